Source: an optimization exercise on an open RTL-to-GDS flow (aim: small area and a short achievable clock period). Production flows keep margins and buffers that such runs may drop.
At most, simulation tests tie the RTL to the original design; equivalence was not proved.
Order is by start time. A run may have started before the one above it ended, and the first run may already hold edits.
Some runs may be left out. An edit can pass the tests and still lose a function that they never use.
Function not checked in runs 2 to 16, 18, 22 and 29: the RTL went through the layout flow alone.
Power is estimated from default activity; no workload was simulated.

### run.sh
#!/bin/bash
# synth_recipe.tcl (not shown) runs the flow's synth.tcl, then flattens the netlist and writes it again
# the make line also repeats each setting of config.mk as NAME=value (left out here)
make -C /OpenROAD-flow-scripts/flow DESIGN_CONFIG=/design/flow/config.mk WORK_HOME=/design/flow/orfs CLKGATE_MAP_FILE= SYNTH_SCRIPT=/design/flow/synth_recipe.tcl finish
### config.mk
export PLATFORM = sky130hd
export DESIGN_NAME = chronos_ex
export DESIGN_NICKNAME = chronos_ex
export VERILOG_FILES = /design/flow/design.v
export SDC_FILE = /design/flow/constraint.sdc
export NUM_CORES = 4
export LEC_CHECK = 0
export CAP_MARGIN = 20
export CORE_MARGIN = 2
export CORE_UTILIZATION = 40
export SLEW_MARGIN = 20
### constraint.sdc
create_clock -name core_clock -period 5.5 [get_ports {clk}]
set_input_delay 1.1000 -clock core_clock [delete_from_list [all_inputs] [get_ports {clk}]]
set_output_delay 1.1000 -clock core_clock [all_outputs]
set_load 0.01 [all_outputs]
### design.v
module decode_alu(
    op1, op2, alu_sel,
    inst, rs1, rs2);
    output reg [31:0] op1, op2;
    output reg [3:0] alu_sel;
    input [31:0] inst, rs1, rs2;
    wire [6:0] opcode = inst[6:0];
    wire [2:0] funct3 = inst[14:12];
    wire [4:0] shamt = inst[24:20];
    wire [6:0] funct7 = inst[31:25];
    wire [11:0] imm12 = inst[31:20];
    wire [19:0] lui_imm = inst[31:12];
    wire [31:0] sign_ext_imm = imm12[11] ? {20'hFFFFF, imm12} : {20'b0, imm12};
    wire [6:0] imm12hi = inst[31:25];
    wire [4:0] imm12lo = inst[11:7];
    wire [11:0] split_imm12 = {imm12hi, imm12lo};
    always @(*) begin
        op1 = (opcode == 7'b0110111) ? {12'b0, lui_imm} : rs1;
        case (opcode)
            7'b0110011:
                op2 = (funct3 == 3'b000 && funct7[5]) ? -rs2 : rs2;
            7'b0010011:
                case (funct3)
                    3'b000, 3'b010, 3'b011, 3'b100, 3'b110, 3'b111:
                        op2 = sign_ext_imm;
                    3'b001, 3'b101:
                        op2 = shamt;
                    default:
                        op2 = 0;
                endcase
            7'b0100011:
                op2 = {{20{split_imm12[11]}}, split_imm12};
            7'b0000011:
                op2 = sign_ext_imm;
            default:
                op2 = rs2;
        endcase
        case (opcode)
            7'b0110011, 7'b0010011:
                case (funct3)
                    3'b000:  alu_sel = 4'd0;
                    3'b001:  alu_sel = 4'd1;
                    3'b010:  alu_sel = 4'd2;
                    3'b011: alu_sel = 4'd3;
                    3'b100:  alu_sel = 4'd4;
                    3'b101:   alu_sel = inst[30] ? 4'd6 : 4'd5;
                    3'b110:   alu_sel = 4'd7;
                    3'b111:  alu_sel = 4'd8;
                    default:  alu_sel = 4'd10;
                endcase
            7'b0000011, 7'b0100011:
                alu_sel = 4'd0;
            7'b0110111:
                alu_sel = 4'd9;
            7'b1100011:
                case (funct3)
                    3'b000, 3'b001:   alu_sel = 4'd4;
                    3'b100, 3'b101:   alu_sel = 4'd2;
                    3'b110, 3'b111: alu_sel = 4'd3;
                    default: alu_sel = 4'd10;
                endcase
            default:
                alu_sel = 4'd10;
        endcase
    end
endmodule
module alu (
	output reg [31:0] alu_out,
	input [31:0] op1,
	input [31:0] op2,
	input [3:0] alu_sel
);
	always @ (*) begin
		case (alu_sel)
			4'd0:  alu_out = op1 + op2;
			4'd1:  alu_out = op1 << op2[4:0];
			4'd2:  alu_out = $signed(op1) < $signed(op2) ? 1 : 0;
			4'd3: alu_out = op1 < op2 ? 1 : 0;
			4'd4:  alu_out = op1 ^ op2;
			4'd5:  alu_out = op1 >> op2[4:0];
			4'd6:  alu_out = $signed(op1) >>> op2[4:0];
			4'd7:   alu_out = op1 | op2;
			4'd8:  alu_out = op1 & op2;
			4'd9:  alu_out = op1 << 12;
			4'd10: alu_out = 0;
			default:   alu_out = 0;
		endcase
	end
endmodule
module branch_gen(
    branch_target, branch_taken,
    inst, pc, alu_out);
    output [31:0] branch_target;
    output reg branch_taken;
    input [31:0] inst, pc, alu_out;
    wire [6:0] opcode = inst[6:0];
    wire [2:0] funct3 = inst[14:12];
    wire [11:0] branch_split_imm = {inst[31], inst[7], inst[30:25], inst[11:8]};
    wire [31:0] branch_imm = { {20{branch_split_imm[11]}}, branch_split_imm };
    assign branch_target = pc + ($signed(branch_imm) << 1);
    always @(*) begin
        branch_taken = 0;
        if (opcode == 7'b1100011) begin
            case (funct3)
                3'b000:
                    branch_taken = (alu_out == 0);
                3'b001:
                    branch_taken = (alu_out != 0);
                3'b100:
                    branch_taken = (alu_out == 1);
                3'b101:
                    branch_taken = (alu_out != 1);
                3'b110:
                    branch_taken = (alu_out == 1);
                3'b111:
                    branch_taken = (alu_out != 1);
                default:
                    branch_taken = 0;
            endcase
        end
    end
endmodule
module store_format (
	input [31:0] instruction,
	input [31:0] data,	 
	input [31:0] addr,	 
	output reg [31:0] write_data,
	output reg [3:0] write_mask
);
	wire [6:0] opcode = instruction[6:0];
	wire [2:0] funct3 = instruction[14:12];
	reg [31:0] write_data_masked;
	always @ (*) begin
		case (funct3)
			3'b000  : write_data_masked = data & 32'hFF;
			3'b001  : write_data_masked = data & 32'hFFFF;
			3'b010  : write_data_masked = data & 32'hFFFFFFFF;
			default: write_data_masked = 32'h0;
		endcase
	end
	always @ (*) begin
		case (addr[1:0])
			2'b00: write_data = write_data_masked;
			2'b01: write_data = write_data_masked << 8;
			2'b10: write_data = write_data_masked << 16;
			2'b11: write_data = write_data_masked << 24;
			default: write_data = 32'b0;
		endcase
	end
	always @ (*) begin
		if (opcode != 7'b0100011)
			write_mask = 4'b0;
		else case (funct3)
			3'b000  : write_mask =    4'b1 << addr[1:0];
			3'b001  : write_mask =   4'b11 << addr[1:0];
			3'b010  : write_mask = 4'b1111;
			default: write_mask = 0;
		endcase
	end
endmodule
module chronos_ex (
	input clk,
	input rst,               
	input in_valid,
	input [31:0] inst,
	input [31:0] pc,
	input [31:0] rs1_data,
	input [31:0] rs2_data,
	output reg out_valid,
	output reg [31:0] result,
	output reg br_taken,
	output reg [31:0] br_target,
	output reg [31:0] mem_wdata,
	output reg [3:0] mem_wmask
);
	wire [31:0] op1_id, op2_id;
	wire [3:0] alu_sel_id;
	decode_alu alu_decoder(
		.op1(op1_id),
		.op2(op2_id),
		.alu_sel(alu_sel_id),
		.inst(inst),
		.rs1(rs1_data),
		.rs2(rs2_data));
	reg valid_ex;
	reg [31:0] inst_ex, pc_ex, op1_ex, op2_ex, rs2_ex;
	reg [3:0] alu_sel_ex;
	always @(posedge clk) begin
		if (rst == 0) begin
			valid_ex <= 0;
			inst_ex <= 0;
			pc_ex <= 0;
			op1_ex <= 0;
			op2_ex <= 0;
			rs2_ex <= 0;
			alu_sel_ex <= 0;
		end
		else begin
			valid_ex <= in_valid;
			inst_ex <= inst;
			pc_ex <= pc;
			op1_ex <= op1_id;
			op2_ex <= op2_id;
			rs2_ex <= rs2_data;
			alu_sel_ex <= alu_sel_id;
		end
	end
	wire [31:0] alu_out_ex;
	alu _alu(
		.alu_out(alu_out_ex),
		.op1(op1_ex),
		.op2(op2_ex),
		.alu_sel(alu_sel_ex));
	wire [31:0] branch_target_ex;
	wire branch_taken_ex;
	branch_gen _branch_gen(
		.branch_target(branch_target_ex),
		.branch_taken(branch_taken_ex),
		.inst(inst_ex),
		.pc(pc_ex),
		.alu_out(alu_out_ex));
	wire [31:0] write_data_ex;
	wire [3:0] write_mask_ex;
	store_format _store_format(
		.instruction(inst_ex),
		.data(rs2_ex),
		.addr(alu_out_ex),
		.write_data(write_data_ex),
		.write_mask(write_mask_ex));
	always @(posedge clk) begin
		if (rst == 0) begin
			out_valid <= 0;
			result <= 0;
			br_taken <= 0;
			br_target <= 0;
			mem_wdata <= 0;
			mem_wmask <= 0;
		end
		else begin
			out_valid <= valid_ex;
			result <= alu_out_ex;
			br_taken <= branch_taken_ex;
			br_target <= branch_target_ex;
			mem_wdata <= write_data_ex;
			mem_wmask <= write_mask_ex;
		end
	end
endmodule
==> notes.md, run 1 <==
* Finish-stage setup viols at 0
* Fin Setup TNS at 0 ps
* Clock transition at path regs at 60 ps
* Reg2reg end: br_taken
* Critical Path End: br_taken
* CTS tree: yes
* Post-Syn Nets at 2,589
* Fillcell total at 4,560
* Fin crit share at 91.5%
* FMAX at 199 MHz
* Max H-tree Level at 1
* Routability Congestion at 1.05
* Wire length per cell at 29.3 um
* Critical Path Start: op2_ex[1]
* Die W at 222 um
* Number of enable flip-flop cells after synthesis at 0
* Worst Path Arrival at 5500 ps
* # nets final at 2,784
* Vias in the first global route at 19.0k
* WS Path Type: reg -> reg
* Grt total ovfl at 0
* Cells after Synth at 2,327
* Vias/cell at 6.31
* VDD IR max at 267 uV
* Status: timing/DRC/antenna clean
* Clk_skew at 29.8 ps
* Static leakage at 9.43 nW
* Clock sinks at 257
* HP Class: reg -> reg
* CP required at 5970 ps
* Drt first pass iters at 6
* CORE AREA at 0.0468 mm2
* Synth top area share at 27.1%
* Area growth, synth to finish at 22.4%
* Multi-input logic area at 0.0127 mm2
* CP Capture Type: flip-flop
* Vias at 19.9k
* PostCTS Resize Cnt at 0
* Port bufs at 232
* Initial antenna violation count at 2
* Cell variety after synth at 91
* Synthesized flop and latch total at 257
* Count leader, synth: dfxtp_1
* Power density cells at 242 mW/mm2
* Synth top area cells: dfxtp_1 27%, ha_1 8.5%, mux4_2 6.5%, nor2_1 4.7%, mux2i_1 4.3%
* Worst path buffer plus inverter count at 1
* Drt initial violations at 2,680
* Worst r2r src: op2_ex[1]
* Global-route wire length before repair at 132,000 um
* Slew Limit Fails at 0
* Antenna Violating Nets Remaining at 0
* Layout cells sized above 1 at 10.9%
* CP Cell Sequence: buf_4, mux2i_1, a2bb2oi_1, o32a_1, mux4_2, o211ai_1, nor4_1, nand4_1, nor4b_2, nand4_1, or4b_1, mux2i_1
* Largest net degree at the start of global routing at 78
* Slew HR at 29.9%
* # DRC at 0
* Clock latency at the later pin of the worst-skew pair at 610 ps
* Post-Route WL at 92,400 um
* Synth Warn # at 5
* Stages on the worst setup path at 12
* Starting Density at 40.6%
* Ant. Diodes at 0
* Slowest Stage Delay on Critical Path at 630 ps
* Hold Vio Cnt, Final at 0
* Synthesized area per cell at 8.17 um2
* Clock root cell: clkbuf_16
* Reg2Reg Setup Slack at 470 ps
* Startpoint types: flip-flop
* Post-route minimum period at 5030 ps
* Family with the most delay on the worst path: simple AND/OR/NAND/NOR gates
* RSZ-0062 raised after global routing: no
* Share of synthesized registers carrying an async set or reset at 0%
* Die area at 0.0493 mm2
* R2R cell count at 12
* CP max stage cell: dfxtp_4
* Commonest cells post-synth: 257 x dfxtp_1, 240 x nor2_1, 172 x nand2_1, 161 x a21oi_1, 134 x clkbuf_1
* Slew @ Worst Pin at 1020 ps
* Synthesized area at 0.0190 mm2
* # rows at 79
* Fin util at 49.8%
* Dominant cell type by area after synthesis: dfxtp_1
* Synth Flop Type: dfxtp_1
* Setup Fix Bufs, Post-CTS at 0
* Post-DP HPWL at 72,400 um
* Cts hold-fix bufs at 0
* All-layer global routing usage at 36.2%
* Sequential element share of the synthesized area at 27.1%
* Num ports at 233
* Clk buf depth at 3
* Die Span Y at 222 um
* CP Max Fanout at 36
* Reg area at 0.00515 mm2
* Max-cap violations at 0
* CTS buffer count at 29
[cells in the final DEF (no fill, tap or decap), drive strengths merged, types with 25 or more instances in the layout]
master | netlist | layout
clkdlybuf4s50 | 0 | 231
o21ai | 114 | 114
dfxtp | 257 | 257
o211ai | 26 | 26
a21oi | 161 | 161
buf | 42 | 109
nor3 | 53 | 53
a22oi | 31 | 31
mux2i | 81 | 81
clkbuf | 134 | 37
o22ai | 31 | 31
a211oi | 32 | 32
nand2 | 172 | 172
a31oi | 35 | 35
ha | 129 | 129
xnor2 | 25 | 25
and2 | 114 | 114
nand3 | 28 | 28
inv | 115 | 117
a21o | 46 | 46
nor2 | 240 | 240
mux4 | 57 | 57
and3 | 30 | 30
[kinds of logic (layout without fill, tap and decap cells)]
| group | after synthesis | count (layout) | synth area share [%] |
|---|---|---|---|
| adder cells (fa/ha/maj) | 131 | 131 | 8.70 |
| AND/OR/NAND/NOR | 792 | 792 | 20.8 |
| multiplexers | 162 | 162 | 12.5 |
| XOR/XNOR | 43 | 43 | 1.98 |
| AO/OA/AOI/OAI | 648 | 648 | 22.7 |
| flip-flops | 257 | 257 | 27.1 |
| buffers and inverters | 294 | 512 | 6.29 |
[layer usage]
metal,vias up,wire length [um],track usage (%),part of all wire [%]
met1,9616,38100,48.2,41
met3,233,9630,8.42,10
li1,8828,-,-,-
met4,2,4690,16.6,5.1
met2,1224,39900,55.8,43
met5,-,16,0,0.017
[metrics by stage]
step	hold WS, ps	instance area, um2	instances	power, mW	worst slack, ps
after floorplan	412	19000	2327	2.90	1250
after global placement	414	22200	3098	3.55	701
after detailed placement	420	22200	3098	3.55	625
after CTS	434	23300	3152	5.62	591
after global routing	461	23300	3152	5.82	359
final	432	23300	3152	5.63	469
[power by group]
part	internal (mW)	total (mW)	switching (mW)	leakage, nW
Clock	1.22	2.07	0.845	0.496
Combinational	0.607	1.49	0.879	6.81
Sequential	1.97	2.08	0.112	2.13
[worst min-delay path by stage]
stage,from,end,slack [ps],cells after the start
after detailed placement,pc_ex[0],br_target[0],420,1
after CTS,pc_ex[0],br_target[0],430,1
after floorplan,pc_ex[0],br_target[0],410,1
final,pc_ex[0],br_target[0],430,1
after global placement,pc_ex[0],br_target[0],410,1
after global routing,pc_ex[0],br_target[0],460,1
[flip-flops by register name, indices dropped and copies added, names as in the netlist]
register and count:
alu_sel_ex 4, br_taken 1, br_target 32, inst_ex 22, mem_wdata 32, mem_wmask 4, op1_ex 32, op2_ex 32
out_valid 1, pc_ex 32, result 32, rs2_ex 32, valid_ex 1
[layout make-up]
cell class | instances | share of cell area (%)
Sequential cell | 257 | 22.1
Clock buffer | 37 | 3.42
Inverter | 118 | 1.91
Tap cell | 607 | 3.26
Multi-Input combinational cell | 1776 | 54.7
Timing Repair Buffer | 340 | 13.6
Clock inverter | 17 | 0.968
==> run 2, diff against run 1 <==
==> design.v (replaced) <==
module decode_alu (
	input [31:0] inst,
	input [31:0] rs1,
	output [31:0] a,
	output [11:0] imm,
	output [9:0] ctl
);
	wire [6:0] opc = inst[6:0];
	wire [2:0] f3 = inst[14:12];
	wire is_op    = opc == 7'b0110011;
	wire is_opimm = opc == 7'b0010011;
	wire is_lui   = opc == 7'b0110111;
	wire is_load  = opc == 7'b0000011;
	wire is_store = opc == 7'b0100011;
	wire is_br    = opc == 7'b1100011;
	assign a = is_lui ? {inst[31:12], 12'b0} : rs1;
	assign imm = is_store ? {inst[31:25], inst[11:7]} : is_lui ? 12'b0 : inst[31:20];
	wire [1:0] k = (is_op | is_opimm) ? 2'd1 :
	               (is_load | is_store | is_lui) ? 2'd2 :
	               is_br ? 2'd3 : 2'd0;
	wire use_imm = is_opimm | is_load | is_store | is_lui;
	wire sub = ((is_op | is_opimm) & (f3 == 3'd2 || f3 == 3'd3)) |
	           (is_op & f3 == 3'd0 & inst[30]) | is_br;
	wire uns = is_br ? f3[1] : f3[0];
	assign ctl = {is_store, k, f3, inst[30], uns, sub, use_imm};
endmodule
module alu (
	input [31:0] a,
	input [31:0] r2,
	input [11:0] imm,
	input [9:0] ctl,
	output [31:0] alu_out,
	output taken
);
	wire use_imm = ctl[0];
	wire sub = ctl[1];
	wire uns = ctl[2];
	wire i30 = ctl[3];
	wire [2:0] f3 = ctl[6:4];
	wire [1:0] k = ctl[8:7];
	wire [31:0] b = use_imm ? {{20{imm[11]}}, imm} : r2;
	wire [31:0] bx = b ^ {32{sub}};
	wire [32:0] s = {1'b0, a} + {1'b0, bx} + {32'b0, sub};
	wire ltu = ~s[32];
	wire lt = uns ? ltu : (ltu ^ a[31] ^ b[31]);
	wire eq = a == b;
	wire left = ~f3[2];
	wire [31:0] ar;
	genvar i;
	generate for (i = 0; i < 32; i = i + 1) begin : g_rev
		assign ar[i] = a[31 - i];
	end endgenerate
	wire [31:0] sx = left ? ar : a;
	wire fill = i30 & a[31] & ~left;
	wire [31:0] sr = $signed({fill, sx}) >>> b[4:0];
	wire [31:0] sl;
	generate for (i = 0; i < 32; i = i + 1) begin : g_rev2
		assign sl[i] = sr[31 - i];
	end endgenerate
	reg [31:0] r;
	always @(*) begin
		r = 32'b0;
		case (k)
			2'd1: case (f3)
				3'd0: r = s[31:0];
				3'd1: r = sl;
				3'd2, 3'd3: r = {31'b0, lt};
				3'd4: r = a ^ b;
				3'd5: r = sr;
				3'd6: r = a | b;
				3'd7: r = a & b;
			endcase
			2'd2: r = s[31:0];
			2'd3: case (f3)
				3'd0, 3'd1: r = a ^ b;
				3'd4, 3'd5, 3'd6, 3'd7: r = {31'b0, lt};
				default: r = 32'b0;
			endcase
			default: r = 32'b0;
		endcase
	end
	assign alu_out = r;
	assign taken = (k == 2'd3) & (f3[2] ? (lt ^ f3[0]) : (~f3[1] & (eq ^ f3[0])));
endmodule
module branch_gen (
	input [31:0] inst,
	input [31:0] pc,
	output [31:0] branch_target
);
	wire [12:0] bimm = {inst[31], inst[7], inst[30:25], inst[11:8], 1'b0};
	assign branch_target = pc + {{19{bimm[12]}}, bimm};
endmodule
module store_mask (
	input [2:0] f3,
	input is_store,
	input [31:0] data,
	output [31:0] d,
	output [1:0] kind       
);
	assign d = f3 == 3'd0 ? {24'b0, data[7:0]} :
	           f3 == 3'd1 ? {16'b0, data[15:0]} :
	           f3 == 3'd2 ? data : 32'b0;
	assign kind = (is_store & f3[2:1] == 2'b00) ? (f3[0] ? 2'd2 : 2'd1) :
	              (is_store & f3 == 3'd2) ? 2'd3 : 2'd0;
endmodule
module store_format (
	input [31:0] d,
	input [1:0] kind,
	input [1:0] lane,
	output [31:0] write_data,
	output [3:0] write_mask
);
	assign write_data = d << {lane, 3'b000};
	wire [3:0] m = kind == 2'd1 ? 4'b0001 : kind == 2'd2 ? 4'b0011 : kind == 2'd3 ? 4'b1111 : 4'b0000;
	assign write_mask = kind == 2'd3 ? 4'b1111 : m << lane;
endmodule
module chronos_ex (
	input clk,
	input rst,               
	input in_valid,
	input [31:0] inst,
	input [31:0] pc,
	input [31:0] rs1_data,
	input [31:0] rs2_data,
	output reg out_valid,
	output reg [31:0] result,
	output reg br_taken,
	output reg [31:0] br_target,
	output [31:0] mem_wdata,
	output [3:0] mem_wmask
);
	wire [31:0] a_id, b_id;
	wire [11:0] imm_id;
	wire [9:0] ctl_id;
	decode_alu dec (
		.inst(inst), .rs1(rs1_data), .a(a_id), .imm(imm_id), .ctl(ctl_id));
	wire [31:0] tgt_id;
	branch_gen bgen (.inst(inst), .pc(pc), .branch_target(tgt_id));
	reg v1;
	reg [31:0] a1, r2_1, tgt1;
	reg [11:0] imm1;
	reg [9:0] ctl1;
	always @(posedge clk) begin
		v1 <= rst & in_valid;
		a1 <= a_id;
		r2_1 <= rs2_data;
		imm1 <= imm_id;
		tgt1 <= tgt_id;
		ctl1 <= ctl_id;
	end
	wire [31:0] alu_out;
	wire taken;
	alu _alu (.a(a1), .r2(r2_1), .imm(imm1), .ctl(ctl1), .alu_out(alu_out), .taken(taken));
	wire [31:0] d2;
	wire [1:0] sk2;
	store_mask sm (.f3(ctl1[6:4]), .is_store(ctl1[9]), .data(r2_1), .d(d2), .kind(sk2));
	reg [31:0] d_q;
	reg [1:0] sk_q;
	always @(posedge clk) begin
		out_valid <= rst & v1;
		result <= alu_out;
		br_taken <= taken;
		br_target <= tgt1;
		d_q <= d2;
		sk_q <= sk2;
	end
	store_format sf (.d(d_q), .kind(sk_q), .lane(result[1:0]),
		.write_data(mem_wdata), .write_mask(mem_wmask));
endmodule
==> notes.md, run 2 <==
* Status: timing/DRC/antenna clean
* Clock sinks at 219
* Flop pwr share at 36.9%
* CP required at 5950 ps
* Synthesized flop and latch total at 219
* RSZ-0062 raised after global routing: no
* Max-cap violations at 0
* Synth Warn # at 2
* HP Class: reg -> reg
* # nets final at 2,141
* CP Cell Sequence: buf_4, mux2i_4, buf_4, nand2_1, o21ai_0, fa_1, a211oi_1, o211ai_1, a41oi_1, o31a_1, o2bb2ai_1, a41oi_1, mux2i_1, nor3_1, nor4_1
* Setup Fix Bufs, Post-CTS at 0
* Antenna Violating Nets Remaining at 0
* Pwr Total at 5.00 mW
* Post-Route WL at 56,500 um
* Synth top area share at 30.5%
* Stages on the worst setup path at 15
* Num ports at 233
* Power density cells at 276 mW/mm2
* Vias at 13.6k
* FMAX at 233 MHz
* Finish-stage setup viols at 0
* Clk buf depth at 3
* Post-DP HPWL at 45,000 um
* Drt initial violations at 1,346
* Slew HR at 25.7%
* WS Path Type: reg -> reg
* Die W at 194 um
* Largest net degree at the start of global routing at 46
* Fin Setup TNS at 0 ps
* Share of synthesized registers carrying an async set or reset at 0%
* Count leader, synth: dfxtp_1
* Initial antenna violation count at 2
* Cts hold-fix bufs at 0
* Static leakage at 7.58 nW
* Layout cells sized above 1 at 7.41%
* Clock transition at path regs at 60 ps
* # rows at 69
* Top layer in use: met4
* Clock latency at the later pin of the worst-skew pair at 570 ps
* Synthesized area at 0.0144 mm2
* Hold WS at 318 ps
* Port bufs at 232
* CTS buffer count at 27
* CP Capture Type: flip-flop
* Comb power frac at 27.5%
* R2R cell count at 15
* Global-route wire length before repair at 84,000 um
* Commonest cells post-synth: 219 x dfxtp_1, 183 x nand2_1, 125 x ha_1, 123 x a21oi_1, 109 x nor2_1
* CP max stage cell: o2bb2ai_1
* VDD IR max at 254 uV
* Area growth, synth to finish at 25.6%
* Cells after Synth at 1,682
* Vias/cell at 5.75
* Drt first pass iters at 5
* Synth top area cells: dfxtp_1 30%, ha_1 11%, mux2i_1 6.4%, mux4_2 5.0%, nand2_1 4.8%
* Synthesized area per cell at 8.56 um2
* Worst path buffer plus inverter count at 2
* Hold depth at 0
* Clock power share at 35.6%
* Fin crit share at 78.1%
* Grt total ovfl at 0
* Slowest Stage Delay on Critical Path at 490 ps
* Fin util at 51.0%
* CP Max Fanout at 23
* CORE AREA at 0.0355 mm2
* Synth Flop Type: dfxtp_1
* Sequential element share of the synthesized area at 30.5%
* Max H-tree Level at 1
* Number of enable flip-flop cells after synthesis at 0
* All-layer global routing usage at 29.4%
* Switching share of power at 31.9%
* Clock root cell: clkbuf_16
* M1 WL at 24,600 um
* Metal2 WL at 25,100 um
* Die Span Y at 194 um
* Hold Vio Cnt, Final at 0
* Vias in the first global route at 13.3k
* Clk_skew at 32.1 ps
* Die area at 0.0375 mm2
* Starting Density at 40.6%
* Highest-count cells in the layout ignoring fill and taps: 232 x clkdlybuf4s50_1, 215 x dfxtp_1, 183 x nand2_1
* Cell variety after synth at 72
* Post-Syn Nets at 1,940
* Slew Limit Fails at 0
* Wire length per cell at 23.9 um
* # DRC at 0
* Startpoint types: flip-flop
* Internal at 3.40 mW
* Metal3 WL at 4560 um
* Family with the most delay on the worst path: compound AO/OA/AOI/OAI gates
* Worst Path Arrival at 4750 ps
* Routability Congestion at 0.977
* PostCTS Resize Cnt at 0
* Slew @ Worst Pin at 1110 ps
* Commonest non-fill, non-tap cell in the layout: clkdlybuf4s50_1
* CTS tree: yes
* Post-route minimum period at 4300 ps
* Dominant cell type by area after synthesis: dfxtp_1
* Net Sw Power at 1.60 mW
[run 2: changes by cell type after synthesis, moves of 20 or more]
cell      delta
nor2_1     -131
clkbuf_1    -70
and2_1      -48
xnor2_1     +40
a21oi_1     -38
dfxtp_1     -38
nor3_1      -36
inv_1       -24
mux4_2      -23
a31oi_1     -22
a21o_1      -21
buf_2       -20
[run 2: cell families (layout without fill, tap and decap cells)]
family,after synthesis,count (layout),share of synthesized area (%)
xor+xnor,86,86,5.23
fa+ha+maj,128,128,11.2
flops,219,219,30.5
mux,132,132,12.1
buf+inv,183,403,5.05
other cells,0,2,0
compound gates,457,457,20.6
simple gates,477,477,15.4
[run 2: worst paths after layout]
| check | start | to | slack [ps] |
|---|---|---|---|
| worst max register to register | ctl1[0] | result[30] | 1200 |
| worst max-delay path | ctl1[0] | result[30] | 1200 |
| worst min-delay path | tgt1[12] | br_target[12] | 320 |
| worst min register to register | tgt1[12] | br_target[12] | 320 |
[run 2: area by class of cell]
cell class / instances / area (um2)
inverters: 94 / 353
diodes: 2 / 5.00
clock inverters: 14 / 154
multi-input cells: 1280 / 9330
repair buffers: 261 / 2540
well taps: 461 / 577
fillers: 3388 / 17400
clock buffers: 34 / 742
flip-flops and latches: 219 / 4390
[run 2: metal layers]
metal	vias to the layer above	global-route usage [%]
met2	631	45.9
met4	0	11.6
met1	6443	39.9
li1	6427	-
met5	-	0
met3	108	5.83
[run 2: worst reg2reg max path, stage by stage, from the launching register on]
cell       delay, ps
dfxtp_1          310
buf_4            260
mux2i_4          290
buf_4            370
nand2_1           90
o21ai_0          130
fa_1             280
a211oi_1         120
o211ai_1         250
a41oi_1          290
o31a_1           410
o2bb2ai_1        490
a41oi_1          260
mux2i_1          210
nor3_1            60
nor4_1           350
[run 2: stage by stage]
step / std cells / area (um2) / setup slack [ps]
after floorplan: 1682 / 14400 / 1410
after global placement: 2315 / 17200 / 1320
after detailed placement: 2315 / 17200 / 1220
after CTS: 2363 / 18100 / 1230
after global routing: 2364 / 18100 / 913
final: 2365 / 18100 / 1200
[run 2: power by group through the flow]
stage / Clock (mW) / Combinational, mW / Sequential (mW)
floorplan: 0 / 0.781 / 1.85
global placement: 0 / 1.36 / 1.88
detailed placement: 0 / 1.35 / 1.87
CTS: 1.82 / 1.36 / 1.84
global route: 1.88 / 1.48 / 1.86
finish: 1.78 / 1.38 / 1.85
==> run 3, diff against run 2 <==
==> design.v (replaced) <==
module decode_alu (
	input [31:0] inst,
	input [31:0] rs1,
	input [31:0] rs2,
	output [31:0] a,
	output [11:0] imm,
	output [11:0] ctl
);
	wire [6:0] opc = inst[6:0];
	wire [2:0] f3 = inst[14:12];
	wire is_op    = opc == 7'b0110011;
	wire is_opimm = opc == 7'b0010011;
	wire is_lui   = opc == 7'b0110111;
	wire is_load  = opc == 7'b0000011;
	wire is_store = opc == 7'b0100011;
	wire is_br    = opc == 7'b1100011;
	wire is_alu   = is_op | is_opimm;
	wire is_sh    = is_alu & (f3[1:0] == 2'b01);
	wire [4:0] shamt = inst[5] ? rs2[4:0] : inst[24:20];
	wire left = ~f3[2];
	wire [31:0] ar;
	genvar i;
	generate for (i = 0; i < 32; i = i + 1) begin : g_rev
		assign ar[i] = rs1[31 - i];
	end endgenerate
	wire [31:0] sx = left ? ar : rs1;
	wire fill = inst[30] & rs1[31] & ~left;
	wire [31:0] sr = $signed({fill, sx}) >>> shamt;
	wire [31:0] sl;
	generate for (i = 0; i < 32; i = i + 1) begin : g_rev2
		assign sl[i] = sr[31 - i];
	end endgenerate
	wire [31:0] a_ns = is_lui ? {inst[31:12], 12'b0} : rs1;
	assign a = is_sh ? (left ? sl : sr) : a_ns;
	assign imm = is_store ? {inst[31:25], inst[11:7]} : (is_lui | is_sh) ? 12'b0 : inst[31:20];
	wire is_slt = is_alu & (f3[2:1] == 2'b01);
	wire do_sub = is_op & (f3 == 3'd0) & inst[30];
	wire do_add = (is_alu & (f3 == 3'd0)) | is_load | is_store | is_lui;
	wire use_imm = is_opimm | is_load | is_store | is_lui | is_sh;
	wire sub = do_sub | is_slt | (is_br & f3[2]);
	wire is_xor = is_alu & (f3 == 3'd4);
	wire is_or  = is_alu & (f3 == 3'd6);
	wire is_and = is_alu & (f3 == 3'd7);
	wire br_x = is_br & (f3[2:1] == 2'b00);
	wire kp = do_add | is_sh | is_xor | is_or | br_x;
	wire kg = is_or | is_and;
	wire en_lt = is_slt | (is_br & f3[2]);
	wire uns = is_br ? f3[1] : f3[0];
	wire ten = is_br & (f3[2:1] != 2'b01);
	wire inv = f3[0];
	wire [1:0] dk = (f3 == 3'd0) ? 2'd1 : (f3 == 3'd1) ? 2'd2 : (f3 == 3'd2) ? 2'd3 : 2'd0;
	assign ctl = {is_store, dk, inv, ten, uns, en_lt, do_add, kg, kp, sub, use_imm};
endmodule
module alu (
	input [31:0] a,
	input [31:0] r2,
	input [11:0] imm,
	input [8:0] ctl,
	output [31:0] alu_out,
	output taken
);
	wire use_imm = ctl[0];
	wire sub = ctl[1];
	wire kp = ctl[2];
	wire kg = ctl[3];
	wire ce = ctl[4];
	wire en_lt = ctl[5];
	wire uns = ctl[6];
	wire ten = ctl[7];
	wire inv = ctl[8];
	wire [31:0] b = use_imm ? {{20{imm[11]}}, imm} : r2;
	wire [31:0] bx = b ^ {32{sub}};
	wire [31:0] p = a ^ bx;
	wire [31:0] g = a & bx;
	wire [32:0] c;
	prefix_carry #(.W(32)) pc0 (.p(p), .g(g), .ci(sub), .c(c));
	wire ltu = ~c[32];
	wire lt = uns ? ltu : (ltu ^ a[31] ^ b[31]);
	wire eq = ~|p;
	wire [31:0] l = (p & {32{kp}}) | (g & {32{kg}});
	wire [31:0] r = l ^ (c[31:0] & {32{ce}});
	assign alu_out = {r[31:1], r[0] | (lt & en_lt)};
	assign taken = ten & ((en_lt ? lt : eq) ^ inv);
endmodule
module prefix_carry #(parameter W = 32) (
	input [W-1:0] p,
	input [W-1:0] g,
	input ci,
	output [W:0] c
);
	localparam L = $clog2(W);
	wire [W-1:0] gg [0:L];
	wire [W-1:0] pp [0:L];
	assign gg[0] = {g[W-1:1], g[0] | (p[0] & ci)};
	assign pp[0] = {p[W-1:1], 1'b0};
	genvar l, i;
	generate for (l = 0; l < L; l = l + 1) begin : g_lev
		for (i = 0; i < W; i = i + 1) begin : g_bit
			if ((i >> l) & 1) begin : g_op
				localparam integer J = ((i >> l) << l) - 1;
				assign gg[l+1][i] = gg[l][i] | (pp[l][i] & gg[l][J]);
				assign pp[l+1][i] = pp[l][i] & pp[l][J];
			end else begin : g_pass
				assign gg[l+1][i] = gg[l][i];
				assign pp[l+1][i] = pp[l][i];
			end
		end
	end endgenerate
	assign c = {gg[L], ci};
endmodule
module branch_gen (
	input [31:0] inst,
	input [31:0] pc,
	output [31:0] branch_target
);
	wire [11:0] bimm = {inst[31], inst[7], inst[30:25], inst[11:8]};
	wire [12:0] lo = {1'b0, pc[12:1]} + {1'b0, bimm};
	wire cy = lo[12];
	wire sg = bimm[11];
	wire [18:0] hi = pc[31:13];
	wire [18:0] inc, dec;
	genvar i;
	generate for (i = 0; i < 19; i = i + 1) begin : g_id
		if (i == 0) begin : g0
			assign inc[i] = ~hi[i];
			assign dec[i] = ~hi[i];
		end else begin : gn
			assign inc[i] = hi[i] ^ (&hi[i-1:0]);
			assign dec[i] = hi[i] ^ ~(|hi[i-1:0]);
		end
	end endgenerate
	wire [18:0] hi_t = (cy == sg) ? hi : (cy ? inc : dec);
	assign branch_target = {hi_t, lo[11:0], pc[0]};
endmodule
module store_mask (
	input [1:0] dk,         
	input is_store,
	input [31:0] data,
	output [31:0] d,
	output [1:0] kind       
);
	assign d = {data[31:16] & {16{dk == 2'd3}}, data[15:8] & {8{dk[1]}}, data[7:0] & {8{dk != 2'd0}}};
	assign kind = is_store ? dk : 2'd0;
endmodule
module store_format (
	input [31:0] d,
	input [1:0] kind,
	input [1:0] lane,
	output [31:0] write_data,
	output [3:0] write_mask
);
	assign write_data = d << {lane, 3'b000};
	wire [3:0] m = kind == 2'd1 ? 4'b0001 : kind == 2'd2 ? 4'b0011 : kind == 2'd3 ? 4'b1111 : 4'b0000;
	assign write_mask = kind == 2'd3 ? 4'b1111 : m << lane;
endmodule
module chronos_ex (
	input clk,
	input rst,               
	input in_valid,
	input [31:0] inst,
	input [31:0] pc,
	input [31:0] rs1_data,
	input [31:0] rs2_data,
	output reg out_valid,
	output reg [31:0] result,
	output reg br_taken,
	output reg [31:0] br_target,
	output [31:0] mem_wdata,
	output [3:0] mem_wmask
);
	wire [31:0] a_id;
	wire [11:0] imm_id;
	wire [11:0] ctl_id;
	decode_alu dec (
		.inst(inst), .rs1(rs1_data), .rs2(rs2_data), .a(a_id), .imm(imm_id), .ctl(ctl_id));
	wire [31:0] tgt_id;
	branch_gen bgen (.inst(inst), .pc(pc), .branch_target(tgt_id));
	reg v1;
	reg [31:0] a1, r2_1, tgt1;
	reg [11:0] imm1;
	reg [11:0] ctl1;
	always @(posedge clk) begin
		v1 <= rst & in_valid;
		a1 <= a_id;
		r2_1 <= rs2_data;
		imm1 <= imm_id;
		tgt1 <= tgt_id;
		ctl1 <= ctl_id;
	end
	wire [31:0] alu_out;
	wire taken;
	alu _alu (.a(a1), .r2(r2_1), .imm(imm1), .ctl(ctl1[8:0]), .alu_out(alu_out), .taken(taken));
	wire [31:0] d2;
	wire [1:0] sk2;
	store_mask sm (.dk(ctl1[10:9]), .is_store(ctl1[11]), .data(r2_1), .d(d2), .kind(sk2));
	reg [31:0] d_q;
	reg [1:0] sk_q;
	always @(posedge clk) begin
		out_valid <= rst & v1;
		result <= alu_out;
		br_taken <= taken;
		br_target <= tgt1;
		d_q <= d2;
		sk_q <= sk2;
	end
	store_format sf (.d(d_q), .kind(sk_q), .lane(result[1:0]),
		.write_data(mem_wdata), .write_mask(mem_wmask));
endmodule
==> notes.md, run 3 <==
* CP Cell Sequence: and2_1, a21oi_1, xnor2_1, ha_1, o21ai_0, o21bai_1, a211oi_1, o21ai_4, a2111oi_4, o2111ai_1, nand3_1, mux2i_1
* Post-Route WL at 42,700 um
* Area growth, synth to finish at 29.2%
* Slew Limit Fails at 0
* Post-DP HPWL at 33,200 um
* Top layer in use: met4
* R2R cell count at 12
* Finish-stage setup viols at 0
* Starting Density at 40.4%
* Synth Warn # at 2
* Comb power frac at 22.4%
* Commonest cells post-synth: 221 x dfxtp_1, 119 x nand2_1, 83 x mux2i_1, 82 x nor2_1, 76 x a21oi_1
* # rows at 63
* Clk buf depth at 3
* Fin crit share at 77.1%
* Reg2reg end: br_taken
* Highest-count cells in the layout ignoring fill and taps: 231 x clkdlybuf4s50_1, 219 x dfxtp_1, 119 x nand2_1
* Slowest Stage Delay on Critical Path at 840 ps
* Antenna Violating Nets Remaining at 0
* Num ports at 233
* Net Sw Power at 1.25 mW
* Number of enable flip-flop cells after synthesis at 0
* Cell variety after synth at 79
* Clock latency at the later pin of the worst-skew pair at 540 ps
* Max H-tree Level at 1
* Dominant cell type by area after synthesis: dfxtp_1
* Share of synthesized registers carrying an async set or reset at 0%
* Die Span Y at 176 um
* CP Max Fanout at 21
* All-layer global routing usage at 27.3%
* Synthesized area per cell at 9.33 um2
* Routability Congestion at 0.965
* # nets final at 1,652
* CP required at 5970 ps
* Wire length per cell at 22.6 um
* Vias in the first global route at 10.6k
* Synth top area share at 37.3%
* Vias at 10.6k
* Clk_skew at 12.9 ps
* Drt first pass iters at 6
* Initial antenna violation count at 0
* M1 WL at 17,800 um
* Switching share of power at 28.8%
* Internal at 3.08 mW
* CP max stage cell: dfxtp_1
* Hold Vio Cnt, Final at 0
* Drt initial violations at 911
* Port bufs at 232
* WS Path Type: reg -> reg
* Worst r2r src: ctl1[0]
* Clock sinks at 221
* Count leader, synth: dfxtp_1
* Final worst slack at 1260 ps
* VDD IR max at 235 uV
* Grt total ovfl at 0
* Cell Count, Final, Fillers Out at 1,885
* Fin Setup TNS at 0 ps
* Reg2Reg Setup Slack at 1260 ps
* Setup Slack @ Placement at 993 ps
* # DRC at 0
* Clock power share at 36.7%
* Layout cells sized above 1 at 8.23%
* Worst Path Arrival at 4710 ps
* Die W at 176 um
* CORE AREA at 0.0294 mm2
* Die area at 0.0311 mm2
* Critical Path End: br_taken
* Clock transition at path regs at 60 ps
* Max-cap violations at 0
* Sequential element share of the synthesized area at 37.3%
* Commonest non-fill, non-tap cell in the layout: clkdlybuf4s50_1
* Startpoint types: flip-flop
* Synth top area cells: dfxtp_1 37%, mux2i_1 7.0%, mux4_2 5.9%, ha_1 4.6%, xnor2_1 4.2%
* Clock root cell: clkbuf_16
* Synthesized flop and latch total at 221
* Metal2 WL at 20,500 um
* Slew HR at 32.7%
* PostCTS Resize Cnt at 0
* Cells after Synth at 1,272
* CP Capture Type: flip-flop
* Metal3 WL at 2750 um
* Cts hold-fix bufs at 0
* Fillcell total at 2,719
* Setup Fix Bufs, Post-CTS at 0
* CTS tree: yes
* HP Class: reg -> reg
* Flop pwr share at 40.9%
* Global-route wire length before repair at 64,600 um
* Largest net degree at the start of global routing at 40
* Placed cells at 1,839
* Post-route minimum period at 4240 ps
* Post-Syn Nets at 1,448
* Synthesized area at 0.0119 mm2
* Critical Path Start: ctl1[0]
* Slew @ Worst Pin at 1010 ps
* Vias/cell at 5.62
* CTS buffer count at 25
* Static leakage at 5.90 nW
* Power density cells at 282 mW/mm2
* Synth Flop Type: dfxtp_1
* Status: timing/DRC/antenna clean
* RSZ-0062 raised after global routing: no
* FMAX at 236 MHz
[run 3: final cells by class]
class | count | area, um2 | share of cell area, %
flip-flops and latches | 221 | 4430 | 28.9
diodes | 1 | 2.50 | 0.0163
repair buffers | 254 | 2480 | 16.2
clock buffers | 39 | 738 | 4.81
well taps | 390 | 488 | 3.18
inverters | 16 | 60.1 | 0.391
multi-input cells | 958 | 7090 | 46.2
clock inverters | 6 | 55.1 | 0.359
[run 3: layer usage]
metal	up-vias	GRT usage, %
li1	5045	-
met1	5052	34.6
met2	420	46.7
met3	80	4.63
met4	0	9.88
met5	-	0
[run 3: power by group through the flow]
stage / Sequential [mW] / Combinational (mW) / Clock [mW]
finish: 1.77 / 0.971 / 1.59
detailed placement: 1.80 / 0.959 / 0
global placement: 1.80 / 0.966 / 0
CTS: 1.77 / 0.965 / 1.63
floorplan: 1.79 / 0.539 / 0
global route: 1.78 / 1.05 / 1.70
[run 3: worst min-delay path by stage]
stage | start | endpoint | slack [ps] | cells after the start
after floorplan | tgt1[0] | br_target[0] | 310 | 0
after global placement | tgt1[13] | br_target[13] | 310 | 0
after detailed placement | tgt1[30] | br_target[30] | 310 | 0
after CTS | tgt1[12] | br_target[12] | 330 | 0
after global routing | tgt1[1] | br_target[1] | 330 | 0
final | tgt1[12] | br_target[12] | 320 | 0
[run 3: worst max-delay path: cells and delay by family (launching register included)]
| kind | cells | cell delay [ps] |
|---|---|---|
| and+or+nand+nor | 2 | 850 |
| xor gates and xnor gates | 1 | 340 |
| muxes | 1 | 190 |
| AOI/OAI and AO/OA | 7 | 1600 |
| DFF | 1 | 840 |
| adders and majority gates | 1 | 360 |
[run 3: cell families after synthesis]
logic type      synth area share, %
fa+ha+maj                      4.89
mux                            14.1
flops                          37.3
simple gates                   16.1
compound gates                 17.4
buf+inv                        3.16
xor+xnor                       7.08
[run 3: through the flow]
| step | total power, mW | area, um2 | hold slack, ps | util, % |
|---|---|---|---|---|
| after global routing | 4.52 | 15300 | 328 | 52.2 |
| after detailed placement | 2.76 | 14500 | 312 | 49.5 |
| after floorplan | 2.33 | 11900 | 310 | - |
| after global placement | 2.77 | 14500 | 310 | 49.5 |
| after CTS | 4.37 | 15300 | 326 | 52.2 |
| final | 4.33 | 15300 | 319 | 52.2 |
==> run 4, diff against run 3 <==
--- a/design.v
+++ b/design.v
@@ -115,21 +115,18 @@
 );
 	wire [11:0] bimm = {inst[31], inst[7], inst[30:25], inst[11:8]};
-	wire [12:0] lo = {1'b0, pc[12:1]} + {1'b0, bimm};
-	wire cy = lo[12];
+	wire [11:0] pl = pc[12:1];
+	wire [11:0] lp = pl ^ bimm;
+	wire [12:0] lc;
+	prefix_carry #(.W(12)) lo_c (.p(lp), .g(pl & bimm), .ci(1'b0), .c(lc));
+	wire cy = lc[12];
 	wire sg = bimm[11];
 	wire [18:0] hi = pc[31:13];
-	wire [18:0] inc, dec;
-	genvar i;
-	generate for (i = 0; i < 19; i = i + 1) begin : g_id
-		if (i == 0) begin : g0
-			assign inc[i] = ~hi[i];
-			assign dec[i] = ~hi[i];
-		end else begin : gn
-			assign inc[i] = hi[i] ^ (&hi[i-1:0]);
-			assign dec[i] = hi[i] ^ ~(|hi[i-1:0]);
-		end
-	end endgenerate
-	wire [18:0] hi_t = (cy == sg) ? hi : (cy ? inc : dec);
-	assign branch_target = {hi_t, lo[11:0], pc[0]};
+	wire [19:0] ic, dc;    
+	prefix_carry #(.W(19)) inc_c (.p(hi), .g(19'b0), .ci(1'b1), .c(ic));
+	prefix_carry #(.W(19)) dec_c (.p(~hi), .g(19'b0), .ci(1'b1), .c(dc));
+	wire up = cy & ~sg;
+	wire dn = ~cy & sg;
+	wire [18:0] hi_t = hi ^ ((ic[18:0] & {19{up}}) | (dc[18:0] & {19{dn}}));
+	assign branch_target = {hi_t, lp ^ lc[11:0], pc[0]};
 endmodule
 module store_mask (
--- a/config.mk
+++ b/config.mk
@@ -9,3 +9,4 @@
 export CORE_MARGIN = 2
 export CORE_UTILIZATION = 40
+export SETUP_SLACK_MARGIN = 2.0
 export SLEW_MARGIN = 20
==> notes.md, run 4 <==
* Status: timing/DRC/antenna clean
* Ant. Diodes at 0
* Wire length per cell at 22.2 um
* CP Capture Type: flip-flop
* Post-route minimum period at 4360 ps
* Sequential element share of the synthesized area at 37.5%
* Grt total ovfl at 0
* CORE AREA at 0.0289 mm2
* Slew @ Worst Pin at 821 ps
* Slew HR at 45.1%
* # rows at 62
* Initial antenna violation count at 0
* Commonest cells post-synth: 221 x dfxtp_1, 97 x nand2_1, 83 x nor2_1, 82 x a21oi_1, 77 x mux2i_1
* FMAX at 229 MHz
* RSZ-0062 raised after global routing: yes
* Die area at 0.0309 mm2
* Cell Count, Final, Fillers Out at 1,921
* Starting Density at 40.9%
* Cts hold-fix bufs at 0
* Drt initial violations at 743
* # nets final at 1,702
* CTS buffer count at 24
* Critical Path Start: inst[8]
* Routability Congestion at 0.999
* Clock transition at path regs at 60 ps
* Switching share of power at 28.2%
* Port bufs at 232
* Max H-tree Level at 1
* Synth top area share at 37.5%
* Post-Syn Nets at 1,444
* All-layer global routing usage at 26.8%
* Reg area at 0.00443 mm2
* Vias/cell at 5.62
* Worst Path Arrival at 4800 ps
* Cell variety after synth at 74
* Internal at 3.18 mW
* VDD IR max at 206 uV
* Area growth, synth to finish at 37.1%
* Pwr Total at 4.44 mW
* # DRC at 0
* Net Sw Power at 1.25 mW
* Slew Limit Fails at 0
* Synth Flop Type: dfxtp_1
* HP Class: reg -> reg
* Synthesized area at 0.0118 mm2
* Count leader, synth: dfxtp_1
* Number of enable flip-flop cells after synthesis at 0
* Comb power frac at 23.1%
* Dominant cell type by area after synthesis: dfxtp_1
* Die W at 176 um
* Vias at 10.8k
* Clk buf depth at 3
* Placed cells at 1,833
* Synthesized flop and latch total at 221
* Static leakage at 6.30 nW
* Synth top area cells: dfxtp_1 37%, mux2i_1 6.5%, mux4_2 5.7%, ha_1 4.8%, xnor2_1 4.5%
* Fin crit share at 79.3%
* Worst r2r src: ctl1[0]
* Antenna Violating Nets Remaining at 0
* Num ports at 233
* Min-delay src: tgt1[21]
* Clk_skew at 9.50 ps
* Clock root cell: clkbuf_16
* Vias in the first global route at 10.7k
* Die Span Y at 176 um
* Clock sinks at 221
* CP required at 5940 ps
* WS Path Type: in -> reg
* Post-Route WL at 42,600 um
* Power density cells at 274 mW/mm2
* Max-cap violations at 0
* Synthesized area per cell at 9.34 um2
* Cells after Synth at 1,264
* Fillcell total at 2,595
* CP Max Fanout at 4
* Synth Warn # at 4
* Largest net degree at the start of global routing at 41
* Flop pwr share at 39.8%
* Startpoint types: input pin
* Clock power share at 37.1%
* Clock latency at the later pin of the worst-skew pair at 520 ps
* Hold Vio Cnt, Final at 0
* Finish-stage setup viols at 0
* CTS tree: yes
* Commonest non-fill, non-tap cell in the layout: clkdlybuf4s50_1
* Highest-count cells in the layout ignoring fill and taps: 219 x clkdlybuf4s50_1, 218 x dfxtp_1, 96 x nand2_1
* Layout cells sized above 1 at 16.5%
* Global-route wire length before repair at 63,700 um
* Share of synthesized registers carrying an async set or reset at 0%
* Post-DP HPWL at 32,100 um
* Multi-input logic area at 0.00733 mm2
* Drt first pass iters at 5
==> run 4: area by class of cell <==
cell class                      instances  share of cell area (%)
Timing Repair Buffer                  307                    18.5
Multi-Input combinational cell        936                    45.4
Inverter                               30                   0.743
Tap cell                              384                    2.97
Sequential cell                       221                    27.4
Clock inverter                         11                   0.874
Timing Repair inverter                  2                  0.0928
Clock buffer                           30                    4.11
==> run 4: logic make-up (layout without fill, tap and decap cells) <==
group,Yosys count,count (layout),synth area share (%)
buffers and inverters,109,380,3.90
AOI/OAI and AO/OA,312,312,17.4
and+or+nand+nor,366,367,15.8
DFF,221,221,37.5
muxes,116,117,13.2
xor gates and xnor gates,90,90,6.68
adders and majority gates,50,50,5.53
==> run 4: metal layers <==
metal / up-vias / share of wire, % / GRT usage (%)
met4: 0 / 4.7 / 11.3
met1: 5150 / 42 / 34.0
met5: - / 0 / 0
met2: 407 / 49 / 46.9
li1: 5138 / - / -
met3: 97 / 4.7 / 2.27
==> run 4: final timing paths <==
path / endpoint / slack (ps) / cells past startpoint
worst min-delay path: br_target[21] / 320 / 0
worst min register to register: br_target[21] / 320 / 0
worst max register to register: result[31] / 2060 / 13
worst max-delay path: tgt1[27] / 1140 / 21
==> run 4: power groups by stage <==
stage	Clock (mW)	Sequential (mW)	Combinational [mW]
finish	1.65	1.76	1.03
detailed placement	0	1.80	0.932
global placement	0	1.80	0.934
CTS	1.67	1.76	0.984
floorplan	0	1.79	0.503
global route	1.74	1.77	1.09
==> run 4: what timing repair did <==
| item | in CTS | in global routing |
|---|---|---|
| buffers inserted | 31 | 12 |
| setup endpoints to repair | 92 | 59 |
| pin swaps | 37 | 36 |
| cloned | 3 | 1 |
| gates resized for setup | 97 | 52 |
==> run 4: worst max-delay path: stages <==
cell       delay, ps
buf_8            100
ha_4             150
inv_2             40
fa_2             230
nor2b_4           50
o21ai_2          140
a21boi_1          90
o21ai_2          210
a21oi_2          110
o2111ai_2        230
a31oi_2          120
nor2_1           120
ha_2             200
or4b_4           490
nor4_4           190
nand4bb_1        190
or3_1            360
or2_4            280
buf_4            160
o21ai_2          110
xor2_1           140
==> run 4: stage by stage <==
step                      utilization (%)  TNS, ps  cell area (um2)  hold WS (ps)  worst slack (ps)
after floorplan                         -        0            11800           310               946
after global placement               50.3        0            14500           310              11.9
after detailed placement             50.3    -54.6            14500           312             -27.4
after CTS                            55.0        0            15900           323               990
after global routing                 56.0        0            16200           325               899
final                                56.0        0            16200           325              1140
==> run 5, diff against run 4 <==
--- a/config.mk
+++ b/config.mk
@@ -9,4 +9,4 @@
 export CORE_MARGIN = 2
 export CORE_UTILIZATION = 40
-export SETUP_SLACK_MARGIN = 2.0
+export SETUP_SLACK_MARGIN = 3.0
 export SLEW_MARGIN = 20
==> notes.md, run 5 <==
* Startpoint types: input pin
* Num ports at 233
* Vias at 12.3k
* Share of synthesized registers carrying an async set or reset at 0%
* Global-route wire length before repair at 70,000 um
* Post-DP HPWL at 32,100 um
* Layout cells sized above 1 at 43.1%
* Synth Area in Adders at 5.53%
* Slew HR at 47.1%
* CP Capture Type: flip-flop
* Drt first pass iters at 7
* All-layer global routing usage at 29.4%
* Clock latency at the later pin of the worst-skew pair at 520 ps
* Fillcell total at 2,127
* Status: timing/DRC/antenna clean
* Cells after Synth at 1,264
* Vias/cell at 5.74
* Commonest cells post-synth: 221 x dfxtp_1, 97 x nand2_1, 83 x nor2_1, 82 x a21oi_1, 77 x mux2i_1
* FMAX at 230 MHz
* Synth Warn # at 4
* Clk buf depth at 3
* Sequential element share of the synthesized area at 37.5%
* Cell Count, Final, Fillers Out at 2,140
* Initial antenna violation count at 1
* Fin crit share at 79.2%
* CP required at 5910 ps
* Die area at 0.0309 mm2
* Fin Setup TNS at 0 ps
* Clk_skew at 20.9 ps
* Finish-stage setup viols at 0
* Worst Path Arrival at 4770 ps
* Multiplexer area fraction after synthesis at 13.2%
* Slowest Stage Delay on Critical Path at 480 ps
* Die Span Y at 176 um
* Post-Synth Simple-Gate Area at 15.8%
* # nets final at 1,917
* Vias in the first global route at 11.9k
* Wire length per cell at 22.8 um
* Largest family of logic cells by synthesized area: compound AO/OA/AOI/OAI gates
* Cell variety after synth at 74
* Setup Slack @ Placement at 79.6 ps
* CP Max Fanout at 5
* Grt total ovfl at 0
* Synth Area in Compound Gates at 17.4%
* Hold Vio Cnt, Final at 0
* Power density cells at 248 mW/mm2
* Static leakage at 8.34 nW
* Cts hold-fix bufs at 0
* WS Path Type: in -> reg
* Clock sinks at 221
* Synth Flop Type: dfxtp_1
* CTS tree: yes
* Port bufs at 232
* HP Class: reg -> reg
* Area growth, synth to finish at 70.5%
* Commonest non-fill, non-tap cell in the layout: dfxtp_1
* Max H-tree Level at 1
* Reg area at 0.00444 mm2
* Synthesized area at 0.0118 mm2
* # rows at 62
* Highest-count cells in the layout ignoring fill and taps: 217 x dfxtp_1, 160 x buf_4, 104 x clkdlybuf4s50_1
* Antenna Violating Nets Remaining at 0
* Die W at 176 um
* Drt initial violations at 1,184
* Clock transition at path regs at 60 ps
* XOR/XNOR Fraction of Synth Area at 6.68%
* RSZ-0062 raised after global routing: yes
* Synth top area share at 37.5%
* # DRC at 0
* Max-cap violations at 0
* CTS buffer count at 25
* Synth top area cells: dfxtp_1 37%, mux2i_1 6.5%, mux4_2 5.7%, ha_1 4.8%, xnor2_1 4.5%
* VDD IR max at 275 uV
* Placed cells at 1,825
* Number of enable flip-flop cells after synthesis at 0
* Starting Density at 40.9%
* CORE AREA at 0.0289 mm2
* Final worst slack at 1140 ps
* Synthesized flop and latch total at 221
* Multi-input logic area at 0.00915 mm2
* Largest net degree at the start of global routing at 41
* CP max stage cell: or4b_4
* Clock root cell: clkbuf_16
* Post-route minimum period at 4360 ps
* Dominant cell type by area after synthesis: dfxtp_1
* Routability Congestion at 0.969
* Synthesized area per cell at 9.34 um2
* Post-Route WL at 48,700 um
* Post-Syn Nets at 1,444
* Count leader, synth: dfxtp_1
* Slew @ Worst Pin at 792 ps
* Slew Limit Fails at 0
* CP Cell Sequence: buf_6, ha_4, inv_2, fa_2, nor2b_4, o21ai_2, a21boi_2, o21ai_2, a21oi_2, o2111ai_2, a31oi_2, nor2_1, ha_2, or4b_4, nor4_4, nand4bb_1, or3_4, or2_4, nor4_4, a41oi_2, xnor2_1
==> run 5: cell count changes in the layout (fill, tap and decap cells not counted), moves of 18 or more <==
cell / before / now
a21oi_1: 68 / 42
a21oi_4: 0 / 18
buf_2: 2 / 32
buf_4: 53 / 160
buf_6: 19 / 100
clkdlybuf4s50_1: 219 / 104
dlygate4sd2_1: 6 / 56
dlymetal6s2s_1: 1 / 22
mux2i_1: 72 / 28
mux2i_4: 1 / 29
nor2_1: 79 / 55
o21ai_0: 60 / 14
o21ai_1: 2 / 24
o21ai_2: 6 / 25
==> run 5: cells by family after synthesis <==
family,Yosys count
AND/OR/NAND/NOR,366
AO/OA/AOI/OAI,312
flip-flops,221
multiplexers,116
buffers and inverters,109
XOR/XNOR,90
adder cells (fa/ha/maj),50
==> run 5: layout make-up <==
type	count	area share, %
antenna	1	0.0124
clock buffer	31	3.42
clock inverter	14	0.852
inverter	30	0.647
multi-input combinational	942	45.4
sequential	221	22.1
tap	384	2.39
timing repair buffer	515	25.1
timing repair inverter	2	0.0684
==> run 5: through the flow <==
stage / power (mW) / cell area (um2) / hold WS, ps / utilization (%)
final: 5.00 / 20100 / 324 / 69.7
after detailed placement: 2.76 / 14700 / 312 / 51.0
after global routing: 5.16 / 20100 / 327 / 69.7
after global placement: 2.76 / 14700 / 310 / 51.0
after CTS: 4.80 / 18500 / 324 / 64.3
after floorplan: 2.35 / 12300 / 310 / -
==> run 5: critical path: cells and delay by family <==
family	cells	cell delay, ps
adders and majority gates	3	540
AOI/OAI and AO/OA	7	990
and+or+nand+nor	8	1840
buffers and inverters	2	140
xor gates and xnor gates	1	150
==> run 5: final timing paths <==
check	startpoint	to	slack, ps	cells after the start
max	inst[8]	tgt1[29]	1140	21
min	tgt1[17]	br_target[17]	320	0
max reg2reg	ctl1[0]	result[31]	2140	14
min reg2reg	tgt1[17]	br_target[17]	320	0
==> run 5: power by group <==
part | internal (mW) | switching, mW | leakage (nW)
sequential | 1.71 | 0.0641 | 1.84
combinational | 0.759 | 0.754 | 6.08
clock | 1.03 | 0.678 | 0.414
==> run 5: repair_timing <==
item | 4_1_cts | 5_1_grt
buffers inserted | 171 | 80
gates resized for setup | 610 | 221
hold endpoints to repair | 0 | 0
pin swaps | 140 | 130
cloned | 17 | 1
endpoints found under the setup margin | 152 | 153
==> run 5: metal layers <==
layer	share of wire (%)	vias to the layer above	GRT usage [%]
met5	0	-	0
met4	5.2	0	13.1
met3	6.9	146	3.40
met2	49	637	50.9
met1	39	5915	36.8
li1	-	5596	-
==> run 6, diff against run 5 <==
==> design.v (replaced) <==
module decode_alu (
	input [31:0] inst,
	input [31:0] rs1,
	input [31:0] rs2,
	output [31:0] a,
	output [31:0] b,
	output [31:0] d,
	output [12:0] ctl
);
	wire [6:0] opc = inst[6:0];
	wire [2:0] f3 = inst[14:12];
	wire is_op    = opc == 7'b0110011;
	wire is_opimm = opc == 7'b0010011;
	wire is_lui   = opc == 7'b0110111;
	wire is_load  = opc == 7'b0000011;
	wire is_store = opc == 7'b0100011;
	wire is_br    = opc == 7'b1100011;
	wire is_alu   = is_op | is_opimm;
	wire is_sll   = is_alu & (f3 == 3'd1);
	wire is_sr    = is_alu & (f3 == 3'd5);
	wire is_slt   = is_alu & (f3[2:1] == 2'b01);
	wire do_sub   = is_op & (f3 == 3'd0) & inst[30];
	wire do_add   = (is_alu & (f3 == 3'd0)) | is_load | is_store | is_lui;
	wire sub = do_sub | is_slt | (is_br & f3[2]);
	wire [31:0] ar;
	genvar i;
	generate for (i = 0; i < 32; i = i + 1) begin : g_rev
		assign ar[i] = rs1[31 - i];
	end endgenerate
	assign a = is_sll ? ar : (rs1 & {32{~is_lui}});
	wire [31:0] iimm = {{20{inst[31]}}, inst[31:20]};
	wire [31:0] simm = {{20{inst[31]}}, inst[31:25], inst[11:7]};
	wire [31:0] bsel = is_lui ? {inst[31:12], 12'b0} :
	                   is_store ? simm :
	                   (is_opimm | is_load) ? iimm : rs2;
	assign b = bsel ^ {32{sub}};
	assign d = {rs2[31:16] & {16{f3 == 3'd2}}, rs2[15:8] & {8{f3 == 3'd1 || f3 == 3'd2}},
	            rs2[7:0] & {8{f3[2] == 1'b0 && f3[1:0] != 2'b11}}};
	wire is_xor = is_alu & (f3 == 3'd4);
	wire is_or  = is_alu & (f3 == 3'd6);
	wire is_and = is_alu & (f3 == 3'd7);
	wire br_x = is_br & (f3[2:1] == 2'b00);
	wire kp = do_add | is_xor | is_or | br_x;
	wire kg = is_or | is_and;
	wire en_lt = is_slt | (is_br & f3[2]);
	wire uns = is_br ? f3[1] : f3[0];
	wire ten = is_br & (f3[2:1] != 2'b01);
	wire inv = f3[0];
	wire arith = inst[30];
	wire [1:0] wk = ~is_store ? 2'd0 : (f3 == 3'd0) ? 2'd1 : (f3 == 3'd1) ? 2'd2 : (f3 == 3'd2) ? 2'd3 : 2'd0;
	assign ctl = {wk, arith, is_sr, is_sll, inv, ten, uns, en_lt, do_add, kg, kp, sub};
endmodule
module alu (
	input [31:0] a,
	input [31:0] b,
	input [10:0] ctl,
	output [31:0] alu_out,
	output taken
);
	wire sub = ctl[0];
	wire kp = ctl[1];
	wire kg = ctl[2];
	wire ce = ctl[3];
	wire en_lt = ctl[4];
	wire uns = ctl[5];
	wire ten = ctl[6];
	wire inv = ctl[7];
	wire kl = ctl[8];
	wire kr = ctl[9];
	wire arith = ctl[10];
	wire [31:0] p = a ^ b;
	wire [31:0] g = a & b;
	wire [32:0] c;
	prefix_carry #(.W(32)) pc0 (.p(p), .g(g), .ci(sub), .c(c));
	wire ltu = ~c[32];
	wire lt = uns ? ltu : (ltu ^ a[31] ^ ~b[31]);
	wire eq = ~|p;
	wire fill = arith & kr & a[31];
	wire [31:0] sr = $signed({fill, a}) >>> b[4:0];
	wire [31:0] sh;
	genvar i;
	generate for (i = 0; i < 32; i = i + 1) begin : g_sh
		assign sh[i] = (sr[i] & kr) | (sr[31 - i] & kl);
	end endgenerate
	wire [31:0] l = (p & {32{kp}}) | (g & {32{kg}});
	wire [31:0] r = (l ^ (c[31:0] & {32{ce}})) | sh;
	assign alu_out = {r[31:1], r[0] | (lt & en_lt)};
	assign taken = ten & ((en_lt ? lt : eq) ^ inv);
endmodule
module prefix_carry #(parameter W = 32) (
	input [W-1:0] p,
	input [W-1:0] g,
	input ci,
	output [W:0] c
);
	localparam L = $clog2(W);
	wire [W-1:0] gg [0:L];
	wire [W-1:0] pp [0:L];
	assign gg[0] = {g[W-1:1], g[0] | (p[0] & ci)};
	assign pp[0] = {p[W-1:1], 1'b0};
	genvar l, i;
	generate for (l = 0; l < L; l = l + 1) begin : g_lev
		for (i = 0; i < W; i = i + 1) begin : g_bit
			if ((i >> l) & 1) begin : g_op
				localparam integer J = ((i >> l) << l) - 1;
				assign gg[l+1][i] = gg[l][i] | (pp[l][i] & gg[l][J]);
				assign pp[l+1][i] = pp[l][i] & pp[l][J];
			end else begin : g_pass
				assign gg[l+1][i] = gg[l][i];
				assign pp[l+1][i] = pp[l][i];
			end
		end
	end endgenerate
	assign c = {gg[L], ci};
endmodule
module branch_gen (
	input [31:0] inst,
	input [31:0] pc,
	output [33:0] branch_lo      
);
	wire [11:0] bimm = {inst[31], inst[7], inst[30:25], inst[11:8]};
	wire [12:0] lo = {1'b0, pc[12:1]} + {1'b0, bimm};
	assign branch_lo = {bimm[11], lo[12], pc[31:13], lo[11:0], pc[0]};
endmodule
module branch_hi (
	input [33:0] branch_lo,
	output [31:0] branch_target
);
	wire sg = branch_lo[33];
	wire cy = branch_lo[32];
	wire [18:0] hi = branch_lo[31:13];
	wire [18:0] inc, dec;
	genvar i;
	generate for (i = 0; i < 19; i = i + 1) begin : g_id
		if (i == 0) begin : g0
			assign inc[i] = ~hi[i];
			assign dec[i] = ~hi[i];
		end else begin : gn
			assign inc[i] = hi[i] ^ (&hi[i-1:0]);
			assign dec[i] = hi[i] ^ ~(|hi[i-1:0]);
		end
	end endgenerate
	wire [18:0] hi_t = (cy == sg) ? hi : (cy ? inc : dec);
	assign branch_target = {hi_t, branch_lo[12:0]};
endmodule
module store_format (
	input [31:0] d,
	input [1:0] kind,       
	input [1:0] lane,
	output [31:0] write_data,
	output [3:0] write_mask
);
	assign write_data = d << {lane, 3'b000};
	wire [3:0] m = kind == 2'd1 ? 4'b0001 : kind == 2'd2 ? 4'b0011 : kind == 2'd3 ? 4'b1111 : 4'b0000;
	assign write_mask = kind == 2'd3 ? 4'b1111 : m << lane;
endmodule
module chronos_ex (
	input clk,
	input rst,               
	input in_valid,
	input [31:0] inst,
	input [31:0] pc,
	input [31:0] rs1_data,
	input [31:0] rs2_data,
	output reg out_valid,
	output reg [31:0] result,
	output reg br_taken,
	output reg [31:0] br_target,
	output [31:0] mem_wdata,
	output [3:0] mem_wmask
);
	wire [31:0] a_id, b_id, d_id;
	wire [12:0] ctl_id;
	decode_alu dec (
		.inst(inst), .rs1(rs1_data), .rs2(rs2_data),
		.a(a_id), .b(b_id), .d(d_id), .ctl(ctl_id));
	wire [33:0] tgt_id;
	branch_gen bgen (.inst(inst), .pc(pc), .branch_lo(tgt_id));
	reg v1;
	reg [31:0] a1, b1, d1;
	reg [33:0] tgt1;
	reg [12:0] ctl1;
	always @(posedge clk) begin
		v1 <= rst & in_valid;
		a1 <= a_id;
		b1 <= b_id;
		d1 <= d_id;
		tgt1 <= tgt_id;
		ctl1 <= ctl_id;
	end
	wire [31:0] alu_out;
	wire taken;
	alu _alu (.a(a1), .b(b1), .ctl(ctl1[10:0]), .alu_out(alu_out), .taken(taken));
	wire [31:0] tgt2;
	branch_hi bhi (.branch_lo(tgt1), .branch_target(tgt2));
	reg [31:0] d_q;
	reg [1:0] sk_q;
	always @(posedge clk) begin
		out_valid <= rst & v1;
		result <= alu_out;
		br_taken <= taken;
		br_target <= tgt2;
		d_q <= d1;
		sk_q <= ctl1[12:11];
	end
	store_format sf (.d(d_q), .kind(sk_q), .lane(result[1:0]),
		.write_data(mem_wdata), .write_mask(mem_wmask));
endmodule
--- a/config.mk
+++ b/config.mk
@@ -9,4 +9,4 @@
 export CORE_MARGIN = 2
 export CORE_UTILIZATION = 40
-export SETUP_SLACK_MARGIN = 3.0
+export SETUP_SLACK_MARGIN = 2.5
 export SLEW_MARGIN = 20
==> notes.md, run 6 <==
* Fin crit share at 54.7%
* Metal2 WL at 17,400 um
* Top layer in use: met4
* Finish-stage setup viols at 0
* Setup Slack @ Placement at 1700 ps
* Slew @ Worst Pin at 1120 ps
* Highest-count cells in the layout ignoring fill and taps: 240 x dfxtp_1, 202 x nand2_1, 197 x clkdlybuf4s50_1
* Metal3 WL at 2490 um
* Hold Vio Cnt, Final at 0
* Multi-input logic area at 0.00701 mm2
* Status: timing/DRC/antenna clean
* Synthesized flop and latch total at 244
* Clock power share at 39.7%
* Power density cells at 289 mW/mm2
* Post-Syn Nets at 1,552
* Die Span Y at 178 um
* Largest net degree at the start of global routing at 65
* Synth top area cells: dfxtp_1 40%, nand2_1 6.3%, ha_1 4.5%, xnor2_1 4.3%, a21oi_1 4.2%
* Synth Warn # at 2
* Static leakage at 6.56 nW
* CP required at 4400 ps
* Routability Congestion at 0.942
* Vias at 11.0k
* CTS tree: yes
* Cells after Synth at 1,376
* Post-Route WL at 39,200 um
* Starting Density at 40.8%
* Vias/cell at 5.48
* Pwr Total at 4.68 mW
* Clock root cell: clkbuf_16
* Largest register FFs at 34
* Fin util at 54.3%
* CP Max Fanout at 12
* Sequential element share of the synthesized area at 40.2%
* Max-cap violations at 0
* Synth top area share at 40.2%
* Synthesized area at 0.0121 mm2
* # rows at 63
* Final worst slack at 2490 ps
* Switching share of power at 26.8%
* Net Sw Power at 1.26 mW
* Initial antenna violation count at 0
* Die W at 178 um
* Comb power frac at 18.3%
* Post-DP HPWL at 29,800 um
* Clk_skew at 10.9 ps
* Clock sinks at 244
* Fin Setup TNS at 0 ps
* Vias in the first global route at 10.3k
* Finished Cell Area at 0.0162 mm2
* Synth Flop Type: dfxtp_1
* HP Class: reg -> reg
* Num ports at 233
* Synthesized area per cell at 8.83 um2
* VDD IR max at 207 uV
* Grt total ovfl at 0
* RSZ-0062 raised after global routing: yes
* Startpoint types: flip-flop
* CP Capture Type: output pin
* Die area at 0.0318 mm2
* Clock latency at the later pin of the worst-skew pair at 550 ps
* Flop pwr share at 41.9%
* Worst Path Arrival at 1910 ps
* Post-route minimum period at 3010 ps
* # nets final at 1,774
* Fillcell total at 2,767
* WS Path Type: reg -> out
* Max H-tree Level at 1
* Layout cells sized above 1 at 10.2%
* FMAX at 332 MHz
* Dominant cell type by area after synthesis: dfxtp_1
* Global-route wire length before repair at 59,100 um
* Commonest non-fill, non-tap cell in the layout: dfxtp_1
* Commonest cells post-synth: 244 x dfxtp_1, 203 x nand2_1, 103 x a21oi_1, 99 x o21ai_0, 59 x xnor2_1
* Area growth, synth to finish at 33.2%
* Number of enable flip-flop cells after synthesis at 0
* CORE AREA at 0.0298 mm2
* DP Area at 0.0148 mm2
* # DRC at 0
* Clk buf depth at 3
* Clock transition at path regs at 60 ps
* Cell variety after synth at 74
* Port bufs at 232
* CTS buffer count at 27
* Share of synthesized registers carrying an async set or reset at 0%
* Drt first pass iters at 5
* Count leader, synth: dfxtp_1
* M1 WL at 18,100 um
* Antenna Violating Nets Remaining at 0
* Reg area at 0.00489 mm2
* Wire length per cell at 19.5 um
* Drt initial violations at 1,070
* Internal at 3.43 mW
* Slew HR at 25.3%
* All-layer global routing usage at 24.2%
* Largest Register: tgt1
* Ant. Diodes at 0
* Slew Limit Fails at 0
run 6: logic make-up (layout without fill, tap and decap cells):
kind of cell | count (synthesis) | count (layout) | share of synthesized area [%]
compound gates | 383 | 384 | 19.9
xor+xnor | 90 | 90 | 6.49
fa+ha+maj | 46 | 46 | 4.78
buf+inv | 107 | 347 | 3.74
flops | 244 | 244 | 40.2
mux | 70 | 70 | 7.81
simple gates | 436 | 436 | 17.0
run 6: worst max-delay path, cell delays in order (launching register included):
cell and delay [ps]:
dfxtp_4 360, buf_4 150, bufbuf_16 280, a211oi_1 210
a21oi_1 70, dlygate4sd2_1 290
run 6: power groups by stage:
stage	logic, mW	clock network, mW	registers (mW)
global placement	0.825	0	2.00
global route	0.928	1.98	1.97
finish	0.857	1.86	1.96
floorplan	0.477	0	1.98
detailed placement	0.830	0	2.00
CTS	0.840	1.89	1.96
run 6: layer usage:
layer / global-route usage, % / up-vias
met4: 7.28 / 0
met3: 3.56 / 72
li1: - / 5352
met1: 34.2 / 5173
met2: 38.1 / 408
met5: 0 / -
run 6: path summary, 6_finish.rpt:
| kind | start | endpoint | slack, ps | cells after the start |
|---|---|---|---|---|
| max | result[0] | mem_wdata[29] | 2490 | 5 |
| min | d1[18] | d_q[18] | 320 | 0 |
| max reg2reg | b1[0] | result[19] | 2600 | 11 |
| min reg2reg | d1[18] | d_q[18] | 320 | 0 |
run 6: layout make-up:
class / instances / area share (%)
Clock buffer: 38 / 4.80
Inverter: 26 / 0.603
Multi-Input combinational cell: 1026 / 43.3
Timing Repair Buffer: 273 / 17.0
Sequential cell: 244 / 30.2
Clock inverter: 10 / 0.982
Tap cell: 390 / 3.02
run 6: what timing repair did:
action | CTS | global route
endpoints found under the setup margin | 68 | 84
gates resized for setup | 55 | 57
cloned | 4 | 0
hold buffers | 0 | 0
buffers inserted | 6 | 14
pin swaps | 3 | 3
run 6: metrics by stage:
stage                     instances  hold WS [ps]
after floorplan                1376           310
after global placement         1935           310
after detailed placement       1935           312
after CTS                      1993           322
after global routing           2007           325
final                          2007           321
==> run 7, diff against run 6 <==
--- a/config.mk
+++ b/config.mk
@@ -9,4 +9,4 @@
 export CORE_MARGIN = 2
 export CORE_UTILIZATION = 40
-export SETUP_SLACK_MARGIN = 2.5
+export SETUP_SLACK_MARGIN = 3.2
 export SLEW_MARGIN = 20
==> notes.md, run 7 <==
* Worst Path Arrival at 1700 ps
* Num ports at 233
* Vias at 12.0k
* VDD IR max at 203 uV
* Largest Register: tgt1
* Slowest Stage Delay on Critical Path at 440 ps
* Clock transition at path regs at 60 ps
* Post-Syn Nets at 1,552
* Dominant cell type by area after synthesis: dfxtp_1
* All-layer global routing usage at 26.8%
* Vias/cell at 5.69
* Count leader, synth: dfxtp_1
* Vias in the first global route at 11.2k
* Cts hold-fix bufs at 0
* Synthesized area at 0.0121 mm2
* Finished Cell Area at 0.0183 mm2
* Die Span Y at 178 um
* # DRC at 0
* Die W at 178 um
* Static leakage at 7.50 nW
* Port bufs at 232
* Clock root cell: clkbuf_16
* Hold Vio Cnt, Final at 0
* Starting Density at 40.8%
* Synth Flop Type: dfxtp_1
* Post-route minimum period at 2800 ps
* Commonest cells post-synth: 244 x dfxtp_1, 203 x nand2_1, 103 x a21oi_1, 99 x o21ai_0, 59 x xnor2_1
* Sequential element share of the synthesized area at 40.2%
* # nets final at 1,873
* Worst path buffer plus inverter count at 3
* WS Path Type: reg -> out
* CP Cell Sequence: buf_12, buf_12, mux2i_1, o21ai_1, buf_2
* Status: timing/DRC/antenna clean
* Family with the most delay on the worst path: flip-flops
* Slew @ Worst Pin at 1100 ps
* Fin Setup TNS at 0 ps
* Ant. Diodes at 0
* CP required at 4400 ps
* Wire length per cell at 21.2 um
* Slew Limit Fails at 0
* HP Class: reg -> reg
* Highest-count cells in the layout ignoring fill and taps: 217 x dfxtp_1, 186 x nand2_1, 108 x clkdlybuf4s50_1
* Routability Congestion at 0.944
* Worst path most repeated cell: buf_12
* Global-route wire length before repair at 65,300 um
* Die area at 0.0318 mm2
* DP Area at 0.0149 mm2
* R2R cell count at 11
* Clk buf depth at 3
* Power density cells at 263 mW/mm2
* CTS tree: yes
* CP max stage cell: dfxtp_4
* Stages on the worst setup path at 5
* Cell variety after synth at 74
* CP Max Fanout at 7
* Largest register FFs at 34
* Drt first pass iters at 6
* CP Capture Type: output pin
* Antenna Violating Nets Remaining at 0
* Hold depth at 0
* Multi-input logic area at 0.00816 mm2
* # rows at 63
* Share of synthesized registers carrying an async set or reset at 0%
* Finish-stage setup viols at 0
* Startpoint types: flip-flop
* Reg2Reg Setup Slack at 2960 ps
* Max-cap violations at 0
* Synth Warn # at 2
* CORE AREA at 0.0298 mm2
* Max H-tree Level at 1
* FMAX at 357 MHz
* Clk_skew at 16.9 ps
* Slew HR at 26.3%
* Layout cells sized above 1 at 28.9%
* Fin crit share at 51.0%
* Post-DP HPWL at 29,600 um
* Synth top area share at 40.2%
* Area growth, synth to finish at 50.5%
* Grt total ovfl at 0
* Clock sinks at 244
* Synthesized area per cell at 8.83 um2
* Synthesized flop and latch total at 244
* Cells after Synth at 1,376
* RSZ-0062 raised after global routing: yes
* CTS buffer count at 27
* Commonest non-fill, non-tap cell in the layout: dfxtp_1
* Reg area at 0.00496 mm2
* Post-Route WL at 44,500 um
* Drt initial violations at 1,118
* Number of enable flip-flop cells after synthesis at 0
* Clock latency at the later pin of the worst-skew pair at 560 ps
* Fillcell total at 2,534
* Initial antenna violation count at 0
* Synth top area cells: dfxtp_1 40%, nand2_1 6.3%, ha_1 4.5%, xnor2_1 4.3%, a21oi_1 4.2%
* Largest net degree at the start of global routing at 65
## run 7: power breakdown
group	total [mW]	internal, mW	switching [mW]
clock	1.72	0.989	0.733
sequential	1.98	1.88	0.0926
combinational	1.11	0.564	0.548
## run 7: path summary, 6_finish.rpt
kind             start       endpoint
max          result[0]  mem_wdata[19]
min           tgt1[10]  br_target[10]
max reg2reg      b1[2]     result[28]
min reg2reg   tgt1[10]  br_target[10]
## run 7: area by class of cell
| class | instances | area share (%) |
|---|---|---|
| Multi-Input combinational cell | 1028 | 44.7 |
| Sequential cell | 244 | 27.1 |
| Timing Repair Buffer | 369 | 20.2 |
| Clock buffer | 33 | 3.98 |
| Tap cell | 390 | 2.67 |
| Inverter | 26 | 0.664 |
| Clock inverter | 11 | 0.596 |
| Timing Repair inverter | 1 | 0.0479 |
## run 7: worst register-to-register path: stages, from the launching register on
cell and delay [ps]:
dfxtp_4 350, buf_12 120, ha_4 240, a21o_1 160, a21oi_2 170, a21o_1 220
a211o_1 180, nand2_2 90, o211a_1 250, o21a_1 210, xnor2_2 170, a221o_1 270
## run 7: cells by family (layout without fill, tap and decap cells)
family / Yosys count / after routing / share of synthesized area [%]
flip-flops: 244 / 244 / 40.2
AO/OA/AOI/OAI: 383 / 383 / 19.9
XOR/XNOR: 90 / 90 / 6.49
buffers and inverters: 107 / 440 / 3.74
AND/OR/NAND/NOR: 436 / 439 / 17.0
multiplexers: 70 / 70 / 7.81
adder cells (fa/ha/maj): 46 / 46 / 4.78
## run 7: layer usage
layer  vias to the layer above  track usage [%]  wire length, um
met4                         0             9.38             1670
met5                         -                0                0
met2                       576             43.1            20500
li1                       5583                -                -
met1                      5668             35.9            18800
met3                       123             5.05             3510
## run 7: timing repair
action | 4_1_cts | 5_1_grt
pin swaps | 76 | 68
gates resized for setup | 504 | 161
gates cloned | 14 | 5
buffers inserted | 78 | 29
endpoints found under the setup margin | 218 | 142
## run 7: metrics by stage
step           setup WS, ps  power [mW]  std cells  util, %  hold slack [ps]
3_3_place_gp           1640        2.84       1932     50.0              310
4_1_cts                2690        4.70       2068     58.2              322
2_1_floorplan          2810        2.47       1376        -              310
5_1_grt                2640        5.00       2102     61.3              327
3_5_place_dp           1580        2.84       1932     50.0              312
6_report               2700        4.81       2102     61.3              319
==> run 8, diff against run 7 <==
==> flow/run.sh (new file) <==
#!/bin/bash
# Own layout flow: the standard layout (standard.sh, standard synthesis
# unchanged), except that buffer_ports gives every port a buf_1 buffer.
# make's full output goes to standard.log; each ORFS step logs under orfs/logs/.
set -euo pipefail
export BUFFER_PORTS_ARGS="-buffer_cell sky130_fd_sc_hd__buf_1"
bash standard.sh > standard.log 2>&1
==> standard.sh (new file) <==
#!/bin/bash
# synth_recipe.tcl (not shown) runs the flow's synth.tcl, then flattens the netlist and writes it again
# the make line also repeats each setting of config.mk as NAME=value (left out here)
make -C /OpenROAD-flow-scripts/flow DESIGN_CONFIG=/design/flow/config.mk WORK_HOME=/design/flow/orfs CLKGATE_MAP_FILE= SYNTH_SCRIPT=/design/flow/synth_recipe.tcl "${@:-finish}"
--- a/config.mk
+++ b/config.mk
@@ -9,4 +9,4 @@
 export CORE_MARGIN = 2
 export CORE_UTILIZATION = 40
-export SETUP_SLACK_MARGIN = 3.2
+export SETUP_SLACK_MARGIN = 2.5
 export SLEW_MARGIN = 20
removed: run.sh
==> notes.md, run 8 <==
* Synthesized flop and latch total at 244
* Commonest non-fill, non-tap cell in the layout: dfxtp_1
* Cell variety after synth at 74
* Num ports at 233
* Fin Setup TNS at 0 ps
* Reg2reg end: result[27]
* R2R cell count at 11
* Synthesized area per cell at 8.83 um2
* Slew HR at 26.4%
* Drt first pass iters at 5
* HP Class: reg -> reg
* Initial antenna violation count at 0
* Antenna Violating Nets Remaining at 0
* Clock transition at path regs at 60 ps
* Routability Congestion at 0.955
* M1 WL at 16,700 um
* Layout cells sized above 1 at 7.21%
* CTS buffer count at 27
* FMAX at 343 MHz
* Slew @ Worst Pin at 1100 ps
* Final worst slack at 2590 ps
* Commonest cells post-synth: 244 x dfxtp_1, 203 x nand2_1, 103 x a21oi_1, 99 x o21ai_0, 59 x xnor2_1
* CP Max Fanout at 38
* Finished Cell Area at 0.0144 mm2
* Area growth, synth to finish at 18.3%
* Number of enable flip-flop cells after synthesis at 0
* Worst r2r src: b1[0]
* Drt initial violations at 1,189
* Post-route minimum period at 2910 ps
* Startpoint types: flip-flop
* Clk buf depth at 3
* Slew Limit Fails at 0
* WS Path Type: reg -> out
* # rows at 63
* Status: timing/DRC/antenna clean
* Max H-tree Level at 1
* Clock sinks at 244
* DP Area at 0.0133 mm2
* Synth Flop Type: dfxtp_1
* # nets final at 1,751
* Clock root cell: clkbuf_16
* CTS tree: yes
* Wire length per cell at 19.1 um
* Max-cap violations at 0
* CP Capture Type: output pin
* Metal2 WL at 16,700 um
* Synth top area share at 40.2%
* Clock latency at the later pin of the worst-skew pair at 550 ps
* Vias in the first global route at 9,927
* Die area at 0.0318 mm2
* Hold depth at 0
* Cts hold-fix bufs at 0
* Starting Density at 40.8%
* CP required at 4400 ps
* Post-Route WL at 37,900 um
* Die Span Y at 178 um
* Share of synthesized registers carrying an async set or reset at 0%
* RSZ-0062 raised after global routing: yes
* Worst Hold End: br_target[12]
* Die W at 178 um
* Hold Vio Cnt, Final at 0
* Highest-count cells in the layout ignoring fill and taps: 241 x dfxtp_1, 231 x buf_1, 202 x nand2_1
* Sequential element share of the synthesized area at 40.2%
* Static leakage at 5.55 nW
* Synthesized area at 0.0121 mm2
* Power density cells at 315 mW/mm2
* Metal3 WL at 3420 um
* Ant. Diodes at 0
* VDD IR max at 229 uV
* Fin crit share at 53.0%
* Finish-stage setup viols at 0
* Cells after Synth at 1,376
* CORE AREA at 0.0298 mm2
* Vias/cell at 5.51
* Reg2Reg Setup Slack at 2620 ps
* Synth top area cells: dfxtp_1 40%, nand2_1 6.3%, ha_1 4.5%, xnor2_1 4.3%, a21oi_1 4.2%
* Largest Register: tgt1
* Largest register FFs at 34
* Grt total ovfl at 0
* # DRC at 0
* Count leader, synth: dfxtp_1
* Vias at 10.9k
* Setup Slack @ Placement at 1450 ps
* Min-delay src: tgt1[12]
* Top layer in use: met4
* Worst Path Arrival at 1810 ps
* All-layer global routing usage at 23.0%
* Clk_skew at 12.5 ps
* Fin util at 48.2%
* Dominant cell type by area after synthesis: dfxtp_1
* Synth Warn # at 2
* Largest net degree at the start of global routing at 65
* Global-route wire length before repair at 56,200 um
* Port bufs at 232
* Post-DP HPWL at 28,700 um
* Post-Syn Nets at 1,552
[run 8: cell counts after synthesis]
Identical to the previous run, type by type.
[run 8: kinds of logic (layout without fill, tap and decap cells)]
group / Yosys count / count (layout) / share of synthesized area (%)
buffers and inverters: 107 / 324 / 3.74
and+or+nand+nor: 436 / 437 / 17.0
muxes: 70 / 70 / 7.81
AOI/OAI and AO/OA: 383 / 383 / 19.9
DFF: 244 / 244 / 40.2
adders and majority gates: 46 / 46 / 4.78
xor gates and xnor gates: 90 / 90 / 6.49
[run 8: critical path, cell delays in order, from the launching register on]
cell	delay, ps
dfxtp_1	330
buf_8	280
nor2_2	140
maj3_1	370
buf_1	130
[run 8: how the worst max path moves through the flow]
stage	from	endpoint	slack (ps)	cells past startpoint
finish	result[0]	mem_wmask[0]	2590	4
global route	result[1]	mem_wmask[2]	2500	6
global placement	inst[3]	b1[14]	1500	7
CTS	result[0]	mem_wmask[0]	2500	4
floorplan	inst[8]	tgt1[11]	2660	12
detailed placement	inst[3]	b1[14]	1450	7
[run 8: final cells by class]
class                      instances  area [um2]
fill                            2885       15400
multi-input combinational       1026        6890
sequential                       244        4890
timing repair buffer             250        1090
clock buffer                      34         732
tap                              390         488
clock inverter                    14         180
inverter                          26         101
[run 8: repair_timing]
item / 4_1_cts / 5_1_grt
pin swaps: 0 / 1
setup buffers: 0 / 1
cloned: 0 / 2
gates resized for setup: 8 / 18
setup endpoints to repair: 95 / 93
[run 8: layer usage]
layer / vias up / GRT usage [%]
met3: 74 / 5.18
met2: 501 / 35.4
met4: 0 / 7.08
li1: 5306 / -
met5: - / 0
met1: 5042 / 32.0
[run 8: report_power, final]
part / total, mW / internal, mW / switching (mW)
registers: 1.97 / 1.88 / 0.0845
logic: 0.728 / 0.290 / 0.438
clock network: 1.83 / 1.09 / 0.739
[run 8: metrics by stage]
stage | std cells | total power, mW | hold WS (ps)
floorplan | 1376 | 2.46 | 310
global placement | 1933 | 2.70 | 310
detailed placement | 1933 | 2.71 | 312
CTS | 1981 | 4.54 | 319
global route | 1984 | 4.71 | 326
finish | 1984 | 4.53 | 319
==> run 9, diff against run 8 <==
==> flow/run.sh (replaced) <==
#!/bin/bash
# Own layout flow: the standard layout (standard.sh, standard synthesis
# unchanged), except that buffer_ports gives every port a buf_2 buffer.
# make's full output goes to standard.log; each ORFS step logs under orfs/logs/.
set -euo pipefail
export BUFFER_PORTS_ARGS="-buffer_cell sky130_fd_sc_hd__buf_2"
bash standard.sh > standard.log 2>&1
==> notes.md, run 9 <==
* VDD IR max at 236 uV
* Routability Congestion at 0.949
* Setup Slack @ Placement at 1540 ps
* CP Cell Sequence: buf_2, nand3b_1, or3_1, nor2_1, nand2_1, mux2i_1, a41oi_4, buf_4, xnor2_1
* RSZ-0062 raised after global routing: yes
* CTS buffer count at 26
* Final worst slack at 2600 ps
* Vias in the first global route at 9,935
* Pwr Total at 4.53 mW
* Global-route wire length before repair at 57,100 um
* CORE AREA at 0.0298 mm2
* Drt first pass iters at 5
* All-layer global routing usage at 23.2%
* Die W at 178 um
* Largest Register: tgt1
* Post-Syn Nets at 1,552
* Drt initial violations at 928
* Synthesized area per cell at 8.83 um2
* Slowest Stage Delay on Critical Path at 470 ps
* Multi-input logic area at 0.00688 mm2
* Power density cells at 310 mW/mm2
* Fin Setup TNS at 0 ps
* Synth Flop Type: dfxtp_1
* Starting Density at 40.8%
* Clock sinks at 244
* Hold WS at 319 ps
* Initial antenna violation count at 1
* HP Class: reg -> reg
* Vias at 10.7k
* Clock root cell: clkbuf_16
* Max H-tree Level at 1
* Synth top area share at 40.2%
* FMAX at 344 MHz
* Share of synthesized registers carrying an async set or reset at 0%
* Layout cells sized above 1 at 21.3%
* CP required at 5950 ps
* Synth Warn # at 2
* Fin crit share at 52.8%
* Fillcell total at 2,831
* Worst Path Arrival at 3350 ps
* Slew @ Worst Pin at 827 ps
* Die area at 0.0318 mm2
* Cells after Synth at 1,376
* Port bufs at 232
* Placed cells at 1,932
* Clock transition at path regs at 60 ps
* Post-Route WL at 37,800 um
* CP Capture Type: flip-flop
* Static leakage at 6.25 nW
* # DRC at 0
* Vias/cell at 5.42
* Grt total ovfl at 0
* Antenna Violating Nets Remaining at 0
* Reg area at 0.00489 mm2
* Commonest non-fill, non-tap cell in the layout: dfxtp_1
* CTS tree: yes
* Wire length per cell at 19.1 um
* Status: timing/DRC/antenna clean
* Sequential element share of the synthesized area at 40.2%
* Die Span Y at 178 um
* Startpoint types: input pin
* Commonest cells post-synth: 244 x dfxtp_1, 203 x nand2_1, 103 x a21oi_1, 99 x o21ai_0, 59 x xnor2_1
* Synthesized area at 0.0121 mm2
* Count leader, synth: dfxtp_1
* Clock latency at the later pin of the worst-skew pair at 560 ps
* # rows at 63
* DP Area at 0.0136 mm2
* Cell Count, Final, Fillers Out at 1,980
* Num ports at 233
* Dominant cell type by area after synthesis: dfxtp_1
* CP max stage cell: or3_1
* Synthesized flop and latch total at 244
* Ant. Diodes at 0
* Largest register FFs at 34
* Cts hold-fix bufs at 0
* Clk buf depth at 3
* Cell variety after synth at 74
* Highest-count cells in the layout ignoring fill and taps: 242 x dfxtp_1, 232 x buf_2, 202 x nand2_1
* Area growth, synth to finish at 20.1%
* Max-cap violations at 0
* Slew Limit Fails at 0
* WS Path Type: in -> reg
* Post-DP HPWL at 29,000 um
* Clk_skew at 17.7 ps
* Fin util at 49.0%
* # nets final at 1,748
* CP Max Fanout at 33
* Largest net degree at the start of global routing at 65
* Slew HR at 44.8%
* Finish-stage setup viols at 0
* Hold Vio Cnt, Final at 0
* Synth top area cells: dfxtp_1 40%, nand2_1 6.3%, ha_1 4.5%, xnor2_1 4.3%, a21oi_1 4.2%
* Finished Cell Area at 0.0146 mm2
* Post-route minimum period at 2900 ps
* Number of enable flip-flop cells after synthesis at 0
==> run 9: cell counts after synthesis <==
No cell type changed its count.
==> run 9: routing by layer <==
| metal | share of wire (%) | global-route usage, % | wire [um] | vias to the layer above |
|---|---|---|---|---|
| met4 | 2.5 | 5.59 | 955 | 2 |
| li1 | - | - | - | 5295 |
| met3 | 6.6 | 3.58 | 2510 | 62 |
| met2 | 45 | 37.5 | 17000 | 429 |
| met5 | 0.034 | 0 | 13 | - |
| met1 | 46 | 32.6 | 17300 | 4953 |
==> run 9: area by class of cell <==
type                            instances  area share [%]
Clock buffer                           37            5.15
Clock inverter                          9            1.06
Inverter                               26           0.669
Multi-Input combinational cell       1026            47.1
Sequential cell                       244            33.5
Tap cell                              390            3.34
Timing Repair Buffer                  248            9.11
==> run 9: final timing paths <==
check / startpoint / to / slack (ps) / depth (start not counted)
min reg2reg: d1[16] / d_q[16] / 320 / 0
max reg2reg: b1[0] / result[27] / 2630 / 11
max: inst[3] / b1[3] / 2600 / 9
min: d1[16] / d_q[16] / 320 / 0
==> run 9: critical path: cells and delay by family <==
family | cells | cell delay [ps]
xor+xnor | 1 | 360
mux | 1 | 310
compound gates | 1 | 40
buf+inv | 2 | 400
simple gates | 4 | 1130
==> run 9: cell families (layout without fill, tap and decap cells) <==
kind of cell             after synthesis  in the layout  synth area share, %
adder cells (fa/ha/maj)               46             46                 4.78
AO/OA/AOI/OAI                        383            383                 19.9
AND/OR/NAND/NOR                      436            437                 17.0
buffers and inverters                107            320                 3.74
XOR/XNOR                              90             90                 6.49
multiplexers                          70             70                 7.81
flip-flops                           244            244                 40.2
==> run 9: power breakdown <==
part	switching, mW	total, mW	internal [mW]
combinational	0.438	0.750	0.311
clock	0.716	1.81	1.10
sequential	0.0801	1.96	1.88
total	1.23	4.53	3.29
==> run 9: repair_timing <==
action                                  4_1_cts  5_1_grt
pin swaps                                     0        1
gates cloned                                  0        1
endpoints found under the setup margin       77       69
buffers inserted                              0        1
resized for setup                            10       10
==> run 10, diff against run 9 <==
--- a/config.mk
+++ b/config.mk
@@ -9,4 +9,5 @@
 export CORE_MARGIN = 2
 export CORE_UTILIZATION = 40
+export CTS_BUF_LIST = sky130_fd_sc_hd__clkbuf_4 sky130_fd_sc_hd__clkbuf_8
 export SETUP_SLACK_MARGIN = 2.5
 export SLEW_MARGIN = 20
==> notes.md, run 10 <==
* Status: timing/DRC/antenna clean
* Initial antenna violation count at 1
* Synth top area share at 40.2%
* Setup Slack @ Placement at 1540 ps
* Pwr Total at 4.45 mW
* Synthesized flop and latch total at 244
* Slew @ Worst Pin at 821 ps
* Num ports at 233
* FMAX at 343 MHz
* Antenna Violating Nets Remaining at 0
* Die area at 0.0318 mm2
* Global-route wire length before repair at 57,600 um
* Post-DP HPWL at 29,000 um
* Fillcell total at 2,841
* Layout cells sized above 1 at 22.7%
* Starting Density at 40.8%
* # rows at 63
* Port bufs at 232
* Slew Limit Fails at 0
* Ant. Diodes at 0
* Synthesized area at 0.0121 mm2
* Multiplexer area fraction after synthesis at 7.81%
* Slew HR at 45.2%
* Cell Count, Final, Fillers Out at 2,004
* Synth Area in Adders at 4.78%
* Final worst slack at 2580 ps
* Synth top area cells: dfxtp_1 40%, nand2_1 6.3%, ha_1 4.5%, xnor2_1 4.3%, a21oi_1 4.2%
* Highest-count cells in the layout ignoring fill and taps: 242 x dfxtp_1, 232 x buf_2, 202 x nand2_1
* Cell variety after synth at 74
* Placed cells at 1,932
* VDD IR max at 165 uV
* Cells after Synth at 1,376
* Fin Setup TNS at 0 ps
* Count leader, synth: dfxtp_1
* WS Path Type: in -> reg
* Dominant cell type by area after synthesis: dfxtp_1
* CTS tree: yes
* Vias at 10.8k
* Max H-tree Level at 2
* Largest family of logic cells by synthesized area: compound AO/OA/AOI/OAI gates
* Hold WS at 320 ps
* Startpoint types: input pin
* Finish-stage setup viols at 0
* Clk buf depth at 3
* # nets final at 1,764
* Die Span Y at 178 um
* Number of enable flip-flop cells after synthesis at 0
* Share of synthesized registers carrying an async set or reset at 0%
* RSZ-0062 raised after global routing: yes
* Max-cap violations at 0
* CP Max Fanout at 33
* CP required at 5930 ps
* Area growth, synth to finish at 20.0%
* Power density cells at 305 mW/mm2
* Die W at 178 um
* Static leakage at 6.28 nW
* CORE AREA at 0.0298 mm2
* Largest register FFs at 34
* Fin crit share at 53.1%
* CTS buffer count at 42
* CP Capture Type: flip-flop
* Vias/cell at 5.40
* Grt total ovfl at 0
* Synth Warn # at 2
* Drt first pass iters at 6
* Wire length per cell at 18.9 um
* Synth Area in Compound Gates at 19.9%
* Clock sinks at 244
* Clock root cell: clkbuf_8
* Routability Congestion at 0.949
* Clock latency at the later pin of the worst-skew pair at 550 ps
* Post-route minimum period at 2920 ps
* Post-Synth Simple-Gate Area at 17.0%
* Largest Register: tgt1
* All-layer global routing usage at 23.5%
* Sequential element share of the synthesized area at 40.2%
* Synth Flop Type: dfxtp_1
* Hold Vio Cnt, Final at 0
* Vias in the first global route at 10.1k
* Worst Path Arrival at 3350 ps
* Clock transition at path regs at 60 ps
* Clk_skew at 16.4 ps
* Largest net degree at the start of global routing at 65
* Commonest non-fill, non-tap cell in the layout: dfxtp_1
* XOR/XNOR Fraction of Synth Area at 6.49%
* Drt initial violations at 895
* Synthesized area per cell at 8.83 um2
* Commonest cells post-synth: 244 x dfxtp_1, 203 x nand2_1, 103 x a21oi_1, 99 x o21ai_0, 59 x xnor2_1
* # DRC at 0
* Cts hold-fix bufs at 0
* Post-Route WL at 38,000 um
* HP Class: reg -> reg
* Post-Syn Nets at 1,552
[run 10: logic make-up after synthesis]
family                     count (synthesis)
buffers and inverters                    107
AOI/OAI and AO/OA                        383
and+or+nand+nor                          436
xor gates and xnor gates                  90
DFF                                      244
adders and majority gates                 46
muxes                                     70
[run 10: path summary, 6_finish.rpt]
kind                 start       endpoint  slack, ps  cells after the start
setup / recovery   inst[3]          b1[3]       2580                      9
hold / removal    tgt1[11]  br_target[11]        320                      0
setup reg to reg     b1[0]     result[27]       2640                     11
hold reg to reg   tgt1[11]  br_target[11]        320                      0
[run 10: what timing repair did]
action / in CTS / in global routing
endpoints found under the hold margin: 0 / 0
endpoints found under the setup margin: 78 / 69
buffers inserted: 0 / 1
cloned: 0 / 1
pin swaps: 0 / 1
resized for setup: 10 / 9
[run 10: cell type report]
class / instances / area (um2) / area share (%)
multi-input combinational: 1026 / 6880 / 47.2
inverter: 26 / 97.6 / 0.669
sequential: 244 / 4890 / 33.5
tap: 390 / 488 / 3.35
timing repair buffer: 248 / 1330 / 9.09
clock buffer: 64 / 806 / 5.53
clock inverter: 6 / 96.3 / 0.661
[run 10: routing by layer]
layer / wire, um / vias to the layer above / GRT usage [%] / part of all wire [%]
met5: 13 / - / 0 / 0.034
met2: 17200 / 426 / 37.5 / 45
met4: 809 / 2 / 7.11 / 2.1
met1: 17400 / 4999 / 32.6 / 46
met3: 2570 / 56 / 4.01 / 6.8
li1: - / 5333 / - / -
[run 10: report_power, final]
group / leakage, nW / switching, mW / internal, mW
combinational: 3.78 / 0.437 / 0.311
clock: 0.469 / 0.711 / 1.03
sequential: 2.03 / 0.0801 / 1.88
total: 6.28 / 1.23 / 3.22
[run 10: worst max-delay path, cell delays in order]
cell and delay [ps]:
buf_2 90, nand3b_1 310, or3_1 470, nor2_1 240, nand2_1 110, mux2i_1 320
a41oi_4 40, buf_4 310, xnor2_1 350
[run 10: per-stage QoR]
step                      instance area (um2)  utilization [%]
after global routing                    14600             48.9
after detailed placement                13600             45.6
after CTS                               14500             48.8
after floorplan                         12100                -
final                                   14600             48.9
after global placement                  13600             45.6
==> run 11, diff against run 10 <==
--- a/design.v
+++ b/design.v
@@ -3,6 +3,7 @@
 	input [31:0] rs1,
 	input [31:0] rs2,
-	output [31:0] a,
-	output [31:0] b,
+	output [31:0] p,
+	output [31:0] g,
+	output [4:0] sa,
 	output [31:0] d,
 	output [12:0] ctl
@@ -10,4 +11,26 @@
 	wire [6:0] opc = inst[6:0];
 	wire [2:0] f3 = inst[14:12];
+	wire i2 = inst[2], i4 = inst[4], i5 = inst[5], i6 = inst[6];
+	wire rev = i4 & (f3 == 3'b001);                    
+	wire shp = i4 & ~i2 & (f3[1:0] == 2'b01);          
+	wire sub_s = (i5 & i4 & ~i2 & (f3 == 3'd0) & inst[30]) |    
+	             (i4 & ~i2 & (f3[2:1] == 2'b01)) |              
+	             (i6 & f3[2]);                                  
+	wire [31:0] ar;
+	genvar i;
+	generate for (i = 0; i < 32; i = i + 1) begin : g_rev
+		assign ar[i] = rs1[31 - i];
+	end endgenerate
+	wire [31:0] a = (rev ? ar : rs1) & {32{~i2}};
+	wire [31:0] iimm = {{20{inst[31]}}, inst[31:20]};
+	wire [31:0] simm = {{20{inst[31]}}, inst[31:25], inst[11:7]};
+	wire [31:0] uimm = {inst[31:12], 12'b0};
+	wire [31:0] bsel = ~i5 ? iimm : i2 ? uimm : (i4 | i6) ? rs2 : simm;
+	wire [31:0] b = (bsel & {32{~shp}}) ^ {32{sub_s}};
+	assign p = a ^ b;
+	assign g = a & b;
+	assign sa = i5 ? rs2[4:0] : inst[24:20];
+	assign d = {rs2[31:16] & {16{f3 == 3'd2}}, rs2[15:8] & {8{f3 == 3'd1 || f3 == 3'd2}},
+	            rs2[7:0] & {8{f3[2] == 1'b0 && f3[1:0] != 2'b11}}};
 	wire is_op    = opc == 7'b0110011;
 	wire is_opimm = opc == 7'b0010011;
@@ -20,21 +43,5 @@
 	wire is_sr    = is_alu & (f3 == 3'd5);
 	wire is_slt   = is_alu & (f3[2:1] == 2'b01);
-	wire do_sub   = is_op & (f3 == 3'd0) & inst[30];
 	wire do_add   = (is_alu & (f3 == 3'd0)) | is_load | is_store | is_lui;
-	wire sub = do_sub | is_slt | (is_br & f3[2]);
-	wire [31:0] ar;
-	genvar i;
-	generate for (i = 0; i < 32; i = i + 1) begin : g_rev
-		assign ar[i] = rs1[31 - i];
-	end endgenerate
-	assign a = is_sll ? ar : (rs1 & {32{~is_lui}});
-	wire [31:0] iimm = {{20{inst[31]}}, inst[31:20]};
-	wire [31:0] simm = {{20{inst[31]}}, inst[31:25], inst[11:7]};
-	wire [31:0] bsel = is_lui ? {inst[31:12], 12'b0} :
-	                   is_store ? simm :
-	                   (is_opimm | is_load) ? iimm : rs2;
-	assign b = bsel ^ {32{sub}};
-	assign d = {rs2[31:16] & {16{f3 == 3'd2}}, rs2[15:8] & {8{f3 == 3'd1 || f3 == 3'd2}},
-	            rs2[7:0] & {8{f3[2] == 1'b0 && f3[1:0] != 2'b11}}};
 	wire is_xor = is_alu & (f3 == 3'd4);
 	wire is_or  = is_alu & (f3 == 3'd6);
@@ -49,11 +56,14 @@
 	wire arith = inst[30];
 	wire [1:0] wk = ~is_store ? 2'd0 : (f3 == 3'd0) ? 2'd1 : (f3 == 3'd1) ? 2'd2 : (f3 == 3'd2) ? 2'd3 : 2'd0;
-	assign ctl = {wk, arith, is_sr, is_sll, inv, ten, uns, en_lt, do_add, kg, kp, sub};
+	assign ctl = {wk, arith, is_sr, is_sll, inv, ten, uns, en_lt, do_add, kg, kp, sub_s};
 endmodule
 module alu (
-	input [31:0] a,
-	input [31:0] b,
+	input [31:0] p,
+	input [31:0] g,
+	input [4:0] sa,
 	input [10:0] ctl,
 	output [31:0] alu_out,
+	output [1:0] lane,
+	output lt_en,
 	output taken
 );
@@ -69,13 +79,12 @@
 	wire kr = ctl[9];
 	wire arith = ctl[10];
-	wire [31:0] p = a ^ b;
-	wire [31:0] g = a & b;
 	wire [32:0] c;
 	prefix_carry #(.W(32)) pc0 (.p(p), .g(g), .ci(sub), .c(c));
 	wire ltu = ~c[32];
-	wire lt = uns ? ltu : (ltu ^ a[31] ^ ~b[31]);
+	wire lt = uns ? ltu : (ltu ^ p[31] ^ sub);
 	wire eq = ~|p;
-	wire fill = arith & kr & a[31];
-	wire [31:0] sr = $signed({fill, a}) >>> b[4:0];
+	assign lt_en = lt & en_lt;
+	wire fill = arith & kr & p[31];
+	wire [31:0] sr = $signed({fill, p}) >>> sa;
 	wire [31:0] sh;
 	genvar i;
@@ -83,7 +92,10 @@
 		assign sh[i] = (sr[i] & kr) | (sr[31 - i] & kl);
 	end endgenerate
-	wire [31:0] l = (p & {32{kp}}) | (g & {32{kg}});
-	wire [31:0] r = (l ^ (c[31:0] & {32{ce}})) | sh;
-	assign alu_out = {r[31:1], r[0] | (lt & en_lt)};
+	wire [31:0] l = ((p & {32{kp}}) | (g & {32{kg}})) ^ (c[31:0] & {32{ce}});
+	wire [31:0] r = l | sh;
+	assign alu_out = {r[31:1], r[0] | lt_en};
+	wire sz = sa == 5'd0;
+	wire so = sa == 5'd1;
+	assign lane = l[1:0] | {kl & ((sz & p[30]) | (so & p[31])), kl & sz & p[31]};
 	assign taken = ten & ((en_lt ? lt : eq) ^ inv);
 endmodule
@@ -168,21 +180,24 @@
 	output reg [31:0] br_target,
 	output [31:0] mem_wdata,
-	output [3:0] mem_wmask
-);
-	wire [31:0] a_id, b_id, d_id;
+	output reg [3:0] mem_wmask
+);
+	wire [31:0] p_id, g_id, d_id;
+	wire [4:0] sa_id;
 	wire [12:0] ctl_id;
 	decode_alu dec (
 		.inst(inst), .rs1(rs1_data), .rs2(rs2_data),
-		.a(a_id), .b(b_id), .d(d_id), .ctl(ctl_id));
+		.p(p_id), .g(g_id), .sa(sa_id), .d(d_id), .ctl(ctl_id));
 	wire [33:0] tgt_id;
 	branch_gen bgen (.inst(inst), .pc(pc), .branch_lo(tgt_id));
 	reg v1;
-	reg [31:0] a1, b1, d1;
+	reg [31:0] p1, g1, d1;
+	reg [4:0] sa1;
 	reg [33:0] tgt1;
 	reg [12:0] ctl1;
 	always @(posedge clk) begin
 		v1 <= rst & in_valid;
-		a1 <= a_id;
-		b1 <= b_id;
+		p1 <= p_id;
+		g1 <= g_id;
+		sa1 <= sa_id;
 		d1 <= d_id;
 		tgt1 <= tgt_id;
@@ -190,10 +205,16 @@
 	end
 	wire [31:0] alu_out;
-	wire taken;
-	alu _alu (.a(a1), .b(b1), .ctl(ctl1[10:0]), .alu_out(alu_out), .taken(taken));
+	wire [1:0] lane;
+	wire taken, lt_en;
+	alu _alu (.p(p1), .g(g1), .sa(sa1), .ctl(ctl1[10:0]),
+		.alu_out(alu_out), .lane(lane), .lt_en(lt_en), .taken(taken));
 	wire [31:0] tgt2;
 	branch_hi bhi (.branch_lo(tgt1), .branch_target(tgt2));
-	reg [31:0] d_q;
-	reg [1:0] sk_q;
+	wire [31:0] w2;
+	wire [3:0] m2;
+	store_format sf (.d(d1), .kind(ctl1[12:11]), .lane(lane),
+		.write_data(w2), .write_mask(m2));
+	reg [31:0] w_q;
+	reg up_q;
 	always @(posedge clk) begin
 		out_valid <= rst & v1;
@@ -201,8 +222,8 @@
 		br_taken <= taken;
 		br_target <= tgt2;
-		d_q <= d1;
-		sk_q <= ctl1[12:11];
+		w_q <= w2;
+		up_q <= lt_en;
+		mem_wmask <= m2;
 	end
-	store_format sf (.d(d_q), .kind(sk_q), .lane(result[1:0]),
-		.write_data(mem_wdata), .write_mask(mem_wmask));
-endmodule
+	assign mem_wdata = up_q ? {w_q[23:0], 8'b0} : w_q;
+endmodule
==> flow/run.sh (replaced) <==
#!/bin/bash
# Own layout flow: the standard layout (standard.sh, standard synthesis
# unchanged), except that buffer_ports gives every port a buf_1 buffer.
# make's full output goes to standard.log; each ORFS step logs under orfs/logs/.
set -euo pipefail
export BUFFER_PORTS_ARGS="-buffer_cell sky130_fd_sc_hd__buf_1"
bash standard.sh > standard.log 2>&1
--- a/config.mk
+++ b/config.mk
@@ -9,5 +9,4 @@
 export CORE_MARGIN = 2
 export CORE_UTILIZATION = 40
-export CTS_BUF_LIST = sky130_fd_sc_hd__clkbuf_4 sky130_fd_sc_hd__clkbuf_8
 export SETUP_SLACK_MARGIN = 2.5
 export SLEW_MARGIN = 20
==> notes.md, run 11 <==
* CP Max Fanout at 5
* Fillcell total at 3,022
* # DRC at 0
* Fin crit share at 54.3%
* HP Class: reg -> reg
* Area growth, synth to finish at 17.5%
* Power density cells at 333 mW/mm2
* Synthesized flop and latch total at 252
* Cell variety after synth at 65
* Placed cells at 1,960
* CORE AREA at 0.0307 mm2
* Post-route minimum period at 2990 ps
* Final worst slack at 2510 ps
* Family with the most delay on the worst path: simple AND/OR/NAND/NOR gates
* Worst Path Arrival at 3470 ps
* Clock root cell: clkbuf_16
* Highest-count cells in the layout ignoring fill and taps: 248 x dfxtp_1, 230 x buf_1, 168 x nand2_1
* R2R cell count at 9
* Clock transition at path regs at 60 ps
* Post-DP HPWL at 30,800 um
* CP Cell Sequence: nor4_4, nand4bb_2, or3_4, or2_4, or4_4, or4_4, or3_1, a21oi_2, xor2_1
* Post-Syn Nets at 1,580
* Cell Count, Final, Fillers Out at 2,015
* # rows at 64
* Slowest Stage Delay on Critical Path at 440 ps
* Worst r2r src: tgt1[14]
* Wire length per cell at 19.8 um
* Sequential element share of the synthesized area at 40.2%
* Layout cells sized above 1 at 9.76%
* All-layer global routing usage at 23.6%
* Fin util at 47.9%
* Pwr Total at 4.90 mW
* Vias in the first global route at 10.7k
* Global-route wire length before repair at 61,000 um
* Startpoint types: flip-flop
* Cells after Synth at 1,404
* CP Capture Type: flip-flop
* Reg2Reg Setup Slack at 2510 ps
* Die W at 181 um
* Drt first pass iters at 5
* Num ports at 233
* Status: timing/DRC/antenna clean
* Antenna Violating Nets Remaining at 0
* Die area at 0.0328 mm2
* VDD IR max at 222 uV
* Largest net degree at the start of global routing at 50
* Cts hold-fix bufs at 0
* Static leakage at 5.86 nW
* Die Span Y at 181 um
* Hold depth at 0
* Synthesized area per cell at 8.93 um2
* RSZ-0062 raised after global routing: yes
* Multi-input logic area at 0.00710 mm2
* Commonest non-fill, non-tap cell in the layout: dfxtp_1
* WS Path Type: reg -> reg
* Initial antenna violation count at 2
* Slew HR at 45.5%
* Max H-tree Level at 1
* Share of synthesized registers carrying an async set or reset at 0%
* Hold WS at 327 ps
* Clk_skew at 14.2 ps
* Post-Route WL at 39,900 um
* Fin Setup TNS at 0 ps
* Worst path buffer plus inverter count at 0
* Vias/cell at 5.53
* Routability Congestion at 0.903
* Clock latency at the later pin of the worst-skew pair at 550 ps
* Reg2reg end: br_target[31]
* Hold Vio Cnt, Final at 0
* Finish-stage setup viols at 0
* CTS tree: yes
* Synth top area cells: dfxtp_1 40%, nand2_1 5.1%, mux2i_1 4.5%, ha_1 4.4%, a21oi_1 4.3%
* Starting Density at 40.8%
* Drt initial violations at 1,059
* CP required at 5990 ps
* Clock sinks at 252
* Clk buf depth at 3
* Worst path most repeated cell: or4_4
* Slew Limit Fails at 0
* Count leader, synth: dfxtp_1
* DP Area at 0.0137 mm2
* Vias at 11.2k
* Synth Flop Type: dfxtp_1
* Synthesized area at 0.0125 mm2
* Port bufs at 232
* Synth Warn # at 2
* FMAX at 335 MHz
* Finished Cell Area at 0.0147 mm2
* Largest register FFs at 34
* Worst Hold End: br_target[5]
* Commonest cells post-synth: 252 x dfxtp_1, 169 x nand2_1, 109 x nor2_1, 108 x a21oi_1, 76 x clkbuf_1
* Number of enable flip-flop cells after synthesis at 0
* Reg area at 0.00506 mm2
* CP max stage cell: or4_4
* Min-delay src: tgt1[5]
* Slew @ Worst Pin at 813 ps
* Grt total ovfl at 0
* Synth top area share at 40.2%
* Max-cap violations at 0
* # nets final at 1,775
* Largest Register: tgt1
* Dominant cell type by area after synthesis: dfxtp_1
* Setup Slack @ Placement at 1800 ps
* Ant. Diodes at 0
* CTS buffer count at 27
[run 11: cell types whose count changed in the layout (fill, tap and decap cells not counted), sizes merged, moves of 13 or more]
cell	before	now
nor2	58	109
o21ai	125	76
mux2	8	47
nand2	204	169
clkbuf	64	36
a221oi	1	19
nand3	21	6
mux2i	43	56
[run 11: worst register-to-register path, cell delays in order (launching register included)]
cell and delay, ps:
dfxtp_4 360, nor4_4 310, nand4bb_2 140, or3_4 360
or2_4 260, or4_4 440, or4_4 440, or3_1 330
a21oi_2 130, xor2_1 140
[run 11: layer usage]
layer	vias up	GRT usage, %	part of all wire [%]	routed length, um
met4	2	7.32	3.1	1260
met3	74	3.99	7.1	2820
met2	461	39.8	46	18300
li1	5375	-	-	-
met5	-	0	0.023	9
met1	5238	30.9	44	17500
[run 11: what timing repair did]
item | in CTS | in global routing
buffers inserted | 2 | 4
pin swaps | 2 | 1
gates resized for setup | 8 | 12
endpoints found under the setup margin | 25 | 62
[run 11: how the worst max path moves through the flow]
stage | start | to | slack, ps | cells after the start
finish | tgt1[14] | br_target[31] | 2510 | 9
global placement | inst[5] | p1[25] | 1890 | 7
global route | tgt1[14] | br_target[31] | 2370 | 9
detailed placement | inst[5] | p1[25] | 1800 | 7
floorplan | inst[12] | p1[21] | 2500 | 8
CTS | inst[2] | p1[25] | 2510 | 7
[run 11: layout make-up]
cell class | instances | share of cell area (%)
clock buffer | 35 | 4.93
clock inverter | 14 | 1.06
inverter | 30 | 0.790
multi-input combinational | 1032 | 48.2
sequential | 252 | 34.3
tap | 396 | 3.36
timing repair buffer | 256 | 7.35
[run 11: power breakdown]
part	internal, mW	leakage (nW)	switching (mW)
logic	0.376	3.35	0.544
clock network	1.03	0.421	0.758
registers	1.99	2.09	0.203
total	3.40	5.86	1.51
[run 11: kinds of logic after synthesis]
logic type | Yosys count | synth area share, %
DFF | 252 | 40.2
buffers and inverters | 120 | 3.65
AOI/OAI and AO/OA | 358 | 18.6
and+or+nand+nor | 426 | 15.9
xor gates and xnor gates | 87 | 6.08
adders and majority gates | 46 | 4.63
muxes | 115 | 10.8
==> run 12, diff against run 11 <==
--- a/config.mk
+++ b/config.mk
@@ -11,2 +11,4 @@
 export SETUP_SLACK_MARGIN = 2.5
 export SLEW_MARGIN = 20
+export SYNTH_HIERARCHICAL = 1
+export SYNTH_MINIMUM_KEEP_SIZE = 0
==> notes.md, run 12 <==
* Net Sw Power at 1.58 mW
* Fin crit share at 52.0%
* Multi-input logic area at 0.00820 mm2
* Vias/cell at 5.83
* Post-DP HPWL at 36,100 um
* Sequential element share of the synthesized area at 35.6%
* Finish-stage setup viols at 0
* CTS buffer count at 27
* Vias in the first global route at 11.8k
* Power density cells at 323 mW/mm2
* Internal at 3.57 mW
* Commonest non-fill, non-tap cell in the layout: dfxtp_1
* Post-Route WL at 47,500 um
* Starting Density at 40.8%
* Min-delay src: tgt1[7]
* All-layer global routing usage at 25.3%
* HP Class: reg -> reg
* Count leader, synth: dfxtp_1
* Synthesized area per cell at 9.27 um2
* Vias at 12.5k
* Fin Setup TNS at 0 ps
* Synth top area share at 35.6%
* Die area at 0.0369 mm2
* Synth Area in Compound Gates at 19.8%
* Clock transition at path regs at 60 ps
* Hold Vio Cnt, Final at 0
* Startpoint types: input pin
* Clk buf depth at 3
* Global-route wire length before repair at 70,900 um
* Multiplexer area fraction after synthesis at 12.1%
* Worst r2r src: p1[17]
* Slew @ Worst Pin at 959 ps
* Worst Path Arrival at 3290 ps
* Layout cells sized above 1 at 12.9%
* Die W at 192 um
* Slew Limit Fails at 0
* Comb power frac at 20.9%
* R2R cell count at 11
* Grt total ovfl at 0
* XOR/XNOR Fraction of Synth Area at 4.64%
* Post-Synth Simple-Gate Area at 16.8%
* WS Path Type: in -> reg
* Fillcell total at 3,434
* Num ports at 233
* Synth Flop Type: dfxtp_1
* CP Capture Type: flip-flop
* Post-Syn Nets at 1,704
* Area growth, synth to finish at 12.2%
* Port bufs at 232
* Critical Path Start: inst[2]
* Reg area at 0.00507 mm2
* FMAX at 350 MHz
* Hold depth at 0
* Share of synthesized registers carrying an async set or reset at 0%
* CTS tree: yes
* Switching share of power at 30.6%
* Max-cap violations at 0
* Static leakage at 6.06 nW
* Post-route minimum period at 2860 ps
* Commonest cells post-synth: 252 x dfxtp_1, 190 x nand2_1, 85 x a21oi_1, 59 x nor2_1, 55 x buf_4
* # nets final at 1,844
* VDD IR max at 246 uV
* CP Max Fanout at 41
* Max H-tree Level at 1
* Cells after Synth at 1,528
* # DRC at 0
* Largest Register: tgt1
* Wire length per cell at 22.2 um
* Synth top area cells: dfxtp_1 36%, mux4_2 5.1%, nand2_1 5.0%, ha_1 3.9%, mux2_2 3.4%
* Routability Congestion at 0.938
* CORE AREA at 0.0347 mm2
* Initial antenna violation count at 5
* RSZ-0062 raised after global routing: no
* Clock root cell: clkbuf_16
* Highest-count cells in the layout ignoring fill and taps: 239 x dfxtp_1, 228 x buf_1, 190 x nand2_1
* # rows at 68
* Drt initial violations at 1,233
* Largest register FFs at 34
* Synthesized flop and latch total at 252
* Clk_skew at 18.9 ps
* Status: timing/DRC/antenna clean
* Number of enable flip-flop cells after synthesis at 0
* Synthesized area at 0.0142 mm2
* Largest family of logic cells by synthesized area: compound AO/OA/AOI/OAI gates
* Fin util at 45.8%
* CP required at 5930 ps
* Clock latency at the later pin of the worst-skew pair at 550 ps
* Clock power share at 35.4%
* Antenna Violating Nets Remaining at 0
* Drt first pass iters at 6
* Largest net degree at the start of global routing at 48
* Clock sinks at 252
* Synth Area in Adders at 4.03%
* Synth Warn # at 8
* Dominant cell type by area after synthesis: dfxtp_1
* Flop pwr share at 43.7%
* Die Span Y at 192 um
* Cell variety after synth at 94
* Slew HR at 35.9%
## run 12: cell types whose count changed after synthesis, moves of 23 or more
cell      delta
a21oi_1     -23
buf_2       +26
buf_4       +55
clkbuf_1    -32
nor2_1      -50
o21ai_0     -43
## run 12: power groups by stage
| stage | Sequential [mW] | Clock, mW | Combinational [mW] |
|---|---|---|---|
| 2_1_floorplan | 2.16 | 0 | 0.781 |
| 3_3_place_gp | 2.26 | 0 | 1.03 |
| 3_5_place_dp | 2.27 | 0 | 1.04 |
| 4_1_cts | 2.23 | 1.86 | 1.05 |
| 5_1_grt | 2.26 | 1.93 | 1.16 |
| 6_report | 2.25 | 1.82 | 1.07 |
## run 12: repair_timing
action,in CTS,in global routing
gates resized for setup,4,22
hold buffers,0,0
buffers inserted,0,6
setup endpoints to repair,43,66
pin swaps,1,2
cloned,1,0
## run 12: kinds of logic (layout without fill, tap and decap cells)
family / count (synthesis) / in the layout
adders and majority gates: 45 / 45
and+or+nand+nor: 476 / 476
DFF: 252 / 252
AOI/OAI and AO/OA: 388 / 389
muxes: 122 / 122
buffers and inverters: 170 / 328
xor gates and xnor gates: 75 / 75
other: 0 / 2
## run 12: path summary, 6_finish.rpt
kind,slack (ps),endpoint
setup / recovery,2640,p1[6]
setup reg to reg,2670,br_taken
hold / removal,330,br_target[7]
hold reg to reg,330,br_target[7]
## run 12: final cells by class
cell class / count / share of cell area, %
multi-input cells: 1107 / 51.6
inverters: 25 / 0.621
repair buffers: 255 / 6.69
diodes: 2 / 0.0315
clock buffers: 40 / 4.93
well taps: 455 / 3.58
flip-flops and latches: 252 / 31.9
clock inverters: 8 / 0.739
## run 12: per-module statistics from Yosys (local to each module, per instance), excerpt
module        cell area (um2)  cells inside  flops+latches
alu                      3460           444              0
branch_gen                777           103              0
branch_hi                 712           107              0
chronos_ex               5410           289            252
decode_alu               2470           378              0
store_format              627            95              0
## run 12: through the flow
step           cell area [um2]  power (mW)  std cells  hold WS (ps)  setup WS, ps
2_1_floorplan            14200        2.94       1528           400          2880
3_3_place_gp             14900        3.30       2087           311          1770
3_5_place_dp             14900        3.31       2087           312          1750
4_1_cts                  15800        5.14       2136           327          2510
5_1_grt                  15900        5.35       2143           333          2500
6_report                 15900        5.14       2144           326          2640
## run 12: critical path, cell delays in order
cell      delay, ps
clkbuf_4        330
nor4bb_4        330
buf_4           380
or2_0           360
a21oi_1         110
xnor2_1         350
ha_1            300
## run 12: layer usage
metal  GRT usage, %  share of wire [%]  vias up
li1               -                  -     5831
met1           33.2                 42     5940
met2           40.3                 45      602
met3           5.17                8.4      114
met4           10.5                4.3        2
met5              0             0.0084        -
==> run 13, diff against run 12 <==
==> design.v: back to that of run 6 <==
--- a/config.mk
+++ b/config.mk
@@ -9,6 +9,4 @@
 export CORE_MARGIN = 2
 export CORE_UTILIZATION = 40
-export SETUP_SLACK_MARGIN = 2.5
+export SETUP_SLACK_MARGIN = 2.8
 export SLEW_MARGIN = 20
-export SYNTH_HIERARCHICAL = 1
-export SYNTH_MINIMUM_KEEP_SIZE = 0
==> notes.md, run 13 <==
* # nets final at 1,790
* Commonest cells post-synth: 244 x dfxtp_1, 203 x nand2_1, 103 x a21oi_1, 99 x o21ai_0, 59 x xnor2_1
* Fin crit share at 52.5%
* Fillcell total at 2,769
* Reg2Reg Setup Slack at 2880 ps
* # DRC at 0
* CP Max Fanout at 5
* Drt first pass iters at 5
* DP Area at 0.0134 mm2
* CTS buffer count at 27
* Clk buf depth at 3
* Clk_skew at 7.75 ps
* Finish-stage setup viols at 0
* Max-cap violations at 0
* Initial antenna violation count at 2
* Worst Path Arrival at 1790 ps
* Area growth, synth to finish at 27.5%
* FMAX at 346 MHz
* XOR/XNOR Fraction of Synth Area at 6.49%
* Synth Warn # at 2
* CTS tree: yes
* Cell variety after synth at 74
* Wire length per cell at 20.0 um
* Slew HR at 26.3%
* Synth Area in Adders at 4.78%
* Static leakage at 5.99 nW
* Post-Syn Nets at 1,552
* Hold depth at 0
* Die Span Y at 178 um
* Slew Limit Fails at 0
* Share of synthesized registers carrying an async set or reset at 0%
* # rows at 63
* Largest family of logic cells by synthesized area: compound AO/OA/AOI/OAI gates
* WS Path Type: reg -> out
* Finished Cell Area at 0.0155 mm2
* CP required at 4400 ps
* Synth Area in Compound Gates at 19.9%
* Slew @ Worst Pin at 1100 ps
* Drt initial violations at 1,066
* Reg2reg end: result[30]
* Synth top area share at 40.2%
* Worst r2r src: a1[22]
* Internal at 3.24 mW
* Synthesized area per cell at 8.83 um2
* Dominant cell type by area after synthesis: dfxtp_1
* Worst Hold End: br_target[10]
* Post-route minimum period at 2890 ps
* Routability Congestion at 0.964
* Hold Vio Cnt, Final at 0
* Clock sinks at 244
* Largest net degree at the start of global routing at 65
* Largest register FFs at 34
* Net Sw Power at 1.30 mW
* Clock transition at path regs at 60 ps
* Num ports at 233
* Min-delay src: tgt1[10]
* Die area at 0.0318 mm2
* Clock power share at 38.0%
* Max H-tree Level at 1
* Commonest non-fill, non-tap cell in the layout: dfxtp_1
* Count leader, synth: dfxtp_1
* All-layer global routing usage at 24.5%
* Antenna Violating Nets Remaining at 0
* Clock latency at the later pin of the worst-skew pair at 550 ps
* Sequential element share of the synthesized area at 40.2%
* Port bufs at 232
* Vias at 11.2k
* Power density cells at 293 mW/mm2
* Post-Synth Simple-Gate Area at 17.0%
* RSZ-0062 raised after global routing: yes
* Global-route wire length before repair at 59,600 um
* Largest Register: tgt1
* Synthesized area at 0.0121 mm2
* Startpoint types: flip-flop
* Post-DP HPWL at 29,200 um
* Grt total ovfl at 0
* Highest-count cells in the layout ignoring fill and taps: 226 x dfxtp_1, 201 x nand2_1, 196 x buf_1
* Post-Route WL at 40,500 um
* CP Capture Type: output pin
* CORE AREA at 0.0298 mm2
* Status: timing/DRC/antenna clean
* Comb power frac at 18.4%
* Die W at 178 um
* Number of enable flip-flop cells after synthesis at 0
* Clock root cell: clkbuf_16
* VDD IR max at 231 uV
* Layout cells sized above 1 at 17.0%
* Synthesized flop and latch total at 244
* Synth Flop Type: dfxtp_1
* HP Class: reg -> reg
* Switching share of power at 28.7%
* Cells after Synth at 1,376
* Synth top area cells: dfxtp_1 40%, nand2_1 6.3%, ha_1 4.5%, xnor2_1 4.3%, a21oi_1 4.2%
* Multiplexer area fraction after synthesis at 7.81%
* Vias in the first global route at 10.4k
* Cell Count, Final, Fillers Out at 2,024
* Vias/cell at 5.56
* Flop pwr share at 43.6%
* Starting Density at 40.8%
* Placed cells at 1,935
* R2R cell count at 8
* Fin Setup TNS at 0 ps
==> run 13: cell count changes after synthesis, moves of 14 or more <==
cell     previous run  this run
o21ai_0            31        99
buf_4              55         4
mux2_2             43         5
o22ai_1            28         1
a21oi_1            85       103
a32oi_1            18         0
buf_2              26        11
xnor2_1            45        59
==> run 13: critical path, cell delays in order (launching register included) <==
cell and delay [ps]:
dfxtp_4 360, buf_12 110, clkinvlp_4 140, buf_12 160, nor2_4 130, nand2_1 80, o21ai_1 90, buf_2 160
==> run 13: metrics by stage <==
| step | util (%) | hold slack, ps | setup slack, ps | power (mW) |
|---|---|---|---|---|
| final | 52.0 | 324 | 2610 | 4.54 |
| after global routing | 52.0 | 326 | 2570 | 4.73 |
| after CTS | 50.0 | 325 | 2660 | 4.50 |
| after detailed placement | 44.8 | 312 | 1490 | 2.71 |
| after global placement | 44.8 | 310 | 1550 | 2.71 |
| after floorplan | - | 310 | 2750 | 2.46 |
==> run 13: cells by family after synthesis <==
logic type,count (synthesis)
flip-flops,244
AND/OR/NAND/NOR,436
multiplexers,70
adder cells (fa/ha/maj),46
XOR/XNOR,90
AO/OA/AOI/OAI,383
buffers and inverters,107
==> run 13: timing repair <==
| action | 4_1_cts | 5_1_grt |
|---|---|---|
| buffers inserted | 12 | 16 |
| gates resized for setup | 105 | 105 |
| cloned | 8 | 4 |
| pin swaps | 18 | 29 |
| setup endpoints to repair | 128 | 116 |
| hold buffers | 0 | 0 |
==> run 13: cell type report <==
cell class / instances / area (um2) / share of cell area, %
Sequential cell: 244 / 4920 / 31.8
Tap cell: 390 / 488 / 3.15
Antenna cell: 1 / 2.50 / 0.0162
Timing Repair Buffer: 288 / 1720 / 11.1
Clock buffer: 32 / 714 / 4.61
Clock inverter: 16 / 145 / 0.937
Multi-Input combinational cell: 1027 / 7400 / 47.8
Inverter: 26 / 101 / 0.654
==> run 13: metal layers <==
metal / routed length [um] / track usage (%) / up-vias
met2: 18300 / 39.1 / 492
met1: 17700 / 34.0 / 5264
met5: 0 / 0 / -
li1: - / - / 5413
met4: 1450 / 7.38 / 0
met3: 3070 / 3.94 / 78
==> run 13: power groups by stage <==
stage	combinational, mW	clock, mW	sequential [mW]
4_1_cts	0.765	1.76	1.97
3_3_place_gp	0.709	0	2.00
5_1_grt	0.909	1.83	1.99
3_5_place_dp	0.713	0	2.00
2_1_floorplan	0.480	0	1.98
6_report	0.837	1.72	1.98
==> run 13: worst max path at each step <==
| stage | slack, ps | depth (start not counted) | startpoint | to |
|---|---|---|---|---|
| final | 2610 | 7 | result[1] | mem_wdata[20] |
| after detailed placement | 1490 | 7 | inst[3] | b1[14] |
| after floorplan | 2750 | 12 | inst[8] | tgt1[11] |
| after global routing | 2570 | 7 | result[1] | mem_wdata[20] |
| after CTS | 2660 | 6 | result[1] | mem_wmask[2] |
| after global placement | 1550 | 7 | inst[3] | b1[14] |
==> run 14, diff against run 13 <==
--- a/config.mk
+++ b/config.mk
@@ -9,4 +9,4 @@
 export CORE_MARGIN = 2
 export CORE_UTILIZATION = 40
-export SETUP_SLACK_MARGIN = 2.8
+export SETUP_SLACK_MARGIN = 2.0
 export SLEW_MARGIN = 20
==> notes.md, run 14 <==
* Synth top area cells: dfxtp_1 40%, nand2_1 6.3%, ha_1 4.5%, xnor2_1 4.3%, a21oi_1 4.2%
* CTS tree: yes
* Num ports at 233
* # DRC at 0
* Drt initial violations at 1,110
* Largest Register: tgt1
* CP required at 5920 ps
* Area growth, synth to finish at 17.1%
* Net Sw Power at 1.25 mW
* Status: timing/DRC/antenna clean
* Flop pwr share at 43.7%
* Global-route wire length before repair at 56,200 um
* Clock latency at the later pin of the worst-skew pair at 550 ps
* Dominant cell type by area after synthesis: dfxtp_1
* Initial antenna violation count at 0
* CTS buffer count at 27
* Drt first pass iters at 6
* Clock root cell: clkbuf_16
* # rows at 63
* VDD IR max at 229 uV
* Commonest non-fill, non-tap cell in the layout: dfxtp_1
* Min-delay src: tgt1[12]
* Starting Density at 40.8%
* Die W at 178 um
* Fin Setup TNS at 0 ps
* Max-cap violations at 0
* Layout cells sized above 1 at 6.60%
* Max H-tree Level at 1
* HP Class: reg -> reg
* Die area at 0.0318 mm2
* Vias in the first global route at 9,928
* CP Max Fanout at 38
* Internal at 3.26 mW
* Critical Path Start: b1[1]
* Wire length per cell at 18.9 um
* Static leakage at 5.49 nW
* Slew HR at 25.6%
* Routability Congestion at 0.955
* Grt total ovfl at 0
* Switching share of power at 27.8%
* Count leader, synth: dfxtp_1
* Worst r2r src: b1[1]
* Finish-stage setup viols at 0
* WS Path Type: reg -> reg
* Setup Fix Bufs, Post-CTS at 0
* Finished Cell Area at 0.0142 mm2
* Cells after Synth at 1,376
* Synthesized area per cell at 8.83 um2
* CP Capture Type: flip-flop
* Clock transition at path regs at 60 ps
* DP Area at 0.0133 mm2
* Worst Path Arrival at 3640 ps
* FMAX at 311 MHz
* Vias at 10.8k
* Hold depth at 0
* Synthesized flop and latch total at 244
* Synthesized area at 0.0121 mm2
* Clock sinks at 244
* Number of enable flip-flop cells after synthesis at 0
* RSZ-0062 raised after global routing: no
* Clk buf depth at 3
* Startpoint types: flip-flop
* Cell variety after synth at 74
* Commonest cells post-synth: 244 x dfxtp_1, 203 x nand2_1, 103 x a21oi_1, 99 x o21ai_0, 59 x xnor2_1
* CORE AREA at 0.0298 mm2
* Post-DP HPWL at 28,700 um
* Clk_skew at 11.9 ps
* Largest register FFs at 34
* Sequential element share of the synthesized area at 40.2%
* # nets final at 1,748
* Share of synthesized registers carrying an async set or reset at 0%
* Die Span Y at 178 um
* Synth Flop Type: dfxtp_1
* Slew Limit Fails at 0
* Ant. Diodes at 0
* Antenna Violating Nets Remaining at 0
* Post-Syn Nets at 1,552
* Highest-count cells in the layout ignoring fill and taps: 242 x dfxtp_1, 232 x buf_1, 203 x nand2_1
* Post-Route WL at 37,500 um
* Clock power share at 40.5%
* R2R cell count at 9
* Hold Vio Cnt, Final at 0
* Comb power frac at 15.8%
* Slew @ Worst Pin at 1110 ps
* Port bufs at 232
* Post-route minimum period at 3210 ps
* Fin crit share at 58.5%
* Largest net degree at the start of global routing at 65
* Synth Warn # at 2
* Vias/cell at 5.48
* All-layer global routing usage at 23.0%
* Power density cells at 317 mW/mm2
* Synth top area share at 40.2%
## run 14: cell counts after synthesis
No cell type changed its count.
## run 14: worst max-delay path, cell delays in order (launching register included)
cell and delay, ps:
dfxtp_2 970, buf_4 380, mux4_2 540, nand2_1 80, o21ai_1 90, o21ai_0 260
mux2i_1 200, a22o_1 260, nor3_1 170, a211oi_1 100
## run 14: cell families after synthesis
family / share of synthesized area, %
AO/OA/AOI/OAI: 19.9
multiplexers: 7.81
flip-flops: 40.2
buffers and inverters: 3.74
AND/OR/NAND/NOR: 17.0
adder cells (fa/ha/maj): 4.78
XOR/XNOR: 6.49
## run 14: worst paths after layout
check | to | slack, ps
max | result[31] | 2290
min | br_target[12] | 320
max reg2reg | result[31] | 2290
min reg2reg | br_target[12] | 320
## run 14: per-stage QoR
stage               power, mW  setup WS (ps)  util [%]  hold slack, ps  std cells
finish                   4.51           2290      47.8             320       1981
global route             4.70           2100      47.8             326       1981
CTS                      4.54           2000      47.7             319       1981
detailed placement       2.71           1450      44.7             312       1933
global placement         2.70           1500      44.7             310       1933
floorplan                2.46           2660         -             310       1376
## run 14: final cells by class
type	count	area [um2]
timing repair buffer	248	991
clock inverter	14	180
inverter	26	97.6
fill	2903	15600
clock buffer	34	732
sequential	244	4890
multi-input combinational	1025	6850
tap	390	488
## run 14: per-layer routing
layer	global-route usage, %	wire (um)
met5	0	0
met1	32.0	16500
met4	7.08	1080
met2	35.4	16500
met3	5.18	3430
## run 14: what timing repair did
action / CTS / global route
hold buffers: 0 / 0
resized for setup: 0 / 1
setup endpoints to repair: 0 / 2
## run 14: power by group through the flow
stage / Sequential (mW) / Combinational [mW] / Clock (mW)
4_1_cts: 1.97 / 0.702 / 1.87
3_3_place_gp: 2.01 / 0.693 / 0
3_5_place_dp: 2.01 / 0.698 / 0
6_report: 1.97 / 0.712 / 1.83
5_1_grt: 1.98 / 0.782 / 1.93
2_1_floorplan: 1.98 / 0.477 / 0
==> run 15, diff against run 14 <==
--- a/design.v
+++ b/design.v
@@ -22,5 +22,9 @@
 	wire do_sub   = is_op & (f3 == 3'd0) & inst[30];
 	wire do_add   = (is_alu & (f3 == 3'd0)) | is_load | is_store | is_lui;
-	wire sub = do_sub | is_slt | (is_br & f3[2]);
+	wire i2 = inst[2], i4 = inst[4], i5 = inst[5], i6 = inst[6];
+	wire rev = i4 & (f3 == 3'b001);                    
+	wire sub_s = (i5 & i4 & ~i2 & (f3 == 3'd0) & inst[30]) |    
+	             (i4 & ~i2 & (f3[2:1] == 2'b01)) |              
+	             (i6 & f3[2]);                                  
 	wire [31:0] ar;
 	genvar i;
@@ -28,11 +32,10 @@
 		assign ar[i] = rs1[31 - i];
 	end endgenerate
-	assign a = is_sll ? ar : (rs1 & {32{~is_lui}});
+	assign a = (rev ? ar : rs1) & {32{~i2}};
 	wire [31:0] iimm = {{20{inst[31]}}, inst[31:20]};
 	wire [31:0] simm = {{20{inst[31]}}, inst[31:25], inst[11:7]};
-	wire [31:0] bsel = is_lui ? {inst[31:12], 12'b0} :
-	                   is_store ? simm :
-	                   (is_opimm | is_load) ? iimm : rs2;
-	assign b = bsel ^ {32{sub}};
+	wire [31:0] uimm = {inst[31:12], 12'b0};
+	wire [31:0] bsel = ~i5 ? iimm : i2 ? uimm : (i4 | i6) ? rs2 : simm;
+	assign b = bsel ^ {32{sub_s}};
 	assign d = {rs2[31:16] & {16{f3 == 3'd2}}, rs2[15:8] & {8{f3 == 3'd1 || f3 == 3'd2}},
 	            rs2[7:0] & {8{f3[2] == 1'b0 && f3[1:0] != 2'b11}}};
@@ -49,5 +52,5 @@
 	wire arith = inst[30];
 	wire [1:0] wk = ~is_store ? 2'd0 : (f3 == 3'd0) ? 2'd1 : (f3 == 3'd1) ? 2'd2 : (f3 == 3'd2) ? 2'd3 : 2'd0;
-	assign ctl = {wk, arith, is_sr, is_sll, inv, ten, uns, en_lt, do_add, kg, kp, sub};
+	assign ctl = {wk, arith, is_sr, is_sll, inv, ten, uns, en_lt, do_add, kg, kp, sub_s};
 endmodule
 module alu (
--- a/config.mk
+++ b/config.mk
@@ -9,4 +9,4 @@
 export CORE_MARGIN = 2
 export CORE_UTILIZATION = 40
-export SETUP_SLACK_MARGIN = 2.0
+export SETUP_SLACK_MARGIN = 2.5
 export SLEW_MARGIN = 20
==> notes.md, run 15 <==
* Status: timing/DRC/antenna clean
* # rows at 63
* CP required at 5990 ps
* Clock root cell: clkbuf_16
* Cts hold-fix bufs at 0
* Multi-input logic area at 0.00687 mm2
* Power density cells at 328 mW/mm2
* Routability Congestion at 0.940
* Port bufs at 232
* Slew @ Worst Pin at 929 ps
* Cells after Synth at 1,358
* Post-Route WL at 37,900 um
* CP Max Fanout at 3
* Startpoint types: flip-flop
* Commonest non-fill, non-tap cell in the layout: dfxtp_1
* Slew HR at 37.8%
* CP Cell Sequence: or3_4, or4b_4, nor4_4, nand2b_2, or4_4, or3_4, or3_4, o22ai_2, xor2_1
* Max H-tree Level at 1
* Static leakage at 5.59 nW
* # nets final at 1,734
* Placed cells at 1,911
* Dominant cell type by area after synthesis: dfxtp_1
* Post-DP HPWL at 29,200 um
* Wire length per cell at 19.3 um
* Slowest Stage Delay on Critical Path at 510 ps
* Drt first pass iters at 5
* Highest-count cells in the layout ignoring fill and taps: 237 x dfxtp_1, 232 x buf_1, 152 x nand2_1
* WS Path Type: reg -> reg
* # DRC at 0
* Clk buf depth at 3
* Finish-stage setup viols at 0
* Hold Vio Cnt, Final at 0
* Largest net degree at the start of global routing at 48
* Starting Density at 40.6%
* Cell Count, Final, Fillers Out at 1,966
* Largest register FFs at 34
* Max-cap violations at 0
* RSZ-0062 raised after global routing: yes
* Commonest cells post-synth: 244 x dfxtp_1, 152 x nand2_1, 109 x a21oi_1, 89 x nor2_1, 79 x o21ai_0
* HP Class: reg -> reg
* Global-route wire length before repair at 56,400 um
* Num ports at 233
* Worst Path Arrival at 3500 ps
* Layout cells sized above 1 at 8.38%
* Vias at 10.7k
* Post-Syn Nets at 1,534
* Synth top area cells: dfxtp_1 40%, mux2i_1 6.3%, nand2_1 4.7%, ha_1 4.6%, a21oi_1 4.5%
* Slew Limit Fails at 0
* FMAX at 332 MHz
* Vias/cell at 5.45
* Count leader, synth: dfxtp_1
* Family with the most delay on the worst path: simple AND/OR/NAND/NOR gates
* Die W at 178 um
* Fin Setup TNS at 0 ps
* Clock transition at path regs at 60 ps
* Fin crit share at 54.8%
* Synthesized flop and latch total at 244
* Drt initial violations at 992
* Ant. Diodes at 0
* Worst path most repeated cell: or3_4
* Pwr Total at 4.72 mW
* Largest Register: tgt1
* CP Capture Type: flip-flop
* CTS buffer count at 26
* Synth top area share at 40.4%
* Grt total ovfl at 0
* Post-route minimum period at 3010 ps
* Cell variety after synth at 64
* Initial antenna violation count at 1
* Clk_skew at 27.5 ps
* VDD IR max at 202 uV
* Vias in the first global route at 9,753
* Synthesized area at 0.0121 mm2
* Clock sinks at 244
* Reg area at 0.00490 mm2
* Die area at 0.0316 mm2
* Die Span Y at 178 um
* Synthesized area per cell at 8.89 um2
* Area growth, synth to finish at 18.9%
* CORE AREA at 0.0297 mm2
* All-layer global routing usage at 23.3%
* Sequential element share of the synthesized area at 40.4%
* Share of synthesized registers carrying an async set or reset at 0%
* CTS tree: yes
* Synth Flop Type: dfxtp_1
* Number of enable flip-flop cells after synthesis at 0
* Antenna Violating Nets Remaining at 0
* Worst path buffer plus inverter count at 0
* Clock latency at the later pin of the worst-skew pair at 560 ps
* CP max stage cell: or4b_4
* Synth Warn # at 2
* Fillcell total at 2,891
run 15: cells by family after synthesis:
logic type / after synthesis / share of synthesized area (%)
adders and majority gates: 46 / 4.81
and+or+nand+nor: 408 / 16.2
buffers and inverters: 119 / 3.78
xor gates and xnor gates: 89 / 6.45
DFF: 244 / 40.4
AOI/OAI and AO/OA: 349 / 18.6
muxes: 103 / 9.66
run 15: metrics by stage:
step	hold slack (ps)	utilization [%]	setup WS [ps]	cell area, um2
6_report	318	48.3	2490	14400
5_1_grt	327	48.3	2400	14400
4_1_cts	320	47.8	2380	14200
3_5_place_dp	312	44.6	2120	13300
3_3_place_gp	310	44.6	2200	13300
2_1_floorplan	310	-	2470	12100
run 15: cell type report:
| class | instances | share of cell area, % |
|---|---|---|
| tap | 390 | 3.40 |
| clock buffer | 36 | 4.93 |
| clock inverter | 10 | 0.827 |
| multi-input combinational | 996 | 47.8 |
| timing repair buffer | 259 | 8.04 |
| sequential | 244 | 34.1 |
| inverter | 31 | 0.836 |
run 15: per-layer routing:
metal  wire length [um]  GRT usage (%)  up-vias  part of all wire [%]
met1              17200           33.4     5002                    45
li1                   -              -     5238                     -
met2              17100           37.1      424                    45
met4                960           5.74        0                   2.5
met3               2600           2.89       55                   6.9
met5                  0              0        -                     0
run 15: path summary, 6_finish.rpt:
kind,from,depth (start not counted),slack (ps),end
setup reg to reg,tgt1[13],9,2490,br_target[31]
hold reg to reg,d1[9],0,320,d_q[9]
setup / recovery,tgt1[13],9,2490,br_target[31]
hold / removal,d1[9],0,320,d_q[9]
run 15: timing repair:
item / in CTS / in global routing
setup endpoints to repair: 31 / 32
buffers inserted: 6 / 1
endpoints found under the hold margin: 0 / 0
gates resized for setup: 25 / 30
gates cloned: 0 / 2
pin swaps: 10 / 8
run 15: power by group:
group          internal (mW)  switching [mW]  leakage (nW)
clock                  0.954           0.719         0.379
combinational          0.402           0.631          3.19
sequential              1.91           0.100          2.03
==> run 16, diff against run 15 <==
--- a/design.v
+++ b/design.v
@@ -22,9 +22,5 @@
 	wire do_sub   = is_op & (f3 == 3'd0) & inst[30];
 	wire do_add   = (is_alu & (f3 == 3'd0)) | is_load | is_store | is_lui;
-	wire i2 = inst[2], i4 = inst[4], i5 = inst[5], i6 = inst[6];
-	wire rev = i4 & (f3 == 3'b001);                    
-	wire sub_s = (i5 & i4 & ~i2 & (f3 == 3'd0) & inst[30]) |    
-	             (i4 & ~i2 & (f3[2:1] == 2'b01)) |              
-	             (i6 & f3[2]);                                  
+	wire sub = do_sub | is_slt | (is_br & f3[2]);
 	wire [31:0] ar;
 	genvar i;
@@ -32,10 +28,11 @@
 		assign ar[i] = rs1[31 - i];
 	end endgenerate
-	assign a = (rev ? ar : rs1) & {32{~i2}};
+	assign a = is_sll ? ar : (rs1 & {32{~is_lui}});
 	wire [31:0] iimm = {{20{inst[31]}}, inst[31:20]};
 	wire [31:0] simm = {{20{inst[31]}}, inst[31:25], inst[11:7]};
-	wire [31:0] uimm = {inst[31:12], 12'b0};
-	wire [31:0] bsel = ~i5 ? iimm : i2 ? uimm : (i4 | i6) ? rs2 : simm;
-	assign b = bsel ^ {32{sub_s}};
+	wire [31:0] bsel = is_lui ? {inst[31:12], 12'b0} :
+	                   is_store ? simm :
+	                   (is_opimm | is_load) ? iimm : rs2;
+	assign b = bsel ^ {32{sub}};
 	assign d = {rs2[31:16] & {16{f3 == 3'd2}}, rs2[15:8] & {8{f3 == 3'd1 || f3 == 3'd2}},
 	            rs2[7:0] & {8{f3[2] == 1'b0 && f3[1:0] != 2'b11}}};
@@ -52,5 +49,5 @@
 	wire arith = inst[30];
 	wire [1:0] wk = ~is_store ? 2'd0 : (f3 == 3'd0) ? 2'd1 : (f3 == 3'd1) ? 2'd2 : (f3 == 3'd2) ? 2'd3 : 2'd0;
-	assign ctl = {wk, arith, is_sr, is_sll, inv, ten, uns, en_lt, do_add, kg, kp, sub_s};
+	assign ctl = {wk, arith, is_sr, is_sll, inv, ten, uns, en_lt, do_add, kg, kp, sub};
 endmodule
 module alu (
--- a/config.mk
+++ b/config.mk
@@ -8,5 +8,7 @@
 export CAP_MARGIN = 20
 export CORE_MARGIN = 2
-export CORE_UTILIZATION = 40
+export CORE_UTILIZATION = 55
+export CTS_CLUSTER_DIAMETER = 80
+export CTS_CLUSTER_SIZE = 30
 export SETUP_SLACK_MARGIN = 2.5
 export SLEW_MARGIN = 20
==> notes.md, run 16 <==
* VDD IR max at 239 uV
* Cell Count, Final, Fillers Out at 1,844
* Reg2reg end: result[31]
* FMAX at 344 MHz
* Post-route minimum period at 2910 ps
* Hold WS at 334 ps
* Area growth, synth to finish at 12.7%
* Commonest non-fill, non-tap cell in the layout: dfxtp_1
* # nets final at 1,736
* Power density cells at 273 mW/mm2
* Synth top area cells: dfxtp_1 40%, nand2_1 6.3%, ha_1 4.5%, xnor2_1 4.3%, a21oi_1 4.2%
* Count leader, synth: dfxtp_1
* Port bufs at 232
* R2R cell count at 9
* Layout cells sized above 1 at 5.56%
* Clk buf depth at 3
* Metal3 WL at 3280 um
* Worst path buffer plus inverter count at 2
* Dominant cell type by area after synthesis: dfxtp_1
* Post-Route WL at 35,900 um
* Synth Flop Type: dfxtp_1
* Post-Syn Nets at 1,552
* Cts hold-fix bufs at 0
* Commonest cells post-synth: 244 x dfxtp_1, 203 x nand2_1, 103 x a21oi_1, 99 x o21ai_0, 59 x xnor2_1
* Global-route wire length before repair at 55,200 um
* Slew @ Worst Pin at 820 ps
* HP Class: reg -> reg
* Fin crit share at 52.9%
* Status: timing/DRC/antenna clean
* Slowest Stage Delay on Critical Path at 370 ps
* Num ports at 233
* Placed cells at 1,821
* Ant. Diodes at 0
* Routability Congestion at 0.943
* Fin Setup TNS at 0 ps
* WS Path Type: reg -> out
* Fin util at 62.9%
* Min-delay src: tgt1[1]
* CP Max Fanout at 37
* M1 WL at 15,800 um
* # rows at 54
* CP Cell Sequence: buf_6, nor2_2, maj3_1, buf_1
* Synthesized area at 0.0121 mm2
* Drt first pass iters at 6
* Die area at 0.0233 mm2
* Worst Path Arrival at 1810 ps
* CP max stage cell: maj3_1
* Number of enable flip-flop cells after synthesis at 0
* Top layer in use: met4
* Share of synthesized registers carrying an async set or reset at 0%
* Grt total ovfl at 0
* Reg area at 0.00489 mm2
* Cells after Synth at 1,376
* Drt initial violations at 1,040
* Clock root cell: clkbuf_16
* Highest-count cells in the layout ignoring fill and taps: 241 x dfxtp_1, 232 x buf_1, 202 x nand2_1
* Synthesized area per cell at 8.83 um2
* CP Capture Type: output pin
* Hold depth at 0
* Hold Vio Cnt, Final at 0
* All-layer global routing usage at 29.7%
* CTS tree: yes
* Multi-input logic area at 0.00688 mm2
* Vias/cell at 5.86
* Synthesized flop and latch total at 244
* Starting Density at 55.8%
* CORE AREA at 0.0218 mm2
* Vias in the first global route at 9,906
* Clock transition at path regs at 110 ps
* Vias at 10.8k
* Static leakage at 5.28 nW
* Worst Hold End: br_target[1]
* Critical Path Start: result[0]
* CTS buffer count at 13
* Max H-tree Level at 1
* Die W at 153 um
* Clock latency at the later pin of the worst-skew pair at 490 ps
* Wire length per cell at 19.5 um
* Synth top area share at 40.2%
* Largest register FFs at 34
* Synth Warn # at 2
* CP required at 4400 ps
* Finish-stage setup viols at 0
* Max-cap violations at 0
* Family with the most delay on the worst path: buffers and inverters
* Worst r2r src: b1[1]
* Slew HR at 45.4%
* Die Span Y at 153 um
* # DRC at 0
* Cell variety after synth at 74
* Initial antenna violation count at 0
* Metal2 WL at 15,600 um
* Post-DP HPWL at 27,300 um
* Startpoint types: flip-flop
* Clock sinks at 244
* Sequential element share of the synthesized area at 40.2%
* Largest net degree at the start of global routing at 65
* Fillcell total at 1,962
* Reg2Reg Setup Slack at 2660 ps
* Largest Register: tgt1
* Antenna Violating Nets Remaining at 0
* RSZ-0062 raised after global routing: no
* Slew Limit Fails at 0
* Clk_skew at 32.4 ps
## run 16: power breakdown
part / switching [mW] / leakage [nW] / internal, mW / total [mW]
registers: 0.0811 / 2.03 / 1.88 / 1.96
clock network: 0.585 / 0.198 / 0.470 / 1.05
logic: 0.438 / 3.05 / 0.289 / 0.727
total: 1.10 / 5.28 / 2.64 / 3.74
## run 16: repair_timing
action                                  4_1_cts  5_1_grt
buffers inserted                              1        3
endpoints found under the setup margin       87       81
pin swaps                                     0        1
resized for setup                             7       13
## run 16: logic make-up (layout without fill, tap and decap cells)
| logic type | count (synthesis) | count (layout) | share of synthesized area [%] |
|---|---|---|---|
| buffers and inverters | 107 | 295 | 3.74 |
| and+or+nand+nor | 436 | 436 | 17.0 |
| adders and majority gates | 46 | 46 | 4.78 |
| xor gates and xnor gates | 90 | 90 | 6.49 |
| AOI/OAI and AO/OA | 383 | 383 | 19.9 |
| muxes | 70 | 70 | 7.81 |
| DFF | 244 | 244 | 40.2 |
## run 16: worst register-to-register path: stages (launching register included)
cell	delay (ps)
dfxtp_4	510
buf_4	300
mux2_1	370
o21ai_0	250
o21ai_0	240
a21oi_1	320
mux2i_1	200
a22o_1	270
nor3_1	180
a211oi_1	90
## run 16: stage by stage
stage               total power [mW]  cell area, um2  worst slack, ps
finish                          3.74           13700             2590
floorplan                       2.46           12100             2660
CTS                             3.74           13600             2500
global route                    3.91           13700             2490
global placement                2.69           13200             1560
detailed placement              2.70           13200             1530
## run 16: routing by layer
layer  GRT usage, %  vias up
met4           9.70        0
li1               -     5251
met3           5.80       66
met5              0        -
met2           45.0      501
met1           42.8     4986
## run 16: how the worst max path moves through the flow
stage                   end  cells after the start  slack, ps
2_1_floorplan      tgt1[11]                     12       2660
3_3_place_gp         b1[14]                      7       1560
3_5_place_dp         b1[14]                      7       1530
4_1_cts        mem_wmask[0]                      4       2500
5_1_grt        mem_wmask[0]                      4       2490
6_report       mem_wmask[0]                      4       2590
## run 16: final cells by class
cell class	instances	area share, %
Clock buffer	14	2.48
Clock inverter	5	0.493
Inverter	26	0.713
Multi-Input combinational cell	1025	50.2
Sequential cell	244	35.7
Tap cell	280	2.56
Timing Repair Buffer	250	7.80
==> run 17, diff against run 16 <==
--- a/design.v
+++ b/design.v
@@ -94,5 +94,5 @@
 	output [W:0] c
 );
-	localparam L = $clog2(W);
+	localparam L = (W > 16) ? 5 : (W > 8) ? 4 : (W > 4) ? 3 : (W > 2) ? 2 : 1;
 	wire [W-1:0] gg [0:L];
 	wire [W-1:0] pp [0:L];
==> notes.md, run 17 <==
* VDD IR max at 239 uV
* RSZ-0062 raised after global routing: no
* Grt total ovfl at 0
* Synth Flop Type: dfxtp_1
* Fin Setup TNS at 0 ps
* Met1 Use GR at 42.8%
* Fin crit share at 52.9%
* Max H-tree Level at 1
* Largest register FFs at 34
* All-layer global routing usage at 29.7%
* Starting Density at 55.8%
* Synthesized flop and latch total at 244
* Static leakage at 5.28 nW
* Routability Congestion at 0.943
* Sequential element share of the synthesized area at 40.2%
* Slew Limit Fails at 0
* Vias/cell at 5.86
* Clk buf depth at 3
* Num ports at 233
* WS Path Type: reg -> out
* Vias at 10.8k
* Post-DP HPWL at 27,300 um
* CP Capture Type: output pin
* Dominant cell type by area after synthesis: dfxtp_1
* Clk_skew at 32.4 ps
* Cell variety after synth at 74
* Commonest cells post-synth: 244 x dfxtp_1, 203 x nand2_1, 103 x a21oi_1, 99 x o21ai_0, 59 x xnor2_1
* Final worst slack at 2590 ps
* Synthesized area at 0.0121 mm2
* Placed cells at 1,821
* Wire length per cell at 19.5 um
* Share of synthesized registers carrying an async set or reset at 0%
* Hold Vio Cnt, Final at 0
* Drt first pass iters at 6
* FMAX at 344 MHz
* Post-route minimum period at 2910 ps
* Highest-count cells in the layout ignoring fill and taps: 241 x dfxtp_1, 232 x buf_1, 202 x nand2_1
* Reg2Reg Setup Slack at 2660 ps
* Clock latency at the later pin of the worst-skew pair at 490 ps
* Port bufs at 232
* Initial antenna violation count at 0
* Most crowded layer after global routing: met2
* Worst Path Arrival at 1810 ps
* Vias in the first global route at 9,906
* HP Class: reg -> reg
* Clock sinks at 244
* Slew @ Worst Pin at 820 ps
* Die Span Y at 153 um
* Ant. Diodes at 0
* Antenna Violating Nets Remaining at 0
* Global-route wire length before repair at 55,200 um
* Largest Register: tgt1
* Count leader, synth: dfxtp_1
* Power density cells at 273 mW/mm2
* Post-Route WL at 35,900 um
* CP Max Fanout at 37
* Synth Warn # at 2
* Synth top area share at 40.2%
* Setup Slack @ Placement at 1530 ps
* CP required at 4400 ps
* Synth top area cells: dfxtp_1 40%, nand2_1 6.3%, ha_1 4.5%, xnor2_1 4.3%, a21oi_1 4.2%
* # nets final at 1,736
* Slowest Stage Delay on Critical Path at 370 ps
* Met2 Use GR at 45.0%
* Slew HR at 45.4%
* Layout cells sized above 1 at 5.56%
* Cell Count, Final, Fillers Out at 1,844
* Cells after Synth at 1,376
* Commonest non-fill, non-tap cell in the layout: dfxtp_1
* Pwr Total at 3.74 mW
* Synthesized area per cell at 8.83 um2
* # DRC at 0
* Status: timing/DRC/antenna clean
* Clock transition at path regs at 110 ps
* Startpoint types: flip-flop
* # rows at 54
* Area growth, synth to finish at 12.7%
* CORE AREA at 0.0218 mm2
* Die area at 0.0233 mm2
* CP max stage cell: maj3_1
* Die W at 153 um
* CTS tree: yes
* Cts hold-fix bufs at 0
* Drt initial violations at 1,040
* Finish-stage setup viols at 0
* Number of enable flip-flop cells after synthesis at 0
* CP Cell Sequence: buf_6, nor2_2, maj3_1, buf_1
* CTS buffer count at 13
* Largest net degree at the start of global routing at 65
* Max-cap violations at 0
* Post-Syn Nets at 1,552
* Clock root cell: clkbuf_16
* Met3 usage at 5.80%
[run 17: cell counts after synthesis]
Identical to the previous run, type by type.
[run 17: path summary, 6_finish.rpt]
kind,end,startpoint,cells past startpoint
setup / recovery,mem_wmask[0],result[0],4
hold reg to reg,br_target[1],tgt1[1],0
setup reg to reg,result[31],b1[1],9
hold / removal,br_target[1],tgt1[1],0
[run 17: kinds of logic (layout without fill, tap and decap cells)]
group,Yosys count,after routing,share of synthesized area (%)
DFF,244,244,40.2
buffers and inverters,107,295,3.74
adders and majority gates,46,46,4.78
xor gates and xnor gates,90,90,6.49
and+or+nand+nor,436,436,17.0
AOI/OAI and AO/OA,383,383,19.9
muxes,70,70,7.81
[run 17: worst max-delay path: cells and delay by family (launching register included)]
family / cells / cell delay (ps)
adder cells (fa/ha/maj): 1 / 370
flip-flops: 1 / 340
buffers and inverters: 2 / 450
AND/OR/NAND/NOR: 1 / 150
[run 17: layout make-up]
| cell class | instances | area (um2) |
|---|---|---|
| clock inverters | 5 | 67.6 |
| fillers | 1962 | 8060 |
| well taps | 280 | 350 |
| inverters | 26 | 97.6 |
| flip-flops and latches | 244 | 4890 |
| clock buffers | 14 | 339 |
| repair buffers | 250 | 1070 |
| multi-input cells | 1025 | 6880 |
[run 17: power by group]
part	switching, mW	internal, mW	total [mW]	leakage, nW
Combinational	0.438	0.289	0.727	3.05
Sequential	0.0811	1.88	1.96	2.03
Clock	0.585	0.470	1.05	0.198
Total	1.10	2.64	3.74	5.28
[run 17: routing by layer]
layer  vias up  share of wire, %
met2       501                43
met4         0               3.4
li1       5251                 -
met5         -                 0
met3        66               9.1
met1      4986                44
[run 17: what timing repair did]
| item | in CTS | in global routing |
|---|---|---|
| endpoints found under the hold margin | 0 | 0 |
| pin swaps | 0 | 1 |
| endpoints found under the setup margin | 87 | 81 |
| gates resized for setup | 7 | 13 |
| setup buffers | 1 | 3 |
[run 17: per-stage QoR]
stage / cell area (um2) / hold WS, ps / utilization (%)
finish: 13700 / 334 / 62.9
global route: 13700 / 341 / 62.9
CTS: 13600 / 337 / 62.5
detailed placement: 13200 / 312 / 60.5
global placement: 13200 / 310 / 60.5
floorplan: 12100 / 310 / -
==> run 18, diff against run 17 <==
--- a/design.v
+++ b/design.v
@@ -22,5 +22,9 @@
 	wire do_sub   = is_op & (f3 == 3'd0) & inst[30];
 	wire do_add   = (is_alu & (f3 == 3'd0)) | is_load | is_store | is_lui;
-	wire sub = do_sub | is_slt | (is_br & f3[2]);
+	wire i2 = inst[2], i4 = inst[4], i5 = inst[5], i6 = inst[6];
+	wire rev = i4 & (f3 == 3'b001);                    
+	wire sub_s = (i5 & i4 & ~i2 & (f3 == 3'd0) & inst[30]) |    
+	             (i4 & ~i2 & (f3[2:1] == 2'b01)) |              
+	             (i6 & f3[2]);                                  
 	wire [31:0] ar;
 	genvar i;
@@ -28,11 +32,10 @@
 		assign ar[i] = rs1[31 - i];
 	end endgenerate
-	assign a = is_sll ? ar : (rs1 & {32{~is_lui}});
+	assign a = (rev ? ar : rs1) & {32{~i2}};
 	wire [31:0] iimm = {{20{inst[31]}}, inst[31:20]};
 	wire [31:0] simm = {{20{inst[31]}}, inst[31:25], inst[11:7]};
-	wire [31:0] bsel = is_lui ? {inst[31:12], 12'b0} :
-	                   is_store ? simm :
-	                   (is_opimm | is_load) ? iimm : rs2;
-	assign b = bsel ^ {32{sub}};
+	wire [31:0] uimm = {inst[31:12], 12'b0};
+	wire [31:0] bsel = ~i5 ? iimm : i2 ? uimm : (i4 | i6) ? rs2 : simm;
+	assign b = bsel ^ {32{sub_s}};
 	assign d = {rs2[31:16] & {16{f3 == 3'd2}}, rs2[15:8] & {8{f3 == 3'd1 || f3 == 3'd2}},
 	            rs2[7:0] & {8{f3[2] == 1'b0 && f3[1:0] != 2'b11}}};
@@ -49,5 +52,5 @@
 	wire arith = inst[30];
 	wire [1:0] wk = ~is_store ? 2'd0 : (f3 == 3'd0) ? 2'd1 : (f3 == 3'd1) ? 2'd2 : (f3 == 3'd2) ? 2'd3 : 2'd0;
-	assign ctl = {wk, arith, is_sr, is_sll, inv, ten, uns, en_lt, do_add, kg, kp, sub};
+	assign ctl = {wk, arith, is_sr, is_sll, inv, ten, uns, en_lt, do_add, kg, kp, sub_s};
 endmodule
 module alu (
@@ -56,4 +59,6 @@
 	input [10:0] ctl,
 	output [31:0] alu_out,
+	output [1:0] lane,
+	output lt_en,
 	output taken
 );
@@ -83,7 +88,11 @@
 		assign sh[i] = (sr[i] & kr) | (sr[31 - i] & kl);
 	end endgenerate
-	wire [31:0] l = (p & {32{kp}}) | (g & {32{kg}});
-	wire [31:0] r = (l ^ (c[31:0] & {32{ce}})) | sh;
-	assign alu_out = {r[31:1], r[0] | (lt & en_lt)};
+	wire [31:0] l = ((p & {32{kp}}) | (g & {32{kg}})) ^ (c[31:0] & {32{ce}});
+	wire [31:0] r = l | sh;
+	assign lt_en = lt & en_lt;
+	assign alu_out = {r[31:1], r[0] | lt_en};
+	wire sz = b[4:0] == 5'd0;
+	wire so = b[4:0] == 5'd1;
+	assign lane = l[1:0] | {kl & ((sz & a[30]) | (so & a[31])), kl & sz & a[31]};
 	assign taken = ten & ((en_lt ? lt : eq) ^ inv);
 endmodule
@@ -168,5 +177,5 @@
 	output reg [31:0] br_target,
 	output [31:0] mem_wdata,
-	output [3:0] mem_wmask
+	output reg [3:0] mem_wmask
 );
 	wire [31:0] a_id, b_id, d_id;
@@ -190,10 +199,16 @@
 	end
 	wire [31:0] alu_out;
-	wire taken;
-	alu _alu (.a(a1), .b(b1), .ctl(ctl1[10:0]), .alu_out(alu_out), .taken(taken));
+	wire [1:0] lane;
+	wire taken, lt_en;
+	alu _alu (.a(a1), .b(b1), .ctl(ctl1[10:0]), .alu_out(alu_out), .lane(lane),
+		.lt_en(lt_en), .taken(taken));
 	wire [31:0] tgt2;
 	branch_hi bhi (.branch_lo(tgt1), .branch_target(tgt2));
-	reg [31:0] d_q;
-	reg [1:0] sk_q;
+	wire [31:0] w2;
+	wire [3:0] m2;
+	store_format sf (.d(d1), .kind(ctl1[12:11]), .lane(lane),
+		.write_data(w2), .write_mask(m2));
+	reg [31:0] w_q;
+	reg up_q;
 	always @(posedge clk) begin
 		out_valid <= rst & v1;
@@ -201,8 +216,8 @@
 		br_taken <= taken;
 		br_target <= tgt2;
-		d_q <= d1;
-		sk_q <= ctl1[12:11];
+		w_q <= w2;
+		up_q <= lt_en;
+		mem_wmask <= m2;
 	end
-	store_format sf (.d(d_q), .kind(sk_q), .lane(result[1:0]),
-		.write_data(mem_wdata), .write_mask(mem_wmask));
-endmodule
+	assign mem_wdata = up_q ? {w_q[23:0], 8'b0} : w_q;
+endmodule
==> notes.md, run 18 <==
* Reg2Reg Setup Slack at 2530 ps
* HP Class: reg -> reg
* CP Max Fanout at 8
* Antenna Violating Nets Remaining at 0
* Cts hold-fix bufs at 0
* CTS buffer count at 14
* Commonest cells post-synth: 247 x dfxtp_1, 179 x nand2_1, 116 x a21oi_1, 87 x nor2_1, 73 x o21ai_0
* FMAX at 336 MHz
* Wire length per cell at 20.5 um
* Clock root cell: clkbuf_16
* CP required at 5890 ps
* Max-cap violations at 0
* Die W at 158 um
* Number of enable flip-flop cells after synthesis at 0
* CP max stage cell: or4_4
* Worst path buffer plus inverter count at 0
* Stages on the worst setup path at 9
* # rows at 56
* Static leakage at 5.67 nW
* Slew @ Worst Pin at 1040 ps
* Share of synthesized registers carrying an async set or reset at 0%
* Highest-count cells in the layout ignoring fill and taps: 240 x dfxtp_1, 232 x buf_1, 179 x nand2_1
* Clk_skew at 21.4 ps
* Dominant cell type by area after synthesis: dfxtp_1
* Synthesized area per cell at 9.16 um2
* Clk buf depth at 3
* Synth top area share at 37.8%
* Synth Warn # at 2
* Clock transition at path regs at 100 ps
* Grt total ovfl at 0
* Finish-stage setup viols at 0
* Vias at 11.5k
* Post-Route WL at 39,400 um
* Starting Density at 55.9%
* Post-DP HPWL at 30,100 um
* Initial antenna violation count at 0
* Metal2 WL at 16,700 um
* Status: timing/DRC/antenna clean
* Clock sinks at 247
* Hold depth at 0
* Placed cells at 1,902
* Routability Congestion at 0.970
* VDD IR max at 352 uV
* Synthesized flop and latch total at 247
* CP Capture Type: flip-flop
* Cells after Synth at 1,428
* Ant. Diodes at 0
* Layout cells sized above 1 at 8.53%
* Post-Syn Nets at 1,604
* Worst Path Arrival at 3370 ps
* Family with the most delay on the worst path: simple AND/OR/NAND/NOR gates
* CP Cell Sequence: ha_2, nand4_1, or2_4, or4_4, a21oi_2, o31ai_1, and4bb_2, mux2_1, o311ai_1
* Die Span Y at 158 um
* Drt first pass iters at 5
* Synth Flop Type: dfxtp_1
* DP Area at 0.0140 mm2
* Power density cells at 296 mW/mm2
* Vias in the first global route at 10.4k
* Cell Count, Final, Fillers Out at 1,926
* Post-route minimum period at 2970 ps
* Slew Limit Fails at 0
* CORE AREA at 0.0234 mm2
* Commonest non-fill, non-tap cell in the layout: dfxtp_1
* # DRC at 0
* # nets final at 1,777
* R2R cell count at 9
* CTS tree: yes
* Synthesized area at 0.0131 mm2
* Hold Vio Cnt, Final at 0
* Cell variety after synth at 79
* Drt initial violations at 1,033
* Max H-tree Level at 1
* Num ports at 233
* Area growth, synth to finish at 11.7%
* Largest net degree at the start of global routing at 52
* Largest Register: tgt1
* Vias/cell at 5.95
* Synth top area cells: dfxtp_1 38%, nand2_1 5.1%, a21oi_1 4.4%, mux4_2 4.3%, ha_1 4.2%
* Fin util at 62.4%
* RSZ-0062 raised after global routing: yes
* M1 WL at 17,500 um
* Metal3 WL at 3620 um
* Top layer in use: met4
* Slew HR at 30.4%
* Fin crit share at 54.1%
* Sequential element share of the synthesized area at 37.8%
* Global-route wire length before repair at 59,900 um
* WS Path Type: reg -> reg
* Finished Cell Area at 0.0146 mm2
* Pwr Total at 4.33 mW
* Startpoint types: flip-flop
* Port bufs at 232
* Largest register FFs at 34
* All-layer global routing usage at 31.1%
* Fin Setup TNS at 0 ps
* Slowest Stage Delay on Critical Path at 520 ps
* Count leader, synth: dfxtp_1
* Clock latency at the later pin of the worst-skew pair at 500 ps
* Die area at 0.0250 mm2
run 18: kinds of logic after synthesis:
| group | count (synthesis) | share of synthesized area, % |
|---|---|---|
| simple gates | 443 | 16.0 |
| xor+xnor | 86 | 5.76 |
| flops | 247 | 37.8 |
| mux | 130 | 13.9 |
| compound gates | 354 | 17.4 |
| fa+ha+maj | 46 | 4.44 |
| buf+inv | 122 | 4.67 |
run 18: through the flow:
step,hold WS (ps),setup slack [ps]
2_1_floorplan,310,2720
3_3_place_gp,311,2130
3_5_place_dp,312,2080
4_1_cts,338,2500
5_1_grt,343,2380
6_report,336,2530
run 18: final cells by class:
class / count / area [um2]
inverters: 31 / 116
well taps: 319 / 399
clock buffers: 15 / 375
repair buffers: 248 / 1020
fillers: 2098 / 8790
clock inverters: 7 / 100
flip-flops and latches: 247 / 4960
multi-input cells: 1059 / 7640
run 18: layer usage:
layer | up-vias | track usage [%]
li1 | 5497 | -
met1 | 5291 | 44.8
met2 | 587 | 46.9
met3 | 88 | 5.78
met4 | 0 | 10.4
met5 | - | 0
run 18: timing repair:
| item | CTS | global route |
|---|---|---|
| resized for setup | 11 | 23 |
| pin swaps | 0 | 1 |
| setup buffers | 0 | 2 |
| setup endpoints to repair | 38 | 47 |
run 18: final timing paths:
path | start | end
setup / recovery | a1[16] | br_taken
hold / removal | tgt1[5] | br_target[5]
setup reg to reg | a1[16] | br_taken
hold reg to reg | tgt1[5] | br_target[5]
run 18: where the power goes:
part	switching, mW	total (mW)	internal (mW)	leakage [nW]
Clock	0.636	1.17	0.531	0.228
Combinational	0.659	1.11	0.449	3.39
Sequential	0.121	2.05	1.93	2.05
==> run 19, diff against run 18 <==
==> design.v: back to that of run 17 <==
--- a/config.mk
+++ b/config.mk
@@ -8,7 +8,8 @@
 export CAP_MARGIN = 20
 export CORE_MARGIN = 2
-export CORE_UTILIZATION = 55
+export CORE_UTILIZATION = 70
 export CTS_CLUSTER_DIAMETER = 80
 export CTS_CLUSTER_SIZE = 30
+export PLACE_DENSITY = 0.8
 export SETUP_SLACK_MARGIN = 2.5
 export SLEW_MARGIN = 20
==> notes.md, run 19 <==
* Status: timing/DRC/antenna clean
* Port bufs at 232
* Clk buf depth at 3
* Commonest cells post-synth: 244 x dfxtp_1, 203 x nand2_1, 103 x a21oi_1, 99 x o21ai_0, 59 x xnor2_1
* Largest net degree at the start of global routing at 65
* Post-DP HPWL at 26,200 um
* Synthesized area at 0.0121 mm2
* Largest Register: tgt1
* Cts hold-fix bufs at 0
* Pwr Total at 3.72 mW
* RSZ-0062 raised after global routing: no
* XOR/XNOR Fraction of Synth Area at 6.49%
* Synth top area cells: dfxtp_1 40%, nand2_1 6.3%, ha_1 4.5%, xnor2_1 4.3%, a21oi_1 4.2%
* All-layer global routing usage at 37.2%
* CORE AREA at 0.0171 mm2
* Slew HR at 47.2%
* Synth top area share at 40.2%
* VDD IR max at 358 uV
* Wire length per cell at 19.7 um
* Static leakage at 5.26 nW
* Fin Setup TNS at 0 ps
* Cell variety after synth at 74
* Post-Route WL at 35,200 um
* Slew @ Worst Pin at 792 ps
* Power density cells at 274 mW/mm2
* Cells after Synth at 1,376
* FMAX at 343 MHz
* Clock transition at path regs at 110 ps
* Largest register FFs at 34
* Hold Vio Cnt, Final at 0
* # rows at 48
* CP Cell Sequence: buf_6, nor2_2, maj3_1, buf_1
* Sequential element share of the synthesized area at 40.2%
* CTS tree: yes
* Multiplexer area fraction after synthesis at 7.81%
* Antenna Violating Nets Remaining at 0
* Highest-count cells in the layout ignoring fill and taps: 240 x dfxtp_1, 232 x buf_1, 202 x nand2_1
* Finished Cell Area at 0.0136 mm2
* Starting Density at 71.0%
* WS Path Type: reg -> out
* Clock root cell: clkbuf_16
* Die area at 0.0184 mm2
* Post-Syn Nets at 1,552
* Commonest non-fill, non-tap cell in the layout: dfxtp_1
* Max-cap violations at 0
* Dominant cell type by area after synthesis: dfxtp_1
* Vias at 11.3k
* Hold WS at 330 ps
* Worst Path Arrival at 1820 ps
* # nets final at 1,732
* HP Class: reg -> reg
* Count leader, synth: dfxtp_1
* Fin util at 79.3%
* Largest family of logic cells by synthesized area: compound AO/OA/AOI/OAI gates
* Fin crit share at 53.1%
* # DRC at 0
* Clock latency at the later pin of the worst-skew pair at 490 ps
* Die Span Y at 136 um
* DP Area at 0.0131 mm2
* Drt initial violations at 1,338
* Area growth, synth to finish at 11.8%
* Slowest Stage Delay on Critical Path at 370 ps
* Post-route minimum period at 2920 ps
* Synth Area in Adders at 4.78%
* Clock sinks at 244
* Worst r2r src: b1[1]
* CP Capture Type: output pin
* Vias in the first global route at 10.1k
* Synth Area in Compound Gates at 19.9%
* Vias/cell at 6.34
* Synthesized flop and latch total at 244
* Ant. Diodes at 0
* CP required at 4400 ps
* Num ports at 233
* Global-route wire length before repair at 53,500 um
* CP max stage cell: maj3_1
* Clk_skew at 17.2 ps
* Synth Flop Type: dfxtp_1
* Post-Synth Simple-Gate Area at 17.0%
* Synthesized area per cell at 8.83 um2
* Startpoint types: flip-flop
* Critical Path Start: result[0]
* Routability Congestion at 1.07
* Slew Limit Fails at 0
* Drt first pass iters at 6
* Share of synthesized registers carrying an async set or reset at 0%
* CTS buffer count at 12
* Die W at 136 um
* CP Max Fanout at 37
* Initial antenna violation count at 0
* Max H-tree Level at 1
* Synth Warn # at 2
* Finish-stage setup viols at 0
* Layout cells sized above 1 at 5.52%
* Number of enable flip-flop cells after synthesis at 0
* Min-delay src: tgt1[6]
* Grt total ovfl at 0
-- run 19: changes by cell type after synthesis, sizes merged, moves of 11 or more --
cell | previous run | this run
o21ai | 78 | 125
mux2 | 42 | 8
nor2 | 87 | 57
nand2 | 179 | 204
a221oi | 22 | 1
mux4 | 34 | 19
a21oi | 117 | 103
xnor2 | 46 | 59
mux2i | 54 | 43
-- run 19: worst paths after layout --
path / end / slack (ps) / depth (start not counted)
hold reg to reg: br_target[6] / 330 / 0
setup / recovery: mem_wmask[0] / 2580 / 4
setup reg to reg: result[29] / 2650 / 8
hold / removal: br_target[6] / 330 / 0
-- run 19: layer usage --
| metal | part of all wire, % | up-vias | global-route usage, % |
|---|---|---|---|
| met4 | 4.4 | 0 | 13.5 |
| met2 | 45 | 715 | 59.0 |
| met1 | 39 | 5219 | 50.5 |
| li1 | - | 5254 | - |
| met3 | 11 | 114 | 7.74 |
| met5 | 0 | - | 0 |
-- run 19: per-stage QoR --
step           std cells  setup slack [ps]
3_5_place_dp        1765              1550
3_3_place_gp        1765              1610
2_1_floorplan       1376              2660
6_report            1784              2580
5_1_grt             1784              2490
4_1_cts             1782              2510
-- run 19: what timing repair did --
| action | in CTS | in global routing |
|---|---|---|
| endpoints found under the hold margin | 0 | 0 |
| setup buffers | 0 | 2 |
| setup endpoints to repair | 101 | 84 |
| resized for setup | 9 | 15 |
-- run 19: logic make-up after synthesis --
logic type,after synthesis
flops,244
mux,70
fa+ha+maj,46
xor+xnor,90
buf+inv,107
compound gates,383
simple gates,436
-- run 19: where the power goes --
group | total [mW] | switching [mW] | internal, mW
combinational | 0.715 | 0.428 | 0.287
sequential | 1.97 | 0.0898 | 1.88
clock | 1.03 | 0.549 | 0.485
-- run 19: critical path: cells and delay by family, from the launching register on --
family        cells  cell delay [ps]
buf+inv           2              450
fa+ha+maj         1              370
simple gates      1              160
flops             1              350
-- run 19: layout make-up --
class	instances	area, um2
timing repair buffer	247	1030
tap	225	282
inverter	26	97.6
clock buffer	13	325
multi-input combinational	1025	6900
sequential	244	4900
fill	1219	3540
clock inverter	4	56.3
==> run 20, diff against run 19 <==
--- a/config.mk
+++ b/config.mk
@@ -6,10 +6,10 @@
 export NUM_CORES = 4
 export LEC_CHECK = 0
+export ABC_AREA = 1
 export CAP_MARGIN = 20
 export CORE_MARGIN = 2
-export CORE_UTILIZATION = 70
+export CORE_UTILIZATION = 55
 export CTS_CLUSTER_DIAMETER = 80
 export CTS_CLUSTER_SIZE = 30
-export PLACE_DENSITY = 0.8
 export SETUP_SLACK_MARGIN = 2.5
 export SLEW_MARGIN = 20
==> notes.md, run 20 <==
* Status: timing/DRC/antenna clean
* Drt initial violations at 1,198
* Grt total ovfl at 0
* Vias/cell at 5.52
* M1 WL at 17,300 um
* Drt first pass iters at 5
* Clk buf depth at 3
* Critical Path Start: result[1]
* Post-Syn Nets at 1,873
* Max-cap violations at 0
* Largest register FFs at 34
* Fin Setup TNS at 0 ps
* Clock transition at path regs at 100 ps
* All-layer global routing usage at 31.1%
* Slew HR at 27.7%
* Power density cells at 272 mW/mm2
* Share of synthesized registers carrying an async set or reset at 0%
* Synth Warn # at 2
* FMAX at 347 MHz
* Sequential element share of the synthesized area at 38.8%
* Dominant cell type by area after synthesis: dfxtp_1
* WS Path Type: reg -> out
* Metal3 WL at 3090 um
* Slew @ Worst Pin at 1080 ps
* Synthesized flop and latch total at 244
* Area growth, synth to finish at 11.3%
* Reg2Reg Setup Slack at 2700 ps
* Startpoint types: flip-flop
* Number of enable flip-flop cells after synthesis at 0
* R2R cell count at 16
* Cell variety after synth at 55
* Fin crit share at 52.4%
* Max H-tree Level at 1
* Routability Congestion at 0.965
* VDD IR max at 306 uV
* Starting Density at 55.7%
* Hold Vio Cnt, Final at 0
* Worst Path Arrival at 1780 ps
* Synth top area share at 38.8%
* CP required at 4400 ps
* CP Capture Type: output pin
* CTS tree: yes
* Post-DP HPWL at 29,800 um
* Die W at 155 um
* Largest Register: tgt1
* HP Class: reg -> reg
* CP Max Fanout at 14
* Layout cells sized above 1 at 5.05%
* Highest-count cells in the layout ignoring fill and taps: 346 x nand2_1, 243 x dfxtp_1, 232 x buf_1
* Worst r2r src: b1[0]
* Port bufs at 232
* Pwr Total at 3.81 mW
* Synthesized area at 0.0126 mm2
* Global-route wire length before repair at 58,500 um
* Commonest cells post-synth: 347 x nand2_1, 244 x dfxtp_1, 194 x inv_1, 133 x nand3_1, 119 x o21ai_0
* Ant. Diodes at 0
* Antenna Violating Nets Remaining at 0
* Clock root cell: clkbuf_16
* Static leakage at 6.20 nW
* Critical Path End: mem_wdata[29]
* Clk_skew at 25.3 ps
* # rows at 55
* # DRC at 0
* Wire length per cell at 17.6 um
* Slew Limit Fails at 0
* Post-route minimum period at 2880 ps
* Num ports at 233
* Cts hold-fix bufs at 0
* Clock latency at the later pin of the worst-skew pair at 480 ps
* CTS buffer count at 13
* Synthesized area per cell at 7.41 um2
* Reg2reg end: result[26]
* Finish-stage setup viols at 0
* Metal2 WL at 17,000 um
* Count leader, synth: nand2_1
* Vias at 12.0k
* Synth top area cells: dfxtp_1 39%, nand2_1 10%, inv_1 5.8%, nand3_1 5.3%, o21ai_0 4.7%
* Initial antenna violation count at 1
* Post-Route WL at 38,200 um
* Clock sinks at 244
* RSZ-0062 raised after global routing: yes
* Synth Flop Type: dfxtp_1
* Cells after Synth at 1,697
* CORE AREA at 0.0226 mm2
* Largest net degree at the start of global routing at 52
* Vias in the first global route at 10.8k
* Top layer in use: met5
* Die area at 0.0241 mm2
* # nets final at 2,054
* Die Span Y at 155 um
* Commonest non-fill, non-tap cell in the layout: nand2_1
run 20: cell count changes after synthesis, moves of 36 or more:
| cell | change |
|---|---|
| and2_1 | -47 |
| a21oi_1 | -42 |
| nand3_1 | +112 |
| nor2_1 | +48 |
| xor2_1 | +36 |
| nand2_1 | +144 |
| xnor2_1 | -52 |
| inv_1 | +170 |
run 20: routing by layer:
layer / global-route usage, % / up-vias
li1: - / 5987
met1: 44.2 / 5408
met2: 49.8 / 521
met3: 5.60 / 48
met4: 6.16 / 2
met5: 0 / -
run 20: logic make-up (layout without fill, tap and decap cells):
group	count (synthesis)	count (layout)	synth area share, %
buffers and inverters	292	478	9.56
flip-flops	244	244	38.8
AND/OR/NAND/NOR	669	669	23.3
AO/OA/AOI/OAI	362	362	17.7
adder cells (fa/ha/maj)	45	45	4.54
multiplexers	11	11	0.876
XOR/XNOR	74	74	5.15
run 20: worst max-delay path: stages, from the launching register on:
cell	delay (ps)
dfxtp_4	420
clkinvlp_4	80
buf_4	190
buf_4	150
o21ai_0	70
o22ai_1	210
buf_1	180
run 20: worst min-delay path by stage:
stage / from / endpoint / slack (ps) / depth (start not counted)
2_1_floorplan: tgt1[0] / br_target[0] / 310 / 0
3_3_place_gp: d1[0] / d_q[0] / 310 / 0
3_5_place_dp: tgt1[8] / br_target[8] / 310 / 0
4_1_cts: d1[9] / d_q[9] / 340 / 0
5_1_grt: d1[27] / d_q[27] / 340 / 0
6_report: d1[26] / d_q[26] / 330 / 0
run 20: stage by stage:
stage	hold slack [ps]	instance area [um2]	util, %	cells	setup WS (ps)
3_3_place_gp	310	13500	59.7	2143	1980
3_5_place_dp	312	13500	59.7	2143	1870
6_report	334	14000	62.0	2168	2620
5_1_grt	342	14000	62.0	2168	2470
4_1_cts	336	14000	61.9	2167	2560
2_1_floorplan	310	12600	-	1697	2950
run 20: power breakdown:
group	total [mW]	switching, mW	leakage, nW	internal, mW
clock	1.11	0.583	0.217	0.530
sequential	1.95	0.0678	2.03	1.89
combinational	0.739	0.494	3.95	0.245
total	3.81	1.14	6.20	2.66
run 20: final cells by class:
| class | count | area (um2) |
|---|---|---|
| well taps | 285 | 357 |
| repair buffers | 246 | 988 |
| flip-flops and latches | 244 | 4890 |
| clock buffers | 15 | 353 |
| multi-input cells | 1161 | 6490 |
| repair inverters | 2 | 15.0 |
| clock inverters | 5 | 92.6 |
| inverters | 210 | 808 |
| fillers | 2172 | 8580 |
run 20: what timing repair did:
action                                  4_1_cts  5_1_grt
resized for setup                             9        6
gates cloned                                  2        0
endpoints found under the setup margin       35       26
buffers inserted                              2        1
==> run 21, diff against run 20 <==
--- a/config.mk
+++ b/config.mk
@@ -6,5 +6,4 @@
 export NUM_CORES = 4
 export LEC_CHECK = 0
-export ABC_AREA = 1
 export CAP_MARGIN = 20
 export CORE_MARGIN = 2
@@ -12,4 +11,4 @@
 export CTS_CLUSTER_DIAMETER = 80
 export CTS_CLUSTER_SIZE = 30
-export SETUP_SLACK_MARGIN = 2.5
+export SETUP_SLACK_MARGIN = 2.7
 export SLEW_MARGIN = 20
==> notes.md, run 21 <==
* CTS buffer count at 13
* Cell variety after synth at 74
* Area growth, synth to finish at 16.5%
* Hold Vio Cnt, Final at 0
* Share of synthesized registers carrying an async set or reset at 0%
* Number of enable flip-flop cells after synthesis at 0
* DP Area at 0.0132 mm2
* Vias in the first global route at 9,875
* Cell Count, Final, Fillers Out at 1,868
* Num ports at 233
* Finish-stage setup viols at 0
* # nets final at 1,761
* Synthesized flop and latch total at 244
* Die W at 153 um
* Post-Route WL at 36,800 um
* Finished Cell Area at 0.0142 mm2
* Slew @ Worst Pin at 648 ps
* Synthesized area at 0.0121 mm2
* Largest net degree at the start of global routing at 65
* Dominant cell type by area after synthesis: dfxtp_1
* Vias at 11.0k
* Initial antenna violation count at 0
* Clock sinks at 244
* Clock transition at path regs at 100 ps
* Synth Flop Type: dfxtp_1
* Routability Congestion at 0.983
* Post-Syn Nets at 1,552
* Largest Register: tgt1
* VDD IR max at 341 uV
* CP Capture Type: output pin
* Cells after Synth at 1,376
* Post-route minimum period at 2770 ps
* CP Max Fanout at 9
* Global-route wire length before repair at 55,800 um
* Synth top area share at 40.2%
* Synth Warn # at 2
* Slew HR at 56.8%
* Max H-tree Level at 1
* CORE AREA at 0.0218 mm2
* Fin crit share at 50.4%
* Worst Path Arrival at 1670 ps
* Vias/cell at 5.88
* Highest-count cells in the layout ignoring fill and taps: 235 x dfxtp_1, 226 x buf_1, 202 x nand2_1
* Drt first pass iters at 5
* Sequential element share of the synthesized area at 40.2%
* Max-cap violations at 0
* Static leakage at 5.45 nW
* Wire length per cell at 19.7 um
* Antenna Violating Nets Remaining at 0
* Count leader, synth: dfxtp_1
* Startpoint types: flip-flop
* # DRC at 0
* Power density cells at 267 mW/mm2
* Post-DP HPWL at 27,200 um
* Setup Slack @ Placement at 1540 ps
* Synth top area cells: dfxtp_1 40%, nand2_1 6.3%, ha_1 4.5%, xnor2_1 4.3%, a21oi_1 4.2%
* Clock root cell: clkbuf_16
* Port bufs at 232
* Slew Limit Fails at 0
* FMAX at 361 MHz
* Largest register FFs at 34
* Placed cells at 1,826
* Commonest cells post-synth: 244 x dfxtp_1, 203 x nand2_1, 103 x a21oi_1, 99 x o21ai_0, 59 x xnor2_1
* WS Path Type: reg -> out
* Cts hold-fix bufs at 0
* Final worst slack at 2730 ps
* Grt total ovfl at 0
* Drt initial violations at 1,318
* Clk buf depth at 3
* # rows at 54
* Ant. Diodes at 0
* Synthesized area per cell at 8.83 um2
* CTS tree: yes
* All-layer global routing usage at 30.0%
* Starting Density at 55.8%
* Die Span Y at 153 um
* Status: timing/DRC/antenna clean
* Clk_skew at 20.8 ps
* CP required at 4400 ps
* HP Class: reg -> reg
* Layout cells sized above 1 at 9.13%
* Clock latency at the later pin of the worst-skew pair at 480 ps
* RSZ-0062 raised after global routing: yes
* Commonest non-fill, non-tap cell in the layout: dfxtp_1
* Fin Setup TNS at 0 ps
* Die area at 0.0233 mm2
## run 21: changes by cell type in the layout (fill, tap and decap cells not counted), sizes merged, moves of 28 or more
cell   delta
nor2     -56
nand2   -146
o21ai    -48
and2     +48
xnor2    +52
inv     -175
nand3   -112
xor2     -36
a21oi    +39
a22oi    +28
mux2i    +32
## run 21: report_power, final
group	internal [mW]	leakage [nW]	switching [mW]	total (mW)
registers	1.88	2.03	0.0878	1.97
logic	0.322	3.23	0.446	0.768
clock network	0.458	0.191	0.590	1.05
total	2.66	5.45	1.12	3.78
## run 21: logic make-up after synthesis
family / share of synthesized area, %
multiplexers: 7.81
AO/OA/AOI/OAI: 19.9
flip-flops: 40.2
AND/OR/NAND/NOR: 17.0
adder cells (fa/ha/maj): 4.78
buffers and inverters: 3.74
XOR/XNOR: 6.49
## run 21: final cells by class
| class | instances | area [um2] |
|---|---|---|
| clock inverter | 5 | 76.3 |
| clock buffer | 13 | 325 |
| inverter | 26 | 101 |
| fill | 1878 | 7600 |
| tap | 280 | 350 |
| sequential | 244 | 4910 |
| timing repair buffer | 274 | 1330 |
| multi-input combinational | 1026 | 7060 |
## run 21: repair_timing
action | 4_1_cts | 5_1_grt
setup buffers | 1 | 19
hold endpoints to repair | 0 | 0
endpoints found under the setup margin | 119 | 94
gates cloned | 3 | 1
resized for setup | 24 | 49
pin swaps | 1 | 9
## run 21: through the flow
stage                     utilization, %  power, mW  hold slack (ps)
after detailed placement            60.7       2.70              312
final                               65.1       3.78              335
after global placement              60.7       2.69              310
after floorplan                        -       2.46              310
after CTS                           63.3       3.74              333
after global routing                65.1       3.96              342
## run 21: final timing paths
check / startpoint / end / cells past startpoint / slack (ps)
worst max-delay path: result[1] / mem_wmask[0] / 5 / 2730
worst min-delay path: tgt1[1] / br_target[1] / 0 / 330
worst max register to register: a1[21] / result[28] / 10 / 2730
worst min register to register: tgt1[1] / br_target[1] / 0 / 330
## run 21: metal layers
| layer | track usage (%) | vias to the layer above | routed length, um |
|---|---|---|---|
| met5 | 0 | - | 0 |
| met4 | 8.86 | 0 | 1230 |
| met3 | 4.92 | 74 | 3800 |
| met2 | 46.1 | 578 | 16000 |
| met1 | 43.8 | 5027 | 15800 |
| li1 | - | 5309 | - |
## run 21: critical path, stage by stage, from the launching register on
cell	delay [ps]
dfxtp_4	360
buf_12	120
buf_4	160
nor2_4	210
maj3_1	200
buf_1	140
==> run 22, diff against run 21 <==
--- a/design.v
+++ b/design.v
@@ -23,4 +23,9 @@
 	wire do_add   = (is_alu & (f3 == 3'd0)) | is_load | is_store | is_lui;
 	wire sub = do_sub | is_slt | (is_br & f3[2]);
+	wire i2 = inst[2], i4 = inst[4];
+	wire rev = i4 & (f3 == 3'b001);                    
+	wire shp = i4 & ~i2 & (f3[1:0] == 2'b01);          
+	wire [4:0] shamt = inst[5] ? rs2[4:0] : inst[24:20];
+	wire fill = inst[30] & f3[2] & rs1[31];
 	wire [31:0] ar;
 	genvar i;
@@ -28,5 +33,8 @@
 		assign ar[i] = rs1[31 - i];
 	end endgenerate
-	assign a = is_sll ? ar : (rs1 & {32{~is_lui}});
+	wire [31:0] x0 = rev ? ar : rs1;
+	wire [31:0] x1 = (shp & shamt[4]) ? {{16{fill}}, x0[31:16]} : x0;
+	wire [31:0] x2 = (shp & shamt[3]) ? {{8{fill}}, x1[31:8]} : x1;
+	assign a = x2 & {32{~i2}};
 	wire [31:0] iimm = {{20{inst[31]}}, inst[31:20]};
 	wire [31:0] simm = {{20{inst[31]}}, inst[31:25], inst[11:7]};
@@ -77,5 +85,5 @@
 	wire eq = ~|p;
 	wire fill = arith & kr & a[31];
-	wire [31:0] sr = $signed({fill, a}) >>> b[4:0];
+	wire [31:0] sr = $signed({fill, a}) >>> b[2:0];
 	wire [31:0] sh;
 	genvar i;
@@ -130,16 +138,16 @@
 	wire cy = branch_lo[32];
 	wire [18:0] hi = branch_lo[31:13];
-	wire [18:0] inc, dec;
+	wire dn = sg & ~cy;
+	wire [18:0] x = hi ^ {19{dn}};
+	wire [18:0] t;
 	genvar i;
-	generate for (i = 0; i < 19; i = i + 1) begin : g_id
+	generate for (i = 0; i < 19; i = i + 1) begin : g_t
 		if (i == 0) begin : g0
-			assign inc[i] = ~hi[i];
-			assign dec[i] = ~hi[i];
+			assign t[i] = 1'b1;
 		end else begin : gn
-			assign inc[i] = hi[i] ^ (&hi[i-1:0]);
-			assign dec[i] = hi[i] ^ ~(|hi[i-1:0]);
+			assign t[i] = &x[i-1:0];
 		end
 	end endgenerate
-	wire [18:0] hi_t = (cy == sg) ? hi : (cy ? inc : dec);
+	wire [18:0] hi_t = hi ^ (t & {19{cy ^ sg}});
 	assign branch_target = {hi_t, branch_lo[12:0]};
 endmodule
--- a/config.mk
+++ b/config.mk
@@ -11,4 +11,4 @@
 export CTS_CLUSTER_DIAMETER = 80
 export CTS_CLUSTER_SIZE = 30
-export SETUP_SLACK_MARGIN = 2.7
+export SETUP_SLACK_MARGIN = 2.5
 export SLEW_MARGIN = 20
==> notes.md, run 22 <==
* Hold WS at 302 ps
* Starting Density at 55.5%
* # DRC at 0
* CP Max Fanout at 20
* Post-Route WL at 33,900 um
* Startpoint types: flip-flop
* # rows at 54
* Wire length per cell at 19.5 um
* Status: timing/DRC/antenna clean
* Reg2Reg Setup Slack at 2600 ps
* Finish-stage setup viols at 0
* Min-delay src: tgt1[4]
* Clock sinks at 244
* Fin Setup TNS at 0 ps
* Worst Hold End: br_target[4]
* Hold Vio Cnt, Final at 0
* Synth Warn # at 2
* Fin crit share at 52.9%
* Post-DP HPWL at 25,400 um
* Count leader, synth: dfxtp_1
* Reg2reg end: result[0]
* Commonest non-fill, non-tap cell in the layout: dfxtp_1
* Dominant cell type by area after synthesis: dfxtp_1
* Synthesized flop and latch total at 244
* Drt initial violations at 834
* Cells after Synth at 1,255
* R2R cell count at 10
* Drt first pass iters at 6
* Layout cells sized above 1 at 8.17%
* Largest Register: tgt1
* Ant. Diodes at 0
* CP required at 4400 ps
* CP Cell Sequence: buf_6, nor2_2, maj3_1, buf_1
* Share of synthesized registers carrying an async set or reset at 0%
* Clk buf depth at 3
* VDD IR max at 193 uV
* Initial antenna violation count at 0
* Family with the most delay on the worst path: flip-flops
* Clock root cell: clkbuf_16
* Commonest cells post-synth: 244 x dfxtp_1, 123 x nand2_1, 85 x a21oi_1, 73 x mux2i_1, 72 x o21ai_0
* # nets final at 1,627
* CTS tree: yes
* Power density cells at 279 mW/mm2
* Clock transition at path regs at 110 ps
* Vias in the first global route at 9,093
* Die area at 0.0230 mm2
* Post-route minimum period at 2910 ps
* Grt total ovfl at 0
* Synthesized area per cell at 9.55 um2
* Global-route wire length before repair at 50,100 um
* Worst path buffer plus inverter count at 2
* Slew @ Worst Pin at 1070 ps
* Hold depth at 0
* CORE AREA at 0.0216 mm2
* Cts hold-fix bufs at 0
* HP Class: reg -> reg
* Die Span Y at 152 um
* Vias/cell at 5.84
* Area growth, synth to finish at 14.4%
* Port bufs at 232
* Largest register FFs at 34
* Worst r2r src: a1[25]
* Max H-tree Level at 1
* FMAX at 344 MHz
* Routability Congestion at 0.943
* Synth top area cells: dfxtp_1 41%, mux2i_1 6.1%, xor2_1 5.0%, ha_1 4.7%, nand2_1 3.9%
* Number of enable flip-flop cells after synthesis at 0
* Cell variety after synth at 72
* RSZ-0062 raised after global routing: no
* Sequential element share of the synthesized area at 40.7%
* Max-cap violations at 0
* Worst Path Arrival at 1810 ps
* Num ports at 233
* Clk_skew at 29.6 ps
* Synthesized area at 0.0120 mm2
* Vias at 10.1k
* Synth Flop Type: dfxtp_1
* Highest-count cells in the layout ignoring fill and taps: 241 x dfxtp_1, 231 x buf_1, 121 x nand2_1
* Antenna Violating Nets Remaining at 0
* CP max stage cell: dfxtp_4
* WS Path Type: reg -> out
* CP Capture Type: output pin
* Static leakage at 5.39 nW
* Slowest Stage Delay on Critical Path at 490 ps
* Post-Syn Nets at 1,432
* Die W at 152 um
* Clock latency at the later pin of the worst-skew pair at 510 ps
* CTS buffer count at 14
* Largest net degree at the start of global routing at 47
* Synth top area share at 40.7%
* All-layer global routing usage at 28.4%
* Slew Limit Fails at 0
* Slew HR at 28.7%
run 22: how the worst max path moves through the flow:
stage | depth (start not counted) | end | from | slack, ps
finish | 4 | mem_wmask[0] | result[0] | 2590
global route | 4 | mem_wmask[0] | result[0] | 2500
global placement | 9 | a1[3] | inst[12] | 1790
CTS | 7 | a1[11] | inst[12] | 2480
floorplan | 12 | tgt1[32] | inst[8] | 2510
detailed placement | 9 | a1[3] | inst[12] | 1730
run 22: final cells by class:
class	instances	area, um2
Clock inverter	6	98.8
Fill cell	1899	7900
Clock buffer	16	379
Inverter	18	67.6
Sequential cell	244	4900
Timing Repair Buffer	253	1080
Tap cell	280	350
Multi-Input combinational cell	919	6850
run 22: timing repair:
item | 4_1_cts | 5_1_grt
setup endpoints to repair | 61 | 76
gates resized for setup | 13 | 24
endpoints found under the hold margin | 0 | 0
pin swaps | 1 | 4
buffers inserted | 0 | 5
cloned | 1 | 1
run 22: stage by stage:
step	instance area [um2]	util [%]	power [mW]	worst slack (ps)	instances
final	13700	63.5	3.82	2590	1736
after global routing	13700	63.5	3.98	2500	1736
after CTS	13600	62.7	3.83	2480	1730
after detailed placement	13000	60.3	2.65	1730	1707
after global placement	13000	60.3	2.64	1790	1707
after floorplan	12000	-	2.42	2510	1255
run 22: worst register-to-register path, cell delays in order (launching register included):
cell and delay, ps:
dfxtp_1 480, ha_1 360, a21o_1 210, a21o_1 180
a21o_1 170, a21o_1 180, a21o_1 200, or3_1 310
o21a_2 220, xnor2_1 130, a221o_1 340
run 22: report_power, final:
part / internal [mW] / switching (mW) / total (mW)
logic: 0.283 / 0.396 / 0.679
registers: 1.88 / 0.0800 / 1.96
clock network: 0.538 / 0.643 / 1.18
run 22: logic make-up after synthesis:
| group | after synthesis | synth area share (%) |
|---|---|---|
| DFF | 244 | 40.7 |
| and+or+nand+nor | 332 | 14.0 |
| AOI/OAI and AO/OA | 328 | 18.3 |
| muxes | 115 | 11.8 |
| buffers and inverters | 93 | 3.17 |
| xor gates and xnor gates | 96 | 7.01 |
| adders and majority gates | 47 | 4.95 |
run 22: metal layers:
layer | routed length (um) | global-route usage, %
met1 | 15200 | 41.2
met2 | 15100 | 43.8
met3 | 2850 | 4.97
met4 | 782 | 7.36
met5 | 0 | 0
==> run 23, diff against run 22 <==
--- a/design.v
+++ b/design.v
@@ -22,5 +22,4 @@
 	wire do_sub   = is_op & (f3 == 3'd0) & inst[30];
 	wire do_add   = (is_alu & (f3 == 3'd0)) | is_load | is_store | is_lui;
-	wire sub = do_sub | is_slt | (is_br & f3[2]);
 	wire i2 = inst[2], i4 = inst[4];
 	wire rev = i4 & (f3 == 3'b001);                    
@@ -37,10 +36,13 @@
 	wire [31:0] x2 = (shp & shamt[3]) ? {{8{fill}}, x1[31:8]} : x1;
 	assign a = x2 & {32{~i2}};
+	wire i5 = inst[5], i6 = inst[6];
+	wire sub_s = (i5 & i4 & ~i2 & (f3 == 3'd0) & inst[30]) |    
+	             (i4 & ~i2 & (f3[2:1] == 2'b01)) |              
+	             (i6 & f3[2]);                                  
 	wire [31:0] iimm = {{20{inst[31]}}, inst[31:20]};
 	wire [31:0] simm = {{20{inst[31]}}, inst[31:25], inst[11:7]};
-	wire [31:0] bsel = is_lui ? {inst[31:12], 12'b0} :
-	                   is_store ? simm :
-	                   (is_opimm | is_load) ? iimm : rs2;
-	assign b = bsel ^ {32{sub}};
+	wire [31:0] uimm = {inst[31:12], 12'b0};
+	wire [31:0] bsel = ~i5 ? iimm : i2 ? uimm : (i4 | i6) ? rs2 : simm;
+	assign b = bsel ^ {32{sub_s}};
 	assign d = {rs2[31:16] & {16{f3 == 3'd2}}, rs2[15:8] & {8{f3 == 3'd1 || f3 == 3'd2}},
 	            rs2[7:0] & {8{f3[2] == 1'b0 && f3[1:0] != 2'b11}}};
@@ -57,5 +59,5 @@
 	wire arith = inst[30];
 	wire [1:0] wk = ~is_store ? 2'd0 : (f3 == 3'd0) ? 2'd1 : (f3 == 3'd1) ? 2'd2 : (f3 == 3'd2) ? 2'd3 : 2'd0;
-	assign ctl = {wk, arith, is_sr, is_sll, inv, ten, uns, en_lt, do_add, kg, kp, sub};
+	assign ctl = {wk, arith, is_sr, is_sll, inv, ten, uns, en_lt, do_add, kg, kp, sub_s};
 endmodule
 module alu (
==> notes.md, run 23 <==
* Status: timing/DRC/antenna clean
* Fillcell total at 1,867
* Clk buf depth at 3
* Fin Setup TNS at 0 ps
* Sequential element share of the synthesized area at 41.1%
* Die W at 151 um
* Clock latency at the later pin of the worst-skew pair at 490 ps
* Wire length per cell at 19.3 um
* Cells after Synth at 1,269
* Clock root cell: clkbuf_16
* R2R cell count at 11
* Slew Limit Fails at 0
* Highest-count cells in the layout ignoring fill and taps: 241 x dfxtp_1, 231 x buf_1, 124 x nand2_1
* Routability Congestion at 0.976
* Largest net degree at the start of global routing at 50
* Synth top area share at 41.1%
* FMAX at 342 MHz
* Post-Syn Nets at 1,446
* Grt total ovfl at 0
* Fin util at 64.2%
* Static leakage at 5.33 nW
* Global-route wire length before repair at 50,100 um
* Max-cap violations at 0
* Drt initial violations at 748
* CP Cell Sequence: buf_12, ha_1, a21o_1, and4_2, o211ai_2, nand3_2, a31oi_4, nor4b_4, o21a_2, xnor2_1, a221o_1
* Vias in the first global route at 9,115
* Die area at 0.0228 mm2
* RSZ-0062 raised after global routing: no
* Port bufs at 232
* Largest Register: tgt1
* Hold WS at 333 ps
* Die Span Y at 151 um
* HP Class: reg -> reg
* Drt first pass iters at 5
* Family with the most delay on the worst path: compound AO/OA/AOI/OAI gates
* Starting Density at 56.3%
* Share of synthesized registers carrying an async set or reset at 0%
* Largest register FFs at 34
* Num ports at 233
* Synth Warn # at 2
* Initial antenna violation count at 0
* # rows at 53
* CP required at 5880 ps
* Hold depth at 0
* Hold Vio Cnt, Final at 0
* Antenna Violating Nets Remaining at 0
* Max H-tree Level at 1
* Stages on the worst setup path at 11
* Layout cells sized above 1 at 8.06%
* Finish-stage setup viols at 0
* Ant. Diodes at 0
* Count leader, synth: dfxtp_1
* Clock transition at path regs at 100 ps
* Slew HR at 39.9%
* Worst Path Arrival at 3310 ps
* Commonest cells post-synth: 244 x dfxtp_1, 125 x nand2_1, 81 x nor2_1, 71 x a21oi_1, 69 x mux2i_1
* Synth Flop Type: dfxtp_1
* Post-DP HPWL at 25,900 um
* Post-Route WL at 33,600 um
* CTS buffer count at 14
* Clock sinks at 244
* CP Capture Type: flip-flop
* Dominant cell type by area after synthesis: dfxtp_1
* Power density cells at 301 mW/mm2
* WS Path Type: reg -> reg
* CTS tree: yes
* Number of enable flip-flop cells after synthesis at 0
* Synth top area cells: dfxtp_1 41%, mux2i_1 5.8%, ha_1 4.7%, xor2_1 4.2%, nand2_1 3.9%
* Commonest non-fill, non-tap cell in the layout: dfxtp_1
* All-layer global routing usage at 28.5%
* VDD IR max at 240 uV
* # nets final at 1,635
* Slowest Stage Delay on Critical Path at 370 ps
* Vias at 10.2k
* Area growth, synth to finish at 13.9%
* # DRC at 0
* Synthesized area per cell at 9.36 um2
* Synthesized flop and latch total at 244
* Slew @ Worst Pin at 902 ps
* Clk_skew at 13.2 ps
* Startpoint types: flip-flop
* CP max stage cell: dfxtp_4
* Cell variety after synth at 62
* Worst path buffer plus inverter count at 1
* Fin crit share at 53.2%
* CP Max Fanout at 16
* CORE AREA at 0.0211 mm2
* Post-route minimum period at 2930 ps
* Vias/cell at 5.84
* Synthesized area at 0.0119 mm2
## run 23: where the power goes
group          switching [mW]  internal [mW]  total, mW
Sequential              0.101           1.91       2.01
Combinational           0.524          0.369      0.894
Clock                   0.631          0.538       1.17
Total                    1.26           2.82       4.07
## run 23: worst paths after layout
kind	slack [ps]	to	startpoint
worst min-delay path	330	d_q[28]	d1[28]
worst max-delay path	2570	result[0]	b1[0]
worst min register to register	330	d_q[28]	d1[28]
worst max register to register	2570	result[0]	b1[0]
## run 23: cell families (layout without fill, tap and decap cells)
| group | Yosys count | after routing | synth area share [%] |
|---|---|---|---|
| flip-flops | 244 | 244 | 41.1 |
| buffers and inverters | 100 | 294 | 3.25 |
| adder cells (fa/ha/maj) | 47 | 47 | 4.99 |
| multiplexers | 119 | 119 | 11.6 |
| AO/OA/AOI/OAI | 311 | 311 | 17.6 |
| XOR/XNOR | 95 | 95 | 7.00 |
| AND/OR/NAND/NOR | 353 | 354 | 14.5 |
## run 23: cell type report
class,instances,area [um2],area share [%]
Timing Repair Buffer,250,1050,7.77
Clock inverter,7,109,0.805
Clock buffer,15,375,2.77
Sequential cell,244,4890,36.2
Tap cell,275,344,2.54
Multi-Input combinational cell,926,6680,49.3
Inverter,22,82.6,0.610
## run 23: per-layer routing
metal | wire (um) | track usage [%]
met3 | 2760 | 4.82
met2 | 14800 | 44.4
met5 | 0 | 0
met1 | 15100 | 41.0
met4 | 903 | 7.66
## run 23: stage by stage
stage | total power [mW] | cell area (um2) | cells | setup WS (ps)
final | 4.07 | 13500 | 1739 | 2570
after global routing | 4.25 | 13500 | 1739 | 2520
after CTS | 4.07 | 13400 | 1734 | 2500
after detailed placement | 2.90 | 12900 | 1712 | 2040
after global placement | 2.89 | 12900 | 1712 | 2060
after floorplan | 2.62 | 11900 | 1269 | 2510
## run 23: worst reg2reg max path: stages, from the launching register on
cell,delay (ps)
dfxtp_4,370
buf_12,160
ha_1,340
a21o_1,220
and4_2,270
o211ai_2,180
nand3_2,130
a31oi_4,310
nor4b_4,100
o21a_2,250
xnor2_1,130
a221o_1,360
## run 23: timing repair
action                                  4_1_cts  5_1_grt
endpoints found under the setup margin       18       48
cloned                                        0        2
endpoints found under the hold margin         0        0
resized for setup                             7       17
buffers inserted                              0        3
pin swaps                                     0        2
hold buffers                                  0        0
==> run 24, diff against run 23 <==
==> config.mk (replaced) <==
export PLATFORM = sky130hd
export DESIGN_NAME = chronos_ex
export DESIGN_NICKNAME = chronos_ex
export VERILOG_FILES = /design/flow/design.v
export SDC_FILE = /design/flow/constraint.sdc
export NUM_CORES = 4
export LEC_CHECK = 0
export CAP_MARGIN = 0
export CORE_MARGIN = 2
export CORE_UTILIZATION = 60
export CTS_CLUSTER_DIAMETER = 60
export CTS_CLUSTER_SIZE = 30
export SETUP_SLACK_MARGIN = 2.6
export SLEW_MARGIN = 0
==> notes.md, run 24 <==
* VDD IR max at 247 uV
* All-layer global routing usage at 30.7%
* Placed cells at 1,702
* Clk buf depth at 3
* CP Max Fanout at 3
* Slowest Stage Delay on Critical Path at 370 ps
* Finish-stage setup viols at 0
* RSZ-0062 raised after global routing: no
* Cells after Synth at 1,269
* Largest net degree at the start of global routing at 41
* Hold Vio Cnt, Final at 0
* Flop pwr share at 45.9%
* Largest Register: tgt1
* # nets final at 1,639
* Grt total ovfl at 0
* CTS buffer count at 18
* Antenna Violating Nets Remaining at 0
* # DRC at 0
* Commonest cells post-synth: 244 x dfxtp_1, 125 x nand2_1, 81 x nor2_1, 71 x a21oi_1, 69 x mux2i_1
* Area growth, synth to finish at 15.8%
* Worst Path Arrival at 3270 ps
* Comb power frac at 20.5%
* Synth Flop Type: dfxtp_1
* CTS tree: yes
* Static leakage at 5.45 nW
* Vias in the first global route at 9,322
* Dominant cell type by area after synthesis: dfxtp_1
* Starting Density at 61.0%
* Ant. Diodes at 0
* Fin Setup TNS at 0 ps
* Sequential element share of the synthesized area at 41.1%
* Port bufs at 232
* Die W at 145 um
* Commonest non-fill, non-tap cell in the layout: dfxtp_1
* Max H-tree Level at 1
* Clock latency at the later pin of the worst-skew pair at 510 ps
* Synthesized area per cell at 9.36 um2
* Die Span Y at 145 um
* Post-DP HPWL at 24,800 um
* CP max stage cell: dfxtp_2
* Die area at 0.0209 mm2
* Synth top area share at 41.1%
* Cell Count, Final, Fillers Out at 1,739
* HP Class: reg -> reg
* Net Sw Power at 1.38 mW
* Share of synthesized registers carrying an async set or reset at 0%
* Post-Syn Nets at 1,446
* Drt initial violations at 803
* Fin crit share at 52.2%
* Slew HR at 13.8%
* Drt first pass iters at 5
* Clock transition at path regs at 100 ps
* Clock sinks at 244
* Synthesized area at 0.0119 mm2
* Global-route wire length before repair at 49,700 um
* CP Cell Sequence: buf_12, ha_1, a21o_1, and4_1, o211ai_2, nand3_2, a31oi_4, nor4b_4, o21a_2, xnor2_1, a221o_1
* FMAX at 348 MHz
* Routability Congestion at 0.985
* Max-cap violations at 0
* Synth Warn # at 2
* CP required at 5900 ps
* Vias at 10.2k
* Clock root cell: clkbuf_16
* Internal at 3.00 mW
* WS Path Type: reg -> reg
* Clk_skew at 24.5 ps
* Cell variety after synth at 62
* Hold WS at 319 ps
* CORE AREA at 0.0195 mm2
* Switching share of power at 31.5%
* Status: timing/DRC/antenna clean
* Layout cells sized above 1 at 8.75%
* Post-Route WL at 32,600 um
* CP Capture Type: flip-flop
* Slew Limit Fails at 0
* Startpoint types: flip-flop
* Initial antenna violation count at 0
* Num ports at 233
* Power density cells at 318 mW/mm2
* Clock power share at 33.5%
* # rows at 51
* Vias/cell at 5.89
* Synthesized flop and latch total at 244
* Count leader, synth: dfxtp_1
* Number of enable flip-flop cells after synthesis at 0
* Largest register FFs at 34
* Synth top area cells: dfxtp_1 41%, mux2i_1 5.8%, ha_1 4.7%, xor2_1 4.2%, nand2_1 3.9%
* Wire length per cell at 18.8 um
* Fillcell total at 1,551
* Slew @ Worst Pin at 1290 ps
* Post-route minimum period at 2870 ps
* Highest-count cells in the layout ignoring fill and taps: 241 x dfxtp_1, 231 x buf_1, 123 x nand2_1
run 24: path summary, 6_finish.rpt:
path         startpoint             to  slack, ps  cells past startpoint
min reg2reg    tgt1[11]  br_target[11]        320                      0
min            tgt1[11]  br_target[11]        320                      0
max               b1[0]      result[0]       2630                     11
max reg2reg       b1[0]      result[0]       2630                     11
run 24: stage by stage:
stage / cell area [um2] / worst slack, ps / util [%] / power, mW
after floorplan: 11900 / 2630 / - / 2.62
after global placement: 12900 / 2050 / 66.3 / 2.88
after detailed placement: 12900 / 1860 / 66.3 / 2.89
after CTS: 13700 / 2590 / 70.4 / 4.38
after global routing: 13800 / 2600 / 70.7 / 4.57
final: 13800 / 2630 / 70.7 / 4.37
run 24: routing by layer:
metal  track usage (%)  wire, um
met4              9.35       961
met3              7.50      3230
met1              42.4     14200
met5                 0         0
met2              47.5     14200
run 24: cell type report:
type	instances	area, um2	share of cell area [%]
well taps	265	332	2.41
multi-input cells	926	6680	48.6
clock inverters	13	209	1.52
inverters	22	82.6	0.600
clock buffers	19	475	3.46
flip-flops and latches	244	4890	35.6
repair buffers	250	1080	7.87
run 24: logic make-up after synthesis:
logic type | Yosys count | synth area share [%]
XOR/XNOR | 95 | 7.00
buffers and inverters | 100 | 3.25
adder cells (fa/ha/maj) | 47 | 4.99
AND/OR/NAND/NOR | 353 | 14.5
AO/OA/AOI/OAI | 311 | 17.6
flip-flops | 244 | 41.1
multiplexers | 119 | 11.6
run 24: worst max-delay path: cells and delay by family, from the launching register on:
family / cells / cell delay (ps)
AO/OA/AOI/OAI: 5 / 1300
AND/OR/NAND/NOR: 3 / 480
flip-flops: 1 / 370
adder cells (fa/ha/maj): 1 / 330
XOR/XNOR: 1 / 150
buffers and inverters: 1 / 130
run 24: what timing repair did:
action                     4_1_cts  5_1_grt
pin swaps                        3        3
setup endpoints to repair       39       42
setup buffers                    2        1
resized for setup               17       16
hold endpoints to repair         0        0
gates cloned                     1        1
hold buffers                     0        0
run 24: power groups by stage:
stage | Combinational (mW) | Sequential, mW | Clock [mW]
after global placement | 0.840 | 2.04 | 0
after CTS | 0.877 | 2.00 | 1.49
final | 0.898 | 2.01 | 1.47
after detailed placement | 0.849 | 2.04 | 0
after global routing | 0.979 | 2.02 | 1.57
after floorplan | 0.607 | 2.01 | 0
==> run 25, diff against run 24 <==
--- a/config.mk
+++ b/config.mk
@@ -8,7 +8,7 @@
 export CAP_MARGIN = 0
 export CORE_MARGIN = 2
-export CORE_UTILIZATION = 60
-export CTS_CLUSTER_DIAMETER = 60
+export CORE_UTILIZATION = 55
+export CTS_CLUSTER_DIAMETER = 80
 export CTS_CLUSTER_SIZE = 30
-export SETUP_SLACK_MARGIN = 2.6
+export SETUP_SLACK_MARGIN = 2.3
 export SLEW_MARGIN = 0
==> notes.md, run 25 <==
* Status: timing/DRC/antenna clean
* Finish-stage setup viols at 0
* Worst path buffer plus inverter count at 1
* Synth top area share at 41.1%
* HP Class: reg -> reg
* Number of enable flip-flop cells after synthesis at 0
* Cell variety after synth at 62
* RSZ-0062 raised after global routing: yes
* Hold depth at 0
* CORE AREA at 0.0211 mm2
* Synthesized area per cell at 9.36 um2
* CP Cell Sequence: buf_6, ha_1, a21o_1, and4_1, o211ai_2, nand3_2, a31oi_4, nor4b_4, o21a_2, xnor2_1, a221o_1
* Clk_skew at 22.4 ps
* Count leader, synth: dfxtp_1
* Wire length per cell at 19.2 um
* CP max stage cell: a221o_1
* Max H-tree Level at 1
* Cells after Synth at 1,269
* Post-DP HPWL at 25,900 um
* Area growth, synth to finish at 13.1%
* Port bufs at 232
* R2R cell count at 11
* All-layer global routing usage at 28.5%
* Vias at 10.1k
* Vias in the first global route at 9,060
* Highest-count cells in the layout ignoring fill and taps: 244 x dfxtp_1, 232 x buf_1, 124 x nand2_1
* Placed cells at 1,712
* CTS tree: yes
* Clock root cell: clkbuf_16
* Min-delay src: tgt1[4]
* Grt total ovfl at 0
* Slew HR at 12.5%
* Drt first pass iters at 5
* Vias/cell at 5.80
* Fin crit share at 55.9%
* Worst Path Arrival at 3450 ps
* Die Span Y at 151 um
* Hold WS at 317 ps
* Clock sinks at 244
* Critical Path Start: b1[0]
* CP required at 5880 ps
* Drt initial violations at 683
* Clk buf depth at 3
* VDD IR max at 256 uV
* Num ports at 233
* Cts hold-fix bufs at 0
* Post-Syn Nets at 1,446
* Sequential element share of the synthesized area at 41.1%
* DP Area at 0.0129 mm2
* # DRC at 0
* Post-route minimum period at 3070 ps
* Commonest non-fill, non-tap cell in the layout: dfxtp_1
* Synth top area cells: dfxtp_1 41%, mux2i_1 5.8%, ha_1 4.7%, xor2_1 4.2%, nand2_1 3.9%
* # nets final at 1,631
* Worst Hold End: br_target[4]
* Largest register FFs at 34
* Reg2Reg Setup Slack at 2430 ps
* Startpoint types: flip-flop
* Reg2reg end: result[0]
* CP Capture Type: flip-flop
* Die W at 151 um
* Antenna Violating Nets Remaining at 0
* Largest net degree at the start of global routing at 50
* Slew @ Worst Pin at 1310 ps
* Share of synthesized registers carrying an async set or reset at 0%
* Commonest cells post-synth: 244 x dfxtp_1, 125 x nand2_1, 81 x nor2_1, 71 x a21oi_1, 69 x mux2i_1
* Post-Route WL at 33,300 um
* Starting Density at 56.3%
* Power density cells at 305 mW/mm2
* Clock transition at path regs at 110 ps
* Global-route wire length before repair at 50,100 um
* Synthesized flop and latch total at 244
* Hold Vio Cnt, Final at 0
* Slowest Stage Delay on Critical Path at 360 ps
* Initial antenna violation count at 0
* Family with the most delay on the worst path: compound AO/OA/AOI/OAI gates
* Synthesized area at 0.0119 mm2
* CTS buffer count at 15
* CP Max Fanout at 31
* WS Path Type: reg -> reg
* Synth Flop Type: dfxtp_1
* # rows at 53
* Layout cells sized above 1 at 7.05%
* Routability Congestion at 0.976
* Static leakage at 5.30 nW
* Ant. Diodes at 0
* FMAX at 326 MHz
* Cell Count, Final, Fillers Out at 1,735
* Die area at 0.0228 mm2
* Slew Limit Fails at 0
* Max-cap violations at 0
* Worst r2r src: b1[0]
* Finished Cell Area at 0.0134 mm2
* Clock latency at the later pin of the worst-skew pair at 490 ps
* Largest Register: tgt1
* Synth Warn # at 2
* Dominant cell type by area after synthesis: dfxtp_1
* Fin Setup TNS at 0 ps
run 25: cell counts after synthesis:
Identical to the previous run, type by type.
run 25: final cells by class:
class / count / area (um2)
inverters: 22 / 82.6
well taps: 275 / 344
multi-input cells: 925 / 6640
flip-flops and latches: 244 / 4880
clock inverters: 8 / 134
fillers: 1889 / 7650
repair buffers: 246 / 980
clock buffers: 15 / 375
run 25: how the worst max path moves through the flow:
stage | cells after the start | end | slack [ps]
2_1_floorplan | 12 | tgt1[32] | 2510
3_3_place_gp | 5 | a1[29] | 2060
3_5_place_dp | 7 | a1[14] | 2060
4_1_cts | 11 | result[0] | 2360
5_1_grt | 11 | result[0] | 2290
6_report | 11 | result[0] | 2430
run 25: worst register-to-register path: stages (launching register included):
cell,delay [ps]
dfxtp_1,340
buf_6,290
ha_1,330
a21o_1,220
and4_1,250
o211ai_2,210
nand3_2,170
a31oi_4,310
nor4b_4,100
o21a_2,250
xnor2_1,130
a221o_1,360
run 25: per-stage QoR:
stage               total power [mW]  util (%)  setup WS, ps
floorplan                       2.62         -          2510
global placement                2.89      61.2          2060
detailed placement              2.90      61.2          2060
CTS                             4.10      63.7          2360
global route                    4.28      63.7          2290
finish                          4.10      63.7          2430
run 25: cells by family after synthesis:
| kind of cell | after synthesis | synth area share (%) |
|---|---|---|
| AOI/OAI and AO/OA | 311 | 17.6 |
| DFF | 244 | 41.1 |
| buffers and inverters | 100 | 3.25 |
| xor gates and xnor gates | 95 | 7.00 |
| adders and majority gates | 47 | 4.99 |
| and+or+nand+nor | 353 | 14.5 |
| muxes | 119 | 11.6 |
run 25: layer usage:
layer	track usage, %	part of all wire [%]
met5	0	0
met4	8.41	2.8
met3	4.82	8.8
met2	44.6	44
met1	40.6	45
run 25: power by group:
part           total, mW  internal, mW  switching (mW)
Combinational      0.873         0.355           0.518
Sequential          2.01          1.91          0.0995
Clock               1.22         0.551           0.668
run 25: timing repair:
item	4_1_cts	5_1_grt
resized for setup	1	4
endpoints found under the setup margin	8	9
buffers inserted	0	0
==> run 26, diff against run 25 <==
--- a/config.mk
+++ b/config.mk
@@ -11,4 +11,6 @@
 export CTS_CLUSTER_DIAMETER = 80
 export CTS_CLUSTER_SIZE = 30
-export SETUP_SLACK_MARGIN = 2.3
+export SETUP_SLACK_MARGIN = 2.5
 export SLEW_MARGIN = 0
+export SYNTH_HIERARCHICAL = 1
+export SYNTH_MINIMUM_KEEP_SIZE = 0
==> notes.md, run 26 <==
* Cells after Synth at 1,341
* Commonest non-fill, non-tap cell in the layout: dfxtp_1
* Wire length per cell at 19.9 um
* CORE AREA at 0.0234 mm2
* Vias at 10.4k
* FMAX at 349 MHz
* Synth top area share at 37.5%
* Synth Warn # at 8
* Multiplexer area fraction after synthesis at 14.0%
* Flop pwr share at 47.8%
* R2R cell count at 11
* Global-route wire length before repair at 53,700 um
* Post-route minimum period at 2870 ps
* Worst path buffer plus inverter count at 2
* Cts hold-fix bufs at 0
* Largest family of logic cells by synthesized area: compound AO/OA/AOI/OAI gates
* Hold WS at 332 ps
* Switching share of power at 31.0%
* Layout cells sized above 1 at 9.14%
* Clock power share at 29.3%
* Commonest cells post-synth: 244 x dfxtp_1, 90 x nand2_1, 89 x mux2i_1, 85 x a21oi_1, 62 x nor2_1
* HP Class: reg -> reg
* Largest net degree at the start of global routing at 40
* Slew @ Worst Pin at 1240 ps
* Post-Route WL at 36,000 um
* Largest register FFs at 34
* Post-Synth Simple-Gate Area at 12.0%
* Clock sinks at 244
* Share of synthesized registers carrying an async set or reset at 0%
* Critical Path Start: result[0]
* Synth Area in Compound Gates at 18.2%
* Worst r2r src: b1[0]
* Synth Area in Adders at 4.47%
* Placed cells at 1,781
* Die W at 158 um
* Slew HR at 16.8%
* Family with the most delay on the worst path: buffers and inverters
* Starting Density at 55.7%
* Worst Path Arrival at 1770 ps
* Die area at 0.0249 mm2
* CP Cell Sequence: buf_6, and2b_4, nand2_1, o21ai_1, buf_1
* Area growth, synth to finish at 8.79%
* VDD IR max at 267 uV
* WS Path Type: reg -> out
* Count leader, synth: dfxtp_1
* Post-DP HPWL at 27,600 um
* CTS buffer count at 14
* Status: timing/DRC/antenna clean
* RSZ-0062 raised after global routing: no
* Grt total ovfl at 0
* Cell variety after synth at 87
* Synth top area cells: dfxtp_1 37%, mux2i_1 6.8%, ha_1 4.3%, xor2_1 3.3%, a21oi_1 3.3%
* Clk buf depth at 3
* Drt first pass iters at 6
* Dominant cell type by area after synthesis: dfxtp_1
* Largest Register: tgt1
* Clk_skew at 20.3 ps
* DP Area at 0.0136 mm2
* Hold Vio Cnt, Final at 0
* XOR/XNOR Fraction of Synth Area at 6.52%
* Vias/cell at 5.73
* Clock transition at path regs at 100 ps
* Synthesized area at 0.0130 mm2
* Worst Hold End: br_target[6]
* Fin Setup TNS at 0 ps
* Min-delay src: tgt1[6]
* Clock latency at the later pin of the worst-skew pair at 500 ps
* Finished Cell Area at 0.0142 mm2
* Clock root cell: clkbuf_16
* CP Capture Type: output pin
* Highest-count cells in the layout ignoring fill and taps: 243 x dfxtp_1, 230 x buf_1, 90 x nand2_1
* Initial antenna violation count at 1
* Max-cap violations at 0
* Power density cells at 296 mW/mm2
* Synthesized area per cell at 9.72 um2
* CP Max Fanout at 37
* Startpoint types: flip-flop
* Reg2reg end: result[23]
* Antenna Violating Nets Remaining at 0
* CTS tree: yes
* # nets final at 1,657
* # DRC at 0
* Finish-stage setup viols at 0
* Slew Limit Fails at 0
* Post-Syn Nets at 1,518
* Slowest Stage Delay on Critical Path at 340 ps
* All-layer global routing usage at 28.0%
* Drt initial violations at 778
* Fin crit share at 52.1%
* CP required at 4400 ps
* Port bufs at 232
* Num ports at 233
* Synth Flop Type: dfxtp_1
* Die Span Y at 158 um
* Routability Congestion at 0.952
* Sequential element share of the synthesized area at 37.5%
* Cell Count, Final, Fillers Out at 1,808
* Net Sw Power at 1.30 mW
* Internal at 2.89 mW
* Vias in the first global route at 9,578
* CP max stage cell: dfxtp_1
* Static leakage at 5.61 nW
* Hold depth at 0
* # rows at 56
* Reg2Reg Setup Slack at 2680 ps
* Synthesized flop and latch total at 244
* Comb power frac at 23.0%
* Number of enable flip-flop cells after synthesis at 0
* Max H-tree Level at 1
==> run 26: cell count changes in the layout (fill, tap and decap cells not counted), moves of 9 or more <==
cell / delta
a221oi_1: -12
nand2_1: -34
a21oi_1: +15
o22ai_1: +16
inv_1: +9
mux2_1: +18
mux2_2: -15
a31oi_1: -10
mux2_4: +20
o21ai_0: -32
xnor2_1: +10
nor2_1: -19
o21ai_1: +30
mux2i_1: +20
==> run 26: how the worst max path moves through the flow <==
stage                                to  depth (start not counted)
after floorplan                tgt1[12]                          6
after global placement           a1[17]                          6
after detailed placement         a1[22]                          6
after CTS                    result[23]                         11
after global routing          result[0]                         11
final                     mem_wdata[20]                          5
==> run 26: cell type report <==
type | instances | area, um2
Sequential cell | 244 | 4890
Antenna cell | 1 | 2.50
Fill cell | 2150 | 9220
Clock inverter | 9 | 136
Timing Repair Buffer | 247 | 1020
Tap cell | 319 | 399
Multi-Input combinational cell | 940 | 7240
Inverter | 33 | 124
Clock buffer | 15 | 375
==> run 26: power groups by stage <==
stage | combinational, mW | sequential (mW) | clock [mW]
finish | 0.962 | 2.00 | 1.23
global route | 1.06 | 2.01 | 1.32
CTS | 0.946 | 2.00 | 1.26
detailed placement | 0.940 | 2.04 | 0
global placement | 0.932 | 2.04 | 0
floorplan | 0.736 | 2.01 | 0
==> run 26: cells by family after synthesis <==
logic type | count (synthesis)
AOI/OAI and AO/OA | 344
and+or+nand+nor | 295
DFF | 244
muxes | 158
buffers and inverters | 157
xor gates and xnor gates | 97
adders and majority gates | 46
==> run 26: timing repair <==
item	CTS	global route
buffers inserted	0	2
gates resized for setup	5	18
pin swaps	0	2
endpoints found under the setup margin	25	65
==> run 26: metal layers <==
layer	vias to the layer above	routed length, um	global-route usage, %
met1	4847	15600	37.9
met3	54	2810	4.95
met2	409	16600	45.3
li1	5057	-	-
met5	-	0	0
met4	0	1050	9.57
==> run 26: per-module statistics from Yosys (local to each module, per instance), a selection <==
module | flops+latches | times used
branch_gen | 0 | 1
store_format | 0 | 1
chronos_ex | 244 | 1
alu | 0 | 1
branch_hi | 0 | 1
decode_alu | 0 | 1
==> run 26: through the flow <==
stage,power [mW],utilization [%],setup slack [ps]
final,4.19,60.6,2630
after detailed placement,2.98,58.0,1910
after CTS,4.20,60.3,2490
after global placement,2.97,58.0,1980
after floorplan,2.75,-,2950
after global routing,4.39,60.6,2500
==> run 27, diff against run 26 <==
--- a/config.mk
+++ b/config.mk
@@ -13,4 +13,2 @@
 export SETUP_SLACK_MARGIN = 2.5
 export SLEW_MARGIN = 0
-export SYNTH_HIERARCHICAL = 1
-export SYNTH_MINIMUM_KEEP_SIZE = 0
==> notes.md, run 27 <==
* Wire length per cell at 19.3 um
* Fillcell total at 1,882
* Vias in the first global route at 9,073
* Slew Limit Fails at 0
* CP required at 4400 ps
* Finished Cell Area at 0.0135 mm2
* Met3 usage at 4.79%
* CTS buffer count at 15
* CORE AREA at 0.0211 mm2
* Met1 Use GR at 40.6%
* Startpoint types: flip-flop
* Worst Path Arrival at 1790 ps
* Clk_skew at 22.5 ps
* Static leakage at 5.34 nW
* Final worst slack at 2610 ps
* FMAX at 346 MHz
* Largest family of logic cells by synthesized area: compound AO/OA/AOI/OAI gates
* Number of enable flip-flop cells after synthesis at 0
* Largest register FFs at 34
* Multiplexer area fraction after synthesis at 11.6%
* Synth Area in Adders at 4.99%
* Setup Slack @ Placement at 2060 ps
* Power density cells at 305 mW/mm2
* All-layer global routing usage at 28.6%
* Drt initial violations at 784
* Cell Count, Final, Fillers Out at 1,738
* Post-route minimum period at 2890 ps
* Clock sinks at 244
* HP Class: reg -> reg
* Fin Setup TNS at 0 ps
* Synth Flop Type: dfxtp_1
* Grt total ovfl at 0
* # DRC at 0
* Vias/cell at 5.81
* Synthesized flop and latch total at 244
* Synth top area share at 41.1%
* Slew @ Worst Pin at 1310 ps
* Dominant cell type by area after synthesis: dfxtp_1
* Largest Register: tgt1
* Synth top area cells: dfxtp_1 41%, mux2i_1 5.8%, ha_1 4.7%, xor2_1 4.2%, nand2_1 3.9%
* Largest net degree at the start of global routing at 50
* XOR/XNOR Fraction of Synth Area at 7.00%
* Area growth, synth to finish at 13.9%
* CP Max Fanout at 37
* Clk buf depth at 3
* Status: timing/DRC/antenna clean
* Count leader, synth: dfxtp_1
* Post-Route WL at 33,600 um
* Cts hold-fix bufs at 0
* Most crowded layer after global routing: met2
* Fin crit share at 52.6%
* Starting Density at 56.3%
* Routability Congestion at 0.976
* # nets final at 1,634
* Synth Area in Compound Gates at 17.6%
* Pwr Total at 4.12 mW
* Clock root cell: clkbuf_16
* DP Area at 0.0129 mm2
* Clock transition at path regs at 120 ps
* Drt first pass iters at 6
* Highest-count cells in the layout ignoring fill and taps: 243 x dfxtp_1, 231 x buf_1, 124 x nand2_1
* Vias at 10.1k
* Sequential element share of the synthesized area at 41.1%
* Share of synthesized registers carrying an async set or reset at 0%
* Slew HR at 12.8%
* Post-DP HPWL at 25,900 um
* Met2 Use GR at 44.9%
* WS Path Type: reg -> out
* VDD IR max at 256 uV
* Max-cap violations at 0
* Max H-tree Level at 1
* Die Span Y at 151 um
* Num ports at 233
* Ant. Diodes at 0
* Layout cells sized above 1 at 7.72%
* Global-route wire length before repair at 50,200 um
* Hold Vio Cnt, Final at 0
* Antenna Violating Nets Remaining at 0
* Cells after Synth at 1,269
* Clock latency at the later pin of the worst-skew pair at 490 ps
* # rows at 53
* Cell variety after synth at 62
* Synthesized area at 0.0119 mm2
* Initial antenna violation count at 0
* Die W at 151 um
* Post-Synth Simple-Gate Area at 14.5%
* Die area at 0.0228 mm2
* Port bufs at 232
* CP Capture Type: output pin
* Placed cells at 1,712
* CTS tree: yes
* Post-Syn Nets at 1,446
* Commonest cells post-synth: 244 x dfxtp_1, 125 x nand2_1, 81 x nor2_1, 71 x a21oi_1, 69 x mux2i_1
* Finish-stage setup viols at 0
* Synth Warn # at 2
* Commonest non-fill, non-tap cell in the layout: dfxtp_1
* RSZ-0062 raised after global routing: no
* Synthesized area per cell at 9.36 um2
==> run 27: cell types whose count changed after synthesis, sizes merged, moves of 17 or more <==
cell / delta
a21oi: -17
buf: -72
clkbuf: +26
mux2: -23
mux2i: -20
nand2: +34
nor2: +18
==> run 27: routing by layer <==
layer	vias to the layer above	part of all wire (%)	wire length, um
met1	4684	44	14900
met5	-	0	0
met4	0	2.8	948
li1	4919	-	-
met3	53	9.0	3010
met2	434	44	14700
==> run 27: cell families (layout without fill, tap and decap cells) <==
| logic type | count (synthesis) | in the layout |
|---|---|---|
| buf+inv | 100 | 294 |
| flops | 244 | 244 |
| xor+xnor | 95 | 95 |
| mux | 119 | 119 |
| fa+ha+maj | 47 | 47 |
| simple gates | 353 | 353 |
| compound gates | 311 | 311 |
==> run 27: worst max-delay path, stage by stage (launching register included) <==
cell     delay [ps]
dfxtp_1         340
buf_6           270
nor2b_4         320
o21ai_0         110
o31ai_1          80
buf_1           180
==> run 27: timing repair <==
action	in CTS	in global routing
endpoints found under the setup margin	17	44
gates cloned	0	1
gates resized for setup	8	16
pin swaps	0	2
buffers inserted	0	2
==> run 27: through the flow <==
step	utilization [%]	hold slack [ps]
6_report	64.2	315
2_1_floorplan	-	310
3_5_place_dp	61.2	312
4_1_cts	63.8	322
3_3_place_gp	61.2	310
5_1_grt	64.2	319
==> run 27: worst paths after layout <==
path / from / end / slack [ps] / cells past startpoint
setup / recovery: result[0] / mem_wmask[2] / 2610 / 5
hold / removal: tgt1[4] / br_target[4] / 310 / 0
setup reg to reg: b1[0] / result[0] / 2610 / 11
hold reg to reg: tgt1[4] / br_target[4] / 310 / 0
==> run 27: cell type report <==
class                      count  area, um2  share of cell area (%)
sequential                   244       4890                    36.1
tap                          275        344                    2.54
inverter                      22       82.6                   0.610
timing repair buffer         249       1050                    7.74
clock buffer                  15        375                    2.77
clock inverter                 8        134                   0.989
multi-input combinational    925       6660                    49.2
==> run 27: power breakdown <==
| part | switching [mW] | internal, mW | leakage (nW) |
|---|---|---|---|
| clock | 0.669 | 0.551 | 0.244 |
| sequential | 0.102 | 1.91 | 2.02 |
| combinational | 0.521 | 0.369 | 3.07 |
==> run 28, diff against run 27 <==
--- a/config.mk
+++ b/config.mk
@@ -11,4 +11,4 @@
 export CTS_CLUSTER_DIAMETER = 80
 export CTS_CLUSTER_SIZE = 30
-export SETUP_SLACK_MARGIN = 2.5
+export SETUP_SLACK_MARGIN = 2.6
 export SLEW_MARGIN = 0
==> notes.md, run 28 <==
* Status: timing/DRC/antenna clean
* Antenna Violating Nets Remaining at 0
* WS Path Type: reg -> reg
* HP Class: reg -> reg
* # DRC at 0
* Clock latency at the later pin of the worst-skew pair at 500 ps
* Synthesized area per cell at 9.36 um2
* Fin Setup TNS at 0 ps
* RSZ-0062 raised after global routing: no
* CP Capture Type: flip-flop
* Highest-count cells in the layout ignoring fill and taps: 241 x dfxtp_1, 231 x buf_1, 124 x nand2_1
* Startpoint types: flip-flop
* Count leader, synth: dfxtp_1
* CP required at 5870 ps
* Fillcell total at 1,883
* Synth top area share at 41.1%
* Finish-stage setup viols at 0
* Die Span Y at 151 um
* # nets final at 1,637
* Initial antenna violation count at 1
* Power density cells at 300 mW/mm2
* Synth Flop Type: dfxtp_1
* Clock root cell: clkbuf_16
* Worst r2r src: a1[25]
* CTS buffer count at 14
* Worst Path Arrival at 3220 ps
* Slew HR at 18.0%
* Area growth, synth to finish at 14.4%
* Port bufs at 232
* Vias at 10.1k
* Die W at 151 um
* CP Max Fanout at 5
* Critical Path Start: a1[25]
* Clock transition at path regs at 110 ps
* Hold depth at 0
* Synthesized flop and latch total at 244
* Grt total ovfl at 0
* Slew @ Worst Pin at 1210 ps
* Largest Register: tgt1
* Vias/cell at 5.81
* Largest register FFs at 34
* Starting Density at 56.3%
* Num ports at 233
* VDD IR max at 201 uV
* Max-cap violations at 0
* Post-route minimum period at 2850 ps
* Slew Limit Fails at 0
* CORE AREA at 0.0211 mm2
* Worst Hold End: br_target[3]
* Global-route wire length before repair at 51,000 um
* Clk buf depth at 3
* R2R cell count at 10
* Commonest non-fill, non-tap cell in the layout: dfxtp_1
* Cell variety after synth at 62
* Synth Warn # at 2
* Synthesized area at 0.0119 mm2
* Clock sinks at 244
* Post-Route WL at 33,300 um
* # rows at 53
* Drt first pass iters at 5
* Fin crit share at 51.8%
* Routability Congestion at 0.932
* Setup Slack @ Placement at 2120 ps
* Static leakage at 5.34 nW
* Reg2Reg Setup Slack at 2650 ps
* FMAX at 351 MHz
* Die area at 0.0228 mm2
* Cell Count, Final, Fillers Out at 1,741
* Ant. Diodes at 0
* Commonest cells post-synth: 244 x dfxtp_1, 125 x nand2_1, 81 x nor2_1, 71 x a21oi_1, 69 x mux2i_1
* Cells after Synth at 1,269
* Layout cells sized above 1 at 8.39%
* Number of enable flip-flop cells after synthesis at 0
* CTS tree: yes
* Sequential element share of the synthesized area at 41.1%
* Vias in the first global route at 9,306
* Post-Syn Nets at 1,446
* All-layer global routing usage at 28.8%
* Fin util at 64.5%
* Share of synthesized registers carrying an async set or reset at 0%
* Max H-tree Level at 1
* Synth top area cells: dfxtp_1 41%, mux2i_1 5.8%, ha_1 4.7%, xor2_1 4.2%, nand2_1 3.9%
* Placed cells at 1,714
* Min-delay src: tgt1[3]
* Final worst slack at 2650 ps
* Hold Vio Cnt, Final at 0
* Reg2reg end: result[0]
* Dominant cell type by area after synthesis: dfxtp_1
* Drt initial violations at 688
* Clk_skew at 28.8 ps
* Wire length per cell at 19.1 um
* Post-DP HPWL at 25,700 um
* Largest net degree at the start of global routing at 50
-- run 28: logic make-up (layout without fill, tap and decap cells) --
logic type,count (synthesis),in the layout,share of synthesized area [%]
buffers and inverters,100,296,3.25
DFF,244,244,41.1
xor gates and xnor gates,95,95,7.00
and+or+nand+nor,353,354,14.5
adders and majority gates,47,47,4.99
muxes,119,119,11.6
AOI/OAI and AO/OA,311,311,17.6
-- run 28: worst max-delay path by stage --
stage	end	slack, ps	depth (start not counted)
global route	result[11]	2570	10
global placement	a1[28]	2110	5
finish	result[0]	2650	10
floorplan	tgt1[11]	2630	12
CTS	mem_wmask[2]	2600	5
detailed placement	a1[15]	2120	7
-- run 28: layer usage --
metal	global-route usage, %	part of all wire [%]	vias to the layer above
met5	0	0	-
met1	42.8	46	4649
met2	43.1	42	488
li1	-	-	4917
met3	4.79	8.6	60
met4	8.32	2.7	0
-- run 28: critical path: stages, from the launching register on --
cell     delay [ps]
dfxtp_2         420
ha_2            340
a21o_1          190
a21o_1          200
a21o_1          180
a21o_1          180
a21o_1          200
or3_1           310
o21a_2          220
xnor2_1         130
a221o_1         350
-- run 28: power breakdown --
part	internal (mW)	switching (mW)	total, mW
clock	0.536	0.631	1.17
sequential	1.91	0.0982	2.01
combinational	0.377	0.531	0.908
total	2.82	1.26	4.08
-- run 28: layout make-up --
cell class                      count  area, um2  area share (%)
Clock buffer                       15        375            2.76
Clock inverter                      7        105           0.773
Inverter                           22       82.6           0.607
Multi-Input combinational cell    926       6710            49.3
Sequential cell                   244       4890            36.0
Tap cell                          275        344            2.53
Timing Repair Buffer              252       1090            8.05
-- run 28: metrics by stage --
step / power (mW) / hold WS [ps] / cell area (um2)
5_1_grt: 4.26 / 321 / 13600
4_1_cts: 4.08 / 322 / 13500
3_3_place_gp: 2.89 / 310 / 12900
3_5_place_dp: 2.90 / 312 / 12900
2_1_floorplan: 2.62 / 310 / 11900
6_report: 4.08 / 318 / 13600
-- run 28: what timing repair did --
| item | CTS | global route |
|---|---|---|
| setup endpoints to repair | 36 | 61 |
| endpoints found under the hold margin | 0 | 0 |
| resized for setup | 14 | 19 |
| gates cloned | 1 | 1 |
| setup buffers | 2 | 1 |
| hold buffers | 0 | 0 |
| pin swaps | 2 | 7 |
==> run 29, diff against run 28 <==
--- a/design.v
+++ b/design.v
@@ -1,4 +1,5 @@
 module decode_alu (
 	input [31:0] inst,
+	input [31:0] pc,
 	input [31:0] rs1,
 	input [31:0] rs2,
@@ -6,6 +7,8 @@
 	output [31:0] b,
 	output [31:0] d,
-	output [12:0] ctl
-);
+	output [12:0] ctl,
+	output [33:0] tgt       
+);
+	branch_gen bgen (.inst(inst), .pc(pc), .branch_lo(tgt));
 	wire [6:0] opc = inst[6:0];
 	wire [2:0] f3 = inst[14:12];
@@ -61,41 +64,4 @@
 	assign ctl = {wk, arith, is_sr, is_sll, inv, ten, uns, en_lt, do_add, kg, kp, sub_s};
 endmodule
-module alu (
-	input [31:0] a,
-	input [31:0] b,
-	input [10:0] ctl,
-	output [31:0] alu_out,
-	output taken
-);
-	wire sub = ctl[0];
-	wire kp = ctl[1];
-	wire kg = ctl[2];
-	wire ce = ctl[3];
-	wire en_lt = ctl[4];
-	wire uns = ctl[5];
-	wire ten = ctl[6];
-	wire inv = ctl[7];
-	wire kl = ctl[8];
-	wire kr = ctl[9];
-	wire arith = ctl[10];
-	wire [31:0] p = a ^ b;
-	wire [31:0] g = a & b;
-	wire [32:0] c;
-	prefix_carry #(.W(32)) pc0 (.p(p), .g(g), .ci(sub), .c(c));
-	wire ltu = ~c[32];
-	wire lt = uns ? ltu : (ltu ^ a[31] ^ ~b[31]);
-	wire eq = ~|p;
-	wire fill = arith & kr & a[31];
-	wire [31:0] sr = $signed({fill, a}) >>> b[2:0];
-	wire [31:0] sh;
-	genvar i;
-	generate for (i = 0; i < 32; i = i + 1) begin : g_sh
-		assign sh[i] = (sr[i] & kr) | (sr[31 - i] & kl);
-	end endgenerate
-	wire [31:0] l = (p & {32{kp}}) | (g & {32{kg}});
-	wire [31:0] r = (l ^ (c[31:0] & {32{ce}})) | sh;
-	assign alu_out = {r[31:1], r[0] | (lt & en_lt)};
-	assign taken = ten & ((en_lt ? lt : eq) ^ inv);
-endmodule
 module prefix_carry #(parameter W = 32) (
 	input [W-1:0] p,
@@ -182,9 +148,8 @@
 	wire [31:0] a_id, b_id, d_id;
 	wire [12:0] ctl_id;
+	wire [33:0] tgt_id;
 	decode_alu dec (
-		.inst(inst), .rs1(rs1_data), .rs2(rs2_data),
-		.a(a_id), .b(b_id), .d(d_id), .ctl(ctl_id));
-	wire [33:0] tgt_id;
-	branch_gen bgen (.inst(inst), .pc(pc), .branch_lo(tgt_id));
+		.inst(inst), .pc(pc), .rs1(rs1_data), .rs2(rs2_data),
+		.a(a_id), .b(b_id), .d(d_id), .ctl(ctl_id), .tgt(tgt_id));
 	reg v1;
 	reg [31:0] a1, b1, d1;
@@ -199,7 +164,33 @@
 		ctl1 <= ctl_id;
 	end
-	wire [31:0] alu_out;
-	wire taken;
-	alu _alu (.a(a1), .b(b1), .ctl(ctl1[10:0]), .alu_out(alu_out), .taken(taken));
+	wire sub = ctl1[0];
+	wire kp = ctl1[1];
+	wire kg = ctl1[2];
+	wire ce = ctl1[3];
+	wire en_lt = ctl1[4];
+	wire uns = ctl1[5];
+	wire ten = ctl1[6];
+	wire inv = ctl1[7];
+	wire kl = ctl1[8];
+	wire kr = ctl1[9];
+	wire arith = ctl1[10];
+	wire [31:0] p = a1 ^ b1;
+	wire [31:0] g = a1 & b1;
+	wire [32:0] c;
+	prefix_carry #(.W(32)) pc0 (.p(p), .g(g), .ci(sub), .c(c));
+	wire ltu = ~c[32];
+	wire lt = uns ? ltu : (ltu ^ a1[31] ^ ~b1[31]);
+	wire eq = ~|p;
+	wire fill = arith & kr & a1[31];
+	wire [31:0] sr = $signed({fill, a1}) >>> b1[2:0];
+	wire [31:0] sh;
+	genvar i;
+	generate for (i = 0; i < 32; i = i + 1) begin : g_sh
+		assign sh[i] = (sr[i] & kr) | (sr[31 - i] & kl);
+	end endgenerate
+	wire [31:0] l = (p & {32{kp}}) | (g & {32{kg}});
+	wire [31:0] r = (l ^ (c[31:0] & {32{ce}})) | sh;
+	wire [31:0] alu_out = {r[31:1], r[0] | (lt & en_lt)};
+	wire taken = ten & ((en_lt ? lt : eq) ^ inv);
 	wire [31:0] tgt2;
 	branch_hi bhi (.branch_lo(tgt1), .branch_target(tgt2));
--- a/config.mk
+++ b/config.mk
@@ -13,2 +13,4 @@
 export SETUP_SLACK_MARGIN = 2.6
 export SLEW_MARGIN = 0
+export SYNTH_HIERARCHICAL = 1
+export SYNTH_MINIMUM_KEEP_SIZE = 300
==> notes.md, run 29 <==
* Initial antenna violation count at 2
* VDD IR max at 200 uV
* Startpoint types: flip-flop
* FMAX at 346 MHz
* Cells after Synth at 1,338
* Antenna Violating Nets Remaining at 0
* Min-delay src: d1[30]
* Vias at 10.5k
* Synthesized flop and latch total at 244
* CP Cell Sequence: ha_1, a21oi_1, o21ai_2, a211o_1, a221o_2, or4_1, nand4_1, o21ai_0, and3_1
* Worst Path Arrival at 3280 ps
* Clock power share at 29.2%
* Reg2reg end: br_taken
* Routability Congestion at 1.03
* Port bufs at 232
* Clk_skew at 41.2 ps
* DP Area at 0.0133 mm2
* Sequential element share of the synthesized area at 38.5%
* # DRC at 0
* Hold depth at 0
* Multi-input logic area at 0.00707 mm2
* Reg area at 0.00489 mm2
* Area growth, synth to finish at 10.3%
* Synth top area cells: dfxtp_1 39%, mux2i_1 6.1%, ha_1 4.4%, xor2_1 3.6%, a21oi_1 3.3%
* Die W at 156 um
* Reg2Reg Setup Slack at 2610 ps
* Static leakage at 5.38 nW
* Pwr Total at 4.19 mW
* R2R cell count at 9
* Clock latency at the later pin of the worst-skew pair at 510 ps
* Clock root cell: clkbuf_16
* Switching share of power at 31.2%
* Die Span Y at 156 um
* Post-Syn Nets at 1,515
* HP Class: reg -> reg
* CP Max Fanout at 5
* Grt total ovfl at 0
* Share of synthesized registers carrying an async set or reset at 0%
* Net Sw Power at 1.31 mW
* Power density cells at 300 mW/mm2
* Largest net degree at the start of global routing at 40
* Post-DP HPWL at 27,400 um
* Synth Warn # at 8
* Synth top area share at 38.5%
* Layout cells sized above 1 at 9.13%
* Largest Register: tgt1
* # nets final at 1,669
* Commonest cells post-synth: 244 x dfxtp_1, 106 x nand2_1, 84 x a21oi_1, 77 x mux2i_1, 74 x nor2_1
* Synthesized area at 0.0127 mm2
* Worst path buffer plus inverter count at 0
* All-layer global routing usage at 28.3%
* Clock transition at path regs at 120 ps
* Global-route wire length before repair at 53,800 um
* Largest register FFs at 34
* Max H-tree Level at 1
* Comb power frac at 22.6%
* CP Capture Type: flip-flop
* WS Path Type: reg -> reg
* Clock sinks at 244
* Slew Limit Fails at 0
* CTS tree: yes
* Vias in the first global route at 9,370
* Count leader, synth: dfxtp_1
* Wire length per cell at 20.1 um
* Family with the most delay on the worst path: compound AO/OA/AOI/OAI gates
* Post-Route WL at 35,900 um
* Commonest non-fill, non-tap cell in the layout: dfxtp_1
* Max-cap violations at 0
* Internal at 2.88 mW
* Slew @ Worst Pin at 1290 ps
* Status: timing/DRC/antenna clean
* Drt initial violations at 876
* Fin crit share at 52.6%
* Highest-count cells in the layout ignoring fill and taps: 239 x dfxtp_1, 230 x buf_1, 106 x nand2_1
* Finished Cell Area at 0.0140 mm2
* Fin Setup TNS at 0 ps
* Drt first pass iters at 5
* Fillcell total at 2,019
* CTS buffer count at 14
* Worst Hold End: d_q[30]
* Dominant cell type by area after synthesis: dfxtp_1
* Die area at 0.0243 mm2
* Hold Vio Cnt, Final at 0
* Flop pwr share at 48.1%
* Slew HR at 13.9%
* CP required at 5890 ps
* CP max stage cell: or4_1
* Worst r2r src: a1[11]
* Vias/cell at 5.91
* Finish-stage setup viols at 0
* Post-route minimum period at 2890 ps
* Clk buf depth at 3
* Starting Density at 56.0%
* # rows at 55
* Number of enable flip-flop cells after synthesis at 0
* CORE AREA at 0.0226 mm2
* Synth Flop Type: dfxtp_1
* RSZ-0062 raised after global routing: yes
* Slowest Stage Delay on Critical Path at 530 ps
* Synthesized area per cell at 9.47 um2
* Num ports at 233
* Cell variety after synth at 87
## run 29: metal layers
layer	global-route usage, %	vias to the layer above	part of all wire (%)
met5	0	-	0
met4	7.91	0	2.5
met3	4.58	50	8.5
met2	43.2	497	43
met1	41.4	4879	46
li1	-	5122	-
## run 29: modules after synthesis, one instance, submodules excluded
| module | cells inside | flip-flops and latches | copies in the design |
|---|---|---|---|
| store_format | 95 | 0 | 1 |
| chronos_ex | 780 | 244 | 1 |
| decode_alu | 463 | 0 | 1 |
## run 29: per-stage QoR
step	std cells	utilization [%]	setup WS [ps]	hold slack [ps]
6_report	1786	61.7	2610	330
4_1_cts	1783	61.3	2600	337
5_1_grt	1786	61.7	2520	341
3_5_place_dp	1759	58.9	2090	312
2_1_floorplan	1338	-	2790	310
3_3_place_gp	1759	58.9	2190	311
## run 29: worst max path at each step
| stage | startpoint | to | cells after the start |
|---|---|---|---|
| after detailed placement | inst[12] | a1[8] | 6 |
| after CTS | result[1] | mem_wdata[19] | 5 |
| final | a1[11] | br_taken | 9 |
| after global placement | inst[12] | a1[15] | 6 |
| after global routing | a1[13] | br_taken | 9 |
| after floorplan | inst[8] | tgt1[11] | 8 |
## run 29: timing repair
action | 4_1_cts | 5_1_grt
hold buffers | 0 | 0
gates resized for setup | 10 | 24
pin swaps | 1 | 3
gates cloned | 0 | 1
endpoints found under the setup margin | 23 | 54
buffers inserted | 0 | 1
## run 29: layout make-up
class	instances	area share, %
sequential	244	35.0
antenna	1	0.0179
clock buffer	17	2.81
timing repair buffer	247	7.31
inverter	30	0.806
tap	285	2.55
clock inverter	7	0.922
multi-input combinational	955	50.6
## run 29: logic make-up after synthesis
kind of cell,after synthesis,share of synthesized area [%]
and+or+nand+nor,353,14.2
AOI/OAI and AO/OA,352,20.1
DFF,244,38.5
buffers and inverters,140,6.35
muxes,111,9.87
xor gates and xnor gates,92,6.36
adders and majority gates,46,4.60
## run 29: power by group through the flow
stage          clock network, mW  logic [mW]  registers, mW
3_5_place_dp                   0       0.911           2.05
4_1_cts                     1.25       0.919           2.01
2_1_floorplan                  0       0.669           2.01
5_1_grt                     1.31        1.04           2.02
3_3_place_gp                   0       0.906           2.05
6_report                    1.22       0.948           2.01
==> run 30, diff against run 29 <==
==> design.v: back to that of run 23 <==
--- a/config.mk
+++ b/config.mk
@@ -9,8 +9,7 @@
 export CORE_MARGIN = 2
 export CORE_UTILIZATION = 55
-export CTS_CLUSTER_DIAMETER = 80
-export CTS_CLUSTER_SIZE = 30
+export CTS_BUF_LIST = sky130_fd_sc_hd__clkbuf_8 sky130_fd_sc_hd__clkbuf_16
+export CTS_CLUSTER_DIAMETER = 60
+export CTS_CLUSTER_SIZE = 24
 export SETUP_SLACK_MARGIN = 2.6
 export SLEW_MARGIN = 0
-export SYNTH_HIERARCHICAL = 1
-export SYNTH_MINIMUM_KEEP_SIZE = 300
==> notes.md, run 30 <==
* M1 WL at 15,000 um
* Top layer in use: met4
* Commonest cells post-synth: 244 x dfxtp_1, 125 x nand2_1, 81 x nor2_1, 71 x a21oi_1, 69 x mux2i_1
* Die W at 151 um
* Hold Vio Cnt, Final at 0
* R2R cell count at 10
* Cell variety after synth at 62
* Static leakage at 5.39 nW
* Synth Area in Compound Gates at 17.6%
* All-layer global routing usage at 28.8%
* Vias in the first global route at 9,313
* Post-DP HPWL at 25,700 um
* Worst r2r src: a1[25]
* Worst Path Arrival at 3200 ps
* Max-cap violations at 0
* Slowest Stage Delay on Critical Path at 400 ps
* Post-Route WL at 33,300 um
* Synth top area cells: dfxtp_1 41%, mux2i_1 5.8%, ha_1 4.7%, xor2_1 4.2%, nand2_1 3.9%
* # nets final at 1,640
* FMAX at 356 MHz
* Die area at 0.0228 mm2
* Largest family of logic cells by synthesized area: compound AO/OA/AOI/OAI gates
* Clock root cell: clkbuf_16
* Die Span Y at 151 um
* Startpoint types: flip-flop
* Cells after Synth at 1,269
* Post-Syn Nets at 1,446
* CP max stage cell: dfxtp_4
* Drt first pass iters at 5
* Cts hold-fix bufs at 0
* Min-delay src: d1[25]
* Clk buf depth at 3
* CP Max Fanout at 5
* Critical Path End: result[0]
* WS Path Type: reg -> reg
* Commonest non-fill, non-tap cell in the layout: dfxtp_1
* Clock sinks at 244
* Clock latency at the later pin of the worst-skew pair at 510 ps
* Worst path buffer plus inverter count at 0
* Fillcell total at 1,853
* Vias at 10.1k
* Starting Density at 56.3%
* Synthesized flop and latch total at 244
* Routability Congestion at 0.932
* Critical Path Start: a1[25]
* CP Cell Sequence: ha_2, a21o_1, a21o_1, a21o_1, a21o_1, a21o_1, or3_1, o21a_2, xnor2_1, a221o_1
* Synth top area share at 41.1%
* CTS tree: yes
* Largest Register: tgt1
* Layout cells sized above 1 at 8.70%
* Worst path most repeated cell: a21o_1
* Clk_skew at 14.1 ps
* Largest net degree at the start of global routing at 50
* Post-route minimum period at 2810 ps
* Pwr Total at 4.21 mW
* Reg2reg end: result[0]
* Max H-tree Level at 1
* Slew HR at 18.7%
* Num ports at 233
* Multi-input logic area at 0.00670 mm2
* Antenna Violating Nets Remaining at 0
* Synth Flop Type: dfxtp_1
* Post-Synth Simple-Gate Area at 14.5%
* VDD IR max at 308 uV
* CTS buffer count at 17
* Metal3 WL at 3300 um
* CORE AREA at 0.0211 mm2
* XOR/XNOR Fraction of Synth Area at 7.00%
* Synth Area in Adders at 4.99%
* Clock transition at path regs at 90 ps
* Vias/cell at 5.75
* Metal2 WL at 13,900 um
* Multiplexer area fraction after synthesis at 11.6%
* Ant. Diodes at 0
* Largest register FFs at 34
* Fin util at 64.9%
* Synth Warn # at 2
* Status: timing/DRC/antenna clean
* Finish-stage setup viols at 0
* Power density cells at 308 mW/mm2
* Family with the most delay on the worst path: compound AO/OA/AOI/OAI gates
* Share of synthesized registers carrying an async set or reset at 0%
* Synthesized area per cell at 9.36 um2
* Stages on the worst setup path at 10
* Sequential element share of the synthesized area at 41.1%
* CP required at 5890 ps
* Hold WS at 319 ps
* Fin crit share at 51.1%
* Fin Setup TNS at 0 ps
* RSZ-0062 raised after global routing: no
* Reg area at 0.00489 mm2
* Count leader, synth: dfxtp_1
* Highest-count cells in the layout ignoring fill and taps: 241 x dfxtp_1, 231 x buf_1, 124 x nand2_1
* Area growth, synth to finish at 15.2%
* # rows at 53
* Initial antenna violation count at 0
* CP Capture Type: flip-flop
* Global-route wire length before repair at 50,900 um
* Number of enable flip-flop cells after synthesis at 0
* Synthesized area at 0.0119 mm2
* Dominant cell type by area after synthesis: dfxtp_1
* Grt total ovfl at 0
* Port bufs at 232
* Slew Limit Fails at 0
* Drt initial violations at 611
* Wire length per cell at 19.0 um
* # DRC at 0
* Slew @ Worst Pin at 1200 ps
* HP Class: reg -> reg
* Reg2Reg Setup Slack at 2690 ps
==> run 30: changes by cell type after synthesis, sizes merged, moves of 7 or more <==
cell    before  now
a21oi       85   71
a221o       35   27
buf         73   19
clkbuf      37   59
inv         29   21
mux2        21   39
mux2i       84   69
nand2      106  125
nand3       26   13
nor2b       13   24
o211ai      18    7
o22ai       11    4
==> run 30: area by class of cell <==
type / instances / area share (%)
repair buffers: 252 / 8.00
clock buffers: 17 / 3.11
multi-input cells: 926 / 49.0
clock inverters: 11 / 1.07
flip-flops and latches: 244 / 35.7
inverters: 22 / 0.603
well taps: 275 / 2.51
==> run 30: how the worst min path moves through the flow <==
stage | end | slack, ps | depth (start not counted)
after floorplan | br_target[0] | 310 | 0
after global placement | d_q[10] | 310 | 0
after detailed placement | d_q[10] | 310 | 0
after CTS | d_q[25] | 320 | 0
after global routing | d_q[25] | 320 | 0
final | d_q[25] | 320 | 0
==> run 30: kinds of logic (layout without fill, tap and decap cells) <==
family          count (synthesis)  count (layout)
simple gates                  353             354
compound gates                311             311
flops                         244             244
mux                           119             119
buf+inv                       100             302
xor+xnor                       95              95
fa+ha+maj                      47              47
==> run 30: where the power goes <==
part	switching, mW	total [mW]	leakage [nW]	internal (mW)
Clock	0.652	1.30	0.279	0.650
Sequential	0.0985	2.01	2.02	1.91
Combinational	0.528	0.905	3.09	0.377
==> run 30: repair_timing <==
action	in CTS	in global routing
pin swaps	2	7
gates cloned	1	1
buffers inserted	2	1
setup endpoints to repair	36	59
gates resized for setup	14	20
==> run 30: through the flow <==
| stage | instances | cell area, um2 | setup slack (ps) |
|---|---|---|---|
| floorplan | 1269 | 11900 | 2630 |
| global placement | 1714 | 12900 | 2110 |
| detailed placement | 1714 | 12900 | 2120 |
| CTS | 1745 | 13600 | 2590 |
| global route | 1747 | 13700 | 2590 |
| finish | 1747 | 13700 | 2690 |
==> run 30: layer usage <==
layer / global-route usage, % / up-vias
met5: 0 / -
met4: 9.35 / 0
met3: 6.08 / 64
met2: 42.9 / 494
met1: 41.6 / 4564
li1: - / 4928
==> run 31, diff against run 30 <==
--- a/config.mk
+++ b/config.mk
@@ -12,4 +12,4 @@
 export CTS_CLUSTER_DIAMETER = 60
 export CTS_CLUSTER_SIZE = 24
-export SETUP_SLACK_MARGIN = 2.6
+export SETUP_SLACK_MARGIN = 2.85
 export SLEW_MARGIN = 0
==> notes.md, run 31 <==
* Clock transition at path regs at 90 ps
* # nets final at 1,667
* Internal at 3.01 mW
* CP Capture Type: output pin
* Die W at 151 um
* Met2 Use GR at 44.7%
* Fin crit share at 49.7%
* All-layer global routing usage at 29.2%
* Vias in the first global route at 9,283
* Clock root cell: clkbuf_16
* # DRC at 0
* Met1 Use GR at 41.2%
* Highest-count cells in the layout ignoring fill and taps: 233 x dfxtp_1, 208 x buf_1, 123 x nand2_1
* Critical Path Start: result[1]
* Synth top area share at 41.1%
* CORE AREA at 0.0211 mm2
* Synthesized flop and latch total at 244
* Ant. Diodes at 0
* Largest net degree at the start of global routing at 41
* Startpoint types: flip-flop
* Drt initial violations at 837
* Post-Route WL at 34,800 um
* Routability Congestion at 0.946
* Initial antenna violation count at 0
* Static leakage at 5.74 nW
* Layout cells sized above 1 at 15.6%
* CTS tree: yes
* Dominant cell type by area after synthesis: dfxtp_1
* Hold Vio Cnt, Final at 0
* Post-Syn Nets at 1,446
* Number of enable flip-flop cells after synthesis at 0
* Wire length per cell at 19.6 um
* RSZ-0062 raised after global routing: yes
* Finish-stage setup viols at 0
* Pwr Total at 4.35 mW
* Worst r2r src: b1[0]
* Post-DP HPWL at 25,800 um
* Worst path buffer plus inverter count at 2
* CP max stage cell: dfxtp_4
* Power density cells at 302 mW/mm2
* CP required at 4400 ps
* Cts hold-fix bufs at 0
* Sequential element share of the synthesized area at 41.1%
* Port bufs at 232
* Fin Setup TNS at 0 ps
* Synth top area cells: dfxtp_1 41%, mux2i_1 5.8%, ha_1 4.7%, xor2_1 4.2%, nand2_1 3.9%
* Largest Register: tgt1
* HP Class: reg -> reg
* Synth Flop Type: dfxtp_1
* CP Max Fanout at 11
* Placed cells at 1,713
* Synth Warn # at 2
* Clk_skew at 23.2 ps
* VDD IR max at 220 uV
* Clk buf depth at 3
* Slew Limit Fails at 0
* Num ports at 233
* FMAX at 366 MHz
* Status: timing/DRC/antenna clean
* Antenna Violating Nets Remaining at 0
* Min-delay src: d1[30]
* Switching share of power at 30.9%
* Slew @ Worst Pin at 1370 ps
* Die Span Y at 151 um
* Max-cap violations at 0
* Most crowded layer after global routing: met2
* Cell variety after synth at 62
* Flop pwr share at 46.3%
* Hold WS at 325 ps
* Slew HR at 8.82%
* Vias/cell at 5.81
* Slowest Stage Delay on Critical Path at 420 ps
* Met3 usage at 6.30%
* Net Sw Power at 1.35 mW
* Fillcell total at 1,746
* Clock power share at 31.3%
* Largest register FFs at 34
* Family with the most delay on the worst path: flip-flops
* Clock latency at the later pin of the worst-skew pair at 510 ps
* Cell Count, Final, Fillers Out at 1,774
* Count leader, synth: dfxtp_1
* Max H-tree Level at 1
* Die area at 0.0228 mm2
* Worst Path Arrival at 1630 ps
* Area growth, synth to finish at 21.5%
* Synthesized area at 0.0119 mm2
* Commonest cells post-synth: 244 x dfxtp_1, 125 x nand2_1, 81 x nor2_1, 71 x a21oi_1, 69 x mux2i_1
* Share of synthesized registers carrying an async set or reset at 0%
* Global-route wire length before repair at 51,100 um
* Starting Density at 56.3%
* Cells after Synth at 1,269
* Commonest non-fill, non-tap cell in the layout: dfxtp_1
* Clock sinks at 244
* WS Path Type: reg -> out
* Grt total ovfl at 0
* Vias at 10.3k
* # rows at 53
* CP Cell Sequence: buf_12, nor2b_1, a211oi_1, a21oi_1, buf_1
* Synthesized area per cell at 9.36 um2
* Drt first pass iters at 5
* CTS buffer count at 18
* Comb power frac at 22.4%
* Post-route minimum period at 2730 ps
## run 31: area by class of cell
type	count	area, um2	share of cell area, %
inverter	22	86.3	0.598
clock buffer	19	475	3.29
multi-input combinational	928	7020	48.6
clock inverter	10	128	0.884
timing repair buffer	276	1470	10.2
tap	275	344	2.38
sequential	244	4910	34.0
## run 31: per-layer routing
metal	wire length, um	up-vias
li1	-	4987
met1	15400	4760
met2	15000	500
met3	3290	62
met4	1000	2
met5	35	-
## run 31: repair_timing
| item | CTS | global route |
|---|---|---|
| endpoints found under the setup margin | 104 | 100 |
| pin swaps | 8 | 23 |
| setup buffers | 14 | 9 |
| resized for setup | 54 | 97 |
| gates cloned | 5 | 4 |
## run 31: final timing paths
check             slack (ps)  cells after the start       endpoint
setup / recovery        2770                      5  mem_wdata[26]
hold / removal           330                      0        d_q[30]
setup reg to reg        2860                     11      result[0]
hold reg to reg          330                      0        d_q[30]
## run 31: power by group through the flow
stage	sequential, mW	clock [mW]	combinational, mW
floorplan	2.01	0	0.612
global placement	2.04	0	0.848
detailed placement	2.04	0	0.858
CTS	2.01	1.39	0.912
global route	2.03	1.46	1.06
finish	2.01	1.36	0.977
## run 31: worst reg2reg max path, stage by stage, from the launching register on
cell and delay, ps:
dfxtp_4 360, buf_12 120, ha_4 240, a21o_1 180
and4_4 190, o211ai_2 200, nand3_2 160, a31oi_4 280
nor4b_4 90, o21a_2 220, xnor2_1 120, a221o_1 340
## run 31: metrics by stage
stage	worst slack (ps)	utilization, %	cell area (um2)
finish	2770	68.5	14400
global route	2710	68.5	14400
CTS	2780	66.3	14000
detailed placement	2080	61.5	13000
global placement	2130	61.5	13000
floorplan	2810	-	12000
## run 31: logic make-up after synthesis
logic type      after synthesis  share of synthesized area (%)
mux                         119                           11.6
xor+xnor                     95                           7.00
compound gates              311                           17.6
simple gates                353                           14.5
fa+ha+maj                    47                           4.99
buf+inv                     100                           3.25
flops                       244                           41.1
==> run 32, diff against run 31 <==
--- a/config.mk
+++ b/config.mk
@@ -12,4 +12,4 @@
 export CTS_CLUSTER_DIAMETER = 60
 export CTS_CLUSTER_SIZE = 24
-export SETUP_SLACK_MARGIN = 2.85
+export SETUP_SLACK_MARGIN = 2.7
 export SLEW_MARGIN = 0
==> notes.md, run 32 <==
* VDD IR max at 271 uV
* Synth top area share at 41.1%
* Synthesized flop and latch total at 244
* All-layer global routing usage at 28.6%
* Slew @ Worst Pin at 911 ps
* Startpoint types: flip-flop
* CP Capture Type: output pin
* # rows at 53
* Largest net degree at the start of global routing at 41
* Post-route minimum period at 2750 ps
* CTS tree: yes
* Post-DP HPWL at 25,700 um
* Hold Vio Cnt, Final at 0
* Share of synthesized registers carrying an async set or reset at 0%
* Clock root cell: clkbuf_16
* Static leakage at 5.49 nW
* WS Path Type: reg -> out
* Synth Warn # at 2
* Vias at 10.1k
* # DRC at 0
* Die area at 0.0228 mm2
* CORE AREA at 0.0211 mm2
* Vias/cell at 5.76
* Max H-tree Level at 1
* Max-cap violations at 0
* Num ports at 233
* Pwr Total at 4.20 mW
* Clock transition at path regs at 90 ps
* Grt total ovfl at 0
* Status: timing/DRC/antenna clean
* Cell variety after synth at 62
* Count leader, synth: dfxtp_1
* Antenna Violating Nets Remaining at 0
* Die Span Y at 151 um
* Slew HR at 39.0%
* Layout cells sized above 1 at 10.4%
* Die W at 151 um
* Port bufs at 232
* Commonest cells post-synth: 244 x dfxtp_1, 125 x nand2_1, 81 x nor2_1, 71 x a21oi_1, 69 x mux2i_1
* Dominant cell type by area after synthesis: dfxtp_1
* Fin Setup TNS at 0 ps
* Slowest Stage Delay on Critical Path at 390 ps
* Starting Density at 56.3%
* CP required at 4400 ps
* FMAX at 364 MHz
* Synthesized area per cell at 9.36 um2
* Fin crit share at 50.0%
* Wire length per cell at 19.2 um
* Slew Limit Fails at 0
* Drt first pass iters at 7
* Commonest non-fill, non-tap cell in the layout: dfxtp_1
* Initial antenna violation count at 1
* Post-Route WL at 33,800 um
* RSZ-0062 raised after global routing: yes
* Largest register FFs at 34
* Worst Path Arrival at 1650 ps
* Worst path buffer plus inverter count at 2
* Family with the most delay on the worst path: flip-flops
* Clk_skew at 20.9 ps
* Clk buf depth at 3
* CP Cell Sequence: buf_12, nor2b_2, nand2_1, o21ai_0, buf_1
* Cts hold-fix bufs at 0
* Synth Flop Type: dfxtp_1
* Largest Register: tgt1
* Reg2Reg Setup Slack at 2780 ps
* Area growth, synth to finish at 17.0%
* Number of enable flip-flop cells after synthesis at 0
* CP Max Fanout at 14
* DP Area at 0.0129 mm2
* Synth top area cells: dfxtp_1 41%, mux2i_1 5.8%, ha_1 4.7%, xor2_1 4.2%, nand2_1 3.9%
* Clock latency at the later pin of the worst-skew pair at 510 ps
* Highest-count cells in the layout ignoring fill and taps: 237 x dfxtp_1, 229 x buf_1, 123 x nand2_1
* Finish-stage setup viols at 0
* Vias in the first global route at 9,243
* Clock sinks at 244
* Power density cells at 302 mW/mm2
* Sequential element share of the synthesized area at 41.1%
* CTS buffer count at 17
* Routability Congestion at 0.952
* Drt initial violations at 613
* CP max stage cell: dfxtp_4
* Cells after Synth at 1,269
* HP Class: reg -> reg
* Synthesized area at 0.0119 mm2
* Global-route wire length before repair at 50,300 um
* Post-Syn Nets at 1,446
* Finished Cell Area at 0.0139 mm2
* # nets final at 1,650
run 32: cell count changes in the layout (fill, tap and decap cells not counted), sizes merged:
cell    change
clkbuf      -4
nor2        -1
buf        -11
clkinv      +2
diode       +1
a21oi       -1
run 32: kinds of logic (layout without fill, tap and decap cells):
logic type	count (synthesis)	after routing	share of synthesized area, %
fa+ha+maj	47	47	4.99
mux	119	119	11.6
other cells	0	1	0
simple gates	353	354	14.5
flops	244	244	41.1
compound gates	311	311	17.6
buf+inv	100	314	3.25
xor+xnor	95	95	7.00
run 32: layout make-up:
type	instances	area, um2
fillers	1822	7190
multi-input cells	926	6750
flip-flops and latches	244	4900
repair buffers	262	1260
clock buffers	18	439
well taps	275	344
clock inverters	12	111
inverters	22	82.6
diodes	1	2.50
run 32: repair_timing:
item / 4_1_cts / 5_1_grt
setup buffers: 3 / 6
pin swaps: 3 / 3
endpoints found under the setup margin: 67 / 76
cloned: 2 / 4
gates resized for setup: 27 / 34
run 32: final timing paths:
kind,startpoint,end,cells after the start
setup reg to reg,b1[25],result[0],10
hold reg to reg,d1[25],d_q[25],0
hold / removal,d1[25],d_q[25],0
setup / recovery,result[0],mem_wdata[20],5
run 32: worst reg2reg max path: stages (launching register included):
cell and delay [ps]:
dfxtp_2 400, ha_4 240, a21o_1 190, a21o_1 190, a21o_1 180, a21o_1 190
a21o_1 200, or3_1 300, o21a_2 220, xnor2_1 130, a221o_1 380
run 32: per-stage QoR:
stage               utilization (%)  cells  worst slack, ps  hold WS, ps
floorplan                         -   1269             2700          310
global placement               61.4   1714             2000          310
detailed placement             61.4   1714             1840          312
CTS                            64.8   1749             2700          329
global route                   65.9   1760             2660          335
finish                         65.9   1760             2750          328
run 32: report_power, final:
group	internal, mW	switching, mW
registers	1.91	0.104
clock network	0.613	0.650
logic	0.394	0.527
run 32: metal layers:
metal  part of all wire, %  GRT usage (%)
met1                    45           41.0
met2                    43           42.9
met3                   9.5           6.45
met4                   2.8           9.25
met5                     0              0
==> run 33, diff against run 32 <==
==> design.v: back to that of run 17 <==
==> notes.md, run 33 <==
* All-layer global routing usage at 30.5%
* Commonest cells post-synth: 244 x dfxtp_1, 203 x nand2_1, 103 x a21oi_1, 99 x o21ai_0, 59 x xnor2_1
* Flop pwr share at 46.3%
* Post-DP HPWL at 27,200 um
* Clock transition at path regs at 90 ps
* Hold WS at 320 ps
* Die Span Y at 153 um
* Starting Density at 55.8%
* CP Capture Type: flip-flop
* CTS tree: yes
* Startpoint types: flip-flop
* Comb power frac at 18.0%
* Clk buf depth at 3
* Routability Congestion at 0.983
* Post-Route WL at 37,100 um
* Wire length per cell at 19.7 um
* Clock root cell: clkbuf_16
* Static leakage at 5.60 nW
* Status: timing/DRC/antenna clean
* Fin util at 66.4%
* Cell variety after synth at 74
* Share of synthesized registers carrying an async set or reset at 0%
* WS Path Type: reg -> reg
* Switching share of power at 29.6%
* Max-cap violations at 0
* RSZ-0062 raised after global routing: yes
* Layout cells sized above 1 at 9.93%
* FMAX at 360 MHz
* Vias at 11.0k
* Clk_skew at 25.2 ps
* Min-delay src: d1[4]
* HP Class: reg -> reg
* R2R cell count at 10
* Vias in the first global route at 10.0k
* Antenna Violating Nets Remaining at 0
* Largest net degree at the start of global routing at 65
* Dominant cell type by area after synthesis: dfxtp_1
* Clock latency at the later pin of the worst-skew pair at 530 ps
* CORE AREA at 0.0218 mm2
* Count leader, synth: dfxtp_1
* CP Max Fanout at 6
* Slew @ Worst Pin at 1230 ps
* Cells after Synth at 1,376
* CTS buffer count at 19
* CP required at 5890 ps
* Post-Syn Nets at 1,552
* Cts hold-fix bufs at 0
* Largest register FFs at 34
* Commonest non-fill, non-tap cell in the layout: dfxtp_1
* Num ports at 233
* Net Sw Power at 1.26 mW
* Vias/cell at 5.85
* Synth top area share at 40.2%
* Grt total ovfl at 0
* Synthesized area per cell at 8.83 um2
* # DRC at 0
* Slew Limit Fails at 0
* Slew HR at 17.8%
* Finish-stage setup viols at 0
* Area growth, synth to finish at 18.8%
* Critical Path Start: a1[21]
* Worst Path Arrival at 3170 ps
* VDD IR max at 352 uV
* Sequential element share of the synthesized area at 40.2%
* Synthesized flop and latch total at 244
* Ant. Diodes at 0
* Hold Vio Cnt, Final at 0
* Highest-count cells in the layout ignoring fill and taps: 235 x dfxtp_1, 225 x buf_1, 202 x nand2_1
* Hold depth at 0
* Power density cells at 295 mW/mm2
* Number of enable flip-flop cells after synthesis at 0
* Clock power share at 35.7%
* Max H-tree Level at 1
* Clock sinks at 244
* Synth Warn # at 2
* Worst r2r src: a1[21]
* Initial antenna violation count at 0
* Global-route wire length before repair at 56,500 um
* Largest Register: tgt1
* Fin Setup TNS at 0 ps
* # rows at 54
* Post-route minimum period at 2780 ps
* # nets final at 1,765
* Die area at 0.0233 mm2
* Drt first pass iters at 5
* Synth Flop Type: dfxtp_1
* Internal at 2.99 mW
* Synth top area cells: dfxtp_1 40%, nand2_1 6.3%, ha_1 4.5%, xnor2_1 4.3%, a21oi_1 4.2%
* Fin crit share at 50.5%
* Port bufs at 232
* Die W at 153 um
* Synthesized area at 0.0121 mm2
* Drt initial violations at 1,244
==> run 33: changes by cell type in the layout (fill, tap and decap cells not counted), moves of 23 or more <==
cell,change
nand2_1,+79
mux2_2,-34
a21oi_1,+32
o21ai_1,+23
xor2_1,-26
o21ai_0,+31
mux2i_1,-26
==> run 33: area by class of cell <==
cell class                      count  area (um2)
Timing Repair Buffer              272        1310
Inverter                           26         101
Clock inverter                     13         213
Clock buffer                       20         489
Sequential cell                   244        4910
Multi-Input combinational cell   1026        7060
Tap cell                          280         350
Fill cell                        1860        7320
==> run 33: timing repair <==
action / 4_1_cts / 5_1_grt
setup endpoints to repair: 123 / 95
setup buffers: 4 / 14
pin swaps: 1 / 10
gates cloned: 3 / 1
resized for setup: 28 / 57
==> run 33: critical path: stages, from the launching register on <==
cell and delay [ps]:
dfxtp_2 430, ha_1 330, a21o_1 200, a21oi_1 230, nor2b_1 80, nor3_1 310
inv_1 160, o211a_1 260, o21a_1 180, xnor2_1 180, a221o_1 300
==> run 33: cells by family after synthesis <==
logic type	synth area share (%)
AOI/OAI and AO/OA	19.9
xor gates and xnor gates	6.49
and+or+nand+nor	17.0
muxes	7.81
DFF	40.2
buffers and inverters	3.74
adders and majority gates	4.78
==> run 33: final timing paths <==
path | to | slack, ps
worst min register to register | d_q[4] | 320
worst max-delay path | result[28] | 2720
worst min-delay path | d_q[4] | 320
worst max register to register | result[28] | 2720
==> run 33: metrics by stage <==
| stage | cell area [um2] | power (mW) | setup WS, ps | cells |
|---|---|---|---|---|
| floorplan | 12200 | 2.46 | 2680 | 1376 |
| global placement | 13200 | 2.69 | 1590 | 1826 |
| detailed placement | 13200 | 2.70 | 1540 | 1826 |
| CTS | 14100 | 4.22 | 2700 | 1866 |
| global route | 14400 | 4.42 | 2680 | 1881 |
| finish | 14400 | 4.25 | 2720 | 1881 |
==> run 33: power by group through the flow <==
stage	clock network [mW]	logic, mW	registers [mW]
2_1_floorplan	0	0.478	1.98
3_3_place_gp	0	0.687	2.01
3_5_place_dp	0	0.693	2.01
4_1_cts	1.54	0.712	1.96
5_1_grt	1.61	0.838	1.98
6_report	1.52	0.767	1.97
==> run 33: routing by layer <==
layer  global-route usage (%)  part of all wire (%)
met1                     43.9                    44
met2                     46.4                    43
met3                     5.29                   9.2
met4                     10.3                   3.6
met5                        0                     0
==> run 34, diff against run 33 <==
==> design.v: back to that of run 23 <==
--- a/config.mk
+++ b/config.mk
@@ -11,5 +11,5 @@
 export CTS_BUF_LIST = sky130_fd_sc_hd__clkbuf_8 sky130_fd_sc_hd__clkbuf_16
 export CTS_CLUSTER_DIAMETER = 60
-export CTS_CLUSTER_SIZE = 24
-export SETUP_SLACK_MARGIN = 2.7
+export CTS_CLUSTER_SIZE = 20
+export SETUP_SLACK_MARGIN = 2.75
 export SLEW_MARGIN = 0
==> notes.md, run 34 <==
* Die W at 151 um
* Synth top area share at 41.1%
* Area growth, synth to finish at 17.5%
* Worst Path Arrival at 1660 ps
* CP required at 4400 ps
* Synthesized flop and latch total at 244
* Max-cap violations at 0
* Num ports at 233
* Clock sinks at 244
* CTS buffer count at 19
* Startpoint types: flip-flop
* Vias/cell at 5.86
* Net Sw Power at 1.29 mW
* M1 WL at 15,100 um
* Clk_skew at 17.2 ps
* Vias in the first global route at 9,404
* # nets final at 1,654
* Fillcell total at 1,833
* Slew @ Worst Pin at 1240 ps
* CORE AREA at 0.0211 mm2
* Commonest cells post-synth: 244 x dfxtp_1, 125 x nand2_1, 81 x nor2_1, 71 x a21oi_1, 69 x mux2i_1
* Cell variety after synth at 62
* Reg2Reg Setup Slack at 2820 ps
* Global-route wire length before repair at 51,000 um
* Clock latency at the later pin of the worst-skew pair at 500 ps
* Count leader, synth: dfxtp_1
* CP Cell Sequence: buf_12, nor2b_1, a211oi_2, a21oi_1, clkbuf_2
* Hold Vio Cnt, Final at 0
* Antenna Violating Nets Remaining at 0
* CP Max Fanout at 10
* Clk buf depth at 3
* Min-delay src: tgt1[12]
* Hold WS at 319 ps
* Wire length per cell at 19.5 um
* Switching share of power at 30.3%
* Synthesized area at 0.0119 mm2
* Grt total ovfl at 0
* Max H-tree Level at 1
* FMAX at 362 MHz
* Worst path buffer plus inverter count at 2
* Fin Setup TNS at 0 ps
* Share of synthesized registers carrying an async set or reset at 0%
* Sequential element share of the synthesized area at 41.1%
* Clock root cell: clkbuf_16
* Worst r2r src: b1[25]
* Power density cells at 305 mW/mm2
* Top layer in use: met4
* Clock power share at 30.9%
* Flop pwr share at 47.4%
* Dominant cell type by area after synthesis: dfxtp_1
* Die Span Y at 151 um
* Synth Flop Type: dfxtp_1
* CP max stage cell: dfxtp_4
* Slew Limit Fails at 0
* Slew HR at 16.1%
* Layout cells sized above 1 at 11.1%
* Fin crit share at 50.2%
* All-layer global routing usage at 29.0%
* Reg2reg end: result[0]
* Finish-stage setup viols at 0
* Starting Density at 56.3%
* Number of enable flip-flop cells after synthesis at 0
* Largest register FFs at 34
* Post-route minimum period at 2760 ps
* Static leakage at 5.56 nW
* Hold depth at 0
* # rows at 53
* R2R cell count at 10
* Slowest Stage Delay on Critical Path at 390 ps
* Largest Register: tgt1
* Metal2 WL at 14,800 um
* Internal at 2.97 mW
* Synthesized area per cell at 9.36 um2
* CTS tree: yes
* Cts hold-fix bufs at 0
* Die area at 0.0228 mm2
* Worst Hold End: br_target[12]
* WS Path Type: reg -> out
* CP Capture Type: output pin
* Drt first pass iters at 5
* HP Class: reg -> reg
* Cells after Synth at 1,269
* Metal3 WL at 3200 um
* Port bufs at 232
* Post-Route WL at 34,200 um
* Synth Warn # at 2
* Initial antenna violation count at 2
* Ant. Diodes at 0
* # DRC at 0
* Family with the most delay on the worst path: flip-flops
* Comb power frac at 21.7%
* Clock transition at path regs at 80 ps
* Vias at 10.3k
* Highest-count cells in the layout ignoring fill and taps: 237 x dfxtp_1, 223 x buf_1, 123 x nand2_1
* Post-DP HPWL at 25,700 um
* Largest net degree at the start of global routing at 41
* Commonest non-fill, non-tap cell in the layout: dfxtp_1
* VDD IR max at 331 uV
* Post-Syn Nets at 1,446
* Synth top area cells: dfxtp_1 41%, mux2i_1 5.8%, ha_1 4.7%, xor2_1 4.2%, nand2_1 3.9%
* RSZ-0062 raised after global routing: yes
* Routability Congestion at 0.943
* Drt initial violations at 605
* Status: timing/DRC/antenna clean
run 34: worst register-to-register path, delay by kind of cell (launching register included):
| family | cells | cell delay [ps] |
|---|---|---|
| AOI/OAI and AO/OA | 7 | 1500 |
| adders and majority gates | 1 | 280 |
| DFF | 1 | 380 |
| xor gates and xnor gates | 1 | 120 |
| and+or+nand+nor | 1 | 300 |
run 34: worst max path at each step:
| stage | startpoint | depth (start not counted) | endpoint |
|---|---|---|---|
| 2_1_floorplan | inst[8] | 12 | tgt1[11] |
| 3_3_place_gp | inst[5] | 5 | a1[28] |
| 3_5_place_dp | inst[2] | 8 | a1[20] |
| 4_1_cts | result[1] | 5 | mem_wmask[2] |
| 5_1_grt | result[1] | 5 | mem_wdata[27] |
| 6_report | result[1] | 5 | mem_wdata[27] |
run 34: layer usage:
metal | up-vias | global-route usage, %
li1 | 4953 | -
met1 | 4831 | 40.0
met2 | 463 | 44.4
met3 | 68 | 7.02
met4 | 0 | 10.3
met5 | - | 0
run 34: kinds of logic (layout without fill, tap and decap cells):
logic type,Yosys count,after routing,share of synthesized area (%)
fa+ha+maj,47,47,4.99
compound gates,311,311,17.6
flops,244,244,41.1
mux,119,119,11.6
buf+inv,100,314,3.25
simple gates,353,354,14.5
xor+xnor,95,95,7.00
run 34: timing repair:
action	CTS	global route
resized for setup	30	45
pin swaps	2	3
endpoints found under the setup margin	66	69
hold endpoints to repair	0	0
buffers inserted	2	7
gates cloned	4	2
run 34: area by class of cell:
type	instances	area, um2	area share [%]
timing repair buffer	264	1290	9.27
clock buffer	19	475	3.41
sequential	244	4900	35.1
tap	275	344	2.46
inverter	22	82.6	0.591
clock inverter	9	91.3	0.654
multi-input combinational	926	6780	48.5
run 34: power groups by stage:
stage	combinational, mW	sequential (mW)	clock [mW]
final	0.925	2.02	1.31
after global routing	1.01	2.02	1.39
after CTS	0.886	2.01	1.33
after detailed placement	0.852	2.05	0
after global placement	0.845	2.04	0
after floorplan	0.609	2.01	0
run 34: per-stage QoR:
stage | cell area (um2) | setup WS, ps | util [%] | std cells | power (mW)
2_1_floorplan | 11900 | 2750 | - | 1269 | 2.62
3_3_place_gp | 13000 | 2190 | 61.5 | 1716 | 2.89
3_5_place_dp | 13000 | 2090 | 61.5 | 1716 | 2.90
4_1_cts | 13800 | 2710 | 65.2 | 1750 | 4.22
5_1_grt | 14000 | 2640 | 66.2 | 1759 | 4.43
6_report | 14000 | 2740 | 66.2 | 1759 | 4.25
==> run 35, diff against run 34 <==
--- a/config.mk
+++ b/config.mk
@@ -8,8 +8,9 @@
 export CAP_MARGIN = 0
 export CORE_MARGIN = 2
-export CORE_UTILIZATION = 55
+export CORE_UTILIZATION = 65
 export CTS_BUF_LIST = sky130_fd_sc_hd__clkbuf_8 sky130_fd_sc_hd__clkbuf_16
 export CTS_CLUSTER_DIAMETER = 60
-export CTS_CLUSTER_SIZE = 20
-export SETUP_SLACK_MARGIN = 2.75
+export CTS_CLUSTER_SIZE = 24
+export PLACE_DENSITY = 0.72
+export SETUP_SLACK_MARGIN = 2.7
 export SLEW_MARGIN = 0
==> notes.md, run 35 <==
* Status: timing/DRC/antenna clean
* Post-route minimum period at 2760 ps
* Largest Register: tgt1
* Antenna Violating Nets Remaining at 0
* Synth top area cells: dfxtp_1 41%, mux2i_1 5.8%, ha_1 4.7%, xor2_1 4.2%, nand2_1 3.9%
* Clock latency at the later pin of the worst-skew pair at 500 ps
* All-layer global routing usage at 32.8%
* Synth Warn # at 2
* Starting Density at 66.1%
* Power density cells at 305 mW/mm2
* Dominant cell type by area after synthesis: dfxtp_1
* Min-delay src: tgt1[6]
* Fillcell total at 1,309
* Global-route wire length before repair at 50,900 um
* Hold WS at 320 ps
* Hold depth at 0
* Share of synthesized registers carrying an async set or reset at 0%
* Max H-tree Level at 1
* Met3 usage at 7.91%
* Die W at 139 um
* Fin util at 77.4%
* Met2 Use GR at 51.5%
* Flop pwr share at 47.6%
* CTS tree: yes
* Vias/cell at 6.12
* Switching share of power at 30.9%
* Clock sinks at 244
* # nets final at 1,652
* HP Class: reg -> reg
* Worst Path Arrival at 3130 ps
* Synth Flop Type: dfxtp_1
* Die area at 0.0194 mm2
* Slew HR at 13.6%
* Met1 Use GR at 45.3%
* Worst Hold End: br_target[6]
* Post-Syn Nets at 1,446
* CP Max Fanout at 3
* Finish-stage setup viols at 0
* Grt total ovfl at 0
* Static leakage at 5.50 nW
* Most crowded layer after global routing: met2
* Setup Slack @ Placement at 2110 ps
* CP Capture Type: flip-flop
* Drt initial violations at 870
* Synthesized area per cell at 9.36 um2
* CORE AREA at 0.0180 mm2
* RSZ-0062 raised after global routing: yes
* Count leader, synth: dfxtp_1
* Area growth, synth to finish at 17.0%
* CTS buffer count at 17
* Die Span Y at 139 um
* Initial antenna violation count at 0
* Pwr Total at 4.23 mW
* Vias at 10.5k
* Synth top area share at 41.1%
* Max-cap violations at 0
* # DRC at 0
* Layout cells sized above 1 at 10.7%
* Cells after Synth at 1,269
* WS Path Type: reg -> reg
* Worst r2r src: b1[0]
* Post-Route WL at 34,200 um
* Commonest non-fill, non-tap cell in the layout: dfxtp_1
* Clock power share at 29.9%
* FMAX at 362 MHz
* Port bufs at 232
* Internal at 2.93 mW
* Commonest cells post-synth: 244 x dfxtp_1, 125 x nand2_1, 81 x nor2_1, 71 x a21oi_1, 69 x mux2i_1
* Synthesized area at 0.0119 mm2
* Fin crit share at 50.2%
* Wire length per cell at 20.0 um
* Startpoint types: flip-flop
* Reg2Reg Setup Slack at 2740 ps
* Num ports at 233
* Clk_skew at 29.7 ps
* Net Sw Power at 1.31 mW
* Clk buf depth at 3
* Synthesized flop and latch total at 244
* Fin Setup TNS at 0 ps
* Hold Vio Cnt, Final at 0
* VDD IR max at 423 uV
* Vias in the first global route at 9,577
* Routability Congestion at 1.01
* Final worst slack at 2740 ps
* Slew Limit Fails at 0
* Reg2reg end: result[19]
* Slew @ Worst Pin at 1290 ps
* Largest net degree at the start of global routing at 50
* Cell variety after synth at 62
* R2R cell count at 13
* Drt first pass iters at 5
* Ant. Diodes at 0
* Highest-count cells in the layout ignoring fill and taps: 234 x dfxtp_1, 230 x buf_1, 124 x nand2_1
* # rows at 49
* Clock transition at path regs at 90 ps
* Clock root cell: clkbuf_16
* Post-DP HPWL at 24,800 um
* Sequential element share of the synthesized area at 41.1%
* CP required at 5870 ps
* Comb power frac at 22.5%
* Number of enable flip-flop cells after synthesis at 0
* Largest register FFs at 34
==> run 35: power by group through the flow <==
stage               logic, mW  registers, mW  clock network [mW]
floorplan               0.608           2.01                   0
global placement        0.837           2.04                   0
detailed placement      0.849           2.04                   0
CTS                     0.884           2.01                1.28
global route             1.03           2.02                1.35
finish                  0.951           2.02                1.27
==> run 35: how the worst max path moves through the flow <==
stage / from / end / depth (start not counted)
2_1_floorplan: inst[8] / tgt1[32] / 12
3_3_place_gp: inst[5] / a1[29] / 5
6_report: b1[0] / result[19] / 13
3_5_place_dp: inst[12] / a1[12] / 7
4_1_cts: inst[5] / a1[29] / 5
5_1_grt: b1[0] / result[29] / 12
==> run 35: what timing repair did <==
item / 4_1_cts / 5_1_grt
setup buffers: 3 / 8
resized for setup: 23 / 42
pin swaps: 2 / 5
setup endpoints to repair: 60 / 69
hold buffers: 0 / 0
cloned: 2 / 5
==> run 35: cell families after synthesis <==
group                      Yosys count  synth area share, %
muxes                              119                 11.6
xor gates and xnor gates            95                 7.00
buffers and inverters              100                 3.25
AOI/OAI and AO/OA                  311                 17.6
adders and majority gates           47                 4.99
and+or+nand+nor                    353                 14.5
DFF                                244                 41.1
==> run 35: worst max-delay path, cell delays in order, from the launching register on <==
cell	delay (ps)
dfxtp_4	370
buf_12	130
ha_4	240
a21o_1	210
and4_4	220
o211ai_4	190
nand3_2	130
buf_4	160
buf_4	130
a31o_2	260
a21oi_2	130
nor2b_1	60
xnor2_1	140
a221o_1	260
==> run 35: layout make-up <==
class	instances	area [um2]	area share [%]
Sequential cell	244	4900	35.3
Multi-Input combinational cell	926	6790	48.8
Timing Repair Buffer	264	1300	9.32
Clock inverter	10	121	0.873
Tap cell	229	287	2.06
Clock buffer	17	425	3.06
Inverter	22	82.6	0.594
==> run 35: through the flow <==
stage / instance area [um2] / instances
after detailed placement: 12900 / 1667
after global routing: 13900 / 1712
final: 13900 / 1712
after floorplan: 11900 / 1269
after CTS: 13600 / 1699
after global placement: 12900 / 1667
==> run 35: routing by layer <==
layer,share of wire (%),routed length [um]
met5,0,0
met4,3.3,1120
met3,11,3730
met2,44,15200
met1,41,14100

==> static timing again, ports no longer ideal <==
In the flow no input, the clock included, has a driving cell. The finished layouts below were timed again as built, in two steps. Step 1 (the two cells are an assumption about what drives the block):
set clk [get_ports {clk}]
set_driving_cell -lib_cell sky130_fd_sc_hd__clkbuf_16 $clk
set_driving_cell -lib_cell sky130_fd_sc_hd__buf_2 [delete_from_list [all_inputs] $clk]
Step 2 also shifts input and output timing later by t, the mid clock arrival at the registers, as if the neighbouring blocks saw the same clock. Slacks: ideal / step 1 / step 2; pairs: ideal / step 1.
run	t (ns)	setup WS [ns]	clock arrival spread, ns	worst slew at a driven data input, ns
run 1	0.654	0.469 / 0.469 / 0.469	0.030 / 0.030	0.08
run 2	0.616	1.202 / 1.202 / 1.166	0.032 / 0.032	0.07
run 3	0.590	1.261 / 1.261 / 0.779	0.014 / 0.014	0.05
run 4	0.563	1.138 / 1.151 / 0.588	0.010 / 0.010	0.06
run 5	0.562	1.143 / 1.160 / 0.598	0.024 / 0.023	0.08
run 6	0.589	2.491 / 2.443 / 2.020	0.011 / 0.011	0.07
run 7	0.600	2.696 / 2.644 / 2.534	0.017 / 0.016	0.07
run 8	0.595	2.585 / 2.537 / 2.143	0.014 / 0.013	0.06
run 9	0.599	2.597 / 2.573 / 2.029	0.019 / 0.018	0.06
run 10	0.584	2.581 / 2.586 / 2.022	0.016 / 0.016	0.06
run 11	0.597	2.514 / 2.514 / 2.126	0.014 / 0.015	0.09
run 12	0.587	2.640 / 2.617 / 2.062	0.019 / 0.020	0.07
run 13	0.597	2.611 / 2.560 / 2.296	0.011 / 0.011	0.05
run 14	0.596	2.285 / 2.274 / 1.907	0.013 / 0.012	0.06
run 15	0.597	2.488 / 2.488 / 2.189	0.030 / 0.030	0.06
run 16	0.522	2.592 / 2.543 / 2.150	0.033 / 0.032	0.06
run 17	0.522	2.592 / 2.543 / 2.150	0.033 / 0.032	0.06
run 18	0.538	2.526 / 2.526 / 2.254	0.023 / 0.023	0.05
run 19	0.526	2.581 / 2.532 / 2.138	0.025 / 0.025	0.05
run 20	0.521	2.620 / 2.570 / 2.180	0.026 / 0.026	0.05
run 21	0.519	2.727 / 2.680 / 2.301	0.022 / 0.022	0.06
run 22	0.542	2.591 / 2.541 / 2.069	0.030 / 0.030	0.09
run 23	0.528	2.573 / 2.549 / 2.179	0.013 / 0.013	0.06
run 24	0.548	2.626 / 2.626 / 2.221	0.032 / 0.032	0.06
run 25	0.532	2.428 / 2.423 / 2.070	0.034 / 0.033	0.07
run 26	0.540	2.632 / 2.583 / 2.112	0.023 / 0.022	0.09
run 27	0.534	2.607 / 2.556 / 2.171	0.036 / 0.037	0.07
run 28	0.538	2.650 / 2.650 / 2.167	0.030 / 0.030	0.07
run 29	0.540	2.607 / 2.607 / 2.249	0.041 / 0.041	0.07
run 30	0.547	2.690 / 2.652 / 2.196	0.015 / 0.014	0.06
run 31	0.551	2.767 / 2.717 / 2.431	0.024 / 0.024	0.06
run 32	0.544	2.753 / 2.703 / 2.291	0.022 / 0.022	0.07
run 33	0.563	2.720 / 2.695 / 2.279	0.029 / 0.028	0.06
run 34	0.542	2.740 / 2.688 / 2.276	0.022 / 0.022	0.07
run 35	0.531	2.739 / 2.692 / 2.246	0.030 / 0.030	0.06
After both steps setup and hold are still met in every run listed. The setup slack of run 12, which loses most, moves by -0.023 ns with the drivers and by -0.578 ns with both steps.
